Source: an optimization exercise on an open RTL-to-GDS flow (aim: small area, a short achievable clock period and few clock cycles). Production flows keep margins and buffers that such runs may drop.
Where RTL was checked, it was by simulation tests only, not by an equivalence proof against the original.
Order is by start time. A run may have started before the one above it ended, and the first run may already hold edits.
Not every run is shown, and edits may drop behaviour that the tests do not exercise.
The RTL of runs 3 to 7, 10 to 13, 15 to 18, 21, 30 and 33 was laid out without a check of its function.

--- flow/config.mk ---
export PLATFORM = sky130hd
export DESIGN_NAME = LBP
export DESIGN_NICKNAME = LBP
export VERILOG_FILES = /design/flow/design.v
export SDC_FILE = /design/flow/constraint.sdc
export NUM_CORES = 4
export LEC_CHECK = 0
export CAP_MARGIN = 20
export CORE_MARGIN = 2
export CORE_UTILIZATION = 40
export SLEW_MARGIN = 20
--- flow/constraint.sdc ---
create_clock -name core_clock -period 5.0 [get_ports {clk}]
set_input_delay 1.0000 -clock core_clock [delete_from_list [all_inputs] [get_ports {clk}]]
set_output_delay 1.0000 -clock core_clock [all_outputs]
set_load 0.01 [all_outputs]
--- flow/design.v ---
`timescale 1ns/10ps
module LBP( 
	clk, 
	reset, 
	gray_addr, 
	gray_req, 
	gray_ready, 
	gray_data, 
	lbp_addr, 
	lbp_valid, 
	lbp_data, 
	finish
);
input clk;
input reset;
input gray_ready;
input [7:0] gray_data;
output reg [13:0] gray_addr;
output reg gray_req;
output reg [13:0] lbp_addr;
output reg lbp_valid;
output reg [7:0] lbp_data;
output reg finish;
reg [2:0] state;
reg [2:0] n_state;
parameter IDLE   = 3'b000;
parameter MASK   = 3'b001;
parameter INPUT  = 3'b010;  
parameter LBP    = 3'b011;
parameter OUTPUT = 3'b100;
parameter FINISH = 3'b101;
wire in_ready;
reg valid_flag;
reg [3:0] in_cnt;
reg [13:0] axis;
reg [13:0] axis_X, axis_Y;
reg [13:0] c [0:8];  
reg [7:0] in_data [0:8];
reg [7:0] T0, T1, T2, T3, T5, T6, T7, T8;
reg [7:0] M0, M1, M2, M3, M5, M6, M7, M8;
reg [2:0] test;
reg [2:0] test1;
reg [2:0] test2;
integer i;
always @(posedge clk or posedge reset) begin
	if (reset) begin
		state <= 0;		
	end
	else begin
		state <= n_state;
	end
end
always @(*) begin
	case(state)
         IDLE: begin
            if (gray_ready) n_state = MASK;
            else n_state = state;
         end
         MASK: begin
         	n_state = INPUT;
         end
         INPUT: begin
         	if (in_ready) n_state = LBP;
         	else n_state = state;
         end
         LBP: begin
         	if (valid_flag) n_state = OUTPUT;
         	else n_state = state;
         end
         OUTPUT: begin
         	if (finish) n_state = FINISH;
         	else if (!lbp_valid) n_state = MASK;
         	else n_state = state;
         end
         FINISH: begin
         	n_state = FINISH;
         end
         default: begin
         	n_state = state;
         end
    endcase
end
always @(posedge clk or posedge reset) begin
	if (reset) begin
		gray_req <= 0;
	end
	else if (n_state == INPUT) begin
		gray_req <= 1;
	end
	else begin
		gray_req <= 0;
	end
end
always @(posedge clk or posedge reset) begin
	if (reset) begin
		in_cnt <= 0;
	end
	else begin
		case(state)
		     INPUT: begin
		     	if (in_cnt < 10) in_cnt <= in_cnt + 1;
 		        else in_cnt <= in_cnt;;
		     end
		     OUTPUT: begin
		     	in_cnt <= 0;
		     end
		     default: begin
		     	in_cnt <= in_cnt;
		     end
		endcase
	end
end
assign in_ready = (in_cnt == 9) ? 1 : 0;
always @(posedge clk or posedge reset) begin
	if (reset) begin
		axis_X <= 1;
		axis_Y <= 0;
	end 
	else begin
        case(state) 
             MASK: begin
             	if (axis_Y == 126) begin
             		axis_Y <= 1;
             		if (axis_X == 126) begin
             			axis_X <= 1;
             		end
             		else begin
             			axis_X <= axis_X + 1;
             		end
             	end
             	else begin
             	    axis_X <= axis_X;
             		axis_Y <= axis_Y + 1;
             	end
             end
             default: begin
             	    axis_X <= axis_X;
             	    axis_Y <= axis_Y;
             end
        endcase
	end
end
always @(posedge clk or posedge reset) begin
	if (reset) begin
		axis <= 0;	
	end
	else begin
		axis <= axis_Y + axis_X * 128;
	end
end
always @(*) begin
	c[4] = axis_Y + axis_X * 128;
	c[0] = c[4] - 129;
	c[1] = c[4] - 128;
	c[2] = c[4] - 127;
	c[3] = c[4] - 1;
	c[5] = c[4] + 1;
	c[6] = c[4] + 127;
	c[7] = c[4] + 128;
	c[8] = c[4] + 129;
end
always @(posedge clk or posedge reset) begin
 	if (reset) begin
 		gray_addr <= 14'd0;
 	end
 	else begin
 		case(state)
             INPUT: begin
             	if (in_cnt <= 8) gray_addr <= c[in_cnt];
             end
             default: begin
             	gray_addr <= gray_addr;
             end
 		endcase
 	end
 end
always @(posedge clk or posedge reset) begin
  	if (reset) begin
  		for(i = 0; i < 9; i = i + 1) begin
  			in_data[i] <= 8'd0;
  		end
  	end
  	else begin
  		in_data[in_cnt - 1] <= gray_data;  
  	end
end 
always @(*) begin
	T0 = (in_data[0] >= in_data[4]) ? 1 : 0;
	T1 = (in_data[1] >= in_data[4]) ? 1 : 0;
	T2 = (in_data[2] >= in_data[4]) ? 1 : 0;
	T3 = (in_data[3] >= in_data[4]) ? 1 : 0;
	T5 = (in_data[5] >= in_data[4]) ? 1 : 0;
	T6 = (in_data[6] >= in_data[4]) ? 1 : 0;
	T7 = (in_data[7] >= in_data[4]) ? 1 : 0;
	T8 = (in_data[8] >= in_data[4]) ? 1 : 0;
end
always @(*) begin
	M0 = T0;
	M1 = T1 << 1;
	M2 = T2 << 2;
	M3 = T3 << 3;
	M5 = T5 << 4;
	M6 = T6 << 5;
	M7 = T7 << 6;
	M8 = T8 << 7;
end
always @(posedge clk or posedge reset) begin
	if (reset) begin
		lbp_data <= 8'd0;	
	end
	else begin
		case(state)
             LBP: begin
             	lbp_data <= M0 + M1 + M2 + M3 + M5 + M6 + M7 + M8;
             end
             default: begin
             	lbp_data <= lbp_data;
             end
		endcase
	end
end
always @(posedge clk or posedge reset) begin
 	if (reset) begin
 		lbp_addr <= 14'd0;
 	end
 	else begin
 		case(state)
             INPUT: begin
             	lbp_addr <= axis;
             end
             default: begin
             	lbp_addr <= lbp_addr;
             end
 		endcase
 	end
 end
always @(posedge clk or posedge reset) begin
	if (reset) begin
		valid_flag <= 0;
	end
	else begin
		case(state)
             LBP: begin
             	valid_flag <= ~ valid_flag; 
             end
             default: begin
             	valid_flag <= valid_flag;
             end
		endcase
	end
end
always @(posedge clk or posedge reset) begin
 	if (reset) begin
 		lbp_valid <= 0;
 	end
 	else if (state == LBP && valid_flag) begin
 		lbp_valid <= 1;
 	end
 	else begin
 		lbp_valid <= 0;
 	end
end
always @(posedge clk or posedge reset) begin
	if (reset) begin
		finish <= 0; 
	end
	else if (state == LBP && valid_flag && axis == 16254) begin
		finish <= 1;
	end
	else begin
		finish <= finish;
	end
end
endmodule
--- flow/run.sh ---
#!/bin/bash
# synth_recipe.tcl (not shown) runs the flow's synth.tcl, then flattens the netlist and writes it again
# the make line also repeats each setting of config.mk as NAME=value (left out here)
make -C /OpenROAD-flow-scripts/flow DESIGN_CONFIG=/design/flow/config.mk WORK_HOME=/design/flow/orfs CLKGATE_MAP_FILE= SYNTH_SCRIPT=/design/flow/synth_recipe.tcl finish
==> results of run 1 <==
==> layer usage <==
layer  global-route usage  part of all wire  routed length [um]
met3               0.0306             0.027                 501
met4               0.0432            0.0066                 123
met2                0.294              0.51                9480
met5                    0                 0                   0
met1                0.211              0.46                8460
==> registers in the layout, indices dropped and copies added (netlist names) <==
register	flops
axis	14
lbp_valid	1
gray_addr	14
in_data	72
valid_flag	1
gray_req	1
axis_Y	14
axis_X	14
lbp_addr	14
lbp_data	8
in_cnt	4
state	3
finish	1
==> cells in the final DEF, fill, tap and decap left out, types with 5 or more instances in the layout <==
master,synthesis,routed
dfrtp_1,160,160
o21a_1,5,5
clkdlybuf4s50_1,0,49
o31ai_1,6,6
nor2b_1,15,15
a31oi_1,8,8
xor2_1,17,17
a21oi_1,54,54
nand4_1,9,9
nand2_1,52,52
a21o_1,13,13
clkbuf_16,0,17
or3_1,5,5
inv_1,35,34
xnor2_1,31,31
o21ai_0,49,49
nor3_1,8,8
nor2_1,72,72
mux2_2,87,87
nand3_1,12,12
nand2b_1,16,16
ha_1,94,94
==> final timing paths <==
check / from / end / slack (ns) / depth (start not counted)
max reg2reg: in_cnt[0]$_DFFE_PP0P_ / gray_addr[13]$_DFFE_PP0P_ / 1.54 / 14
min: axis_X[13]$_DFFE_PP0P_ / axis_X[13]$_DFFE_PP0P_ / 0.48 / 1
min reg2reg: axis_X[13]$_DFFE_PP0P_ / axis_X[13]$_DFFE_PP0P_ / 0.48 / 1
min in group asynchronous: reset / lbp_addr[2]$_DFFE_PP0P_ / 1.08 / 2
max: in_cnt[0]$_DFFE_PP0P_ / gray_addr[13]$_DFFE_PP0P_ / 1.54 / 14
max in group asynchronous: reset / in_data[7][7]$_DFFE_PP0N_ / 3.07 / 3
==> cell families (layout without fill, tap and decap cells) <==
family                     after synthesis  in the layout
muxes                                   87             87
and+or+nand+nor                        215            215
AOI/OAI and AO/OA                      160            160
xor gates and xnor gates                48             48
adders and majority gates               97             97
DFF                                    161            161
buffers and inverters                   55            121
==> metrics by stage <==
| step | hold slack (ns) | setup slack (ns) | area [um^2] | instances |
|---|---|---|---|---|
| after global placement | 0.461 | 1.61 | 9720 | 1137 |
| after floorplan | 0.375 | 1.56 | 8900 | 823 |
| after global routing | 0.497 | 1.30 | 10400 | 1169 |
| after detailed placement | 0.462 | 1.54 | 9720 | 1137 |
| final | 0.479 | 1.54 | 10400 | 1169 |
| after CTS | 0.478 | 1.54 | 10400 | 1169 |
==> cell type report <==
| type | instances | area (um^2) | share of cell area |
|---|---|---|---|
| Inverter | 36 | 139 | 0.0134 |
| Sequential cell | 161 | 4030 | 0.389 |
| Clock inverter | 12 | 181 | 0.0175 |
| Timing Repair Buffer | 53 | 546 | 0.0527 |
| Tap cell | 280 | 350 | 0.0338 |
| Clock buffer | 20 | 457 | 0.0441 |
| Multi-Input combinational cell | 607 | 4650 | 0.449 |
==> worst reg2reg max path, stage by stage, from the launching register on <==
cell      delay, ns
dfrtp_1        0.48
inv_1          0.14
ha_1           0.29
nor3b_1        0.16
o31ai_1        0.24
buf_4          0.19
ha_1           0.25
a211oi_1       0.24
nor2_1         0.11
o221a_2        0.27
nor2_1         0.20
o21ai_2        0.12
o41ai_2        0.32
xor2_1         0.18
o221ai_1       0.13
==> results.sh, run 1 <==
export IMPL_antenna_cells=0
export IMPL_cts_buffers=17
export IMPL_drt_pass1_iter_count=5
export IMPL_synth_most_common_cell="dfrtp_1"
export IMPL_hold_viol_final=0
export IMPL_syn_to_final_growth_pct=16.4
export IMPL_gr_total_overflow=0
export IMPL_initialDrtViolationCount=198
export IMPL_io_buffers=49
export IMPL_drive_gt1_frac=0.156
export IMPL_wl_um=18600
export IMPL_critPathTopFamily="compound AO/OA/AOI/OAI gates"
export IMPL_critPathRequiredTime_ns=5.28
export IMPL_setup_worst_path_end_class="flip-flop"
export IMPL_worstPathCellList="inv_1, ha_1, nor3b_1, o31ai_1, buf_4, ha_1, a211oi_1, nor2_1, o221a_2, nor2_1, o21ai_2, o41ai_2, xor2_1, o221ai_1"
export IMPL_synth_edf_count=0
export IMPL_vias_per_cell=5.23
export IMPL_fin_util=0.474
export IMPL_cp_max_fo=7
export IMPL_start_util=0.408
export IMPL_grt_pass1_wl_um=31800
export IMPL_ys_seq_elements=161
export IMPL_dp_hpwl_um=13500
export IMPL_syn_area_um2=8900
export IMPL_n_fill_cell=2004
export IMPL_yosysWarnings=3
export IMPL_finClkSkew_ns=0.0192
export IMPL_clkTransAtPathRegs_ns=0.06
export IMPL_max_stage_delay_ns=0.48
export IMPL_slew_violations=0
export IMPL_synth_compound_area_share=0.109
export IMPL_synth_xor_area_frac=0.0472
export IMPL_cts_tree="yes"
export IMPL_criticalPathCategory="reg -> reg"
export IMPL_die_area_um2=23500
export IMPL_yosys_top_cells_count="160 x dfrtp_1, 94 x ha_1, 87 x mux2_2"
export IMPL_track_usage=0.167
export IMPL_synth_simple_area_share=0.117
export IMPL_status="timing/DRC/antenna clean"
export IMPL_clk_latency_ns=0.43
export IMPL_die_h_um=153
export IMPL_syn_nets=931
export IMPL_synthMuxAreaShare=0.110
export IMPL_post_cts_resize_count=0
export IMPL_cts_setup_buffers=0
export IMPL_synth_adder_area_share=0.139
export IMPL_gp_congestion=0.862
export IMPL_wl_per_cell_um=15.9
export IMPL_synth_distinct_cells=55
export IMPL_placementRows=54
export IMPL_critPathArrivalTime_ns=3.74
export IMPL_grt_max_degree=73
export IMPL_clockBufferDepth=2
export IMPL_cts_htree_levels=4
export IMPL_cp_slowest_cell="dfrtp_1"
export IMPL_synth_top_area_share=0.450
export IMPL_path_buf_inv=2
export IMPL_io_pins=50
export IMPL_synthArstFlopShare=1.00
export IMPL_dieWidth_um=153
export IMPL_timing_final_crit_share=0.692
export IMPL_clock_sinks=161
export IMPL_nets=984
export IMPL_tightest_slew_ns=0.934
export IMPL_fin_setup_tns_ns=0
export IMPL_synth_area_leaders="dfrtp_1 45%, ha_1 13%, mux2_2 11%, xnor2_1 3.1%, a21oi_1 3.0%"
export IMPL_synth_top_family_by_area="adder cells"
export IMPL_setup_violations=0
export IMPL_avgSynthCellArea_um2=10.8
export IMPL_root_buffer="clkbuf_16"
export IMPL_cts_hold_buf=0
export IMPL_relSlewSlack=0.377
export IMPL_drv_cap=0
export IMPL_clock_fmax_mhz=289
export IMPL_synth_seq_area_share=0.453
export IMPL_synth_main_ff_cell="dfrtp_1"
export IMPL_final_antenna_net_count=0
export IMPL_yosysTopAreaCell="dfrtp_1"
export IMPL_grt_pass1_vias=6295
export IMPL_startpoint_type="flip-flop"
export IMPL_core_area_um2=21800
export IMPL_vias=6115
export IMPL_antenna_found_initial=0
export IMPL_grt_setup_unrepaired="false"
export IMPL_post_route_drc_count=0
export IMPL_fin_crit_ns=3.46
export IMPL_hold_path_class="reg -> reg"
export IMPL_postSynthCellCount=823
Testbench counts, summed over its fixed seeds: cycles 714,420.
Power of run 1 is not shown: the default activity estimate is doubtful for this run.
==> inputs of run 2 (changes only) <==
==> flow/design.v (replaced) <==
`timescale 1ns/10ps
module LBP(
	clk,
	reset,
	gray_addr,
	gray_req,
	gray_ready,
	gray_data,
	lbp_addr,
	lbp_valid,
	lbp_data,
	finish
);
input clk;
input reset;
input gray_ready;
input [7:0] gray_data;
output [13:0] gray_addr;
output reg gray_req;
output reg [13:0] lbp_addr;
output reg lbp_valid;
output reg [7:0] lbp_data;
output reg finish;
localparam S  = 8;         
localparam H  = S - 2;     
localparam IW = 3;         
reg [6:0] row;
reg [6:0] col;
reg [IW-1:0] ri;           
assign gray_addr = {row, col};
wire run      = gray_ready & ~finish;
wire col_end  = (ri == S-1);
wire last     = col_end & (col == 7'd127) & (row == 7'd127);
always @(posedge clk or posedge reset) begin
	if (reset) begin
		row <= 7'd0;
		col <= 7'd0;
		ri  <= {IW{1'b0}};
	end
	else if (run) begin
		if (col_end) begin
			ri  <= {IW{1'b0}};
			col <= col + 7'd1;
			if (col == 7'd127) row <= row - 7'd1;           
			else               row <= row - (S - 1);       
		end
		else begin
			ri  <= ri + 1'b1;
			row <= row + 7'd1;
		end
	end
end
reg [7:0] p [1:S+1];
integer k;
always @(posedge clk) begin
	p[1] <= gray_data;
	for (k = 2; k <= S + 1; k = k + 1) p[k] <= p[k-1];
end
wire [7:0] x = gray_data;
wire n_up    = p[1]   >= x;    
wire n_dl    = p[S-1] >= x;    
wire n_l     = p[S]   >= x;    
wire n_ul    = p[S+1] >= x;    
wire c_up    = x >= p[1];      
wire c_dl    = x >= p[S-1];    
wire c_l     = x >= p[S];      
wire c_ul    = x >= p[S+1];    
reg [3:0] q1;
reg [4:0] qm [2:S-1];
reg [5:0] qs;
reg [6:0] qs1;
always @(posedge clk) begin
	q1 <= {n_dl, n_l, n_up, n_ul};
	qm[2] <= {c_up, q1};
	for (k = 3; k <= S - 1; k = k + 1) qm[k] <= qm[k-1];
	qs  <= {c_dl, qm[S-1]};
	qs1 <= {c_l, qs};
end
wire [7:0] code = {c_ul, qs1[4], qs1[3], qs1[6], qs1[2], qs1[5], qs1[1], qs1[0]};
always @(posedge clk) begin
	lbp_data <= code;
	lbp_addr <= {row - 7'd1, col - 7'd1};
end
always @(posedge clk or posedge reset) begin
	if (reset) begin
		lbp_valid <= 1'b0;
		finish    <= 1'b0;
		gray_req  <= 1'b1;
	end
	else begin
		lbp_valid <= run & (ri >= 2) & (col >= 7'd2);
		if (run & last) begin
			finish   <= 1'b1;
			gray_req <= 1'b0;
		end
	end
end
endmodule
==> results.sh, run 2 <==
export IMPL_wl_um=7740
export IMPL_criticalPathCategory="reg -> out"
export IMPL_setup_worst_path_end_class="output port"
export IMPL_gp_congestion=0.786
export IMPL_avgSynthCellArea_um2=12.4
export IMPL_syn_nets=459
export IMPL_placementRows=41
export IMPL_die_h_um=117
export IMPL_synth_seq_area_share=0.657
export IMPL_yosysWarnings=3
export IMPL_finClkSkew_ns=0.00668
export IMPL_grt_setup_unrepaired="false"
export IMPL_synthArstFlopShare=0.124
export IMPL_initialDrtViolationCount=92
export IMPL_post_route_drc_count=0
export IMPL_post_cts_resize_count=0
export IMPL_syn_area_um2=5060
export IMPL_critPathRequiredTime_ns=4.00
export IMPL_relSlewSlack=0.450
export IMPL_timing_final_crit_share=0.545
export IMPL_clk_latency_ns=0.42
export IMPL_nets=516
export IMPL_top_regs="p (72), qm (30), lbp_addr (14)"
export IMPL_start_util=0.406
export IMPL_synth_compound_area_share=0.0613
export IMPL_tightest_slew_ns=0.824
export IMPL_die_area_um2=13600
export IMPL_setup_violations=0
export IMPL_synth_distinct_cells=50
export IMPL_hold_viol_final=0
export IMPL_cp_slowest_cell="dfrtp_1"
export IMPL_ys_seq_elements=161
export IMPL_dieWidth_um=117
export IMPL_synth_most_common_cell="dfxtp_1"
export IMPL_clock_sinks=161
export IMPL_worstPathCellList="clkdlybuf4s50_1"
export IMPL_cp_max_fo=12
export IMPL_slew_violations=0
export IMPL_grt_pass1_vias=2804
export IMPL_synth_main_ff_cell="dfxtp_1"
export IMPL_clock_fmax_mhz=367
export IMPL_postSynthCellCount=408
export IMPL_synthMuxAreaShare=0
export IMPL_critPathTopFamily="flip-flops"
export IMPL_io_pins=50
export IMPL_regMostFlops="p"
export IMPL_syn_to_final_growth_pct=23.3
export IMPL_drv_cap=0
export IMPL_antenna_found_initial=0
export IMPL_synth_area_leaders="dfxtp_1 56%, ha_1 9.9%, dfrtp_1 9.4%, inv_1 3.2%, xnor2_1 2.2%"
export IMPL_synth_xor_area_frac=0.0381
export IMPL_fin_crit_ns=2.72
export IMPL_root_buffer="clkbuf_16"
export IMPL_startpoint_type="flip-flop"
export IMPL_antenna_cells=0
export IMPL_track_usage=0.131
export IMPL_core_area_um2=12500
export IMPL_cts_hold_buf=0
export IMPL_status="timing/DRC/antenna clean"
export IMPL_clkTransAtPathRegs_ns=0.06
export IMPL_vias=2937
export IMPL_max_stage_delay_ns=0.67
export IMPL_yosysTopAreaCell="dfxtp_1"
export IMPL_cts_htree_levels=4
export IMPL_path_buf_inv=1
export IMPL_hold_path_class="reg -> reg"
export IMPL_cts_buffers=17
export IMPL_synth_adder_area_share=0.0989
export IMPL_final_cell_mix="141 x dfxtp_1, 49 x clkdlybuf4s50_1, 43 x inv_1"
export IMPL_yosys_top_cells_count="141 x dfxtp_1, 43 x inv_1, 40 x ha_1"
export IMPL_cts_tree="yes"
export IMPL_synth_top_family_by_area="adder cells"
export IMPL_drive_gt1_frac=0.0774
export IMPL_layout_commonest_cell="dfxtp_1"
export IMPL_vias_per_cell=4.52
export IMPL_io_buffers=49
export IMPL_fin_setup_tns_ns=0
export IMPL_synth_top_area_share=0.558
export IMPL_synth_edf_count=0
export IMPL_critPathArrivalTime_ns=1.72
export IMPL_clockBufferDepth=2
export IMPL_final_antenna_net_count=0
export IMPL_grt_pass1_wl_um=13000
export IMPL_wl_per_cell_um=11.9
export IMPL_cts_setup_buffers=0
export IMPL_drt_pass1_iter_count=4
export IMPL_gr_total_overflow=0
export IMPL_dp_hpwl_um=5290
export IMPL_largest_reg_flops=72
export IMPL_synth_simple_area_share=0.0912
export IMPL_grt_max_degree=21
## run 2: cell count changes in the layout (fill, tap and decap cells not counted), sizes merged, moves of 12 or more
cell	delta
dfrtp	-141
dfxtp	+141
nand2	-37
o21ai	-38
nor2	-57
xnor2	-18
nand2b	-12
inv	+12
ha	-54
mux2	-87
a21oi	-41
## run 2: worst paths after layout
| kind | slack (ns) | to | cells past startpoint | start |
|---|---|---|---|---|
| min reg2reg | 0.32 | qs1[4]$_DFF_P_ | 0 | qs[4]$_DFF_P_ |
| max in group asynchronous | 3.42 | ri[0]$_DFFE_PP0P_ | 2 | reset |
| max reg2reg | 3.02 | col[5]$_DFFE_PP0P_ | 6 | ri[1]$_DFFE_PP0P_ |
| max | 2.28 | gray_addr[9] | 1 | row[2]$_DFFE_PP0P_ |
| min in group asynchronous | 1.07 | row[3]$_DFFE_PP0P_ | 2 | reset |
| min | 0.32 | qs1[4]$_DFF_P_ | 0 | qs[4]$_DFF_P_ |
## run 2: cell families (layout without fill, tap and decap cells)
| logic type | Yosys count | in the layout |
|---|---|---|
| AO/OA/AOI/OAI | 49 | 49 |
| XOR/XNOR | 22 | 22 |
| adder cells (fa/ha/maj) | 40 | 40 |
| buffers and inverters | 54 | 124 |
| flip-flops | 161 | 161 |
| AND/OR/NAND/NOR | 82 | 82 |
## run 2: stage by stage
step / area [um^2] / instances / utilization / worst slack (ns) / hold slack (ns)
floorplan: 5060 / 408 / - / 2.78 / 0.310
global placement: 5660 / 618 / 0.454 / 2.05 / 0.310
detailed placement: 5660 / 618 / 0.454 / 1.96 / 0.312
CTS: 6240 / 650 / 0.501 / 2.28 / 0.322
global route: 6240 / 650 / 0.501 / 2.20 / 0.326
finish: 6240 / 650 / 0.501 / 2.28 / 0.320
## run 2: final cells by class
class	instances	area, um^2
sequential	161	3320
fill	1120	6220
clock buffer	19	433
inverter	43	161
clock inverter	13	154
tap	172	215
multi-input combinational	193	1470
timing repair buffer	49	490
## run 2: routing by layer
metal | track usage | vias to the layer above | routed length [um]
met4 | 0.0817 | 0 | 231
met3 | 0.0529 | 24 | 413
li1 | - | 1469 | -
met5 | 0 | - | 0
met1 | 0.151 | 1370 | 3530
met2 | 0.202 | 74 | 3560
Testbench counts for the RTL of run 2, summed over its fixed seeds: cycles 64,515.
Power of run 2 is not shown: the default activity estimate is doubtful for this run.
==> inputs of run 3 (changes only) <==
--- a/flow/design.v
+++ b/flow/design.v
@@ -57,14 +57,26 @@
 	for (k = 2; k <= S + 1; k = k + 1) p[k] <= p[k-1];
 end
 wire [7:0] x = gray_data;
-wire n_up    = p[1]   >= x;    
-wire n_dl    = p[S-1] >= x;    
-wire n_l     = p[S]   >= x;    
-wire n_ul    = p[S+1] >= x;    
-wire c_up    = x >= p[1];      
-wire c_dl    = x >= p[S-1];    
-wire c_l     = x >= p[S];      
-wire c_ul    = x >= p[S+1];    
+function ge8;
+	input [7:0] a;
+	input [7:0] b;
+	integer j;
+	reg r;
+	begin
+		r = 1'b1;
+		for (j = 0; j < 8; j = j + 1)
+			r = (a[j] & ~b[j]) | (a[j] & r) | (~b[j] & r);
+		ge8 = r;
+	end
+endfunction
+wire n_up = ge8(p[1], x);    
+wire n_dl = ge8(p[S-1], x);    
+wire n_l = ge8(p[S], x);    
+wire n_ul = ge8(p[S+1], x);    
+wire c_up = ge8(x, p[1]);      
+wire c_dl = ge8(x, p[S-1]);    
+wire c_l = ge8(x, p[S]);      
+wire c_ul = ge8(x, p[S+1]);    
 reg [3:0] q1;
 reg [4:0] qm [2:S-1];
 reg [5:0] qs;
--- a/flow/config.mk
+++ b/flow/config.mk
@@ -7,5 +7,5 @@
 export LEC_CHECK = 0
 export CAP_MARGIN = 20
 export CORE_MARGIN = 2
-export CORE_UTILIZATION = 40
+export CORE_UTILIZATION = 65
 export SLEW_MARGIN = 20
==> results.sh, run 3 <==
export IMPL_io_pins=50
export IMPL_vias=3113
export IMPL_critPathTopFamily="buffers and inverters"
export IMPL_met2_usage=0.391
export IMPL_reg2regPathDepth=7
export IMPL_vias_per_cell=5.39
export IMPL_synth_top_area_share=0.568
export IMPL_worstPathCellList="clkdlybuf4s50_1"
export IMPL_dpl_instance_area_um2=5470
export IMPL_nets=484
export IMPL_fin_setup_tns_ns=0
export IMPL_criticalPathCategory="reg -> out"
export IMPL_die_h_um=91.5
export IMPL_setup_violations=0
export IMPL_timing_final_crit_share=0.543
export IMPL_yosys_top_cells_count="141 x dfxtp_1, 22 x nand2_1, 21 x inv_1"
export IMPL_gr_total_overflow=0
export IMPL_syn_area_um2=4970
export IMPL_drt_pass1_iter_count=5
export IMPL_critPathArrivalTime_ns=1.71
export IMPL_largest_reg_flops=72
export IMPL_r2r_start="ri[0]$_DFFE_PP0P_"
export IMPL_top_regs="p (72), qm (30), lbp_addr (14)"
export IMPL_cp_depth=1
export IMPL_fin_util=0.823
export IMPL_finClkSkew_ns=0.00888
export IMPL_clockBufferDepth=2
export IMPL_synthArstFlopShare=0.124
export IMPL_synth_adder_area_share=0.0445
export IMPL_grt_max_degree=21
export IMPL_wl_per_cell_um=15.1
export IMPL_antenna_found_initial=0
export IMPL_cts_tree="yes"
export IMPL_hold_path_class="reg -> reg"
export IMPL_tightest_slew_ns=0.765
export IMPL_syn_to_final_growth_pct=21.4
export IMPL_slew_violations=0
export IMPL_start_util=0.678
export IMPL_r2r_slack_ns=2.76
export IMPL_synth_most_common_cell="dfxtp_1"
export IMPL_placementRows=31
export IMPL_core_area_um2=7330
export IMPL_relSlewSlack=0.490
export IMPL_clock_sinks=161
export IMPL_hold_ws_ns=0.323
export IMPL_hold_viol_final=0
export IMPL_yosysTopAreaCell="dfxtp_1"
export IMPL_clock_fmax_mhz=368
export IMPL_synth_distinct_cells=56
export IMPL_grt_busiest_layer="met2"
export IMPL_status="timing/DRC/antenna clean"
export IMPL_synth_edf_count=0
export IMPL_io_buffers=49
export IMPL_cts_hold_buf=0
export IMPL_final_cell_mix="141 x dfxtp_1, 49 x clkdlybuf4s50_1, 22 x nand2_1"
export IMPL_postSynthCellCount=411
export IMPL_synthMuxAreaShare=0.00403
export IMPL_fin_area_um2=6040
export IMPL_post_cts_resize_count=0
export IMPL_max_stage_delay_ns=0.61
export IMPL_layout_commonest_cell="dfxtp_1"
export IMPL_drv_cap=0
export IMPL_startpoint_type="flip-flop"
export IMPL_crit_path_end="gray_addr[10]"
export IMPL_use_met3=0.0598
export IMPL_cts_buffers=17
export IMPL_cts_htree_levels=4
export IMPL_regMostFlops="p"
export IMPL_syn_nets=429
export IMPL_clk_latency_ns=0.52
export IMPL_dp_hpwl_um=5530
export IMPL_grt_pass1_vias=3092
export IMPL_ys_seq_elements=161
export IMPL_path_buf_inv=1
export IMPL_synth_compound_area_share=0.0850
export IMPL_track_usage=0.225
export IMPL_final_antenna_net_count=0
export IMPL_initialDrtViolationCount=150
export IMPL_post_route_drc_count=0
export IMPL_r2r_end="row[2]$_DFFE_PP0P_"
export IMPL_cp_max_fo=12
export IMPL_synth_xor_area_frac=0.0370
export IMPL_use_met1=0.246
export IMPL_avgSynthCellArea_um2=12.1
export IMPL_cts_setup_buffers=0
export IMPL_grt_pass1_wl_um=14400
export IMPL_dieWidth_um=91.5
export IMPL_crit_path_start="row[3]$_DFFE_PP0P_"
export IMPL_die_area_um2=8370
export IMPL_synth_area_leaders="dfxtp_1 57%, dfrtp_1 9.6%, nand2b_1 2.3%, maj3_1 2.0%, nor2b_1 2.0%"
export IMPL_wl_um=8740
export IMPL_root_buffer="clkbuf_8"
export IMPL_fin_crit_ns=2.71
export IMPL_critPathRequiredTime_ns=4.00
export IMPL_antenna_cells=0
export IMPL_yosysWarnings=3
export IMPL_clkTransAtPathRegs_ns=0.07
export IMPL_cp_slowest_cell="clkdlybuf4s50_1"
export IMPL_gp_congestion=0.820
export IMPL_setup_worst_path_end_class="output port"
export IMPL_synth_simple_area_share=0.122
export IMPL_synth_top_family_by_area="simple AND/OR/NAND/NOR gates"
export IMPL_drive_gt1_frac=0.0898
export IMPL_synth_seq_area_share=0.668
export IMPL_synth_main_ff_cell="dfxtp_1"
export IMPL_grt_setup_unrepaired="false"
## run 3: how the worst min path moves through the flow
stage	startpoint	end	slack [ns]	cells past startpoint
finish	p[3][5]$_DFF_P_	p[4][5]$_DFF_P_	0.32	0
global route	qs[0]$_DFF_P_	qs1[0]$_DFF_P_	0.33	0
CTS	p[3][5]$_DFF_P_	p[4][5]$_DFF_P_	0.33	0
detailed placement	qm[2][2]$_DFF_P_	qm[3][2]$_DFF_P_	0.31	0
global placement	qs[1]$_DFF_P_	qs1[1]$_DFF_P_	0.31	0
floorplan	qs1[0]$_DFF_P_	lbp_data[0]$_DFF_P_	0.31	0
## run 3: cell families (layout without fill, tap and decap cells)
family / Yosys count / after routing
flops: 161 / 161
buf+inv: 34 / 102
mux: 2 / 2
fa+ha+maj: 20 / 20
simple gates: 114 / 114
xor+xnor: 21 / 21
compound gates: 59 / 59
## run 3: cell type report
type | instances | area, um^2
Clock buffer | 17 | 414
Fill cell | 410 | 1290
Clock inverter | 15 | 150
Tap cell | 99 | 124
Inverter | 21 | 78.8
Timing Repair Buffer | 49 | 490
Sequential cell | 161 | 3320
Multi-Input combinational cell | 216 | 1450
## run 3: routing by layer
metal	vias to the layer above	wire [um]
met2	100	4620
met4	0	290
met5	-	0
met3	23	381
met1	1478	3450
li1	1512	-
## run 3: stage by stage
step / cells / setup WS, ns
floorplan: 411 / 2.83
global placement: 546 / 2.02
detailed placement: 546 / 1.95
CTS: 578 / 2.28
global route: 578 / 2.22
finish: 578 / 2.29
Power of run 3 is not shown: the default activity estimate is doubtful for this run.
==> inputs of run 4 (changes only) <==
--- a/flow/config.mk
+++ b/flow/config.mk
@@ -8,4 +8,5 @@
 export CAP_MARGIN = 20
 export CORE_MARGIN = 2
 export CORE_UTILIZATION = 65
+export SETUP_SLACK_MARGIN = 3
 export SLEW_MARGIN = 20
==> results.sh, run 4 <==
export IMPL_status="timing/DRC/antenna clean"
export IMPL_cts_tree="yes"
export IMPL_postSynthCellCount=411
export IMPL_hold_viol_final=0
export IMPL_clockBufferDepth=2
export IMPL_final_antenna_net_count=0
export IMPL_grt_pass1_vias=3450
export IMPL_yosysWarnings=3
export IMPL_timing_final_crit_share=0.430
export IMPL_holdPathStages=0
export IMPL_criticalPathCategory="reg -> out"
export IMPL_nets=512
export IMPL_cp_slowest_cell="dfstp_2"
export IMPL_dieWidth_um=91.5
export IMPL_wl_um=10100
export IMPL_syn_nets=429
export IMPL_min_to="qm[5][0]$_DFF_P_"
export IMPL_ys_seq_elements=161
export IMPL_synth_top_area_share=0.568
export IMPL_grt_max_degree=21
export IMPL_syn_area_um2=4970
export IMPL_critPathTopFamily="flip-flops"
export IMPL_initialDrtViolationCount=196
export IMPL_clkTransAtPathRegs_ns=0.07
export IMPL_gr_total_overflow=0
export IMPL_final_seq_area_um2=3350
export IMPL_avgSynthCellArea_um2=12.1
export IMPL_critPathArrivalTime_ns=1.15
export IMPL_final_cell_mix="136 x dfxtp_1, 27 x buf_4, 24 x buf_2"
export IMPL_grt_setup_unrepaired="true"
export IMPL_cts_htree_levels=4
export IMPL_synth_seq_area_share=0.668
export IMPL_vias_per_cell=5.56
export IMPL_crit_path_start="gray_req$_DFFE_PP1P_"
export IMPL_synthArstFlopShare=0.124
export IMPL_die_h_um=91.5
export IMPL_synth_area_leaders="dfxtp_1 57%, dfrtp_1 9.6%, nand2b_1 2.3%, maj3_1 2.0%, nor2b_1 2.0%"
export IMPL_largest_reg_flops=72
export IMPL_antenna_cells=0
export IMPL_yosys_top_cells_count="141 x dfxtp_1, 22 x nand2_1, 21 x inv_1"
export IMPL_post_route_drc_count=0
export IMPL_synth_most_common_cell="dfxtp_1"
export IMPL_fin_crit_ns=2.15
export IMPL_core_area_um2=7330
export IMPL_startpoint_type="flip-flop"
export IMPL_tightest_slew_ns=0.776
export IMPL_regMostFlops="p"
export IMPL_vias=3367
export IMPL_fin_util=0.851
export IMPL_cp_max_fo=2
export IMPL_clk_latency_ns=0.51
export IMPL_finClkSkew_ns=0.00926
export IMPL_drv_cap=0
export IMPL_r2r_end="row[4]$_DFFE_PP0P_"
export IMPL_reg2regPathDepth=8
export IMPL_fin_setup_tns_ns=0
export IMPL_n_fill_cell=356
export IMPL_relSlewSlack=0.482
export IMPL_gp_congestion=0.847
export IMPL_r2r_start="row[0]$_DFFE_PP0P_"
export IMPL_path_buf_inv=1
export IMPL_placementRows=31
export IMPL_max_stage_delay_ns=0.54
export IMPL_synth_distinct_cells=56
export IMPL_setup_worst_path_end_class="output port"
export IMPL_synth_edf_count=0
export IMPL_layout_commonest_cell="dfxtp_1"
export IMPL_syn_to_final_growth_pct=25.5
export IMPL_synth_main_ff_cell="dfxtp_1"
export IMPL_die_area_um2=8370
export IMPL_cts_buffers=17
export IMPL_hold_ws_ns=0.325
export IMPL_track_usage=0.244
export IMPL_clock_sinks=161
export IMPL_top_regs="p (72), qm (30), lbp_addr (14)"
export IMPL_drt_pass1_iter_count=5
export IMPL_setup_violations=0
export IMPL_antenna_found_initial=0
export IMPL_yosysTopAreaCell="dfxtp_1"
export IMPL_root_buffer="clkbuf_8"
export IMPL_multi_input_area_um2=1540
export IMPL_dp_hpwl_um=5510
export IMPL_grt_pass1_wl_um=15900
export IMPL_drive_gt1_frac=0.294
export IMPL_io_pins=50
export IMPL_hold_path_class="reg -> reg"
export IMPL_worstPathCellList="buf_6"
export IMPL_hold_path_startpoint="qm[4][0]$_DFF_P_"
export IMPL_clock_fmax_mhz=465
export IMPL_slew_violations=0
export IMPL_r2r_slack_ns=3.01
export IMPL_critPathRequiredTime_ns=4.00
export IMPL_io_buffers=49
export IMPL_wl_per_cell_um=16.6
export IMPL_start_util=0.678
==> run 4: cell counts after synthesis <==
Identical to the previous run, type by type.
==> run 4: worst max-delay path by stage <==
stage	endpoint	slack [ns]	cells past startpoint
floorplan	q1[2]$_DFF_P_	2.92	5
global placement	col[6]$_DFFE_PP0P_	2.12	5
detailed placement	col[5]$_DFFE_PP0P_	2.05	6
CTS	gray_req	2.83	1
global route	gray_req	2.80	1
finish	gray_req	2.85	1
==> run 4: cell type report <==
type / instances / share of cell area
sequential: 161 / 0.536
clock buffer: 17 / 0.0664
timing repair buffer: 77 / 0.0932
clock inverter: 15 / 0.0235
inverter: 21 / 0.0140
multi-input combinational: 216 / 0.247
tap: 99 / 0.0198
==> run 4: routing by layer <==
| metal | wire (um) | vias to the layer above | global-route usage |
|---|---|---|---|
| li1 | - | 1563 | - |
| met1 | 3800 | 1603 | 0.258 |
| met3 | 638 | 36 | 0.0589 |
| met2 | 5330 | 165 | 0.441 |
| met5 | 0 | - | 0 |
| met4 | 325 | 0 | 0.138 |
==> run 4: cell families after synthesis <==
logic type,count (synthesis),synth area share
compound gates,59,0.0850
xor+xnor,21,0.0370
fa+ha+maj,20,0.0445
buf+inv,34,0.0392
flops,161,0.668
mux,2,0.00403
simple gates,114,0.122
==> run 4: what timing repair did <==
item / in CTS / in global routing
pin swaps: 0 / 1
endpoints found under the setup margin: 63 / 30
gates resized for setup: 204 / 18
buffers inserted: 19 / 9
hold buffers: 0 / 0
==> run 4: per-stage QoR <==
stage | cells | setup slack, ns | area [um^2]
floorplan | 411 | 2.92 | 5000
global placement | 546 | 2.12 | 5500
detailed placement | 546 | 2.05 | 5500
CTS | 597 | 2.83 | 6140
global route | 606 | 2.80 | 6240
finish | 606 | 2.85 | 6240
==> run 4: worst reg2reg max path, stage by stage, from the launching register on <==
cell,delay (ns)
dfrtp_1,0.37
buf_4,0.13
buf_4,0.14
inv_1,0.13
ha_1,0.25
nand2b_1,0.16
a211oi_1,0.28
o21ai_0,0.18
xnor2_1,0.26
Power of run 4 is not shown: the default activity estimate is doubtful for this run.
==> inputs of run 5 (changes only) <==
--- a/flow/config.mk
+++ b/flow/config.mk
@@ -8,5 +8,6 @@
 export CAP_MARGIN = 20
 export CORE_MARGIN = 2
 export CORE_UTILIZATION = 65
+export CTS_BUF_LIST = sky130_fd_sc_hd__clkbuf_8
 export SETUP_SLACK_MARGIN = 3
 export SLEW_MARGIN = 20
==> results.sh, run 5 <==
export IMPL_status="timing/DRC/antenna clean"
export IMPL_final_cell_mix="135 x dfxtp_1, 27 x buf_2, 23 x buf_4"
export IMPL_drive_gt1_frac=0.283
export IMPL_synth_seq_area_share=0.668
export IMPL_cts_hold_buf=0
export IMPL_dieWidth_um=91.5
export IMPL_die_area_um2=8370
export IMPL_initialDrtViolationCount=140
export IMPL_clkTransAtPathRegs_ns=0.09
export IMPL_wl_um=8960
export IMPL_layout_commonest_cell="dfxtp_1"
export IMPL_start_util=0.678
export IMPL_gr_total_overflow=0
export IMPL_critPathArrivalTime_ns=1.07
export IMPL_grt_pass1_vias=3338
export IMPL_fin_util=0.816
export IMPL_synth_area_leaders="dfxtp_1 57%, dfrtp_1 9.6%, nand2b_1 2.3%, maj3_1 2.0%, nor2b_1 2.0%"
export IMPL_synth_most_common_cell="dfxtp_1"
export IMPL_cts_buffers=17
export IMPL_postLayoutSetupSlackWorst_ns=2.93
export IMPL_worstPathCellList="buf_6"
export IMPL_multi_input_area_um2=1530
export IMPL_syn_to_final_growth_pct=20.3
export IMPL_startpoint_type="flip-flop"
export IMPL_vias_per_cell=5.31
export IMPL_synth_distinct_cells=56
export IMPL_yosys_top_cells_count="141 x dfxtp_1, 22 x nand2_1, 21 x inv_1"
export IMPL_yosysTopAreaCell="dfxtp_1"
export IMPL_fin_crit_ns=2.07
export IMPL_synth_top_area_share=0.568
export IMPL_post_route_drc_count=0
export IMPL_tightest_slew_ns=0.744
export IMPL_root_buffer="clkbuf_8"
export IMPL_ys_seq_elements=161
export IMPL_avgSynthCellArea_um2=12.1
export IMPL_r2r_slack_ns=3.12
export IMPL_r2r_end="row[3]$_DFFE_PP0P_"
export IMPL_synthArstFlopShare=0.124
export IMPL_place_ws_ns=2.05
export IMPL_syn_area_um2=4970
export IMPL_synth_main_ff_cell="dfxtp_1"
export IMPL_cts_htree_levels=4
export IMPL_yosysWarnings=3
export IMPL_reg2regPathDepth=7
export IMPL_dp_hpwl_um=5510
export IMPL_path_buf_inv=1
export IMPL_drv_cap=0
export IMPL_track_usage=0.232
export IMPL_cp_max_fo=2
export IMPL_fin_setup_tns_ns=0
export IMPL_hold_path_startpoint="qs1[4]$_DFF_P_"
export IMPL_grt_setup_unrepaired="true"
export IMPL_critPathRequiredTime_ns=4.00
export IMPL_vias=3192
export IMPL_antenna_found_initial=0
export IMPL_clock_sinks=161
export IMPL_slew_violations=0
export IMPL_min_to="lbp_data[6]$_DFF_P_"
export IMPL_fin_area_um2=5980
export IMPL_critPathTopFamily="flip-flops"
export IMPL_hold_path_class="reg -> reg"
export IMPL_setup_violations=0
export IMPL_regMostFlops="p"
export IMPL_cts_tree="yes"
export IMPL_die_h_um=91.5
export IMPL_drt_pass1_iter_count=4
export IMPL_n_fill_cell=422
export IMPL_cp_slowest_cell="dfstp_2"
export IMPL_max_stage_delay_ns=0.55
export IMPL_finClkSkew_ns=0.0141
export IMPL_nets=507
export IMPL_top_regs="p (72), qm (30), lbp_addr (14)"
export IMPL_holdPathStages=0
export IMPL_syn_nets=429
export IMPL_io_pins=50
export IMPL_clk_latency_ns=0.44
export IMPL_grt_max_degree=21
export IMPL_core_area_um2=7330
export IMPL_clock_fmax_mhz=482
export IMPL_criticalPathCategory="reg -> out"
export IMPL_hold_viol_final=0
export IMPL_placementRows=31
export IMPL_timing_final_crit_share=0.415
export IMPL_clockBufferDepth=2
export IMPL_wl_per_cell_um=14.9
export IMPL_setup_worst_path_end_class="output port"
export IMPL_antenna_cells=0
export IMPL_synth_edf_count=0
export IMPL_final_antenna_net_count=0
export IMPL_r2r_start="col[0]$_DFFE_PP0P_"
export IMPL_grt_pass1_wl_um=15100
export IMPL_postSynthCellCount=411
export IMPL_largest_reg_flops=72
export IMPL_io_buffers=49
export IMPL_gp_congestion=0.847
export IMPL_relSlewSlack=0.503
export IMPL_dpl_instance_area_um2=5500
export IMPL_final_seq_area_um2=3350
-- run 5: cell count changes in the layout (fill, tap and decap cells not counted), moves of 2 or more --
cell	change
inv_2	+2
clkbuf_8	+16
buf_6	-3
inv_1	-2
buf_4	-4
buf_2	+3
clkbuf_16	-16
-- run 5: cell families (layout without fill, tap and decap cells) --
group                      count (synthesis)  count (layout)  share of synthesized area
AOI/OAI and AO/OA                         59              59                     0.0850
muxes                                      2               2                    0.00403
xor gates and xnor gates                  21              21                     0.0370
adders and majority gates                 20              20                     0.0445
DFF                                      161             161                      0.668
and+or+nand+nor                          114             114                      0.122
buffers and inverters                     34             125                     0.0392
-- run 5: layout make-up --
cell class,instances,area share
multi-input cells,216,0.255
flip-flops and latches,161,0.559
inverters,21,0.0146
repair buffers,72,0.0870
well taps,99,0.0207
clock inverters,15,0.0245
clock buffers,17,0.0391
-- run 5: timing repair --
action,4_1_cts,5_1_grt
pin swaps,0,2
hold endpoints to repair,0,0
gates cloned,0,0
setup buffers,18,5
gates resized for setup,186,35
setup endpoints to repair,63,41
-- run 5: how the worst max path moves through the flow --
stage / start / end / slack, ns / cells past startpoint
3_5_place_dp: gray_ready / col[5]$_DFFE_PP0P_ / 2.05 / 6
2_1_floorplan: gray_data[1] / q1[2]$_DFF_P_ / 2.92 / 5
6_report: gray_req$_DFFE_PP1P_ / gray_req / 2.93 / 1
3_3_place_gp: gray_ready / col[6]$_DFFE_PP0P_ / 2.12 / 5
5_1_grt: gray_req$_DFFE_PP1P_ / gray_req / 2.87 / 1
4_1_cts: gray_req$_DFFE_PP1P_ / gray_req / 2.89 / 1
-- run 5: through the flow --
step                hold WS [ns]  instances
finish                     0.329        601
global route               0.327        601
CTS                        0.328        596
detailed placement         0.312        546
global placement           0.310        546
floorplan                  0.310        411
-- run 5: routing by layer --
| metal | vias up | global-route usage | wire length [um] |
|---|---|---|---|
| li1 | 1561 | - | - |
| met1 | 1519 | 0.260 | 3670 |
| met2 | 97 | 0.410 | 4710 |
| met3 | 15 | 0.0722 | 426 |
| met4 | 0 | 0.0922 | 149 |
| met5 | - | 0 | 0 |
-- run 5: worst reg2reg max path: cells and delay by family (launching register included) --
family / cells / cell delay [ns]
xor gates and xnor gates: 1 / 0.15
adders and majority gates: 1 / 0.21
and+or+nand+nor: 2 / 0.57
buffers and inverters: 1 / 0.16
DFF: 1 / 0.40
AOI/OAI and AO/OA: 2 / 0.29
Power of run 5 is not shown: the default activity estimate is doubtful for this run.
==> inputs of run 6 (changes only) <==
==> flow/flow/run.sh (new file) <==
#!/bin/bash
# Standard ORFS flow, with port buffers and timing repair free to use any
# buffer/gate size instead of only same-footprint swaps.
set -euo pipefail
bash standard.sh MATCH_CELL_FOOTPRINT=0 "BUFFER_PORTS_ARGS=-buffer_cell sky130_fd_sc_hd__buf_2" finish > standard_flow.log 2>&1
==> flow/standard.sh (new file) <==
#!/bin/bash
# synth_recipe.tcl (not shown) runs the flow's synth.tcl, then flattens the netlist and writes it again
# the make line also repeats each setting of config.mk as NAME=value (left out here)
make -C /OpenROAD-flow-scripts/flow DESIGN_CONFIG=/design/flow/config.mk WORK_HOME=/design/flow/orfs CLKGATE_MAP_FILE= SYNTH_SCRIPT=/design/flow/synth_recipe.tcl "${@:-finish}"
removed: flow/run.sh
==> results.sh, run 6 <==
export IMPL_status="timing/DRC/antenna clean"
export IMPL_startpoint_type="flip-flop"
export IMPL_hold_path_startpoint="p[2][4]$_DFF_P_"
export IMPL_setup_worst_path_end_class="output port"
export IMPL_post_route_drc_count=0
export IMPL_synth_area_leaders="dfxtp_1 57%, dfrtp_1 9.6%, nand2b_1 2.3%, maj3_1 2.0%, nor2b_1 2.0%"
export IMPL_hold_ws_ns=0.328
export IMPL_reg2regPathDepth=6
export IMPL_cp_max_fo=2
export IMPL_initialDrtViolationCount=107
export IMPL_synth_main_ff_cell="dfxtp_1"
export IMPL_path_buf_inv=1
export IMPL_clockBufferDepth=2
export IMPL_regMostFlops="p"
export IMPL_clkTransAtPathRegs_ns=0.08
export IMPL_n_fill_cell=457
export IMPL_final_antenna_net_count=0
export IMPL_root_buffer="clkbuf_8"
export IMPL_gp_congestion=0.815
export IMPL_yosysWarnings=3
export IMPL_final_cells=597
export IMPL_clock_fmax_mhz=487
export IMPL_r2r_start="ri[1]$_DFFE_PP0P_"
export IMPL_synth_top_area_share=0.568
export IMPL_tightest_slew_ns=0.733
export IMPL_grt_pass1_vias=2996
export IMPL_finClkSkew_ns=0.0122
export IMPL_cts_hold_buf=0
export IMPL_synth_seq_area_share=0.668
export IMPL_postSynthCellCount=411
export IMPL_wl_um=8090
export IMPL_io_buffers=49
export IMPL_setup_violations=0
export IMPL_critPathArrivalTime_ns=1.05
export IMPL_fin_setup_tns_ns=0
export IMPL_critPathRequiredTime_ns=4.00
export IMPL_grt_max_degree=21
export IMPL_hold_path_class="reg -> reg"
export IMPL_synth_most_common_cell="dfxtp_1"
export IMPL_slew_violations=0
export IMPL_dp_cells=546
export IMPL_start_util=0.678
export IMPL_r2r_slack_ns=3.10
export IMPL_largest_reg_flops=72
export IMPL_max_stage_delay_ns=0.55
export IMPL_io_pins=50
export IMPL_critPathTopFamily="flip-flops"
export IMPL_layout_commonest_cell="dfxtp_1"
export IMPL_worstPathCellList="buf_6"
export IMPL_holdPathStages=0
export IMPL_clock_sinks=161
export IMPL_fin_util=0.800
export IMPL_cts_htree_levels=4
export IMPL_yosysTopAreaCell="dfxtp_1"
export IMPL_track_usage=0.207
export IMPL_gr_total_overflow=0
export IMPL_hold_viol_final=0
export IMPL_antenna_cells=0
export IMPL_dp_hpwl_um=5270
export IMPL_drv_cap=0
export IMPL_nets=504
export IMPL_fin_crit_ns=2.05
export IMPL_min_to="p[3][4]$_DFF_P_"
export IMPL_relSlewSlack=0.511
export IMPL_cts_tree="yes"
export IMPL_synthArstFlopShare=0.124
export IMPL_r2r_end="gray_req$_DFFE_PP1P_"
export IMPL_die_h_um=91.5
export IMPL_clk_latency_ns=0.42
export IMPL_syn_area_um2=4970
export IMPL_syn_to_final_growth_pct=17.9
export IMPL_ys_seq_elements=161
export IMPL_syn_nets=429
export IMPL_drive_gt1_frac=0.265
export IMPL_top_regs="p (72), qm (30), lbp_addr (14)"
export IMPL_wl_per_cell_um=13.5
export IMPL_core_area_um2=7330
export IMPL_grt_pass1_wl_um=13600
export IMPL_final_cell_mix="141 x dfxtp_1, 41 x buf_2, 22 x nand2_1"
export IMPL_antenna_found_initial=0
export IMPL_avgSynthCellArea_um2=12.1
export IMPL_die_area_um2=8370
export IMPL_dieWidth_um=91.5
export IMPL_cts_buffers=17
export IMPL_vias_per_cell=5.21
export IMPL_placementRows=31
export IMPL_synth_edf_count=0
export IMPL_synth_distinct_cells=56
export IMPL_vias=3112
export IMPL_timing_final_crit_share=0.411
export IMPL_drt_pass1_iter_count=5
export IMPL_cp_slowest_cell="dfstp_2"
export IMPL_grt_setup_unrepaired="true"
export IMPL_yosys_top_cells_count="141 x dfxtp_1, 22 x nand2_1, 21 x inv_1"
export IMPL_criticalPathCategory="reg -> out"
==> run 6: through the flow <==
| step | area, um^2 | setup WS, ns |
|---|---|---|
| 6_report | 5860 | 2.95 |
| 3_3_place_gp | 5260 | 2.52 |
| 2_1_floorplan | 5000 | 2.92 |
| 5_1_grt | 5860 | 2.90 |
| 3_5_place_dp | 5260 | 2.47 |
| 4_1_cts | 5770 | 2.91 |
==> run 6: cell families after synthesis <==
logic type               Yosys count  share of synthesized area
adder cells (fa/ha/maj)           20                     0.0445
multiplexers                       2                    0.00403
flip-flops                       161                      0.668
AO/OA/AOI/OAI                     59                     0.0850
buffers and inverters             34                     0.0392
XOR/XNOR                          21                     0.0370
AND/OR/NAND/NOR                  114                      0.122
==> run 6: layout make-up <==
cell class,instances,area (um^2),share of cell area
repair buffers,69,454,0.0775
inverters,21,86.3,0.0147
flip-flops and latches,161,3340,0.570
multi-input cells,216,1500,0.255
well taps,99,124,0.0211
clock buffers,19,262,0.0446
clock inverters,12,100,0.0171
==> run 6: repair_timing <==
item                       in CTS  in global routing
pin swaps                       0                  1
setup endpoints to repair      23                 13
gates resized for setup        16                  9
setup buffers                  16                  4
==> run 6: routing by layer <==
metal	up-vias	track usage	routed length (um)
met5	-	0	0
met3	16	0.0581	397
met1	1456	0.235	3390
met4	0	0.0833	125
met2	95	0.367	4180
li1	1545	-	-
==> run 6: worst max-delay path by stage <==
| stage | slack [ns] | start | cells past startpoint | endpoint |
|---|---|---|---|---|
| 2_1_floorplan | 2.92 | gray_data[1] | 5 | q1[2]$_DFF_P_ |
| 3_3_place_gp | 2.52 | gray_ready | 5 | col[6]$_DFFE_PP0P_ |
| 3_5_place_dp | 2.47 | gray_ready | 6 | col[5]$_DFFE_PP0P_ |
| 4_1_cts | 2.91 | gray_req$_DFFE_PP1P_ | 1 | gray_req |
| 5_1_grt | 2.90 | gray_req$_DFFE_PP1P_ | 1 | gray_req |
| 6_report | 2.95 | gray_req$_DFFE_PP1P_ | 1 | gray_req |
Power of run 6 is not shown: the default activity estimate is doubtful for this run.
==> inputs of run 7 (changes only) <==
--- a/flow/design.v
+++ b/flow/design.v
@@ -28,7 +28,7 @@
 reg [6:0] col;
 reg [IW-1:0] ri;           
 assign gray_addr = {row, col};
-wire run      = gray_ready & ~finish;
+wire run      = gray_ready & gray_req;
 wire col_end  = (ri == S-1);
 wire last     = col_end & (col == 7'd127) & (row == 7'd127);
 always @(posedge clk or posedge reset) begin
@@ -50,13 +50,14 @@
 		end
 	end
 end
+reg [7:0] x;
 reg [7:0] p [1:S+1];
 integer k;
 always @(posedge clk) begin
-	p[1] <= gray_data;
+	x    <= gray_data;
+	p[1] <= x;
 	for (k = 2; k <= S + 1; k = k + 1) p[k] <= p[k-1];
 end
-wire [7:0] x = gray_data;
 function ge8;
 	input [7:0] a;
 	input [7:0] b;
@@ -89,22 +90,27 @@
 	qs1 <= {c_l, qs};
 end
 wire [7:0] code = {c_ul, qs1[4], qs1[3], qs1[6], qs1[2], qs1[5], qs1[1], qs1[0]};
+wire       new_col = (ri == {IW{1'b0}});
+wire [6:0] c_row   = ~new_col ? row - 7'd2 :
+                     (col == 7'd0) ? row : row + (S - 2);
+wire [6:0] c_col   = new_col ? col - 7'd2 : col - 7'd1;
 always @(posedge clk) begin
 	lbp_data <= code;
-	lbp_addr <= {row - 7'd1, col - 7'd1};
+	lbp_addr <= {c_row, c_col};
 end
+reg x_valid;
 always @(posedge clk or posedge reset) begin
 	if (reset) begin
+		x_valid   <= 1'b0;
 		lbp_valid <= 1'b0;
 		finish    <= 1'b0;
 		gray_req  <= 1'b1;
 	end
 	else begin
-		lbp_valid <= run & (ri >= 2) & (col >= 7'd2);
-		if (run & last) begin
-			finish   <= 1'b1;
-			gray_req <= 1'b0;
-		end
+		x_valid   <= run & (ri >= 2) & (col >= 7'd2);
+		lbp_valid <= x_valid;
+		if (run & last) gray_req <= 1'b0;
+		if (~gray_req)  finish   <= 1'b1;
 	end
 end
 endmodule
==> flow/run.sh (new file) <==
#!/bin/bash
# synth_recipe.tcl (not shown) runs the flow's synth.tcl, then flattens the netlist and writes it again
# the make line also repeats each setting of config.mk as NAME=value (left out here)
make -C /OpenROAD-flow-scripts/flow DESIGN_CONFIG=/design/flow/config.mk WORK_HOME=/design/flow/orfs CLKGATE_MAP_FILE= SYNTH_SCRIPT=/design/flow/synth_recipe.tcl finish
removed: flow/flow/run.sh
removed: flow/standard.sh
==> results.sh, run 7 <==
export IMPL_wl_per_cell_um=17.1
export IMPL_fin_crit_ns=2.35
export IMPL_postSynthCellCount=434
export IMPL_slew_violations=0
export IMPL_synthArstFlopShare=0.124
export IMPL_r2r_slack_ns=2.65
export IMPL_r2r_start="ri[1]$_DFFE_PP0P_"
export IMPL_grt_pass1_wl_um=15500
export IMPL_reg2regPathDepth=10
export IMPL_ys_seq_elements=170
export IMPL_critPathArrivalTime_ns=2.69
export IMPL_synth_compound_area_share=0.0835
export IMPL_root_buffer="clkbuf_8"
export IMPL_final_antenna_net_count=0
export IMPL_hold_path_class="reg -> reg"
export IMPL_criticalPathCategory="reg -> reg"
export IMPL_n_fill_cell=405
export IMPL_clk_latency_ns=0.45
export IMPL_wl_um=11200
export IMPL_io_pins=50
export IMPL_hold_viol_final=0
export IMPL_nets=566
export IMPL_grt_setup_unrepaired="true"
export IMPL_start_util=0.661
export IMPL_synth_distinct_cells=49
export IMPL_grt_pass1_vias=3364
export IMPL_dp_hpwl_um=5900
export IMPL_fin_setup_tns_ns=0
export IMPL_drive_gt1_frac=0.323
export IMPL_synth_seq_area_share=0.656
export IMPL_cts_tree="yes"
export IMPL_setup_violations=0
export IMPL_vias=3616
export IMPL_tightest_slew_ns=0.850
export IMPL_die_h_um=94.7
export IMPL_cts_hold_buf=0
export IMPL_io_buffers=49
export IMPL_track_usage=0.230
export IMPL_yosysTopAreaCell="dfxtp_1"
export IMPL_clockBufferDepth=2
export IMPL_cts_buffers=17
export IMPL_regMostFlops="p"
export IMPL_timing_final_crit_share=0.470
export IMPL_largest_reg_flops=72
export IMPL_yosysWarnings=3
export IMPL_synth_simple_area_share=0.110
export IMPL_r2r_end="row[6]$_DFFE_PP0P_"
export IMPL_clock_sinks=170
export IMPL_syn_to_final_growth_pct=28.4
export IMPL_dp_cells=577
export IMPL_synth_main_ff_cell="dfxtp_1"
export IMPL_layout_commonest_cell="dfxtp_1"
export IMPL_yosys_top_cells_count="149 x dfxtp_1, 23 x maj3_1, 21 x inv_1, 21 x nand2_1, 20 x dfrtp_1"
export IMPL_cp_common_cell="ha_4"
export IMPL_holdPathStages=0
export IMPL_antenna_found_initial=0
export IMPL_critPathRequiredTime_ns=5.34
export IMPL_core_area_um2=8090
export IMPL_final_cells=656
export IMPL_max_stage_delay_ns=0.43
export IMPL_final_cell_mix="142 x dfxtp_1, 32 x buf_4, 29 x buf_6"
export IMPL_cp_slowest_cell="dfrtp_1"
export IMPL_synthMuxAreaShare=0.00398
export IMPL_top_regs="p (72), qm (30), lbp_addr (14)"
export IMPL_clkTransAtPathRegs_ns=0.11
export IMPL_drt_pass1_iter_count=5
export IMPL_grt_max_degree=25
export IMPL_gr_total_overflow=0
export IMPL_placementRows=33
export IMPL_status="timing/DRC/antenna clean"
export IMPL_post_route_drc_count=0
export IMPL_antenna_cells=0
export IMPL_synth_most_common_cell="dfxtp_1"
export IMPL_syn_area_um2=5350
export IMPL_startpoint_type="flip-flop"
export IMPL_dieWidth_um=94.7
export IMPL_die_area_um2=8970
export IMPL_gp_congestion=0.864
export IMPL_synth_edf_count=0
export IMPL_synth_area_leaders="dfxtp_1 56%, dfrtp_1 9.4%, maj3_1 4.3%, ha_1 3.7%, xnor2_1 2.8%"
export IMPL_vias_per_cell=5.51
export IMPL_synth_top_area_share=0.558
export IMPL_cts_htree_levels=4
export IMPL_synth_top_family_by_area="simple AND/OR/NAND/NOR gates"
export IMPL_initialDrtViolationCount=132
export IMPL_relSlewSlack=0.433
export IMPL_synth_adder_area_share=0.0842
export IMPL_clock_fmax_mhz=426
export IMPL_setup_worst_path_end_class="flip-flop"
export IMPL_crit_path_start="ri[1]$_DFFE_PP0P_"
export IMPL_finClkSkew_ns=0.0152
export IMPL_cp_max_fo=3
export IMPL_synth_xor_area_frac=0.0344
export IMPL_hold_path_startpoint="qm[4][2]$_DFF_P_"
export IMPL_drv_cap=0
export IMPL_syn_nets=462
export IMPL_avgSynthCellArea_um2=12.3
export IMPL_worstPathCellList="ha_2, ha_4, nand3_4, inv_4, ha_4, nor2b_4, o31a_1, or4_1, and3_1, xnor2_1"
export IMPL_crit_path_end="row[6]$_DFFE_PP0P_"
run 7: cells by family (layout without fill, tap and decap cells):
logic type,after synthesis,in the layout
flip-flops,170,170
AND/OR/NAND/NOR,102,102
AO/OA/AOI/OAI,66,66
adder cells (fa/ha/maj),40,40
buffers and inverters,33,150
XOR/XNOR,21,21
multiplexers,2,2
run 7: layout make-up:
class                      count  area, um^2  share of cell area
clock buffer                  17         234              0.0341
multi-input combinational    231        1900               0.276
clock inverter                15         174              0.0253
sequential                   170        3540               0.515
timing repair buffer          95         787               0.115
tap                          105         131              0.0191
inverter                      22         100              0.0146
timing repair inverter         1        5.00            0.000729
run 7: routing by layer:
| layer | GRT usage | vias to the layer above | wire length (um) |
|---|---|---|---|
| met5 | 0 | - | 0 |
| met4 | 0.0918 | 0 | 323 |
| met3 | 0.0630 | 28 | 534 |
| met2 | 0.407 | 116 | 5910 |
| met1 | 0.262 | 1772 | 4440 |
| li1 | - | 1700 | - |
run 7: worst min path at each step:
| stage | slack [ns] | endpoint |
|---|---|---|
| 2_1_floorplan | 0.31 | lbp_data[0]$_DFF_P_ |
| 3_3_place_gp | 0.31 | lbp_data[1]$_DFF_P_ |
| 3_5_place_dp | 0.31 | lbp_data[2]$_DFF_P_ |
| 4_1_cts | 0.33 | qs[1]$_DFF_P_ |
| 5_1_grt | 0.33 | p[4][1]$_DFF_P_ |
| 6_report | 0.33 | qm[5][2]$_DFF_P_ |
run 7: per-stage QoR:
stage | hold WS (ns) | util | setup WS [ns] | cell area, um^2
after floorplan | 0.310 | - | 2.66 | 5430
after global placement | 0.310 | 0.738 | 2.09 | 5970
after detailed placement | 0.312 | 0.738 | 2.01 | 5970
after CTS | 0.327 | 0.818 | 2.71 | 6620
after global routing | 0.331 | 0.848 | 2.58 | 6870
final | 0.327 | 0.848 | 2.65 | 6870
run 7: repair_timing:
item	CTS	global route
cloned	0	1
pin swaps	4	19
setup buffers	26	20
setup endpoints to repair	46	50
resized for setup	168	69
run 7: critical path, delay by kind of cell (launching register included):
family,cells,cell delay (ns)
adder cells (fa/ha/maj),3,0.61
AO/OA/AOI/OAI,1,0.27
flip-flops,1,0.43
XOR/XNOR,1,0.12
AND/OR/NAND/NOR,4,0.77
buffers and inverters,1,0.05
Power of run 7 is not shown: the default activity estimate is doubtful for this run.
==> inputs of run 8 (changes only) <==
==> flow/design.v (replaced) <==
`timescale 1ns/10ps
module LBP(
	clk,
	reset,
	gray_addr,
	gray_req,
	gray_ready,
	gray_data,
	lbp_addr,
	lbp_valid,
	lbp_data,
	finish
);
input clk;
input reset;
input gray_ready;
input [7:0] gray_data;
output [13:0] gray_addr;
output reg gray_req;
output reg [13:0] lbp_addr;
output reg lbp_valid;
output reg [7:0] lbp_data;
output reg finish;
localparam S  = 8;         
localparam H  = S - 2;     
localparam IW = 3;         
reg [6:0] row;
reg [6:0] col;
reg [IW-1:0] ri;           
assign gray_addr = {row, col};
wire run      = gray_ready & ~finish;
wire col_end  = (ri == S-1);
wire last     = col_end & (col == 7'd127) & (row == 7'd127);
always @(posedge clk or posedge reset) begin
	if (reset) begin
		row <= 7'd0;
		col <= 7'd0;
		ri  <= {IW{1'b0}};
	end
	else if (run) begin
		if (col_end) begin
			ri  <= {IW{1'b0}};
			col <= col + 7'd1;
			if (col == 7'd127) row <= row - 7'd1;           
			else               row <= row - (S - 1);       
		end
		else begin
			ri  <= ri + 1'b1;
			row <= row + 7'd1;
		end
	end
end
reg [7:0] p [1:S+1];
integer k;
always @(posedge clk) begin
	p[1] <= gray_data;
	for (k = 2; k <= S + 1; k = k + 1) p[k] <= p[k-1];
end
function ge8;
	input [7:0] a;
	input [7:0] b;
	integer j;
	reg r;
	begin
		r = 1'b1;
		for (j = 0; j < 8; j = j + 1)
			r = (a[j] & ~b[j]) | (a[j] & r) | (~b[j] & r);
		ge8 = r;
	end
endfunction
wire [7:0] x = gray_data;
wire [7:0] c = p[S+1];
wire c_dr  = ge8(x,    c);     
wire c_r   = ge8(p[1], c);     
wire c_ur  = ge8(p[2], c);     
wire c_d   = ge8(p[S], c);     
wire x_ul  = ge8(c, x);        
wire r_l   = ge8(c, p[1]);     
wire ur_dl = ge8(c, p[2]);     
wire d_u   = ge8(c, p[S]);     
reg       q1;
reg [1:0] q2;
reg [2:0] qm [3:S];
reg [3:0] qs1;
always @(posedge clk) begin
	q1    <= x_ul;
	q2    <= {r_l, q1};
	qm[3] <= {ur_dl, q2};
	for (k = 4; k <= S; k = k + 1) qm[k] <= qm[k-1];
	qs1   <= {d_u, qm[S]};
end
wire [7:0] code = {c_dr, c_d, qs1[2], c_r, qs1[1], c_ur, qs1[3], qs1[0]};
always @(posedge clk) begin
	lbp_data <= code;
	lbp_addr <= {row - 7'd1, col - 7'd1};
end
always @(posedge clk or posedge reset) begin
	if (reset) begin
		lbp_valid <= 1'b0;
		finish    <= 1'b0;
		gray_req  <= 1'b1;
	end
	else begin
		lbp_valid <= run & (ri >= 2) & (col >= 7'd2);
		if (run & last) begin
			finish   <= 1'b1;
			gray_req <= 1'b0;
		end
	end
end
endmodule
==> results.sh, run 8 <==
export IMPL_synth_most_common_cell="dfxtp_1"
export IMPL_clock_sinks=139
export IMPL_postSynthCellCount=385
export IMPL_synth_main_ff_cell="dfxtp_1"
export IMPL_syn_nets=404
export IMPL_critPathTopFamily="flip-flops"
export IMPL_dieWidth_um=87.1
export IMPL_setup_violations=0
export IMPL_synth_adder_area_share=0.0382
export IMPL_drt_pass1_iter_count=5
export IMPL_grt_pass1_wl_um=13200
export IMPL_clockBufferDepth=2
export IMPL_finClkSkew_ns=0.0155
export IMPL_initialDrtViolationCount=119
export IMPL_dp_hpwl_um=5280
export IMPL_grt_max_degree=21
export IMPL_start_util=0.668
export IMPL_ys_seq_elements=139
export IMPL_status="timing/DRC/antenna clean"
export IMPL_hold_path_class="reg -> reg"
export IMPL_grt_setup_unrepaired="true"
export IMPL_yosys_top_cells_count="119 x dfxtp_1, 24 x inv_1, 21 x nand2_1"
export IMPL_grt_pass1_vias=2933
export IMPL_hold_ws_ns=0.325
export IMPL_wl_per_cell_um=15.2
export IMPL_critPathArrivalTime_ns=1.06
export IMPL_final_seq_area_um2=2900
export IMPL_gr_total_overflow=0
export IMPL_tightest_slew_ns=0.779
export IMPL_cp_slowest_cell="dfstp_2"
export IMPL_hold_viol_final=0
export IMPL_cts_htree_levels=4
export IMPL_synth_simple_area_share=0.123
export IMPL_post_route_drc_count=0
export IMPL_criticalPathCategory="reg -> out"
export IMPL_yosysWarnings=3
export IMPL_antenna_found_initial=0
export IMPL_timing_final_crit_share=0.413
export IMPL_max_stage_delay_ns=0.54
export IMPL_placementRows=30
export IMPL_slew_violations=0
export IMPL_avgSynthCellArea_um2=11.7
export IMPL_worstPathCellList="buf_6"
export IMPL_synthArstFlopShare=0.144
export IMPL_yosysTopAreaCell="dfxtp_1"
export IMPL_wl_um=8420
export IMPL_cts_buffers=17
export IMPL_synth_top_family_by_area="simple AND/OR/NAND/NOR gates"
export IMPL_relSlewSlack=0.480
export IMPL_nets=480
export IMPL_dpl_instance_area_um2=5020
export IMPL_startpoint_type="flip-flop"
export IMPL_fin_setup_tns_ns=0
export IMPL_final_cell_mix="116 x dfxtp_1, 25 x inv_1, 20 x nand2_1"
export IMPL_place_ws_ns=2.21
export IMPL_synthMuxAreaShare=0
export IMPL_regMostFlops="p"
export IMPL_cts_tree="yes"
export IMPL_synth_top_area_share=0.531
export IMPL_synth_seq_area_share=0.643
export IMPL_syn_area_um2=4490
export IMPL_synth_area_leaders="dfxtp_1 53%, dfrtp_1 11%, ha_1 2.2%, xnor2_1 2.1%, xor2_1 2.1%"
export IMPL_antenna_cells=0
export IMPL_root_buffer="clkbuf_8"
export IMPL_vias_per_cell=5.56
export IMPL_core_area_um2=6720
export IMPL_critPathRequiredTime_ns=4.00
export IMPL_drv_cap=0
export IMPL_fin_crit_ns=2.06
export IMPL_synth_compound_area_share=0.117
export IMPL_setup_worst_path_end_class="output port"
export IMPL_postLayoutSetupSlackWorst_ns=2.94
export IMPL_syn_to_final_growth_pct=22.8
export IMPL_die_area_um2=7590
export IMPL_clk_latency_ns=0.44
export IMPL_fin_area_um2=5510
export IMPL_clock_fmax_mhz=484
export IMPL_io_buffers=49
export IMPL_cts_hold_buf=0
export IMPL_synth_distinct_cells=63
export IMPL_gp_congestion=0.797
export IMPL_cp_max_fo=2
export IMPL_largest_reg_flops=72
export IMPL_final_antenna_net_count=0
export IMPL_top_regs="p (72), qm (18), lbp_addr (14)"
export IMPL_clkTransAtPathRegs_ns=0.07
export IMPL_synth_xor_area_frac=0.0429
export IMPL_n_fill_cell=372
export IMPL_layout_commonest_cell="dfxtp_1"
export IMPL_die_h_um=87.1
export IMPL_multi_input_area_um2=1510
export IMPL_drive_gt1_frac=0.271
export IMPL_path_buf_inv=1
export IMPL_synth_edf_count=0
export IMPL_vias=3077
export IMPL_track_usage=0.232
export IMPL_io_pins=50
[run 8: cell types whose count changed in the layout (fill, tap and decap cells not counted), sizes merged, moves of 7 or more]
| cell | previous run | this run |
|---|---|---|
| maj3 | 23 | 7 |
| buf | 79 | 41 |
| dfxtp | 149 | 119 |
| ha | 16 | 8 |
| clkbuf | 23 | 30 |
| nor2 | 7 | 16 |
| xor2 | 4 | 11 |
[run 8: kinds of logic (layout without fill, tap and decap cells)]
family,count (synthesis),in the layout
DFF,139,139
and+or+nand+nor,100,100
AOI/OAI and AO/OA,72,72
buffers and inverters,37,125
xor gates and xnor gates,22,22
adders and majority gates,15,15
[run 8: layout make-up]
class | count | area share
clock buffers | 17 | 0.0425
clock inverters | 14 | 0.0327
inverters | 26 | 0.0177
multi-input cells | 209 | 0.273
flip-flops and latches | 139 | 0.527
well taps | 80 | 0.0182
repair buffers | 68 | 0.0890
[run 8: per-stage QoR]
| stage | utilization | instances |
|---|---|---|
| 3_3_place_gp | 0.747 | 503 |
| 6_report | 0.820 | 553 |
| 2_1_floorplan | - | 385 |
| 4_1_cts | 0.824 | 551 |
| 5_1_grt | 0.820 | 553 |
| 3_5_place_dp | 0.747 | 503 |
[run 8: what timing repair did]
action	CTS	global route
pin swaps	3	2
resized for setup	144	31
endpoints found under the setup margin	52	30
hold endpoints to repair	0	0
buffers inserted	17	2
[run 8: worst paths after layout]
check	startpoint	endpoint	slack (ns)	depth (start not counted)
worst max register to register	ri[0]$_DFFE_PP0P_	row[5]$_DFFE_PP0P_	3.14	6
min in group asynchronous	reset	row[4]$_DFFE_PP0P_	1.00	2
max in group asynchronous	reset	col[1]$_DFFE_PP0P_	3.45	2
worst max-delay path	gray_req$_DFFE_PP1P_	gray_req	2.94	1
worst min-delay path	qm[5][2]$_DFF_P_	qm[6][2]$_DFF_P_	0.32	0
worst min register to register	qm[5][2]$_DFF_P_	qm[6][2]$_DFF_P_	0.32	0
[run 8: metal layers]
layer / GRT usage / vias to the layer above / share of wire
met1: 0.242 / 1450 / 0.39
met2: 0.416 / 116 / 0.53
met3: 0.0796 / 19 / 0.065
met4: 0.108 / 0 / 0.019
li1: - / 1492 / -
met5: 0 / - / 0
Testbench counts for the RTL of run 8, summed over its fixed seeds: cycles 64,515.
Power of run 8 is not shown: the default activity estimate is doubtful for this run.
==> inputs of run 9 (changes only) <==
==> flow/flow/run.sh (new file) <==
#!/bin/bash
# Standard ORFS flow, with port buffers and timing repair free to use any
# buffer/gate size instead of only same-footprint swaps.
set -euo pipefail
bash standard.sh MATCH_CELL_FOOTPRINT=0 "BUFFER_PORTS_ARGS=-buffer_cell sky130_fd_sc_hd__buf_2" finish > standard_flow.log 2>&1
==> flow/standard.sh (new file) <==
#!/bin/bash
# synth_recipe.tcl (not shown) runs the flow's synth.tcl, then flattens the netlist and writes it again
# the make line also repeats each setting of config.mk as NAME=value (left out here)
make -C /OpenROAD-flow-scripts/flow DESIGN_CONFIG=/design/flow/config.mk WORK_HOME=/design/flow/orfs CLKGATE_MAP_FILE= SYNTH_SCRIPT=/design/flow/synth_recipe.tcl "${@:-finish}"
removed: flow/run.sh
==> results.sh, run 9 <==
export IMPL_ys_seq_elements=139
export IMPL_synth_simple_area_share=0.123
export IMPL_die_area_um2=7590
export IMPL_gp_congestion=0.784
export IMPL_final_cell_mix="119 x dfxtp_1, 41 x buf_2, 26 x inv_1"
export IMPL_drive_gt1_frac=0.271
export IMPL_cts_hold_buf=0
export IMPL_cp_slowest_cell="dfstp_2"
export IMPL_crit_path_start="gray_req$_DFFE_PP1P_"
export IMPL_synth_top_family_by_area="simple AND/OR/NAND/NOR gates"
export IMPL_criticalPathCategory="reg -> out"
export IMPL_post_route_drc_count=0
export IMPL_max_stage_delay_ns=0.54
export IMPL_antenna_found_initial=0
export IMPL_synth_compound_area_share=0.117
export IMPL_r2r_end="row[3]$_DFFE_PP0P_"
export IMPL_clockBufferDepth=2
export IMPL_synth_adder_area_share=0.0382
export IMPL_avgSynthCellArea_um2=11.7
export IMPL_postLayoutSetupSlackWorst_ns=2.96
export IMPL_final_cells=553
export IMPL_clkTransAtPathRegs_ns=0.07
export IMPL_grt_pass1_wl_um=13000
export IMPL_clock_fmax_mhz=489
export IMPL_wl_um=7910
export IMPL_hold_path_class="reg -> reg"
export IMPL_clock_sinks=139
export IMPL_wl_per_cell_um=14.3
export IMPL_io_pins=50
export IMPL_critPathTopFamily="flip-flops"
export IMPL_critPathArrivalTime_ns=1.04
export IMPL_synth_edf_count=0
export IMPL_syn_area_um2=4490
export IMPL_r2r_slack_ns=3.13
export IMPL_grt_max_degree=21
export IMPL_cts_htree_levels=4
export IMPL_vias_per_cell=5.42
export IMPL_initialDrtViolationCount=137
export IMPL_synth_top_area_share=0.531
export IMPL_final_antenna_net_count=0
export IMPL_synth_most_common_cell="dfxtp_1"
export IMPL_synthMuxAreaShare=0
export IMPL_worstPathCellList="buf_6"
export IMPL_die_h_um=87.1
export IMPL_tightest_slew_ns=0.778
export IMPL_relSlewSlack=0.481
export IMPL_cp_max_fo=2
export IMPL_dp_cells=503
export IMPL_place_ws_ns=2.64
export IMPL_cts_tree="yes"
export IMPL_critPathRequiredTime_ns=4.00
export IMPL_synth_area_leaders="dfxtp_1 53%, dfrtp_1 11%, ha_1 2.2%, xnor2_1 2.1%, xor2_1 2.1%"
export IMPL_nets=479
export IMPL_setup_worst_path_end_class="output port"
export IMPL_setup_violations=0
export IMPL_finClkSkew_ns=0.00838
export IMPL_core_area_um2=6720
export IMPL_syn_nets=404
export IMPL_slew_violations=0
export IMPL_reg2regPathDepth=7
export IMPL_gr_total_overflow=0
export IMPL_clk_latency_ns=0.42
export IMPL_drt_pass1_iter_count=4
export IMPL_hold_viol_final=0
export IMPL_fin_crit_ns=2.04
export IMPL_crit_path_end="gray_req"
export IMPL_synth_xor_area_frac=0.0429
export IMPL_synthArstFlopShare=0.144
export IMPL_placementRows=30
export IMPL_root_buffer="clkbuf_8"
export IMPL_track_usage=0.226
export IMPL_top_regs="p (72), qm (18), lbp_addr (14)"
export IMPL_yosys_top_cells_count="119 x dfxtp_1, 24 x inv_1, 21 x nand2_1"
export IMPL_timing_final_crit_share=0.409
export IMPL_layout_commonest_cell="dfxtp_1"
export IMPL_largest_reg_flops=72
export IMPL_synth_main_ff_cell="dfxtp_1"
export IMPL_synth_distinct_cells=63
export IMPL_cts_buffers=17
export IMPL_grt_pass1_vias=2943
export IMPL_drv_cap=0
export IMPL_dieWidth_um=87.1
export IMPL_yosysTopAreaCell="dfxtp_1"
export IMPL_dp_hpwl_um=5060
export IMPL_cp_depth=1
export IMPL_io_buffers=49
export IMPL_startpoint_type="flip-flop"
export IMPL_path_buf_inv=1
export IMPL_postSynthCellCount=385
export IMPL_regMostFlops="p"
export IMPL_syn_to_final_growth_pct=20.2
export IMPL_fin_setup_tns_ns=0
export IMPL_r2r_start="col[0]$_DFFE_PP0P_"
export IMPL_antenna_cells=0
export IMPL_grt_setup_unrepaired="true"
export IMPL_start_util=0.668
export IMPL_vias=2999
export IMPL_status="timing/DRC/antenna clean"
export IMPL_synth_seq_area_share=0.643
export IMPL_yosysWarnings=3
run 9: cells by family after synthesis:
kind of cell,count (synthesis)
adder cells (fa/ha/maj),15
AO/OA/AOI/OAI,72
AND/OR/NAND/NOR,100
flip-flops,139
XOR/XNOR,22
buffers and inverters,37
run 9: how the worst min path moves through the flow:
stage | from | end | slack [ns] | cells past startpoint
after floorplan | qs1[0]$_DFF_P_ | lbp_data[0]$_DFF_P_ | 0.31 | 0
after global placement | qm[4][0]$_DFF_P_ | qm[5][0]$_DFF_P_ | 0.31 | 0
after detailed placement | p[5][4]$_DFF_P_ | p[6][4]$_DFF_P_ | 0.31 | 0
after CTS | p[5][4]$_DFF_P_ | p[6][4]$_DFF_P_ | 0.32 | 0
after global routing | p[4][2]$_DFF_P_ | p[5][2]$_DFF_P_ | 0.33 | 0
final | p[3][4]$_DFF_P_ | p[4][4]$_DFF_P_ | 0.32 | 0
run 9: what timing repair did:
action	4_1_cts	5_1_grt
gates cloned	0	0
pin swaps	0	3
setup endpoints to repair	15	17
buffers inserted	14	4
gates resized for setup	13	11
hold endpoints to repair	0	0
run 9: per-layer routing:
layer | share of wire | GRT usage | vias to the layer above
li1 | - | - | 1485
met4 | 0.017 | 0.102 | 0
met5 | 0 | 0 | -
met2 | 0.51 | 0.382 | 81
met3 | 0.046 | 0.0834 | 15
met1 | 0.43 | 0.255 | 1418
run 9: final cells by class:
| type | instances | area, um^2 |
|---|---|---|
| sequential | 139 | 2900 |
| multi-input combinational | 209 | 1460 |
| fill | 417 | 1320 |
| timing repair buffer | 67 | 430 |
| clock buffer | 19 | 262 |
| clock inverter | 13 | 149 |
| tap | 80 | 100 |
| inverter | 26 | 97.6 |
run 9: through the flow:
step | util | hold WS [ns] | area (um^2)
finish | 0.803 | 0.324 | 5400
global route | 0.803 | 0.331 | 5400
CTS | 0.790 | 0.323 | 5310
detailed placement | 0.710 | 0.312 | 4770
global placement | 0.710 | 0.310 | 4770
floorplan | - | 0.310 | 4490
Power of run 9 is not shown: the default activity estimate is doubtful for this run.
==> inputs of run 10 (changes only) <==
--- a/flow/design.v
+++ b/flow/design.v
@@ -28,26 +28,22 @@
 reg [6:0] col;
 reg [IW-1:0] ri;           
 assign gray_addr = {row, col};
-wire run      = gray_ready & ~finish;
-wire col_end  = (ri == S-1);
-wire last     = col_end & (col == 7'd127) & (row == 7'd127);
-always @(posedge clk or posedge reset) begin
-	if (reset) begin
+wire col_end = (ri == S-1);
+wire last    = (col == 7'd127) & (row == 7'd127);    
+always @(posedge clk) begin
+	if (~gray_ready) begin
 		row <= 7'd0;
 		col <= 7'd0;
 		ri  <= {IW{1'b0}};
 	end
-	else if (run) begin
+	else begin
+		ri <= ri + 1'b1;                                    
 		if (col_end) begin
-			ri  <= {IW{1'b0}};
 			col <= col + 7'd1;
 			if (col == 7'd127) row <= row - 7'd1;           
 			else               row <= row - (S - 1);       
 		end
-		else begin
-			ri  <= ri + 1'b1;
-			row <= row + 7'd1;
-		end
+		else row <= row + 7'd1;
 	end
 end
 reg [7:0] p [1:S+1];
@@ -101,8 +97,8 @@
 		gray_req  <= 1'b1;
 	end
 	else begin
-		lbp_valid <= run & (ri >= 2) & (col >= 7'd2);
-		if (run & last) begin
+		lbp_valid <= gray_ready & ~finish & (ri >= 2) & (col >= 7'd2);
+		if (gray_ready & last) begin
 			finish   <= 1'b1;
 			gray_req <= 1'b0;
 		end
==> results.sh, run 10 <==
export IMPL_gr_total_overflow=0
export IMPL_synth_main_ff_cell="dfxtp_1"
export IMPL_cp_slowest_cell="dfstp_2"
export IMPL_clock_sinks=139
export IMPL_dieWidth_um=86.0
export IMPL_start_util=0.681
export IMPL_vias_per_cell=5.35
export IMPL_synth_simple_area_share=0.132
export IMPL_post_route_drc_count=0
export IMPL_cp_max_fo=2
export IMPL_fin_setup_tns_ns=0
export IMPL_cp_depth=1
export IMPL_setup_violations=0
export IMPL_synthMuxAreaShare=0.00687
export IMPL_drt_pass1_iter_count=4
export IMPL_critPathArrivalTime_ns=1.06
export IMPL_synth_top_family_by_area="simple AND/OR/NAND/NOR gates"
export IMPL_holdPathStages=0
export IMPL_ys_seq_elements=139
export IMPL_worstPathCellList="buf_6"
export IMPL_hold_path_class="reg -> reg"
export IMPL_grt_pass1_vias=2613
export IMPL_status="timing/DRC/antenna clean"
export IMPL_wl_um=7240
export IMPL_startpoint_type="flip-flop"
export IMPL_n_fill_cell=398
export IMPL_finClkSkew_ns=0.00734
export IMPL_setup_worst_path_end_class="output port"
export IMPL_gp_congestion=0.777
export IMPL_synth_adder_area_share=0.0681
export IMPL_timing_final_crit_share=0.413
export IMPL_synth_seq_area_share=0.640
export IMPL_layout_commonest_cell="dfxtp_1"
export IMPL_vias=2868
export IMPL_syn_nets=395
export IMPL_cts_hold_buf=0
export IMPL_cts_htree_levels=4
export IMPL_relSlewSlack=0.683
export IMPL_drive_gt1_frac=0.264
export IMPL_antenna_cells=0
export IMPL_postSynthCellCount=377
export IMPL_antenna_found_initial=0
export IMPL_reg2regPathDepth=5
export IMPL_synth_most_common_cell="dfxtp_1"
export IMPL_io_pins=50
export IMPL_largest_reg_flops=72
export IMPL_wl_per_cell_um=13.5
export IMPL_tightest_slew_ns=0.475
export IMPL_cts_buffers=17
export IMPL_core_area_um2=6420
export IMPL_grt_max_degree=18
export IMPL_yosysWarnings=3
export IMPL_clkTransAtPathRegs_ns=0.08
export IMPL_dp_hpwl_um=4730
export IMPL_avgSynthCellArea_um2=11.6
export IMPL_die_h_um=86.0
export IMPL_synth_area_leaders="dfxtp_1 62%, maj3_1 2.7%, xor2_1 2.2%, nand2b_1 2.1%, nor2b_1 2.1%"
export IMPL_path_buf_inv=1
export IMPL_io_buffers=49
export IMPL_root_buffer="clkbuf_8"
export IMPL_synth_top_area_share=0.623
export IMPL_r2r_start="p[9][2]$_DFF_P_"
export IMPL_grt_setup_unrepaired="true"
export IMPL_final_cell_mix="122 x dfxtp_1, 48 x buf_2, 20 x nor2_1"
export IMPL_track_usage=0.200
export IMPL_synthArstFlopShare=0.0216
export IMPL_slew_violations=0
export IMPL_synth_distinct_cells=44
export IMPL_max_stage_delay_ns=0.55
export IMPL_crit_path_start="gray_req$_DFFE_PP1P_"
export IMPL_placementRows=29
export IMPL_die_area_um2=7400
export IMPL_cts_tree="yes"
export IMPL_synth_edf_count=0
export IMPL_syn_to_final_growth_pct=19.0
export IMPL_final_antenna_net_count=0
export IMPL_regMostFlops="p"
export IMPL_initialDrtViolationCount=83
export IMPL_clk_latency_ns=0.42
export IMPL_synth_compound_area_share=0.0902
export IMPL_fin_crit_ns=2.06
export IMPL_top_regs="p (72), qm (18), lbp_addr (14)"
export IMPL_clockBufferDepth=2
export IMPL_syn_area_um2=4370
export IMPL_nets=464
export IMPL_hold_path_startpoint="qm[8][1]$_DFF_P_"
export IMPL_hold_viol_final=0
export IMPL_synth_xor_area_frac=0.0381
export IMPL_yosys_top_cells_count="136 x dfxtp_1, 20 x nor2_1, 18 x inv_1, 18 x nand2_1"
export IMPL_criticalPathCategory="reg -> out"
export IMPL_clock_fmax_mhz=484
export IMPL_drv_cap=0
export IMPL_critPathTopFamily="flip-flops"
export IMPL_grt_pass1_wl_um=11400
export IMPL_critPathRequiredTime_ns=4.00
export IMPL_yosysTopAreaCell="dfxtp_1"
## run 10: cell count changes in the layout (fill, tap and decap cells not counted), moves of 7 or more
cell	change
or2b_1	+7
maj3_2	+7
inv_1	-7
a21oi_1	-8
dfrtp_2	-12
buf_2	+7
buf_6	-7
nand3_1	-9
nor2b_1	+7
dfxtp_4	+9
## run 10: area by class of cell
type	count	area (um^2)	share of cell area
Sequential cell	139	2840	0.546
Clock inverter	14	138	0.0264
Timing Repair Buffer	61	342	0.0656
Inverter	18	67.6	0.0130
Multi-Input combinational cell	209	1470	0.283
Clock buffer	18	248	0.0476
Tap cell	77	96.3	0.0185
## run 10: what timing repair did
| action | in CTS | in global routing |
|---|---|---|
| setup endpoints to repair | 13 | 12 |
| gates resized for setup | 20 | 5 |
| setup buffers | 1 | 11 |
## run 10: path summary, 6_finish.rpt
| path | end | slack [ns] |
|---|---|---|
| min in group asynchronous | lbp_valid$_DFF_PP0_ | 0.43 |
| worst max register to register | q2[1]$_DFF_P_ | 3.19 |
| worst min register to register | qs1[1]$_DFF_P_ | 0.33 |
| worst max-delay path | gray_req | 2.94 |
| max in group asynchronous | gray_req$_DFFE_PP1P_ | 4.37 |
| worst min-delay path | qs1[1]$_DFF_P_ | 0.33 |
## run 10: through the flow
stage	util	std cells	setup WS (ns)	hold WS [ns]	area (um^2)
floorplan	-	377	2.87	0.310	4380
finish	0.810	536	2.94	0.325	5200
CTS	0.796	525	2.92	0.325	5110
global placement	0.729	492	2.71	0.310	4680
global route	0.810	536	2.91	0.333	5200
detailed placement	0.729	492	2.70	0.312	4680
## run 10: layer usage
layer  share of wire  global-route usage
met5               0                   0
met4           0.013              0.0981
met3           0.055              0.0539
met2            0.52               0.362
met1            0.41               0.214
## run 10: cell families after synthesis
logic type,count (synthesis)
flip-flops,139
AND/OR/NAND/NOR,107
AO/OA/AOI/OAI,53
buffers and inverters,29
adder cells (fa/ha/maj),27
XOR/XNOR,19
multiplexers,3
Power of run 10 is not shown: the default activity estimate is doubtful for this run.
==> inputs of run 11 (changes only) <==
--- a/flow/config.mk
+++ b/flow/config.mk
@@ -9,5 +9,5 @@
 export CORE_MARGIN = 2
 export CORE_UTILIZATION = 65
 export CTS_BUF_LIST = sky130_fd_sc_hd__clkbuf_8
-export SETUP_SLACK_MARGIN = 3
+export SETUP_SLACK_MARGIN = 3.2
 export SLEW_MARGIN = 20
==> results.sh, run 11 <==
export IMPL_place_ws_ns=2.66
export IMPL_critPathTopFamily="flip-flops"
export IMPL_drive_gt1_frac=0.298
export IMPL_syn_nets=395
export IMPL_io_buffers=49
export IMPL_ys_seq_elements=139
export IMPL_synth_seq_area_share=0.640
export IMPL_clockBufferDepth=2
export IMPL_grt_setup_unrepaired="true"
export IMPL_dieWidth_um=86.0
export IMPL_setup_worst_path_end_class="output port"
export IMPL_hold_viol_final=0
export IMPL_largest_reg_flops=72
export IMPL_finClkSkew_ns=0.00817
export IMPL_avgSynthCellArea_um2=11.6
export IMPL_status="timing/DRC/antenna clean"
export IMPL_clock_sinks=139
export IMPL_cp_slowest_cell="dfstp_2"
export IMPL_synth_area_leaders="dfxtp_1 62%, maj3_1 2.7%, xor2_1 2.2%, nand2b_1 2.1%, nor2b_1 2.1%"
export IMPL_met1_length_um=3340
export IMPL_regMostFlops="p"
export IMPL_nets=468
export IMPL_initialDrtViolationCount=93
export IMPL_root_buffer="clkbuf_8"
export IMPL_wl_met3_um=400
export IMPL_cts_htree_levels=4
export IMPL_clk_latency_ns=0.43
export IMPL_slew_violations=0
export IMPL_setup_violations=0
export IMPL_track_usage=0.227
export IMPL_critPathArrivalTime_ns=1.06
export IMPL_synth_most_common_cell="dfxtp_1"
export IMPL_worstPathCellList="buf_6"
export IMPL_layout_commonest_cell="dfxtp_1"
export IMPL_hold_path_class="reg -> reg"
export IMPL_yosysWarnings=3
export IMPL_placementRows=29
export IMPL_postSynthCellCount=377
export IMPL_cts_buffers=17
export IMPL_highest_layer="met4"
export IMPL_syn_to_final_growth_pct=24.8
export IMPL_grt_pass1_wl_um=12700
export IMPL_synth_main_ff_cell="dfxtp_1"
export IMPL_die_area_um2=7400
export IMPL_clock_fmax_mhz=485
export IMPL_dp_hpwl_um=4810
export IMPL_final_antenna_net_count=0
export IMPL_start_util=0.681
export IMPL_yosys_top_cells_count="136 x dfxtp_1, 20 x nor2_1, 18 x inv_1, 18 x nand2_1"
export IMPL_cts_tree="yes"
export IMPL_met2WireLength_um=4100
export IMPL_max_stage_delay_ns=0.54
export IMPL_core_area_um2=6420
export IMPL_synth_distinct_cells=44
export IMPL_path_buf_inv=1
export IMPL_cp_max_fo=2
export IMPL_top_regs="p (72), qm (18), lbp_addr (14)"
export IMPL_startpoint_type="flip-flop"
export IMPL_antenna_found_initial=0
export IMPL_wl_per_cell_um=14.8
export IMPL_timing_final_crit_share=0.412
export IMPL_wl_um=8000
export IMPL_relSlewSlack=0.688
export IMPL_drv_cap=0
export IMPL_postLayoutSetupSlackWorst_ns=2.94
export IMPL_synthArstFlopShare=0.0216
export IMPL_gr_total_overflow=0
export IMPL_syn_area_um2=4370
export IMPL_cts_hold_buf=0
export IMPL_tightest_slew_ns=0.468
export IMPL_fin_crit_ns=2.06
export IMPL_final_cell_mix="115 x dfxtp_1, 30 x buf_2, 20 x nor2_1, 20 x inv_1, 19 x buf_6"
export IMPL_clkTransAtPathRegs_ns=0.07
export IMPL_fin_setup_tns_ns=0
export IMPL_gp_congestion=0.778
export IMPL_critPathRequiredTime_ns=4.00
export IMPL_die_h_um=86.0
export IMPL_post_route_drc_count=0
export IMPL_antenna_cells=0
export IMPL_synth_top_area_share=0.623
export IMPL_grt_pass1_vias=2792
export IMPL_vias=2912
export IMPL_criticalPathCategory="reg -> out"
export IMPL_io_pins=50
export IMPL_yosysTopAreaCell="dfxtp_1"
export IMPL_synth_edf_count=0
export IMPL_drt_pass1_iter_count=5
export IMPL_grt_max_degree=18
export IMPL_vias_per_cell=5.39
==> run 11: cell type report <==
| type | count | area [um^2] |
|---|---|---|
| Sequential cell | 139 | 2860 |
| Multi-Input combinational cell | 209 | 1520 |
| Fill cell | 345 | 968 |
| Timing Repair Buffer | 65 | 484 |
| Clock buffer | 18 | 248 |
| Clock inverter | 14 | 179 |
| Tap cell | 77 | 96.3 |
| Inverter | 18 | 67.6 |
==> run 11: worst paths after layout <==
path                                       from                    to  slack [ns]  depth (start not counted)
setup / recovery           gray_req$_DFFE_PP1P_              gray_req        2.94                          1
hold / removal                  p[4][3]$_DFF_P_       p[5][3]$_DFF_P_        0.32                          0
setup reg to reg            col[0]$_SDFFE_PN0P_     row[6]$_SDFF_PN0_        3.25                          7
hold reg to reg                 p[4][3]$_DFF_P_       p[5][3]$_DFF_P_        0.32                          0
max in group asynchronous                 reset  gray_req$_DFFE_PP1P_        4.37                          2
min in group asynchronous                 reset    finish$_DFFE_PP0P_        0.42                          2
==> run 11: metrics by stage <==
stage,utilization,area (um^2),instances,hold slack (ns)
detailed placement,0.729,4680,492,0.312
finish,0.849,5450,540,0.320
global placement,0.729,4680,492,0.309
floorplan,-,4380,377,0.310
CTS,0.834,5360,538,0.319
global route,0.849,5450,540,0.331
==> run 11: logic make-up after synthesis <==
family	Yosys count	share of synthesized area
buf+inv	29	0.0249
xor+xnor	19	0.0381
mux	3	0.00687
compound gates	53	0.0902
fa+ha+maj	27	0.0681
flops	139	0.640
simple gates	107	0.132
==> run 11: worst register-to-register path: stages, from the launching register on <==
cell and delay, ns:
dfxtp_4 0.36, buf_4 0.15, ha_4 0.16, nand4_1 0.18, nor2_1 0.29, a21oi_1 0.10
a31oi_1 0.23, mux2i_1 0.21
==> run 11: timing repair <==
action | 4_1_cts | 5_1_grt
setup buffers | 14 | 2
resized for setup | 43 | 22
setup endpoints to repair | 49 | 47
pin swaps | 0 | 8
cloned | 0 | 0
==> run 11: layer usage <==
metal | global-route usage | vias to the layer above
li1 | - | 1437
met1 | 0.261 | 1360
met2 | 0.383 | 99
met3 | 0.0683 | 16
met4 | 0.111 | 0
met5 | 0 | -
Power of run 11 is not shown: the default activity estimate is doubtful for this run.
==> inputs of run 12 (changes only) <==
--- a/flow/config.mk
+++ b/flow/config.mk
@@ -9,5 +9,5 @@
 export CORE_MARGIN = 2
 export CORE_UTILIZATION = 65
 export CTS_BUF_LIST = sky130_fd_sc_hd__clkbuf_8
-export SETUP_SLACK_MARGIN = 3.2
+export SETUP_SLACK_MARGIN = 2.9
 export SLEW_MARGIN = 20
==> results.sh, run 12 <==
export IMPL_crit_path_end="gray_req"
export IMPL_critPathTopFamily="flip-flops"
export IMPL_setup_violations=0
export IMPL_worstPathCellList="buf_6"
export IMPL_finClkSkew_ns=0.00602
export IMPL_hold_path_class="reg -> reg"
export IMPL_criticalPathCategory="reg -> out"
export IMPL_top_regs="p (72), qm (18), lbp_addr (14)"
export IMPL_clockBufferDepth=2
export IMPL_track_usage=0.200
export IMPL_fin_util=0.792
export IMPL_cp_slowest_cell="dfstp_2"
export IMPL_cts_buffers=17
export IMPL_dp_hpwl_um=4730
export IMPL_max_stage_delay_ns=0.55
export IMPL_syn_nets=395
export IMPL_synth_distinct_cells=44
export IMPL_initialDrtViolationCount=93
export IMPL_grt_pass1_vias=2627
export IMPL_clkTransAtPathRegs_ns=0.08
export IMPL_r2r_end="q2[1]$_DFF_P_"
export IMPL_die_area_um2=7400
export IMPL_fin_crit_ns=2.06
export IMPL_clock_sinks=139
export IMPL_yosys_top_cells_count="136 x dfxtp_1, 20 x nor2_1, 18 x inv_1, 18 x nand2_1"
export IMPL_setup_worst_path_end_class="output port"
export IMPL_synth_area_leaders="dfxtp_1 62%, maj3_1 2.7%, xor2_1 2.2%, nand2b_1 2.1%, nor2b_1 2.1%"
export IMPL_syn_to_final_growth_pct=16.4
export IMPL_cts_tree="yes"
export IMPL_drive_gt1_frac=0.233
export IMPL_synthArstFlopShare=0.0216
export IMPL_slew_violations=0
export IMPL_final_antenna_net_count=0
export IMPL_drv_cap=0
export IMPL_status="timing/DRC/antenna clean"
export IMPL_synth_seq_area_share=0.640
export IMPL_synth_main_ff_cell="dfxtp_1"
export IMPL_timing_final_crit_share=0.413
export IMPL_relSlewSlack=0.688
export IMPL_grt_max_degree=18
export IMPL_antenna_cells=0
export IMPL_critPathRequiredTime_ns=4.00
export IMPL_root_buffer="clkbuf_8"
export IMPL_synth_most_common_cell="dfxtp_1"
export IMPL_io_pins=50
export IMPL_clk_latency_ns=0.42
export IMPL_vias_per_cell=5.37
export IMPL_start_util=0.681
export IMPL_critPathArrivalTime_ns=1.06
export IMPL_cp_max_fo=2
export IMPL_io_buffers=49
export IMPL_wl_per_cell_um=13.3
export IMPL_cts_htree_levels=4
export IMPL_cts_setup_buffers=0
export IMPL_nets=452
export IMPL_yosysWarnings=3
export IMPL_cp_depth=1
export IMPL_die_h_um=86.0
export IMPL_r2r_start="p[9][2]$_DFF_P_"
export IMPL_vias=2814
export IMPL_synth_top_area_share=0.623
export IMPL_gp_congestion=0.777
export IMPL_largest_reg_flops=72
export IMPL_ys_seq_elements=139
export IMPL_reg2regPathDepth=5
export IMPL_avgSynthCellArea_um2=11.6
export IMPL_grt_setup_unrepaired="false"
export IMPL_syn_area_um2=4370
export IMPL_yosysTopAreaCell="dfxtp_1"
export IMPL_wl_um=6970
export IMPL_core_area_um2=6420
export IMPL_regMostFlops="p"
export IMPL_r2r_slack_ns=3.19
export IMPL_synth_edf_count=0
export IMPL_startpoint_type="flip-flop"
export IMPL_layout_commonest_cell="dfxtp_1"
export IMPL_drt_pass1_iter_count=4
export IMPL_postSynthCellCount=377
export IMPL_tightest_slew_ns=0.468
export IMPL_fin_setup_tns_ns=0
export IMPL_placementRows=29
export IMPL_crit_path_start="gray_req$_DFFE_PP1P_"
export IMPL_dieWidth_um=86.0
export IMPL_grt_pass1_wl_um=11400
export IMPL_post_route_drc_count=0
export IMPL_clock_fmax_mhz=484
export IMPL_final_cell_mix="127 x dfxtp_1, 48 x buf_2, 20 x nor2_1"
export IMPL_antenna_found_initial=0
export IMPL_hold_viol_final=0
export IMPL_holdPathStages=0
export IMPL_path_buf_inv=1
export IMPL_gr_total_overflow=0
==> run 12: cell count changes in the layout (fill, tap and decap cells not counted), moves of 2 or more <==
cell,before,now
buf_2,30,48
buf_6,19,1
buf_4,16,0
dfxtp_4,14,1
dfxtp_1,115,127
inv_6,0,5
clkinv_2,4,0
bufinv_16,4,1
clkinv_4,1,3
ha_1,4,6
ha_4,2,0
==> run 12: stage by stage <==
| stage | hold WS [ns] | area [um^2] | setup WS, ns | cells |
|---|---|---|---|---|
| 4_1_cts | 0.325 | 5070 | 2.91 | 524 |
| 3_5_place_dp | 0.312 | 4680 | 2.70 | 492 |
| 5_1_grt | 0.334 | 5090 | 2.91 | 524 |
| 3_3_place_gp | 0.310 | 4680 | 2.71 | 492 |
| 6_report | 0.325 | 5090 | 2.94 | 524 |
| 2_1_floorplan | 0.310 | 4380 | 2.87 | 377 |
==> run 12: worst register-to-register path, delay by kind of cell (launching register included) <==
kind	cells	cell delay [ns]
adders and majority gates	2	0.65
and+or+nand+nor	1	0.16
AOI/OAI and AO/OA	2	0.41
DFF	1	0.51
==> run 12: worst min path at each step <==
stage / start / end / slack (ns)
floorplan: qs1[0]$_DFF_P_ / lbp_data[0]$_DFF_P_ / 0.31
global placement: p[4][2]$_DFF_P_ / p[5][2]$_DFF_P_ / 0.31
detailed placement: qm[6][1]$_DFF_P_ / qm[7][1]$_DFF_P_ / 0.31
CTS: p[5][3]$_DFF_P_ / p[6][3]$_DFF_P_ / 0.33
global route: p[5][3]$_DFF_P_ / p[6][3]$_DFF_P_ / 0.33
finish: p[5][3]$_DFF_P_ / p[6][3]$_DFF_P_ / 0.33
==> run 12: layout make-up <==
| type | instances | area, um^2 |
|---|---|---|
| clock inverters | 14 | 138 |
| clock buffers | 18 | 248 |
| multi-input cells | 209 | 1470 |
| repair buffers | 49 | 251 |
| well taps | 77 | 96.3 |
| fillers | 424 | 1340 |
| flip-flops and latches | 139 | 2810 |
| inverters | 18 | 67.6 |
==> run 12: cell families after synthesis <==
family	count (synthesis)	share of synthesized area
DFF	139	0.640
and+or+nand+nor	107	0.132
AOI/OAI and AO/OA	53	0.0902
buffers and inverters	29	0.0249
adders and majority gates	27	0.0681
xor gates and xnor gates	19	0.0381
muxes	3	0.00687
==> run 12: layer usage <==
metal,share of wire,GRT usage
met4,0.015,0.0996
met3,0.045,0.0529
met5,0,0
met2,0.52,0.360
met1,0.42,0.215
==> run 12: what timing repair did <==
action | 4_1_cts | 5_1_grt
hold buffers | 0 | 0
setup endpoints to repair | 8 | 4
gates resized for setup | 8 | 4
Power of run 12 is not shown: the default activity estimate is doubtful for this run.
==> inputs of run 13 (changes only) <==
--- a/flow/config.mk
+++ b/flow/config.mk
@@ -9,5 +9,6 @@
 export CORE_MARGIN = 2
 export CORE_UTILIZATION = 65
 export CTS_BUF_LIST = sky130_fd_sc_hd__clkbuf_8
-export SETUP_SLACK_MARGIN = 2.9
+export CTS_CLUSTER_SIZE = 20
+export SETUP_SLACK_MARGIN = 3
 export SLEW_MARGIN = 20
==> results.sh, run 13 <==
export IMPL_postSynthCellCount=377
export IMPL_yosys_top_cells_count="136 x dfxtp_1, 20 x nor2_1, 18 x inv_1, 18 x nand2_1"
export IMPL_drive_gt1_frac=0.264
export IMPL_antenna_found_initial=0
export IMPL_vias_per_cell=5.35
export IMPL_die_h_um=86.0
export IMPL_regMostFlops="p"
export IMPL_synthArstFlopShare=0.0216
export IMPL_synth_area_leaders="dfxtp_1 62%, maj3_1 2.7%, xor2_1 2.2%, nand2b_1 2.1%, nor2b_1 2.1%"
export IMPL_worstPathCellList="buf_6"
export IMPL_io_pins=50
export IMPL_finClkSkew_ns=0.00734
export IMPL_startpoint_type="flip-flop"
export IMPL_clock_sinks=139
export IMPL_setup_violations=0
export IMPL_final_cell_mix="122 x dfxtp_1, 48 x buf_2, 20 x nor2_1"
export IMPL_final_antenna_net_count=0
export IMPL_initialDrtViolationCount=83
export IMPL_drt_pass1_iter_count=4
export IMPL_grt_pass1_wl_um=11400
export IMPL_synthMuxAreaShare=0.00687
export IMPL_largest_reg_flops=72
export IMPL_cts_htree_levels=4
export IMPL_grt_pass1_vias=2613
export IMPL_cts_hold_buf=0
export IMPL_synth_adder_area_share=0.0681
export IMPL_synth_main_ff_cell="dfxtp_1"
export IMPL_cp_slowest_cell="dfstp_2"
export IMPL_clock_fmax_mhz=484
export IMPL_antenna_cells=0
export IMPL_tightest_slew_ns=0.475
export IMPL_n_fill_cell=398
export IMPL_hold_viol_final=0
export IMPL_synth_most_common_cell="dfxtp_1"
export IMPL_syn_nets=395
export IMPL_drv_cap=0
export IMPL_synth_distinct_cells=44
export IMPL_clk_latency_ns=0.42
export IMPL_cp_max_fo=2
export IMPL_ys_seq_elements=139
export IMPL_dp_hpwl_um=4730
export IMPL_fin_setup_tns_ns=0
export IMPL_status="timing/DRC/antenna clean"
export IMPL_critPathRequiredTime_ns=4.00
export IMPL_path_buf_inv=1
export IMPL_track_usage=0.200
export IMPL_synth_edf_count=0
export IMPL_yosysWarnings=3
export IMPL_relSlewSlack=0.683
export IMPL_core_area_um2=6420
export IMPL_wl_per_cell_um=13.5
export IMPL_wl_um=7240
export IMPL_critPathArrivalTime_ns=1.06
export IMPL_fin_crit_ns=2.06
export IMPL_clkTransAtPathRegs_ns=0.08
export IMPL_timing_final_crit_share=0.413
export IMPL_hold_path_class="reg -> reg"
export IMPL_root_buffer="clkbuf_8"
export IMPL_syn_area_um2=4370
export IMPL_slew_violations=0
export IMPL_start_util=0.681
export IMPL_syn_to_final_growth_pct=19.0
export IMPL_synth_simple_area_share=0.132
export IMPL_cts_buffers=17
export IMPL_avgSynthCellArea_um2=11.6
export IMPL_critPathTopFamily="flip-flops"
export IMPL_io_buffers=49
export IMPL_grt_setup_unrepaired="true"
export IMPL_criticalPathCategory="reg -> out"
export IMPL_die_area_um2=7400
export IMPL_post_route_drc_count=0
export IMPL_grt_max_degree=18
export IMPL_clockBufferDepth=2
export IMPL_synth_top_area_share=0.623
export IMPL_setup_worst_path_end_class="output port"
export IMPL_nets=464
export IMPL_cts_tree="yes"
export IMPL_gr_total_overflow=0
export IMPL_yosysTopAreaCell="dfxtp_1"
export IMPL_synth_seq_area_share=0.640
export IMPL_dieWidth_um=86.0
export IMPL_synth_top_family_by_area="simple AND/OR/NAND/NOR gates"
export IMPL_placementRows=29
export IMPL_synth_xor_area_frac=0.0381
export IMPL_max_stage_delay_ns=0.55
export IMPL_vias=2868
export IMPL_layout_commonest_cell="dfxtp_1"
export IMPL_top_regs="p (72), qm (18), lbp_addr (14)"
export IMPL_gp_congestion=0.777
export IMPL_synth_compound_area_share=0.0902
==> run 13: cell counts after synthesis <==
No cell type changed its count.
==> run 13: worst paths after layout <==
kind | startpoint | to | slack (ns) | cells after the start
worst max-delay path | gray_req$_DFFE_PP1P_ | gray_req | 2.94 | 1
worst min register to register | qm[8][1]$_DFF_P_ | qs1[1]$_DFF_P_ | 0.33 | 0
max in group asynchronous | reset | gray_req$_DFFE_PP1P_ | 4.37 | 2
worst max register to register | p[9][2]$_DFF_P_ | q2[1]$_DFF_P_ | 3.19 | 5
min in group asynchronous | reset | lbp_valid$_DFF_PP0_ | 0.43 | 2
worst min-delay path | qm[8][1]$_DFF_P_ | qs1[1]$_DFF_P_ | 0.33 | 0
==> run 13: what timing repair did <==
action                     in CTS  in global routing
setup endpoints to repair      13                 12
resized for setup              20                  5
setup buffers                   1                 11
==> run 13: stage by stage <==
| stage | setup slack, ns | cell area (um^2) | util | std cells | hold slack [ns] |
|---|---|---|---|---|---|
| after global routing | 2.91 | 5200 | 0.810 | 536 | 0.333 |
| after detailed placement | 2.70 | 4680 | 0.729 | 492 | 0.312 |
| after CTS | 2.92 | 5110 | 0.796 | 525 | 0.325 |
| after floorplan | 2.87 | 4380 | - | 377 | 0.310 |
| final | 2.94 | 5200 | 0.810 | 536 | 0.325 |
| after global placement | 2.71 | 4680 | 0.729 | 492 | 0.310 |
==> run 13: final cells by class <==
type	count	area (um^2)	area share
inverter	18	67.6	0.0130
sequential	139	2840	0.546
clock buffer	18	248	0.0476
clock inverter	14	138	0.0264
timing repair buffer	61	342	0.0656
tap	77	96.3	0.0185
multi-input combinational	209	1470	0.283
==> run 13: cells by family after synthesis <==
logic type	after synthesis
compound gates	53
xor+xnor	19
mux	3
flops	139
simple gates	107
buf+inv	29
fa+ha+maj	27
==> run 13: metal layers <==
| layer | routed length (um) | vias up | track usage |
|---|---|---|---|
| met5 | 0 | - | 0 |
| met4 | 94 | 0 | 0.0981 |
| met3 | 400 | 11 | 0.0539 |
| met2 | 3740 | 89 | 0.362 |
| met1 | 3000 | 1333 | 0.214 |
| li1 | - | 1435 | - |
Power of run 13 is not shown: the default activity estimate is doubtful for this run.
==> inputs of run 14 (changes only) <==
--- a/flow/design.v
+++ b/flow/design.v
@@ -31,7 +31,7 @@
 wire col_end = (ri == S-1);
 wire last    = (col == 7'd127) & (row == 7'd127);    
 always @(posedge clk) begin
-	if (~gray_ready) begin
+	if (~gray_req) begin
 		row <= 7'd0;
 		col <= 7'd0;
 		ri  <= {IW{1'b0}};
@@ -94,14 +94,12 @@
 	if (reset) begin
 		lbp_valid <= 1'b0;
 		finish    <= 1'b0;
-		gray_req  <= 1'b1;
+		gray_req  <= 1'b0;
 	end
 	else begin
-		lbp_valid <= gray_ready & ~finish & (ri >= 2) & (col >= 7'd2);
-		if (gray_ready & last) begin
-			finish   <= 1'b1;
-			gray_req <= 1'b0;
-		end
+		gray_req  <= gray_ready;
+		lbp_valid <= gray_req & ~finish & (ri >= 2) & (col >= 7'd2);
+		if (gray_req & last) finish <= 1'b1;
 	end
 end
 endmodule
--- a/flow/config.mk
+++ b/flow/config.mk
@@ -9,6 +9,5 @@
 export CORE_MARGIN = 2
 export CORE_UTILIZATION = 65
 export CTS_BUF_LIST = sky130_fd_sc_hd__clkbuf_8
-export CTS_CLUSTER_SIZE = 20
 export SETUP_SLACK_MARGIN = 3
 export SLEW_MARGIN = 20
==> results.sh, run 14 <==
export IMPL_initialDrtViolationCount=115
export IMPL_synth_area_leaders="dfxtp_1 62%, maj3_1 2.7%, xor2_1 2.6%, ha_1 2.3%, nand2b_1 2.1%"
export IMPL_io_pins=50
export IMPL_fin_util=0.816
export IMPL_grt_setup_unrepaired="true"
export IMPL_synth_top_area_share=0.622
export IMPL_status="timing/DRC/antenna clean"
export IMPL_grt_pass1_vias=2632
export IMPL_syn_to_final_growth_pct=19.8
export IMPL_largest_reg_flops=72
export IMPL_nets=469
export IMPL_finClkSkew_ns=0.00973
export IMPL_hold_path_class="reg -> reg"
export IMPL_startpoint_type="flip-flop"
export IMPL_fin_crit_ns=2.00
export IMPL_avgSynthCellArea_um2=11.6
export IMPL_use_met1=0.223
export IMPL_timing_final_crit_share=0.400
export IMPL_synthArstFlopShare=0.0216
export IMPL_cts_tree="yes"
export IMPL_grt_busiest_layer="met2"
export IMPL_drv_cap=0
export IMPL_path_buf_inv=1
export IMPL_r2r_start="col[0]$_SDFFE_PN0P_"
export IMPL_die_h_um=86.1
export IMPL_fin_setup_tns_ns=0
export IMPL_crit_path_start="row[2]$_SDFF_PN0_"
export IMPL_clock_fmax_mhz=499
export IMPL_critPathArrivalTime_ns=1.00
export IMPL_critPathTopFamily="flip-flops"
export IMPL_setup_worst_path_end_class="output port"
export IMPL_criticalPathCategory="reg -> out"
export IMPL_synth_seq_area_share=0.639
export IMPL_slew_violations=0
export IMPL_grt_pass1_wl_um=11600
export IMPL_gr_total_overflow=0
export IMPL_yosys_top_cells_count="136 x dfxtp_1, 20 x inv_1, 19 x nor2_1"
export IMPL_clock_sinks=139
export IMPL_post_route_drc_count=0
export IMPL_wl_per_cell_um=13.4
export IMPL_syn_area_um2=4380
export IMPL_cts_htree_levels=4
export IMPL_drt_pass1_iter_count=4
export IMPL_met2_usage=0.364
export IMPL_gp_congestion=0.814
export IMPL_hold_viol_final=0
export IMPL_synth_most_common_cell="dfxtp_1"
export IMPL_synth_main_ff_cell="dfxtp_1"
export IMPL_track_usage=0.209
export IMPL_cts_hold_buf=0
export IMPL_synth_distinct_cells=42
export IMPL_top_regs="p (72), qm (18), lbp_addr (14)"
export IMPL_ys_seq_elements=139
export IMPL_yosysTopAreaCell="dfxtp_1"
export IMPL_max_stage_delay_ns=0.42
export IMPL_placementRows=29
export IMPL_clockBufferDepth=2
export IMPL_core_area_um2=6420
export IMPL_io_buffers=49
export IMPL_dp_hpwl_um=4830
export IMPL_n_fill_cell=407
export IMPL_worstPathCellList="buf_2"
export IMPL_clk_latency_ns=0.43
export IMPL_hold_path_startpoint="qm[7][2]$_DFF_P_"
export IMPL_dieWidth_um=86.1
export IMPL_use_met3=0.0885
export IMPL_antenna_cells=0
export IMPL_layout_commonest_cell="dfxtp_1"
export IMPL_yosysWarnings=3
export IMPL_die_area_um2=7410
export IMPL_cts_buffers=17
export IMPL_regMostFlops="p"
export IMPL_root_buffer="clkbuf_8"
export IMPL_drive_gt1_frac=0.272
export IMPL_hold_ws_ns=0.326
export IMPL_wl_um=7260
export IMPL_vias=2881
export IMPL_postSynthCellCount=377
export IMPL_final_antenna_net_count=0
export IMPL_setup_violations=0
export IMPL_relSlewSlack=0.682
export IMPL_syn_nets=396
export IMPL_vias_per_cell=5.34
export IMPL_cp_max_fo=12
export IMPL_cp_slowest_cell="dfxtp_4"
export IMPL_tightest_slew_ns=0.476
export IMPL_final_cell_mix="122 x dfxtp_1, 48 x buf_2, 20 x inv_1"
export IMPL_clkTransAtPathRegs_ns=0.08
export IMPL_critPathRequiredTime_ns=4.00
export IMPL_antenna_found_initial=0
export IMPL_start_util=0.682
export IMPL_grt_max_degree=17
export IMPL_synth_edf_count=0
-- run 14: changes by cell type after synthesis, moves of 3 or more --
cell and change:
a31oi_1 -3, and2_1 -3, clkbuf_1 -3, xnor2_1 -3
-- run 14: cell families after synthesis --
family / after synthesis / share of synthesized area
DFF: 139 / 0.639
adders and majority gates: 28 / 0.0709
buffers and inverters: 30 / 0.0263
and+or+nand+nor: 103 / 0.124
muxes: 5 / 0.0114
AOI/OAI and AO/OA: 54 / 0.0926
xor gates and xnor gates: 18 / 0.0360
-- run 14: repair_timing --
item,4_1_cts,5_1_grt
endpoints found under the hold margin,0,0
endpoints found under the setup margin,17,15
setup buffers,3,12
resized for setup,22,10
cloned,0,0
-- run 14: final timing paths --
kind | cells past startpoint | slack [ns] | to
min in group asynchronous | 2 | 0.42 | finish$_DFFE_PP0P_
max reg2reg | 6 | 3.14 | row[5]$_SDFF_PN0_
min reg2reg | 0 | 0.33 | qm[8][2]$_DFF_P_
min | 0 | 0.33 | qm[8][2]$_DFF_P_
max | 1 | 3.00 | gray_addr[9]
max in group asynchronous | 2 | 4.43 | gray_req$_DFF_PP0_
-- run 14: per-stage QoR --
step	area (um^2)	instances	setup slack, ns
after floorplan	4390	377	2.87
after global placement	4690	493	2.72
after detailed placement	4690	493	2.69
after CTS	5120	528	2.92
after global routing	5240	540	2.95
final	5240	540	3.00
-- run 14: layout make-up --
| type | instances | area (um^2) | share of cell area |
|---|---|---|---|
| sequential | 139 | 2850 | 0.543 |
| inverter | 20 | 75.1 | 0.0143 |
| tap | 77 | 96.3 | 0.0184 |
| clock inverter | 15 | 140 | 0.0267 |
| clock buffer | 17 | 234 | 0.0446 |
| timing repair buffer | 64 | 364 | 0.0694 |
| multi-input combinational | 208 | 1490 | 0.283 |
-- run 14: worst reg2reg max path, cell delays in order, from the launching register on --
cell and delay (ns):
dfxtp_4 0.39, ha_1 0.19, nand4_1 0.28, a211oi_2 0.35
o21ai_0 0.12, a32oi_1 0.25, mux2i_1 0.20
-- run 14: layer usage --
| metal | vias up | wire length, um |
|---|---|---|
| li1 | 1448 | - |
| met1 | 1350 | 3070 |
| met2 | 76 | 3770 |
| met3 | 7 | 356 |
| met4 | 0 | 63 |
| met5 | - | 0 |
Testbench counts for the RTL of run 14, summed over its fixed seeds: cycles 64,518.
Power of run 14 is not shown: the default activity estimate is doubtful for this run.
==> inputs of run 15 (changes only) <==
--- a/flow/design.v
+++ b/flow/design.v
@@ -31,7 +31,7 @@
 wire col_end = (ri == S-1);
 wire last    = (col == 7'd127) & (row == 7'd127);    
 always @(posedge clk) begin
-	if (~gray_req) begin
+	if (~gray_ready) begin
 		row <= 7'd0;
 		col <= 7'd0;
 		ri  <= {IW{1'b0}};
@@ -94,12 +94,14 @@
 	if (reset) begin
 		lbp_valid <= 1'b0;
 		finish    <= 1'b0;
-		gray_req  <= 1'b0;
+		gray_req  <= 1'b1;
 	end
 	else begin
-		gray_req  <= gray_ready;
-		lbp_valid <= gray_req & ~finish & (ri >= 2) & (col >= 7'd2);
-		if (gray_req & last) finish <= 1'b1;
+		lbp_valid <= gray_ready & ~finish & (ri >= 2) & (col >= 7'd2);
+		if (gray_ready & last) begin
+			finish   <= 1'b1;
+			gray_req <= 1'b0;
+		end
 	end
 end
 endmodule
--- a/flow/config.mk
+++ b/flow/config.mk
@@ -9,5 +9,5 @@
 export CORE_MARGIN = 2
 export CORE_UTILIZATION = 65
 export CTS_BUF_LIST = sky130_fd_sc_hd__clkbuf_8
-export SETUP_SLACK_MARGIN = 3
+export SETUP_SLACK_MARGIN = 2.8
 export SLEW_MARGIN = 20
==> results.sh, run 15 <==
export IMPL_drive_gt1_frac=0.215
export IMPL_clockBufferDepth=2
export IMPL_dieWidth_um=86.0
export IMPL_holdPathStages=0
export IMPL_grt_max_degree=18
export IMPL_r2r_slack_ns=3.03
export IMPL_cp_max_fo=9
export IMPL_yosysTopAreaCell="dfxtp_1"
export IMPL_setup_worst_path_end_class="output port"
export IMPL_cts_tree="yes"
export IMPL_layout_commonest_cell="dfxtp_1"
export IMPL_fin_crit_ns=2.15
export IMPL_clock_fmax_mhz=466
export IMPL_setup_violations=0
export IMPL_grt_pass1_wl_um=12200
export IMPL_critPathArrivalTime_ns=1.15
export IMPL_grt_pass1_vias=2744
export IMPL_vias_per_cell=5.36
export IMPL_synthMuxAreaShare=0.00687
export IMPL_wl_per_cell_um=13.6
export IMPL_r2r_start="ri[0]$_SDFF_PN0_"
export IMPL_io_pins=50
export IMPL_min_to="qm[7][2]$_DFF_P_"
export IMPL_hold_viol_final=0
export IMPL_cp_slowest_cell="dfxtp_1"
export IMPL_drt_pass1_iter_count=5
export IMPL_max_stage_delay_ns=0.52
export IMPL_synth_xor_area_frac=0.0381
export IMPL_synth_top_area_share=0.623
export IMPL_die_area_um2=7400
export IMPL_post_route_drc_count=0
export IMPL_avgSynthCellArea_um2=11.6
export IMPL_timing_final_crit_share=0.429
export IMPL_slew_violations=0
export IMPL_final_antenna_net_count=0
export IMPL_vias=2801
export IMPL_wl_um=7090
export IMPL_gr_total_overflow=0
export IMPL_ys_seq_elements=139
export IMPL_top_regs="p (72), qm (18), lbp_addr (14)"
export IMPL_antenna_found_initial=0
export IMPL_grt_setup_unrepaired="false"
export IMPL_critPathRequiredTime_ns=4.00
export IMPL_synth_main_ff_cell="dfxtp_1"
export IMPL_worstPathCellList="buf_2"
export IMPL_synth_seq_area_share=0.640
export IMPL_largest_reg_flops=72
export IMPL_syn_area_um2=4370
export IMPL_fin_setup_tns_ns=0
export IMPL_die_h_um=86.0
export IMPL_root_buffer="clkbuf_8"
export IMPL_synth_distinct_cells=44
export IMPL_core_area_um2=6420
export IMPL_synthArstFlopShare=0.0216
export IMPL_cts_htree_levels=4
export IMPL_critPathTopFamily="flip-flops"
export IMPL_r2r_end="row[2]$_SDFF_PN0_"
export IMPL_io_buffers=49
export IMPL_synth_area_leaders="dfxtp_1 62%, maj3_1 2.7%, xor2_1 2.2%, nand2b_1 2.1%, nor2b_1 2.1%"
export IMPL_dp_hpwl_um=4720
export IMPL_initialDrtViolationCount=71
export IMPL_clock_sinks=139
export IMPL_synth_adder_area_share=0.0681
export IMPL_syn_nets=395
export IMPL_fin_area_um2=5070
export IMPL_placementRows=29
export IMPL_syn_to_final_growth_pct=16.1
export IMPL_start_util=0.681
export IMPL_postSynthCellCount=377
export IMPL_synth_most_common_cell="dfxtp_1"
export IMPL_hold_path_class="reg -> reg"
export IMPL_clkTransAtPathRegs_ns=0.07
export IMPL_drv_cap=0
export IMPL_finClkSkew_ns=0.0123
export IMPL_criticalPathCategory="reg -> out"
export IMPL_startpoint_type="flip-flop"
export IMPL_relSlewSlack=0.616
export IMPL_yosysWarnings=3
export IMPL_final_cell_mix="133 x dfxtp_1, 49 x buf_2, 20 x nor2_1"
export IMPL_synth_top_family_by_area="simple AND/OR/NAND/NOR gates"
export IMPL_clk_latency_ns=0.42
export IMPL_path_buf_inv=1
export IMPL_dpl_instance_area_um2=4670
export IMPL_tightest_slew_ns=0.575
export IMPL_gp_congestion=0.817
export IMPL_yosys_top_cells_count="136 x dfxtp_1, 20 x nor2_1, 18 x inv_1, 18 x nand2_1"
export IMPL_antenna_cells=0
export IMPL_synth_edf_count=0
export IMPL_hold_path_startpoint="qm[6][2]$_DFF_P_"
export IMPL_synth_simple_area_share=0.132
export IMPL_synth_compound_area_share=0.0902
export IMPL_track_usage=0.214
export IMPL_regMostFlops="p"
export IMPL_nets=452
export IMPL_status="timing/DRC/antenna clean"
export IMPL_cts_buffers=17
export IMPL_reg2regPathDepth=6
-- run 15: cell count changes in the layout (fill, tap and decap cells not counted), sizes merged, moves of 2 or more --
cell / before / now
buf: 64 / 49
inv: 26 / 22
a31oi: 3 / 6
and2: 1 / 4
clkinv: 4 / 1
xnor2: 5 / 8
a211oi: 8 / 6
a21oi: 4 / 2
clkbuf: 17 / 19
mux2i: 5 / 3
nor3: 15 / 13
o22ai: 2 / 4
xor2: 13 / 11
-- run 15: stage by stage --
stage | util | worst slack, ns | std cells | hold slack (ns)
4_1_cts | 0.790 | 2.81 | 523 | 0.323
6_report | 0.790 | 2.85 | 523 | 0.321
3_5_place_dp | 0.727 | 2.61 | 492 | 0.312
3_3_place_gp | 0.727 | 2.66 | 492 | 0.310
2_1_floorplan | - | 2.80 | 377 | 0.310
5_1_grt | 0.790 | 2.81 | 523 | 0.332
-- run 15: worst max-delay path by stage --
stage	endpoint	startpoint	cells after the start
6_report	gray_addr[1]	col[1]$_SDFFE_PN0P_	1
5_1_grt	gray_addr[1]	col[1]$_SDFFE_PN0P_	1
4_1_cts	gray_addr[10]	row[3]$_SDFF_PN0_	1
3_5_place_dp	q1$_DFF_P_	gray_data[2]	6
3_3_place_gp	q1$_DFF_P_	gray_data[2]	6
2_1_floorplan	q1$_DFF_P_	gray_data[2]	5
-- run 15: cells by family after synthesis --
| kind of cell | after synthesis |
|---|---|
| fa+ha+maj | 27 |
| buf+inv | 29 |
| simple gates | 107 |
| mux | 3 |
| compound gates | 53 |
| flops | 139 |
| xor+xnor | 19 |
-- run 15: area by class of cell --
cell class / count / area, um^2
inverter: 18 / 67.6
multi-input combinational: 209 / 1460
fill: 407 / 1350
clock buffer: 19 / 262
clock inverter: 12 / 138
timing repair buffer: 49 / 245
tap: 77 / 96.3
sequential: 139 / 2800
-- run 15: timing repair --
action / in CTS / in global routing
gates resized for setup: 1 / 2
endpoints found under the setup margin: 1 / 2
buffers inserted: 0 / 0
hold buffers: 0 / 0
-- run 15: metal layers --
| layer | up-vias | routed length [um] | global-route usage | part of all wire |
|---|---|---|---|---|
| met3 | 11 | 350 | 0.0654 | 0.049 |
| met5 | - | 0 | 0 | 0 |
| met1 | 1295 | 3090 | 0.247 | 0.44 |
| met4 | 0 | 106 | 0.0996 | 0.015 |
| li1 | 1410 | - | - | - |
| met2 | 85 | 3550 | 0.364 | 0.50 |
Power of run 15 is not shown: the default activity estimate is doubtful for this run.
==> inputs of run 16 (changes only) <==
--- a/flow/config.mk
+++ b/flow/config.mk
@@ -9,5 +9,5 @@
 export CORE_MARGIN = 2
 export CORE_UTILIZATION = 65
 export CTS_BUF_LIST = sky130_fd_sc_hd__clkbuf_8
-export SETUP_SLACK_MARGIN = 2.8
+export SETUP_SLACK_MARGIN = 2.6
 export SLEW_MARGIN = 20
==> results.sh, run 16 <==
export IMPL_status="timing/DRC/antenna clean"
export IMPL_slew_violations=0
export IMPL_startpoint_type="flip-flop"
export IMPL_antenna_cells=0
export IMPL_largest_reg_flops=72
export IMPL_cts_buffers=17
export IMPL_wl_um=7180
export IMPL_cp_slowest_cell="dfxtp_1"
export IMPL_fin_crit_ns=2.21
export IMPL_timing_final_crit_share=0.442
export IMPL_clock_sinks=139
export IMPL_grt_pass1_wl_um=11900
export IMPL_drive_gt1_frac=0.208
export IMPL_root_buffer="clkbuf_8"
export IMPL_drv_cap=0
export IMPL_top_regs="p (72), qm (18), lbp_addr (14)"
export IMPL_core_area_um2=6420
export IMPL_max_stage_delay_ns=0.57
export IMPL_regMostFlops="p"
export IMPL_io_buffers=49
export IMPL_final_antenna_net_count=0
export IMPL_syn_area_um2=4370
export IMPL_critPathArrivalTime_ns=1.21
export IMPL_synth_area_leaders="dfxtp_1 62%, maj3_1 2.7%, xor2_1 2.2%, nand2b_1 2.1%, nor2b_1 2.1%"
export IMPL_cts_setup_buffers=0
export IMPL_dp_hpwl_um=4780
export IMPL_final_seq_area_um2=2800
export IMPL_grt_setup_unrepaired="false"
export IMPL_ys_seq_elements=139
export IMPL_cp_max_fo=11
export IMPL_worstPathCellList="buf_2"
export IMPL_setup_violations=0
export IMPL_relSlewSlack=0.628
export IMPL_clockBufferDepth=2
export IMPL_fin_setup_tns_ns=0
export IMPL_layout_commonest_cell="dfxtp_1"
export IMPL_tightest_slew_ns=0.558
export IMPL_vias_per_cell=5.34
export IMPL_post_route_drc_count=0
export IMPL_critPathTopFamily="flip-flops"
export IMPL_postSynthCellCount=377
export IMPL_hold_path_class="reg -> reg"
export IMPL_synth_edf_count=0
export IMPL_cts_htree_levels=4
export IMPL_yosys_top_cells_count="136 x dfxtp_1, 20 x nor2_1, 18 x inv_1, 18 x nand2_1"
export IMPL_criticalPathCategory="reg -> out"
export IMPL_grt_pass1_vias=2651
export IMPL_nets=452
export IMPL_syn_to_final_growth_pct=16.4
export IMPL_synth_seq_area_share=0.640
export IMPL_synthArstFlopShare=0.0216
export IMPL_avgSynthCellArea_um2=11.6
export IMPL_drt_pass1_iter_count=4
export IMPL_multi_input_area_um2=1460
export IMPL_synth_main_ff_cell="dfxtp_1"
export IMPL_antenna_found_initial=0
export IMPL_clk_latency_ns=0.43
export IMPL_cts_hold_buf=0
export IMPL_synth_top_area_share=0.623
export IMPL_critPathRequiredTime_ns=4.00
export IMPL_syn_nets=395
export IMPL_dieWidth_um=86.0
export IMPL_post_cts_resize_count=0
export IMPL_initialDrtViolationCount=94
export IMPL_hold_viol_final=0
export IMPL_clkTransAtPathRegs_ns=0.08
export IMPL_die_h_um=86.0
export IMPL_synth_distinct_cells=44
export IMPL_n_fill_cell=406
export IMPL_final_cell_mix="136 x dfxtp_1, 49 x buf_2, 20 x nor2_1"
export IMPL_synth_most_common_cell="dfxtp_1"
export IMPL_met2_usage=0.358
export IMPL_grt_busiest_layer="met2"
export IMPL_grt_max_degree=18
export IMPL_die_area_um2=7400
export IMPL_cts_tree="yes"
export IMPL_setup_worst_path_end_class="output port"
export IMPL_finClkSkew_ns=0.00966
export IMPL_yosysTopAreaCell="dfxtp_1"
export IMPL_start_util=0.681
export IMPL_gr_total_overflow=0
export IMPL_vias=2798
export IMPL_gp_congestion=0.812
export IMPL_io_pins=50
export IMPL_placementRows=29
export IMPL_yosysWarnings=3
export IMPL_use_met3=0.0760
export IMPL_use_met1=0.239
export IMPL_wl_per_cell_um=13.7
export IMPL_track_usage=0.213
export IMPL_clock_fmax_mhz=453
export IMPL_path_buf_inv=1
==> run 16: cell counts after synthesis <==
No cell type changed its count.
==> run 16: cell type report <==
class,count,share of cell area
Sequential cell,139,0.550
Multi-Input combinational cell,209,0.288
Clock buffer,18,0.0487
Timing Repair Buffer,49,0.0482
Clock inverter,14,0.0332
Tap cell,77,0.0189
Inverter,18,0.0133
==> run 16: logic make-up (layout without fill, tap and decap cells) <==
| logic type | Yosys count | in the layout | synth area share |
|---|---|---|---|
| flops | 139 | 139 | 0.640 |
| simple gates | 107 | 107 | 0.132 |
| compound gates | 53 | 53 | 0.0902 |
| buf+inv | 29 | 99 | 0.0249 |
| fa+ha+maj | 27 | 27 | 0.0681 |
| xor+xnor | 19 | 19 | 0.0381 |
| mux | 3 | 3 | 0.00687 |
==> run 16: per-stage QoR <==
step	utilization	cell area [um^2]	cells	worst slack, ns	hold slack, ns
6_report	0.792	5090	524	2.79	0.324
5_1_grt	0.792	5090	524	2.73	0.325
4_1_cts	0.792	5090	524	2.78	0.324
3_5_place_dp	0.727	4670	492	2.59	0.312
3_3_place_gp	0.727	4670	492	2.62	0.310
2_1_floorplan	-	4370	377	2.78	0.310
==> run 16: layer usage <==
layer	share of wire	wire (um)
met5	0	0
met4	0.018	127
met3	0.054	387
met2	0.50	3620
met1	0.42	3040
==> run 16: path summary, 6_finish.rpt <==
path	from	to	slack [ns]	cells past startpoint
worst max-delay path	col[2]$_SDFFE_PN0P_	gray_addr[2]	2.79	1
worst min-delay path	qm[6][2]$_DFF_P_	qm[7][2]$_DFF_P_	0.32	0
worst max register to register	ri[1]$_SDFF_PN0_	row[2]$_SDFF_PN0_	3.00	6
worst min register to register	qm[6][2]$_DFF_P_	qm[7][2]$_DFF_P_	0.32	0
max in group asynchronous	reset	gray_req$_DFFE_PP1P_	4.37	2
min in group asynchronous	reset	lbp_valid$_DFF_PP0_	0.42	2
Power of run 16 is not shown: the default activity estimate is doubtful for this run.
==> inputs of run 17 (changes only) <==
--- a/flow/config.mk
+++ b/flow/config.mk
@@ -9,5 +9,5 @@
 export CORE_MARGIN = 2
 export CORE_UTILIZATION = 65
 export CTS_BUF_LIST = sky130_fd_sc_hd__clkbuf_8
-export SETUP_SLACK_MARGIN = 2.6
+export SETUP_SLACK_MARGIN = 2.4
 export SLEW_MARGIN = 20
==> results.sh, run 17 <==
export IMPL_synth_edf_count=0
export IMPL_regMostFlops="p"
export IMPL_fin_setup_tns_ns=0
export IMPL_fin_area_um2=5090
export IMPL_synth_distinct_cells=44
export IMPL_setup_violations=0
export IMPL_critPathRequiredTime_ns=4.00
export IMPL_root_buffer="clkbuf_8"
export IMPL_dp_cells=492
export IMPL_clk_latency_ns=0.43
export IMPL_yosys_top_cells_count="136 x dfxtp_1, 20 x nor2_1, 18 x inv_1, 18 x nand2_1"
export IMPL_start_util=0.681
export IMPL_die_h_um=86.0
export IMPL_syn_nets=395
export IMPL_r2r_start="ri[1]$_SDFF_PN0_"
export IMPL_grt_setup_unrepaired="false"
export IMPL_multi_input_area_um2=1460
export IMPL_placementRows=29
export IMPL_dieWidth_um=86.0
export IMPL_antenna_found_initial=0
export IMPL_wl_um=7180
export IMPL_top_regs="p (72), qm (18), lbp_addr (14)"
export IMPL_postSynthCellCount=377
export IMPL_cp_slowest_cell="dfxtp_1"
export IMPL_path_buf_inv=1
export IMPL_cp_depth=1
export IMPL_grt_pass1_vias=2651
export IMPL_critPathArrivalTime_ns=1.21
export IMPL_hold_path_startpoint="qm[6][2]$_DFF_P_"
export IMPL_cts_tree="yes"
export IMPL_die_area_um2=7400
export IMPL_initialDrtViolationCount=94
export IMPL_final_cell_mix="136 x dfxtp_1, 49 x buf_2, 20 x nor2_1"
export IMPL_avgSynthCellArea_um2=11.6
export IMPL_status="timing/DRC/antenna clean"
export IMPL_reg2regPathDepth=6
export IMPL_syn_to_final_growth_pct=16.4
export IMPL_critPathTopFamily="flip-flops"
export IMPL_timing_final_crit_share=0.442
export IMPL_max_stage_delay_ns=0.57
export IMPL_synth_most_common_cell="dfxtp_1"
export IMPL_r2r_slack_ns=3.00
export IMPL_relSlewSlack=0.628
export IMPL_final_cells=524
export IMPL_synth_top_area_share=0.623
export IMPL_clockBufferDepth=2
export IMPL_dp_hpwl_um=4780
export IMPL_antenna_cells=0
export IMPL_slew_violations=0
export IMPL_drive_gt1_frac=0.208
export IMPL_io_pins=50
export IMPL_gp_congestion=0.812
export IMPL_grt_pass1_wl_um=11900
export IMPL_layout_commonest_cell="dfxtp_1"
export IMPL_cts_buffers=17
export IMPL_r2r_end="row[2]$_SDFF_PN0_"
export IMPL_cts_htree_levels=4
export IMPL_final_seq_area_um2=2800
export IMPL_nets=452
export IMPL_track_usage=0.213
export IMPL_gr_total_overflow=0
export IMPL_synthArstFlopShare=0.0216
export IMPL_hold_path_class="reg -> reg"
export IMPL_post_cts_resize_count=0
export IMPL_drv_cap=0
export IMPL_io_buffers=49
export IMPL_holdPathStages=0
export IMPL_grt_max_degree=18
export IMPL_vias_per_cell=5.34
export IMPL_min_to="qm[7][2]$_DFF_P_"
export IMPL_n_fill_cell=406
export IMPL_fin_crit_ns=2.21
export IMPL_setup_worst_path_end_class="output port"
export IMPL_cts_setup_buffers=0
export IMPL_drt_pass1_iter_count=4
export IMPL_worstPathCellList="buf_2"
export IMPL_yosysWarnings=3
export IMPL_syn_area_um2=4370
export IMPL_finClkSkew_ns=0.00966
export IMPL_yosysTopAreaCell="dfxtp_1"
export IMPL_vias=2798
export IMPL_clock_fmax_mhz=453
export IMPL_criticalPathCategory="reg -> out"
export IMPL_startpoint_type="flip-flop"
export IMPL_synth_seq_area_share=0.640
export IMPL_core_area_um2=6420
export IMPL_cts_hold_buf=0
export IMPL_ys_seq_elements=139
export IMPL_cp_max_fo=11
export IMPL_dpl_instance_area_um2=4670
export IMPL_hold_viol_final=0
export IMPL_largest_reg_flops=72
export IMPL_final_antenna_net_count=0
export IMPL_synth_main_ff_cell="dfxtp_1"
export IMPL_tightest_slew_ns=0.558
export IMPL_clkTransAtPathRegs_ns=0.08
export IMPL_synth_area_leaders="dfxtp_1 62%, maj3_1 2.7%, xor2_1 2.2%, nand2b_1 2.1%, nor2b_1 2.1%"
export IMPL_wl_per_cell_um=13.7
export IMPL_post_route_drc_count=0
export IMPL_clock_sinks=139
==> run 17: worst max path at each step <==
stage,from,end,slack (ns)
final,col[2]$_SDFFE_PN0P_,gray_addr[2],2.79
after global routing,col[2]$_SDFFE_PN0P_,gray_addr[2],2.73
after CTS,col[2]$_SDFFE_PN0P_,gray_addr[2],2.78
after detailed placement,gray_data[0],q1$_DFF_P_,2.59
after global placement,gray_data[0],q1$_DFF_P_,2.62
after floorplan,gray_data[0],q1$_DFF_P_,2.78
==> run 17: cell type report <==
| cell class | instances | area share |
|---|---|---|
| repair buffers | 49 | 0.0482 |
| clock inverters | 14 | 0.0332 |
| inverters | 18 | 0.0133 |
| well taps | 77 | 0.0189 |
| multi-input cells | 209 | 0.288 |
| flip-flops and latches | 139 | 0.550 |
| clock buffers | 18 | 0.0487 |
==> run 17: per-layer routing <==
metal	wire length, um	up-vias	GRT usage
li1	-	1409	-
met1	3040	1302	0.239
met2	3620	74	0.358
met3	387	13	0.0760
met4	127	0	0.102
met5	0	-	0
==> run 17: cells by family (layout without fill, tap and decap cells) <==
kind of cell,Yosys count,count (layout),synth area share
flip-flops,139,139,0.640
AND/OR/NAND/NOR,107,107,0.132
AO/OA/AOI/OAI,53,53,0.0902
buffers and inverters,29,99,0.0249
adder cells (fa/ha/maj),27,27,0.0681
XOR/XNOR,19,19,0.0381
multiplexers,3,3,0.00687
==> run 17: through the flow <==
step,setup slack (ns),hold WS (ns),util
2_1_floorplan,2.78,0.310,-
3_3_place_gp,2.62,0.310,0.727
3_5_place_dp,2.59,0.312,0.727
4_1_cts,2.78,0.324,0.792
5_1_grt,2.73,0.325,0.792
6_report,2.79,0.324,0.792
Power of run 17 is not shown: the default activity estimate is doubtful for this run.
==> inputs of run 18 (changes only) <==
--- a/flow/config.mk
+++ b/flow/config.mk
@@ -7,7 +7,7 @@
 export LEC_CHECK = 0
 export CAP_MARGIN = 20
 export CORE_MARGIN = 2
-export CORE_UTILIZATION = 65
+export CORE_UTILIZATION = 80
 export CTS_BUF_LIST = sky130_fd_sc_hd__clkbuf_8
-export SETUP_SLACK_MARGIN = 2.4
+export SETUP_SLACK_MARGIN = 3
 export SLEW_MARGIN = 20
==> results.sh, run 18 <==
export IMPL_synth_most_common_cell="dfxtp_1"
export IMPL_cts_hold_buf=0
export IMPL_placementRows=26
export IMPL_status="stopped before the end"
export IMPL_post_cts_resize_count=24
export IMPL_io_buffers=49
export IMPL_syn_area_um2=4370
export IMPL_io_pins=50
export IMPL_synth_seq_area_share=0.640
export IMPL_yosysTopAreaCell="dfxtp_1"
export IMPL_cts_htree_levels=4
export IMPL_yosysWarnings=3
export IMPL_dieWidth_um=77.9
export IMPL_root_buffer="clkbuf_8"
export IMPL_clock_sinks=139
export IMPL_cts_buffers=17
export IMPL_clockBufferDepth=2
export IMPL_stop_stage="clock tree synthesis"
export IMPL_yosys_top_cells_count="136 x dfxtp_1, 20 x nor2_1, 18 x inv_1, 18 x nand2_1"
export IMPL_synth_top_area_share=0.623
export IMPL_syn_nets=395
export IMPL_postSynthCellCount=377
export IMPL_synth_edf_count=0
export IMPL_gp_congestion=0.855
export IMPL_synth_area_leaders="dfxtp_1 62%, maj3_1 2.7%, xor2_1 2.2%, nand2b_1 2.1%, nor2b_1 2.1%"
export IMPL_avgSynthCellArea_um2=11.6
export IMPL_ys_seq_elements=139
export IMPL_cts_setup_buffers=3
export IMPL_start_util=0.840
export IMPL_die_h_um=77.9
export IMPL_dp_hpwl_um=6140
export IMPL_dpl_instance_area_um2=4670
export IMPL_synthArstFlopShare=0.0216
export IMPL_synth_distinct_cells=44
export IMPL_first_error="[ERROR DPL-0033] detailed placement checks failed during check placement."
export IMPL_synth_main_ff_cell="dfxtp_1"
-- run 18: worst max-delay path by stage --
stage / to / slack (ns) / depth (start not counted)
3_3_place_gp: q1$_DFF_P_ / 2.72 / 6
2_1_floorplan: q1$_DFF_P_ / 2.87 / 5
3_5_place_dp: q1$_DFF_P_ / 2.67 / 6
-- run 18: metrics by stage --
step                      setup WS, ns  instances  hold WS [ns]
after floorplan                   2.87        377         0.310
after detailed placement          2.67        485         0.312
after global placement            2.72        485         0.310
-- run 18: logic make-up after synthesis --
group,Yosys count,share of synthesized area
compound gates,53,0.0902
xor+xnor,19,0.0381
fa+ha+maj,27,0.0681
simple gates,107,0.132
flops,139,0.640
buf+inv,29,0.0249
mux,3,0.00687
==> inputs of run 19 (changes only) <==
--- a/flow/design.v
+++ b/flow/design.v
@@ -31,7 +31,7 @@
 wire col_end = (ri == S-1);
 wire last    = (col == 7'd127) & (row == 7'd127);    
 always @(posedge clk) begin
-	if (~gray_ready) begin
+	if (~gray_req) begin
 		row <= 7'd0;
 		col <= 7'd0;
 		ri  <= {IW{1'b0}};
@@ -94,14 +94,12 @@
 	if (reset) begin
 		lbp_valid <= 1'b0;
 		finish    <= 1'b0;
-		gray_req  <= 1'b1;
+		gray_req  <= 1'b0;
 	end
 	else begin
-		lbp_valid <= gray_ready & ~finish & (ri >= 2) & (col >= 7'd2);
-		if (gray_ready & last) begin
-			finish   <= 1'b1;
-			gray_req <= 1'b0;
-		end
+		gray_req  <= gray_ready;
+		lbp_valid <= gray_req & ~finish & (ri >= 2) & (col >= 7'd2);
+		if (gray_req & last) finish <= 1'b1;
 	end
 end
 endmodule
--- a/flow/config.mk
+++ b/flow/config.mk
@@ -7,7 +7,9 @@
 export LEC_CHECK = 0
 export CAP_MARGIN = 20
 export CORE_MARGIN = 2
-export CORE_UTILIZATION = 80
+export CORE_UTILIZATION = 65
 export CTS_BUF_LIST = sky130_fd_sc_hd__clkbuf_8
+export CTS_CLUSTER_DIAMETER = 100
+export CTS_CLUSTER_SIZE = 30
 export SETUP_SLACK_MARGIN = 3
 export SLEW_MARGIN = 20
==> results.sh, run 19 <==
export IMPL_status="timing/DRC/antenna clean"
export IMPL_grt_pass1_wl_um=11600
export IMPL_clock_sinks=139
export IMPL_root_buffer="clkbuf_8"
export IMPL_clk_latency_ns=0.43
export IMPL_synth_top_area_share=0.622
export IMPL_final_cell_mix="122 x dfxtp_1, 48 x buf_2, 20 x inv_1"
export IMPL_setup_violations=0
export IMPL_synthArstFlopShare=0.0216
export IMPL_clockBufferDepth=2
export IMPL_top_regs="p (72), qm (18), lbp_addr (14)"
export IMPL_core_area_um2=6420
export IMPL_cp_depth=1
export IMPL_vias=2881
export IMPL_timing_final_crit_share=0.400
export IMPL_ys_seq_elements=139
export IMPL_placementRows=29
export IMPL_clkTransAtPathRegs_ns=0.08
export IMPL_cts_buffers=17
export IMPL_fin_util=0.816
export IMPL_drv_cap=0
export IMPL_r2r_start="col[0]$_SDFFE_PN0P_"
export IMPL_postSynthCellCount=377
export IMPL_initialDrtViolationCount=115
export IMPL_drive_gt1_frac=0.272
export IMPL_largest_reg_flops=72
export IMPL_synth_edf_count=0
export IMPL_cp_max_fo=12
export IMPL_final_antenna_net_count=0
export IMPL_cts_htree_levels=4
export IMPL_io_buffers=49
export IMPL_grt_max_degree=17
export IMPL_die_area_um2=7410
export IMPL_yosysTopAreaCell="dfxtp_1"
export IMPL_clock_fmax_mhz=499
export IMPL_relSlewSlack=0.682
export IMPL_antenna_cells=0
export IMPL_hold_ws_ns=0.326
export IMPL_setup_worst_path_end_class="output port"
export IMPL_grt_setup_unrepaired="true"
export IMPL_gr_total_overflow=0
export IMPL_nets=469
export IMPL_r2r_end="row[5]$_SDFF_PN0_"
export IMPL_avgSynthCellArea_um2=11.6
export IMPL_io_pins=50
export IMPL_vias_per_cell=5.34
export IMPL_yosysWarnings=3
export IMPL_criticalPathCategory="reg -> out"
export IMPL_synth_main_ff_cell="dfxtp_1"
export IMPL_reg2regPathDepth=6
export IMPL_slew_violations=0
export IMPL_tightest_slew_ns=0.476
export IMPL_grt_pass1_vias=2632
export IMPL_dp_hpwl_um=4830
export IMPL_crit_path_end="gray_addr[9]"
export IMPL_regMostFlops="p"
export IMPL_hold_path_class="reg -> reg"
export IMPL_cp_slowest_cell="dfxtp_4"
export IMPL_fin_crit_ns=2.00
export IMPL_critPathArrivalTime_ns=1.00
export IMPL_start_util=0.682
export IMPL_hold_viol_final=0
export IMPL_wl_per_cell_um=13.4
export IMPL_crit_path_start="row[2]$_SDFF_PN0_"
export IMPL_syn_nets=396
export IMPL_critPathRequiredTime_ns=4.00
export IMPL_synth_most_common_cell="dfxtp_1"
export IMPL_die_h_um=86.1
export IMPL_wl_um=7260
export IMPL_cts_tree="yes"
export IMPL_synth_distinct_cells=42
export IMPL_yosys_top_cells_count="136 x dfxtp_1, 20 x inv_1, 19 x nor2_1"
export IMPL_finClkSkew_ns=0.00973
export IMPL_synth_area_leaders="dfxtp_1 62%, maj3_1 2.7%, xor2_1 2.6%, ha_1 2.3%, nand2b_1 2.1%"
export IMPL_gp_congestion=0.814
export IMPL_fin_setup_tns_ns=0
export IMPL_worstPathCellList="buf_2"
export IMPL_r2r_slack_ns=3.14
export IMPL_track_usage=0.209
export IMPL_n_fill_cell=407
export IMPL_syn_to_final_growth_pct=19.8
export IMPL_synth_seq_area_share=0.639
export IMPL_post_route_drc_count=0
export IMPL_startpoint_type="flip-flop"
export IMPL_critPathTopFamily="flip-flops"
export IMPL_path_buf_inv=1
export IMPL_dieWidth_um=86.1
export IMPL_drt_pass1_iter_count=4
export IMPL_layout_commonest_cell="dfxtp_1"
export IMPL_antenna_found_initial=0
export IMPL_max_stage_delay_ns=0.42
export IMPL_syn_area_um2=4380
## run 19: routing by layer
metal,track usage,part of all wire
met5,0,0
met4,0.0794,0.0087
met2,0.364,0.52
met3,0.0885,0.049
met1,0.223,0.42
## run 19: area by class of cell
cell class	count	area [um^2]	share of cell area
Multi-Input combinational cell	208	1490	0.283
Timing Repair Buffer	64	364	0.0694
Clock inverter	15	140	0.0267
Clock buffer	17	234	0.0446
Sequential cell	139	2850	0.543
Tap cell	77	96.3	0.0184
Inverter	20	75.1	0.0143
## run 19: how the worst min path moves through the flow
stage          slack, ns  cells after the start                   to             start
5_1_grt             0.34                      0      p[8][3]$_DFF_P_   p[7][3]$_DFF_P_
3_5_place_dp        0.31                      0     qm[5][1]$_DFF_P_  qm[4][1]$_DFF_P_
6_report            0.33                      0     qm[8][2]$_DFF_P_  qm[7][2]$_DFF_P_
3_3_place_gp        0.31                      0  lbp_data[0]$_DFF_P_    qs1[0]$_DFF_P_
2_1_floorplan       0.31                      0  lbp_data[0]$_DFF_P_    qs1[0]$_DFF_P_
4_1_cts             0.33                      0     qm[8][2]$_DFF_P_  qm[7][2]$_DFF_P_
## run 19: logic make-up after synthesis
group | Yosys count | share of synthesized area
XOR/XNOR | 18 | 0.0360
multiplexers | 5 | 0.0114
flip-flops | 139 | 0.639
buffers and inverters | 30 | 0.0263
AO/OA/AOI/OAI | 54 | 0.0926
AND/OR/NAND/NOR | 103 | 0.124
adder cells (fa/ha/maj) | 28 | 0.0709
## run 19: per-stage QoR
step,worst slack (ns),std cells,instance area (um^2)
2_1_floorplan,2.87,377,4390
3_3_place_gp,2.72,493,4690
3_5_place_dp,2.69,493,4690
4_1_cts,2.92,528,5120
5_1_grt,2.95,540,5240
6_report,3.00,540,5240
## run 19: repair_timing
item,4_1_cts,5_1_grt
endpoints found under the setup margin,17,15
hold buffers,0,0
gates resized for setup,22,10
setup buffers,3,12
endpoints found under the hold margin,0,0
Testbench counts for the RTL of run 19, summed over its fixed seeds: cycles 64,518.
Power of run 19 is not shown: the default activity estimate is doubtful for this run.
==> inputs of run 20 (changes only) <==
--- a/flow/config.mk
+++ b/flow/config.mk
@@ -8,8 +8,6 @@
 export CAP_MARGIN = 20
 export CORE_MARGIN = 2
 export CORE_UTILIZATION = 65
-export CTS_BUF_LIST = sky130_fd_sc_hd__clkbuf_8
-export CTS_CLUSTER_DIAMETER = 100
-export CTS_CLUSTER_SIZE = 30
+export CTS_BUF_LIST = sky130_fd_sc_hd__clkbuf_8 sky130_fd_sc_hd__clkbuf_16
 export SETUP_SLACK_MARGIN = 3
 export SLEW_MARGIN = 20
==> results.sh, run 20 <==
export IMPL_largest_reg_flops=72
export IMPL_postSynthCellCount=377
export IMPL_setup_violations=0
export IMPL_clock_fmax_mhz=490
export IMPL_criticalPathCategory="reg -> out"
export IMPL_antenna_cells=0
export IMPL_io_buffers=49
export IMPL_max_stage_delay_ns=0.40
export IMPL_fin_crit_ns=2.04
export IMPL_cp_depth=1
export IMPL_relSlewSlack=0.670
export IMPL_drt_pass1_iter_count=5
export IMPL_die_area_um2=7410
export IMPL_placementRows=29
export IMPL_final_cell_mix="122 x dfxtp_1, 35 x buf_2, 20 x inv_1"
export IMPL_cp_max_fo=2
export IMPL_grt_pass1_vias=2832
export IMPL_tightest_slew_ns=0.495
export IMPL_hold_path_class="reg -> reg"
export IMPL_antenna_found_initial=0
export IMPL_cp_slowest_cell="dfrtp_2"
export IMPL_final_antenna_net_count=0
export IMPL_layout_commonest_cell="dfxtp_1"
export IMPL_initialDrtViolationCount=131
export IMPL_syn_nets=396
export IMPL_wl_per_cell_um=15.4
export IMPL_path_buf_inv=1
export IMPL_critPathTopFamily="flip-flops"
export IMPL_post_route_drc_count=0
export IMPL_core_area_um2=6420
export IMPL_die_h_um=86.1
export IMPL_critPathRequiredTime_ns=4.00
export IMPL_cts_htree_levels=4
export IMPL_timing_final_crit_share=0.408
export IMPL_yosysWarnings=3
export IMPL_synth_top_area_share=0.622
export IMPL_synth_edf_count=0
export IMPL_syn_to_final_growth_pct=26.7
export IMPL_dieWidth_um=86.1
export IMPL_setup_worst_path_end_class="output port"
export IMPL_worstPathCellList="buf_6"
export IMPL_dp_hpwl_um=4830
export IMPL_cts_hold_buf=0
export IMPL_avgSynthCellArea_um2=11.6
export IMPL_r2r_slack_ns=3.03
export IMPL_yosys_top_cells_count="136 x dfxtp_1, 20 x inv_1, 19 x nor2_1"
export IMPL_vias_per_cell=5.59
export IMPL_fin_util=0.863
export IMPL_regMostFlops="p"
export IMPL_hold_viol_final=0
export IMPL_clk_latency_ns=0.52
export IMPL_slew_violations=0
export IMPL_track_usage=0.231
export IMPL_reg2regPathDepth=7
export IMPL_synth_area_leaders="dfxtp_1 62%, maj3_1 2.7%, xor2_1 2.6%, ha_1 2.3%, nand2b_1 2.1%"
export IMPL_synthArstFlopShare=0.0216
export IMPL_r2r_end="row[6]$_SDFF_PN0_"
export IMPL_wl_um=8370
export IMPL_finClkSkew_ns=0.00574
export IMPL_synth_most_common_cell="dfxtp_1"
export IMPL_crit_path_end="gray_req"
export IMPL_synth_distinct_cells=42
export IMPL_top_regs="p (72), qm (18), lbp_addr (14)"
export IMPL_ys_seq_elements=139
export IMPL_fin_setup_tns_ns=0
export IMPL_yosysTopAreaCell="dfxtp_1"
export IMPL_io_pins=50
export IMPL_critPathArrivalTime_ns=1.04
export IMPL_synth_seq_area_share=0.639
export IMPL_drive_gt1_frac=0.278
export IMPL_synth_main_ff_cell="dfxtp_1"
export IMPL_syn_area_um2=4380
export IMPL_drv_cap=0
export IMPL_cts_tree="yes"
export IMPL_startpoint_type="flip-flop"
export IMPL_start_util=0.682
export IMPL_vias=3039
export IMPL_r2r_start="col[1]$_SDFFE_PN0P_"
export IMPL_status="timing/DRC/antenna clean"
export IMPL_gr_total_overflow=0
export IMPL_grt_setup_unrepaired="true"
export IMPL_clock_sinks=139
export IMPL_grt_pass1_wl_um=12900
export IMPL_grt_max_degree=17
export IMPL_clkTransAtPathRegs_ns=0.06
export IMPL_crit_path_start="gray_req$_DFF_PP0_"
export IMPL_root_buffer="clkbuf_8"
export IMPL_clockBufferDepth=2
export IMPL_gp_congestion=0.814
export IMPL_cts_buffers=17
export IMPL_nets=473
## run 20: cell counts after synthesis
No cell type changed its count.
## run 20: kinds of logic (layout without fill, tap and decap cells)
logic type               count (synthesis)  count (layout)  synth area share
AO/OA/AOI/OAI                           54              54            0.0926
XOR/XNOR                                18              18            0.0360
adder cells (fa/ha/maj)                 28              28            0.0709
flip-flops                             139             139             0.639
multiplexers                             5               5            0.0114
buffers and inverters                   30             120            0.0263
AND/OR/NAND/NOR                        103             103             0.124
## run 20: metal layers
| metal | global-route usage | share of wire |
|---|---|---|
| met1 | 0.243 | 0.38 |
| met2 | 0.405 | 0.51 |
| met3 | 0.0683 | 0.053 |
| met4 | 0.139 | 0.053 |
| met5 | 0 | 0 |
## run 20: layout make-up
type	instances	area [um^2]
sequential	139	2850
multi-input combinational	208	1500
fill	318	877
timing repair buffer	68	475
clock buffer	17	414
clock inverter	15	140
tap	77	96.3
inverter	20	75.1
## run 20: how the worst min path moves through the flow
stage          slack, ns             start                   to  cells after the start
6_report            0.32    qs1[3]$_DFF_P_  lbp_data[1]$_DFF_P_                      0
2_1_floorplan       0.31    qs1[0]$_DFF_P_  lbp_data[0]$_DFF_P_                      0
5_1_grt             0.33             reset  lbp_valid$_DFF_PP0_                      2
4_1_cts             0.32  qm[7][2]$_DFF_P_     qm[8][2]$_DFF_P_                      0
3_3_place_gp        0.31    qs1[0]$_DFF_P_  lbp_data[0]$_DFF_P_                      0
3_5_place_dp        0.31  qm[4][1]$_DFF_P_     qm[5][1]$_DFF_P_                      0
## run 20: repair_timing
action | 4_1_cts | 5_1_grt
setup buffers | 16 | 3
endpoints found under the setup margin | 19 | 18
pin swaps | 0 | 2
endpoints found under the hold margin | 0 | 0
gates resized for setup | 33 | 13
## run 20: per-stage QoR
step | cells | setup WS (ns) | hold WS [ns] | area (um^2)
final | 544 | 2.96 | 0.321 | 5550
after global placement | 493 | 2.72 | 0.310 | 4690
after detailed placement | 493 | 2.69 | 0.312 | 4690
after floorplan | 377 | 2.87 | 0.310 | 4390
after global routing | 544 | 2.91 | 0.328 | 5550
after CTS | 541 | 2.91 | 0.325 | 5440
Power of run 20 is not shown: the default activity estimate is doubtful for this run.
==> inputs of run 21 (changes only) <==
--- a/flow/design.v
+++ b/flow/design.v
@@ -31,7 +31,7 @@
 wire col_end = (ri == S-1);
 wire last    = (col == 7'd127) & (row == 7'd127);    
 always @(posedge clk) begin
-	if (~gray_req) begin
+	if (~gray_ready) begin
 		row <= 7'd0;
 		col <= 7'd0;
 		ri  <= {IW{1'b0}};
@@ -94,12 +94,14 @@
 	if (reset) begin
 		lbp_valid <= 1'b0;
 		finish    <= 1'b0;
-		gray_req  <= 1'b0;
+		gray_req  <= 1'b1;
 	end
 	else begin
-		gray_req  <= gray_ready;
-		lbp_valid <= gray_req & ~finish & (ri >= 2) & (col >= 7'd2);
-		if (gray_req & last) finish <= 1'b1;
+		lbp_valid <= gray_ready & ~finish & (ri >= 2) & (col >= 7'd2);
+		if (gray_ready & last) begin
+			finish   <= 1'b1;
+			gray_req <= 1'b0;
+		end
 	end
 end
 endmodule
==> flow/flow/run.sh (replaced) <==
#!/bin/bash
# Standard ORFS flow, with port buffers and timing repair free to use any
# buffer/gate size instead of only same-footprint swaps.
set -euo pipefail
bash standard.sh MATCH_CELL_FOOTPRINT=0 "BUFFER_PORTS_ARGS=-buffer_cell sky130_fd_sc_hd__buf_1" finish > standard_flow.log 2>&1
--- a/flow/config.mk
+++ b/flow/config.mk
@@ -8,6 +8,6 @@
 export CAP_MARGIN = 20
 export CORE_MARGIN = 2
 export CORE_UTILIZATION = 65
-export CTS_BUF_LIST = sky130_fd_sc_hd__clkbuf_8 sky130_fd_sc_hd__clkbuf_16
+export CTS_BUF_LIST = sky130_fd_sc_hd__clkbuf_8
 export SETUP_SLACK_MARGIN = 3
 export SLEW_MARGIN = 20
==> results.sh, run 21 <==
export IMPL_dpl_instance_area_um2=4620
export IMPL_synth_seq_area_share=0.640
export IMPL_r2r_slack_ns=3.13
export IMPL_tightest_slew_ns=0.479
export IMPL_yosysTopAreaCell="dfxtp_1"
export IMPL_start_util=0.681
export IMPL_critPathArrivalTime_ns=1.08
export IMPL_clockBufferDepth=2
export IMPL_fin_setup_tns_ns=0
export IMPL_synth_edf_count=0
export IMPL_hold_path_startpoint="p[5][1]$_DFF_P_"
export IMPL_grt_max_degree=18
export IMPL_critPathTopFamily="flip-flops"
export IMPL_gr_total_overflow=0
export IMPL_placementRows=29
export IMPL_critPathRequiredTime_ns=4.00
export IMPL_io_pins=50
export IMPL_antenna_cells=0
export IMPL_cts_tree="yes"
export IMPL_wl_per_cell_um=13.4
export IMPL_dieWidth_um=86.0
export IMPL_clkTransAtPathRegs_ns=0.08
export IMPL_grt_pass1_wl_um=11900
export IMPL_multi_input_area_um2=1470
export IMPL_drive_gt1_frac=0.191
export IMPL_setup_worst_path_end_class="output port"
export IMPL_synth_main_ff_cell="dfxtp_1"
export IMPL_slew_violations=0
export IMPL_postSynthCellCount=377
export IMPL_post_route_drc_count=0
export IMPL_synth_most_common_cell="dfxtp_1"
export IMPL_setup_violations=0
export IMPL_final_antenna_net_count=0
export IMPL_grt_setup_unrepaired="true"
export IMPL_relSlewSlack=0.678
export IMPL_criticalPathCategory="reg -> out"
export IMPL_fin_area_um2=5170
export IMPL_worstPathCellList="buf_6"
export IMPL_dp_hpwl_um=4760
export IMPL_yosysWarnings=3
export IMPL_io_buffers=49
export IMPL_fin_crit_ns=2.08
export IMPL_syn_nets=395
export IMPL_crit_path_start="gray_req$_DFFE_PP1P_"
export IMPL_synth_distinct_cells=44
export IMPL_hold_viol_final=0
export IMPL_clock_fmax_mhz=481
export IMPL_drv_cap=0
export IMPL_die_area_um2=7400
export IMPL_path_buf_inv=1
export IMPL_clk_latency_ns=0.43
export IMPL_largest_reg_flops=72
export IMPL_initialDrtViolationCount=106
export IMPL_syn_area_um2=4370
export IMPL_max_stage_delay_ns=0.55
export IMPL_top_regs="p (72), qm (18), lbp_addr (14)"
export IMPL_regMostFlops="p"
export IMPL_startpoint_type="flip-flop"
export IMPL_grt_pass1_vias=2695
export IMPL_root_buffer="clkbuf_8"
export IMPL_final_cell_mix="122 x dfxtp_1, 35 x buf_1, 20 x nor2_1"
export IMPL_layout_commonest_cell="dfxtp_1"
export IMPL_clock_sinks=139
export IMPL_antenna_found_initial=0
export IMPL_gp_congestion=0.792
export IMPL_wl_um=7190
export IMPL_nets=465
export IMPL_fin_util=0.806
export IMPL_final_seq_area_um2=2850
export IMPL_status="timing/DRC/antenna clean"
export IMPL_core_area_um2=6420
export IMPL_ys_seq_elements=139
export IMPL_cp_max_fo=2
export IMPL_r2r_start="col[1]$_SDFFE_PN0P_"
export IMPL_drt_pass1_iter_count=4
export IMPL_cp_slowest_cell="dfstp_2"
export IMPL_cts_buffers=17
export IMPL_avgSynthCellArea_um2=11.6
export IMPL_synth_area_leaders="dfxtp_1 62%, maj3_1 2.7%, xor2_1 2.2%, nand2b_1 2.1%, nor2b_1 2.1%"
export IMPL_cts_htree_levels=4
export IMPL_track_usage=0.209
export IMPL_timing_final_crit_share=0.416
export IMPL_synth_top_area_share=0.623
export IMPL_finClkSkew_ns=0.00902
export IMPL_vias_per_cell=5.24
export IMPL_syn_to_final_growth_pct=18.3
export IMPL_hold_path_class="reg -> reg"
export IMPL_yosys_top_cells_count="136 x dfxtp_1, 20 x nor2_1, 18 x inv_1, 18 x nand2_1"
export IMPL_die_h_um=86.0
export IMPL_vias=2815
export IMPL_synthArstFlopShare=0.0216
export IMPL_n_fill_cell=386
## run 21: cell types whose count changed after synthesis, moves of 3 or more
cell and change:
and2_1 +3, a31oi_1 +3, clkbuf_1 +3, xnor2_1 +3
## run 21: logic make-up after synthesis
| logic type | after synthesis | synth area share |
|---|---|---|
| compound gates | 53 | 0.0902 |
| mux | 3 | 0.00687 |
| fa+ha+maj | 27 | 0.0681 |
| simple gates | 107 | 0.132 |
| flops | 139 | 0.640 |
| xor+xnor | 19 | 0.0381 |
| buf+inv | 29 | 0.0249 |
## run 21: timing repair
action,4_1_cts,5_1_grt
resized for setup,35,8
hold buffers,0,0
setup endpoints to repair,15,16
buffers inserted,3,10
## run 21: worst paths after layout
kind,to,cells past startpoint
setup / recovery,gray_req,1
hold / removal,p[6][1]$_DFF_P_,0
setup reg to reg,row[3]$_SDFF_PN0_,7
hold reg to reg,p[6][1]$_DFF_P_,0
max in group asynchronous,gray_req$_DFFE_PP1P_,2
min in group asynchronous,finish$_DFFE_PP0P_,2
## run 21: area by class of cell
class	count	area share
clock buffers	18	0.0479
well taps	77	0.0186
multi-input cells	209	0.285
clock inverters	14	0.0264
inverters	18	0.0131
repair buffers	62	0.0590
flip-flops and latches	139	0.550
## run 21: metal layers
layer,vias to the layer above,share of wire,track usage
li1,1442,-,-
met1,1303,0.45,0.234
met2,56,0.50,0.359
met3,14,0.038,0.0693
met4,0,0.015,0.0981
met5,-,0,0
## run 21: worst register-to-register path, cell delays in order (launching register included)
cell,delay [ns]
dfxtp_4,0.35
buf_4,0.15
ha_1,0.24
nand4_1,0.24
o31ai_1,0.36
a31oi_1,0.15
xnor2_1,0.19
nor2_1,0.05
## run 21: metrics by stage
stage / hold slack [ns] / setup WS [ns] / instances
3_3_place_gp: 0.309 / 2.72 / 492
5_1_grt: 0.330 / 2.88 / 537
2_1_floorplan: 0.310 / 2.87 / 377
6_report: 0.322 / 2.92 / 537
4_1_cts: 0.325 / 2.91 / 527
3_5_place_dp: 0.312 / 2.70 / 492
Power of run 21 is not shown: the default activity estimate is doubtful for this run.
==> inputs of run 22 (changes only) <==
--- a/flow/design.v
+++ b/flow/design.v
@@ -31,7 +31,7 @@
 wire col_end = (ri == S-1);
 wire last    = (col == 7'd127) & (row == 7'd127);    
 always @(posedge clk) begin
-	if (~gray_ready) begin
+	if (~gray_req) begin
 		row <= 7'd0;
 		col <= 7'd0;
 		ri  <= {IW{1'b0}};
@@ -94,14 +94,12 @@
 	if (reset) begin
 		lbp_valid <= 1'b0;
 		finish    <= 1'b0;
-		gray_req  <= 1'b1;
+		gray_req  <= 1'b0;
 	end
 	else begin
-		lbp_valid <= gray_ready & ~finish & (ri >= 2) & (col >= 7'd2);
-		if (gray_ready & last) begin
-			finish   <= 1'b1;
-			gray_req <= 1'b0;
-		end
+		gray_req  <= gray_ready;
+		lbp_valid <= gray_req & ~finish & (ri >= 2) & (col >= 7'd2);
+		if (gray_req & last) finish <= 1'b1;
 	end
 end
 endmodule
==> flow/flow/run.sh (replaced) <==
#!/bin/bash
# Standard ORFS flow, with port buffers and timing repair free to use any
# buffer/gate size instead of only same-footprint swaps.
set -euo pipefail
bash standard.sh MATCH_CELL_FOOTPRINT=0 "BUFFER_PORTS_ARGS=-buffer_cell sky130_fd_sc_hd__buf_2" finish > standard_flow.log 2>&1
--- a/flow/config.mk
+++ b/flow/config.mk
@@ -9,5 +9,5 @@
 export CORE_MARGIN = 2
 export CORE_UTILIZATION = 65
 export CTS_BUF_LIST = sky130_fd_sc_hd__clkbuf_8
-export SETUP_SLACK_MARGIN = 3
+export SETUP_SLACK_MARGIN = 2.9
 export SLEW_MARGIN = 20
==> results.sh, run 22 <==
export IMPL_synth_seq_area_share=0.639
export IMPL_holdPathStages=0
export IMPL_cts_htree_levels=4
export IMPL_vias=2790
export IMPL_gp_congestion=0.814
export IMPL_cp_slowest_cell="dfxtp_2"
export IMPL_max_stage_delay_ns=0.44
export IMPL_multi_input_area_um2=1480
export IMPL_core_area_um2=6420
export IMPL_setup_violations=0
export IMPL_yosysWarnings=3
export IMPL_startpoint_type="flip-flop"
export IMPL_status="timing/DRC/antenna clean"
export IMPL_critPathRequiredTime_ns=4.00
export IMPL_synth_top_area_share=0.622
export IMPL_syn_to_final_growth_pct=16.4
export IMPL_setup_worst_path_end_class="output port"
export IMPL_clockBufferDepth=2
export IMPL_finClkSkew_ns=0.0102
export IMPL_largest_reg_flops=72
export IMPL_yosys_top_cells_count="136 x dfxtp_1, 20 x inv_1, 19 x nor2_1"
export IMPL_io_pins=50
export IMPL_cts_buffers=17
export IMPL_path_buf_inv=1
export IMPL_antenna_found_initial=0
export IMPL_grt_max_degree=17
export IMPL_r2r_start="col[1]$_SDFFE_PN0P_"
export IMPL_track_usage=0.206
export IMPL_worstPathCellList="buf_2"
export IMPL_r2r_end="row[5]$_SDFF_PN0_"
export IMPL_tightest_slew_ns=0.474
export IMPL_synth_area_leaders="dfxtp_1 62%, maj3_1 2.7%, xor2_1 2.6%, ha_1 2.3%, nand2b_1 2.1%"
export IMPL_n_fill_cell=435
export IMPL_initialDrtViolationCount=125
export IMPL_antenna_cells=0
export IMPL_fin_setup_tns_ns=0
export IMPL_cp_max_fo=11
export IMPL_drive_gt1_frac=0.238
export IMPL_clkTransAtPathRegs_ns=0.08
export IMPL_root_buffer="clkbuf_8"
export IMPL_drt_pass1_iter_count=4
export IMPL_timing_final_crit_share=0.407
export IMPL_wl_um=7050
export IMPL_clk_latency_ns=0.43
export IMPL_critPathTopFamily="flip-flops"
export IMPL_nets=456
export IMPL_syn_nets=396
export IMPL_r2r_slack_ns=3.07
export IMPL_hold_viol_final=0
export IMPL_relSlewSlack=0.684
export IMPL_start_util=0.682
export IMPL_final_seq_area_um2=2810
export IMPL_hold_path_startpoint="qm[7][2]$_DFF_P_"
export IMPL_fin_area_um2=5090
export IMPL_synth_most_common_cell="dfxtp_1"
export IMPL_crit_path_start="row[3]$_SDFF_PN0_"
export IMPL_slew_violations=0
export IMPL_grt_setup_unrepaired="true"
export IMPL_dpl_instance_area_um2=4690
export IMPL_gr_total_overflow=0
export IMPL_layout_commonest_cell="dfxtp_1"
export IMPL_synth_distinct_cells=42
export IMPL_final_antenna_net_count=0
export IMPL_synth_main_ff_cell="dfxtp_1"
export IMPL_yosysTopAreaCell="dfxtp_1"
export IMPL_cp_depth=1
export IMPL_grt_pass1_vias=2569
export IMPL_fin_crit_ns=2.03
export IMPL_final_cell_mix="126 x dfxtp_1, 49 x buf_2, 20 x inv_1"
export IMPL_dp_hpwl_um=4830
export IMPL_avgSynthCellArea_um2=11.6
export IMPL_post_route_drc_count=0
export IMPL_dieWidth_um=86.1
export IMPL_top_regs="p (72), qm (18), lbp_addr (14)"
export IMPL_synthArstFlopShare=0.0216
export IMPL_drv_cap=0
export IMPL_criticalPathCategory="reg -> out"
export IMPL_synth_edf_count=0
export IMPL_regMostFlops="p"
export IMPL_clock_fmax_mhz=492
export IMPL_vias_per_cell=5.29
export IMPL_critPathArrivalTime_ns=1.03
export IMPL_ys_seq_elements=139
export IMPL_die_h_um=86.1
export IMPL_reg2regPathDepth=6
export IMPL_syn_area_um2=4380
export IMPL_io_buffers=49
export IMPL_cts_tree="yes"
export IMPL_min_to="qm[8][2]$_DFF_P_"
export IMPL_wl_per_cell_um=13.4
export IMPL_postSynthCellCount=377
export IMPL_clock_sinks=139
export IMPL_grt_pass1_wl_um=11400
export IMPL_hold_path_class="reg -> reg"
export IMPL_placementRows=29
export IMPL_die_area_um2=7410
-- run 22: cell types whose count changed in the layout (fill, tap and decap cells not counted), sizes merged, moves of 3 or more --
cell | before | now
and2 | 4 | 1
clkbuf | 31 | 17
a31oi | 6 | 3
inv | 23 | 26
xnor2 | 8 | 5
-- run 22: how the worst max path moves through the flow --
stage	to	slack [ns]
5_1_grt	row[2]$_SDFF_PN0_	2.90
4_1_cts	gray_addr[4]	2.90
2_1_floorplan	q1$_DFF_P_	2.87
6_report	gray_addr[10]	2.97
3_3_place_gp	q1$_DFF_P_	2.72
3_5_place_dp	q1$_DFF_P_	2.69
-- run 22: stage by stage --
| step | hold slack, ns | instances | utilization | worst slack [ns] |
|---|---|---|---|---|
| 6_report | 0.325 | 527 | 0.793 | 2.97 |
| 3_5_place_dp | 0.312 | 493 | 0.730 | 2.69 |
| 3_3_place_gp | 0.310 | 493 | 0.730 | 2.72 |
| 4_1_cts | 0.329 | 525 | 0.789 | 2.90 |
| 5_1_grt | 0.335 | 527 | 0.793 | 2.90 |
| 2_1_floorplan | 0.310 | 377 | - | 2.87 |
-- run 22: repair_timing --
item | in CTS | in global routing
gates resized for setup | 7 | 6
endpoints found under the setup margin | 7 | 8
hold buffers | 0 | 0
setup buffers | 0 | 2
-- run 22: metal layers --
layer / global-route usage / part of all wire
met5: 0 / 0
met4: 0.0779 / 0.013
met3: 0.0876 / 0.055
met2: 0.354 / 0.51
met1: 0.224 / 0.42
-- run 22: cells by family after synthesis --
group | synth area share
buf+inv | 0.0263
mux | 0.0114
fa+ha+maj | 0.0709
compound gates | 0.0926
xor+xnor | 0.0360
simple gates | 0.124
flops | 0.639
-- run 22: layout make-up --
cell class                      instances  share of cell area
Sequential cell                       139               0.552
Clock buffer                           17              0.0459
Timing Repair Buffer                   51              0.0511
Clock inverter                         15              0.0275
Tap cell                               77              0.0189
Inverter                               20              0.0147
Multi-Input combinational cell        208               0.290
Testbench counts for the RTL of run 22, summed over its fixed seeds: cycles 64,518.
Power of run 22 is not shown: the default activity estimate is doubtful for this run.
==> inputs of run 23 (changes only) <==
==> flow/flow/run.sh (replaced) <==
#!/bin/bash
# Standard ORFS flow, with port buffers and timing repair free to use any
# buffer/gate size instead of only same-footprint swaps, and a clock tree
# built without dummy balancing loads.
set -euo pipefail
export CTS_ARGS="-sink_clustering_enable -repair_clock_nets -buf_list sky130_fd_sc_hd__clkbuf_8 -dont_use_dummy_load"
bash standard.sh MATCH_CELL_FOOTPRINT=0 "BUFFER_PORTS_ARGS=-buffer_cell sky130_fd_sc_hd__buf_2" finish > standard_flow.log 2>&1
--- a/flow/config.mk
+++ b/flow/config.mk
@@ -9,5 +9,5 @@
 export CORE_MARGIN = 2
 export CORE_UTILIZATION = 65
 export CTS_BUF_LIST = sky130_fd_sc_hd__clkbuf_8
-export SETUP_SLACK_MARGIN = 2.9
+export SETUP_SLACK_MARGIN = 3
 export SLEW_MARGIN = 20
==> results.sh, run 23 <==
export IMPL_vias_per_cell=5.43
export IMPL_gp_congestion=0.814
export IMPL_slew_violations=0
export IMPL_fin_crit_ns=1.98
export IMPL_synth_top_area_share=0.622
export IMPL_synth_edf_count=0
export IMPL_final_antenna_net_count=0
export IMPL_drt_pass1_iter_count=4
export IMPL_synth_main_ff_cell="dfxtp_1"
export IMPL_final_seq_area_um2=2840
export IMPL_tightest_slew_ns=0.503
export IMPL_drv_cap=0
export IMPL_cts_buffers=17
export IMPL_worstPathCellList="buf_2"
export IMPL_top_regs="p (72), qm (18), lbp_addr (14)"
export IMPL_setup_violations=0
export IMPL_dieWidth_um=86.1
export IMPL_placementRows=29
export IMPL_criticalPathCategory="reg -> out"
export IMPL_cp_max_fo=3
export IMPL_io_pins=50
export IMPL_wl_um=7270
export IMPL_holdPathStages=0
export IMPL_die_area_um2=7410
export IMPL_post_route_drc_count=0
export IMPL_finClkSkew_ns=0.0220
export IMPL_avgSynthCellArea_um2=11.6
export IMPL_wl_per_cell_um=13.9
export IMPL_clkTransAtPathRegs_ns=0.07
export IMPL_setup_worst_path_end_class="output port"
export IMPL_drive_gt1_frac=0.243
export IMPL_yosysTopAreaCell="dfxtp_1"
export IMPL_synth_most_common_cell="dfxtp_1"
export IMPL_yosysWarnings=3
export IMPL_r2r_start="col[1]$_SDFFE_PN0P_"
export IMPL_final_cell_mix="122 x dfxtp_1, 49 x buf_2, 20 x inv_1"
export IMPL_antenna_found_initial=0
export IMPL_clock_fmax_mhz=506
export IMPL_max_stage_delay_ns=0.41
export IMPL_n_fill_cell=421
export IMPL_timing_final_crit_share=0.395
export IMPL_syn_area_um2=4380
export IMPL_hold_ws_ns=0.313
export IMPL_cp_slowest_cell="dfrtp_1"
export IMPL_syn_nets=396
export IMPL_critPathArrivalTime_ns=0.98
export IMPL_dp_hpwl_um=4830
export IMPL_hold_path_startpoint="qm[7][2]$_DFF_P_"
export IMPL_status="timing/DRC/antenna clean"
export IMPL_initialDrtViolationCount=127
export IMPL_startpoint_type="flip-flop"
export IMPL_reg2regPathDepth=6
export IMPL_critPathRequiredTime_ns=4.00
export IMPL_hold_viol_final=0
export IMPL_synthArstFlopShare=0.0216
export IMPL_yosys_top_cells_count="136 x dfxtp_1, 20 x inv_1, 19 x nor2_1"
export IMPL_multi_input_area_um2=1490
export IMPL_grt_max_degree=17
export IMPL_fin_setup_tns_ns=0
export IMPL_grt_pass1_wl_um=11400
export IMPL_place_ws_ns=2.69
export IMPL_die_h_um=86.1
export IMPL_grt_pass1_vias=2634
export IMPL_r2r_end="row[5]$_SDFF_PN0_"
export IMPL_layout_commonest_cell="dfxtp_1"
export IMPL_start_util=0.682
export IMPL_min_to="qm[8][2]$_DFF_P_"
export IMPL_critPathTopFamily="flip-flops"
export IMPL_clk_latency_ns=0.43
export IMPL_hold_path_class="reg -> reg"
export IMPL_path_buf_inv=1
export IMPL_r2r_slack_ns=3.14
export IMPL_synth_distinct_cells=42
export IMPL_synth_area_leaders="dfxtp_1 62%, maj3_1 2.7%, xor2_1 2.6%, ha_1 2.3%, nand2b_1 2.1%"
export IMPL_io_buffers=49
export IMPL_postSynthCellCount=377
export IMPL_core_area_um2=6420
export IMPL_relSlewSlack=0.665
export IMPL_nets=466
export IMPL_cts_htree_levels=4
export IMPL_syn_to_final_growth_pct=15.7
export IMPL_largest_reg_flops=72
export IMPL_antenna_cells=0
export IMPL_cts_hold_buf=0
export IMPL_gr_total_overflow=0
export IMPL_cts_tree="yes"
export IMPL_vias=2836
export IMPL_regMostFlops="p"
export IMPL_synth_seq_area_share=0.639
export IMPL_ys_seq_elements=139
export IMPL_track_usage=0.204
export IMPL_clock_sinks=139
export IMPL_clockBufferDepth=2
export IMPL_grt_setup_unrepaired="true"
export IMPL_root_buffer="clkbuf_8"
export IMPL_postLayoutSetupSlackWorst_ns=3.02
==> run 23: cell families (layout without fill, tap and decap cells) <==
kind of cell / count (synthesis) / after routing / synth area share
AO/OA/AOI/OAI: 54 / 54 / 0.0926
XOR/XNOR: 18 / 18 / 0.0360
adder cells (fa/ha/maj): 28 / 28 / 0.0709
buffers and inverters: 30 / 98 / 0.0263
flip-flops: 139 / 139 / 0.639
multiplexers: 5 / 5 / 0.0114
AND/OR/NAND/NOR: 103 / 103 / 0.124
==> run 23: cell type report <==
type,count,share of cell area
timing repair buffer,61,0.0662
inverter,20,0.0148
sequential,139,0.561
clock buffer,17,0.0462
tap,77,0.0190
multi-input combinational,208,0.293
==> run 23: metal layers <==
| layer | vias to the layer above | wire length (um) | GRT usage |
|---|---|---|---|
| met4 | 0 | 87 | 0.0823 |
| met3 | 13 | 363 | 0.0760 |
| met2 | 70 | 3770 | 0.362 |
| met1 | 1337 | 3050 | 0.219 |
| met5 | - | 0 | 0 |
| li1 | 1416 | - | - |
==> run 23: repair_timing <==
action                     4_1_cts  5_1_grt
buffers inserted                 1       11
resized for setup               19        9
setup endpoints to repair       15       12
pin swaps                        0        1
gates cloned                     0        0
==> run 23: worst max path at each step <==
stage | depth (start not counted) | start | to
floorplan | 5 | gray_data[2] | q1$_DFF_P_
global placement | 6 | gray_data[0] | q1$_DFF_P_
detailed placement | 6 | gray_data[0] | q1$_DFF_P_
CTS | 1 | row[2]$_SDFF_PN0_ | gray_addr[9]
global route | 7 | ri[1]$_SDFF_PN0_ | row[2]$_SDFF_PN0_
finish | 1 | finish$_DFFE_PP0P_ | finish
==> run 23: stage by stage <==
| step | cells | utilization | area (um^2) |
|---|---|---|---|
| after floorplan | 377 | - | 4390 |
| after global placement | 493 | 0.730 | 4690 |
| after detailed placement | 493 | 0.730 | 4690 |
| after CTS | 511 | 0.772 | 4960 |
| after global routing | 522 | 0.789 | 5070 |
| final | 522 | 0.789 | 5070 |
Power of run 23 is not shown: the default activity estimate is doubtful for this run.
==> inputs of run 24 (changes only) <==
==> flow/flow/run.sh (replaced) <==
#!/bin/bash
# Standard ORFS flow, with port buffers and timing repair free to use any
# buffer/gate size instead of only same-footprint swaps, and a clock tree
# built without dummy balancing loads.
set -euo pipefail
export CTS_ARGS="-sink_clustering_enable -repair_clock_nets -buf_list sky130_fd_sc_hd__clkbuf_8 -dont_use_dummy_load -root_buf sky130_fd_sc_hd__clkbuf_16"
bash standard.sh MATCH_CELL_FOOTPRINT=0 "BUFFER_PORTS_ARGS=-buffer_cell sky130_fd_sc_hd__buf_2" finish > standard_flow.log 2>&1
==> results.sh, run 24 <==
export IMPL_status="timing/DRC/antenna clean"
export IMPL_yosysTopAreaCell="dfxtp_1"
export IMPL_synth_distinct_cells=42
export IMPL_synthArstFlopShare=0.0216
export IMPL_syn_area_um2=4380
export IMPL_vias_per_cell=5.43
export IMPL_r2r_slack_ns=3.14
export IMPL_final_cells=510
export IMPL_postSynthCellCount=377
export IMPL_antenna_found_initial=0
export IMPL_cp_max_fo=4
export IMPL_yosys_top_cells_count="136 x dfxtp_1, 20 x inv_1, 19 x nor2_1"
export IMPL_setup_violations=0
export IMPL_cts_htree_levels=4
export IMPL_vias=2769
export IMPL_start_util=0.682
export IMPL_clk_latency_ns=0.36
export IMPL_relSlewSlack=0.670
export IMPL_final_antenna_net_count=0
export IMPL_initialDrtViolationCount=102
export IMPL_wl_um=7060
export IMPL_die_area_um2=7410
export IMPL_dp_hpwl_um=4830
export IMPL_clockBufferDepth=2
export IMPL_grt_pass1_vias=2615
export IMPL_grt_pass1_wl_um=11400
export IMPL_criticalPathCategory="in -> reg"
export IMPL_final_cell_mix="126 x dfxtp_1, 49 x buf_2, 20 x inv_1"
export IMPL_gp_congestion=0.814
export IMPL_synth_main_ff_cell="dfxtp_1"
export IMPL_timing_final_crit_share=0.393
export IMPL_placementRows=29
export IMPL_drv_cap=0
export IMPL_hold_viol_final=0
export IMPL_die_h_um=86.1
export IMPL_track_usage=0.205
export IMPL_ys_seq_elements=139
export IMPL_drt_pass1_iter_count=4
export IMPL_regMostFlops="p"
export IMPL_critPathArrivalTime_ns=2.23
export IMPL_finClkSkew_ns=0.0223
export IMPL_yosysWarnings=3
export IMPL_drive_gt1_frac=0.212
export IMPL_syn_nets=396
export IMPL_startpoint_type="input pin"
export IMPL_synth_top_area_share=0.622
export IMPL_layout_commonest_cell="dfxtp_1"
export IMPL_io_pins=50
export IMPL_setup_worst_path_end_class="flip-flop"
export IMPL_core_area_um2=6420
export IMPL_top_regs="p (72), qm (18), lbp_addr (14)"
export IMPL_wl_per_cell_um=13.8
export IMPL_largest_reg_flops=72
export IMPL_cts_hold_buf=0
export IMPL_synth_area_leaders="dfxtp_1 62%, maj3_1 2.7%, xor2_1 2.6%, ha_1 2.3%, nand2b_1 2.1%"
export IMPL_syn_to_final_growth_pct=13.3
export IMPL_cts_buffers=17
export IMPL_nets=454
export IMPL_grt_setup_unrepaired="true"
export IMPL_grt_max_degree=17
export IMPL_clock_fmax_mhz=509
export IMPL_gr_total_overflow=0
export IMPL_fin_crit_ns=1.96
export IMPL_root_buffer="clkbuf_16"
export IMPL_cts_tree="yes"
export IMPL_synth_seq_area_share=0.639
export IMPL_antenna_cells=0
export IMPL_fin_util=0.772
export IMPL_n_fill_cell=451
export IMPL_dp_cells=493
export IMPL_clkTransAtPathRegs_ns=0.07
export IMPL_synth_edf_count=0
export IMPL_avgSynthCellArea_um2=11.6
export IMPL_slew_violations=0
export IMPL_fin_setup_tns_ns=0
export IMPL_clock_sinks=139
export IMPL_critPathRequiredTime_ns=5.26
export IMPL_io_buffers=49
export IMPL_post_route_drc_count=0
export IMPL_tightest_slew_ns=0.495
export IMPL_synth_most_common_cell="dfxtp_1"
export IMPL_hold_path_class="reg -> reg"
export IMPL_dieWidth_um=86.1
## run 24: cell counts after synthesis
No cell type changed its count.
## run 24: area by class of cell
cell class	instances	area [um^2]	area share
repair buffers	49	245	0.0494
clock buffers	17	245	0.0494
well taps	77	96.3	0.0194
flip-flops and latches	139	2810	0.567
multi-input cells	208	1490	0.299
inverters	20	75.1	0.0151
## run 24: timing repair
item | in CTS | in global routing
hold endpoints to repair | 0 | 0
pin swaps | 0 | 1
gates resized for setup | 9 | 6
setup endpoints to repair | 9 | 7
setup buffers | 0 | 0
## run 24: logic make-up after synthesis
group | count (synthesis) | synth area share
buf+inv | 30 | 0.0263
flops | 139 | 0.639
fa+ha+maj | 28 | 0.0709
mux | 5 | 0.0114
compound gates | 54 | 0.0926
xor+xnor | 18 | 0.0360
simple gates | 103 | 0.124
## run 24: final timing paths
path                                     startpoint             endpoint  depth (start not counted)
worst max-delay path                   gray_data[0]           q1$_DFF_P_                          6
worst min-delay path               qm[7][2]$_DFF_P_     qm[8][2]$_DFF_P_                          0
worst max register to register  col[1]$_SDFFE_PN0P_    row[5]$_SDFF_PN0_                          6
worst min register to register     qm[7][2]$_DFF_P_     qm[8][2]$_DFF_P_                          0
max in group asynchronous                     reset   gray_req$_DFF_PP0_                          2
min in group asynchronous                     reset  lbp_valid$_DFF_PP0_                          2
## run 24: critical path, stage by stage
cell,delay (ns)
buf_2,0.11
nor2b_1,0.13
maj3_2,0.30
a31o_1,0.19
maj3_2,0.30
a221oi_2,0.20
## run 24: metrics by stage
| step | worst slack [ns] | area (um^2) | hold WS (ns) |
|---|---|---|---|
| after global placement | 2.72 | 4690 | 0.310 |
| after floorplan | 2.87 | 4390 | 0.310 |
| after detailed placement | 2.69 | 4690 | 0.312 |
| final | 3.04 | 4960 | 0.313 |
| after CTS | 3.00 | 4940 | 0.316 |
| after global routing | 2.98 | 4960 | 0.323 |
## run 24: layer usage
metal	global-route usage	vias to the layer above	routed length [um]
li1	-	1397	-
met1	0.218	1281	2970
met2	0.360	76	3600
met3	0.0703	15	344
met4	0.0996	0	145
met5	0	-	0
Power of run 24 is not shown: the default activity estimate is doubtful for this run.
==> inputs of run 25 (changes only) <==
==> flow/flow/run.sh (replaced) <==
#!/bin/bash
# Standard ORFS flow, with port buffers and timing repair free to use any
# buffer/gate size instead of only same-footprint swaps, and a clock tree
# built without dummy balancing loads.
set -euo pipefail
export CTS_ARGS="-sink_clustering_enable -repair_clock_nets -buf_list sky130_fd_sc_hd__clkbuf_4 -root_buf sky130_fd_sc_hd__clkbuf_16 -dont_use_dummy_load"
bash standard.sh MATCH_CELL_FOOTPRINT=0 "BUFFER_PORTS_ARGS=-buffer_cell sky130_fd_sc_hd__buf_2" finish > standard_flow.log 2>&1
--- a/flow/config.mk
+++ b/flow/config.mk
@@ -8,6 +8,6 @@
 export CAP_MARGIN = 20
 export CORE_MARGIN = 2
 export CORE_UTILIZATION = 65
-export CTS_BUF_LIST = sky130_fd_sc_hd__clkbuf_8
+export CTS_BUF_LIST = sky130_fd_sc_hd__clkbuf_4
 export SETUP_SLACK_MARGIN = 3
 export SLEW_MARGIN = 20
==> results.sh, run 25 <==
export IMPL_status="timing/DRC/antenna clean"
export IMPL_critPathArrivalTime_ns=2.23
export IMPL_setup_violations=0
export IMPL_clock_fmax_mhz=506
export IMPL_startpoint_type="input pin"
export IMPL_track_usage=0.199
export IMPL_postSynthCellCount=377
export IMPL_grt_pass1_wl_um=11200
export IMPL_critPathTopFamily="adder cells"
export IMPL_timing_final_crit_share=0.395
export IMPL_drive_gt1_frac=0.215
export IMPL_gp_congestion=0.814
export IMPL_dieWidth_um=86.1
export IMPL_antenna_found_initial=0
export IMPL_worstPathCellList="buf_2, nor2b_1, maj3_2, a31o_1, maj3_2, a221oi_2"
export IMPL_met1_length_um=2860
export IMPL_yosys_top_cells_count="136 x dfxtp_1, 20 x inv_1, 19 x nor2_1"
export IMPL_grt_setup_unrepaired="true"
export IMPL_root_buffer="clkbuf_16"
export IMPL_setup_worst_path_end_class="flip-flop"
export IMPL_vias_per_cell=5.41
export IMPL_syn_to_final_growth_pct=11.1
export IMPL_grt_max_degree=17
export IMPL_grt_pass1_vias=2590
export IMPL_die_area_um2=7410
export IMPL_final_cell_mix="125 x dfxtp_1, 49 x buf_2, 20 x inv_1"
export IMPL_avgSynthCellArea_um2=11.6
export IMPL_clk_latency_ns=0.36
export IMPL_postLayoutSetupSlackWorst_ns=3.02
export IMPL_finClkSkew_ns=0.0343
export IMPL_syn_area_um2=4380
export IMPL_clockBufferDepth=2
export IMPL_synth_area_leaders="dfxtp_1 62%, maj3_1 2.7%, xor2_1 2.6%, ha_1 2.3%, nand2b_1 2.1%"
export IMPL_highest_layer="met4"
export IMPL_io_pins=50
export IMPL_cts_buffers=17
export IMPL_post_route_drc_count=0
export IMPL_relSlewSlack=0.679
export IMPL_synth_top_area_share=0.622
export IMPL_synth_main_ff_cell="dfxtp_1"
export IMPL_cts_htree_levels=4
export IMPL_syn_nets=396
export IMPL_antenna_cells=0
export IMPL_largest_reg_flops=72
export IMPL_synth_most_common_cell="dfxtp_1"
export IMPL_wl_per_cell_um=13.5
export IMPL_fin_area_um2=4860
export IMPL_tightest_slew_ns=0.481
export IMPL_criticalPathCategory="in -> reg"
export IMPL_hold_ws_ns=0.310
export IMPL_hold_viol_final=0
export IMPL_yosysTopAreaCell="dfxtp_1"
export IMPL_wl_um=6870
export IMPL_synth_edf_count=0
export IMPL_cts_tree="yes"
export IMPL_slew_violations=0
export IMPL_fin_setup_tns_ns=0
export IMPL_fin_crit_ns=1.98
export IMPL_clock_sinks=139
export IMPL_gr_total_overflow=0
export IMPL_ys_seq_elements=139
export IMPL_cp_common_cell="maj3_2"
export IMPL_cp_slowest_cell="maj3_2"
export IMPL_drv_cap=0
export IMPL_clkTransAtPathRegs_ns=0.10
export IMPL_hold_path_class="reg -> reg"
export IMPL_synthArstFlopShare=0.0216
export IMPL_max_stage_delay_ns=0.30
export IMPL_drt_pass1_iter_count=4
export IMPL_io_buffers=49
export IMPL_placementRows=29
export IMPL_die_h_um=86.1
export IMPL_met2WireLength_um=3470
export IMPL_final_antenna_net_count=0
export IMPL_dp_hpwl_um=4830
export IMPL_synth_distinct_cells=42
export IMPL_vias=2760
export IMPL_place_ws_ns=2.69
export IMPL_core_area_um2=6420
export IMPL_nets=454
export IMPL_cp_max_fo=4
export IMPL_wl_met3_um=406
export IMPL_initialDrtViolationCount=71
export IMPL_yosysWarnings=3
export IMPL_regMostFlops="p"
export IMPL_dpl_instance_area_um2=4690
export IMPL_synth_seq_area_share=0.639
export IMPL_critPathRequiredTime_ns=5.25
export IMPL_top_regs="p (72), qm (18), lbp_addr (14)"
export IMPL_layout_commonest_cell="dfxtp_1"
export IMPL_start_util=0.682
export IMPL_path_buf_inv=1
-- run 25: cell counts after synthesis --
Identical to the previous run, type by type.
-- run 25: worst reg2reg max path: stages (launching register included) --
cell and delay [ns]:
dfxtp_2 0.40, ha_1 0.21, nand4_1 0.26, a211oi_2 0.34, o21ai_0 0.12, a32oi_1 0.26
mux2i_1 0.21
-- run 25: layer usage --
metal / track usage / vias to the layer above
met1: 0.216 / 1268
li1: - / 1396
met5: 0 / -
met3: 0.0645 / 14
met4: 0.101 / 0
met2: 0.347 / 82
-- run 25: cells by family after synthesis --
family | count (synthesis) | share of synthesized area
DFF | 139 | 0.639
and+or+nand+nor | 103 | 0.124
AOI/OAI and AO/OA | 54 | 0.0926
buffers and inverters | 30 | 0.0263
adders and majority gates | 28 | 0.0709
xor gates and xnor gates | 18 | 0.0360
muxes | 5 | 0.0114
-- run 25: final timing paths --
path	start	to	slack, ns	depth (start not counted)
max in group asynchronous	reset	gray_req$_DFF_PP0_	4.35	2
min in group asynchronous	reset	lbp_valid$_DFF_PP0_	0.51	2
setup reg to reg	col[1]$_SDFFE_PN0P_	row[5]$_SDFF_PN0_	3.15	6
hold reg to reg	qm[7][2]$_DFF_P_	qm[8][2]$_DFF_P_	0.31	0
setup / recovery	gray_data[0]	q1$_DFF_P_	3.02	6
hold / removal	qm[7][2]$_DFF_P_	qm[8][2]$_DFF_P_	0.31	0
-- run 25: what timing repair did --
action                                  CTS  global route
gates resized for setup                  10             7
buffers inserted                          0             0
endpoints found under the setup margin   10             8
cloned                                    0             0
hold buffers                              0             0
-- run 25: final cells by class --
type / instances / area (um^2)
Tap cell: 77 / 96.3
Clock buffer: 17 / 145
Multi-Input combinational cell: 208 / 1490
Fill cell: 472 / 1560
Timing Repair Buffer: 49 / 245
Inverter: 20 / 75.1
Sequential cell: 139 / 2820
-- run 25: stage by stage --
step	util	std cells
after floorplan	-	377
final	0.757	510
after CTS	0.755	510
after global routing	0.757	510
after global placement	0.730	493
after detailed placement	0.730	493
Power of run 25 is not shown: the default activity estimate is doubtful for this run.
==> inputs of run 26 (changes only) <==
==> flow/flow/run.sh (replaced) <==
#!/bin/bash
# Standard ORFS flow, with port buffers and timing repair free to use any
# buffer/gate size instead of only same-footprint swaps, and a clock tree
# built without dummy balancing loads.
set -euo pipefail
export CTS_ARGS="-sink_clustering_enable -repair_clock_nets -buf_list sky130_fd_sc_hd__clkbuf_8 -dont_use_dummy_load"
bash standard.sh MATCH_CELL_FOOTPRINT=0 "BUFFER_PORTS_ARGS=-buffer_cell sky130_fd_sc_hd__buf_2" finish > standard_flow.log 2>&1
--- a/flow/config.mk
+++ b/flow/config.mk
@@ -8,6 +8,6 @@
 export CAP_MARGIN = 20
 export CORE_MARGIN = 2
 export CORE_UTILIZATION = 65
-export CTS_BUF_LIST = sky130_fd_sc_hd__clkbuf_4
-export SETUP_SLACK_MARGIN = 3
+export CTS_BUF_LIST = sky130_fd_sc_hd__clkbuf_8
+export SETUP_SLACK_MARGIN = 3.1
 export SLEW_MARGIN = 20
==> results.sh, run 26 <==
export IMPL_cts_htree_levels=4
export IMPL_cts_tree="yes"
export IMPL_top_regs="p (72), qm (18), lbp_addr (14)"
export IMPL_synth_edf_count=0
export IMPL_r2r_start="col[0]$_SDFFE_PN0P_"
export IMPL_io_buffers=49
export IMPL_antenna_cells=0
export IMPL_ys_seq_elements=139
export IMPL_io_pins=50
export IMPL_min_to="p[8][5]$_DFF_P_"
export IMPL_startpoint_type="flip-flop"
export IMPL_layout_commonest_cell="dfxtp_1"
export IMPL_relSlewSlack=0.665
export IMPL_die_h_um=86.1
export IMPL_n_fill_cell=374
export IMPL_wl_per_cell_um=14.1
export IMPL_grt_pass1_wl_um=12200
export IMPL_grt_setup_unrepaired="true"
export IMPL_nets=472
export IMPL_final_seq_area_um2=2850
export IMPL_final_antenna_net_count=0
export IMPL_core_area_um2=6420
export IMPL_holdPathStages=0
export IMPL_gr_total_overflow=0
export IMPL_dieWidth_um=86.1
export IMPL_synth_main_ff_cell="dfxtp_1"
export IMPL_setup_violations=0
export IMPL_critPathArrivalTime_ns=0.93
export IMPL_cts_hold_buf=0
export IMPL_dp_cells=493
export IMPL_hold_path_startpoint="p[7][5]$_DFF_P_"
export IMPL_drt_pass1_iter_count=4
export IMPL_yosys_top_cells_count="136 x dfxtp_1, 20 x inv_1, 19 x nor2_1"
export IMPL_clkTransAtPathRegs_ns=0.06
export IMPL_setup_worst_path_end_class="output port"
export IMPL_final_cell_mix="120 x dfxtp_1, 33 x buf_2, 20 x inv_1"
export IMPL_timing_final_crit_share=0.386
export IMPL_wl_met3_um=380
export IMPL_clock_fmax_mhz=519
export IMPL_gp_congestion=0.816
export IMPL_syn_nets=396
export IMPL_met1_length_um=3060
export IMPL_wl_um=7420
export IMPL_largest_reg_flops=72
export IMPL_die_area_um2=7410
export IMPL_highest_layer="met4"
export IMPL_synth_most_common_cell="dfxtp_1"
export IMPL_clock_sinks=139
export IMPL_grt_max_degree=17
export IMPL_reg2regPathDepth=6
export IMPL_postSynthCellCount=377
export IMPL_tightest_slew_ns=0.502
export IMPL_synth_top_area_share=0.622
export IMPL_hold_viol_final=0
export IMPL_post_route_drc_count=0
export IMPL_r2r_slack_ns=3.12
export IMPL_r2r_end="row[5]$_SDFF_PN0_"
export IMPL_clk_latency_ns=0.43
export IMPL_slew_violations=0
export IMPL_cp_slowest_cell="dfrtp_2"
export IMPL_vias_per_cell=5.43
export IMPL_multi_input_area_um2=1500
export IMPL_root_buffer="clkbuf_8"
export IMPL_dp_hpwl_um=4780
export IMPL_cts_buffers=17
export IMPL_track_usage=0.217
export IMPL_critPathTopFamily="flip-flops"
export IMPL_avgSynthCellArea_um2=11.6
export IMPL_worstPathCellList="buf_6"
export IMPL_yosysTopAreaCell="dfxtp_1"
export IMPL_placementRows=29
export IMPL_clockBufferDepth=2
export IMPL_regMostFlops="p"
export IMPL_cp_max_fo=2
export IMPL_syn_to_final_growth_pct=19.5
export IMPL_final_cells=528
export IMPL_vias=2865
export IMPL_grt_pass1_vias=2744
export IMPL_start_util=0.682
export IMPL_synthArstFlopShare=0.0216
export IMPL_hold_path_class="reg -> reg"
export IMPL_yosysWarnings=3
export IMPL_syn_area_um2=4380
export IMPL_path_buf_inv=1
export IMPL_synth_area_leaders="dfxtp_1 62%, maj3_1 2.7%, xor2_1 2.6%, ha_1 2.3%, nand2b_1 2.1%"
export IMPL_met2WireLength_um=3840
export IMPL_drv_cap=0
export IMPL_antenna_found_initial=0
export IMPL_fin_crit_ns=1.93
export IMPL_finClkSkew_ns=0.0216
export IMPL_synth_seq_area_share=0.639
export IMPL_critPathRequiredTime_ns=4.00
export IMPL_fin_setup_tns_ns=0
export IMPL_status="timing/DRC/antenna clean"
export IMPL_fin_util=0.815
export IMPL_max_stage_delay_ns=0.40
export IMPL_initialDrtViolationCount=135
export IMPL_synth_distinct_cells=42
export IMPL_drive_gt1_frac=0.259
export IMPL_cp_depth=1
export IMPL_criticalPathCategory="reg -> out"
[run 26: how the worst max path moves through the flow]
stage	startpoint	to	slack [ns]
after floorplan	gray_data[2]	q1$_DFF_P_	2.87
after global placement	gray_data[0]	q1$_DFF_P_	2.71
after detailed placement	gray_data[0]	q1$_DFF_P_	2.69
after CTS	gray_req$_DFF_PP0_	gray_req	3.05
after global routing	col[0]$_SDFFE_PN0P_	row[5]$_SDFF_PN0_	3.01
final	gray_req$_DFF_PP0_	gray_req	3.07
[run 26: kinds of logic (layout without fill, tap and decap cells)]
group | after synthesis | in the layout | synth area share
AOI/OAI and AO/OA | 54 | 54 | 0.0926
DFF | 139 | 139 | 0.639
buffers and inverters | 30 | 104 | 0.0263
adders and majority gates | 28 | 28 | 0.0709
and+or+nand+nor | 103 | 103 | 0.124
muxes | 5 | 5 | 0.0114
xor gates and xnor gates | 18 | 18 | 0.0360
[run 26: layout make-up]
type	instances	area share
well taps	77	0.0184
inverters	20	0.0143
flip-flops and latches	139	0.545
multi-input cells	208	0.286
clock buffers	17	0.0447
repair buffers	67	0.0918
[run 26: layer usage]
layer  vias up  global-route usage
met5         -                   0
met4         0              0.0924
met3        17              0.0703
met2        83               0.385
met1      1335               0.237
li1       1430                   -
[run 26: per-stage QoR]
stage / setup WS, ns / area, um^2 / hold slack (ns)
after floorplan: 2.87 / 4390 / 0.310
after global placement: 2.71 / 4690 / 0.310
after detailed placement: 2.69 / 4690 / 0.312
after CTS: 3.05 / 5180 / 0.319
after global routing: 3.01 / 5230 / 0.328
final: 3.07 / 5230 / 0.319
[run 26: repair_timing]
action	4_1_cts	5_1_grt
setup buffers	18	0
setup endpoints to repair	19	22
resized for setup	40	10
Power of run 26 is not shown: the default activity estimate is doubtful for this run.
==> inputs of run 27 (changes only) <==
==> flow/flow/run.sh (replaced) <==
#!/bin/bash
# Standard ORFS flow, with port buffers and timing repair free to use any
# buffer/gate size instead of only same-footprint swaps, and a clock tree
# built without dummy balancing loads.
set -euo pipefail
export CTS_ARGS="-sink_clustering_enable -repair_clock_nets -buf_list sky130_fd_sc_hd__clkbuf_8 -dont_use_dummy_load"
bash standard.sh MATCH_CELL_FOOTPRINT=0 "BUFFER_PORTS_ARGS=-buffer_cell sky130_fd_sc_hd__buf_1" finish > standard_flow.log 2>&1
--- a/flow/config.mk
+++ b/flow/config.mk
@@ -9,5 +9,5 @@
 export CORE_MARGIN = 2
 export CORE_UTILIZATION = 65
 export CTS_BUF_LIST = sky130_fd_sc_hd__clkbuf_8
-export SETUP_SLACK_MARGIN = 3.1
+export SETUP_SLACK_MARGIN = 3
 export SLEW_MARGIN = 20
==> results.sh, run 27 <==
export IMPL_status="timing/DRC/antenna clean"
export IMPL_critPathTopFamily="flip-flops"
export IMPL_synth_most_common_cell="dfxtp_1"
export IMPL_synth_edf_count=0
export IMPL_start_util=0.682
export IMPL_final_seq_area_um2=2840
export IMPL_critPathRequiredTime_ns=4.00
export IMPL_criticalPathCategory="reg -> out"
export IMPL_postSynthCellCount=377
export IMPL_timing_final_crit_share=0.391
export IMPL_grt_max_degree=17
export IMPL_io_buffers=49
export IMPL_fin_setup_tns_ns=0
export IMPL_r2r_start="ri[1]$_SDFF_PN0_"
export IMPL_final_cell_mix="122 x dfxtp_1, 38 x buf_1, 20 x inv_1"
export IMPL_initialDrtViolationCount=97
export IMPL_dp_hpwl_um=4750
export IMPL_gr_total_overflow=0
export IMPL_relSlewSlack=0.685
export IMPL_syn_to_final_growth_pct=13.7
export IMPL_die_area_um2=7410
export IMPL_wl_um=6880
export IMPL_worstPathCellList="clkbuf_2"
export IMPL_cp_slowest_cell="dfrtp_1"
export IMPL_track_usage=0.202
export IMPL_hold_path_class="reg -> reg"
export IMPL_yosysWarnings=3
export IMPL_synth_top_area_share=0.622
export IMPL_slew_violations=0
export IMPL_startpoint_type="flip-flop"
export IMPL_synthArstFlopShare=0.0216
export IMPL_gp_congestion=0.825
export IMPL_vias_per_cell=5.42
export IMPL_syn_nets=396
export IMPL_layout_commonest_cell="dfxtp_1"
export IMPL_syn_area_um2=4380
export IMPL_path_buf_inv=1
export IMPL_clock_sinks=139
export IMPL_synth_seq_area_share=0.639
export IMPL_core_area_um2=6420
export IMPL_avgSynthCellArea_um2=11.6
export IMPL_cts_htree_levels=4
export IMPL_r2r_end="row[2]$_SDFF_PN0_"
export IMPL_critPathArrivalTime_ns=0.96
export IMPL_wl_per_cell_um=13.3
export IMPL_drive_gt1_frac=0.148
export IMPL_placementRows=29
export IMPL_r2r_slack_ns=3.13
export IMPL_finClkSkew_ns=0.0234
export IMPL_root_buffer="clkbuf_8"
export IMPL_fin_crit_ns=1.96
export IMPL_top_regs="p (72), qm (18), lbp_addr (14)"
export IMPL_cts_hold_buf=0
export IMPL_largest_reg_flops=72
export IMPL_synth_area_leaders="dfxtp_1 62%, maj3_1 2.7%, xor2_1 2.6%, ha_1 2.3%, nand2b_1 2.1%"
export IMPL_multi_input_area_um2=1490
export IMPL_n_fill_cell=436
export IMPL_nets=461
export IMPL_dpl_instance_area_um2=4630
export IMPL_post_route_drc_count=0
export IMPL_place_ws_ns=2.71
export IMPL_grt_pass1_wl_um=11400
export IMPL_clkTransAtPathRegs_ns=0.06
export IMPL_reg2regPathDepth=7
export IMPL_grt_pass1_vias=2564
export IMPL_regMostFlops="p"
export IMPL_fin_area_um2=4980
export IMPL_max_stage_delay_ns=0.40
export IMPL_die_h_um=86.1
export IMPL_grt_setup_unrepaired="false"
export IMPL_cts_tree="yes"
export IMPL_hold_path_startpoint="p[3][4]$_DFF_P_"
export IMPL_drv_cap=0
export IMPL_ys_seq_elements=139
export IMPL_hold_viol_final=0
export IMPL_setup_worst_path_end_class="output port"
export IMPL_yosysTopAreaCell="dfxtp_1"
export IMPL_min_to="p[4][4]$_DFF_P_"
export IMPL_clockBufferDepth=2
export IMPL_antenna_found_initial=0
export IMPL_final_antenna_net_count=0
export IMPL_clock_fmax_mhz=511
export IMPL_drt_pass1_iter_count=4
export IMPL_hold_ws_ns=0.314
export IMPL_synth_distinct_cells=42
export IMPL_synth_main_ff_cell="dfxtp_1"
export IMPL_antenna_cells=0
export IMPL_postLayoutSetupSlackWorst_ns=3.04
export IMPL_yosys_top_cells_count="136 x dfxtp_1, 20 x inv_1, 19 x nor2_1"
export IMPL_io_pins=50
export IMPL_cts_buffers=17
export IMPL_vias=2804
export IMPL_cp_max_fo=3
export IMPL_setup_violations=0
export IMPL_holdPathStages=0
export IMPL_tightest_slew_ns=0.472
export IMPL_dieWidth_um=86.1
export IMPL_clk_latency_ns=0.43
-- run 27: cells by family after synthesis --
logic type	after synthesis	synth area share
adders and majority gates	28	0.0709
muxes	5	0.0114
DFF	139	0.639
buffers and inverters	30	0.0263
and+or+nand+nor	103	0.124
xor gates and xnor gates	18	0.0360
AOI/OAI and AO/OA	54	0.0926
-- run 27: final cells by class --
| cell class | instances | area share |
|---|---|---|
| clock buffers | 17 | 0.0470 |
| inverters | 20 | 0.0151 |
| well taps | 77 | 0.0194 |
| flip-flops and latches | 139 | 0.570 |
| repair buffers | 56 | 0.0503 |
| multi-input cells | 208 | 0.298 |
-- run 27: per-stage QoR --
stage,cells,utilization
2_1_floorplan,377,-
3_3_place_gp,493,0.720
3_5_place_dp,493,0.720
4_1_cts,511,0.763
5_1_grt,517,0.775
6_report,517,0.775
-- run 27: how the worst max path moves through the flow --
stage / start / endpoint / slack, ns / cells after the start
4_1_cts: row[2]$_SDFF_PN0_ / gray_addr[9] / 2.94 / 1
6_report: finish$_DFFE_PP0P_ / finish / 3.04 / 1
3_3_place_gp: gray_data[0] / q1$_DFF_P_ / 2.72 / 6
2_1_floorplan: gray_data[2] / q1$_DFF_P_ / 2.87 / 5
3_5_place_dp: gray_data[2] / q1$_DFF_P_ / 2.71 / 6
5_1_grt: row[2]$_SDFF_PN0_ / gray_addr[9] / 3.00 / 1
-- run 27: what timing repair did --
item	4_1_cts	5_1_grt
setup endpoints to repair	15	14
buffers inserted	1	6
gates resized for setup	20	17
-- run 27: per-layer routing --
layer | vias up | GRT usage | wire (um)
li1 | 1414 | - | -
met1 | 1290 | 0.224 | 2950
met2 | 87 | 0.348 | 3440
met3 | 13 | 0.0731 | 372
met4 | 0 | 0.0837 | 113
met5 | - | 0 | 0
Power of run 27 is not shown: the default activity estimate is doubtful for this run.
==> inputs of run 28 (changes only) <==
==> flow/flow/run.sh (replaced) <==
#!/bin/bash
# Standard ORFS flow, with port buffers and timing repair free to use any
# buffer/gate size instead of only same-footprint swaps, and a clock tree
# built without dummy balancing loads.
set -euo pipefail
export CTS_ARGS="-sink_clustering_enable -repair_clock_nets -buf_list {sky130_fd_sc_hd__clkbuf_4 sky130_fd_sc_hd__clkbuf_8} -root_buf sky130_fd_sc_hd__clkbuf_16 -dont_use_dummy_load"
bash standard.sh MATCH_CELL_FOOTPRINT=0 "BUFFER_PORTS_ARGS=-buffer_cell sky130_fd_sc_hd__buf_2" finish > standard_flow.log 2>&1
--- a/flow/config.mk
+++ b/flow/config.mk
@@ -8,6 +8,6 @@
 export CAP_MARGIN = 20
 export CORE_MARGIN = 2
 export CORE_UTILIZATION = 65
-export CTS_BUF_LIST = sky130_fd_sc_hd__clkbuf_8
+export CTS_BUF_LIST = sky130_fd_sc_hd__clkbuf_4
 export SETUP_SLACK_MARGIN = 3
 export SLEW_MARGIN = 20
==> results.sh, run 28 <==
export IMPL_min_to="qm[8][2]$_DFF_P_"
export IMPL_cts_hold_buf=0
export IMPL_core_area_um2=6420
export IMPL_yosys_top_cells_count="136 x dfxtp_1, 20 x inv_1, 19 x nor2_1"
export IMPL_r2r_slack_ns=3.14
export IMPL_cts_buffers=17
export IMPL_critPathRequiredTime_ns=5.26
export IMPL_fin_crit_ns=1.96
export IMPL_layout_commonest_cell="dfxtp_1"
export IMPL_final_antenna_net_count=0
export IMPL_die_h_um=86.1
export IMPL_hold_viol_final=0
export IMPL_yosysWarnings=3
export IMPL_finClkSkew_ns=0.0223
export IMPL_clock_sinks=139
export IMPL_track_usage=0.205
export IMPL_max_stage_delay_ns=0.30
export IMPL_fin_setup_tns_ns=0
export IMPL_drive_gt1_frac=0.212
export IMPL_cp_slowest_cell="maj3_2"
export IMPL_crit_path_start="gray_data[0]"
export IMPL_startpoint_type="input pin"
export IMPL_slew_violations=0
export IMPL_cts_setup_buffers=0
export IMPL_drv_cap=0
export IMPL_drt_pass1_iter_count=4
export IMPL_avgSynthCellArea_um2=11.6
export IMPL_critPathArrivalTime_ns=2.23
export IMPL_relSlewSlack=0.670
export IMPL_wl_um=7060
export IMPL_setup_worst_path_end_class="flip-flop"
export IMPL_final_cell_mix="126 x dfxtp_1, 49 x buf_2, 20 x inv_1"
export IMPL_setup_violations=0
export IMPL_antenna_found_initial=0
export IMPL_grt_pass1_wl_um=11400
export IMPL_r2r_end="row[5]$_SDFF_PN0_"
export IMPL_cts_tree="yes"
export IMPL_n_fill_cell=451
export IMPL_root_buffer="clkbuf_16"
export IMPL_syn_nets=396
export IMPL_tightest_slew_ns=0.495
export IMPL_syn_area_um2=4380
export IMPL_synthArstFlopShare=0.0216
export IMPL_clock_fmax_mhz=509
export IMPL_io_buffers=49
export IMPL_clockBufferDepth=2
export IMPL_synth_most_common_cell="dfxtp_1"
export IMPL_top_regs="p (72), qm (18), lbp_addr (14)"
export IMPL_yosysTopAreaCell="dfxtp_1"
export IMPL_r2r_start="col[1]$_SDFFE_PN0P_"
export IMPL_reg2regPathDepth=6
export IMPL_post_route_drc_count=0
export IMPL_synth_seq_area_share=0.639
export IMPL_timing_final_crit_share=0.393
export IMPL_synth_area_leaders="dfxtp_1 62%, maj3_1 2.7%, xor2_1 2.6%, ha_1 2.3%, nand2b_1 2.1%"
export IMPL_synth_main_ff_cell="dfxtp_1"
export IMPL_postSynthCellCount=377
export IMPL_clk_latency_ns=0.36
export IMPL_cp_depth=6
export IMPL_grt_setup_unrepaired="true"
export IMPL_cp_common_cell="maj3_2"
export IMPL_dp_hpwl_um=4830
export IMPL_grt_pass1_vias=2615
export IMPL_largest_reg_flops=72
export IMPL_synth_edf_count=0
export IMPL_regMostFlops="p"
export IMPL_cp_max_fo=4
export IMPL_critPathTopFamily="adder cells"
export IMPL_syn_to_final_growth_pct=13.3
export IMPL_antenna_cells=0
export IMPL_io_pins=50
export IMPL_criticalPathCategory="in -> reg"
export IMPL_dieWidth_um=86.1
export IMPL_vias=2769
export IMPL_wl_per_cell_um=13.8
export IMPL_ys_seq_elements=139
export IMPL_nets=454
export IMPL_holdPathStages=0
export IMPL_die_area_um2=7410
export IMPL_status="timing/DRC/antenna clean"
export IMPL_grt_max_degree=17
export IMPL_clkTransAtPathRegs_ns=0.07
export IMPL_hold_path_startpoint="qm[7][2]$_DFF_P_"
export IMPL_path_buf_inv=1
export IMPL_gr_total_overflow=0
export IMPL_initialDrtViolationCount=102
export IMPL_worstPathCellList="buf_2, nor2b_1, maj3_2, a31o_1, maj3_2, a221oi_2"
export IMPL_start_util=0.682
export IMPL_placementRows=29
export IMPL_synth_top_area_share=0.622
export IMPL_cts_htree_levels=4
export IMPL_vias_per_cell=5.43
export IMPL_synth_distinct_cells=42
export IMPL_gp_congestion=0.814
export IMPL_hold_path_class="reg -> reg"
-- run 28: cell counts after synthesis --
No cell type changed its count.
-- run 28: metrics by stage --
stage                util  hold WS [ns]  setup WS, ns  cell area, um^2  cells
floorplan               -         0.310          2.87             4390    377
global placement    0.730         0.310          2.72             4690    493
detailed placement  0.730         0.312          2.69             4690    493
CTS                 0.770         0.316          3.00             4940    510
global route        0.772         0.323          2.98             4960    510
finish              0.772         0.313          3.04             4960    510
-- run 28: final cells by class --
type | count | area (um^2) | area share
multi-input cells | 208 | 1490 | 0.299
inverters | 20 | 75.1 | 0.0151
well taps | 77 | 96.3 | 0.0194
repair buffers | 49 | 245 | 0.0494
clock buffers | 17 | 245 | 0.0494
flip-flops and latches | 139 | 2810 | 0.567
-- run 28: cell families (layout without fill, tap and decap cells) --
kind of cell,after synthesis,after routing,synth area share
buffers and inverters,30,86,0.0263
multiplexers,5,5,0.0114
XOR/XNOR,18,18,0.0360
adder cells (fa/ha/maj),28,28,0.0709
AO/OA/AOI/OAI,54,54,0.0926
AND/OR/NAND/NOR,103,103,0.124
flip-flops,139,139,0.639
-- run 28: per-layer routing --
metal,global-route usage,wire (um),up-vias
li1,-,-,1397
met1,0.218,2970,1281
met2,0.360,3600,76
met3,0.0703,344,15
met4,0.0996,145,0
met5,0,0,-
-- run 28: worst max path at each step --
stage	to	slack, ns
global placement	q1$_DFF_P_	2.72
detailed placement	q1$_DFF_P_	2.69
floorplan	q1$_DFF_P_	2.87
finish	q1$_DFF_P_	3.04
global route	q1$_DFF_P_	2.98
CTS	gray_addr[4]	3.00
-- run 28: worst register-to-register path, cell delays in order (launching register included) --
cell      delay [ns]
dfxtp_2         0.39
ha_1            0.23
nand4_1         0.26
a211oi_2        0.34
o21ai_0         0.12
a32oi_1         0.25
mux2i_1         0.20
-- run 28: repair_timing --
action | 4_1_cts | 5_1_grt
endpoints found under the hold margin | 0 | 0
resized for setup | 9 | 6
setup endpoints to repair | 9 | 7
pin swaps | 0 | 1
Power of run 28 is not shown: the default activity estimate is doubtful for this run.
==> inputs of run 29 (changes only) <==
==> flow/flow/run.sh (replaced) <==
#!/bin/bash
# Standard ORFS flow, with port buffers and timing repair free to use any
# buffer/gate size instead of only same-footprint swaps, and a clock tree
# built without dummy balancing loads.
set -euo pipefail
export CTS_ARGS="-sink_clustering_enable -repair_clock_nets -buf_list sky130_fd_sc_hd__clkbuf_4 -root_buf sky130_fd_sc_hd__clkbuf_8 -dont_use_dummy_load"
bash standard.sh MATCH_CELL_FOOTPRINT=0 "BUFFER_PORTS_ARGS=-buffer_cell sky130_fd_sc_hd__buf_2" finish > standard_flow.log 2>&1
==> results.sh, run 29 <==
export IMPL_status="timing/DRC/antenna clean"
export IMPL_gr_total_overflow=0
export IMPL_r2r_start="col[0]$_SDFFE_PN0P_"
export IMPL_synth_adder_area_share=0.0709
export IMPL_critPathTopFamily="flip-flops"
export IMPL_layout_commonest_cell="dfxtp_1"
export IMPL_clock_sinks=139
export IMPL_final_antenna_net_count=0
export IMPL_criticalPathCategory="reg -> out"
export IMPL_slew_violations=0
export IMPL_place_ws_ns=2.69
export IMPL_relSlewSlack=0.683
export IMPL_timing_final_crit_share=0.388
export IMPL_vias=2802
export IMPL_root_buffer="clkbuf_8"
export IMPL_critPathArrivalTime_ns=0.94
export IMPL_ys_seq_elements=139
export IMPL_synth_edf_count=0
export IMPL_avgSynthCellArea_um2=11.6
export IMPL_clockBufferDepth=2
export IMPL_synth_main_ff_cell="dfxtp_1"
export IMPL_synth_area_leaders="dfxtp_1 62%, maj3_1 2.7%, xor2_1 2.6%, ha_1 2.3%, nand2b_1 2.1%"
export IMPL_synth_simple_area_share=0.124
export IMPL_synth_compound_area_share=0.0926
export IMPL_wl_per_cell_um=13.4
export IMPL_io_pins=50
export IMPL_syn_nets=396
export IMPL_postSynthCellCount=377
export IMPL_cp_max_fo=11
export IMPL_synth_distinct_cells=42
export IMPL_nets=460
export IMPL_synth_top_area_share=0.622
export IMPL_placementRows=29
export IMPL_largest_reg_flops=72
export IMPL_dieWidth_um=86.1
export IMPL_max_stage_delay_ns=0.41
export IMPL_cts_htree_levels=4
export IMPL_wl_um=6890
export IMPL_synth_most_common_cell="dfxtp_1"
export IMPL_fin_crit_ns=1.94
export IMPL_final_cell_mix="122 x dfxtp_1, 49 x buf_2, 20 x inv_1"
export IMPL_initialDrtViolationCount=60
export IMPL_grt_max_degree=17
export IMPL_syn_area_um2=4380
export IMPL_track_usage=0.199
export IMPL_startpoint_type="flip-flop"
export IMPL_post_route_drc_count=0
export IMPL_syn_to_final_growth_pct=12.3
export IMPL_cts_tree="yes"
export IMPL_antenna_cells=0
export IMPL_io_buffers=49
export IMPL_grt_pass1_wl_um=11200
export IMPL_die_area_um2=7410
export IMPL_yosysWarnings=3
export IMPL_cts_hold_buf=0
export IMPL_core_area_um2=6420
export IMPL_yosysTopAreaCell="dfxtp_1"
export IMPL_synthMuxAreaShare=0.0114
export IMPL_start_util=0.682
export IMPL_hold_path_class="reg -> reg"
export IMPL_postLayoutSetupSlackWorst_ns=3.06
export IMPL_synth_seq_area_share=0.639
export IMPL_cts_buffers=17
export IMPL_clock_fmax_mhz=515
export IMPL_critPathRequiredTime_ns=4.00
export IMPL_hold_path_startpoint="qm[7][2]$_DFF_P_"
export IMPL_synth_xor_area_frac=0.0360
export IMPL_regMostFlops="p"
export IMPL_drt_pass1_iter_count=5
export IMPL_setup_violations=0
export IMPL_synthArstFlopShare=0.0216
export IMPL_cp_slowest_cell="dfxtp_4"
export IMPL_clkTransAtPathRegs_ns=0.10
export IMPL_antenna_found_initial=0
export IMPL_fin_setup_tns_ns=0
export IMPL_fin_area_um2=4910
export IMPL_r2r_slack_ns=3.15
export IMPL_dp_hpwl_um=4830
export IMPL_n_fill_cell=462
export IMPL_gp_congestion=0.814
export IMPL_drive_gt1_frac=0.232
export IMPL_crit_path_start="row[3]$_SDFF_PN0_"
export IMPL_synth_top_family_by_area="simple AND/OR/NAND/NOR gates"
export IMPL_grt_pass1_vias=2606
export IMPL_finClkSkew_ns=0.0362
export IMPL_die_h_um=86.1
export IMPL_hold_viol_final=0
export IMPL_path_buf_inv=1
export IMPL_drv_cap=0
export IMPL_dpl_instance_area_um2=4690
export IMPL_setup_worst_path_end_class="output port"
export IMPL_grt_setup_unrepaired="false"
export IMPL_vias_per_cell=5.43
export IMPL_worstPathCellList="buf_2"
export IMPL_top_regs="p (72), qm (18), lbp_addr (14)"
export IMPL_yosys_top_cells_count="136 x dfxtp_1, 20 x inv_1, 19 x nor2_1"
export IMPL_clk_latency_ns=0.41
export IMPL_tightest_slew_ns=0.475
run 29: cell counts after synthesis:
No cell type changed its count.
run 29: what timing repair did:
| item | in CTS | in global routing |
|---|---|---|
| setup buffers | 1 | 5 |
| pin swaps | 0 | 0 |
| setup endpoints to repair | 15 | 8 |
| gates resized for setup | 18 | 7 |
| endpoints found under the hold margin | 0 | 0 |
run 29: metal layers:
metal,part of all wire,global-route usage
met5,0,0
met4,0.020,0.0938
met3,0.052,0.0674
met2,0.51,0.347
met1,0.42,0.215
run 29: kinds of logic (layout without fill, tap and decap cells):
kind of cell / after synthesis / in the layout
flip-flops: 139 / 139
buffers and inverters: 30 / 92
multiplexers: 5 / 5
AND/OR/NAND/NOR: 103 / 103
XOR/XNOR: 18 / 18
AO/OA/AOI/OAI: 54 / 54
adder cells (fa/ha/maj): 28 / 28
run 29: per-stage QoR:
| stage | utilization | std cells | hold WS, ns |
|---|---|---|---|
| after detailed placement | 0.730 | 493 | 0.312 |
| after CTS | 0.756 | 511 | 0.315 |
| after global routing | 0.765 | 516 | 0.322 |
| after global placement | 0.730 | 493 | 0.310 |
| final | 0.765 | 516 | 0.314 |
| after floorplan | - | 377 | 0.310 |
run 29: layout make-up:
| class | instances | area [um^2] | share of cell area |
|---|---|---|---|
| timing repair buffer | 55 | 290 | 0.0591 |
| clock buffer | 17 | 134 | 0.0272 |
| sequential | 139 | 2830 | 0.577 |
| multi-input combinational | 208 | 1490 | 0.302 |
| tap | 77 | 96.3 | 0.0196 |
| inverter | 20 | 75.1 | 0.0153 |
run 29: final timing paths:
kind                       depth (start not counted)                   to
max in group asynchronous                          2   gray_req$_DFF_PP0_
min in group asynchronous                          2  lbp_valid$_DFF_PP0_
setup reg to reg                                   6    row[5]$_SDFF_PN0_
hold / removal                                     0     qm[8][2]$_DFF_P_
setup / recovery                                   1        gray_addr[10]
hold reg to reg                                    0     qm[8][2]$_DFF_P_
Power of run 29 is not shown: the default activity estimate is doubtful for this run.
==> inputs of run 30 (changes only) <==
--- a/flow/design.v
+++ b/flow/design.v
@@ -64,13 +64,29 @@
 		ge8 = r;
 	end
 endfunction
+function [1:0] cmp8;
+	input [7:0] a;
+	input [7:0] b;
+	integer j, w;
+	reg [7:0] g, l;
+	begin
+		g = a & ~b;                
+		l = ~a & b;                
+		for (w = 1; w < 8; w = w * 2)
+			for (j = 7; j >= 0; j = j - 2 * w) begin
+				g[j] = g[j] | (~l[j] & g[j-w]);
+				l[j] = l[j] | (~g[j] & l[j-w]);
+			end
+		cmp8 = {~l[7], ~g[7]};
+	end
+endfunction
 wire [7:0] x = gray_data;
 wire [7:0] c = p[S+1];
-wire c_dr  = ge8(x,    c);     
+wire c_dr, x_ul;
+assign {c_dr, x_ul} = cmp8(x, c);   
 wire c_r   = ge8(p[1], c);     
 wire c_ur  = ge8(p[2], c);     
 wire c_d   = ge8(p[S], c);     
-wire x_ul  = ge8(c, x);        
 wire r_l   = ge8(c, p[1]);     
 wire ur_dl = ge8(c, p[2]);     
 wire d_u   = ge8(c, p[S]);     
==> flow/flow/run.sh (replaced) <==
#!/bin/bash
# Standard ORFS flow, with port buffers and timing repair free to use any
# buffer/gate size instead of only same-footprint swaps, and a clock tree
# built without dummy balancing loads.
set -euo pipefail
export CTS_ARGS="-sink_clustering_enable -repair_clock_nets -buf_list sky130_fd_sc_hd__clkbuf_4 -root_buf sky130_fd_sc_hd__clkbuf_16 -dont_use_dummy_load"
bash standard.sh MATCH_CELL_FOOTPRINT=0 "BUFFER_PORTS_ARGS=-buffer_cell sky130_fd_sc_hd__buf_2" finish > standard_flow.log 2>&1
==> results.sh, run 30 <==
export IMPL_status="timing/DRC/antenna clean"
export IMPL_synth_area_leaders="dfxtp_1 61%, nand2b_1 3.5%, xor2_1 2.4%, ha_1 2.3%, maj3_1 2.3%"
export IMPL_post_route_drc_count=0
export IMPL_crit_path_start="gray_req$_DFF_PP0_"
export IMPL_startpoint_type="flip-flop"
export IMPL_io_buffers=49
export IMPL_cts_htree_levels=4
export IMPL_cts_buffers=17
export IMPL_dpl_instance_area_um2=4740
export IMPL_synth_most_common_cell="dfxtp_1"
export IMPL_hold_path_class="reg -> reg"
export IMPL_criticalPathCategory="reg -> out"
export IMPL_grt_pass1_vias=2751
export IMPL_cp_slowest_cell="dfrtp_2"
export IMPL_avgSynthCellArea_um2=11.2
export IMPL_start_util=0.664
export IMPL_worstPathCellList="buf_2"
export IMPL_root_buffer="clkbuf_16"
export IMPL_io_pins=50
export IMPL_clk_latency_ns=0.35
export IMPL_nets=475
export IMPL_slew_violations=0
export IMPL_holdPathStages=0
export IMPL_syn_area_um2=4430
export IMPL_synth_distinct_cells=58
export IMPL_wl_per_cell_um=14.1
export IMPL_synthArstFlopShare=0.0216
export IMPL_ys_seq_elements=139
export IMPL_vias=2977
export IMPL_cts_setup_buffers=0
export IMPL_grt_setup_unrepaired="false"
export IMPL_synth_top_area_share=0.614
export IMPL_yosysWarnings=3
export IMPL_antenna_cells=0
export IMPL_relSlewSlack=0.654
export IMPL_postLayoutSetupSlackWorst_ns=3.07
export IMPL_r2r_start="col[0]$_SDFFE_PN0P_"
export IMPL_clockBufferDepth=2
export IMPL_critPathRequiredTime_ns=4.00
export IMPL_final_cell_mix="124 x dfxtp_1, 49 x buf_2, 25 x nand2b_1"
export IMPL_syn_to_final_growth_pct=11.1
export IMPL_yosysTopAreaCell="dfxtp_1"
export IMPL_finClkSkew_ns=0.0292
export IMPL_setup_worst_path_end_class="output port"
export IMPL_drive_gt1_frac=0.192
export IMPL_cp_max_fo=6
export IMPL_fin_setup_tns_ns=0
export IMPL_track_usage=0.217
export IMPL_reg2regPathDepth=6
export IMPL_layout_commonest_cell="dfxtp_1"
export IMPL_die_area_um2=7500
export IMPL_core_area_um2=6680
export IMPL_regMostFlops="p"
export IMPL_final_antenna_net_count=0
export IMPL_grt_max_degree=19
export IMPL_gp_congestion=0.847
export IMPL_r2r_slack_ns=3.12
export IMPL_hold_viol_final=0
export IMPL_gr_total_overflow=0
export IMPL_synth_main_ff_cell="dfxtp_1"
export IMPL_clock_fmax_mhz=517
export IMPL_critPathTopFamily="flip-flops"
export IMPL_yosys_top_cells_count="136 x dfxtp_1, 25 x nand2b_1, 23 x nor2_1"
export IMPL_place_ws_ns=2.76
export IMPL_die_h_um=86.6
export IMPL_r2r_end="row[4]$_SDFF_PN0_"
export IMPL_dieWidth_um=86.6
export IMPL_vias_per_cell=5.57
export IMPL_initialDrtViolationCount=80
export IMPL_syn_nets=416
export IMPL_clkTransAtPathRegs_ns=0.11
export IMPL_placementRows=30
export IMPL_fin_util=0.737
export IMPL_grt_pass1_wl_um=12300
export IMPL_antenna_found_initial=0
export IMPL_critPathArrivalTime_ns=0.93
export IMPL_setup_violations=0
export IMPL_fin_crit_ns=1.93
export IMPL_synth_seq_area_share=0.631
export IMPL_top_regs="p (72), qm (18), lbp_addr (14)"
export IMPL_drv_cap=0
export IMPL_postSynthCellCount=397
export IMPL_path_buf_inv=1
export IMPL_wl_um=7530
export IMPL_dp_hpwl_um=5180
export IMPL_hold_path_startpoint="p[4][5]$_DFF_P_"
export IMPL_cts_tree="yes"
export IMPL_min_to="p[5][5]$_DFF_P_"
export IMPL_drt_pass1_iter_count=5
export IMPL_fin_area_um2=4930
export IMPL_timing_final_crit_share=0.387
export IMPL_largest_reg_flops=72
export IMPL_clock_sinks=139
export IMPL_max_stage_delay_ns=0.45
export IMPL_synth_edf_count=0
export IMPL_tightest_slew_ns=0.506
==> run 30: metrics by stage <==
step | std cells | hold WS, ns
after floorplan | 397 | 0.310
after global placement | 517 | 0.310
after detailed placement | 517 | 0.312
after CTS | 534 | 0.304
after global routing | 534 | 0.308
final | 534 | 0.306
==> run 30: worst max-delay path by stage <==
stage,endpoint,slack [ns],cells past startpoint
2_1_floorplan,q1$_DFF_P_,3.08,4
3_3_place_gp,q1$_DFF_P_,2.82,5
3_5_place_dp,q1$_DFF_P_,2.76,5
4_1_cts,gray_addr[2],2.98,1
5_1_grt,row[4]$_SDFF_PN0_,3.00,6
6_report,gray_req,3.07,1
==> run 30: layer usage <==
metal,GRT usage,wire (um),vias to the layer above
li1,-,-,1480
met1,0.249,3190,1383
met2,0.360,3790,99
met3,0.0829,415,15
met4,0.0952,131,0
met5,0,0,-
==> run 30: area by class of cell <==
type	count	area [um^2]
clock buffer	17	145
timing repair buffer	49	245
inverter	23	86.3
sequential	139	2830
tap	80	100
fill	501	1760
multi-input combinational	226	1520
==> run 30: kinds of logic after synthesis <==
group | count (synthesis) | share of synthesized area
DFF | 139 | 0.631
and+or+nand+nor | 126 | 0.151
AOI/OAI and AO/OA | 60 | 0.0993
buffers and inverters | 32 | 0.0288
xor gates and xnor gates | 18 | 0.0356
adders and majority gates | 18 | 0.0451
muxes | 4 | 0.00903
==> run 30: what timing repair did <==
| item | in CTS | in global routing |
|---|---|---|
| hold buffers | 0 | 0 |
| endpoints found under the setup margin | 12 | 11 |
| gates resized for setup | 11 | 10 |
Power of run 30 is not shown: the default activity estimate is doubtful for this run.
==> inputs of run 31 (changes only) <==
--- a/flow/design.v
+++ b/flow/design.v
@@ -64,29 +64,13 @@
 		ge8 = r;
 	end
 endfunction
-function [1:0] cmp8;
-	input [7:0] a;
-	input [7:0] b;
-	integer j, w;
-	reg [7:0] g, l;
-	begin
-		g = a & ~b;                
-		l = ~a & b;                
-		for (w = 1; w < 8; w = w * 2)
-			for (j = 7; j >= 0; j = j - 2 * w) begin
-				g[j] = g[j] | (~l[j] & g[j-w]);
-				l[j] = l[j] | (~g[j] & l[j-w]);
-			end
-		cmp8 = {~l[7], ~g[7]};
-	end
-endfunction
 wire [7:0] x = gray_data;
 wire [7:0] c = p[S+1];
-wire c_dr, x_ul;
-assign {c_dr, x_ul} = cmp8(x, c);   
+wire c_dr  = ge8(x,    c);     
 wire c_r   = ge8(p[1], c);     
 wire c_ur  = ge8(p[2], c);     
 wire c_d   = ge8(p[S], c);     
+wire x_ul  = ge8(c, x);        
 wire r_l   = ge8(c, p[1]);     
 wire ur_dl = ge8(c, p[2]);     
 wire d_u   = ge8(c, p[S]);     
==> flow/flow/run.sh (replaced) <==
#!/bin/bash
# Standard ORFS flow, with port buffers and timing repair free to use any
# buffer/gate size instead of only same-footprint swaps, and a clock tree
# built without dummy balancing loads.
set -euo pipefail
export CTS_ARGS="-sink_clustering_enable -repair_clock_nets -buf_list sky130_fd_sc_hd__clkbuf_4 -root_buf sky130_fd_sc_hd__clkbuf_16 -dont_use_dummy_load"
bash standard.sh MATCH_CELL_FOOTPRINT=0 "BUFFER_PORTS_ARGS=-buffer_cell sky130_fd_sc_hd__buf_1" finish > standard_flow.log 2>&1
--- a/flow/config.mk
+++ b/flow/config.mk
@@ -9,5 +9,5 @@
 export CORE_MARGIN = 2
 export CORE_UTILIZATION = 65
 export CTS_BUF_LIST = sky130_fd_sc_hd__clkbuf_4
-export SETUP_SLACK_MARGIN = 3
+export SETUP_SLACK_MARGIN = 3.1
 export SLEW_MARGIN = 20
==> results.sh, run 31 <==
export IMPL_final_cell_mix="121 x dfxtp_1, 32 x buf_1, 20 x inv_1"
export IMPL_timing_final_crit_share=0.390
export IMPL_synth_seq_area_share=0.639
export IMPL_grt_busiest_layer="met2"
export IMPL_reg2regPathDepth=7
export IMPL_synth_most_common_cell="dfxtp_1"
export IMPL_cts_tree="yes"
export IMPL_final_antenna_net_count=0
export IMPL_met2_usage=0.359
export IMPL_io_pins=50
export IMPL_use_met3=0.0654
export IMPL_fin_setup_tns_ns=0
export IMPL_syn_area_um2=4380
export IMPL_path_buf_inv=1
export IMPL_setup_worst_path_end_class="flip-flop"
export IMPL_start_util=0.682
export IMPL_synth_distinct_cells=42
export IMPL_clockBufferDepth=2
export IMPL_initialDrtViolationCount=72
export IMPL_grt_pass1_vias=2599
export IMPL_synth_top_area_share=0.622
export IMPL_core_area_um2=6420
export IMPL_fin_crit_ns=1.95
export IMPL_critPathTopFamily="adder cells"
export IMPL_status="timing/DRC/antenna clean"
export IMPL_gr_total_overflow=0
export IMPL_yosysTopAreaCell="dfxtp_1"
export IMPL_critPathRequiredTime_ns=5.25
export IMPL_vias_per_cell=5.37
export IMPL_synth_area_leaders="dfxtp_1 62%, maj3_1 2.7%, xor2_1 2.6%, ha_1 2.3%, nand2b_1 2.1%"
export IMPL_nets=468
export IMPL_drt_pass1_iter_count=4
export IMPL_vias=2814
export IMPL_yosysWarnings=3
export IMPL_syn_nets=396
export IMPL_largest_reg_flops=72
export IMPL_cp_slowest_cell="maj3_2"
export IMPL_gp_congestion=0.824
export IMPL_io_buffers=49
export IMPL_postSynthCellCount=377
export IMPL_dieWidth_um=86.1
export IMPL_antenna_found_initial=0
export IMPL_drv_cap=0
export IMPL_track_usage=0.207
export IMPL_cp_max_fo=4
export IMPL_synthArstFlopShare=0.0216
export IMPL_relSlewSlack=0.675
export IMPL_regMostFlops="p"
export IMPL_final_seq_area_um2=2850
export IMPL_placementRows=29
export IMPL_clock_fmax_mhz=513
export IMPL_criticalPathCategory="in -> reg"
export IMPL_grt_pass1_wl_um=11600
export IMPL_grt_setup_unrepaired="true"
export IMPL_synth_edf_count=0
export IMPL_clock_sinks=139
export IMPL_clk_latency_ns=0.36
export IMPL_critPathArrivalTime_ns=2.20
export IMPL_slew_violations=0
export IMPL_die_h_um=86.1
export IMPL_wl_per_cell_um=13.9
export IMPL_cp_common_cell="maj3_2"
export IMPL_fin_area_um2=5010
export IMPL_n_fill_cell=427
export IMPL_cts_buffers=17
export IMPL_dp_hpwl_um=4840
export IMPL_antenna_cells=0
export IMPL_startpoint_type="input pin"
export IMPL_syn_to_final_growth_pct=14.5
export IMPL_multi_input_area_um2=1510
export IMPL_finClkSkew_ns=0.0371
export IMPL_worstPathCellList="clkbuf_2, nor2b_4, maj3_2, a31o_1, maj3_2, a221oi_2"
export IMPL_clkTransAtPathRegs_ns=0.09
export IMPL_post_route_drc_count=0
export IMPL_die_area_um2=7410
export IMPL_cts_htree_levels=4
export IMPL_wl_um=7260
export IMPL_holdPathStages=0
export IMPL_hold_viol_final=0
export IMPL_use_met1=0.234
export IMPL_cts_hold_buf=0
export IMPL_hold_path_class="reg -> reg"
export IMPL_root_buffer="clkbuf_16"
export IMPL_yosys_top_cells_count="136 x dfxtp_1, 20 x inv_1, 19 x nor2_1"
export IMPL_cp_depth=6
export IMPL_setup_violations=0
export IMPL_max_stage_delay_ns=0.30
export IMPL_dpl_instance_area_um2=4630
export IMPL_ys_seq_elements=139
export IMPL_layout_commonest_cell="dfxtp_1"
export IMPL_avgSynthCellArea_um2=11.6
export IMPL_synth_main_ff_cell="dfxtp_1"
export IMPL_top_regs="p (72), qm (18), lbp_addr (14)"
export IMPL_drive_gt1_frac=0.181
export IMPL_grt_max_degree=17
export IMPL_tightest_slew_ns=0.486
run 31: cell types whose count changed after synthesis, moves of 4 or more:
cell | before | now
clkbuf_1 | 3 | 8
nand4_1 | 8 | 3
nor3_1 | 11 | 15
nand3_1 | 8 | 1
nand2b_1 | 25 | 15
or2b_1 | 0 | 7
nor2_1 | 23 | 19
maj3_2 | 0 | 8
a211oi_1 | 1 | 8
nand2_1 | 22 | 18
a21oi_1 | 10 | 4
run 31: cells by family after synthesis:
family,count (synthesis),synth area share
DFF,139,0.639
and+or+nand+nor,103,0.124
AOI/OAI and AO/OA,54,0.0926
buffers and inverters,30,0.0263
adders and majority gates,28,0.0709
xor gates and xnor gates,18,0.0360
muxes,5,0.0114
run 31: final cells by class:
class / count / area share
inverters: 20 / 0.0150
repair buffers: 63 / 0.0669
multi-input cells: 208 / 0.301
clock buffers: 17 / 0.0290
flip-flops and latches: 139 / 0.569
well taps: 77 / 0.0192
run 31: routing by layer:
metal,vias to the layer above,routed length [um],share of wire
li1,1429,-,-
met1,1286,3080,0.42
met2,93,3760,0.52
met3,6,358,0.049
met4,0,63,0.0087
met5,-,0,0
run 31: final timing paths:
check	from	endpoint	slack [ns]
min in group asynchronous	reset	lbp_valid$_DFF_PP0_	0.48
hold reg to reg	p[6][5]$_DFF_P_	p[7][5]$_DFF_P_	0.31
setup / recovery	gray_data[0]	q1$_DFF_P_	3.05
max in group asynchronous	reset	gray_req$_DFF_PP0_	4.38
setup reg to reg	col[0]$_SDFFE_PN0P_	row[6]$_SDFF_PN0_	3.20
hold / removal	p[6][5]$_DFF_P_	p[7][5]$_DFF_P_	0.31
run 31: repair_timing:
item,in CTS,in global routing
gates resized for setup,35,25
pin swaps,0,2
endpoints found under the setup margin,20,19
setup buffers,4,10
run 31: through the flow:
step	std cells	setup slack, ns	utilization	hold slack (ns)
5_1_grt	524	2.98	0.780	0.307
3_3_place_gp	493	2.72	0.720	0.310
3_5_place_dp	493	2.70	0.720	0.312
4_1_cts	514	3.01	0.757	0.311
2_1_floorplan	377	2.87	-	0.310
6_report	524	3.05	0.780	0.310
Testbench counts for the RTL of run 31, summed over its fixed seeds: cycles 64,518.
Power of run 31 is not shown: the default activity estimate is doubtful for this run.
==> inputs of run 32 (changes only) <==
==> flow/flow/run.sh (replaced) <==
#!/bin/bash
# Standard ORFS flow, with port buffers and timing repair free to use any
# buffer/gate size instead of only same-footprint swaps, and a clock tree
# built without dummy balancing loads.
set -euo pipefail
export CTS_ARGS="-sink_clustering_enable -repair_clock_nets -buf_list sky130_fd_sc_hd__clkbuf_8 -root_buf sky130_fd_sc_hd__clkbuf_16 -dont_use_dummy_load"
bash standard.sh MATCH_CELL_FOOTPRINT=0 "BUFFER_PORTS_ARGS=-buffer_cell sky130_fd_sc_hd__buf_1" finish > standard_flow.log 2>&1
--- a/flow/config.mk
+++ b/flow/config.mk
@@ -8,6 +8,6 @@
 export CAP_MARGIN = 20
 export CORE_MARGIN = 2
 export CORE_UTILIZATION = 65
-export CTS_BUF_LIST = sky130_fd_sc_hd__clkbuf_4
-export SETUP_SLACK_MARGIN = 3.1
+export CTS_BUF_LIST = sky130_fd_sc_hd__clkbuf_8
+export SETUP_SLACK_MARGIN = 3
 export SLEW_MARGIN = 20
==> results.sh, run 32 <==
export IMPL_antenna_found_initial=0
export IMPL_core_area_um2=6420
export IMPL_hold_path_class="reg -> reg"
export IMPL_synth_main_ff_cell="dfxtp_1"
export IMPL_grt_setup_unrepaired="false"
export IMPL_synth_seq_area_share=0.639
export IMPL_synth_adder_area_share=0.0709
export IMPL_synth_simple_area_share=0.124
export IMPL_postSynthCellCount=377
export IMPL_r2r_slack_ns=3.14
export IMPL_drive_gt1_frac=0.0993
export IMPL_synth_distinct_cells=42
export IMPL_io_pins=50
export IMPL_critPathTopFamily="flip-flops"
export IMPL_avgSynthCellArea_um2=11.6
export IMPL_clockBufferDepth=2
export IMPL_slew_violations=0
export IMPL_cts_tree="yes"
export IMPL_timing_final_crit_share=0.390
export IMPL_n_fill_cell=449
export IMPL_worstPathCellList="buf_1"
export IMPL_cts_setup_buffers=0
export IMPL_syn_to_final_growth_pct=12.0
export IMPL_tightest_slew_ns=0.492
export IMPL_cts_buffers=17
export IMPL_track_usage=0.202
export IMPL_yosysTopAreaCell="dfxtp_1"
export IMPL_place_ws_ns=2.71
export IMPL_synth_most_common_cell="dfxtp_1"
export IMPL_largest_reg_flops=72
export IMPL_setup_violations=0
export IMPL_gp_congestion=0.825
export IMPL_wl_um=6730
export IMPL_drt_pass1_iter_count=4
export IMPL_crit_path_start="row[6]$_SDFF_PN0_"
export IMPL_use_met3=0.0731
export IMPL_clkTransAtPathRegs_ns=0.06
export IMPL_clock_fmax_mhz=513
export IMPL_cp_max_fo=5
export IMPL_post_route_drc_count=0
export IMPL_drv_cap=0
export IMPL_dieWidth_um=86.1
export IMPL_top_regs="p (72), qm (18), lbp_addr (14)"
export IMPL_root_buffer="clkbuf_16"
export IMPL_synth_top_family_by_area="simple AND/OR/NAND/NOR gates"
export IMPL_initialDrtViolationCount=98
export IMPL_finClkSkew_ns=0.0225
export IMPL_dp_cells=493
export IMPL_nets=454
export IMPL_cp_slowest_cell="dfxtp_1"
export IMPL_fin_setup_tns_ns=0
export IMPL_final_antenna_net_count=0
export IMPL_startpoint_type="flip-flop"
export IMPL_syn_nets=396
export IMPL_die_area_um2=7410
export IMPL_gr_total_overflow=0
export IMPL_cts_hold_buf=0
export IMPL_max_stage_delay_ns=0.43
export IMPL_use_met1=0.225
export IMPL_crit_path_end="gray_addr[13]"
export IMPL_fin_crit_ns=1.95
export IMPL_regMostFlops="p"
export IMPL_wl_per_cell_um=13.2
export IMPL_grt_max_degree=17
export IMPL_layout_commonest_cell="dfxtp_1"
export IMPL_hold_viol_final=0
export IMPL_vias_per_cell=5.44
export IMPL_cp_depth=1
export IMPL_io_buffers=49
export IMPL_dp_hpwl_um=4750
export IMPL_start_util=0.682
export IMPL_path_buf_inv=1
export IMPL_clk_latency_ns=0.36
export IMPL_synth_area_leaders="dfxtp_1 62%, maj3_1 2.7%, xor2_1 2.6%, ha_1 2.3%, nand2b_1 2.1%"
export IMPL_met2_usage=0.347
export IMPL_reg2regPathDepth=7
export IMPL_cts_htree_levels=4
export IMPL_status="timing/DRC/antenna clean"
export IMPL_synth_xor_area_frac=0.0360
export IMPL_antenna_cells=0
export IMPL_relSlewSlack=0.672
export IMPL_grt_pass1_vias=2567
export IMPL_grt_pass1_wl_um=11400
export IMPL_final_cells=510
export IMPL_synth_top_area_share=0.622
export IMPL_vias=2772
export IMPL_grt_busiest_layer="met2"
export IMPL_synthMuxAreaShare=0.0114
export IMPL_synthArstFlopShare=0.0216
export IMPL_criticalPathCategory="reg -> out"
export IMPL_ys_seq_elements=139
export IMPL_r2r_start="ri[1]$_SDFF_PN0_"
export IMPL_yosysWarnings=3
export IMPL_syn_area_um2=4380
export IMPL_yosys_top_cells_count="136 x dfxtp_1, 20 x inv_1, 19 x nor2_1"
export IMPL_placementRows=29
export IMPL_setup_worst_path_end_class="output port"
export IMPL_clock_sinks=139
export IMPL_postLayoutSetupSlackWorst_ns=3.05
export IMPL_synth_edf_count=0
export IMPL_critPathRequiredTime_ns=4.00
export IMPL_critPathArrivalTime_ns=0.95
export IMPL_final_cell_mix="126 x dfxtp_1, 49 x buf_1, 20 x inv_1"
export IMPL_die_h_um=86.1
export IMPL_r2r_end="row[2]$_SDFF_PN0_"
export IMPL_synth_compound_area_share=0.0926
## run 32: cell count changes in the layout (fill, tap and decap cells not counted), moves of 4 or more
cell / delta
buf_1: +17
clkbuf_4: -16
clkbuf_8: +16
buf_4: -14
clkbuf_2: -13
dfxtp_4: -10
dfxtp_1: +5
dfxtp_2: +5
buf_6: -4
## run 32: cell families after synthesis
group / after synthesis
AOI/OAI and AO/OA: 54
xor gates and xnor gates: 18
adders and majority gates: 28
buffers and inverters: 30
DFF: 139
muxes: 5
and+or+nand+nor: 103
## run 32: metrics by stage
stage | hold WS [ns] | area (um^2) | util
2_1_floorplan | 0.310 | 4390 | -
3_3_place_gp | 0.310 | 4630 | 0.720
3_5_place_dp | 0.312 | 4630 | 0.720
4_1_cts | 0.317 | 4880 | 0.760
5_1_grt | 0.313 | 4900 | 0.764
6_report | 0.314 | 4900 | 0.764
## run 32: area by class of cell
| class | count | area, um^2 | area share |
|---|---|---|---|
| Multi-Input combinational cell | 208 | 1490 | 0.303 |
| Tap cell | 77 | 96.3 | 0.0196 |
| Inverter | 20 | 75.1 | 0.0153 |
| Clock buffer | 17 | 245 | 0.0500 |
| Sequential cell | 139 | 2820 | 0.575 |
| Timing Repair Buffer | 49 | 184 | 0.0375 |
## run 32: per-layer routing
| metal | vias up | part of all wire |
|---|---|---|
| met5 | - | 0 |
| met4 | 0 | 0.017 |
| met3 | 13 | 0.049 |
| met2 | 69 | 0.50 |
| met1 | 1292 | 0.43 |
| li1 | 1398 | - |
## run 32: worst register-to-register path, cell delays in order, from the launching register on
cell     delay (ns)
dfxtp_1        0.36
ha_1           0.16
ha_2           0.33
inv_1          0.14
nor3_2         0.27
mux2i_1        0.25
xor2_1         0.18
nor2_1         0.05
## run 32: what timing repair did
action | in CTS | in global routing
hold endpoints to repair | 0 | 0
setup endpoints to repair | 9 | 8
resized for setup | 9 | 8
## run 32: how the worst min path moves through the flow
stage	startpoint	endpoint	slack (ns)	cells after the start
final	p[3][4]$_DFF_P_	p[4][4]$_DFF_P_	0.31	0
after global routing	p[3][7]$_DFF_P_	p[4][7]$_DFF_P_	0.31	0
after CTS	p[3][4]$_DFF_P_	p[4][4]$_DFF_P_	0.32	0
after detailed placement	qm[3][0]$_DFF_P_	qm[4][0]$_DFF_P_	0.31	0
after global placement	qs1[0]$_DFF_P_	lbp_data[0]$_DFF_P_	0.31	0
after floorplan	qs1[0]$_DFF_P_	lbp_data[0]$_DFF_P_	0.31	0
Power of run 32 is not shown: the default activity estimate is doubtful for this run.
==> inputs of run 33 (changes only) <==
--- a/flow/design.v
+++ b/flow/design.v
@@ -64,13 +64,29 @@
 		ge8 = r;
 	end
 endfunction
+function [1:0] cmp8;
+	input [7:0] a;
+	input [7:0] b;
+	integer j, w;
+	reg [7:0] g, l;
+	begin
+		g = a & ~b;                
+		l = ~a & b;                
+		for (w = 1; w < 8; w = w * 2)
+			for (j = 7; j >= 0; j = j - 2 * w) begin
+				g[j] = g[j] | (~l[j] & g[j-w]);
+				l[j] = l[j] | (~g[j] & l[j-w]);
+			end
+		cmp8 = {~l[7], ~g[7]};
+	end
+endfunction
 wire [7:0] x = gray_data;
 wire [7:0] c = p[S+1];
-wire c_dr  = ge8(x,    c);     
+wire c_dr, x_ul;
+assign {c_dr, x_ul} = cmp8(x, c);   
 wire c_r   = ge8(p[1], c);     
 wire c_ur  = ge8(p[2], c);     
 wire c_d   = ge8(p[S], c);     
-wire x_ul  = ge8(c, x);        
 wire r_l   = ge8(c, p[1]);     
 wire ur_dl = ge8(c, p[2]);     
 wire d_u   = ge8(c, p[S]);     
==> results.sh, run 33 <==
export IMPL_synth_top_area_share=0.614
export IMPL_worstPathCellList="buf_1"
export IMPL_regMostFlops="p"
export IMPL_dieWidth_um=86.6
export IMPL_synth_seq_area_share=0.631
export IMPL_finClkSkew_ns=0.0227
export IMPL_wl_per_cell_um=13.9
export IMPL_hold_ws_ns=0.303
export IMPL_clockBufferDepth=2
export IMPL_grt_max_degree=19
export IMPL_max_stage_delay_ns=0.44
export IMPL_cts_tree="yes"
export IMPL_critPathArrivalTime_ns=0.97
export IMPL_tightest_slew_ns=0.543
export IMPL_fin_setup_tns_ns=0
export IMPL_cp_max_fo=13
export IMPL_status="timing/DRC/antenna clean"
export IMPL_setup_worst_path_end_class="output port"
export IMPL_cts_htree_levels=4
export IMPL_yosysTopAreaCell="dfxtp_1"
export IMPL_placementRows=30
export IMPL_syn_nets=416
export IMPL_setup_violations=0
export IMPL_cts_buffers=17
export IMPL_gp_congestion=0.851
export IMPL_antenna_cells=0
export IMPL_nets=475
export IMPL_clk_latency_ns=0.36
export IMPL_critPathTopFamily="flip-flops"
export IMPL_vias_per_cell=5.48
export IMPL_yosysWarnings=3
export IMPL_drv_cap=0
export IMPL_synth_edf_count=0
export IMPL_antenna_found_initial=0
export IMPL_drt_pass1_iter_count=4
export IMPL_startpoint_type="flip-flop"
export IMPL_synth_most_common_cell="dfxtp_1"
export IMPL_hold_viol_final=0
export IMPL_clock_sinks=139
export IMPL_syn_to_final_growth_pct=11.9
export IMPL_layout_commonest_cell="dfxtp_1"
export IMPL_grt_pass1_vias=2768
export IMPL_cts_hold_buf=0
export IMPL_slew_violations=0
export IMPL_n_fill_cell=490
export IMPL_r2r_slack_ns=3.12
export IMPL_root_buffer="clkbuf_16"
export IMPL_path_buf_inv=1
export IMPL_grt_pass1_wl_um=12400
export IMPL_die_area_um2=7500
export IMPL_criticalPathCategory="reg -> out"
export IMPL_clkTransAtPathRegs_ns=0.08
export IMPL_postSynthCellCount=397
export IMPL_ys_seq_elements=139
export IMPL_post_route_drc_count=0
export IMPL_dp_hpwl_um=5130
export IMPL_drive_gt1_frac=0.0837
export IMPL_yosys_top_cells_count="136 x dfxtp_1, 25 x nand2b_1, 23 x nor2_1"
export IMPL_die_h_um=86.6
export IMPL_grt_setup_unrepaired="true"
export IMPL_core_area_um2=6680
export IMPL_io_pins=50
export IMPL_synth_area_leaders="dfxtp_1 61%, nand2b_1 3.5%, xor2_1 2.4%, ha_1 2.3%, maj3_1 2.3%"
export IMPL_wl_um=7430
export IMPL_syn_area_um2=4430
export IMPL_top_regs="p (72), qm (18), lbp_addr (14)"
export IMPL_timing_final_crit_share=0.395
export IMPL_clock_fmax_mhz=507
export IMPL_track_usage=0.218
export IMPL_relSlewSlack=0.629
export IMPL_start_util=0.664
export IMPL_synthArstFlopShare=0.0216
export IMPL_gr_total_overflow=0
export IMPL_final_cell_mix="124 x dfxtp_1, 49 x buf_1, 25 x nand2b_1"
export IMPL_cp_slowest_cell="dfxtp_4"
export IMPL_avgSynthCellArea_um2=11.2
export IMPL_final_antenna_net_count=0
export IMPL_vias=2928
export IMPL_largest_reg_flops=72
export IMPL_hold_path_class="reg -> reg"
export IMPL_synth_main_ff_cell="dfxtp_1"
export IMPL_fin_crit_ns=1.97
export IMPL_synth_distinct_cells=58
export IMPL_critPathRequiredTime_ns=4.00
export IMPL_initialDrtViolationCount=139
export IMPL_io_buffers=49
## run 33: changes by cell type after synthesis, sizes merged, moves of 4 or more
cell / delta
nor3: -4
a21oi: +6
nand4: +5
buf: +5
or2b: -7
nand2b: +10
nand2: +4
nand3: +8
maj3: -10
a211oi: -7
clkbuf: -6
nor2: +4
## run 33: timing repair
item	CTS	global route
hold endpoints to repair	0	0
endpoints found under the setup margin	13	8
pin swaps	0	0
setup buffers	0	0
resized for setup	12	8
## run 33: path summary, 6_finish.rpt
check,start,cells after the start,end
setup reg to reg,p[9][4]$_DFF_P_,5,qm[3][2]$_DFF_P_
min in group asynchronous,reset,2,lbp_valid$_DFF_PP0_
hold / removal,p[5][5]$_DFF_P_,0,p[6][5]$_DFF_P_
max in group asynchronous,reset,2,gray_req$_DFF_PP0_
hold reg to reg,p[5][5]$_DFF_P_,0,p[6][5]$_DFF_P_
setup / recovery,col[2]$_SDFFE_PN0P_,1,gray_addr[2]
## run 33: logic make-up after synthesis
family | synth area share
buffers and inverters | 0.0288
AND/OR/NAND/NOR | 0.151
flip-flops | 0.631
XOR/XNOR | 0.0356
AO/OA/AOI/OAI | 0.0993
adder cells (fa/ha/maj) | 0.0451
multiplexers | 0.00903
## run 33: final cells by class
class | instances | area [um^2] | share of cell area
clock buffer | 17 | 245 | 0.0494
inverter | 23 | 86.3 | 0.0174
multi-input combinational | 226 | 1520 | 0.307
sequential | 139 | 2820 | 0.569
tap | 80 | 100 | 0.0202
timing repair buffer | 49 | 184 | 0.0371
## run 33: stage by stage
step	instance area (um^2)	utilization	setup WS, ns	std cells
after CTS	4940	0.739	2.94	534
after detailed placement	4680	0.700	2.72	517
final	4960	0.743	3.03	534
after global routing	4960	0.743	2.97	534
after global placement	4680	0.700	2.83	517
after floorplan	4430	-	3.08	397
## run 33: metal layers
| layer | track usage | vias to the layer above | wire [um] |
|---|---|---|---|
| met1 | 0.257 | 1362 | 3410 |
| met4 | 0.111 | 0 | 110 |
| met2 | 0.357 | 76 | 3580 |
| li1 | - | 1477 | - |
| met3 | 0.0695 | 13 | 324 |
| met5 | 0 | - | 0 |
Power of run 33 is not shown: the default activity estimate is doubtful for this run.
==> inputs of run 34 (changes only) <==
--- a/flow/design.v
+++ b/flow/design.v
@@ -30,8 +30,9 @@
 assign gray_addr = {row, col};
 wire col_end = (ri == S-1);
 wire last    = (col == 7'd127) & (row == 7'd127);    
+reg run;
 always @(posedge clk) begin
-	if (~gray_req) begin
+	if (~run) begin
 		row <= 7'd0;
 		col <= 7'd0;
 		ri  <= {IW{1'b0}};
@@ -111,11 +112,13 @@
 		lbp_valid <= 1'b0;
 		finish    <= 1'b0;
 		gray_req  <= 1'b0;
+		run       <= 1'b0;
 	end
 	else begin
 		gray_req  <= gray_ready;
-		lbp_valid <= gray_req & ~finish & (ri >= 2) & (col >= 7'd2);
-		if (gray_req & last) finish <= 1'b1;
+		run       <= gray_ready & ~finish;
+		lbp_valid <= run & ~finish & (ri >= 2) & (col >= 7'd2);
+		if (run & last) finish <= 1'b1;
 	end
 end
 endmodule
==> results.sh, run 34 <==
export IMPL_antenna_cells=0
export IMPL_cts_htree_levels=4
export IMPL_reg2regPathDepth=6
export IMPL_dp_hpwl_um=4440
export IMPL_setup_violations=0
export IMPL_clockBufferDepth=2
export IMPL_dp_cells=490
export IMPL_hold_viol_final=0
export IMPL_synth_top_area_share=0.632
export IMPL_place_ws_ns=2.70
export IMPL_post_route_drc_count=0
export IMPL_timing_final_crit_share=0.394
export IMPL_regMostFlops="p"
export IMPL_drv_cap=0
export IMPL_status="timing/DRC/antenna clean"
export IMPL_clkTransAtPathRegs_ns=0.07
export IMPL_slew_violations=0
export IMPL_syn_to_final_growth_pct=13.2
export IMPL_gr_total_overflow=0
export IMPL_relSlewSlack=0.617
export IMPL_syn_nets=393
export IMPL_io_pins=50
export IMPL_yosysWarnings=3
export IMPL_antenna_found_initial=0
export IMPL_critPathRequiredTime_ns=5.23
export IMPL_syn_area_um2=4310
export IMPL_yosysTopAreaCell="dfxtp_1"
export IMPL_startpoint_type="flip-flop"
export IMPL_criticalPathCategory="reg -> reg"
export IMPL_top_regs="p (72), qm (18), lbp_addr (14)"
export IMPL_synth_seq_area_share=0.655
export IMPL_cts_tree="yes"
export IMPL_cp_max_fo=3
export IMPL_nets=453
export IMPL_grt_setup_unrepaired="true"
export IMPL_vias=2707
export IMPL_drive_gt1_frac=0.123
export IMPL_layout_commonest_cell="dfxtp_1"
export IMPL_wl_um=6610
export IMPL_avgSynthCellArea_um2=11.5
export IMPL_synth_edf_count=0
export IMPL_io_buffers=49
export IMPL_wl_per_cell_um=13.0
export IMPL_core_area_um2=6390
export IMPL_fin_util=0.764
export IMPL_tightest_slew_ns=0.573
export IMPL_postSynthCellCount=374
export IMPL_synth_most_common_cell="dfxtp_1"
export IMPL_ys_seq_elements=140
export IMPL_cts_buffers=17
export IMPL_track_usage=0.194
export IMPL_fin_crit_ns=1.97
export IMPL_postLayoutSetupSlackWorst_ns=3.03
export IMPL_final_antenna_net_count=0
export IMPL_gp_congestion=0.865
export IMPL_fin_setup_tns_ns=0
export IMPL_setup_worst_path_end_class="flip-flop"
export IMPL_hold_path_class="reg -> reg"
export IMPL_grt_pass1_vias=2438
export IMPL_holdPathStages=0
export IMPL_root_buffer="clkbuf_16"
export IMPL_grt_max_degree=21
export IMPL_clk_latency_ns=0.35
export IMPL_largest_reg_flops=72
export IMPL_dieWidth_um=85.4
export IMPL_clock_sinks=140
export IMPL_drt_pass1_iter_count=4
export IMPL_final_cell_mix="122 x dfxtp_1, 49 x buf_1, 31 x nor2_1"
export IMPL_placementRows=29
export IMPL_grt_pass1_wl_um=10800
export IMPL_synth_main_ff_cell="dfxtp_1"
export IMPL_final_cells=509
export IMPL_vias_per_cell=5.32
export IMPL_synth_area_leaders="dfxtp_1 63%, maj3_1 5.3%, nor2_1 2.7%, dfrtp_1 2.3%, ha_1 2.3%"
export IMPL_die_h_um=85.4
export IMPL_initialDrtViolationCount=83
export IMPL_yosys_top_cells_count="136 x dfxtp_1, 31 x nor2_1, 26 x nand2_1"
export IMPL_r2r_slack_ns=3.03
export IMPL_finClkSkew_ns=0.0175
export IMPL_start_util=0.674
export IMPL_clock_fmax_mhz=508
export IMPL_synthArstFlopShare=0.0286
export IMPL_synth_distinct_cells=47
export IMPL_critPathArrivalTime_ns=2.20
export IMPL_die_area_um2=7290
## run 34: cell count changes after synthesis, moves of 3 or more
cell	previous run	this run
xnor2_1	6	9
nor3_1	11	6
nand2b_1	25	9
maj3_2	0	7
clkbuf_1	3	10
nand2_1	22	26
nand3_1	8	5
maj3_1	10	23
nand4_1	8	4
nor2b_1	15	7
nand3b_1	3	0
nor2_1	23	31
## run 34: layout make-up
type                       instances  area, um^2
clock buffer                      17         245
timing repair buffer              51         199
sequential                       140        2850
fill                             425        1510
tap                               77        96.3
inverter                          21        81.3
multi-input combinational        203        1410
## run 34: worst paths after layout
path	startpoint	end
worst max-delay path	p[2][0]$_DFF_P_	lbp_data[2]$_DFF_P_
worst min-delay path	qm[7][2]$_DFF_P_	qm[8][2]$_DFF_P_
worst max register to register	p[2][0]$_DFF_P_	lbp_data[2]$_DFF_P_
worst min register to register	qm[7][2]$_DFF_P_	qm[8][2]$_DFF_P_
max in group asynchronous	reset	run$_DFF_PP0_
min in group asynchronous	reset	finish$_DFFE_PP0P_
## run 34: critical path, cell delays in order (launching register included)
cell      delay [ns]
dfxtp_2         0.33
nand2b_4        0.13
maj3_2          0.29
maj3_2          0.31
maj3_2          0.31
maj3_2          0.31
o21a_1          0.17
## run 34: stage by stage
stage / instance area (um^2) / hold WS [ns]
final: 4880 / 0.313
after global routing: 4880 / 0.320
after CTS: 4820 / 0.313
after detailed placement: 4550 / 0.312
after global placement: 4550 / 0.310
after floorplan: 4310 / 0.310
## run 34: kinds of logic (layout without fill, tap and decap cells)
group                      after synthesis  after routing  synth area share
DFF                                    140            140             0.655
and+or+nand+nor                         99             99             0.110
AOI/OAI and AO/OA                       45             45            0.0694
adders and majority gates               38             38            0.0950
buffers and inverters                   31             89            0.0270
xor gates and xnor gates                19             19            0.0386
muxes                                    2              2           0.00465
## run 34: repair_timing
item	CTS	global route
gates resized for setup	14	14
endpoints found under the setup margin	15	8
hold buffers	0	0
pin swaps	0	5
setup buffers	0	2
## run 34: layer usage
metal	share of wire	wire (um)	vias up	track usage
met1	0.46	3020	1253	0.236
met4	0.016	108	0	0.0808
met2	0.48	3180	78	0.300
li1	-	-	1367	-
met3	0.046	302	9	0.0856
met5	0	0	-	0
Testbench counts for the RTL of run 34, summed over its fixed seeds: cycles 64,518.
Power of run 34 is not shown: the default activity estimate is doubtful for this run.
==> inputs of run 35 (changes only) <==
--- a/flow/design.v
+++ b/flow/design.v
@@ -30,9 +30,8 @@
 assign gray_addr = {row, col};
 wire col_end = (ri == S-1);
 wire last    = (col == 7'd127) & (row == 7'd127);    
-reg run;
 always @(posedge clk) begin
-	if (~run) begin
+	if (~gray_req) begin
 		row <= 7'd0;
 		col <= 7'd0;
 		ri  <= {IW{1'b0}};
@@ -65,29 +64,13 @@
 		ge8 = r;
 	end
 endfunction
-function [1:0] cmp8;
-	input [7:0] a;
-	input [7:0] b;
-	integer j, w;
-	reg [7:0] g, l;
-	begin
-		g = a & ~b;                
-		l = ~a & b;                
-		for (w = 1; w < 8; w = w * 2)
-			for (j = 7; j >= 0; j = j - 2 * w) begin
-				g[j] = g[j] | (~l[j] & g[j-w]);
-				l[j] = l[j] | (~g[j] & l[j-w]);
-			end
-		cmp8 = {~l[7], ~g[7]};
-	end
-endfunction
 wire [7:0] x = gray_data;
 wire [7:0] c = p[S+1];
-wire c_dr, x_ul;
-assign {c_dr, x_ul} = cmp8(x, c);   
+wire c_dr  = ge8(x,    c);     
 wire c_r   = ge8(p[1], c);     
 wire c_ur  = ge8(p[2], c);     
 wire c_d   = ge8(p[S], c);     
+wire x_ul  = ge8(c, x);        
 wire r_l   = ge8(c, p[1]);     
 wire ur_dl = ge8(c, p[2]);     
 wire d_u   = ge8(c, p[S]);     
@@ -112,13 +95,11 @@
 		lbp_valid <= 1'b0;
 		finish    <= 1'b0;
 		gray_req  <= 1'b0;
-		run       <= 1'b0;
 	end
 	else begin
 		gray_req  <= gray_ready;
-		run       <= gray_ready & ~finish;
-		lbp_valid <= run & ~finish & (ri >= 2) & (col >= 7'd2);
-		if (run & last) finish <= 1'b1;
+		lbp_valid <= gray_req & ~finish & (ri >= 2) & (col >= 7'd2);
+		if (gray_req & last) finish <= 1'b1;
 	end
 end
 endmodule
==> flow/flow/run.sh (replaced) <==
#!/bin/bash
# Standard ORFS flow, with port buffers and timing repair free to use any
# buffer/gate size instead of only same-footprint swaps, and a clock tree
# built without dummy balancing loads.
set -euo pipefail
export CTS_ARGS="-sink_clustering_enable -repair_clock_nets -buf_list sky130_fd_sc_hd__clkbuf_4 -root_buf sky130_fd_sc_hd__clkbuf_16 -dont_use_dummy_load"
bash standard.sh MATCH_CELL_FOOTPRINT=0 "BUFFER_PORTS_ARGS=-buffer_cell sky130_fd_sc_hd__buf_1" finish > standard_flow.log 2>&1
--- a/flow/config.mk
+++ b/flow/config.mk
@@ -8,6 +8,6 @@
 export CAP_MARGIN = 20
 export CORE_MARGIN = 2
 export CORE_UTILIZATION = 65
-export CTS_BUF_LIST = sky130_fd_sc_hd__clkbuf_8
+export CTS_BUF_LIST = sky130_fd_sc_hd__clkbuf_4
 export SETUP_SLACK_MARGIN = 3
 export SLEW_MARGIN = 20
==> results.sh, run 35 <==
export IMPL_grt_pass1_vias=2592
export IMPL_fin_setup_tns_ns=0
export IMPL_grt_max_degree=17
export IMPL_antenna_found_initial=0
export IMPL_clkTransAtPathRegs_ns=0.12
export IMPL_core_area_um2=6420
export IMPL_startpoint_type="input pin"
export IMPL_timing_final_crit_share=0.389
export IMPL_cts_tree="yes"
export IMPL_yosys_top_cells_count="136 x dfxtp_1, 20 x inv_1, 19 x nor2_1"
export IMPL_yosysWarnings=3
export IMPL_io_pins=50
export IMPL_place_ws_ns=2.71
export IMPL_clk_latency_ns=0.36
export IMPL_layout_commonest_cell="dfxtp_1"
export IMPL_synth_distinct_cells=42
export IMPL_synth_top_area_share=0.622
export IMPL_clock_fmax_mhz=515
export IMPL_cp_max_fo=3
export IMPL_tightest_slew_ns=0.499
export IMPL_track_usage=0.202
export IMPL_cp_slowest_cell="maj3_2"
export IMPL_syn_area_um2=4380
export IMPL_worstPathCellList="buf_1, nor2b_4, maj3_2, a31o_1, maj3_2, a221oi_2"
export IMPL_vias=2771
export IMPL_hold_ws_ns=0.313
export IMPL_start_util=0.682
export IMPL_post_route_drc_count=0
export IMPL_cts_hold_buf=0
export IMPL_dp_hpwl_um=4750
export IMPL_placementRows=29
export IMPL_gp_congestion=0.825
export IMPL_synth_main_ff_cell="dfxtp_1"
export IMPL_die_area_um2=7410
export IMPL_criticalPathCategory="in -> reg"
export IMPL_grt_setup_unrepaired="false"
export IMPL_relSlewSlack=0.667
export IMPL_initialDrtViolationCount=93
export IMPL_root_buffer="clkbuf_16"
export IMPL_postSynthCellCount=377
export IMPL_final_cell_mix="124 x dfxtp_1, 49 x buf_1, 20 x inv_1"
export IMPL_cp_common_cell="maj3_2"
export IMPL_status="timing/DRC/antenna clean"
export IMPL_synth_seq_area_share=0.639
export IMPL_clockBufferDepth=2
export IMPL_largest_reg_flops=72
export IMPL_n_fill_cell=475
export IMPL_yosysTopAreaCell="dfxtp_1"
export IMPL_drive_gt1_frac=0.106
export IMPL_synth_edf_count=0
export IMPL_setup_worst_path_end_class="flip-flop"
export IMPL_syn_to_final_growth_pct=9.97
export IMPL_slew_violations=0
export IMPL_setup_violations=0
export IMPL_wl_um=6740
export IMPL_nets=455
export IMPL_avgSynthCellArea_um2=11.6
export IMPL_clock_sinks=139
export IMPL_synth_area_leaders="dfxtp_1 62%, maj3_1 2.7%, xor2_1 2.6%, ha_1 2.3%, nand2b_1 2.1%"
export IMPL_postLayoutSetupSlackWorst_ns=3.06
export IMPL_gr_total_overflow=0
export IMPL_regMostFlops="p"
export IMPL_io_buffers=49
export IMPL_vias_per_cell=5.42
export IMPL_synthArstFlopShare=0.0216
export IMPL_critPathArrivalTime_ns=2.20
export IMPL_hold_viol_final=0
export IMPL_multi_input_area_um2=1490
export IMPL_critPathRequiredTime_ns=5.26
export IMPL_drv_cap=0
export IMPL_hold_path_class="reg -> reg"
export IMPL_antenna_cells=0
export IMPL_wl_per_cell_um=13.2
export IMPL_die_h_um=86.1
export IMPL_synth_most_common_cell="dfxtp_1"
export IMPL_drt_pass1_iter_count=4
export IMPL_final_antenna_net_count=0
export IMPL_dieWidth_um=86.1
export IMPL_top_regs="p (72), qm (18), lbp_addr (14)"
export IMPL_ys_seq_elements=139
export IMPL_grt_pass1_wl_um=11400
export IMPL_cts_buffers=17
export IMPL_fin_crit_ns=1.94
export IMPL_cts_htree_levels=4
export IMPL_syn_nets=396
export IMPL_final_seq_area_um2=2820
export IMPL_finClkSkew_ns=0.0387
export IMPL_max_stage_delay_ns=0.30
==> run 35: final cells by class <==
class	count	area share
timing repair buffer	50	0.0398
clock buffer	17	0.0301
multi-input combinational	208	0.308
tap	77	0.0200
sequential	139	0.586
inverter	20	0.0156
==> run 35: path summary, 6_finish.rpt <==
| check | from | to | slack, ns | depth (start not counted) |
|---|---|---|---|---|
| max | gray_data[2] | q1$_DFF_P_ | 3.06 | 6 |
| min | p[3][7]$_DFF_P_ | p[4][7]$_DFF_P_ | 0.31 | 0 |
| max reg2reg | ri[1]$_SDFF_PN0_ | row[2]$_SDFF_PN0_ | 3.13 | 7 |
| min reg2reg | p[3][7]$_DFF_P_ | p[4][7]$_DFF_P_ | 0.31 | 0 |
| max in group asynchronous | reset | gray_req$_DFF_PP0_ | 4.37 | 2 |
| min in group asynchronous | reset | lbp_valid$_DFF_PP0_ | 0.49 | 2 |
==> run 35: cells by family (layout without fill, tap and decap cells) <==
logic type	after synthesis	after routing	share of synthesized area
AO/OA/AOI/OAI	54	54	0.0926
XOR/XNOR	18	18	0.0360
adder cells (fa/ha/maj)	28	28	0.0709
buffers and inverters	30	87	0.0263
flip-flops	139	139	0.639
multiplexers	5	5	0.0114
AND/OR/NAND/NOR	103	103	0.124
==> run 35: layer usage <==
layer | vias to the layer above | wire length, um | part of all wire | global-route usage
met5 | - | 0 | 0 | 0
met3 | 12 | 350 | 0.052 | 0.0645
li1 | 1399 | - | - | -
met1 | 1274 | 2900 | 0.43 | 0.223
met4 | 0 | 104 | 0.015 | 0.101
met2 | 86 | 3390 | 0.50 | 0.349
==> run 35: critical path: cells and delay by family <==
kind | cells | cell delay [ns]
fa+ha+maj | 2 | 0.59
compound gates | 2 | 0.37
simple gates | 1 | 0.14
buf+inv | 1 | 0.09
==> run 35: through the flow <==
step | area, um^2 | instances | utilization
after global routing | 4810 | 511 | 0.750
after detailed placement | 4630 | 493 | 0.720
after global placement | 4630 | 493 | 0.720
final | 4810 | 511 | 0.750
after floorplan | 4390 | 377 | -
after CTS | 4780 | 510 | 0.745
==> run 35: repair_timing <==
item,in CTS,in global routing
gates resized for setup,9,10
buffers inserted,0,1
setup endpoints to repair,9,11
cloned,0,0
Testbench counts for the RTL of run 35, summed over its fixed seeds: cycles 64,518.
Power of run 35 is not shown: the default activity estimate is doubtful for this run.
==> inputs of run 36 (changes only) <==
--- a/flow/config.mk
+++ b/flow/config.mk
@@ -7,7 +7,7 @@
 export LEC_CHECK = 0
 export CAP_MARGIN = 20
 export CORE_MARGIN = 2
-export CORE_UTILIZATION = 65
+export CORE_UTILIZATION = 70
 export CTS_BUF_LIST = sky130_fd_sc_hd__clkbuf_4
 export SETUP_SLACK_MARGIN = 3
 export SLEW_MARGIN = 20
==> results.sh, run 36 <==
export IMPL_synthMuxAreaShare=0.0114
export IMPL_avgSynthCellArea_um2=11.6
export IMPL_max_stage_delay_ns=0.31
export IMPL_grt_pass1_vias=2663
export IMPL_clkTransAtPathRegs_ns=0.09
export IMPL_vias_per_cell=5.53
export IMPL_gp_congestion=0.778
export IMPL_root_buffer="clkbuf_16"
export IMPL_hold_path_class="reg -> reg"
export IMPL_dp_hpwl_um=4960
export IMPL_holdPathStages=0
export IMPL_cts_buffers=17
export IMPL_cp_slowest_cell="maj3_2"
export IMPL_syn_area_um2=4380
export IMPL_worstPathCellList="buf_1, nor2b_1, maj3_2, a31o_1, maj3_2, a221oi_2"
export IMPL_synth_distinct_cells=42
export IMPL_drt_pass1_iter_count=4
export IMPL_r2r_slack_ns=3.07
export IMPL_synth_compound_area_share=0.0926
export IMPL_relSlewSlack=0.688
export IMPL_die_h_um=83.1
export IMPL_hold_ws_ns=0.303
export IMPL_n_fill_cell=380
export IMPL_syn_to_final_growth_pct=9.83
export IMPL_regMostFlops="p"
export IMPL_setup_violations=0
export IMPL_vias=2810
export IMPL_placementRows=28
export IMPL_antenna_cells=0
export IMPL_final_cell_mix="123 x dfxtp_1, 49 x buf_1, 20 x inv_1"
export IMPL_cts_hold_buf=0
export IMPL_fin_setup_tns_ns=0
export IMPL_drive_gt1_frac=0.106
export IMPL_largest_reg_flops=72
export IMPL_post_route_drc_count=0
export IMPL_timing_final_crit_share=0.396
export IMPL_layout_commonest_cell="dfxtp_1"
export IMPL_clock_fmax_mhz=505
export IMPL_top_regs="p (72), qm (18), lbp_addr (14)"
export IMPL_critPathRequiredTime_ns=5.26
export IMPL_syn_nets=396
export IMPL_startpoint_type="input pin"
export IMPL_postLayoutSetupSlackWorst_ns=3.02
export IMPL_final_antenna_net_count=0
export IMPL_grt_setup_unrepaired="true"
export IMPL_cts_tree="yes"
export IMPL_dieWidth_um=83.1
export IMPL_hold_path_startpoint="p[4][3]$_DFF_P_"
export IMPL_r2r_end="row[2]$_SDFF_PN0_"
export IMPL_track_usage=0.218
export IMPL_cts_htree_levels=4
export IMPL_setup_worst_path_end_class="flip-flop"
export IMPL_synth_adder_area_share=0.0709
export IMPL_ys_seq_elements=139
export IMPL_cp_max_fo=4
export IMPL_slew_violations=0
export IMPL_synth_most_common_cell="dfxtp_1"
export IMPL_status="timing/DRC/antenna clean"
export IMPL_yosys_top_cells_count="136 x dfxtp_1, 20 x inv_1, 19 x nor2_1"
export IMPL_synth_main_ff_cell="dfxtp_1"
export IMPL_io_pins=50
export IMPL_min_to="p[5][3]$_DFF_P_"
export IMPL_clockBufferDepth=2
export IMPL_drv_cap=0
export IMPL_r2r_start="ri[0]$_SDFF_PN0_"
export IMPL_synth_simple_area_share=0.124
export IMPL_criticalPathCategory="in -> reg"
export IMPL_postSynthCellCount=377
export IMPL_synth_xor_area_frac=0.0360
export IMPL_clk_latency_ns=0.35
export IMPL_initialDrtViolationCount=90
export IMPL_yosysTopAreaCell="dfxtp_1"
export IMPL_tightest_slew_ns=0.467
export IMPL_synth_top_area_share=0.622
export IMPL_yosysWarnings=3
export IMPL_core_area_um2=5990
export IMPL_synth_edf_count=0
export IMPL_place_ws_ns=2.68
export IMPL_io_buffers=49
export IMPL_grt_max_degree=17
export IMPL_reg2regPathDepth=7
export IMPL_gr_total_overflow=0
export IMPL_synthArstFlopShare=0.0216
export IMPL_cp_common_cell="maj3_2"
export IMPL_die_area_um2=6900
export IMPL_nets=454
export IMPL_wl_um=7040
export IMPL_start_util=0.731
export IMPL_synth_seq_area_share=0.639
export IMPL_grt_pass1_wl_um=11700
export IMPL_synth_top_family_by_area="simple AND/OR/NAND/NOR gates"
export IMPL_critPathArrivalTime_ns=2.24
export IMPL_synth_area_leaders="dfxtp_1 62%, maj3_1 2.7%, xor2_1 2.6%, ha_1 2.3%, nand2b_1 2.1%"
export IMPL_fin_crit_ns=1.98
export IMPL_hold_viol_final=0
export IMPL_antenna_found_initial=0
export IMPL_finClkSkew_ns=0.0368
export IMPL_clock_sinks=139
export IMPL_wl_per_cell_um=13.9
-- run 36: cell counts after synthesis --
No cell type changed its count.
-- run 36: kinds of logic (layout without fill, tap and decap cells) --
| kind of cell | count (synthesis) | after routing |
|---|---|---|
| compound gates | 54 | 54 |
| xor+xnor | 18 | 18 |
| fa+ha+maj | 28 | 28 |
| buf+inv | 30 | 86 |
| flops | 139 | 139 |
| mux | 5 | 5 |
| simple gates | 103 | 103 |
-- run 36: per-stage QoR --
| stage | instance area [um^2] | instances | utilization |
|---|---|---|---|
| detailed placement | 4620 | 491 | 0.772 |
| global placement | 4620 | 491 | 0.772 |
| floorplan | 4390 | 377 | - |
| finish | 4810 | 508 | 0.803 |
| CTS | 4780 | 508 | 0.798 |
| global route | 4810 | 508 | 0.803 |
-- run 36: timing repair --
| item | CTS | global route |
|---|---|---|
| cloned | 0 | 0 |
| buffers inserted | 0 | 0 |
| gates resized for setup | 11 | 10 |
| endpoints found under the setup margin | 11 | 11 |
-- run 36: worst max-delay path: cells and delay by family --
| kind | cells | cell delay, ns |
|---|---|---|
| AO/OA/AOI/OAI | 2 | 0.38 |
| AND/OR/NAND/NOR | 1 | 0.14 |
| buffers and inverters | 1 | 0.10 |
| adder cells (fa/ha/maj) | 2 | 0.61 |
-- run 36: how the worst max path moves through the flow --
stage / startpoint / endpoint / slack, ns / cells after the start
global placement: gray_data[0] / q1$_DFF_P_ / 2.73 / 6
floorplan: gray_data[2] / q1$_DFF_P_ / 2.87 / 5
finish: gray_data[0] / q1$_DFF_P_ / 3.02 / 6
CTS: col[5]$_SDFFE_PN0P_ / gray_addr[5] / 3.00 / 1
global route: gray_data[0] / q1$_DFF_P_ / 2.95 / 6
detailed placement: gray_data[0] / q1$_DFF_P_ / 2.68 / 6
-- run 36: layer usage --
layer,up-vias,share of wire,track usage
met1,1294,0.41,0.244
met5,-,0,0
met4,0,0.029,0.104
met2,96,0.50,0.368
li1,1396,-,-
met3,24,0.054,0.0775
-- run 36: final cells by class --
class                   instances  area [um^2]  share of cell area
multi-input cells             208         1490               0.309
well taps                      75         93.8              0.0195
clock buffers                  17          145              0.0302
flip-flops and latches        139         2830               0.588
inverters                      20         75.1              0.0156
repair buffers                 49          184              0.0383
Power of run 36 is not shown: the default activity estimate is doubtful for this run.
==> inputs of run 37 (changes only) <==
==> flow/flow/run.sh (replaced) <==
#!/bin/bash
# Standard ORFS flow, with port buffers and timing repair free to use any
# buffer/gate size instead of only same-footprint swaps, and a clock tree
# built without dummy balancing loads.
set -euo pipefail
export CTS_ARGS="-sink_clustering_enable -repair_clock_nets -buf_list sky130_fd_sc_hd__clkbuf_8 -root_buf sky130_fd_sc_hd__clkbuf_16 -dont_use_dummy_load"
bash standard.sh MATCH_CELL_FOOTPRINT=0 "BUFFER_PORTS_ARGS=-buffer_cell sky130_fd_sc_hd__buf_1" finish > standard_flow.log 2>&1
--- a/flow/config.mk
+++ b/flow/config.mk
@@ -7,7 +7,8 @@
 export LEC_CHECK = 0
 export CAP_MARGIN = 20
 export CORE_MARGIN = 2
-export CORE_UTILIZATION = 70
-export CTS_BUF_LIST = sky130_fd_sc_hd__clkbuf_4
+export CORE_UTILIZATION = 65
+export CTS_BUF_LIST = sky130_fd_sc_hd__clkbuf_8
+export GPL_TIMING_DRIVEN = 1
 export SETUP_SLACK_MARGIN = 3
 export SLEW_MARGIN = 20
==> results.sh, run 37 <==
export IMPL_status="timing/DRC/antenna clean"
export IMPL_nets=454
export IMPL_syn_nets=396
export IMPL_setup_violations=0
export IMPL_dp_hpwl_um=4750
export IMPL_criticalPathCategory="reg -> out"
export IMPL_drive_gt1_frac=0.0993
export IMPL_cp_depth=1
export IMPL_final_cell_mix="126 x dfxtp_1, 49 x buf_1, 20 x inv_1"
export IMPL_synthArstFlopShare=0.0216
export IMPL_grt_pass1_vias=2567
export IMPL_postSynthCellCount=377
export IMPL_cp_max_fo=5
export IMPL_syn_to_final_growth_pct=12.0
export IMPL_antenna_found_initial=0
export IMPL_io_pins=50
export IMPL_cp_slowest_cell="dfxtp_1"
export IMPL_post_route_drc_count=0
export IMPL_track_usage=0.202
export IMPL_start_util=0.682
export IMPL_core_area_um2=6420
export IMPL_clkTransAtPathRegs_ns=0.06
export IMPL_holdPathStages=0
export IMPL_final_antenna_net_count=0
export IMPL_cts_hold_buf=0
export IMPL_tightest_slew_ns=0.492
export IMPL_cts_buffers=17
export IMPL_clockBufferDepth=2
export IMPL_critPathArrivalTime_ns=0.95
export IMPL_yosysWarnings=3
export IMPL_synth_edf_count=0
export IMPL_critPathRequiredTime_ns=4.00
export IMPL_yosys_top_cells_count="136 x dfxtp_1, 20 x inv_1, 19 x nor2_1"
export IMPL_wl_um=6730
export IMPL_timing_final_crit_share=0.390
export IMPL_fin_setup_tns_ns=0
export IMPL_die_h_um=86.1
export IMPL_gp_congestion=0.825
export IMPL_n_fill_cell=449
export IMPL_top_regs="p (72), qm (18), lbp_addr (14)"
export IMPL_path_buf_inv=1
export IMPL_slew_violations=0
export IMPL_cts_setup_buffers=0
export IMPL_grt_max_degree=17
export IMPL_worstPathCellList="buf_1"
export IMPL_vias_per_cell=5.44
export IMPL_cts_htree_levels=4
export IMPL_synth_most_common_cell="dfxtp_1"
export IMPL_synth_seq_area_share=0.639
export IMPL_clk_latency_ns=0.36
export IMPL_finClkSkew_ns=0.0225
export IMPL_root_buffer="clkbuf_16"
export IMPL_fin_crit_ns=1.95
export IMPL_synth_area_leaders="dfxtp_1 62%, maj3_1 2.7%, xor2_1 2.6%, ha_1 2.3%, nand2b_1 2.1%"
export IMPL_dieWidth_um=86.1
export IMPL_fin_util=0.764
export IMPL_drt_pass1_iter_count=4
export IMPL_antenna_cells=0
export IMPL_regMostFlops="p"
export IMPL_startpoint_type="flip-flop"
export IMPL_io_buffers=49
export IMPL_grt_setup_unrepaired="false"
export IMPL_clock_fmax_mhz=513
export IMPL_syn_area_um2=4380
export IMPL_initialDrtViolationCount=98
export IMPL_ys_seq_elements=139
export IMPL_avgSynthCellArea_um2=11.6
export IMPL_hold_ws_ns=0.314
export IMPL_cts_tree="yes"
export IMPL_largest_reg_flops=72
export IMPL_vias=2772
export IMPL_synth_distinct_cells=42
export IMPL_die_area_um2=7410
export IMPL_layout_commonest_cell="dfxtp_1"
export IMPL_placementRows=29
export IMPL_clock_sinks=139
export IMPL_hold_path_class="reg -> reg"
export IMPL_synth_top_area_share=0.622
export IMPL_relSlewSlack=0.672
export IMPL_grt_pass1_wl_um=11400
export IMPL_setup_worst_path_end_class="output port"
export IMPL_synth_main_ff_cell="dfxtp_1"
export IMPL_post_cts_resize_count=9
export IMPL_gr_total_overflow=0
export IMPL_hold_viol_final=0
export IMPL_critPathTopFamily="flip-flops"
export IMPL_drv_cap=0
export IMPL_reg2regPathDepth=7
export IMPL_wl_per_cell_um=13.2
export IMPL_yosysTopAreaCell="dfxtp_1"
export IMPL_max_stage_delay_ns=0.43
-- run 37: cell count changes in the layout (fill, tap and decap cells not counted) --
| cell | delta |
|---|---|
| dfxtp_4 | -1 |
| dfxtp_1 | +3 |
| clkbuf_4 | -16 |
| dfxtp_2 | -2 |
| clkbuf_8 | +16 |
-- run 37: final timing paths --
kind | from | end | slack, ns
min in group asynchronous | reset | finish$_DFFE_PP0P_ | 0.48
worst min-delay path | p[3][4]$_DFF_P_ | p[4][4]$_DFF_P_ | 0.31
worst max register to register | ri[1]$_SDFF_PN0_ | row[2]$_SDFF_PN0_ | 3.14
worst max-delay path | row[6]$_SDFF_PN0_ | gray_addr[13] | 3.05
max in group asynchronous | reset | gray_req$_DFF_PP0_ | 4.38
worst min register to register | p[3][4]$_DFF_P_ | p[4][4]$_DFF_P_ | 0.31
-- run 37: final cells by class --
type	count	area [um^2]	area share
clock buffers	17	245	0.0500
inverters	20	75.1	0.0153
multi-input cells	208	1490	0.303
flip-flops and latches	139	2820	0.575
well taps	77	96.3	0.0196
repair buffers	49	184	0.0375
-- run 37: cells by family after synthesis --
family	Yosys count	share of synthesized area
flops	139	0.639
compound gates	54	0.0926
simple gates	103	0.124
buf+inv	30	0.0263
fa+ha+maj	28	0.0709
xor+xnor	18	0.0360
mux	5	0.0114
-- run 37: metal layers --
layer	routed length, um	vias to the layer above	global-route usage
met5	0	-	0
met4	114	0	0.0837
met1	2920	1292	0.225
li1	-	1398	-
met3	330	13	0.0731
met2	3360	69	0.347
-- run 37: metrics by stage --
stage | cell area, um^2 | worst slack [ns] | cells
detailed placement | 4630 | 2.71 | 493
global placement | 4630 | 2.72 | 493
floorplan | 4390 | 2.87 | 377
finish | 4900 | 3.05 | 510
global route | 4900 | 3.00 | 510
CTS | 4880 | 3.00 | 510
Power of run 37 is not shown: the default activity estimate is doubtful for this run.
==> inputs of run 38 (changes only) <==
==> flow/flow/run.sh (replaced) <==
#!/bin/bash
# Standard ORFS flow, with port buffers and timing repair free to use any
# buffer/gate size instead of only same-footprint swaps, and a clock tree
# built without dummy balancing loads.
set -euo pipefail
export CTS_ARGS="-sink_clustering_enable -repair_clock_nets -buf_list sky130_fd_sc_hd__clkbuf_4 -root_buf sky130_fd_sc_hd__clkbuf_16 -dont_use_dummy_load"
bash standard.sh MATCH_CELL_FOOTPRINT=0 "BUFFER_PORTS_ARGS=-buffer_cell sky130_fd_sc_hd__buf_1" finish > standard_flow.log 2>&1
--- a/flow/config.mk
+++ b/flow/config.mk
@@ -8,7 +8,6 @@
 export CAP_MARGIN = 20
 export CORE_MARGIN = 2
 export CORE_UTILIZATION = 65
-export CTS_BUF_LIST = sky130_fd_sc_hd__clkbuf_8
-export GPL_TIMING_DRIVEN = 1
-export SETUP_SLACK_MARGIN = 3
+export CTS_BUF_LIST = sky130_fd_sc_hd__clkbuf_4
+export SETUP_SLACK_MARGIN = 2.95
 export SLEW_MARGIN = 20
==> results.sh, run 38 <==
export IMPL_drv_cap=0
export IMPL_clockBufferDepth=2
export IMPL_tightest_slew_ns=0.484
export IMPL_avgSynthCellArea_um2=11.6
export IMPL_clock_sinks=139
export IMPL_initialDrtViolationCount=107
export IMPL_antenna_cells=0
export IMPL_gp_congestion=0.825
export IMPL_grt_setup_unrepaired="false"
export IMPL_clock_fmax_mhz=504
export IMPL_vias_per_cell=5.38
export IMPL_clkTransAtPathRegs_ns=0.10
export IMPL_vias=2744
export IMPL_max_stage_delay_ns=0.47
export IMPL_worstPathCellList="buf_1"
export IMPL_gr_total_overflow=0
export IMPL_hold_path_class="reg -> reg"
export IMPL_io_pins=50
export IMPL_top_regs="p (72), qm (18), lbp_addr (14)"
export IMPL_clk_latency_ns=0.36
export IMPL_drive_gt1_frac=0.0924
export IMPL_yosysWarnings=3
export IMPL_cp_max_fo=7
export IMPL_fin_setup_tns_ns=0
export IMPL_start_util=0.682
export IMPL_slew_violations=0
export IMPL_timing_final_crit_share=0.397
export IMPL_cts_buffers=17
export IMPL_dp_hpwl_um=4750
export IMPL_setup_violations=0
export IMPL_final_antenna_net_count=0
export IMPL_syn_area_um2=4380
export IMPL_io_buffers=49
export IMPL_hold_viol_final=0
export IMPL_ys_seq_elements=139
export IMPL_root_buffer="clkbuf_16"
export IMPL_regMostFlops="p"
export IMPL_antenna_found_initial=0
export IMPL_synthArstFlopShare=0.0216
export IMPL_criticalPathCategory="reg -> out"
export IMPL_syn_nets=396
export IMPL_track_usage=0.202
export IMPL_setup_worst_path_end_class="output port"
export IMPL_synth_edf_count=0
export IMPL_dieWidth_um=86.1
export IMPL_critPathTopFamily="flip-flops"
export IMPL_wl_um=6690
export IMPL_syn_to_final_growth_pct=9.49
export IMPL_yosysTopAreaCell="dfxtp_1"
export IMPL_fin_crit_ns=1.99
export IMPL_synth_most_common_cell="dfxtp_1"
export IMPL_drt_pass1_iter_count=4
export IMPL_path_buf_inv=1
export IMPL_grt_max_degree=17
export IMPL_grt_pass1_vias=2589
export IMPL_cts_htree_levels=4
export IMPL_cts_setup_buffers=0
export IMPL_post_route_drc_count=0
export IMPL_final_cell_mix="129 x dfxtp_1, 49 x buf_1, 20 x inv_1"
export IMPL_finClkSkew_ns=0.0391
export IMPL_die_area_um2=7410
export IMPL_placementRows=29
export IMPL_grt_pass1_wl_um=11400
export IMPL_synth_seq_area_share=0.639
export IMPL_largest_reg_flops=72
export IMPL_wl_per_cell_um=13.1
export IMPL_yosys_top_cells_count="136 x dfxtp_1, 20 x inv_1, 19 x nor2_1"
export IMPL_cp_slowest_cell="dfxtp_1"
export IMPL_cts_tree="yes"
export IMPL_die_h_um=86.1
export IMPL_postSynthCellCount=377
export IMPL_core_area_um2=6420
export IMPL_synth_area_leaders="dfxtp_1 62%, maj3_1 2.7%, xor2_1 2.6%, ha_1 2.3%, nand2b_1 2.1%"
export IMPL_startpoint_type="flip-flop"
export IMPL_synth_main_ff_cell="dfxtp_1"
export IMPL_critPathArrivalTime_ns=0.99
export IMPL_critPathRequiredTime_ns=4.00
export IMPL_nets=454
export IMPL_synth_distinct_cells=42
export IMPL_relSlewSlack=0.677
export IMPL_status="timing/DRC/antenna clean"
export IMPL_layout_commonest_cell="dfxtp_1"
export IMPL_synth_top_area_share=0.622
==> run 38: cell counts after synthesis <==
Identical to the previous run, type by type.
==> run 38: logic make-up (layout without fill, tap and decap cells) <==
| family | Yosys count | in the layout | share of synthesized area |
|---|---|---|---|
| buffers and inverters | 30 | 86 | 0.0263 |
| XOR/XNOR | 18 | 18 | 0.0360 |
| multiplexers | 5 | 5 | 0.0114 |
| flip-flops | 139 | 139 | 0.639 |
| adder cells (fa/ha/maj) | 28 | 28 | 0.0709 |
| AO/OA/AOI/OAI | 54 | 54 | 0.0926 |
| AND/OR/NAND/NOR | 103 | 103 | 0.124 |
==> run 38: per-layer routing <==
| layer | track usage | up-vias | routed length, um |
|---|---|---|---|
| li1 | - | 1393 | - |
| met1 | 0.223 | 1251 | 2860 |
| met2 | 0.349 | 85 | 3350 |
| met3 | 0.0645 | 15 | 345 |
| met4 | 0.101 | 0 | 130 |
| met5 | 0 | - | 0 |
==> run 38: per-stage QoR <==
stage / std cells / worst slack (ns) / hold slack (ns) / cell area [um^2] / utilization
after floorplan: 377 / 2.87 / 0.310 / 4390 / -
after global placement: 493 / 2.72 / 0.310 / 4630 / 0.720
after detailed placement: 493 / 2.71 / 0.312 / 4630 / 0.720
after CTS: 510 / 2.96 / 0.307 / 4780 / 0.744
after global routing: 510 / 2.96 / 0.303 / 4790 / 0.746
final: 510 / 3.01 / 0.315 / 4790 / 0.746
==> run 38: worst paths after layout <==
path	startpoint	endpoint	slack, ns	cells after the start
max	col[3]$_SDFFE_PN0P_	gray_addr[3]	3.01	1
min	qm[6][2]$_DFF_P_	qm[7][2]$_DFF_P_	0.32	0
max reg2reg	col[1]$_SDFFE_PN0P_	row[5]$_SDFF_PN0_	3.14	6
min reg2reg	qm[6][2]$_DFF_P_	qm[7][2]$_DFF_P_	0.32	0
max in group asynchronous	reset	gray_req$_DFF_PP0_	4.38	2
min in group asynchronous	reset	lbp_valid$_DFF_PP0_	0.49	2
==> run 38: final cells by class <==
type	count	area (um^2)
Sequential cell	139	2810
Timing Repair Buffer	49	184
Tap cell	77	96.3
Inverter	20	75.1
Fill cell	478	1630
Multi-Input combinational cell	208	1490
Clock buffer	17	145
==> run 38: timing repair <==
item | in CTS | in global routing
hold endpoints to repair | 0 | 0
hold buffers | 0 | 0
pin swaps | 0 | 0
resized for setup | 5 | 6
gates cloned | 0 | 0
setup endpoints to repair | 5 | 7
Power of run 38 is not shown: the default activity estimate is doubtful for this run.
==> inputs of run 39 (changes only) <==
--- a/flow/config.mk
+++ b/flow/config.mk
@@ -7,7 +7,7 @@
 export LEC_CHECK = 0
 export CAP_MARGIN = 20
 export CORE_MARGIN = 2
-export CORE_UTILIZATION = 65
+export CORE_UTILIZATION = 60
 export CTS_BUF_LIST = sky130_fd_sc_hd__clkbuf_4
-export SETUP_SLACK_MARGIN = 2.95
+export SETUP_SLACK_MARGIN = 3
 export SLEW_MARGIN = 20
==> results.sh, run 39 <==
export IMPL_status="timing/DRC/antenna clean"
export IMPL_cts_buffers=17
export IMPL_r2r_slack_ns=3.16
export IMPL_fin_crit_ns=2.00
export IMPL_synth_main_ff_cell="dfxtp_1"
export IMPL_ys_seq_elements=139
export IMPL_final_cell_mix="124 x dfxtp_1, 48 x buf_1, 20 x inv_1"
export IMPL_synth_top_area_share=0.622
export IMPL_startpoint_type="input pin"
export IMPL_clkTransAtPathRegs_ns=0.11
export IMPL_yosysWarnings=3
export IMPL_hold_path_class="reg -> reg"
export IMPL_tightest_slew_ns=0.499
export IMPL_cts_hold_buf=0
export IMPL_io_pins=50
export IMPL_syn_to_final_growth_pct=10.7
export IMPL_fin_setup_tns_ns=0
export IMPL_drv_cap=0
export IMPL_cp_common_cell="maj3_2"
export IMPL_finClkSkew_ns=0.0420
export IMPL_critPathArrivalTime_ns=2.24
export IMPL_reg2regPathDepth=7
export IMPL_root_buffer="clkbuf_16"
export IMPL_final_antenna_net_count=0
export IMPL_worstPathCellList="clkbuf_2, nor2b_1, maj3_2, a31o_1, maj3_2, a221oi_2"
export IMPL_grt_setup_unrepaired="true"
export IMPL_clock_fmax_mhz=500
export IMPL_die_area_um2=8000
export IMPL_grt_pass1_vias=2490
export IMPL_cts_tree="yes"
export IMPL_grt_max_degree=17
export IMPL_syn_area_um2=4380
export IMPL_drt_pass1_iter_count=4
export IMPL_r2r_end="row[2]$_SDFF_PN0_"
export IMPL_dieWidth_um=89.4
export IMPL_critPathTopFamily="adder cells"
export IMPL_setup_violations=0
export IMPL_dp_hpwl_um=4730
export IMPL_setup_worst_path_end_class="flip-flop"
export IMPL_postSynthCellCount=377
export IMPL_grt_pass1_wl_um=10900
export IMPL_drive_gt1_frac=0.108
export IMPL_yosys_top_cells_count="136 x dfxtp_1, 20 x inv_1, 19 x nor2_1"
export IMPL_yosysTopAreaCell="dfxtp_1"
export IMPL_track_usage=0.182
export IMPL_cp_max_fo=4
export IMPL_gp_congestion=0.821
export IMPL_synth_seq_area_share=0.639
export IMPL_r2r_start="ri[0]$_SDFF_PN0_"
export IMPL_crit_path_start="gray_data[0]"
export IMPL_critPathRequiredTime_ns=5.24
export IMPL_n_fill_cell=579
export IMPL_placementRows=31
export IMPL_post_route_drc_count=0
export IMPL_clockBufferDepth=2
export IMPL_vias_per_cell=5.12
export IMPL_cp_slowest_cell="maj3_2"
export IMPL_crit_path_end="q1$_DFF_P_"
export IMPL_cp_depth=6
export IMPL_max_stage_delay_ns=0.30
export IMPL_wl_um=6680
export IMPL_initialDrtViolationCount=94
export IMPL_top_regs="p (72), qm (18), lbp_addr (14)"
export IMPL_relSlewSlack=0.667
export IMPL_final_seq_area_um2=2830
export IMPL_clock_sinks=139
export IMPL_synth_area_leaders="dfxtp_1 62%, maj3_1 2.7%, xor2_1 2.6%, ha_1 2.3%, nand2b_1 2.1%"
export IMPL_wl_per_cell_um=12.5
export IMPL_path_buf_inv=1
export IMPL_vias=2728
export IMPL_antenna_found_initial=0
export IMPL_cts_htree_levels=4
export IMPL_slew_violations=0
export IMPL_die_h_um=89.4
export IMPL_antenna_cells=0
export IMPL_regMostFlops="p"
export IMPL_core_area_um2=7180
export IMPL_hold_viol_final=0
export IMPL_layout_commonest_cell="dfxtp_1"
export IMPL_io_buffers=49
export IMPL_clk_latency_ns=0.36
export IMPL_avgSynthCellArea_um2=11.6
export IMPL_largest_reg_flops=72
export IMPL_multi_input_area_um2=1490
export IMPL_synthArstFlopShare=0.0216
export IMPL_synth_edf_count=0
export IMPL_timing_final_crit_share=0.400
export IMPL_syn_nets=396
export IMPL_criticalPathCategory="in -> reg"
export IMPL_start_util=0.610
export IMPL_nets=455
export IMPL_gr_total_overflow=0
export IMPL_synth_distinct_cells=42
export IMPL_synth_most_common_cell="dfxtp_1"
## run 39: per-stage QoR
| step | hold slack [ns] | util | setup WS, ns | std cells | cell area (um^2) |
|---|---|---|---|---|---|
| floorplan | 0.310 | - | 2.87 | 377 | 4390 |
| global placement | 0.310 | 0.648 | 2.72 | 515 | 4650 |
| detailed placement | 0.312 | 0.648 | 2.68 | 515 | 4650 |
| CTS | 0.312 | 0.671 | 3.01 | 532 | 4810 |
| global route | 0.302 | 0.676 | 2.96 | 533 | 4850 |
| finish | 0.311 | 0.676 | 3.00 | 533 | 4850 |
## run 39: metal layers
metal	vias up	GRT usage	share of wire
met5	-	0	0
met2	71	0.305	0.51
met1	1257	0.211	0.44
li1	1396	-	-
met4	0	0.0746	0.0076
met3	4	0.0674	0.046
## run 39: worst reg2reg max path, stage by stage (launching register included)
cell,delay [ns]
dfxtp_1,0.36
ha_1,0.16
ha_2,0.33
inv_1,0.14
nor3_2,0.27
mux2i_1,0.25
xor2_1,0.17
nor2_1,0.05
## run 39: how the worst min path moves through the flow
stage	endpoint	cells after the start	slack, ns	from
after floorplan	lbp_data[0]$_DFF_P_	0	0.31	qs1[0]$_DFF_P_
after global placement	lbp_data[0]$_DFF_P_	0	0.31	qs1[0]$_DFF_P_
after detailed placement	lbp_data[3]$_DFF_P_	0	0.31	qs1[1]$_DFF_P_
after CTS	qm[8][2]$_DFF_P_	0	0.31	qm[7][2]$_DFF_P_
after global routing	qm[8][2]$_DFF_P_	0	0.30	qm[7][2]$_DFF_P_
final	qm[8][2]$_DFF_P_	0	0.31	qm[7][2]$_DFF_P_
## run 39: cell type report
cell class              count  area share
inverters                  20      0.0155
multi-input cells         208       0.306
flip-flops and latches    139       0.583
clock buffers              17      0.0299
repair buffers             50      0.0397
well taps                  99      0.0255
## run 39: cell families after synthesis
family | count (synthesis) | share of synthesized area
muxes | 5 | 0.0114
AOI/OAI and AO/OA | 54 | 0.0926
buffers and inverters | 30 | 0.0263
DFF | 139 | 0.639
and+or+nand+nor | 103 | 0.124
adders and majority gates | 28 | 0.0709
xor gates and xnor gates | 18 | 0.0360
## run 39: repair_timing
action                                  CTS  global route
endpoints found under the hold margin     0             0
pin swaps                                 0             2
gates resized for setup                  11            11
endpoints found under the setup margin   11            12
buffers inserted                          0             1
Power of run 39 is not shown: the default activity estimate is doubtful for this run.
==> inputs of run 40 (changes only) <==
--- a/flow/design.v
+++ b/flow/design.v
@@ -30,8 +30,9 @@
 assign gray_addr = {row, col};
 wire col_end = (ri == S-1);
 wire last    = (col == 7'd127) & (row == 7'd127);    
+reg run;
 always @(posedge clk) begin
-	if (~gray_req) begin
+	if (~run) begin
 		row <= 7'd0;
 		col <= 7'd0;
 		ri  <= {IW{1'b0}};
@@ -64,13 +65,29 @@
 		ge8 = r;
 	end
 endfunction
+function [1:0] cmp8;
+	input [7:0] a;
+	input [7:0] b;
+	integer j, w;
+	reg [7:0] g, l;
+	begin
+		g = a & ~b;                
+		l = ~a & b;                
+		for (w = 1; w < 8; w = w * 2)
+			for (j = 7; j >= 0; j = j - 2 * w) begin
+				g[j] = g[j] | (~l[j] & g[j-w]);
+				l[j] = l[j] | (~g[j] & l[j-w]);
+			end
+		cmp8 = {~l[7], ~g[7]};
+	end
+endfunction
 wire [7:0] x = gray_data;
 wire [7:0] c = p[S+1];
-wire c_dr  = ge8(x,    c);     
+wire c_dr, x_ul;
+assign {c_dr, x_ul} = cmp8(x, c);   
 wire c_r   = ge8(p[1], c);     
 wire c_ur  = ge8(p[2], c);     
 wire c_d   = ge8(p[S], c);     
-wire x_ul  = ge8(c, x);        
 wire r_l   = ge8(c, p[1]);     
 wire ur_dl = ge8(c, p[2]);     
 wire d_u   = ge8(c, p[S]);     
@@ -95,11 +112,13 @@
 		lbp_valid <= 1'b0;
 		finish    <= 1'b0;
 		gray_req  <= 1'b0;
+		run       <= 1'b0;
 	end
 	else begin
 		gray_req  <= gray_ready;
-		lbp_valid <= gray_req & ~finish & (ri >= 2) & (col >= 7'd2);
-		if (gray_req & last) finish <= 1'b1;
+		run       <= gray_ready & ~finish;
+		lbp_valid <= run & ~finish & (ri >= 2) & (col >= 7'd2);
+		if (run & last) finish <= 1'b1;
 	end
 end
 endmodule
--- a/flow/config.mk
+++ b/flow/config.mk
@@ -7,7 +7,7 @@
 export LEC_CHECK = 0
 export CAP_MARGIN = 20
 export CORE_MARGIN = 2
-export CORE_UTILIZATION = 60
+export CORE_UTILIZATION = 65
 export CTS_BUF_LIST = sky130_fd_sc_hd__clkbuf_4
 export SETUP_SLACK_MARGIN = 3
 export SLEW_MARGIN = 20
==> results.sh, run 40 <==
export IMPL_regMostFlops="p"
export IMPL_io_pins=50
export IMPL_status="timing/DRC/antenna clean"
export IMPL_clock_sinks=140
export IMPL_antenna_cells=0
export IMPL_top_regs="p (72), qm (18), lbp_addr (14)"
export IMPL_fin_crit_ns=1.98
export IMPL_synth_distinct_cells=47
export IMPL_layout_commonest_cell="dfxtp_1"
export IMPL_critPathTopFamily="adder cells"
export IMPL_cp_slowest_cell="dfxtp_2"
export IMPL_synthArstFlopShare=0.0286
export IMPL_critPathRequiredTime_ns=5.23
export IMPL_antenna_found_initial=0
export IMPL_synth_most_common_cell="dfxtp_1"
export IMPL_use_met3=0.0885
export IMPL_path_buf_inv=0
export IMPL_initialDrtViolationCount=84
export IMPL_startpoint_type="flip-flop"
export IMPL_relSlewSlack=0.633
export IMPL_worstPathCellList="nand2b_4, maj3_2, maj3_2, maj3_2, maj3_2, o21a_1"
export IMPL_synthMuxAreaShare=0.00465
export IMPL_gr_total_overflow=0
export IMPL_largest_reg_flops=72
export IMPL_drv_cap=0
export IMPL_syn_to_final_growth_pct=11.2
export IMPL_hold_path_class="reg -> reg"
export IMPL_synth_top_family_by_area="simple AND/OR/NAND/NOR gates"
export IMPL_track_usage=0.193
export IMPL_synth_top_area_share=0.632
export IMPL_met2_usage=0.293
export IMPL_clockBufferDepth=2
export IMPL_setup_violations=0
export IMPL_vias=2704
export IMPL_cp_max_fo=3
export IMPL_post_route_drc_count=0
export IMPL_cts_htree_levels=4
export IMPL_synth_simple_area_share=0.110
export IMPL_cts_buffers=17
export IMPL_postSynthCellCount=374
export IMPL_clock_fmax_mhz=505
export IMPL_yosys_top_cells_count="136 x dfxtp_1, 31 x nor2_1, 26 x nand2_1"
export IMPL_root_buffer="clkbuf_16"
export IMPL_grt_max_degree=21
export IMPL_critPathArrivalTime_ns=2.21
export IMPL_placementRows=29
export IMPL_synth_area_leaders="dfxtp_1 63%, maj3_1 5.3%, nor2_1 2.7%, dfrtp_1 2.3%, ha_1 2.3%"
export IMPL_timing_final_crit_share=0.396
export IMPL_avgSynthCellArea_um2=11.5
export IMPL_finClkSkew_ns=0.0300
export IMPL_slew_violations=0
export IMPL_start_util=0.674
export IMPL_die_area_um2=7290
export IMPL_ys_seq_elements=140
export IMPL_synth_adder_area_share=0.0950
export IMPL_cp_common_cell="maj3_2"
export IMPL_grt_setup_unrepaired="true"
export IMPL_io_buffers=49
export IMPL_gp_congestion=0.865
export IMPL_grt_pass1_vias=2409
export IMPL_tightest_slew_ns=0.550
export IMPL_grt_busiest_layer="met2"
export IMPL_dieWidth_um=85.4
export IMPL_synth_main_ff_cell="dfxtp_1"
export IMPL_clkTransAtPathRegs_ns=0.11
export IMPL_wl_per_cell_um=12.9
export IMPL_grt_pass1_wl_um=10700
export IMPL_yosysTopAreaCell="dfxtp_1"
export IMPL_criticalPathCategory="reg -> reg"
export IMPL_use_met1=0.235
export IMPL_drive_gt1_frac=0.125
export IMPL_synth_seq_area_share=0.655
export IMPL_drt_pass1_iter_count=4
export IMPL_clk_latency_ns=0.36
export IMPL_synth_edf_count=0
export IMPL_max_stage_delay_ns=0.34
export IMPL_syn_area_um2=4310
export IMPL_synth_xor_area_frac=0.0386
export IMPL_final_antenna_net_count=0
export IMPL_vias_per_cell=5.30
export IMPL_syn_nets=393
export IMPL_wl_um=6570
export IMPL_fin_setup_tns_ns=0
export IMPL_dp_hpwl_um=4440
export IMPL_hold_viol_final=0
export IMPL_synth_compound_area_share=0.0694
export IMPL_nets=454
export IMPL_cts_hold_buf=0
export IMPL_yosysWarnings=3
export IMPL_cts_tree="yes"
export IMPL_setup_worst_path_end_class="flip-flop"
export IMPL_core_area_um2=6390
export IMPL_final_cell_mix="121 x dfxtp_1, 49 x buf_1, 31 x nor2_1"
export IMPL_die_h_um=85.4
==> run 40: area by class of cell <==
class / count / area, um^2
sequential: 140 / 2850
tap: 77 / 96.3
fill: 446 / 1600
multi-input combinational: 203 / 1410
inverter: 21 / 78.8
timing repair buffer: 52 / 206
clock buffer: 17 / 145
==> run 40: layer usage <==
metal,vias to the layer above,wire (um)
met3,12,345
met2,84,3060
met5,-,0
met1,1236,3030
met4,0,123
li1,1372,-
==> run 40: repair_timing <==
action                     4_1_cts  5_1_grt
pin swaps                        0        5
setup buffers                    1        2
setup endpoints to repair       14       12
gates resized for setup         15       14
==> run 40: logic make-up after synthesis <==
logic type	count (synthesis)
adder cells (fa/ha/maj)	38
flip-flops	140
XOR/XNOR	19
AO/OA/AOI/OAI	45
buffers and inverters	31
AND/OR/NAND/NOR	99
multiplexers	2
==> run 40: final timing paths <==
path                             startpoint                   to  slack [ns]  cells past startpoint
max                         p[2][0]$_DFF_P_  lbp_data[2]$_DFF_P_        3.02                      6
min                        qm[7][1]$_DFF_P_     qm[8][1]$_DFF_P_        0.31                      0
max reg2reg                 p[2][0]$_DFF_P_  lbp_data[2]$_DFF_P_        3.02                      6
min reg2reg                qm[7][1]$_DFF_P_     qm[8][1]$_DFF_P_        0.31                      0
max in group asynchronous             reset        run$_DFF_PP0_        4.34                      2
min in group asynchronous             reset   finish$_DFFE_PP0P_        0.50                      2
==> run 40: worst register-to-register path: cells and delay by family, from the launching register on <==
kind                     cells  cell delay (ns)
AO/OA/AOI/OAI                1             0.17
adder cells (fa/ha/maj)      4             1.23
flip-flops                   1             0.34
AND/OR/NAND/NOR              1             0.13
==> run 40: through the flow <==
step                cells  setup WS [ns]   util  hold WS, ns  instance area, um^2
global placement      490           2.74  0.713        0.310                 4550
global route          510           2.94  0.750        0.320                 4790
detailed placement    490           2.70  0.713        0.312                 4550
CTS                   508           2.98  0.741        0.310                 4730
finish                510           3.02  0.750        0.314                 4790
floorplan             374           2.86      -        0.310                 4310
Testbench counts for the RTL of run 40, summed over its fixed seeds: cycles 64,518.
Power of run 40 is not shown: the default activity estimate is doubtful for this run.
==> inputs of run 41 (changes only) <==
==> flow/flow/run.sh (replaced) <==
#!/bin/bash
# Standard ORFS flow, with port buffers and timing repair free to use any
# buffer/gate size instead of only same-footprint swaps, and a clock tree
# built without dummy balancing loads.
set -euo pipefail
export CTS_ARGS="-sink_clustering_enable -repair_clock_nets -buf_list sky130_fd_sc_hd__clkbuf_4 -root_buf sky130_fd_sc_hd__clkbuf_16 -dont_use_dummy_load"
bash standard.sh MATCH_CELL_FOOTPRINT=0 "BUFFER_PORTS_ARGS=-buffer_cell sky130_fd_sc_hd__buf_2" finish > standard_flow.log 2>&1
==> results.sh, run 41 <==
export IMPL_largest_reg_flops=72
export IMPL_wl_per_cell_um=12.9
export IMPL_relSlewSlack=0.645
export IMPL_cp_max_fo=3
export IMPL_nets=453
export IMPL_crit_path_end="qs1[3]$_DFF_P_"
export IMPL_crit_path_start="p[8][0]$_DFF_P_"
export IMPL_clock_fmax_mhz=515
export IMPL_status="timing/DRC/antenna clean"
export IMPL_finClkSkew_ns=0.0207
export IMPL_postSynthCellCount=374
export IMPL_synth_top_area_share=0.632
export IMPL_io_pins=50
export IMPL_final_seq_area_um2=2850
export IMPL_grt_setup_unrepaired="true"
export IMPL_grt_pass1_vias=2510
export IMPL_io_buffers=49
export IMPL_timing_final_crit_share=0.388
export IMPL_final_antenna_net_count=0
export IMPL_die_h_um=85.4
export IMPL_hold_path_class="reg -> reg"
export IMPL_fin_crit_ns=1.94
export IMPL_yosysTopAreaCell="dfxtp_1"
export IMPL_start_util=0.674
export IMPL_setup_violations=0
export IMPL_avgSynthCellArea_um2=11.5
export IMPL_core_area_um2=6390
export IMPL_syn_nets=393
export IMPL_r2r_slack_ns=3.06
export IMPL_drt_pass1_iter_count=6
export IMPL_cts_hold_buf=0
export IMPL_track_usage=0.195
export IMPL_yosysWarnings=3
export IMPL_initialDrtViolationCount=116
export IMPL_synth_seq_area_share=0.655
export IMPL_synthArstFlopShare=0.0286
export IMPL_synth_main_ff_cell="dfxtp_1"
export IMPL_vias_per_cell=5.31
export IMPL_startpoint_type="flip-flop"
export IMPL_cts_htree_levels=4
export IMPL_dp_hpwl_um=4570
export IMPL_synth_area_leaders="dfxtp_1 63%, maj3_1 5.3%, nor2_1 2.7%, dfrtp_1 2.3%, ha_1 2.3%"
export IMPL_clkTransAtPathRegs_ns=0.09
export IMPL_reg2regPathDepth=6
export IMPL_slew_violations=0
export IMPL_gp_congestion=0.870
export IMPL_critPathArrivalTime_ns=2.21
export IMPL_antenna_cells=0
export IMPL_yosys_top_cells_count="136 x dfxtp_1, 31 x nor2_1, 26 x nand2_1"
export IMPL_hold_path_startpoint="p[6][3]$_DFF_P_"
export IMPL_synth_edf_count=0
export IMPL_clk_latency_ns=0.33
export IMPL_dieWidth_um=85.4
export IMPL_regMostFlops="p"
export IMPL_final_cell_mix="121 x dfxtp_1, 49 x buf_2, 31 x nor2_1"
export IMPL_max_stage_delay_ns=0.37
export IMPL_root_buffer="clkbuf_16"
export IMPL_cts_tree="yes"
export IMPL_placementRows=29
export IMPL_tightest_slew_ns=0.533
export IMPL_ys_seq_elements=140
export IMPL_cp_slowest_cell="a2111o_1"
export IMPL_grt_pass1_wl_um=11000
export IMPL_grt_max_degree=21
export IMPL_cts_buffers=17
export IMPL_clock_sinks=140
export IMPL_critPathRequiredTime_ns=5.27
export IMPL_antenna_found_initial=0
export IMPL_cp_common_cell="maj3_2"
export IMPL_synth_distinct_cells=47
export IMPL_setup_worst_path_end_class="flip-flop"
export IMPL_hold_viol_final=0
export IMPL_r2r_start="p[8][0]$_DFF_P_"
export IMPL_layout_commonest_cell="dfxtp_1"
export IMPL_syn_to_final_growth_pct=11.9
export IMPL_multi_input_area_um2=1390
export IMPL_gr_total_overflow=0
export IMPL_wl_um=6550
export IMPL_clockBufferDepth=2
export IMPL_fin_setup_tns_ns=0
export IMPL_n_fill_cell=435
export IMPL_vias=2704
export IMPL_synth_most_common_cell="dfxtp_1"
export IMPL_syn_area_um2=4310
export IMPL_drv_cap=0
export IMPL_r2r_end="qs1[3]$_DFF_P_"
export IMPL_drive_gt1_frac=0.231
export IMPL_die_area_um2=7290
export IMPL_post_route_drc_count=0
export IMPL_worstPathCellList="nor2b_1, maj3_2, maj3_2, maj3_2, a2111o_1, a21boi_1"
export IMPL_criticalPathCategory="reg -> reg"
export IMPL_top_regs="p (72), qm (18), lbp_addr (14)"
-- run 41: cell count changes in the layout (fill, tap and decap cells not counted), moves of 2 or more --
cell / previous run / this run
buf_2: 0 / 49
buf_1: 49 / 0
dfxtp_2: 10 / 12
dfxtp_4: 5 / 3
-- run 41: what timing repair did --
action / 4_1_cts / 5_1_grt
buffers inserted: 2 / 0
hold endpoints to repair: 0 / 0
gates resized for setup: 14 / 10
endpoints found under the setup margin: 14 / 9
pin swaps: 1 / 8
-- run 41: layout make-up --
cell class,count,share of cell area
timing repair buffer,51,0.0540
clock buffer,17,0.0301
multi-input combinational,203,0.288
tap,77,0.0200
inverter,21,0.0164
sequential,140,0.591
-- run 41: worst min-delay path by stage --
stage                               end  slack (ns)  cells after the start
floorplan           lbp_data[0]$_DFF_P_        0.31                      0
global placement         qs1[1]$_DFF_P_        0.31                      0
detailed placement     qm[5][1]$_DFF_P_        0.31                      0
CTS                     p[7][3]$_DFF_P_        0.31                      0
global route            p[7][3]$_DFF_P_        0.32                      0
finish                  p[7][3]$_DFF_P_        0.31                      0
-- run 41: logic make-up after synthesis --
logic type | after synthesis | synth area share
buf+inv | 31 | 0.0270
fa+ha+maj | 38 | 0.0950
mux | 2 | 0.00465
compound gates | 45 | 0.0694
xor+xnor | 19 | 0.0386
simple gates | 99 | 0.110
flops | 140 | 0.655
-- run 41: metrics by stage --
step	cell area [um^2]	utilization	hold slack, ns	setup WS [ns]	std cells
after floorplan	4310	-	0.310	2.86	374
after global placement	4620	0.723	0.310	2.72	490
after detailed placement	4620	0.723	0.313	2.70	490
after CTS	4800	0.751	0.314	3.00	509
after global routing	4820	0.755	0.324	2.98	509
final	4820	0.755	0.310	3.06	509
-- run 41: critical path, delay by kind of cell, from the launching register on --
kind                       cells  cell delay, ns
adders and majority gates      3            0.93
AOI/OAI and AO/OA              2            0.49
DFF                            1            0.33
and+or+nand+nor                1            0.13
-- run 41: per-layer routing --
metal	up-vias	share of wire	GRT usage
met5	-	0	0
met2	78	0.48	0.315
met4	0	0.017	0.0952
li1	1369	-	-
met1	1247	0.45	0.237
met3	10	0.050	0.0623
Power of run 41 is not shown: the default activity estimate is doubtful for this run.
==> inputs of run 42 (changes only) <==
--- a/flow/design.v
+++ b/flow/design.v
@@ -30,9 +30,8 @@
 assign gray_addr = {row, col};
 wire col_end = (ri == S-1);
 wire last    = (col == 7'd127) & (row == 7'd127);    
-reg run;
 always @(posedge clk) begin
-	if (~run) begin
+	if (~gray_req) begin
 		row <= 7'd0;
 		col <= 7'd0;
 		ri  <= {IW{1'b0}};
@@ -65,29 +64,13 @@
 		ge8 = r;
 	end
 endfunction
-function [1:0] cmp8;
-	input [7:0] a;
-	input [7:0] b;
-	integer j, w;
-	reg [7:0] g, l;
-	begin
-		g = a & ~b;                
-		l = ~a & b;                
-		for (w = 1; w < 8; w = w * 2)
-			for (j = 7; j >= 0; j = j - 2 * w) begin
-				g[j] = g[j] | (~l[j] & g[j-w]);
-				l[j] = l[j] | (~g[j] & l[j-w]);
-			end
-		cmp8 = {~l[7], ~g[7]};
-	end
-endfunction
 wire [7:0] x = gray_data;
 wire [7:0] c = p[S+1];
-wire c_dr, x_ul;
-assign {c_dr, x_ul} = cmp8(x, c);   
+wire c_dr  = ge8(x,    c);     
 wire c_r   = ge8(p[1], c);     
 wire c_ur  = ge8(p[2], c);     
 wire c_d   = ge8(p[S], c);     
+wire x_ul  = ge8(c, x);        
 wire r_l   = ge8(c, p[1]);     
 wire ur_dl = ge8(c, p[2]);     
 wire d_u   = ge8(c, p[S]);     
@@ -112,13 +95,11 @@
 		lbp_valid <= 1'b0;
 		finish    <= 1'b0;
 		gray_req  <= 1'b0;
-		run       <= 1'b0;
 	end
 	else begin
 		gray_req  <= gray_ready;
-		run       <= gray_ready & ~finish;
-		lbp_valid <= run & ~finish & (ri >= 2) & (col >= 7'd2);
-		if (run & last) finish <= 1'b1;
+		lbp_valid <= gray_req & ~finish & (ri >= 2) & (col >= 7'd2);
+		if (gray_req & last) finish <= 1'b1;
 	end
 end
 endmodule
==> flow/flow/run.sh (replaced) <==
#!/bin/bash
# Standard ORFS flow, with port buffers and timing repair free to use any
# buffer/gate size instead of only same-footprint swaps, and a clock tree
# built without dummy balancing loads.
set -euo pipefail
export CTS_ARGS="-sink_clustering_enable -repair_clock_nets -buf_list sky130_fd_sc_hd__clkbuf_4 -root_buf sky130_fd_sc_hd__clkbuf_16 -dont_use_dummy_load"
bash standard.sh MATCH_CELL_FOOTPRINT=0 "BUFFER_PORTS_ARGS=-buffer_cell sky130_fd_sc_hd__buf_1" finish > standard_flow.log 2>&1
--- a/flow/config.mk
+++ b/flow/config.mk
@@ -9,5 +9,6 @@
 export CORE_MARGIN = 2
 export CORE_UTILIZATION = 65
 export CTS_BUF_LIST = sky130_fd_sc_hd__clkbuf_4
+export PLACE_DENSITY = 0.85
 export SETUP_SLACK_MARGIN = 3
 export SLEW_MARGIN = 20
==> results.sh, run 42 <==
export IMPL_synth_area_leaders="dfxtp_1 62%, maj3_1 2.7%, xor2_1 2.6%, ha_1 2.3%, nand2b_1 2.1%"
export IMPL_synth_top_area_share=0.622
export IMPL_final_antenna_net_count=0
export IMPL_critPathArrivalTime_ns=2.22
export IMPL_vias=2789
export IMPL_cts_buffers=17
export IMPL_ys_seq_elements=139
export IMPL_critPathTopFamily="adder cells"
export IMPL_gr_total_overflow=0
export IMPL_startpoint_type="input pin"
export IMPL_track_usage=0.219
export IMPL_gp_congestion=0.800
export IMPL_relSlewSlack=0.669
export IMPL_dieWidth_um=86.1
export IMPL_hold_ws_ns=0.303
export IMPL_grt_pass1_wl_um=12400
export IMPL_grt_pass1_vias=2817
export IMPL_path_buf_inv=1
export IMPL_worstPathCellList="buf_1, nor2b_4, maj3_2, a31o_1, maj3_2, a221oi_2"
export IMPL_tightest_slew_ns=0.497
export IMPL_fin_setup_tns_ns=0
export IMPL_final_cell_mix="124 x dfxtp_1, 49 x buf_1, 20 x inv_1"
export IMPL_cts_hold_buf=0
export IMPL_hold_path_startpoint="qs1[0]$_DFF_P_"
export IMPL_clkTransAtPathRegs_ns=0.11
export IMPL_hold_path_class="reg -> reg"
export IMPL_n_fill_cell=445
export IMPL_antenna_found_initial=0
export IMPL_yosysWarnings=3
export IMPL_finClkSkew_ns=0.0362
export IMPL_criticalPathCategory="in -> reg"
export IMPL_avgSynthCellArea_um2=11.6
export IMPL_clock_sinks=139
export IMPL_vias_per_cell=5.44
export IMPL_yosysTopAreaCell="dfxtp_1"
export IMPL_cp_common_cell="maj3_2"
export IMPL_start_util=0.682
export IMPL_max_stage_delay_ns=0.30
export IMPL_holdPathStages=0
export IMPL_cts_htree_levels=4
export IMPL_cp_slowest_cell="maj3_2"
export IMPL_synth_distinct_cells=42
export IMPL_cts_tree="yes"
export IMPL_hold_viol_final=0
export IMPL_top_regs="p (72), qm (18), lbp_addr (14)"
export IMPL_timing_final_crit_share=0.391
export IMPL_clock_fmax_mhz=512
export IMPL_r2r_slack_ns=3.19
export IMPL_synth_edf_count=0
export IMPL_dp_hpwl_um=5070
export IMPL_setup_violations=0
export IMPL_io_buffers=49
export IMPL_wl_um=7410
export IMPL_placementRows=29
export IMPL_min_to="lbp_data[0]$_DFF_P_"
export IMPL_synth_most_common_cell="dfxtp_1"
export IMPL_drive_gt1_frac=0.110
export IMPL_place_ws_ns=2.70
export IMPL_r2r_end="row[2]$_SDFF_PN0_"
export IMPL_clockBufferDepth=2
export IMPL_r2r_start="ri[0]$_SDFF_PN0_"
export IMPL_cp_max_fo=3
export IMPL_drv_cap=0
export IMPL_syn_area_um2=4380
export IMPL_largest_reg_flops=72
export IMPL_critPathRequiredTime_ns=5.26
export IMPL_yosys_top_cells_count="136 x dfxtp_1, 20 x inv_1, 19 x nor2_1"
export IMPL_regMostFlops="p"
export IMPL_status="timing/DRC/antenna clean"
export IMPL_post_route_drc_count=0
export IMPL_grt_setup_unrepaired="true"
export IMPL_wl_per_cell_um=14.4
export IMPL_reg2regPathDepth=7
export IMPL_io_pins=50
export IMPL_postLayoutSetupSlackWorst_ns=3.05
export IMPL_initialDrtViolationCount=61
export IMPL_synth_main_ff_cell="dfxtp_1"
export IMPL_dpl_instance_area_um2=4630
export IMPL_nets=457
export IMPL_slew_violations=0
export IMPL_die_h_um=86.1
export IMPL_drt_pass1_iter_count=4
export IMPL_fin_crit_ns=1.95
export IMPL_setup_worst_path_end_class="flip-flop"
export IMPL_postSynthCellCount=377
export IMPL_antenna_cells=0
export IMPL_synthArstFlopShare=0.0216
export IMPL_syn_nets=396
export IMPL_root_buffer="clkbuf_16"
export IMPL_layout_commonest_cell="dfxtp_1"
export IMPL_grt_max_degree=17
export IMPL_clk_latency_ns=0.36
export IMPL_synth_seq_area_share=0.639
export IMPL_die_area_um2=7410
export IMPL_core_area_um2=6420
export IMPL_fin_area_um2=4840
export IMPL_syn_to_final_growth_pct=10.5
==> run 42: worst max path at each step <==
stage,startpoint,end,depth (start not counted)
after floorplan,gray_data[2],q1$_DFF_P_,5
after global placement,gray_data[0],q1$_DFF_P_,6
after detailed placement,gray_data[0],q1$_DFF_P_,6
after CTS,col[1]$_SDFFE_PN0P_,row[2]$_SDFF_PN0_,6
after global routing,gray_data[0],q1$_DFF_P_,6
final,gray_data[2],q1$_DFF_P_,6
==> run 42: repair_timing <==
| item | 4_1_cts | 5_1_grt |
|---|---|---|
| resized for setup | 10 | 10 |
| gates cloned | 0 | 0 |
| setup endpoints to repair | 10 | 13 |
| pin swaps | 0 | 1 |
| setup buffers | 0 | 3 |
==> run 42: worst register-to-register path, cell delays in order, from the launching register on <==
cell and delay [ns]:
dfxtp_1 0.37, ha_1 0.21, ha_4 0.23, inv_1 0.11, nor3_2 0.26, mux2i_1 0.26, xor2_1 0.19, nor2_1 0.05
==> run 42: metal layers <==
metal,track usage,up-vias,share of wire
met5,0,-,0
met4,0.0866,0,0.018
met3,0.0731,15,0.050
met2,0.388,80,0.51
met1,0.240,1297,0.42
li1,-,1397,-
==> run 42: final cells by class <==
| class | instances | area (um^2) | area share |
|---|---|---|---|
| flip-flops and latches | 139 | 2820 | 0.583 |
| multi-input cells | 208 | 1500 | 0.309 |
| repair buffers | 52 | 206 | 0.0427 |
| clock buffers | 17 | 145 | 0.0300 |
| well taps | 77 | 96.3 | 0.0199 |
| inverters | 20 | 75.1 | 0.0155 |
==> run 42: cells by family (layout without fill, tap and decap cells) <==
group                      after synthesis  after routing  synth area share
AOI/OAI and AO/OA                       54             54            0.0926
xor gates and xnor gates                18             18            0.0360
adders and majority gates               28             28            0.0709
buffers and inverters                   30             89            0.0263
DFF                                    139            139             0.639
muxes                                    5              5            0.0114
and+or+nand+nor                        103            103             0.124
==> run 42: through the flow <==
step / cells / utilization
3_3_place_gp: 493 / 0.720
6_report: 513 / 0.754
3_5_place_dp: 493 / 0.720
5_1_grt: 513 / 0.754
4_1_cts: 510 / 0.745
2_1_floorplan: 377 / -
Testbench counts for the RTL of run 42, summed over its fixed seeds: cycles 64,518.
Power of run 42 is not shown: the default activity estimate is doubtful for this run.
==> inputs of run 43 (changes only) <==
--- a/flow/config.mk
+++ b/flow/config.mk
@@ -9,6 +9,6 @@
 export CORE_MARGIN = 2
 export CORE_UTILIZATION = 65
 export CTS_BUF_LIST = sky130_fd_sc_hd__clkbuf_4
-export PLACE_DENSITY = 0.85
+export PLACE_DENSITY = 0.5
 export SETUP_SLACK_MARGIN = 3
 export SLEW_MARGIN = 20
==> results.sh, run 43 <==
export IMPL_cp_slowest_cell="maj3_2"
export IMPL_syn_nets=396
export IMPL_synth_xor_area_frac=0.0360
export IMPL_vias_per_cell=5.42
export IMPL_syn_area_um2=4380
export IMPL_synthArstFlopShare=0.0216
export IMPL_initialDrtViolationCount=93
export IMPL_top_regs="p (72), qm (18), lbp_addr (14)"
export IMPL_io_pins=50
export IMPL_postSynthCellCount=377
export IMPL_grt_max_degree=17
export IMPL_cts_buffers=17
export IMPL_wl_um=6740
export IMPL_n_fill_cell=475
export IMPL_synth_edf_count=0
export IMPL_syn_to_final_growth_pct=9.97
export IMPL_startpoint_type="input pin"
export IMPL_yosysTopAreaCell="dfxtp_1"
export IMPL_largest_reg_flops=72
export IMPL_io_buffers=49
export IMPL_synth_area_leaders="dfxtp_1 62%, maj3_1 2.7%, xor2_1 2.6%, ha_1 2.3%, nand2b_1 2.1%"
export IMPL_hold_ws_ns=0.313
export IMPL_cts_tree="yes"
export IMPL_cp_common_cell="maj3_2"
export IMPL_grt_setup_unrepaired="false"
export IMPL_dp_hpwl_um=4750
export IMPL_clockBufferDepth=2
export IMPL_placementRows=29
export IMPL_antenna_cells=0
export IMPL_wl_per_cell_um=13.2
export IMPL_dieWidth_um=86.1
export IMPL_worstPathCellList="buf_1, nor2b_4, maj3_2, a31o_1, maj3_2, a221oi_2"
export IMPL_synth_compound_area_share=0.0926
export IMPL_post_route_drc_count=0
export IMPL_finClkSkew_ns=0.0387
export IMPL_avgSynthCellArea_um2=11.6
export IMPL_drv_cap=0
export IMPL_gp_congestion=0.825
export IMPL_synth_most_common_cell="dfxtp_1"
export IMPL_drt_pass1_iter_count=4
export IMPL_synth_simple_area_share=0.124
export IMPL_antenna_found_initial=0
export IMPL_die_area_um2=7410
export IMPL_gr_total_overflow=0
export IMPL_setup_worst_path_end_class="flip-flop"
export IMPL_synth_adder_area_share=0.0709
export IMPL_relSlewSlack=0.667
export IMPL_place_ws_ns=2.71
export IMPL_core_area_um2=6420
export IMPL_synth_top_area_share=0.622
export IMPL_synth_top_family_by_area="simple AND/OR/NAND/NOR gates"
export IMPL_critPathRequiredTime_ns=5.26
export IMPL_tightest_slew_ns=0.499
export IMPL_timing_final_crit_share=0.389
export IMPL_cts_htree_levels=4
export IMPL_wl_met3_um=350
export IMPL_cp_max_fo=3
export IMPL_root_buffer="clkbuf_16"
export IMPL_hold_viol_final=0
export IMPL_drive_gt1_frac=0.106
export IMPL_met2WireLength_um=3390
export IMPL_yosysWarnings=3
export IMPL_hold_path_class="reg -> reg"
export IMPL_nets=455
export IMPL_fin_setup_tns_ns=0
export IMPL_synth_main_ff_cell="dfxtp_1"
export IMPL_max_stage_delay_ns=0.30
export IMPL_regMostFlops="p"
export IMPL_die_h_um=86.1
export IMPL_vias=2771
export IMPL_cts_hold_buf=0
export IMPL_slew_violations=0
export IMPL_synth_seq_area_share=0.639
export IMPL_criticalPathCategory="in -> reg"
export IMPL_critPathArrivalTime_ns=2.20
export IMPL_yosys_top_cells_count="136 x dfxtp_1, 20 x inv_1, 19 x nor2_1"
export IMPL_clock_fmax_mhz=515
export IMPL_clk_latency_ns=0.36
export IMPL_synth_distinct_cells=42
export IMPL_final_antenna_net_count=0
export IMPL_synthMuxAreaShare=0.0114
export IMPL_fin_crit_ns=1.94
export IMPL_clock_sinks=139
export IMPL_postLayoutSetupSlackWorst_ns=3.06
export IMPL_track_usage=0.202
export IMPL_grt_pass1_wl_um=11400
export IMPL_status="timing/DRC/antenna clean"
export IMPL_setup_violations=0
export IMPL_met1_length_um=2900
export IMPL_clkTransAtPathRegs_ns=0.12
export IMPL_layout_commonest_cell="dfxtp_1"
export IMPL_start_util=0.682
export IMPL_highest_layer="met4"
export IMPL_ys_seq_elements=139
export IMPL_final_cell_mix="124 x dfxtp_1, 49 x buf_1, 20 x inv_1"
export IMPL_grt_pass1_vias=2592
==> run 43: path summary, 6_finish.rpt <==
kind / startpoint / endpoint / slack, ns / cells past startpoint
worst max-delay path: gray_data[2] / q1$_DFF_P_ / 3.06 / 6
worst min-delay path: p[3][7]$_DFF_P_ / p[4][7]$_DFF_P_ / 0.31 / 0
worst max register to register: ri[1]$_SDFF_PN0_ / row[2]$_SDFF_PN0_ / 3.13 / 7
worst min register to register: p[3][7]$_DFF_P_ / p[4][7]$_DFF_P_ / 0.31 / 0
max in group asynchronous: reset / gray_req$_DFF_PP0_ / 4.37 / 2
min in group asynchronous: reset / lbp_valid$_DFF_PP0_ / 0.49 / 2
==> run 43: final cells by class <==
type	count	area [um^2]	area share
Timing Repair Buffer	50	191	0.0398
Multi-Input combinational cell	208	1490	0.308
Tap cell	77	96.3	0.0200
Inverter	20	75.1	0.0156
Sequential cell	139	2820	0.586
Clock buffer	17	145	0.0301
==> run 43: stage by stage <==
step,area (um^2),cells,util
5_1_grt,4810,511,0.750
3_3_place_gp,4630,493,0.720
6_report,4810,511,0.750
3_5_place_dp,4630,493,0.720
4_1_cts,4780,510,0.745
2_1_floorplan,4390,377,-
==> run 43: repair_timing <==
action,4_1_cts,5_1_grt
endpoints found under the setup margin,9,11
resized for setup,9,10
setup buffers,0,1
gates cloned,0,0
==> run 43: cells by family after synthesis <==
logic type               Yosys count
buffers and inverters             30
XOR/XNOR                          18
adder cells (fa/ha/maj)           28
AO/OA/AOI/OAI                     54
AND/OR/NAND/NOR                  103
flip-flops                       139
multiplexers                       5
==> run 43: worst max-delay path, delay by kind of cell <==
family	cells	cell delay, ns
AOI/OAI and AO/OA	2	0.37
buffers and inverters	1	0.09
and+or+nand+nor	1	0.14
adders and majority gates	2	0.59
==> run 43: routing by layer <==
layer  vias up  global-route usage
met2        86               0.349
met5         -                   0
met3        12              0.0645
met1      1274               0.223
li1       1399                   -
met4         0               0.101
Power of run 43 is not shown: the default activity estimate is doubtful for this run.

## static timing again, ports no longer ideal
Ports are ideal in the flow. The routed layouts listed here were re-timed in OpenROAD. Step 1 (the two cells are an assumption about what drives the block):
set clk [get_ports {clk}]
set_driving_cell -lib_cell sky130_fd_sc_hd__clkbuf_16 $clk
set_driving_cell -lib_cell sky130_fd_sc_hd__buf_2 [delete_from_list [all_inputs] $clk]
Step 2, shift: input delay + t, output delay - t, t = (earliest + latest rising clock arrival at the registers) / 2. This alone moves slack from input paths to output paths. Three values: no drivers, after step 1, after step 2; two values: the first two.
run | t (ns) | setup WS [ns] | worst data-port slew with drivers (ns)
run 1 | 0.465 | 1.539 / 1.539 / 1.539 | 0.03
run 2 | 0.455 | 2.277 / 2.238 / 1.943 | 0.04
run 3 | 0.547 | 2.286 / 2.253 / 1.854 | 0.06
run 4 | 0.534 | 2.851 / 2.825 / 2.477 | 0.03
run 5 | 0.464 | 2.926 / 2.895 / 2.607 | 0.03
run 6 | 0.443 | 2.946 / 2.914 / 2.586 | 0.04
run 7 | 0.472 | 2.652 / 2.652 / 2.259 | 0.05
run 8 | 0.458 | 2.935 / 2.907 / 2.566 | 0.03
run 9 | 0.449 | 2.955 / 2.925 / 2.769 | 0.04
run 10 | 0.447 | 2.935 / 2.907 / 2.698 | 0.03
run 11 | 0.451 | 2.938 / 2.910 / 2.659 | 0.03
run 12 | 0.449 | 2.935 / 2.907 / 2.697 | 0.03
run 13 | 0.447 | 2.935 / 2.907 / 2.698 | 0.03
run 14 | 0.451 | 2.998 / 2.970 / 2.680 | 0.03
run 15 | 0.443 | 2.854 / 2.825 / 2.603 | 0.03
run 16 | 0.452 | 2.791 / 2.760 / 2.595 | 0.03
run 17 | 0.452 | 2.791 / 2.760 / 2.595 | 0.03
run 19 | 0.451 | 2.998 / 2.970 / 2.680 | 0.03
run 20 | 0.548 | 2.960 / 2.930 / 2.675 | 0.03
run 21 | 0.455 | 2.922 / 2.894 / 2.690 | 0.03
run 22 | 0.453 | 2.967 / 2.940 / 2.681 | 0.03
run 23 | 0.448 | 3.025 / 2.997 / 2.667 | 0.03
run 24 | 0.388 | 3.037 / 3.003 / 2.666 | 0.03
run 25 | 0.379 | 3.024 / 3.007 / 2.662 | 0.03
run 26 | 0.444 | 3.072 / 3.047 / 2.678 | 0.04
run 27 | 0.444 | 3.044 / 3.015 / 2.694 | 0.03
run 28 | 0.388 | 3.037 / 3.003 / 2.666 | 0.03
run 29 | 0.421 | 3.058 / 3.030 / 2.665 | 0.03
run 30 | 0.367 | 3.067 / 3.034 / 2.792 | 0.03
run 31 | 0.371 | 3.050 / 3.042 / 2.682 | 0.04
run 32 | 0.382 | 3.051 / 3.018 / 2.694 | 0.03
run 33 | 0.383 | 3.027 / 2.994 / 2.767 | 0.03
run 34 | 0.378 | 3.031 / 3.019 / 2.709 | 0.03
run 35 | 0.374 | 3.057 / 3.032 / 2.692 | 0.03
run 36 | 0.365 | 3.019 / 3.027 / 2.667 | 0.03
run 37 | 0.382 | 3.051 / 3.018 / 2.694 | 0.03
run 38 | 0.377 | 3.015 / 2.981 / 2.692 | 0.03
run 39 | 0.371 | 3.001 / 3.013 / 2.642 | 0.03
run 40 | 0.379 | 3.021 / 3.015 / 2.709 | 0.03
run 41 | 0.364 | 3.058 / 3.023 / 2.727 | 0.03
run 42 | 0.378 | 3.047 / 3.020 / 2.686 | 0.03
run 43 | 0.374 | 3.057 / 3.032 / 2.692 | 0.03
After both steps setup and hold are still met in every run listed. The setup slack of run 3, which loses most, moves by -0.033 ns with the drivers and by -0.432 ns with both steps.
